Source: an optimization exercise on an open RTL-to-GDS flow (aim: small area). Production flows keep margins and buffers that such runs may drop.
RTL that was checked went through simulation tests only; none was proved equivalent to the original.
The runs stand in the order in which they began. Some may have run side by side, so a run need not build on the results above it, and the first need not be the original design.
Not every run is shown, and edits may drop behaviour that the tests do not exercise.
No functional check of the RTL was part of runs 2 to 10 and 18.

File: design/flow/design.v
module requant (
	clk,
	ce,
	rst,
	data_in,
	sync_in,
	gain,
	data_out,
	sync_out,
	addr,
	ovfl
);
	parameter integer INPUT_WIDTH = 18;
	parameter integer OUTPUT_WIDTH = 8;
	parameter integer GAIN_WIDTH = (INPUT_WIDTH - OUTPUT_WIDTH) + 1;
	parameter integer CHANNELS = 2048;
	input wire clk;
	input wire ce;
	input wire rst;
	input wire [(2 * INPUT_WIDTH) - 1:0] data_in;
	input wire sync_in;
	input wire [INPUT_WIDTH - OUTPUT_WIDTH:0] gain;
	output reg [(2 * OUTPUT_WIDTH) - 1:0] data_out;
	output reg sync_out;
	output reg [$clog2(CHANNELS) - 1:0] addr;
	output reg ovfl;
	reg signed [INPUT_WIDTH - 1:0] in_re;
	reg signed [INPUT_WIDTH - 1:0] in_im;
	reg signed [OUTPUT_WIDTH - 1:0] out_re;
	reg signed [OUTPUT_WIDTH - 1:0] out_im;
	reg re_ovfl;
	reg im_ovfl;
	reg signed [GAIN_WIDTH:0] gain_buf;
	parameter integer MULT_WIDTH = GAIN_WIDTH + INPUT_WIDTH;
	localparam signed [MULT_WIDTH - 1:0] ClampHigh = (2 ** (INPUT_WIDTH - 1)) - 1;
	localparam signed [MULT_WIDTH - 1:0] ClampLow = -(2 ** (INPUT_WIDTH - 1));
	reg signed [MULT_WIDTH - 1:0] mult_re;
	reg signed [MULT_WIDTH - 1:0] mult_im;
	reg signed [OUTPUT_WIDTH - 1:0] mult_re_trunc;
	reg signed [OUTPUT_WIDTH - 1:0] mult_im_trunc;
	always @(*) begin
		mult_re_trunc = mult_re[INPUT_WIDTH - 1-:OUTPUT_WIDTH];
		mult_im_trunc = mult_im[INPUT_WIDTH - 1-:OUTPUT_WIDTH];
	end
	always @(posedge clk)
		if (rst)
			addr <= 0;
		else if (ce && sync_in)
			addr <= 1;
		else if (ce)
			addr <= addr + 1;
		else
			addr <= addr;
	parameter integer DELAY = 4;
	reg [DELAY - 1:0] sync_fifo;
	always @(posedge clk) sync_fifo[DELAY - 1] <= sync_in;
	genvar i;
	generate
		for (i = 0; i < (DELAY - 1); i = i + 1) begin : genblk1
			always @(posedge clk) sync_fifo[i] <= sync_fifo[i + 1];
		end
	endgenerate
	always @(*) sync_out = sync_fifo[0];
	always @(posedge clk)
		if (rst) begin
			in_re <= 0;
			in_im <= 0;
		end
		else if (ce) begin
			in_re <= data_in[INPUT_WIDTH+:INPUT_WIDTH];
			in_im <= data_in[0+:INPUT_WIDTH];
		end
		else begin
			in_re <= in_re;
			in_im <= in_im;
		end
	always @(posedge clk)
		if (rst)
			gain_buf <= 0;
		else if (ce)
			gain_buf <= $signed({1'b0, gain});
		else
			gain_buf <= gain_buf;
	always @(posedge clk)
		if (rst) begin
			mult_re <= 0;
			mult_im <= 0;
		end
		else if (ce) begin
			mult_re <= gain_buf * in_re;
			mult_im <= gain_buf * in_im;
		end
		else begin
			mult_re <= mult_re;
			mult_im <= mult_im;
		end
	always @(posedge clk)
		if (rst) begin
			out_re <= 0;
			out_im <= 0;
		end
		else if (ce) begin
			if (mult_re > ClampHigh)
				out_re <= ClampHigh[INPUT_WIDTH - 1-:OUTPUT_WIDTH];
			else if (mult_re < ClampLow)
				out_re <= ClampLow[INPUT_WIDTH - 1-:OUTPUT_WIDTH];
			else if (mult_re < 0)
				out_re <= mult_re_trunc + 1;
			else
				out_re <= mult_re_trunc;
			if (mult_im > ClampHigh)
				out_im <= ClampHigh[INPUT_WIDTH - 1-:OUTPUT_WIDTH];
			else if (mult_im < ClampLow)
				out_im <= ClampLow[INPUT_WIDTH - 1-:OUTPUT_WIDTH];
			else if (mult_im < 0)
				out_im <= mult_im_trunc + 1;
			else
				out_im <= mult_im_trunc;
		end
		else begin
			out_re <= out_re;
			out_im <= out_im;
		end
	always @(posedge clk)
		if (rst)
			data_out <= 0;
		else if (ce)
			data_out <= {out_re, out_im};
		else
			data_out <= data_out;
	always @(posedge clk)
		if (rst) begin
			re_ovfl <= 0;
			im_ovfl <= 0;
			ovfl <= 0;
		end
		else if (ce) begin
			if ((mult_re > ClampHigh) || (mult_re < ClampLow))
				re_ovfl <= 1;
			else
				re_ovfl <= 0;
			if ((mult_im > ClampHigh) || (mult_im < ClampLow))
				im_ovfl <= 1;
			else
				im_ovfl <= 0;
			ovfl <= im_ovfl | re_ovfl;
		end
		else begin
			re_ovfl <= re_ovfl;
			im_ovfl <= im_ovfl;
			ovfl <= ovfl;
		end
endmodule
File: design/flow/run.sh
#!/bin/bash
# synth_recipe.tcl (not shown) runs the flow's synth.tcl, then flattens the netlist and writes it again
# the make line also repeats each setting of config.mk as NAME=value (left out here)
make -C /OpenROAD-flow-scripts/flow DESIGN_CONFIG=/design/flow/config.mk WORK_HOME=/design/flow/orfs CLKGATE_MAP_FILE= SYNTH_SCRIPT=/design/flow/synth_recipe.tcl finish
File: design/flow/config.mk
export PLATFORM = sky130hd
export DESIGN_NAME = requant
export DESIGN_NICKNAME = requant
export VERILOG_FILES = /design/flow/design.v
export SDC_FILE = /design/flow/constraint.sdc
export NUM_CORES = 4
export LEC_CHECK = 0
export CAP_MARGIN = 20
export CORE_MARGIN = 2
export CORE_UTILIZATION = 40
export SLEW_MARGIN = 20
File: design/flow/constraint.sdc
create_clock -name core_clock -period 7.0 [get_ports {clk}]
set_input_delay 1.4000 -clock core_clock [delete_from_list [all_inputs] [get_ports {clk}]]
set_output_delay 1.4000 -clock core_clock [all_outputs]
set_load 0.01 [all_outputs]
==> flow_metrics.py, run 1 <==
metrics = {
    "finish": {
        "diodes": 0,
        "multi_input_area_um2": 14900,
        "n_fill_cell": 4870,
        "seqCellArea_um2": 3110,
        "mostFrequentLayoutCells": "inv_1, fa_1, nand2_1",
        "drive_gt1_share_pct": 3.29,
        "syn_to_final_growth_pct": 9.12,
        "layout_commonest_cell": "inv_1",
        "fin_area_um2": 22200,
        "final_nets": 2862,
    },
    "synthesis": {
        "yosysSeqAreaShare_pct": 15.3,
        "syn_area_um2": 20300,
        "ys_warn_count": 1,
        "synth_top_area_share_pct": 34.7,
        "ys_async_sr_fraction_pct": 0,
        "ys_types": 78,
        "synth.largest_area_cell": "fa_1",
        "ys_ff_latch": 155,
        "postSynthCellCount": 2340,
        "synthFlopType": "dfxtp_1",
        "synth.avg_cell_area_um2": 8.68,
        "synthTopCellsByArea": "fa_1, dfxtp_1, inv_1",
        "synth_edf_count": 0,
    },
    "placement": {
        "gp_congestion": 0.865,
        "dp_hpwl_um": 37600,
        "portBuffers": 79,
        "dpl_cell_area_um2": 21600,
    },
    "route": {
        "wirelength_um": 48000,
        "ant_nets": 0,
        "dr.pass1.iters": 5,
        "viasPerCell": 5.01,
        "route.detailed.drc": 0,
        "dr.first_iter.drc_count": 668,
        "routedWlPerCell_um": 15.9,
        "vias": 15100,
    },
    "timing": {
        "tightestPinTransition_ns": 0.968,
        "fin_tns_setup_ns": 0,
        "slew_headroom_pct": 35.4,
        "timing.fmax_ghz": 0.163,
        "min_period_over_period_pct": 87.8,
        "fin_skew_ns": 0.0263,
        "final-hold-violation-count": 0,
        "period_needed_ns": 6.15,
        "slew_viol_final": 0,
        "rsz0062_at_grt": "false",
        "setup_viol": 0,
    },
    "clock_network": {
        "numCtsBuffers": 17,
        "tritoncts": "done",
        "cts_resized": 0,
        "clkTransAtPathRegs_ns": 0.07,
        "cts_num_sinks": 155,
        "clk_path_buf_depth": 2,
        "holdBufCountCts": 0,
        "htree_levels": 4,
        "cts_root_buf": "clkbuf_16",
        "cts_setup_buffers": 0,
        "clk_latency_ns": 0.49,
    },
    "grt": {
        "grt-ovfl-total": 0,
        "grt_pass1_vias": 16000,
        "antenna_found_initial": 0,
        "grt_pass1_wl_um": 82200,
        "grtUsageTotal_pct": 19.4,
        "grt_max_degree": 77,
    },
    "worst_setup_path": {
        "arrival_ns": 6.51,
        "cp_max_fo": 25,
        "cp_data_required_time_ns": 7.37,
        "start_kind": "register",
        "end_kind": "register",
        "timing_worst_setup_path_type": "register to register",
        "reg2reg_slack_ns": 0.85,
    },
    "floorplanning": {
        "die_h_um": 229,
        "ioPinCount": 80,
        "die-area_um2": 52600,
        "rows": 82,
        "core_area_um2": 50200,
        "die_w_um": 229,
        "initial_core_util_pct": 40.5,
    },
    "hold_path": {
        "hold_class": "register to register",
    },
    "status": {
        "status": "no timing/DRC/antenna violations",
    },
    "job": {
        "maxCapViolCount": 0,
    },
}
-- area by class of cell --
type / count / share of cell area (%)
multi-input combinational: 1584 / 67.3
tap: 672 / 3.79
timing repair buffer: 94 / 4.07
clock inverter: 13 / 0.694
sequential: 155 / 14.0
inverter: 478 / 8.10
clock buffer: 19 / 2.00
-- path summary, 6_finish.rpt --
check,to,startpoint,cells past startpoint
worst max-delay path,mult_im[28]$_SDFFE_PP0P_,gain_buf[5]$_SDFFE_PP0P_,19
worst min-delay path,sync_fifo[1]$_DFF_P_,sync_fifo[2]$_DFF_P_,0
worst max register to register,mult_im[28]$_SDFFE_PP0P_,gain_buf[5]$_SDFFE_PP0P_,19
worst min register to register,sync_fifo[1]$_DFF_P_,sync_fifo[2]$_DFF_P_,0
-- state kept, by name (all words and copies together) (netlist names), 8 cells and up --
name      flops
out_im        8
data_out     16
mult_im      29
gain_buf     11
in_im        18
mult_re      29
addr         11
in_re        18
out_re        8
-- metal layers --
metal | global-route usage [%] | routed length (um)
met3 | 3.49 | 2640
met4 | 4.67 | 622
met2 | 29.8 | 20900
met5 | 0 | 0
met1 | 28.2 | 23800
-- stage by stage --
| stage | hold slack, ns | std cells | setup slack, ns | util, % |
|---|---|---|---|---|
| 2_1_floorplan | 0.310 | 2340 | 1.40 | - |
| 3_3_place_gp | 0.311 | 2983 | 1.03 | 43.0 |
| 3_5_place_dp | 0.312 | 2983 | 0.913 | 43.0 |
| 4_1_cts | 0.330 | 3015 | 0.900 | 44.2 |
| 5_1_grt | 0.337 | 3015 | 0.578 | 44.2 |
| 6_report | 0.329 | 3015 | 0.852 | 44.2 |
-- synth_stat cells (all sizes together), types with 20 or more instances --
library cell	count
mux2i	90
o21a	20
fa	352
ha	129
nor2	155
nand4	22
nor3	40
nand2	343
o21ai	33
dfxtp	155
clkbuf	112
inv	478
and2	119
xnor2	34
a21oi	65
-- critical path, cell delays in order, from the launching register on --
cell and delay, ns:
dfxtp_1 0.72, buf_4 0.45, nand2_1 0.12, fa_1 0.54, fa_1 0.45, fa_1 0.54, inv_1 0.05, fa_1 0.47
inv_1 0.05, fa_1 0.47, inv_1 0.04, ha_1 0.35, a21o_1 0.20, a21o_1 0.20, a211o_1 0.33, o221ai_2 0.21
o211a_1 0.29, o31ai_2 0.10, a211o_1 0.31, o311a_1 0.12
-- cell families after synthesis --
kind of cell / after synthesis / synth area share, %
xor+xnor: 50 / 2.16
flops: 155 / 15.3
compound gates: 207 / 7.12
simple gates: 756 / 17.1
fa+ha+maj: 481 / 42.6
buf+inv: 601 / 11.2
mux: 90 / 4.44
Power of run 1 is not shown: the default activity estimate is doubtful for this run.
==> inputs of run 2 (changes only) <==
==> design/flow/design.v (replaced) <==
module requant (
	clk,
	ce,
	rst,
	data_in,
	sync_in,
	gain,
	data_out,
	sync_out,
	addr,
	ovfl
);
	input wire clk;
	input wire ce;
	input wire rst;
	input wire [35:0] data_in;
	input wire sync_in;
	input wire [10:0] gain;
	output wire [15:0] data_out;
	output wire sync_out;
	output reg [10:0] addr;
	output wire ovfl;
	wire [10:0] g = gain;
	wire gnz = |g;
	wire [10:0] gz;       
	assign gz[0] = 1'b1;
	genvar gi;
	generate
		for (gi = 1; gi < 11; gi = gi + 1) begin : gzb
			assign gz[gi] = gz[gi - 1] & ~g[gi - 1];
		end
	endgenerate
	wire [10:0] gm1 = g ^ gz;    
	wire re_s = data_in[35];
	wire [16:0] re_a = data_in[34:18] ^ {17{re_s}};
	wire [10:0] re_c = gm1 & {11{re_s & gnz}};
	wire [16:0] re_po;    
	assign re_po[16] = re_a[16];
	generate
		for (gi = 0; gi < 16; gi = gi + 1) begin : re_pob
			assign re_po[gi] = re_po[gi + 1] | re_a[gi];
		end
	endgenerate
	wire re_c1;
	wire re_c2;
	wire re_s3;
	wire re_c4;
	wire re_c5;
	wire re_s6;
	wire re_c7;
	wire re_s8;
	wire re_c9;
	wire re_c10;
	wire re_s11;
	wire re_c12;
	wire re_s13;
	wire re_c14;
	wire re_s15;
	wire re_c16;
	wire re_c17;
	wire re_s18;
	wire re_c19;
	wire re_s20;
	wire re_c21;
	wire re_s22;
	wire re_c23;
	wire re_s24;
	wire re_c25;
	wire re_c26;
	wire re_s27;
	wire re_c28;
	wire re_s29;
	wire re_c30;
	wire re_s31;
	wire re_c32;
	wire re_s33;
	wire re_c34;
	wire re_s35;
	wire re_c36;
	wire re_c37;
	wire re_s38;
	wire re_c39;
	wire re_s40;
	wire re_c41;
	wire re_s42;
	wire re_c43;
	wire re_s44;
	wire re_c45;
	wire re_s46;
	wire re_c47;
	wire re_s48;
	wire re_c49;
	wire re_c50;
	wire re_s51;
	wire re_c52;
	wire re_s53;
	wire re_c54;
	wire re_s55;
	wire re_c56;
	wire re_s57;
	wire re_c58;
	wire re_s59;
	wire re_c60;
	wire re_s61;
	wire re_c62;
	wire re_s63;
	wire re_c64;
	wire re_c65;
	wire re_s66;
	wire re_c67;
	wire re_s68;
	wire re_c69;
	wire re_s70;
	wire re_c71;
	wire re_s72;
	wire re_c73;
	wire re_s74;
	wire re_c75;
	wire re_s76;
	wire re_c77;
	wire re_s78;
	wire re_c79;
	wire re_s80;
	wire re_c81;
	wire re_c82;
	wire re_s83;
	wire re_c84;
	wire re_s85;
	wire re_c86;
	wire re_s87;
	wire re_c88;
	wire re_s89;
	wire re_c90;
	wire re_s91;
	wire re_c92;
	wire re_s93;
	wire re_c94;
	wire re_s95;
	wire re_c96;
	wire re_s97;
	wire re_c98;
	wire re_s99;
	wire re_c100;
	wire re_c101;
	wire re_s102;
	wire re_c103;
	wire re_s104;
	wire re_c105;
	wire re_s106;
	wire re_c107;
	wire re_s108;
	wire re_c109;
	wire re_s110;
	wire re_c111;
	wire re_s112;
	wire re_c113;
	wire re_s114;
	wire re_c115;
	wire re_s116;
	wire re_c117;
	wire re_s118;
	wire re_c119;
	wire re_s120;
	wire re_c121;
	wire re_s122;
	wire re_c123;
	wire re_s124;
	wire re_c125;
	wire re_s126;
	wire re_c127;
	wire re_s128;
	wire re_c129;
	wire re_s130;
	wire re_c131;
	wire re_s132;
	wire re_c133;
	wire re_s134;
	wire re_c135;
	wire re_s136;
	wire re_c137;
	wire re_s138;
	wire re_c139;
	wire re_s140;
	wire re_c141;
	wire re_s142;
	wire re_c143;
	wire re_s144;
	wire re_c145;
	wire re_s146;
	wire re_c147;
	wire re_s148;
	wire re_c149;
	wire re_s150;
	wire re_c151;
	wire re_s152;
	wire re_c153;
	wire re_s154;
	wire re_c155;
	wire re_s156;
	wire re_c157;
	wire re_s158;
	wire re_c159;
	wire re_s160;
	wire re_c161;
	wire re_s162;
	wire re_c163;
	wire re_s164;
	wire re_c165;
	wire re_s166;
	wire re_c167;
	wire re_s168;
	wire re_c169;
	wire re_s170;
	wire re_c171;
	wire re_s172;
	wire re_c173;
	wire re_s174;
	wire re_c175;
	wire re_s176;
	wire re_c177;
	wire re_s178;
	wire re_c179;
	wire re_s180;
	wire re_c181;
	wire re_s182;
	wire re_c183;
	wire re_s184;
	wire re_c185;
	wire re_s186;
	wire re_c187;
	wire re_s188;
	wire re_c189;
	wire re_s190;
	wire re_c191;
	wire re_s192;
	wire re_c193;
	wire re_s194;
	wire re_c195;
	wire re_s196;
	wire re_c197;
	wire re_s198;
	wire re_c199;
	wire re_s200;
	wire re_c201;
	wire re_s202;
	wire re_c203;
	wire re_s204;
	wire re_c205;
	wire re_s206;
	wire re_c207;
	wire re_s208;
	wire re_c209;
	wire re_s210;
	wire re_c211;
	wire re_s212;
	wire re_c213;
	wire re_s214;
	wire re_c215;
	wire re_s216;
	wire re_c217;
	wire re_s218;
	wire re_c219;
	wire re_s220;
	wire re_c221;
	wire re_s222;
	wire re_c223;
	wire re_s224;
	wire re_c225;
	wire re_s226;
	wire re_c227;
	wire re_s228;
	wire re_c229;
	wire re_s230;
	wire re_c231;
	wire re_s232;
	wire re_c233;
	wire re_s234;
	wire re_c235;
	wire re_s236;
	wire re_c237;
	wire re_s238;
	wire re_c239;
	wire re_s240;
	assign re_c1 = re_c[0] & (re_a[0] & g[0]);
	assign re_s3 = re_c[1] ^ (re_a[1] & g[0]) ^ (re_a[0] & g[1]);
	assign re_c2 = (re_c[1] & (re_a[1] & g[0])) | (re_c[1] & (re_a[0] & g[1])) | ((re_a[1] & g[0]) & (re_a[0] & g[1]));
	assign re_c4 = re_c1 & re_s3;
	assign re_s6 = re_c[2] ^ (re_a[2] & g[0]) ^ (re_a[1] & g[1]);
	assign re_c5 = (re_c[2] & (re_a[2] & g[0])) | (re_c[2] & (re_a[1] & g[1])) | ((re_a[2] & g[0]) & (re_a[1] & g[1]));
	assign re_s8 = (re_a[0] & g[2]) ^ re_c2 ^ re_s6;
	assign re_c7 = ((re_a[0] & g[2]) & re_c2) | ((re_a[0] & g[2]) & re_s6) | (re_c2 & re_s6);
	assign re_c9 = re_c4 & re_s8;
	assign re_s11 = re_c[3] ^ (re_a[3] & g[0]) ^ (re_a[2] & g[1]);
	assign re_c10 = (re_c[3] & (re_a[3] & g[0])) | (re_c[3] & (re_a[2] & g[1])) | ((re_a[3] & g[0]) & (re_a[2] & g[1]));
	assign re_s13 = (re_a[1] & g[2]) ^ (re_a[0] & g[3]) ^ re_c5;
	assign re_c12 = ((re_a[1] & g[2]) & (re_a[0] & g[3])) | ((re_a[1] & g[2]) & re_c5) | ((re_a[0] & g[3]) & re_c5);
	assign re_s15 = re_s11 ^ re_s13 ^ re_c7;
	assign re_c14 = (re_s11 & re_s13) | (re_s11 & re_c7) | (re_s13 & re_c7);
	assign re_c16 = re_c9 & re_s15;
	assign re_s18 = re_c[4] ^ (re_a[4] & g[0]) ^ (re_a[3] & g[1]);
	assign re_c17 = (re_c[4] & (re_a[4] & g[0])) | (re_c[4] & (re_a[3] & g[1])) | ((re_a[4] & g[0]) & (re_a[3] & g[1]));
	assign re_s20 = (re_a[2] & g[2]) ^ (re_a[1] & g[3]) ^ (re_a[0] & g[4]);
	assign re_c19 = ((re_a[2] & g[2]) & (re_a[1] & g[3])) | ((re_a[2] & g[2]) & (re_a[0] & g[4])) | ((re_a[1] & g[3]) & (re_a[0] & g[4]));
	assign re_s22 = re_c10 ^ re_s18 ^ re_s20;
	assign re_c21 = (re_c10 & re_s18) | (re_c10 & re_s20) | (re_s18 & re_s20);
	assign re_s24 = re_c12 ^ re_s22 ^ re_c14;
	assign re_c23 = (re_c12 & re_s22) | (re_c12 & re_c14) | (re_s22 & re_c14);
	assign re_c25 = re_c16 & re_s24;
	assign re_s27 = re_c[5] ^ (re_a[5] & g[0]) ^ (re_a[4] & g[1]);
	assign re_c26 = (re_c[5] & (re_a[5] & g[0])) | (re_c[5] & (re_a[4] & g[1])) | ((re_a[5] & g[0]) & (re_a[4] & g[1]));
	assign re_s29 = (re_a[3] & g[2]) ^ (re_a[2] & g[3]) ^ (re_a[1] & g[4]);
	assign re_c28 = ((re_a[3] & g[2]) & (re_a[2] & g[3])) | ((re_a[3] & g[2]) & (re_a[1] & g[4])) | ((re_a[2] & g[3]) & (re_a[1] & g[4]));
	assign re_s31 = (re_a[0] & g[5]) ^ re_c17 ^ re_c19;
	assign re_c30 = ((re_a[0] & g[5]) & re_c17) | ((re_a[0] & g[5]) & re_c19) | (re_c17 & re_c19);
	assign re_s33 = re_s27 ^ re_s29 ^ re_s31;
	assign re_c32 = (re_s27 & re_s29) | (re_s27 & re_s31) | (re_s29 & re_s31);
	assign re_s35 = re_c21 ^ re_s33 ^ re_c23;
	assign re_c34 = (re_c21 & re_s33) | (re_c21 & re_c23) | (re_s33 & re_c23);
	assign re_c36 = re_c25 & re_s35;
	assign re_s38 = re_c[6] ^ (re_a[6] & g[0]) ^ (re_a[5] & g[1]);
	assign re_c37 = (re_c[6] & (re_a[6] & g[0])) | (re_c[6] & (re_a[5] & g[1])) | ((re_a[6] & g[0]) & (re_a[5] & g[1]));
	assign re_s40 = (re_a[4] & g[2]) ^ (re_a[3] & g[3]) ^ (re_a[2] & g[4]);
	assign re_c39 = ((re_a[4] & g[2]) & (re_a[3] & g[3])) | ((re_a[4] & g[2]) & (re_a[2] & g[4])) | ((re_a[3] & g[3]) & (re_a[2] & g[4]));
	assign re_s42 = (re_a[1] & g[5]) ^ (re_a[0] & g[6]) ^ re_c26;
	assign re_c41 = ((re_a[1] & g[5]) & (re_a[0] & g[6])) | ((re_a[1] & g[5]) & re_c26) | ((re_a[0] & g[6]) & re_c26);
	assign re_s44 = re_c28 ^ re_s38 ^ re_s40;
	assign re_c43 = (re_c28 & re_s38) | (re_c28 & re_s40) | (re_s38 & re_s40);
	assign re_s46 = re_c30 ^ re_s42 ^ re_s44;
	assign re_c45 = (re_c30 & re_s42) | (re_c30 & re_s44) | (re_s42 & re_s44);
	assign re_s48 = re_c32 ^ re_s46 ^ re_c34;
	assign re_c47 = (re_c32 & re_s46) | (re_c32 & re_c34) | (re_s46 & re_c34);
	assign re_c49 = re_c36 & re_s48;
	assign re_s51 = re_c[7] ^ (re_a[7] & g[0]) ^ (re_a[6] & g[1]);
	assign re_c50 = (re_c[7] & (re_a[7] & g[0])) | (re_c[7] & (re_a[6] & g[1])) | ((re_a[7] & g[0]) & (re_a[6] & g[1]));
	assign re_s53 = (re_a[5] & g[2]) ^ (re_a[4] & g[3]) ^ (re_a[3] & g[4]);
	assign re_c52 = ((re_a[5] & g[2]) & (re_a[4] & g[3])) | ((re_a[5] & g[2]) & (re_a[3] & g[4])) | ((re_a[4] & g[3]) & (re_a[3] & g[4]));
	assign re_s55 = (re_a[2] & g[5]) ^ (re_a[1] & g[6]) ^ (re_a[0] & g[7]);
	assign re_c54 = ((re_a[2] & g[5]) & (re_a[1] & g[6])) | ((re_a[2] & g[5]) & (re_a[0] & g[7])) | ((re_a[1] & g[6]) & (re_a[0] & g[7]));
	assign re_s57 = re_c37 ^ re_c39 ^ re_s51;
	assign re_c56 = (re_c37 & re_c39) | (re_c37 & re_s51) | (re_c39 & re_s51);
	assign re_s59 = re_s53 ^ re_s55 ^ re_c41;
	assign re_c58 = (re_s53 & re_s55) | (re_s53 & re_c41) | (re_s55 & re_c41);
	assign re_s61 = re_c43 ^ re_s57 ^ re_s59;
	assign re_c60 = (re_c43 & re_s57) | (re_c43 & re_s59) | (re_s57 & re_s59);
	assign re_s63 = re_c45 ^ re_s61 ^ re_c47;
	assign re_c62 = (re_c45 & re_s61) | (re_c45 & re_c47) | (re_s61 & re_c47);
	assign re_c64 = re_c49 & re_s63;
	assign re_s66 = re_c[8] ^ (re_a[8] & g[0]) ^ (re_a[7] & g[1]);
	assign re_c65 = (re_c[8] & (re_a[8] & g[0])) | (re_c[8] & (re_a[7] & g[1])) | ((re_a[8] & g[0]) & (re_a[7] & g[1]));
	assign re_s68 = (re_a[6] & g[2]) ^ (re_a[5] & g[3]) ^ (re_a[4] & g[4]);
	assign re_c67 = ((re_a[6] & g[2]) & (re_a[5] & g[3])) | ((re_a[6] & g[2]) & (re_a[4] & g[4])) | ((re_a[5] & g[3]) & (re_a[4] & g[4]));
	assign re_s70 = (re_a[3] & g[5]) ^ (re_a[2] & g[6]) ^ (re_a[1] & g[7]);
	assign re_c69 = ((re_a[3] & g[5]) & (re_a[2] & g[6])) | ((re_a[3] & g[5]) & (re_a[1] & g[7])) | ((re_a[2] & g[6]) & (re_a[1] & g[7]));
	assign re_s72 = (re_a[0] & g[8]) ^ re_c50 ^ re_c52;
	assign re_c71 = ((re_a[0] & g[8]) & re_c50) | ((re_a[0] & g[8]) & re_c52) | (re_c50 & re_c52);
	assign re_s74 = re_c54 ^ re_s66 ^ re_s68;
	assign re_c73 = (re_c54 & re_s66) | (re_c54 & re_s68) | (re_s66 & re_s68);
	assign re_s76 = re_s70 ^ re_s72 ^ re_c56;
	assign re_c75 = (re_s70 & re_s72) | (re_s70 & re_c56) | (re_s72 & re_c56);
	assign re_s78 = re_s74 ^ re_c58 ^ re_s76;
	assign re_c77 = (re_s74 & re_c58) | (re_s74 & re_s76) | (re_c58 & re_s76);
	assign re_s80 = re_c60 ^ re_s78 ^ re_c62;
	assign re_c79 = (re_c60 & re_s78) | (re_c60 & re_c62) | (re_s78 & re_c62);
	assign re_c81 = re_c64 & re_s80;
	assign re_s83 = re_c[9] ^ (re_a[9] & g[0]) ^ (re_a[8] & g[1]);
	assign re_c82 = (re_c[9] & (re_a[9] & g[0])) | (re_c[9] & (re_a[8] & g[1])) | ((re_a[9] & g[0]) & (re_a[8] & g[1]));
	assign re_s85 = (re_a[7] & g[2]) ^ (re_a[6] & g[3]) ^ (re_a[5] & g[4]);
	assign re_c84 = ((re_a[7] & g[2]) & (re_a[6] & g[3])) | ((re_a[7] & g[2]) & (re_a[5] & g[4])) | ((re_a[6] & g[3]) & (re_a[5] & g[4]));
	assign re_s87 = (re_a[4] & g[5]) ^ (re_a[3] & g[6]) ^ (re_a[2] & g[7]);
	assign re_c86 = ((re_a[4] & g[5]) & (re_a[3] & g[6])) | ((re_a[4] & g[5]) & (re_a[2] & g[7])) | ((re_a[3] & g[6]) & (re_a[2] & g[7]));
	assign re_s89 = (re_a[1] & g[8]) ^ (re_a[0] & g[9]) ^ re_c65;
	assign re_c88 = ((re_a[1] & g[8]) & (re_a[0] & g[9])) | ((re_a[1] & g[8]) & re_c65) | ((re_a[0] & g[9]) & re_c65);
	assign re_s91 = re_c67 ^ re_c69 ^ re_s83;
	assign re_c90 = (re_c67 & re_c69) | (re_c67 & re_s83) | (re_c69 & re_s83);
	assign re_s93 = re_s85 ^ re_s87 ^ re_c71;
	assign re_c92 = (re_s85 & re_s87) | (re_s85 & re_c71) | (re_s87 & re_c71);
	assign re_s95 = re_s89 ^ re_c73 ^ re_s91;
	assign re_c94 = (re_s89 & re_c73) | (re_s89 & re_s91) | (re_c73 & re_s91);
	assign re_s97 = re_c75 ^ re_s93 ^ re_s95;
	assign re_c96 = (re_c75 & re_s93) | (re_c75 & re_s95) | (re_s93 & re_s95);
	assign re_s99 = re_c77 ^ re_s97 ^ re_c79;
	assign re_c98 = (re_c77 & re_s97) | (re_c77 & re_c79) | (re_s97 & re_c79);
	assign re_c100 = re_c81 & re_s99;
	assign re_s102 = re_c[10] ^ (re_a[10] & g[0]) ^ (re_a[9] & g[1]);
	assign re_c101 = (re_c[10] & (re_a[10] & g[0])) | (re_c[10] & (re_a[9] & g[1])) | ((re_a[10] & g[0]) & (re_a[9] & g[1]));
	assign re_s104 = (re_a[8] & g[2]) ^ (re_a[7] & g[3]) ^ (re_a[6] & g[4]);
	assign re_c103 = ((re_a[8] & g[2]) & (re_a[7] & g[3])) | ((re_a[8] & g[2]) & (re_a[6] & g[4])) | ((re_a[7] & g[3]) & (re_a[6] & g[4]));
	assign re_s106 = (re_a[5] & g[5]) ^ (re_a[4] & g[6]) ^ (re_a[3] & g[7]);
	assign re_c105 = ((re_a[5] & g[5]) & (re_a[4] & g[6])) | ((re_a[5] & g[5]) & (re_a[3] & g[7])) | ((re_a[4] & g[6]) & (re_a[3] & g[7]));
	assign re_s108 = (re_a[2] & g[8]) ^ (re_a[1] & g[9]) ^ (re_a[0] & g[10]);
	assign re_c107 = ((re_a[2] & g[8]) & (re_a[1] & g[9])) | ((re_a[2] & g[8]) & (re_a[0] & g[10])) | ((re_a[1] & g[9]) & (re_a[0] & g[10]));
	assign re_s110 = re_c82 ^ re_c84 ^ re_c86;
	assign re_c109 = (re_c82 & re_c84) | (re_c82 & re_c86) | (re_c84 & re_c86);
	assign re_s112 = re_s102 ^ re_s104 ^ re_s106;
	assign re_c111 = (re_s102 & re_s104) | (re_s102 & re_s106) | (re_s104 & re_s106);
	assign re_s114 = re_s108 ^ re_c88 ^ re_s110;
	assign re_c113 = (re_s108 & re_c88) | (re_s108 & re_s110) | (re_c88 & re_s110);
	assign re_s116 = re_c90 ^ re_s112 ^ re_c92;
	assign re_c115 = (re_c90 & re_s112) | (re_c90 & re_c92) | (re_s112 & re_c92);
	assign re_s118 = re_c94 ^ re_s114 ^ re_s116;
	assign re_c117 = (re_c94 & re_s114) | (re_c94 & re_s116) | (re_s114 & re_s116);
	assign re_s120 = re_c96 ^ re_s118 ^ re_c98;
	assign re_c119 = (re_c96 & re_s118) | (re_c96 & re_c98) | (re_s118 & re_c98);
	assign re_s122 = (re_a[11] & g[0]) ^ (re_a[10] & g[1]) ^ (re_a[9] & g[2]);
	assign re_c121 = ((re_a[11] & g[0]) & (re_a[10] & g[1])) | ((re_a[11] & g[0]) & (re_a[9] & g[2])) | ((re_a[10] & g[1]) & (re_a[9] & g[2]));
	assign re_s124 = (re_a[8] & g[3]) ^ (re_a[7] & g[4]) ^ (re_a[6] & g[5]);
	assign re_c123 = ((re_a[8] & g[3]) & (re_a[7] & g[4])) | ((re_a[8] & g[3]) & (re_a[6] & g[5])) | ((re_a[7] & g[4]) & (re_a[6] & g[5]));
	assign re_s126 = (re_a[5] & g[6]) ^ (re_a[4] & g[7]) ^ (re_a[3] & g[8]);
	assign re_c125 = ((re_a[5] & g[6]) & (re_a[4] & g[7])) | ((re_a[5] & g[6]) & (re_a[3] & g[8])) | ((re_a[4] & g[7]) & (re_a[3] & g[8]));
	assign re_s128 = (re_a[2] & g[9]) ^ (re_a[1] & g[10]) ^ re_c101;
	assign re_c127 = ((re_a[2] & g[9]) & (re_a[1] & g[10])) | ((re_a[2] & g[9]) & re_c101) | ((re_a[1] & g[10]) & re_c101);
	assign re_s130 = re_c103 ^ re_c105 ^ re_c107;
	assign re_c129 = (re_c103 & re_c105) | (re_c103 & re_c107) | (re_c105 & re_c107);
	assign re_s132 = re_s122 ^ re_s124 ^ re_s126;
	assign re_c131 = (re_s122 & re_s124) | (re_s122 & re_s126) | (re_s124 & re_s126);
	assign re_s134 = re_c109 ^ re_s128 ^ re_s130;
	assign re_c133 = (re_c109 & re_s128) | (re_c109 & re_s130) | (re_s128 & re_s130);
	assign re_s136 = re_c111 ^ re_s132 ^ re_c113;
	assign re_c135 = (re_c111 & re_s132) | (re_c111 & re_c113) | (re_s132 & re_c113);
	assign re_s138 = re_s134 ^ re_c115 ^ re_s136;
	assign re_c137 = (re_s134 & re_c115) | (re_s134 & re_s136) | (re_c115 & re_s136);
	assign re_s140 = re_c117 ^ re_s138 ^ re_c119;
	assign re_c139 = (re_c117 & re_s138) | (re_c117 & re_c119) | (re_s138 & re_c119);
	assign re_s142 = (re_a[12] & g[0]) ^ (re_a[11] & g[1]) ^ (re_a[10] & g[2]);
	assign re_c141 = ((re_a[12] & g[0]) & (re_a[11] & g[1])) | ((re_a[12] & g[0]) & (re_a[10] & g[2])) | ((re_a[11] & g[1]) & (re_a[10] & g[2]));
	assign re_s144 = (re_a[9] & g[3]) ^ (re_a[8] & g[4]) ^ (re_a[7] & g[5]);
	assign re_c143 = ((re_a[9] & g[3]) & (re_a[8] & g[4])) | ((re_a[9] & g[3]) & (re_a[7] & g[5])) | ((re_a[8] & g[4]) & (re_a[7] & g[5]));
	assign re_s146 = (re_a[6] & g[6]) ^ (re_a[5] & g[7]) ^ (re_a[4] & g[8]);
	assign re_c145 = ((re_a[6] & g[6]) & (re_a[5] & g[7])) | ((re_a[6] & g[6]) & (re_a[4] & g[8])) | ((re_a[5] & g[7]) & (re_a[4] & g[8]));
	assign re_s148 = (re_a[3] & g[9]) ^ (re_a[2] & g[10]) ^ re_c121;
	assign re_c147 = ((re_a[3] & g[9]) & (re_a[2] & g[10])) | ((re_a[3] & g[9]) & re_c121) | ((re_a[2] & g[10]) & re_c121);
	assign re_s150 = re_c123 ^ re_c125 ^ re_s142;
	assign re_c149 = (re_c123 & re_c125) | (re_c123 & re_s142) | (re_c125 & re_s142);
	assign re_s152 = re_s144 ^ re_s146 ^ re_c127;
	assign re_c151 = (re_s144 & re_s146) | (re_s144 & re_c127) | (re_s146 & re_c127);
	assign re_s154 = re_c129 ^ re_s148 ^ re_c131;
	assign re_c153 = (re_c129 & re_s148) | (re_c129 & re_c131) | (re_s148 & re_c131);
	assign re_s156 = re_s150 ^ re_c133 ^ re_s152;
	assign re_c155 = (re_s150 & re_c133) | (re_s150 & re_s152) | (re_c133 & re_s152);
	assign re_s158 = re_s154 ^ re_c135 ^ re_s156;
	assign re_c157 = (re_s154 & re_c135) | (re_s154 & re_s156) | (re_c135 & re_s156);
	assign re_s160 = re_c137 ^ re_s158 ^ re_c139;
	assign re_c159 = (re_c137 & re_s158) | (re_c137 & re_c139) | (re_s158 & re_c139);
	assign re_s162 = (re_a[13] & g[0]) ^ (re_a[12] & g[1]) ^ (re_a[11] & g[2]);
	assign re_c161 = ((re_a[13] & g[0]) & (re_a[12] & g[1])) | ((re_a[13] & g[0]) & (re_a[11] & g[2])) | ((re_a[12] & g[1]) & (re_a[11] & g[2]));
	assign re_s164 = (re_a[10] & g[3]) ^ (re_a[9] & g[4]) ^ (re_a[8] & g[5]);
	assign re_c163 = ((re_a[10] & g[3]) & (re_a[9] & g[4])) | ((re_a[10] & g[3]) & (re_a[8] & g[5])) | ((re_a[9] & g[4]) & (re_a[8] & g[5]));
	assign re_s166 = (re_a[7] & g[6]) ^ (re_a[6] & g[7]) ^ (re_a[5] & g[8]);
	assign re_c165 = ((re_a[7] & g[6]) & (re_a[6] & g[7])) | ((re_a[7] & g[6]) & (re_a[5] & g[8])) | ((re_a[6] & g[7]) & (re_a[5] & g[8]));
	assign re_s168 = (re_a[4] & g[9]) ^ (re_a[3] & g[10]) ^ re_c141;
	assign re_c167 = ((re_a[4] & g[9]) & (re_a[3] & g[10])) | ((re_a[4] & g[9]) & re_c141) | ((re_a[3] & g[10]) & re_c141);
	assign re_s170 = re_c143 ^ re_c145 ^ re_s162;
	assign re_c169 = (re_c143 & re_c145) | (re_c143 & re_s162) | (re_c145 & re_s162);
	assign re_s172 = re_s164 ^ re_s166 ^ re_c147;
	assign re_c171 = (re_s164 & re_s166) | (re_s164 & re_c147) | (re_s166 & re_c147);
	assign re_s174 = re_s168 ^ re_c149 ^ re_s170;
	assign re_c173 = (re_s168 & re_c149) | (re_s168 & re_s170) | (re_c149 & re_s170);
	assign re_s176 = re_c151 ^ re_c153 ^ re_s172;
	assign re_c175 = (re_c151 & re_c153) | (re_c151 & re_s172) | (re_c153 & re_s172);
	assign re_s178 = re_s174 ^ re_c155 ^ re_s176;
	assign re_c177 = (re_s174 & re_c155) | (re_s174 & re_s176) | (re_c155 & re_s176);
	assign re_s180 = re_c157 ^ re_s178 ^ re_c159;
	assign re_c179 = (re_c157 & re_s178) | (re_c157 & re_c159) | (re_s178 & re_c159);
	assign re_s182 = (re_a[14] & g[0]) ^ (re_a[13] & g[1]) ^ (re_a[12] & g[2]);
	assign re_c181 = ((re_a[14] & g[0]) & (re_a[13] & g[1])) | ((re_a[14] & g[0]) & (re_a[12] & g[2])) | ((re_a[13] & g[1]) & (re_a[12] & g[2]));
	assign re_s184 = (re_a[11] & g[3]) ^ (re_a[10] & g[4]) ^ (re_a[9] & g[5]);
	assign re_c183 = ((re_a[11] & g[3]) & (re_a[10] & g[4])) | ((re_a[11] & g[3]) & (re_a[9] & g[5])) | ((re_a[10] & g[4]) & (re_a[9] & g[5]));
	assign re_s186 = (re_a[8] & g[6]) ^ (re_a[7] & g[7]) ^ (re_a[6] & g[8]);
	assign re_c185 = ((re_a[8] & g[6]) & (re_a[7] & g[7])) | ((re_a[8] & g[6]) & (re_a[6] & g[8])) | ((re_a[7] & g[7]) & (re_a[6] & g[8]));
	assign re_s188 = (re_a[5] & g[9]) ^ (re_a[4] & g[10]) ^ re_c161;
	assign re_c187 = ((re_a[5] & g[9]) & (re_a[4] & g[10])) | ((re_a[5] & g[9]) & re_c161) | ((re_a[4] & g[10]) & re_c161);
	assign re_s190 = re_c163 ^ re_c165 ^ re_s182;
	assign re_c189 = (re_c163 & re_c165) | (re_c163 & re_s182) | (re_c165 & re_s182);
	assign re_s192 = re_s184 ^ re_s186 ^ re_c167;
	assign re_c191 = (re_s184 & re_s186) | (re_s184 & re_c167) | (re_s186 & re_c167);
	assign re_s194 = re_s188 ^ re_c169 ^ re_s190;
	assign re_c193 = (re_s188 & re_c169) | (re_s188 & re_s190) | (re_c169 & re_s190);
	assign re_s196 = re_c171 ^ re_s192 ^ re_c173;
	assign re_c195 = (re_c171 & re_s192) | (re_c171 & re_c173) | (re_s192 & re_c173);
	assign re_s198 = re_s194 ^ re_c175 ^ re_s196;
	assign re_c197 = (re_s194 & re_c175) | (re_s194 & re_s196) | (re_c175 & re_s196);
	assign re_s200 = re_c177 ^ re_s198 ^ re_c179;
	assign re_c199 = (re_c177 & re_s198) | (re_c177 & re_c179) | (re_s198 & re_c179);
	assign re_s202 = (re_a[15] & g[0]) ^ (re_a[14] & g[1]) ^ (re_a[13] & g[2]);
	assign re_c201 = ((re_a[15] & g[0]) & (re_a[14] & g[1])) | ((re_a[15] & g[0]) & (re_a[13] & g[2])) | ((re_a[14] & g[1]) & (re_a[13] & g[2]));
	assign re_s204 = (re_a[12] & g[3]) ^ (re_a[11] & g[4]) ^ (re_a[10] & g[5]);
	assign re_c203 = ((re_a[12] & g[3]) & (re_a[11] & g[4])) | ((re_a[12] & g[3]) & (re_a[10] & g[5])) | ((re_a[11] & g[4]) & (re_a[10] & g[5]));
	assign re_s206 = (re_a[9] & g[6]) ^ (re_a[8] & g[7]) ^ (re_a[7] & g[8]);
	assign re_c205 = ((re_a[9] & g[6]) & (re_a[8] & g[7])) | ((re_a[9] & g[6]) & (re_a[7] & g[8])) | ((re_a[8] & g[7]) & (re_a[7] & g[8]));
	assign re_s208 = (re_a[6] & g[9]) ^ (re_a[5] & g[10]) ^ re_c181;
	assign re_c207 = ((re_a[6] & g[9]) & (re_a[5] & g[10])) | ((re_a[6] & g[9]) & re_c181) | ((re_a[5] & g[10]) & re_c181);
	assign re_s210 = re_c183 ^ re_c185 ^ re_s202;
	assign re_c209 = (re_c183 & re_c185) | (re_c183 & re_s202) | (re_c185 & re_s202);
	assign re_s212 = re_s204 ^ re_s206 ^ re_c187;
	assign re_c211 = (re_s204 & re_s206) | (re_s204 & re_c187) | (re_s206 & re_c187);
	assign re_s214 = re_s208 ^ re_c189 ^ re_s210;
	assign re_c213 = (re_s208 & re_c189) | (re_s208 & re_s210) | (re_c189 & re_s210);
	assign re_s216 = re_c191 ^ re_s212 ^ re_c193;
	assign re_c215 = (re_c191 & re_s212) | (re_c191 & re_c193) | (re_s212 & re_c193);
	assign re_s218 = re_s214 ^ re_c195 ^ re_s216;
	assign re_c217 = (re_s214 & re_c195) | (re_s214 & re_s216) | (re_c195 & re_s216);
	assign re_s220 = re_c197 ^ re_s218 ^ re_c199;
	assign re_c219 = (re_c197 & re_s218) | (re_c197 & re_c199) | (re_s218 & re_c199);
	assign re_s222 = (re_a[16] & g[0]) ^ (re_a[15] & g[1]) ^ (re_a[14] & g[2]);
	assign re_c221 = ((re_a[16] & g[0]) & (re_a[15] & g[1])) | ((re_a[16] & g[0]) & (re_a[14] & g[2])) | ((re_a[15] & g[1]) & (re_a[14] & g[2]));
	assign re_s224 = (re_a[13] & g[3]) ^ (re_a[12] & g[4]) ^ (re_a[11] & g[5]);
	assign re_c223 = ((re_a[13] & g[3]) & (re_a[12] & g[4])) | ((re_a[13] & g[3]) & (re_a[11] & g[5])) | ((re_a[12] & g[4]) & (re_a[11] & g[5]));
	assign re_s226 = (re_a[10] & g[6]) ^ (re_a[9] & g[7]) ^ (re_a[8] & g[8]);
	assign re_c225 = ((re_a[10] & g[6]) & (re_a[9] & g[7])) | ((re_a[10] & g[6]) & (re_a[8] & g[8])) | ((re_a[9] & g[7]) & (re_a[8] & g[8]));
	assign re_s228 = (re_a[7] & g[9]) ^ (re_a[6] & g[10]) ^ re_c201;
	assign re_c227 = ((re_a[7] & g[9]) & (re_a[6] & g[10])) | ((re_a[7] & g[9]) & re_c201) | ((re_a[6] & g[10]) & re_c201);
	assign re_s230 = re_c203 ^ re_c205 ^ re_s222;
	assign re_c229 = (re_c203 & re_c205) | (re_c203 & re_s222) | (re_c205 & re_s222);
	assign re_s232 = re_s224 ^ re_s226 ^ re_c207;
	assign re_c231 = (re_s224 & re_s226) | (re_s224 & re_c207) | (re_s226 & re_c207);
	assign re_s234 = re_s228 ^ re_c209 ^ re_s230;
	assign re_c233 = (re_s228 & re_c209) | (re_s228 & re_s230) | (re_c209 & re_s230);
	assign re_s236 = re_c211 ^ re_s232 ^ re_c213;
	assign re_c235 = (re_c211 & re_s232) | (re_c211 & re_c213) | (re_s232 & re_c213);
	assign re_s238 = re_s234 ^ re_c215 ^ re_s236;
	assign re_c237 = (re_s234 & re_c215) | (re_s234 & re_s236) | (re_c215 & re_s236);
	assign re_s240 = re_c217 ^ re_s238 ^ re_c219;
	assign re_c239 = (re_c217 & re_s238) | (re_c217 & re_c219) | (re_s238 & re_c219);
	wire [6:0] re_q0 = {re_s240, re_s220, re_s200, re_s180, re_s160, re_s140, re_s120};
	wire re_cin = re_c100;
	wire re_ovp = (g[1] & re_po[16]) | (g[2] & re_po[15]) | (g[3] & re_po[14]) | (g[4] & re_po[13]) | (g[5] & re_po[12]) | (g[6] & re_po[11]) | (g[7] & re_po[10]) | (g[8] & re_po[9]) | (g[9] & re_po[8]) | (g[10] & re_po[7]) | re_c221 | re_c223 | re_c225 | re_c227 | re_c229 | re_c231 | re_c233 | re_c235 | re_c237 | re_c239;
	wire im_s = data_in[17];
	wire [16:0] im_a = data_in[16:0] ^ {17{im_s}};
	wire [10:0] im_c = gm1 & {11{im_s & gnz}};
	wire [16:0] im_po;    
	assign im_po[16] = im_a[16];
	generate
		for (gi = 0; gi < 16; gi = gi + 1) begin : im_pob
			assign im_po[gi] = im_po[gi + 1] | im_a[gi];
		end
	endgenerate
	wire im_c1;
	wire im_c2;
	wire im_s3;
	wire im_c4;
	wire im_c5;
	wire im_s6;
	wire im_c7;
	wire im_s8;
	wire im_c9;
	wire im_c10;
	wire im_s11;
	wire im_c12;
	wire im_s13;
	wire im_c14;
	wire im_s15;
	wire im_c16;
	wire im_c17;
	wire im_s18;
	wire im_c19;
	wire im_s20;
	wire im_c21;
	wire im_s22;
	wire im_c23;
	wire im_s24;
	wire im_c25;
	wire im_c26;
	wire im_s27;
	wire im_c28;
	wire im_s29;
	wire im_c30;
	wire im_s31;
	wire im_c32;
	wire im_s33;
	wire im_c34;
	wire im_s35;
	wire im_c36;
	wire im_c37;
	wire im_s38;
	wire im_c39;
	wire im_s40;
	wire im_c41;
	wire im_s42;
	wire im_c43;
	wire im_s44;
	wire im_c45;
	wire im_s46;
	wire im_c47;
	wire im_s48;
	wire im_c49;
	wire im_c50;
	wire im_s51;
	wire im_c52;
	wire im_s53;
	wire im_c54;
	wire im_s55;
	wire im_c56;
	wire im_s57;
	wire im_c58;
	wire im_s59;
	wire im_c60;
	wire im_s61;
	wire im_c62;
	wire im_s63;
	wire im_c64;
	wire im_c65;
	wire im_s66;
	wire im_c67;
	wire im_s68;
	wire im_c69;
	wire im_s70;
	wire im_c71;
	wire im_s72;
	wire im_c73;
	wire im_s74;
	wire im_c75;
	wire im_s76;
	wire im_c77;
	wire im_s78;
	wire im_c79;
	wire im_s80;
	wire im_c81;
	wire im_c82;
	wire im_s83;
	wire im_c84;
	wire im_s85;
	wire im_c86;
	wire im_s87;
	wire im_c88;
	wire im_s89;
	wire im_c90;
	wire im_s91;
	wire im_c92;
	wire im_s93;
	wire im_c94;
	wire im_s95;
	wire im_c96;
	wire im_s97;
	wire im_c98;
	wire im_s99;
	wire im_c100;
	wire im_c101;
	wire im_s102;
	wire im_c103;
	wire im_s104;
	wire im_c105;
	wire im_s106;
	wire im_c107;
	wire im_s108;
	wire im_c109;
	wire im_s110;
	wire im_c111;
	wire im_s112;
	wire im_c113;
	wire im_s114;
	wire im_c115;
	wire im_s116;
	wire im_c117;
	wire im_s118;
	wire im_c119;
	wire im_s120;
	wire im_c121;
	wire im_s122;
	wire im_c123;
	wire im_s124;
	wire im_c125;
	wire im_s126;
	wire im_c127;
	wire im_s128;
	wire im_c129;
	wire im_s130;
	wire im_c131;
	wire im_s132;
	wire im_c133;
	wire im_s134;
	wire im_c135;
	wire im_s136;
	wire im_c137;
	wire im_s138;
	wire im_c139;
	wire im_s140;
	wire im_c141;
	wire im_s142;
	wire im_c143;
	wire im_s144;
	wire im_c145;
	wire im_s146;
	wire im_c147;
	wire im_s148;
	wire im_c149;
	wire im_s150;
	wire im_c151;
	wire im_s152;
	wire im_c153;
	wire im_s154;
	wire im_c155;
	wire im_s156;
	wire im_c157;
	wire im_s158;
	wire im_c159;
	wire im_s160;
	wire im_c161;
	wire im_s162;
	wire im_c163;
	wire im_s164;
	wire im_c165;
	wire im_s166;
	wire im_c167;
	wire im_s168;
	wire im_c169;
	wire im_s170;
	wire im_c171;
	wire im_s172;
	wire im_c173;
	wire im_s174;
	wire im_c175;
	wire im_s176;
	wire im_c177;
	wire im_s178;
	wire im_c179;
	wire im_s180;
	wire im_c181;
	wire im_s182;
	wire im_c183;
	wire im_s184;
	wire im_c185;
	wire im_s186;
	wire im_c187;
	wire im_s188;
	wire im_c189;
	wire im_s190;
	wire im_c191;
	wire im_s192;
	wire im_c193;
	wire im_s194;
	wire im_c195;
	wire im_s196;
	wire im_c197;
	wire im_s198;
	wire im_c199;
	wire im_s200;
	wire im_c201;
	wire im_s202;
	wire im_c203;
	wire im_s204;
	wire im_c205;
	wire im_s206;
	wire im_c207;
	wire im_s208;
	wire im_c209;
	wire im_s210;
	wire im_c211;
	wire im_s212;
	wire im_c213;
	wire im_s214;
	wire im_c215;
	wire im_s216;
	wire im_c217;
	wire im_s218;
	wire im_c219;
	wire im_s220;
	wire im_c221;
	wire im_s222;
	wire im_c223;
	wire im_s224;
	wire im_c225;
	wire im_s226;
	wire im_c227;
	wire im_s228;
	wire im_c229;
	wire im_s230;
	wire im_c231;
	wire im_s232;
	wire im_c233;
	wire im_s234;
	wire im_c235;
	wire im_s236;
	wire im_c237;
	wire im_s238;
	wire im_c239;
	wire im_s240;
	assign im_c1 = im_c[0] & (im_a[0] & g[0]);
	assign im_s3 = im_c[1] ^ (im_a[1] & g[0]) ^ (im_a[0] & g[1]);
	assign im_c2 = (im_c[1] & (im_a[1] & g[0])) | (im_c[1] & (im_a[0] & g[1])) | ((im_a[1] & g[0]) & (im_a[0] & g[1]));
	assign im_c4 = im_c1 & im_s3;
	assign im_s6 = im_c[2] ^ (im_a[2] & g[0]) ^ (im_a[1] & g[1]);
	assign im_c5 = (im_c[2] & (im_a[2] & g[0])) | (im_c[2] & (im_a[1] & g[1])) | ((im_a[2] & g[0]) & (im_a[1] & g[1]));
	assign im_s8 = (im_a[0] & g[2]) ^ im_c2 ^ im_s6;
	assign im_c7 = ((im_a[0] & g[2]) & im_c2) | ((im_a[0] & g[2]) & im_s6) | (im_c2 & im_s6);
	assign im_c9 = im_c4 & im_s8;
	assign im_s11 = im_c[3] ^ (im_a[3] & g[0]) ^ (im_a[2] & g[1]);
	assign im_c10 = (im_c[3] & (im_a[3] & g[0])) | (im_c[3] & (im_a[2] & g[1])) | ((im_a[3] & g[0]) & (im_a[2] & g[1]));
	assign im_s13 = (im_a[1] & g[2]) ^ (im_a[0] & g[3]) ^ im_c5;
	assign im_c12 = ((im_a[1] & g[2]) & (im_a[0] & g[3])) | ((im_a[1] & g[2]) & im_c5) | ((im_a[0] & g[3]) & im_c5);
	assign im_s15 = im_s11 ^ im_s13 ^ im_c7;
	assign im_c14 = (im_s11 & im_s13) | (im_s11 & im_c7) | (im_s13 & im_c7);
	assign im_c16 = im_c9 & im_s15;
	assign im_s18 = im_c[4] ^ (im_a[4] & g[0]) ^ (im_a[3] & g[1]);
	assign im_c17 = (im_c[4] & (im_a[4] & g[0])) | (im_c[4] & (im_a[3] & g[1])) | ((im_a[4] & g[0]) & (im_a[3] & g[1]));
	assign im_s20 = (im_a[2] & g[2]) ^ (im_a[1] & g[3]) ^ (im_a[0] & g[4]);
	assign im_c19 = ((im_a[2] & g[2]) & (im_a[1] & g[3])) | ((im_a[2] & g[2]) & (im_a[0] & g[4])) | ((im_a[1] & g[3]) & (im_a[0] & g[4]));
	assign im_s22 = im_c10 ^ im_s18 ^ im_s20;
	assign im_c21 = (im_c10 & im_s18) | (im_c10 & im_s20) | (im_s18 & im_s20);
	assign im_s24 = im_c12 ^ im_s22 ^ im_c14;
	assign im_c23 = (im_c12 & im_s22) | (im_c12 & im_c14) | (im_s22 & im_c14);
	assign im_c25 = im_c16 & im_s24;
	assign im_s27 = im_c[5] ^ (im_a[5] & g[0]) ^ (im_a[4] & g[1]);
	assign im_c26 = (im_c[5] & (im_a[5] & g[0])) | (im_c[5] & (im_a[4] & g[1])) | ((im_a[5] & g[0]) & (im_a[4] & g[1]));
	assign im_s29 = (im_a[3] & g[2]) ^ (im_a[2] & g[3]) ^ (im_a[1] & g[4]);
	assign im_c28 = ((im_a[3] & g[2]) & (im_a[2] & g[3])) | ((im_a[3] & g[2]) & (im_a[1] & g[4])) | ((im_a[2] & g[3]) & (im_a[1] & g[4]));
	assign im_s31 = (im_a[0] & g[5]) ^ im_c17 ^ im_c19;
	assign im_c30 = ((im_a[0] & g[5]) & im_c17) | ((im_a[0] & g[5]) & im_c19) | (im_c17 & im_c19);
	assign im_s33 = im_s27 ^ im_s29 ^ im_s31;
	assign im_c32 = (im_s27 & im_s29) | (im_s27 & im_s31) | (im_s29 & im_s31);
	assign im_s35 = im_c21 ^ im_s33 ^ im_c23;
	assign im_c34 = (im_c21 & im_s33) | (im_c21 & im_c23) | (im_s33 & im_c23);
	assign im_c36 = im_c25 & im_s35;
	assign im_s38 = im_c[6] ^ (im_a[6] & g[0]) ^ (im_a[5] & g[1]);
	assign im_c37 = (im_c[6] & (im_a[6] & g[0])) | (im_c[6] & (im_a[5] & g[1])) | ((im_a[6] & g[0]) & (im_a[5] & g[1]));
	assign im_s40 = (im_a[4] & g[2]) ^ (im_a[3] & g[3]) ^ (im_a[2] & g[4]);
	assign im_c39 = ((im_a[4] & g[2]) & (im_a[3] & g[3])) | ((im_a[4] & g[2]) & (im_a[2] & g[4])) | ((im_a[3] & g[3]) & (im_a[2] & g[4]));
	assign im_s42 = (im_a[1] & g[5]) ^ (im_a[0] & g[6]) ^ im_c26;
	assign im_c41 = ((im_a[1] & g[5]) & (im_a[0] & g[6])) | ((im_a[1] & g[5]) & im_c26) | ((im_a[0] & g[6]) & im_c26);
	assign im_s44 = im_c28 ^ im_s38 ^ im_s40;
	assign im_c43 = (im_c28 & im_s38) | (im_c28 & im_s40) | (im_s38 & im_s40);
	assign im_s46 = im_c30 ^ im_s42 ^ im_s44;
	assign im_c45 = (im_c30 & im_s42) | (im_c30 & im_s44) | (im_s42 & im_s44);
	assign im_s48 = im_c32 ^ im_s46 ^ im_c34;
	assign im_c47 = (im_c32 & im_s46) | (im_c32 & im_c34) | (im_s46 & im_c34);
	assign im_c49 = im_c36 & im_s48;
	assign im_s51 = im_c[7] ^ (im_a[7] & g[0]) ^ (im_a[6] & g[1]);
	assign im_c50 = (im_c[7] & (im_a[7] & g[0])) | (im_c[7] & (im_a[6] & g[1])) | ((im_a[7] & g[0]) & (im_a[6] & g[1]));
	assign im_s53 = (im_a[5] & g[2]) ^ (im_a[4] & g[3]) ^ (im_a[3] & g[4]);
	assign im_c52 = ((im_a[5] & g[2]) & (im_a[4] & g[3])) | ((im_a[5] & g[2]) & (im_a[3] & g[4])) | ((im_a[4] & g[3]) & (im_a[3] & g[4]));
	assign im_s55 = (im_a[2] & g[5]) ^ (im_a[1] & g[6]) ^ (im_a[0] & g[7]);
	assign im_c54 = ((im_a[2] & g[5]) & (im_a[1] & g[6])) | ((im_a[2] & g[5]) & (im_a[0] & g[7])) | ((im_a[1] & g[6]) & (im_a[0] & g[7]));
	assign im_s57 = im_c37 ^ im_c39 ^ im_s51;
	assign im_c56 = (im_c37 & im_c39) | (im_c37 & im_s51) | (im_c39 & im_s51);
	assign im_s59 = im_s53 ^ im_s55 ^ im_c41;
	assign im_c58 = (im_s53 & im_s55) | (im_s53 & im_c41) | (im_s55 & im_c41);
	assign im_s61 = im_c43 ^ im_s57 ^ im_s59;
	assign im_c60 = (im_c43 & im_s57) | (im_c43 & im_s59) | (im_s57 & im_s59);
	assign im_s63 = im_c45 ^ im_s61 ^ im_c47;
	assign im_c62 = (im_c45 & im_s61) | (im_c45 & im_c47) | (im_s61 & im_c47);
	assign im_c64 = im_c49 & im_s63;
	assign im_s66 = im_c[8] ^ (im_a[8] & g[0]) ^ (im_a[7] & g[1]);
	assign im_c65 = (im_c[8] & (im_a[8] & g[0])) | (im_c[8] & (im_a[7] & g[1])) | ((im_a[8] & g[0]) & (im_a[7] & g[1]));
	assign im_s68 = (im_a[6] & g[2]) ^ (im_a[5] & g[3]) ^ (im_a[4] & g[4]);
	assign im_c67 = ((im_a[6] & g[2]) & (im_a[5] & g[3])) | ((im_a[6] & g[2]) & (im_a[4] & g[4])) | ((im_a[5] & g[3]) & (im_a[4] & g[4]));
	assign im_s70 = (im_a[3] & g[5]) ^ (im_a[2] & g[6]) ^ (im_a[1] & g[7]);
	assign im_c69 = ((im_a[3] & g[5]) & (im_a[2] & g[6])) | ((im_a[3] & g[5]) & (im_a[1] & g[7])) | ((im_a[2] & g[6]) & (im_a[1] & g[7]));
	assign im_s72 = (im_a[0] & g[8]) ^ im_c50 ^ im_c52;
	assign im_c71 = ((im_a[0] & g[8]) & im_c50) | ((im_a[0] & g[8]) & im_c52) | (im_c50 & im_c52);
	assign im_s74 = im_c54 ^ im_s66 ^ im_s68;
	assign im_c73 = (im_c54 & im_s66) | (im_c54 & im_s68) | (im_s66 & im_s68);
	assign im_s76 = im_s70 ^ im_s72 ^ im_c56;
	assign im_c75 = (im_s70 & im_s72) | (im_s70 & im_c56) | (im_s72 & im_c56);
	assign im_s78 = im_s74 ^ im_c58 ^ im_s76;
	assign im_c77 = (im_s74 & im_c58) | (im_s74 & im_s76) | (im_c58 & im_s76);
	assign im_s80 = im_c60 ^ im_s78 ^ im_c62;
	assign im_c79 = (im_c60 & im_s78) | (im_c60 & im_c62) | (im_s78 & im_c62);
	assign im_c81 = im_c64 & im_s80;
	assign im_s83 = im_c[9] ^ (im_a[9] & g[0]) ^ (im_a[8] & g[1]);
	assign im_c82 = (im_c[9] & (im_a[9] & g[0])) | (im_c[9] & (im_a[8] & g[1])) | ((im_a[9] & g[0]) & (im_a[8] & g[1]));
	assign im_s85 = (im_a[7] & g[2]) ^ (im_a[6] & g[3]) ^ (im_a[5] & g[4]);
	assign im_c84 = ((im_a[7] & g[2]) & (im_a[6] & g[3])) | ((im_a[7] & g[2]) & (im_a[5] & g[4])) | ((im_a[6] & g[3]) & (im_a[5] & g[4]));
	assign im_s87 = (im_a[4] & g[5]) ^ (im_a[3] & g[6]) ^ (im_a[2] & g[7]);
	assign im_c86 = ((im_a[4] & g[5]) & (im_a[3] & g[6])) | ((im_a[4] & g[5]) & (im_a[2] & g[7])) | ((im_a[3] & g[6]) & (im_a[2] & g[7]));
	assign im_s89 = (im_a[1] & g[8]) ^ (im_a[0] & g[9]) ^ im_c65;
	assign im_c88 = ((im_a[1] & g[8]) & (im_a[0] & g[9])) | ((im_a[1] & g[8]) & im_c65) | ((im_a[0] & g[9]) & im_c65);
	assign im_s91 = im_c67 ^ im_c69 ^ im_s83;
	assign im_c90 = (im_c67 & im_c69) | (im_c67 & im_s83) | (im_c69 & im_s83);
	assign im_s93 = im_s85 ^ im_s87 ^ im_c71;
	assign im_c92 = (im_s85 & im_s87) | (im_s85 & im_c71) | (im_s87 & im_c71);
	assign im_s95 = im_s89 ^ im_c73 ^ im_s91;
	assign im_c94 = (im_s89 & im_c73) | (im_s89 & im_s91) | (im_c73 & im_s91);
	assign im_s97 = im_c75 ^ im_s93 ^ im_s95;
	assign im_c96 = (im_c75 & im_s93) | (im_c75 & im_s95) | (im_s93 & im_s95);
	assign im_s99 = im_c77 ^ im_s97 ^ im_c79;
	assign im_c98 = (im_c77 & im_s97) | (im_c77 & im_c79) | (im_s97 & im_c79);
	assign im_c100 = im_c81 & im_s99;
	assign im_s102 = im_c[10] ^ (im_a[10] & g[0]) ^ (im_a[9] & g[1]);
	assign im_c101 = (im_c[10] & (im_a[10] & g[0])) | (im_c[10] & (im_a[9] & g[1])) | ((im_a[10] & g[0]) & (im_a[9] & g[1]));
	assign im_s104 = (im_a[8] & g[2]) ^ (im_a[7] & g[3]) ^ (im_a[6] & g[4]);
	assign im_c103 = ((im_a[8] & g[2]) & (im_a[7] & g[3])) | ((im_a[8] & g[2]) & (im_a[6] & g[4])) | ((im_a[7] & g[3]) & (im_a[6] & g[4]));
	assign im_s106 = (im_a[5] & g[5]) ^ (im_a[4] & g[6]) ^ (im_a[3] & g[7]);
	assign im_c105 = ((im_a[5] & g[5]) & (im_a[4] & g[6])) | ((im_a[5] & g[5]) & (im_a[3] & g[7])) | ((im_a[4] & g[6]) & (im_a[3] & g[7]));
	assign im_s108 = (im_a[2] & g[8]) ^ (im_a[1] & g[9]) ^ (im_a[0] & g[10]);
	assign im_c107 = ((im_a[2] & g[8]) & (im_a[1] & g[9])) | ((im_a[2] & g[8]) & (im_a[0] & g[10])) | ((im_a[1] & g[9]) & (im_a[0] & g[10]));
	assign im_s110 = im_c82 ^ im_c84 ^ im_c86;
	assign im_c109 = (im_c82 & im_c84) | (im_c82 & im_c86) | (im_c84 & im_c86);
	assign im_s112 = im_s102 ^ im_s104 ^ im_s106;
	assign im_c111 = (im_s102 & im_s104) | (im_s102 & im_s106) | (im_s104 & im_s106);
	assign im_s114 = im_s108 ^ im_c88 ^ im_s110;
	assign im_c113 = (im_s108 & im_c88) | (im_s108 & im_s110) | (im_c88 & im_s110);
	assign im_s116 = im_c90 ^ im_s112 ^ im_c92;
	assign im_c115 = (im_c90 & im_s112) | (im_c90 & im_c92) | (im_s112 & im_c92);
	assign im_s118 = im_c94 ^ im_s114 ^ im_s116;
	assign im_c117 = (im_c94 & im_s114) | (im_c94 & im_s116) | (im_s114 & im_s116);
	assign im_s120 = im_c96 ^ im_s118 ^ im_c98;
	assign im_c119 = (im_c96 & im_s118) | (im_c96 & im_c98) | (im_s118 & im_c98);
	assign im_s122 = (im_a[11] & g[0]) ^ (im_a[10] & g[1]) ^ (im_a[9] & g[2]);
	assign im_c121 = ((im_a[11] & g[0]) & (im_a[10] & g[1])) | ((im_a[11] & g[0]) & (im_a[9] & g[2])) | ((im_a[10] & g[1]) & (im_a[9] & g[2]));
	assign im_s124 = (im_a[8] & g[3]) ^ (im_a[7] & g[4]) ^ (im_a[6] & g[5]);
	assign im_c123 = ((im_a[8] & g[3]) & (im_a[7] & g[4])) | ((im_a[8] & g[3]) & (im_a[6] & g[5])) | ((im_a[7] & g[4]) & (im_a[6] & g[5]));
	assign im_s126 = (im_a[5] & g[6]) ^ (im_a[4] & g[7]) ^ (im_a[3] & g[8]);
	assign im_c125 = ((im_a[5] & g[6]) & (im_a[4] & g[7])) | ((im_a[5] & g[6]) & (im_a[3] & g[8])) | ((im_a[4] & g[7]) & (im_a[3] & g[8]));
	assign im_s128 = (im_a[2] & g[9]) ^ (im_a[1] & g[10]) ^ im_c101;
	assign im_c127 = ((im_a[2] & g[9]) & (im_a[1] & g[10])) | ((im_a[2] & g[9]) & im_c101) | ((im_a[1] & g[10]) & im_c101);
	assign im_s130 = im_c103 ^ im_c105 ^ im_c107;
	assign im_c129 = (im_c103 & im_c105) | (im_c103 & im_c107) | (im_c105 & im_c107);
	assign im_s132 = im_s122 ^ im_s124 ^ im_s126;
	assign im_c131 = (im_s122 & im_s124) | (im_s122 & im_s126) | (im_s124 & im_s126);
	assign im_s134 = im_c109 ^ im_s128 ^ im_s130;
	assign im_c133 = (im_c109 & im_s128) | (im_c109 & im_s130) | (im_s128 & im_s130);
	assign im_s136 = im_c111 ^ im_s132 ^ im_c113;
	assign im_c135 = (im_c111 & im_s132) | (im_c111 & im_c113) | (im_s132 & im_c113);
	assign im_s138 = im_s134 ^ im_c115 ^ im_s136;
	assign im_c137 = (im_s134 & im_c115) | (im_s134 & im_s136) | (im_c115 & im_s136);
	assign im_s140 = im_c117 ^ im_s138 ^ im_c119;
	assign im_c139 = (im_c117 & im_s138) | (im_c117 & im_c119) | (im_s138 & im_c119);
	assign im_s142 = (im_a[12] & g[0]) ^ (im_a[11] & g[1]) ^ (im_a[10] & g[2]);
	assign im_c141 = ((im_a[12] & g[0]) & (im_a[11] & g[1])) | ((im_a[12] & g[0]) & (im_a[10] & g[2])) | ((im_a[11] & g[1]) & (im_a[10] & g[2]));
	assign im_s144 = (im_a[9] & g[3]) ^ (im_a[8] & g[4]) ^ (im_a[7] & g[5]);
	assign im_c143 = ((im_a[9] & g[3]) & (im_a[8] & g[4])) | ((im_a[9] & g[3]) & (im_a[7] & g[5])) | ((im_a[8] & g[4]) & (im_a[7] & g[5]));
	assign im_s146 = (im_a[6] & g[6]) ^ (im_a[5] & g[7]) ^ (im_a[4] & g[8]);
	assign im_c145 = ((im_a[6] & g[6]) & (im_a[5] & g[7])) | ((im_a[6] & g[6]) & (im_a[4] & g[8])) | ((im_a[5] & g[7]) & (im_a[4] & g[8]));
	assign im_s148 = (im_a[3] & g[9]) ^ (im_a[2] & g[10]) ^ im_c121;
	assign im_c147 = ((im_a[3] & g[9]) & (im_a[2] & g[10])) | ((im_a[3] & g[9]) & im_c121) | ((im_a[2] & g[10]) & im_c121);
	assign im_s150 = im_c123 ^ im_c125 ^ im_s142;
	assign im_c149 = (im_c123 & im_c125) | (im_c123 & im_s142) | (im_c125 & im_s142);
	assign im_s152 = im_s144 ^ im_s146 ^ im_c127;
	assign im_c151 = (im_s144 & im_s146) | (im_s144 & im_c127) | (im_s146 & im_c127);
	assign im_s154 = im_c129 ^ im_s148 ^ im_c131;
	assign im_c153 = (im_c129 & im_s148) | (im_c129 & im_c131) | (im_s148 & im_c131);
	assign im_s156 = im_s150 ^ im_c133 ^ im_s152;
	assign im_c155 = (im_s150 & im_c133) | (im_s150 & im_s152) | (im_c133 & im_s152);
	assign im_s158 = im_s154 ^ im_c135 ^ im_s156;
	assign im_c157 = (im_s154 & im_c135) | (im_s154 & im_s156) | (im_c135 & im_s156);
	assign im_s160 = im_c137 ^ im_s158 ^ im_c139;
	assign im_c159 = (im_c137 & im_s158) | (im_c137 & im_c139) | (im_s158 & im_c139);
	assign im_s162 = (im_a[13] & g[0]) ^ (im_a[12] & g[1]) ^ (im_a[11] & g[2]);
	assign im_c161 = ((im_a[13] & g[0]) & (im_a[12] & g[1])) | ((im_a[13] & g[0]) & (im_a[11] & g[2])) | ((im_a[12] & g[1]) & (im_a[11] & g[2]));
	assign im_s164 = (im_a[10] & g[3]) ^ (im_a[9] & g[4]) ^ (im_a[8] & g[5]);
	assign im_c163 = ((im_a[10] & g[3]) & (im_a[9] & g[4])) | ((im_a[10] & g[3]) & (im_a[8] & g[5])) | ((im_a[9] & g[4]) & (im_a[8] & g[5]));
	assign im_s166 = (im_a[7] & g[6]) ^ (im_a[6] & g[7]) ^ (im_a[5] & g[8]);
	assign im_c165 = ((im_a[7] & g[6]) & (im_a[6] & g[7])) | ((im_a[7] & g[6]) & (im_a[5] & g[8])) | ((im_a[6] & g[7]) & (im_a[5] & g[8]));
	assign im_s168 = (im_a[4] & g[9]) ^ (im_a[3] & g[10]) ^ im_c141;
	assign im_c167 = ((im_a[4] & g[9]) & (im_a[3] & g[10])) | ((im_a[4] & g[9]) & im_c141) | ((im_a[3] & g[10]) & im_c141);
	assign im_s170 = im_c143 ^ im_c145 ^ im_s162;
	assign im_c169 = (im_c143 & im_c145) | (im_c143 & im_s162) | (im_c145 & im_s162);
	assign im_s172 = im_s164 ^ im_s166 ^ im_c147;
	assign im_c171 = (im_s164 & im_s166) | (im_s164 & im_c147) | (im_s166 & im_c147);
	assign im_s174 = im_s168 ^ im_c149 ^ im_s170;
	assign im_c173 = (im_s168 & im_c149) | (im_s168 & im_s170) | (im_c149 & im_s170);
	assign im_s176 = im_c151 ^ im_c153 ^ im_s172;
	assign im_c175 = (im_c151 & im_c153) | (im_c151 & im_s172) | (im_c153 & im_s172);
	assign im_s178 = im_s174 ^ im_c155 ^ im_s176;
	assign im_c177 = (im_s174 & im_c155) | (im_s174 & im_s176) | (im_c155 & im_s176);
	assign im_s180 = im_c157 ^ im_s178 ^ im_c159;
	assign im_c179 = (im_c157 & im_s178) | (im_c157 & im_c159) | (im_s178 & im_c159);
	assign im_s182 = (im_a[14] & g[0]) ^ (im_a[13] & g[1]) ^ (im_a[12] & g[2]);
	assign im_c181 = ((im_a[14] & g[0]) & (im_a[13] & g[1])) | ((im_a[14] & g[0]) & (im_a[12] & g[2])) | ((im_a[13] & g[1]) & (im_a[12] & g[2]));
	assign im_s184 = (im_a[11] & g[3]) ^ (im_a[10] & g[4]) ^ (im_a[9] & g[5]);
	assign im_c183 = ((im_a[11] & g[3]) & (im_a[10] & g[4])) | ((im_a[11] & g[3]) & (im_a[9] & g[5])) | ((im_a[10] & g[4]) & (im_a[9] & g[5]));
	assign im_s186 = (im_a[8] & g[6]) ^ (im_a[7] & g[7]) ^ (im_a[6] & g[8]);
	assign im_c185 = ((im_a[8] & g[6]) & (im_a[7] & g[7])) | ((im_a[8] & g[6]) & (im_a[6] & g[8])) | ((im_a[7] & g[7]) & (im_a[6] & g[8]));
	assign im_s188 = (im_a[5] & g[9]) ^ (im_a[4] & g[10]) ^ im_c161;
	assign im_c187 = ((im_a[5] & g[9]) & (im_a[4] & g[10])) | ((im_a[5] & g[9]) & im_c161) | ((im_a[4] & g[10]) & im_c161);
	assign im_s190 = im_c163 ^ im_c165 ^ im_s182;
	assign im_c189 = (im_c163 & im_c165) | (im_c163 & im_s182) | (im_c165 & im_s182);
	assign im_s192 = im_s184 ^ im_s186 ^ im_c167;
	assign im_c191 = (im_s184 & im_s186) | (im_s184 & im_c167) | (im_s186 & im_c167);
	assign im_s194 = im_s188 ^ im_c169 ^ im_s190;
	assign im_c193 = (im_s188 & im_c169) | (im_s188 & im_s190) | (im_c169 & im_s190);
	assign im_s196 = im_c171 ^ im_s192 ^ im_c173;
	assign im_c195 = (im_c171 & im_s192) | (im_c171 & im_c173) | (im_s192 & im_c173);
	assign im_s198 = im_s194 ^ im_c175 ^ im_s196;
	assign im_c197 = (im_s194 & im_c175) | (im_s194 & im_s196) | (im_c175 & im_s196);
	assign im_s200 = im_c177 ^ im_s198 ^ im_c179;
	assign im_c199 = (im_c177 & im_s198) | (im_c177 & im_c179) | (im_s198 & im_c179);
	assign im_s202 = (im_a[15] & g[0]) ^ (im_a[14] & g[1]) ^ (im_a[13] & g[2]);
	assign im_c201 = ((im_a[15] & g[0]) & (im_a[14] & g[1])) | ((im_a[15] & g[0]) & (im_a[13] & g[2])) | ((im_a[14] & g[1]) & (im_a[13] & g[2]));
	assign im_s204 = (im_a[12] & g[3]) ^ (im_a[11] & g[4]) ^ (im_a[10] & g[5]);
	assign im_c203 = ((im_a[12] & g[3]) & (im_a[11] & g[4])) | ((im_a[12] & g[3]) & (im_a[10] & g[5])) | ((im_a[11] & g[4]) & (im_a[10] & g[5]));
	assign im_s206 = (im_a[9] & g[6]) ^ (im_a[8] & g[7]) ^ (im_a[7] & g[8]);
	assign im_c205 = ((im_a[9] & g[6]) & (im_a[8] & g[7])) | ((im_a[9] & g[6]) & (im_a[7] & g[8])) | ((im_a[8] & g[7]) & (im_a[7] & g[8]));
	assign im_s208 = (im_a[6] & g[9]) ^ (im_a[5] & g[10]) ^ im_c181;
	assign im_c207 = ((im_a[6] & g[9]) & (im_a[5] & g[10])) | ((im_a[6] & g[9]) & im_c181) | ((im_a[5] & g[10]) & im_c181);
	assign im_s210 = im_c183 ^ im_c185 ^ im_s202;
	assign im_c209 = (im_c183 & im_c185) | (im_c183 & im_s202) | (im_c185 & im_s202);
	assign im_s212 = im_s204 ^ im_s206 ^ im_c187;
	assign im_c211 = (im_s204 & im_s206) | (im_s204 & im_c187) | (im_s206 & im_c187);
	assign im_s214 = im_s208 ^ im_c189 ^ im_s210;
	assign im_c213 = (im_s208 & im_c189) | (im_s208 & im_s210) | (im_c189 & im_s210);
	assign im_s216 = im_c191 ^ im_s212 ^ im_c193;
	assign im_c215 = (im_c191 & im_s212) | (im_c191 & im_c193) | (im_s212 & im_c193);
	assign im_s218 = im_s214 ^ im_c195 ^ im_s216;
	assign im_c217 = (im_s214 & im_c195) | (im_s214 & im_s216) | (im_c195 & im_s216);
	assign im_s220 = im_c197 ^ im_s218 ^ im_c199;
	assign im_c219 = (im_c197 & im_s218) | (im_c197 & im_c199) | (im_s218 & im_c199);
	assign im_s222 = (im_a[16] & g[0]) ^ (im_a[15] & g[1]) ^ (im_a[14] & g[2]);
	assign im_c221 = ((im_a[16] & g[0]) & (im_a[15] & g[1])) | ((im_a[16] & g[0]) & (im_a[14] & g[2])) | ((im_a[15] & g[1]) & (im_a[14] & g[2]));
	assign im_s224 = (im_a[13] & g[3]) ^ (im_a[12] & g[4]) ^ (im_a[11] & g[5]);
	assign im_c223 = ((im_a[13] & g[3]) & (im_a[12] & g[4])) | ((im_a[13] & g[3]) & (im_a[11] & g[5])) | ((im_a[12] & g[4]) & (im_a[11] & g[5]));
	assign im_s226 = (im_a[10] & g[6]) ^ (im_a[9] & g[7]) ^ (im_a[8] & g[8]);
	assign im_c225 = ((im_a[10] & g[6]) & (im_a[9] & g[7])) | ((im_a[10] & g[6]) & (im_a[8] & g[8])) | ((im_a[9] & g[7]) & (im_a[8] & g[8]));
	assign im_s228 = (im_a[7] & g[9]) ^ (im_a[6] & g[10]) ^ im_c201;
	assign im_c227 = ((im_a[7] & g[9]) & (im_a[6] & g[10])) | ((im_a[7] & g[9]) & im_c201) | ((im_a[6] & g[10]) & im_c201);
	assign im_s230 = im_c203 ^ im_c205 ^ im_s222;
	assign im_c229 = (im_c203 & im_c205) | (im_c203 & im_s222) | (im_c205 & im_s222);
	assign im_s232 = im_s224 ^ im_s226 ^ im_c207;
	assign im_c231 = (im_s224 & im_s226) | (im_s224 & im_c207) | (im_s226 & im_c207);
	assign im_s234 = im_s228 ^ im_c209 ^ im_s230;
	assign im_c233 = (im_s228 & im_c209) | (im_s228 & im_s230) | (im_c209 & im_s230);
	assign im_s236 = im_c211 ^ im_s232 ^ im_c213;
	assign im_c235 = (im_c211 & im_s232) | (im_c211 & im_c213) | (im_s232 & im_c213);
	assign im_s238 = im_s234 ^ im_c215 ^ im_s236;
	assign im_c237 = (im_s234 & im_c215) | (im_s234 & im_s236) | (im_c215 & im_s236);
	assign im_s240 = im_c217 ^ im_s238 ^ im_c219;
	assign im_c239 = (im_c217 & im_s238) | (im_c217 & im_c219) | (im_s238 & im_c219);
	wire [6:0] im_q0 = {im_s240, im_s220, im_s200, im_s180, im_s160, im_s140, im_s120};
	wire im_cin = im_c100;
	wire im_ovp = (g[1] & im_po[16]) | (g[2] & im_po[15]) | (g[3] & im_po[14]) | (g[4] & im_po[13]) | (g[5] & im_po[12]) | (g[6] & im_po[11]) | (g[7] & im_po[10]) | (g[8] & im_po[9]) | (g[9] & im_po[8]) | (g[10] & im_po[7]) | im_c221 | im_c223 | im_c225 | im_c227 | im_c229 | im_c231 | im_c233 | im_c235 | im_c237 | im_c239;
	reg [6:0] re_q0_r, im_q0_r;
	reg re_cin_r, im_cin_r, re_s_r, im_s_r, re_ovp_r, im_ovp_r;
	always @(posedge clk)
		if (ce) begin
			re_q0_r <= re_q0;
			re_cin_r <= re_cin;
			re_s_r <= re_s;
			re_ovp_r <= re_ovp;
			im_q0_r <= im_q0;
			im_cin_r <= im_cin;
			im_s_r <= im_s;
			im_ovp_r <= im_ovp;
		end
	function automatic [8:0] finish;
		input [6:0] q0;
		input cin, s, ovp;
		reg [7:0] v, r;
		reg [8:0] cy;
		reg ov;
		integer k;
		begin
			v = {s, q0 ^ {7{s}}};
			cy[0] = cin ^ s;
			for (k = 0; k < 8; k = k + 1) begin
				r[k] = v[k] ^ cy[k];
				cy[k + 1] = v[k] & cy[k];
			end
			ov = ovp | (cin & (&q0));
			finish = {ov, ov ? {s, {7{~s}}} : r};
		end
	endfunction
	wire [8:0] re_f = finish(re_q0_r, re_cin_r, re_s_r, re_ovp_r);
	wire [8:0] im_f = finish(im_q0_r, im_cin_r, im_s_r, im_ovp_r);
	reg [16:0] st2, st3, st4;
	reg [3:0] vld;
	always @(posedge clk)
		if (ce) begin
			st2 <= {re_f[8] | im_f[8], re_f[7:0], im_f[7:0]};
			st3 <= st2;
			st4 <= st3;
		end
	always @(posedge clk)
		if (rst)
			vld <= 4'b0000;
		else if (ce)
			vld <= {vld[2:0], 1'b1};
	assign data_out = st4[15:0] & {16{vld[3]}};
	assign ovfl = st4[16] & vld[3];
	wire [10:0] acy;
	assign acy[0] = 1'b1;
	generate
		for (gi = 1; gi < 11; gi = gi + 1) begin : acyb
			assign acy[gi] = acy[gi - 1] & addr[gi - 1];
		end
	endgenerate
	always @(posedge clk)
		if (rst)
			addr <= 11'd0;
		else if (ce) begin
			if (sync_in)
				addr <= 11'd1;
			else
				addr <= addr ^ acy;
		end
	reg [3:0] sync_fifo;
	always @(posedge clk) sync_fifo <= {sync_in, sync_fifo[3:1]};
	assign sync_out = sync_fifo[0];
endmodule
==> flow_metrics.py, run 2 <==
metrics = {
    "worst_setup_path": {
        "start_kind": "input port",
        "critPathCapture": "re_ovp_r$_DFFE_PP_",
        "cpLargestDelayFamily": "adder cells",
        "arrival_ns": 8.59,
        "crit_start": "gain[1]",
        "timing_worst_setup_path_type": "input port to register",
        "worst_r2r_path_depth": 9,
        "worst-path-stages": 31,
        "reg2reg_slack_ns": 4.30,
        "cp_max_fo": 2,
        "critical-path-slowest-cell": "fa_1",
        "crit_buf_inv": 5,
        "timing.rr.start": "im_s_r$_DFFE_PP_",
        "crit_path_frequent_cell": "ha_4",
        "rr_endpoint": "st2[7]$_DFFE_PP_",
        "end_kind": "register",
        "critPathMaxStageDelay_ns": 0.51,
        "cp_data_required_time_ns": 7.09,
    },
    "status": {
        "status": "complete, but fails checks",
        "so.violations": "setup timing",
    },
    "finish": {
        "fin_area_um2": 14000,
        "mostFrequentLayoutCells": "inv_1, fa_1, and2_1",
        "n_fill_cell": 2607,
        "reg_top3": "st2 x17, st3 x17, st4 x17",
        "final_nets": 1559,
        "layout_commonest_cell": "inv_1",
        "diodes": 0,
        "drive_gt1_share_pct": 16.0,
        "syn_to_final_growth_pct": 22.6,
    },
    "route": {
        "wirelength_um": 26700,
        "vias": 7598,
        "dr.first_iter.drc_count": 374,
        "routedWlPerCell_um": 16.4,
        "dr.pass1.iters": 4,
        "route.detailed.drc": 0,
        "viasPerCell": 4.66,
        "ant_nets": 0,
    },
    "timing": {
        "hold_ws_ns": 0.328,
        "setup_viol": 8,
        "slew_viol_final": 0,
        "slew_headroom_pct": 49.2,
        "period_needed_ns": 8.51,
        "timing.fmax_ghz": 0.118,
        "tightestPinTransition_ns": 0.761,
        "fin_ws_ns": -1.51,
        "min_period_over_period_pct": 122,
        "final-hold-violation-count": 0,
        "rsz0062_at_grt": "true",
        "fin_skew_ns": 0.00826,
    },
    "job": {
        "maxCapViolCount": 0,
    },
    "grt": {
        "grt_pass1_wl_um": 43300,
        "grt_pass1_vias": 8309,
        "use_met1_pct": 25.7,
        "grt.busiest_layer": "met2",
        "antenna_found_initial": 0,
        "grt-ovfl-total": 0,
        "grt_max_degree": 65,
        "grtUsageMet3_pct": 3.06,
        "grtUsageTotal_pct": 18.6,
        "grtUsageMet2_pct": 30.9,
    },
    "synthesis": {
        "synth.avg_cell_area_um2": 10.3,
        "ys_async_sr_fraction_pct": 0,
        "synthTopCellsByArea": "fa_1, edfxtp_1, and2_1",
        "synth_top_area_share_pct": 40.4,
        "ys_ff_latch": 90,
        "synth.largest_area_cell": "fa_1",
        "postSynthCellCount": 1106,
        "yosysSeqAreaShare_pct": 22.1,
        "synth_commonest_cells": "fa_1, inv_1, and2_1, nand2_1, edfxtp_1",
        "synth_edf_count": 71,
        "syn_area_um2": 11400,
        "ys_types": 50,
        "synthFlopType": "edfxtp_1",
        "yosysMostFrequentCell": "fa_1",
        "ys_warn_count": 1,
    },
    "floorplanning": {
        "ioPinCount": 80,
        "rows": 61,
        "die_h_um": 173,
        "core_area_um2": 27900,
        "initial_core_util_pct": 40.8,
        "die-area_um2": 29800,
        "die_w_um": 173,
    },
    "placement": {
        "dp_hpwl_um": 20800,
        "portBuffers": 79,
        "gp_congestion": 0.852,
        "dpl_cell_area_um2": 13400,
    },
    "clock_network": {
        "numCtsBuffers": 9,
        "clkTransAtPathRegs_ns": 0.07,
        "htree_levels": 3,
        "clk_path_buf_depth": 2,
        "cts_num_sinks": 90,
        "holdBufCountCts": 0,
        "cts_root_buf": "clkbuf_16",
        "clk_latency_ns": 0.35,
        "tritoncts": "done",
    },
    "hold_path": {
        "hold_class": "register to register",
    },
}
run 2: cell types whose count changed in the layout (fill, tap and decap cells not counted), moves of 86 or more:
cell     delta
ha_1      -108
nand2_1   -233
mux2i_1    -86
inv_1     -271
nor2_1    -116
dfxtp_1   -134
fa_1      -153
run 2: per-layer routing:
layer	wire length [um]	share of wire, %
met1	12100	45
met2	12600	47
met3	1550	5.8
met4	412	1.5
met5	0	0
run 2: kinds of logic after synthesis:
family	count (synthesis)	share of synthesized area, %
and+or+nand+nor	374	17.4
other	1	0.0329
adders and majority gates	260	43.7
buffers and inverters	272	9.19
xor gates and xnor gates	53	4.08
muxes	6	0.549
DFF	90	22.1
AOI/OAI and AO/OA	50	3.00
run 2: through the flow:
| stage | cells | worst slack, ns | TNS, ns | utilization, % |
|---|---|---|---|---|
| CTS | 1629 | -1.96 | -9.53 | 49.4 |
| global route | 1631 | -1.77 | -7.77 | 50.0 |
| floorplan | 1107 | -1.72 | -8.32 | - |
| global placement | 1609 | -2.55 | -19.96 | 48.1 |
| detailed placement | 1609 | -2.65 | -20.74 | 48.1 |
| finish | 1631 | -1.51 | -6.16 | 50.0 |
run 2: area by class of cell:
type / instances / area (um2) / area share, %
clock buffers: 9 / 225 / 1.61
clock inverters: 7 / 81.3 / 0.583
inverters: 218 / 838 / 6.00
well taps: 378 / 473 / 3.39
flip-flops and latches: 90 / 2510 / 18.0
repair buffers: 184 / 1700 / 12.2
multi-input cells: 745 / 8130 / 58.3
run 2: worst min-delay path by stage:
stage / startpoint / endpoint / slack [ns] / cells past startpoint
after floorplan: sync_fifo[1]$_DFF_P_ / sync_fifo[0]$_DFF_P_ / 0.31 / 0
after global placement: sync_fifo[2]$_DFF_P_ / sync_fifo[1]$_DFF_P_ / 0.31 / 0
after detailed placement: sync_fifo[2]$_DFF_P_ / sync_fifo[1]$_DFF_P_ / 0.31 / 0
after CTS: sync_fifo[2]$_DFF_P_ / sync_fifo[1]$_DFF_P_ / 0.33 / 0
after global routing: sync_fifo[3]$_DFF_P_ / sync_fifo[2]$_DFF_P_ / 0.34 / 0
final: sync_fifo[2]$_DFF_P_ / sync_fifo[1]$_DFF_P_ / 0.33 / 0
run 2: worst reg2reg max path, stage by stage (launching register included):
cell	delay (ns)
edfxtp_1	0.60
xor2_1	0.23
ha_1	0.23
ha_1	0.20
ha_1	0.19
ha_1	0.20
ha_1	0.19
ha_1	0.22
nand2_1	0.07
mux2_2	0.33
run 2: repair_timing:
item / 4_1_cts / 5_1_grt
endpoints found under the setup margin: 15 / 14
gates cloned: 0 / 2
pin swaps: 39 / 28
gates resized for setup: 28 / 35
buffers inserted: 4 / 3
Power of run 2 is not shown: the default activity estimate is doubtful for this run.
## Run 3: large edit since run 2, in outline
design/flow/design.v: 1087 -> 1591 lines; modules unchanged: 0
  requant_fa: new, 9 lines
  requant_ha: new, 8 lines
  requant_pp: new, 6 lines
  requant: edited, 1087 -> 1568 lines, shown in part
==> module requant_fa as of run 3 <==
module requant_fa (a, b, ci, s, co);
	input wire a;
	input wire b;
	input wire ci;
	output wire s;
	output wire co;
	assign s = a ^ b ^ ci;
	assign co = (a & b) | (a & ci) | (b & ci);
endmodule
==> module requant_ha as of run 3 <==
module requant_ha (a, b, s, co);
	input wire a;
	input wire b;
	output wire s;
	output wire co;
	assign s = a ^ b;
	assign co = a & b;
endmodule
==> module requant_pp as of run 3 <==
module requant_pp (na, nb, p);
	input wire na;
	input wire nb;
	output wire p;
	assign p = ~(na | nb);
endmodule
==> module requant, changes in run 3, first 86 of 2514 lines <==
@@ -22,1014 +22,1480 @@
 	output wire ovfl;
 	wire [10:0] g = gain;
-	wire gnz = |g;
-	wire [10:0] gz;       
-	assign gz[0] = 1'b1;
-	genvar gi;
-	generate
-		for (gi = 1; gi < 11; gi = gi + 1) begin : gzb
-			assign gz[gi] = gz[gi - 1] & ~g[gi - 1];
-		end
-	endgenerate
-	wire [10:0] gm1 = g ^ gz;    
+	wire [10:0] gn = ~gain;
+	wire [10:0] o2, o4, o8, gor;
+	assign o2 = {g[10:1] | g[9:0], g[0]};
+	assign o4 = {o2[10:2] | o2[8:0], o2[1:0]};
+	assign o8 = {o4[10:4] | o4[6:0], o4[3:0]};
+	assign gor = {o8[10:8] | o8[2:0], o8[7:0]};
+	wire gnz = gor[10];
+	wire [10:0] gm1 = g ^ ~{gor[9:0], 1'b0};           
 	wire re_s = data_in[35];
-	wire [16:0] re_a = data_in[34:18] ^ {17{re_s}};
+	wire [16:0] re_an = ~(data_in[34:18] ^ {17{re_s}});    
+	wire [16:0] re_a = ~re_an;
 	wire [10:0] re_c = gm1 & {11{re_s & gnz}};
 	wire [16:0] re_po;    
 	assign re_po[16] = re_a[16];
-	generate
-		for (gi = 0; gi < 16; gi = gi + 1) begin : re_pob
-			assign re_po[gi] = re_po[gi + 1] | re_a[gi];
-		end
-	endgenerate
-	wire re_c1;
-	wire re_c2;
-	wire re_s3;
-	wire re_c4;
-	wire re_c5;
-	wire re_s6;
-	wire re_c7;
-	wire re_s8;
-	wire re_c9;
-	wire re_c10;
-	wire re_s11;
-	wire re_c12;
-	wire re_s13;
-	wire re_c14;
-	wire re_s15;
-	wire re_c16;
-	wire re_c17;
-	wire re_s18;
-	wire re_c19;
-	wire re_s20;
-	wire re_c21;
-	wire re_s22;
-	wire re_c23;
-	wire re_s24;
-	wire re_c25;
-	wire re_c26;
-	wire re_s27;
-	wire re_c28;
-	wire re_s29;
-	wire re_c30;
-	wire re_s31;
-	wire re_c32;
-	wire re_s33;
-	wire re_c34;
-	wire re_s35;
-	wire re_c36;
-	wire re_c37;
-	wire re_s38;
-	wire re_c39;
-	wire re_s40;
-	wire re_c41;
-	wire re_s42;
-	wire re_c43;
-	wire re_s44;
-	wire re_c45;
-	wire re_s46;
-	wire re_c47;
-	wire re_s48;
-	wire re_c49;
-	wire re_c50;
-	wire re_s51;
-	wire re_c52;
-	wire re_s53;
--- a/design/flow/config.mk
+++ b/design/flow/config.mk
@@ -10,2 +10,4 @@
 export CORE_UTILIZATION = 40
 export SLEW_MARGIN = 20
+export SYNTH_HIERARCHICAL = 1
+export SYNTH_MINIMUM_KEEP_SIZE = 0
==> flow_metrics.py, run 3 <==
metrics = {
    "grt": {
        "grtUsageTotal_pct": 20.0,
        "antenna_found_initial": 1,
        "grt_pass1_vias": 8138,
        "grt_max_degree": 57,
        "grt_pass1_wl_um": 41500,
        "grt-ovfl-total": 0,
    },
    "route": {
        "vias": 7532,
        "viasPerCell": 5.10,
        "met2_wirelength_um": 11700,
        "route.detailed.drc": 0,
        "routed-wl-met3_um": 1290,
        "highest_layer": "met5",
        "ant_nets": 0,
        "routedWlPerCell_um": 16.8,
        "wirelength_um": 24700,
        "dr.first_iter.drc_count": 471,
        "dr.pass1.iters": 5,
        "routedLengthMet1_um": 11300,
    },
    "synthesis": {
        "yosysSeqAreaShare_pct": 24.2,
        "synth-xor-area-share_pct": 5.15,
        "synth.avg_cell_area_um2": 11.2,
        "synth_top_family_by_area": "adder cells",
        "synth-simple-area-share_pct": 16.6,
        "ys_ff_latch": 90,
        "synthTopCellsByArea": "fa_1, edfxtp_1, nor2_1",
        "synth_commonest_cells": "nor2_1, fa_1, edfxtp_1, ha_1, xnor2_1",
        "ys_async_sr_fraction_pct": 0,
        "synth_edf_count": 71,
        "postSynthCellCount": 929,
        "synth_top_area_share_pct": 40.5,
        "syn_area_um2": 10400,
        "synth-compound-area-share_pct": 4.22,
        "synthMuxAreaShare_pct": 0.796,
        "ys_warn_count": 7,
        "synthFlopType": "edfxtp_1",
        "yosysMostFrequentCell": "nor2_1",
        "ys_types": 48,
        "synth.largest_area_cell": "fa_1",
        "synth_fa_ha_area_share_pct": 47.6,
    },
    "timing": {
        "tightestPinTransition_ns": 0.812,
        "min_period_over_period_pct": 103,
        "fin_skew_ns": 0.00997,
        "final-hold-violation-count": 0,
        "fin_ws_ns": -0.178,
        "timing.fmax_ghz": 0.139,
        "slew_headroom_pct": 45.7,
        "rsz0062_at_grt": "true",
        "setup_viol": 2,
        "slew_viol_final": 0,
        "period_needed_ns": 7.18,
    },
    "floorplanning": {
        "die_h_um": 165,
        "die-area_um2": 27200,
        "initial_core_util_pct": 40.9,
        "ioPinCount": 80,
        "die_w_um": 165,
        "core_area_um2": 25300,
        "rows": 58,
    },
    "clock_network": {
        "htree_levels": 3,
        "clk_latency_ns": 0.35,
        "clk_path_buf_depth": 2,
        "holdBufCountCts": 0,
        "tritoncts": "done",
        "cts_num_sinks": 90,
        "clkTransAtPathRegs_ns": 0.07,
        "cts_root_buf": "clkbuf_16",
        "numCtsBuffers": 9,
    },
    "worst_setup_path": {
        "timing_worst_setup_path_type": "input port to register",
        "arrival_ns": 7.28,
        "start_kind": "input port",
        "reg2reg_slack_ns": 4.30,
        "critPathMaxStageDelay_ns": 0.51,
        "cp_data_required_time_ns": 7.10,
        "path_cells": "buf_2, buf_4, xnor2_2, buf_4, nor2_2, fa_1, fa_1, fa_1, fa_1, fa_1, ha_1, fa_2, fa_2, fa_2, fa_2, fa_2, fa_2, nor4_4, nand3_2, nor4_2, nand4_1",
        "end_kind": "register",
        "critical-path-slowest-cell": "fa_1",
        "cp_max_fo": 4,
        "crit_path_frequent_cell": "fa_2",
    },
    "finish": {
        "diodes": 0,
        "final_util_pct": 53.3,
        "syn_to_final_growth_pct": 30.3,
        "mostFrequentLayoutCells": "nor2_1, fa_1, buf_4",
        "final_nets": 1458,
        "layout_commonest_cell": "nor2_1",
        "reg_top3": "st2 x17, st3 x17, st4 x17",
        "final_cells": 1476,
        "drive_gt1_share_pct": 23.2,
    },
    "placement": {
        "gp_congestion": 0.875,
        "dp_hpwl_um": 20500,
        "place_inst": 1443,
        "portBuffers": 79,
    },
    "job": {
        "maxCapViolCount": 0,
    },
    "status": {
        "so.violations": "setup timing",
        "status": "complete, but fails checks",
    },
    "hold_path": {
        "hold_class": "register to register",
    },
}
[run 3: changes by cell type after synthesis, moves of 27 or more]
cell / before / now
and2_1: 178 / 17
xor2_1: 50 / 23
xnor2_1: 3 / 38
nor2_1: 39 / 311
clkbuf_1: 47 / 5
nand2_1: 112 / 12
inv_1: 218 / 24
[run 3: path summary, 6_finish.rpt]
check                        from                    to  depth (start not counted)
max                   data_in[17]    im_ovp_r$_DFFE_PP_                         21
min reg2reg  sync_fifo[1]$_DFF_P_  sync_fifo[0]$_DFF_P_                          0
min          sync_fifo[1]$_DFF_P_  sync_fifo[0]$_DFF_P_                          0
max reg2reg      re_s_r$_DFFE_PP_     st2[14]$_DFFE_PP_                         10
[run 3: per-layer routing]
layer,global-route usage (%),vias to the layer above
met1,28.1,3758
met5,0,-
met3,2.86,29
met4,5.38,2
li1,-,3512
met2,32.6,231
[run 3: final cells by class]
type / count / area (um2)
Clock buffer: 12 / 268
Clock inverter: 4 / 31.3
Fill cell: 2238 / 11800
Inverter: 25 / 105
Multi-Input combinational cell: 802 / 8310
Sequential cell: 90 / 2510
Tap cell: 330 / 413
Timing Repair Buffer: 211 / 1860
Timing Repair inverter: 2 / 12.5
[run 3: worst max-delay path: cells and delay by family]
kind,cells,cell delay (ns)
adder cells (fa/ha/maj),12,4.63
AND/OR/NAND/NOR,5,0.60
buffers and inverters,3,0.47
XOR/XNOR,1,0.16
[run 3: kinds of logic (layout without fill, tap and decap cells)]
kind of cell | count (synthesis) | in the layout
buffers and inverters | 37 | 254
xor gates and xnor gates | 61 | 61
AOI/OAI and AO/OA | 66 | 66
adders and majority gates | 269 | 269
and+or+nand+nor | 398 | 398
muxes | 8 | 8
DFF | 90 | 90
[run 3: metrics by stage]
step	TNS [ns]	setup WS [ns]	cell area (um2)	hold WS, ns
2_1_floorplan	-0.900	-0.452	10800	0.310
3_3_place_gp	-3.41	-1.08	12800	0.311
3_5_place_dp	-4.03	-1.25	12800	0.314
4_1_cts	-0.729	-0.475	13400	0.333
5_1_grt	-0.742	-0.396	13500	0.347
6_report	-0.301	-0.178	13500	0.330
[run 3: modules after synthesis, one instance, submodules excluded]
module / cell area (um2) / times used / cells inside / flip-flops and latches
requant: 4750 / 1 / 421 / 90
requant_fa: 20.0 / 210 / 1 / 0
requant_ha: 12.5 / 34 / 1 / 0
requant_pp: 3.75 / 264 / 1 / 0
[run 3: timing repair]
item                       4_1_cts  5_1_grt
pin swaps                       33       21
cloned                           3        0
hold endpoints to repair         0        0
setup endpoints to repair        4        2
gates resized for setup         92       27
setup buffers                   13        1
Power of run 3 is not shown: the default activity estimate is doubtful for this run.
==> inputs of run 4 (changes only) <==
--- a/design/flow/design.v
+++ b/design/flow/design.v
@@ -759,5 +759,5 @@
 	requant_fa u_re_s394 (.a(re_c242), .b(re_s261), .ci(re_c393), .s(re_s394), .co(re_c395));
 	requant_fa u_re_s396 (.a(re_c262), .b(re_s281), .ci(re_c395), .s(re_s396), .co(re_c397));
-	requant_fa u_re_s398 (.a(re_c282), .b(re_s301), .ci(re_c397), .s(re_s398), .co(re_c399));
+	requant_ha u_re_s398 (.a(re_c282), .b(re_s301), .s(re_s398), .co(re_c399));
 	requant_fa u_re_s400 (.a(re_c302), .b(re_s321), .ci(re_c399), .s(re_s400), .co(re_c401));
 	requant_fa u_re_s402 (.a(re_c322), .b(re_s341), .ci(re_c401), .s(re_s402), .co(re_c403));
@@ -1470,5 +1470,5 @@
 	requant_fa u_im_s394 (.a(im_c242), .b(im_s261), .ci(im_c393), .s(im_s394), .co(im_c395));
 	requant_fa u_im_s396 (.a(im_c262), .b(im_s281), .ci(im_c395), .s(im_s396), .co(im_c397));
-	requant_fa u_im_s398 (.a(im_c282), .b(im_s301), .ci(im_c397), .s(im_s398), .co(im_c399));
+	requant_ha u_im_s398 (.a(im_c282), .b(im_s301), .s(im_s398), .co(im_c399));
 	requant_fa u_im_s400 (.a(im_c302), .b(im_s321), .ci(im_c399), .s(im_s400), .co(im_c401));
 	requant_fa u_im_s402 (.a(im_c322), .b(im_s341), .ci(im_c401), .s(im_s402), .co(im_c403));
@@ -1479,4 +1479,5 @@
 	reg re_r11_0;
 	reg re_r12_0;
+	reg re_k13_r;
 	reg re_r13_0;
 	reg re_r14_0;
@@ -1489,4 +1490,5 @@
 	reg im_r11_0;
 	reg im_r12_0;
+	reg im_k13_r;
 	reg im_r13_0;
 	reg im_r14_0;
@@ -1501,4 +1503,5 @@
 			re_r11_0 <= re_s394;
 			re_r12_0 <= re_s396;
+			re_k13_r <= re_c397;
 			re_r13_0 <= re_s398;
 			re_r14_0 <= re_s400;
@@ -1511,4 +1514,5 @@
 			im_r11_0 <= im_s394;
 			im_r12_0 <= im_s396;
+			im_k13_r <= im_c397;
 			im_r13_0 <= im_s398;
 			im_r14_0 <= im_s400;
@@ -1518,6 +1522,48 @@
 			im_ovp_r <= im_ovp;
 		end
-	wire [8:0] re_f = finish1({re_r16_0, re_r15_0, re_r14_0, re_r13_0, re_r12_0, re_r11_0, re_r10_0}, re_cin_r, re_s_r, re_ovp_r);
-	wire [8:0] im_f = finish1({im_r16_0, im_r15_0, im_r14_0, im_r13_0, im_r12_0, im_r11_0, im_r10_0}, im_cin_r, im_s_r, im_ovp_r);
+	wire re2_s1;
+	wire re2_c2;
+	wire re2_s3;
+	wire re2_c4;
+	wire re2_s5;
+	wire re2_c6;
+	wire re2_s7;
+	wire re2_c8;
+	wire re2_s9;
+	wire re2_c10;
+	wire re2_s11;
+	wire re2_c12;
+	wire re2_s13;
+	wire re2_c14;
+	requant_ha u_re2_s1 (.a(re_cin_r), .b(re_r10_0), .s(re2_s1), .co(re2_c2));
+	requant_ha u_re2_s3 (.a(re_r11_0), .b(re2_c2), .s(re2_s3), .co(re2_c4));
+	requant_ha u_re2_s5 (.a(re_r12_0), .b(re2_c4), .s(re2_s5), .co(re2_c6));
+	requant_fa u_re2_s7 (.a(re_k13_r), .b(re_r13_0), .ci(re2_c6), .s(re2_s7), .co(re2_c8));
+	requant_ha u_re2_s9 (.a(re_r14_0), .b(re2_c8), .s(re2_s9), .co(re2_c10));
+	requant_ha u_re2_s11 (.a(re_r15_0), .b(re2_c10), .s(re2_s11), .co(re2_c12));
+	requant_ha u_re2_s13 (.a(re_r16_0), .b(re2_c12), .s(re2_s13), .co(re2_c14));
+	wire [8:0] re_f = finish2({re2_s13, re2_s11, re2_s9, re2_s7, re2_s5, re2_s3, re2_s1}, re_s_r, re_ovp_r | re2_c14);
+	wire im2_s1;
+	wire im2_c2;
+	wire im2_s3;
+	wire im2_c4;
+	wire im2_s5;
+	wire im2_c6;
+	wire im2_s7;
+	wire im2_c8;
+	wire im2_s9;
+	wire im2_c10;
+	wire im2_s11;
+	wire im2_c12;
+	wire im2_s13;
+	wire im2_c14;
+	requant_ha u_im2_s1 (.a(im_cin_r), .b(im_r10_0), .s(im2_s1), .co(im2_c2));
+	requant_ha u_im2_s3 (.a(im_r11_0), .b(im2_c2), .s(im2_s3), .co(im2_c4));
+	requant_ha u_im2_s5 (.a(im_r12_0), .b(im2_c4), .s(im2_s5), .co(im2_c6));
+	requant_fa u_im2_s7 (.a(im_k13_r), .b(im_r13_0), .ci(im2_c6), .s(im2_s7), .co(im2_c8));
+	requant_ha u_im2_s9 (.a(im_r14_0), .b(im2_c8), .s(im2_s9), .co(im2_c10));
+	requant_ha u_im2_s11 (.a(im_r15_0), .b(im2_c10), .s(im2_s11), .co(im2_c12));
+	requant_ha u_im2_s13 (.a(im_r16_0), .b(im2_c12), .s(im2_s13), .co(im2_c14));
+	wire [8:0] im_f = finish2({im2_s13, im2_s11, im2_s9, im2_s7, im2_s5, im2_s3, im2_s1}, im_s_r, im_ovp_r | im2_c14);
 	function automatic [8:0] finish1;
 		input [6:0] q0;
==> flow_metrics.py, run 4 <==
metrics = {
    "route": {
        "ant_nets": 0,
        "met2_wirelength_um": 12100,
        "vias": 7581,
        "dr.pass1.iters": 5,
        "routed-wl-met3_um": 1050,
        "routedWlPerCell_um": 16.7,
        "routedLengthMet1_um": 11500,
        "dr.first_iter.drc_count": 446,
        "wirelength_um": 25100,
        "highest_layer": "met4",
        "route.detailed.drc": 0,
        "viasPerCell": 5.05,
    },
    "timing": {
        "fin_tns_setup_ns": 0,
        "timing.fmax_ghz": 0.146,
        "period_needed_ns": 6.85,
        "slew_viol_final": 0,
        "tightestPinTransition_ns": 0.875,
        "fin_ws_ns": 0.145,
        "final-hold-violation-count": 0,
        "slew_headroom_pct": 41.5,
        "min_period_over_period_pct": 97.9,
        "fin_skew_ns": 0.0203,
        "setup_viol": 0,
    },
    "synthesis": {
        "synth_fa_ha_area_share_pct": 48.4,
        "postSynthCellCount": 933,
        "ys_ff_latch": 92,
        "syn_area_um2": 10500,
        "synth-simple-area-share_pct": 16.1,
        "yosysSeqAreaShare_pct": 24.4,
        "synthFlopType": "edfxtp_1",
        "synth-xor-area-share_pct": 4.74,
        "synth_top_family_by_area": "adder cells",
        "synth_commonest_cells": "nor2_1, fa_1, edfxtp_1, ha_1, xnor2_1",
        "ys_warn_count": 7,
        "synth.largest_area_cell": "fa_1",
        "synthMuxAreaShare_pct": 0.689,
        "synth-compound-area-share_pct": 4.25,
        "ys_async_sr_fraction_pct": 0,
        "synth.avg_cell_area_um2": 11.3,
        "synth_top_area_share_pct": 39.9,
        "ys_types": 41,
        "synth_edf_count": 73,
        "yosysMostFrequentCell": "nor2_1",
        "synthTopCellsByArea": "fa_1, edfxtp_1, nor2_1",
    },
    "worst_setup_path": {
        "crit_buf_inv": 2,
        "crit_path_frequent_cell": "fa_2",
        "cp_max_fo": 4,
        "arrival_ns": 6.96,
        "crit_start": "data_in[27]",
        "path_cells": "clkdlybuf4s50_1, xor2_2, inv_2, nor2_1, fa_1, fa_2, fa_2, fa_1, fa_1, ha_1, ha_2, fa_2, fa_2, fa_2, nor4_2, nand3_1, nor4_2, nand4_1",
        "end_kind": "register",
        "timing_worst_setup_path_type": "input port to register",
        "critical-path-slowest-cell": "clkdlybuf4s50_1",
        "critPathMaxStageDelay_ns": 0.53,
        "start_kind": "input port",
        "timing.rr.start": "im_cin_r$_DFFE_PP_",
        "cpLargestDelayFamily": "adder cells",
        "cp_data_required_time_ns": 7.10,
    },
    "grt": {
        "grt_max_degree": 56,
        "grtUsageTotal_pct": 18.6,
        "grt_pass1_wl_um": 41300,
        "grt-ovfl-total": 0,
        "antenna_found_initial": 0,
        "grt_pass1_vias": 7999,
    },
    "clock_network": {
        "clk_path_buf_depth": 2,
        "cts_num_sinks": 92,
        "htree_levels": 3,
        "clk_latency_ns": 0.36,
        "tritoncts": "done",
        "cts_root_buf": "clkbuf_16",
        "holdBufCountCts": 0,
        "clkTransAtPathRegs_ns": 0.08,
        "numCtsBuffers": 9,
    },
    "floorplanning": {
        "rows": 59,
        "die-area_um2": 27600,
        "core_area_um2": 26000,
        "die_h_um": 166,
        "die_w_um": 166,
        "initial_core_util_pct": 40.5,
        "ioPinCount": 80,
    },
    "placement": {
        "pre_cts_slack_ns": -0.701,
        "dp_hpwl_um": 20100,
        "gp_congestion": 0.864,
        "portBuffers": 79,
    },
    "hold_path": {
        "hold_start": "sync_fifo[1]$_DFF_P_",
        "hold_class": "register to register",
    },
    "job": {
        "maxCapViolCount": 0,
    },
    "finish": {
        "reg_top3": "st2 x17, st3 x17, st4 x17",
        "layout_commonest_cell": "nor2_1",
        "diodes": 0,
        "syn_to_final_growth_pct": 29.9,
        "mostFrequentLayoutCells": "nor2_1, fa_1, buf_4",
        "drive_gt1_share_pct": 20.5,
        "final_nets": 1492,
    },
    "status": {
        "status": "no timing/DRC/antenna violations",
    },
}
## run 4: cell types whose count changed after synthesis, sizes merged, moves of 3 or more
| cell | before | now |
|---|---|---|
| a21o | 11 | 14 |
| ha | 56 | 68 |
| inv | 25 | 22 |
| xor2 | 23 | 19 |
| nand4 | 9 | 4 |
| o31ai | 3 | 6 |
## run 4: cell type report
cell class | instances | area (um2)
well taps | 335 | 419
multi-input cells | 808 | 8210
fillers | 2305 | 12300
repair buffers | 230 | 2120
inverters | 22 | 85.1
clock buffers | 10 | 229
clock inverters | 5 | 40.0
flip-flops and latches | 92 | 2570
## run 4: metal layers
| layer | GRT usage (%) | up-vias |
|---|---|---|
| met1 | 27.0 | 3803 |
| met3 | 2.17 | 23 |
| met5 | 0 | - |
| met4 | 4.54 | 0 |
| li1 | - | 3547 |
| met2 | 30.3 | 208 |
## run 4: repair_timing
action | in CTS | in global routing
pin swaps | 0 | 22
resized for setup | 3 | 80
setup buffers | 0 | 9
gates cloned | 0 | 2
hold endpoints to repair | 0 | 0
setup endpoints to repair | 2 | 2
## run 4: per-stage QoR
stage          util, %  instance area (um2)  cells  hold slack, ns
2_1_floorplan        -                10600    933           0.310
3_3_place_gp      49.7                12900   1476           0.313
6_report          52.6                13700   1502           0.332
4_1_cts           50.8                13200   1491           0.332
3_5_place_dp      49.7                12900   1476           0.313
5_1_grt           52.6                13700   1502           0.339
## run 4: cell families (layout without fill, tap and decap cells)
group,count (synthesis),in the layout
buffers and inverters,33,267
AO/OA/AOI/OAI,65,65
XOR/XNOR,57,57
adder cells (fa/ha/maj),282,282
flip-flops,92,92
multiplexers,7,7
AND/OR/NAND/NOR,397,397
## run 4: Yosys stat by module, one instance, submodules excluded
module      copies in the design  cell area [um2]  flip-flops and latches
requant_ha                    48             12.5                       0
requant_fa                   210             20.0                       0
requant_pp                   264             3.75                       0
requant                        1             4730                      92
## run 4: final timing paths
check                          to  slack (ns)  cells after the start
max            re_ovp_r$_DFFE_PP_        0.15                     18
min          sync_fifo[0]$_DFF_P_        0.33                      0
max reg2reg      st2[0]$_DFFE_PP_        3.71                     10
min reg2reg  sync_fifo[0]$_DFF_P_        0.33                      0
Power of run 4 is not shown: the default activity estimate is doubtful for this run.
==> inputs of run 5 (changes only) <==
--- a/design/flow/config.mk
+++ b/design/flow/config.mk
@@ -9,4 +9,5 @@
 export CORE_MARGIN = 2
 export CORE_UTILIZATION = 40
+export GPL_TIMING_DRIVEN = 0
 export SLEW_MARGIN = 20
 export SYNTH_HIERARCHICAL = 1
==> flow_metrics.py, run 5 <==
metrics = {
    "worst_setup_path": {
        "path_cells": "clkdlybuf4s50_1, xnor2_4, nor2_1, fa_1, fa_1, fa_1, fa_1, fa_1, ha_1, ha_1, fa_1, fa_1, fa_2, nor4_1, nand3_1, nor4_2, nand4_1",
        "timing_worst_setup_path_type": "input port to register",
        "cp_data_required_time_ns": 7.00,
        "cp_max_fo": 3,
        "crit_start": "data_in[12]",
        "crit_buf_inv": 1,
        "arrival_ns": 7.07,
        "critical-path-slowest-cell": "clkdlybuf4s50_1",
        "reg2reg_slack_ns": 3.80,
        "worst_r2r_path_depth": 10,
        "critPathMaxStageDelay_ns": 0.64,
        "rr_endpoint": "st2[1]$_DFFE_PP_",
        "cpLargestDelayFamily": "adder cells",
        "timing.rr.start": "im_cin_r$_DFFE_PP_",
        "end_kind": "register",
        "start_kind": "input port",
        "crit_path_frequent_cell": "fa_1",
    },
    "hold_path": {
        "min_delay_path_depth": 0,
        "hold_class": "register to register",
        "whs_endpoint": "sync_fifo[0]$_DFF_P_",
        "hold_start": "sync_fifo[1]$_DFF_P_",
    },
    "synthesis": {
        "ys_async_sr_fraction_pct": 0,
        "ys_ff_latch": 92,
        "synth.largest_area_cell": "fa_1",
        "synthTopCellsByArea": "fa_1, edfxtp_1, nor2_1",
        "synth_commonest_cells": "nor2_1, fa_1, edfxtp_1, ha_1, xnor2_1",
        "ys_warn_count": 7,
        "synthFlopType": "edfxtp_1",
        "syn_area_um2": 10500,
        "synth_edf_count": 73,
        "yosysMostFrequentCell": "nor2_1",
        "synth_top_area_share_pct": 39.9,
        "synth.avg_cell_area_um2": 11.3,
        "postSynthCellCount": 933,
        "yosysSeqAreaShare_pct": 24.4,
        "ys_types": 41,
    },
    "floorplanning": {
        "core_area_um2": 26000,
        "die_w_um": 166,
        "die-area_um2": 27600,
        "ioPinCount": 80,
        "rows": 59,
        "die_h_um": 166,
        "initial_core_util_pct": 40.5,
    },
    "timing": {
        "slew_viol_final": 0,
        "period_needed_ns": 7.07,
        "final-hold-violation-count": 0,
        "min_period_over_period_pct": 101,
        "setup_viol": 1,
        "fin_skew_ns": 0.00615,
        "rsz0062_at_grt": "true",
        "tightestPinTransition_ns": 0.784,
        "timing.fmax_ghz": 0.141,
        "fin_ws_ns": -0.0725,
        "slew_headroom_pct": 47.5,
    },
    "placement": {
        "dpl_cell_area_um2": 11900,
        "dp_hpwl_um": 18100,
        "portBuffers": 79,
        "gp_congestion": 0.834,
    },
    "finish": {
        "drive_gt1_share_pct": 15.4,
        "syn_to_final_growth_pct": 27.3,
        "reg_top3": "st2 x17, st3 x17, st4 x17",
        "layout_commonest_cell": "nor2_1",
        "final_nets": 1430,
        "mostFrequentLayoutCells": "nor2_1, fa_1, edfxtp_1",
        "fin_area_um2": 13400,
    },
    "clock_network": {
        "clk_latency_ns": 0.33,
        "cts_root_buf": "clkbuf_16",
        "cts_num_sinks": 92,
        "clkTransAtPathRegs_ns": 0.07,
        "clk_path_buf_depth": 2,
        "htree_levels": 3,
        "numCtsBuffers": 9,
        "tritoncts": "done",
    },
    "grt": {
        "grtUsageTotal_pct": 19.5,
        "grt_max_degree": 59,
        "antenna_found_initial": 1,
        "grt-ovfl-total": 0,
        "grt_pass1_vias": 8290,
        "grt_pass1_wl_um": 43000,
    },
    "job": {
        "maxCapViolCount": 0,
    },
    "route": {
        "dr.first_iter.drc_count": 518,
        "route.detailed.drc": 0,
        "dr.pass1.iters": 5,
        "ant_nets": 0,
        "routedWlPerCell_um": 18.0,
        "viasPerCell": 5.31,
        "vias": 7662,
        "wirelength_um": 26000,
    },
    "status": {
        "so.violations": "setup timing",
        "status": "complete, but fails checks",
    },
}
[run 5: cell type report]
| class | count | area, um2 |
|---|---|---|
| Timing Repair Buffer | 152 | 1430 |
| Clock inverter | 5 | 60.1 |
| Buffer | 11 | 125 |
| Fill cell | 2277 | 12600 |
| Multi-Input combinational cell | 808 | 8320 |
| Clock buffer | 11 | 233 |
| Tap cell | 335 | 419 |
| Inverter | 22 | 206 |
| Sequential cell | 92 | 2570 |
| Antenna cell | 1 | 2.50 |
| Timing Repair inverter | 5 | 40.0 |
[run 5: through the flow]
step                      util (%)  hold slack (ns)  TNS (ns)  setup WS (ns)  std cells
after floorplan                  -            0.310         0        0.00976        933
after global placement        45.5            0.312     -8.31          -1.97       1347
after detailed placement      45.8            0.313     -7.33          -1.83       1349
after CTS                     51.4            0.329   -0.0109        -0.0109       1441
after global routing          51.6            0.345    -0.434         -0.231       1441
final                         51.6            0.327   -0.0725        -0.0725       1442
[run 5: how the worst max path moves through the flow]
stage | end | slack [ns] | cells past startpoint
floorplan | re_ovp_r$_DFFE_PP_ | 0.01 | 18
global placement | re_ovp_r$_DFFE_PP_ | -1.97 | 19
detailed placement | re_ovp_r$_DFFE_PP_ | -1.83 | 19
CTS | re_ovp_r$_DFFE_PP_ | -0.01 | 17
global route | im_ovp_r$_DFFE_PP_ | -0.23 | 18
finish | im_ovp_r$_DFFE_PP_ | -0.07 | 17
[run 5: cells by family after synthesis]
family / synth area share [%]
compound gates: 4.25
xor+xnor: 4.74
fa+ha+maj: 48.4
buf+inv: 1.35
flops: 24.4
mux: 0.689
simple gates: 16.1
[run 5: Yosys stat by module (local to each module, per instance)]
module      copies in the design  cells inside
requant                        1           411
requant_fa                   210             1
requant_ha                    48             1
requant_pp                   264             1
[run 5: repair_timing]
action | CTS | global route
endpoints found under the setup margin | 7 | 2
endpoints found under the hold margin | 0 | 0
hold buffers | 0 | 0
gates resized for setup | 120 | 9
gates cloned | 5 | 0
pin swaps | 28 | 3
buffers inserted | 71 | 0
[run 5: layer usage]
metal,global-route usage (%),vias to the layer above,routed length (um)
met5,0,-,0
met2,31.0,333,12100
met3,4.03,53,2130
li1,-,3433,-
met4,6.00,0,664
met1,27.3,3843,11100
Power of run 5 is not shown: the default activity estimate is doubtful for this run.
==> inputs of run 6 (changes only) <==
--- a/design/flow/design.v
+++ b/design/flow/design.v
@@ -16,4 +16,23 @@
 	assign co = a & b;
 endmodule
+module requant_and2 (a, b, y);
+	input wire a;
+	input wire b;
+	output wire y;
+	assign y = a & b;
+endmodule
+module requant_or2 (a, b, y);
+	input wire a;
+	input wire b;
+	output wire y;
+	assign y = a | b;
+endmodule
+module requant_ao21 (a, b, c, y);
+	input wire a;
+	input wire b;
+	input wire c;
+	output wire y;
+	assign y = (a & b) | c;
+endmodule
 module requant_pp (na, nb, p);
 	input wire na;
@@ -437,33 +456,33 @@
 	wire re_s361;
 	wire re_c362;
-	wire re_g363;
-	wire re_p364;
-	wire re_g365;
-	wire re_p366;
-	wire re_g367;
-	wire re_p368;
-	wire re_g369;
-	wire re_p370;
-	wire re_g371;
-	wire re_p372;
-	wire re_g373;
-	wire re_p374;
-	wire re_g375;
-	wire re_p376;
-	wire re_g377;
-	wire re_p378;
-	wire re_g379;
-	wire re_p380;
-	wire re_g381;
-	wire re_p382;
-	wire re_g383;
-	wire re_g384;
-	wire re_g385;
-	wire re_g386;
-	wire re_g387;
-	wire re_g388;
-	wire re_g389;
-	wire re_g390;
-	wire re_g391;
+	wire re_w363;
+	wire re_w364;
+	wire re_w365;
+	wire re_w366;
+	wire re_w367;
+	wire re_w368;
+	wire re_w369;
+	wire re_w370;
+	wire re_w371;
+	wire re_w372;
+	wire re_w373;
+	wire re_w374;
+	wire re_w375;
+	wire re_w376;
+	wire re_w377;
+	wire re_w378;
+	wire re_w379;
+	wire re_w380;
+	wire re_w381;
+	wire re_w382;
+	wire re_w383;
+	wire re_w384;
+	wire re_w385;
+	wire re_w386;
+	wire re_w387;
+	wire re_w388;
+	wire re_w389;
+	wire re_w390;
+	wire re_w391;
 	wire re_s392;
 	wire re_c393;
@@ -480,4 +499,15 @@
 	wire re_s404;
 	wire re_c405;
+	wire re_w406;
+	wire re_w407;
+	wire re_w408;
+	wire re_w409;
+	wire re_w410;
+	wire re_w411;
+	wire re_w412;
+	wire re_w413;
+	wire re_w414;
+	wire re_w415;
+	wire re_w416;
 	requant_pp u_re_p1 (.na(re_an[0]), .nb(gn[0]), .p(re_p1));
 	requant_pp u_re_p2 (.na(re_an[1]), .nb(gn[0]), .p(re_p2));
@@ -727,33 +757,33 @@
 	requant_fa u_re_s359 (.a(re_s355), .b(re_c338), .ci(re_s357), .s(re_s359), .co(re_c360));
 	requant_ha u_re_s361 (.a(re_c340), .b(re_s359), .s(re_s361), .co(re_c362));
-	assign re_g363 = re_p1 & re_c[0];
-	assign re_p364 = re_p1 | re_c[0];
-	assign re_g365 = re_s133 & re_c[1];
-	assign re_p366 = re_s133 | re_c[1];
-	assign re_g367 = re_c[2] & re_s137;
-	assign re_p368 = re_c[2] | re_s137;
-	assign re_g369 = re_s141 & re_s143;
-	assign re_p370 = re_s141 | re_s143;
-	assign re_g371 = re_s151 & re_s149;
-	assign re_p372 = re_s151 | re_s149;
-	assign re_g373 = re_s159 & re_s161;
-	assign re_p374 = re_s159 | re_s161;
-	assign re_g375 = re_s171 & re_s173;
-	assign re_p376 = re_s171 | re_s173;
-	assign re_g377 = re_s185 & re_s187;
-	assign re_p378 = re_s185 | re_s187;
-	assign re_g379 = re_s201 & re_s203;
-	assign re_p380 = re_s201 | re_s203;
-	assign re_g381 = re_c204 & re_s221;
-	assign re_p382 = re_c204 | re_s221;
-	assign re_g383 = re_g365 | (re_p366 & re_g363);
-	assign re_g384 = re_g367 | (re_p368 & re_g383);
-	assign re_g385 = re_g369 | (re_p370 & re_g384);
-	assign re_g386 = re_g371 | (re_p372 & re_g385);
-	assign re_g387 = re_g373 | (re_p374 & re_g386);
-	assign re_g388 = re_g375 | (re_p376 & re_g387);
-	assign re_g389 = re_g377 | (re_p378 & re_g388);
-	assign re_g390 = re_g379 | (re_p380 & re_g389);
-	assign re_g391 = re_g381 | (re_p382 & re_g390);
+	requant_and2 u_re_w363 (.a(re_p1), .b(re_c[0]), .y(re_w363));
+	requant_or2 u_re_w364 (.a(re_p1), .b(re_c[0]), .y(re_w364));
+	requant_and2 u_re_w365 (.a(re_s133), .b(re_c[1]), .y(re_w365));
+	requant_or2 u_re_w366 (.a(re_s133), .b(re_c[1]), .y(re_w366));
+	requant_and2 u_re_w367 (.a(re_c[2]), .b(re_s137), .y(re_w367));
+	requant_or2 u_re_w368 (.a(re_c[2]), .b(re_s137), .y(re_w368));
+	requant_and2 u_re_w369 (.a(re_s141), .b(re_s143), .y(re_w369));
+	requant_or2 u_re_w370 (.a(re_s141), .b(re_s143), .y(re_w370));
+	requant_and2 u_re_w371 (.a(re_s151), .b(re_s149), .y(re_w371));
+	requant_or2 u_re_w372 (.a(re_s151), .b(re_s149), .y(re_w372));
+	requant_and2 u_re_w373 (.a(re_s159), .b(re_s161), .y(re_w373));
+	requant_or2 u_re_w374 (.a(re_s159), .b(re_s161), .y(re_w374));
+	requant_and2 u_re_w375 (.a(re_s171), .b(re_s173), .y(re_w375));
+	requant_or2 u_re_w376 (.a(re_s171), .b(re_s173), .y(re_w376));
+	requant_and2 u_re_w377 (.a(re_s185), .b(re_s187), .y(re_w377));
+	requant_or2 u_re_w378 (.a(re_s185), .b(re_s187), .y(re_w378));
+	requant_and2 u_re_w379 (.a(re_s201), .b(re_s203), .y(re_w379));
+	requant_or2 u_re_w380 (.a(re_s201), .b(re_s203), .y(re_w380));
+	requant_and2 u_re_w381 (.a(re_c204), .b(re_s221), .y(re_w381));
+	requant_or2 u_re_w382 (.a(re_c204), .b(re_s221), .y(re_w382));
+	requant_ao21 u_re_w383 (.a(re_w366), .b(re_w363), .c(re_w365), .y(re_w383));
+	requant_ao21 u_re_w384 (.a(re_w368), .b(re_w383), .c(re_w367), .y(re_w384));
+	requant_ao21 u_re_w385 (.a(re_w370), .b(re_w384), .c(re_w369), .y(re_w385));
+	requant_ao21 u_re_w386 (.a(re_w372), .b(re_w385), .c(re_w371), .y(re_w386));
+	requant_ao21 u_re_w387 (.a(re_w374), .b(re_w386), .c(re_w373), .y(re_w387));
+	requant_ao21 u_re_w388 (.a(re_w376), .b(re_w387), .c(re_w375), .y(re_w388));
+	requant_ao21 u_re_w389 (.a(re_w378), .b(re_w388), .c(re_w377), .y(re_w389));
+	requant_ao21 u_re_w390 (.a(re_w380), .b(re_w389), .c(re_w379), .y(re_w390));
+	requant_ao21 u_re_w391 (.a(re_w382), .b(re_w390), .c(re_w381), .y(re_w391));
 	requant_ha u_re_s392 (.a(re_s239), .b(re_s241), .s(re_s392), .co(re_c393));
 	requant_fa u_re_s394 (.a(re_c242), .b(re_s261), .ci(re_c393), .s(re_s394), .co(re_c395));
@@ -763,5 +793,17 @@
 	requant_fa u_re_s402 (.a(re_c322), .b(re_s341), .ci(re_c401), .s(re_s402), .co(re_c403));
 	requant_fa u_re_s404 (.a(re_c342), .b(re_s361), .ci(re_c403), .s(re_s404), .co(re_c405));
-	wire re_ovp = (g[1] & re_po[16]) | (g[2] & re_po[15]) | (g[3] & re_po[14]) | (g[4] & re_po[13]) | (g[5] & re_po[12]) | (g[6] & re_po[11]) | (g[7] & re_po[10]) | (g[8] & re_po[9]) | (g[9] & re_po[8]) | (g[10] & re_po[7]) | re_c344 | re_c346 | re_c348 | re_c350 | re_c352 | re_c354 | re_c356 | re_c358 | re_c360 | re_c362 | re_c405;
+	requant_or2 u_re_w406 (.a(re_c344), .b(re_c346), .y(re_w406));
+	requant_or2 u_re_w407 (.a(re_c348), .b(re_w406), .y(re_w407));
+	requant_or2 u_re_w408 (.a(re_ovhi), .b(re_c350), .y(re_w408));
+	requant_or2 u_re_w409 (.a(re_w407), .b(re_c352), .y(re_w409));
+	requant_or2 u_re_w410 (.a(re_w408), .b(re_w409), .y(re_w410));
+	requant_or2 u_re_w411 (.a(re_c354), .b(re_w410), .y(re_w411));
+	requant_or2 u_re_w412 (.a(re_c356), .b(re_w411), .y(re_w412));
+	requant_or2 u_re_w413 (.a(re_w412), .b(re_c358), .y(re_w413));
+	requant_or2 u_re_w414 (.a(re_w413), .b(re_c360), .y(re_w414));
+	requant_or2 u_re_w415 (.a(re_w414), .b(re_c362), .y(re_w415));
+	requant_or2 u_re_w416 (.a(re_w415), .b(re_c405), .y(re_w416));
+	wire re_ovhi = (g[1] & re_po[16]) | (g[2] & re_po[15]) | (g[3] & re_po[14]) | (g[4] & re_po[13]) | (g[5] & re_po[12]) | (g[6] & re_po[11]) | (g[7] & re_po[10]) | (g[8] & re_po[9]) | (g[9] & re_po[8]) | (g[10] & re_po[7]);
+	wire re_ovp = re_w416;
 	wire im_s = data_in[17];
 	wire [16:0] im_an = ~(data_in[16:0] ^ {17{im_s}});    
@@ -1148,33 +1190,33 @@
 	wire im_s361;
 	wire im_c362;
-	wire im_g363;
-	wire im_p364;
-	wire im_g365;
-	wire im_p366;
-	wire im_g367;
-	wire im_p368;
-	wire im_g369;
-	wire im_p370;
-	wire im_g371;
-	wire im_p372;
-	wire im_g373;
-	wire im_p374;
-	wire im_g375;
-	wire im_p376;
-	wire im_g377;
-	wire im_p378;
-	wire im_g379;
-	wire im_p380;
-	wire im_g381;
-	wire im_p382;
-	wire im_g383;
-	wire im_g384;
-	wire im_g385;
-	wire im_g386;
-	wire im_g387;
-	wire im_g388;
-	wire im_g389;
-	wire im_g390;
-	wire im_g391;
+	wire im_w363;
+	wire im_w364;
+	wire im_w365;
+	wire im_w366;
+	wire im_w367;
+	wire im_w368;
+	wire im_w369;
+	wire im_w370;
+	wire im_w371;
+	wire im_w372;
+	wire im_w373;
+	wire im_w374;
+	wire im_w375;
+	wire im_w376;
+	wire im_w377;
+	wire im_w378;
+	wire im_w379;
+	wire im_w380;
+	wire im_w381;
+	wire im_w382;
+	wire im_w383;
+	wire im_w384;
+	wire im_w385;
+	wire im_w386;
+	wire im_w387;
+	wire im_w388;
+	wire im_w389;
+	wire im_w390;
+	wire im_w391;
 	wire im_s392;
 	wire im_c393;
@@ -1191,4 +1233,15 @@
 	wire im_s404;
 	wire im_c405;
+	wire im_w406;
+	wire im_w407;
+	wire im_w408;
+	wire im_w409;
+	wire im_w410;
+	wire im_w411;
+	wire im_w412;
+	wire im_w413;
+	wire im_w414;
+	wire im_w415;
+	wire im_w416;
 	requant_pp u_im_p1 (.na(im_an[0]), .nb(gn[0]), .p(im_p1));
 	requant_pp u_im_p2 (.na(im_an[1]), .nb(gn[0]), .p(im_p2));
@@ -1438,33 +1491,33 @@
 	requant_fa u_im_s359 (.a(im_s355), .b(im_c338), .ci(im_s357), .s(im_s359), .co(im_c360));
 	requant_ha u_im_s361 (.a(im_c340), .b(im_s359), .s(im_s361), .co(im_c362));
-	assign im_g363 = im_p1 & im_c[0];
-	assign im_p364 = im_p1 | im_c[0];
-	assign im_g365 = im_s133 & im_c[1];
-	assign im_p366 = im_s133 | im_c[1];
-	assign im_g367 = im_c[2] & im_s137;
-	assign im_p368 = im_c[2] | im_s137;
-	assign im_g369 = im_s141 & im_s143;
-	assign im_p370 = im_s141 | im_s143;
-	assign im_g371 = im_s151 & im_s149;
-	assign im_p372 = im_s151 | im_s149;
-	assign im_g373 = im_s159 & im_s161;
-	assign im_p374 = im_s159 | im_s161;
-	assign im_g375 = im_s171 & im_s173;
-	assign im_p376 = im_s171 | im_s173;
-	assign im_g377 = im_s185 & im_s187;
-	assign im_p378 = im_s185 | im_s187;
-	assign im_g379 = im_s201 & im_s203;
-	assign im_p380 = im_s201 | im_s203;
-	assign im_g381 = im_c204 & im_s221;
-	assign im_p382 = im_c204 | im_s221;
-	assign im_g383 = im_g365 | (im_p366 & im_g363);
-	assign im_g384 = im_g367 | (im_p368 & im_g383);
-	assign im_g385 = im_g369 | (im_p370 & im_g384);
-	assign im_g386 = im_g371 | (im_p372 & im_g385);
-	assign im_g387 = im_g373 | (im_p374 & im_g386);
-	assign im_g388 = im_g375 | (im_p376 & im_g387);
-	assign im_g389 = im_g377 | (im_p378 & im_g388);
-	assign im_g390 = im_g379 | (im_p380 & im_g389);
-	assign im_g391 = im_g381 | (im_p382 & im_g390);
+	requant_and2 u_im_w363 (.a(im_p1), .b(im_c[0]), .y(im_w363));
+	requant_or2 u_im_w364 (.a(im_p1), .b(im_c[0]), .y(im_w364));
+	requant_and2 u_im_w365 (.a(im_s133), .b(im_c[1]), .y(im_w365));
+	requant_or2 u_im_w366 (.a(im_s133), .b(im_c[1]), .y(im_w366));
+	requant_and2 u_im_w367 (.a(im_c[2]), .b(im_s137), .y(im_w367));
+	requant_or2 u_im_w368 (.a(im_c[2]), .b(im_s137), .y(im_w368));
+	requant_and2 u_im_w369 (.a(im_s141), .b(im_s143), .y(im_w369));
+	requant_or2 u_im_w370 (.a(im_s141), .b(im_s143), .y(im_w370));
+	requant_and2 u_im_w371 (.a(im_s151), .b(im_s149), .y(im_w371));
+	requant_or2 u_im_w372 (.a(im_s151), .b(im_s149), .y(im_w372));
+	requant_and2 u_im_w373 (.a(im_s159), .b(im_s161), .y(im_w373));
+	requant_or2 u_im_w374 (.a(im_s159), .b(im_s161), .y(im_w374));
+	requant_and2 u_im_w375 (.a(im_s171), .b(im_s173), .y(im_w375));
+	requant_or2 u_im_w376 (.a(im_s171), .b(im_s173), .y(im_w376));
+	requant_and2 u_im_w377 (.a(im_s185), .b(im_s187), .y(im_w377));
+	requant_or2 u_im_w378 (.a(im_s185), .b(im_s187), .y(im_w378));
+	requant_and2 u_im_w379 (.a(im_s201), .b(im_s203), .y(im_w379));
+	requant_or2 u_im_w380 (.a(im_s201), .b(im_s203), .y(im_w380));
+	requant_and2 u_im_w381 (.a(im_c204), .b(im_s221), .y(im_w381));
+	requant_or2 u_im_w382 (.a(im_c204), .b(im_s221), .y(im_w382));
+	requant_ao21 u_im_w383 (.a(im_w366), .b(im_w363), .c(im_w365), .y(im_w383));
+	requant_ao21 u_im_w384 (.a(im_w368), .b(im_w383), .c(im_w367), .y(im_w384));
+	requant_ao21 u_im_w385 (.a(im_w370), .b(im_w384), .c(im_w369), .y(im_w385));
+	requant_ao21 u_im_w386 (.a(im_w372), .b(im_w385), .c(im_w371), .y(im_w386));
+	requant_ao21 u_im_w387 (.a(im_w374), .b(im_w386), .c(im_w373), .y(im_w387));
+	requant_ao21 u_im_w388 (.a(im_w376), .b(im_w387), .c(im_w375), .y(im_w388));
+	requant_ao21 u_im_w389 (.a(im_w378), .b(im_w388), .c(im_w377), .y(im_w389));
+	requant_ao21 u_im_w390 (.a(im_w380), .b(im_w389), .c(im_w379), .y(im_w390));
+	requant_ao21 u_im_w391 (.a(im_w382), .b(im_w390), .c(im_w381), .y(im_w391));
 	requant_ha u_im_s392 (.a(im_s239), .b(im_s241), .s(im_s392), .co(im_c393));
 	requant_fa u_im_s394 (.a(im_c242), .b(im_s261), .ci(im_c393), .s(im_s394), .co(im_c395));
@@ -1474,5 +1527,17 @@
 	requant_fa u_im_s402 (.a(im_c322), .b(im_s341), .ci(im_c401), .s(im_s402), .co(im_c403));
 	requant_fa u_im_s404 (.a(im_c342), .b(im_s361), .ci(im_c403), .s(im_s404), .co(im_c405));
-	wire im_ovp = (g[1] & im_po[16]) | (g[2] & im_po[15]) | (g[3] & im_po[14]) | (g[4] & im_po[13]) | (g[5] & im_po[12]) | (g[6] & im_po[11]) | (g[7] & im_po[10]) | (g[8] & im_po[9]) | (g[9] & im_po[8]) | (g[10] & im_po[7]) | im_c344 | im_c346 | im_c348 | im_c350 | im_c352 | im_c354 | im_c356 | im_c358 | im_c360 | im_c362 | im_c405;
+	requant_or2 u_im_w406 (.a(im_c344), .b(im_c346), .y(im_w406));
+	requant_or2 u_im_w407 (.a(im_c348), .b(im_w406), .y(im_w407));
+	requant_or2 u_im_w408 (.a(im_ovhi), .b(im_c350), .y(im_w408));
+	requant_or2 u_im_w409 (.a(im_w407), .b(im_c352), .y(im_w409));
+	requant_or2 u_im_w410 (.a(im_w408), .b(im_w409), .y(im_w410));
+	requant_or2 u_im_w411 (.a(im_c354), .b(im_w410), .y(im_w411));
+	requant_or2 u_im_w412 (.a(im_c356), .b(im_w411), .y(im_w412));
+	requant_or2 u_im_w413 (.a(im_w412), .b(im_c358), .y(im_w413));
+	requant_or2 u_im_w414 (.a(im_w413), .b(im_c360), .y(im_w414));
+	requant_or2 u_im_w415 (.a(im_w414), .b(im_c362), .y(im_w415));
+	requant_or2 u_im_w416 (.a(im_w415), .b(im_c405), .y(im_w416));
+	wire im_ovhi = (g[1] & im_po[16]) | (g[2] & im_po[15]) | (g[3] & im_po[14]) | (g[4] & im_po[13]) | (g[5] & im_po[12]) | (g[6] & im_po[11]) | (g[7] & im_po[10]) | (g[8] & im_po[9]) | (g[9] & im_po[8]) | (g[10] & im_po[7]);
+	wire im_ovp = im_w416;
 	reg re_cin_r;
 	reg re_r10_0;
@@ -1499,5 +1564,5 @@
 	always @(posedge clk)
 		if (ce) begin
-			re_cin_r <= re_g391;
+			re_cin_r <= re_w391;
 			re_r10_0 <= re_s392;
 			re_r11_0 <= re_s394;
@@ -1510,5 +1575,5 @@
 			re_s_r <= re_s;
 			re_ovp_r <= re_ovp;
-			im_cin_r <= im_g391;
+			im_cin_r <= im_w391;
 			im_r10_0 <= im_s392;
 			im_r11_0 <= im_s394;
==> design/flow/flow/run.sh (new file) <==
#!/bin/bash
# Standard ORFS layout, with plain buf_1 cells as the port buffers.
set -euo pipefail
bash standard.sh "BUFFER_PORTS_ARGS=-buffer_cell sky130_fd_sc_hd__buf_1" finish > make_finish.log 2>&1
==> design/flow/standard.sh (new file) <==
#!/bin/bash
# synth_recipe.tcl (not shown) runs the flow's synth.tcl, then flattens the netlist and writes it again
# the make line also repeats each setting of config.mk as NAME=value (left out here)
make -C /OpenROAD-flow-scripts/flow DESIGN_CONFIG=/design/flow/config.mk WORK_HOME=/design/flow/orfs CLKGATE_MAP_FILE= SYNTH_SCRIPT=/design/flow/synth_recipe.tcl "${@:-finish}"
removed: design/flow/run.sh
==> flow_metrics.py, run 6 <==
metrics = {
    "status": {
        "status": "no timing/DRC/antenna violations",
    },
    "finish": {
        "final_nets": 1391,
        "n_fill_cell": 2463,
        "syn_to_final_growth_pct": 13.5,
        "multi_input_area_um2": 8370,
        "mostFrequentLayoutCells": "nor2_1, fa_1, buf_1",
        "fin_area_um2": 12200,
        "layout_commonest_cell": "nor2_1",
        "diodes": 0,
        "seqCellArea_um2": 2570,
        "drive_gt1_share_pct": 6.37,
        "reg_top3": "st2 x17, st3 x17, st4 x17",
    },
    "worst_setup_path": {
        "timing_worst_setup_path_type": "input port to register",
        "worst_r2r_path_depth": 10,
        "arrival_ns": 6.91,
        "end_kind": "register",
        "reg2reg_slack_ns": 3.89,
        "cp_data_required_time_ns": 7.09,
        "timing.rr.start": "im_cin_r$_DFFE_PP_",
        "critPathMaxStageDelay_ns": 0.51,
        "cp_max_fo": 11,
        "crit_path_frequent_cell": "fa_1",
        "critical-path-slowest-cell": "fa_1",
        "rr_endpoint": "st2[3]$_DFFE_PP_",
        "path_cells": "clkbuf_2, buf_6, clkbuf_4, buf_8, xnor2_4, nor2_1, fa_1, fa_1, fa_1, fa_1, fa_1, ha_1, ha_1, fa_1, fa_1, fa_1, or2_1",
        "start_kind": "input port",
    },
    "timing": {
        "slew_viol_final": 0,
        "tightestPinTransition_ns": 1.05,
        "fin_ws_ns": 0.181,
        "fin_skew_ns": 0.00834,
        "min_period_over_period_pct": 97.4,
        "slew_headroom_pct": 29.8,
        "setup_viol": 0,
        "rsz0062_at_grt": "false",
        "timing.fmax_ghz": 0.147,
        "final-hold-violation-count": 0,
        "period_needed_ns": 6.82,
    },
    "job": {
        "maxCapViolCount": 0,
    },
    "synthesis": {
        "synth_edf_count": 73,
        "synthFlopType": "edfxtp_1",
        "synthTopCellsByArea": "fa_1, edfxtp_1, nor2_1",
        "yosysSeqAreaShare_pct": 23.9,
        "synth_commonest_cells": "nor2_1, fa_1, edfxtp_1, ha_1, xnor2_1",
        "postSynthCellCount": 967,
        "synth.avg_cell_area_um2": 11.1,
        "synth_top_area_share_pct": 39.0,
        "ys_types": 46,
        "yosysMostFrequentCell": "nor2_1",
        "ys_ff_latch": 92,
        "ys_async_sr_fraction_pct": 0,
        "syn_area_um2": 10800,
        "synth.largest_area_cell": "fa_1",
        "ys_warn_count": 7,
    },
    "placement": {
        "dpl_cell_area_um2": 11600,
        "dp_hpwl_um": 17600,
        "pre_cts_slack_ns": -0.781,
        "portBuffers": 79,
        "gp_congestion": 0.824,
    },
    "floorplanning": {
        "ioPinCount": 80,
        "rows": 60,
        "die-area_um2": 28200,
        "die_h_um": 168,
        "core_area_um2": 26700,
        "die_w_um": 168,
        "initial_core_util_pct": 40.3,
    },
    "grt": {
        "grtUsageTotal_pct": 17.6,
        "grt-ovfl-total": 0,
        "grt_pass1_wl_um": 39200,
        "antenna_found_initial": 0,
        "grt_max_degree": 36,
        "grt_pass1_vias": 7836,
    },
    "clock_network": {
        "cts_root_buf": "clkbuf_16",
        "cts_setup_buffers": 0,
        "cts_num_sinks": 92,
        "tritoncts": "done",
        "numCtsBuffers": 9,
        "holdBufCountCts": 0,
        "clk_path_buf_depth": 2,
        "clk_latency_ns": 0.35,
        "htree_levels": 3,
        "clkTransAtPathRegs_ns": 0.07,
    },
    "route": {
        "vias": 7324,
        "route.detailed.drc": 0,
        "viasPerCell": 5.20,
        "dr.first_iter.drc_count": 400,
        "routedWlPerCell_um": 16.9,
        "dr.pass1.iters": 4,
        "wirelength_um": 23700,
        "ant_nets": 0,
    },
    "hold_path": {
        "whs_endpoint": "sync_fifo[2]$_DFF_P_",
        "hold_class": "register to register",
        "min_delay_path_depth": 0,
        "hold_start": "sync_fifo[3]$_DFF_P_",
    },
}
[run 6: worst max-delay path, delay by kind of cell]
kind                       cells  cell delay [ns]
xor gates and xnor gates       1             0.40
adders and majority gates     10             3.92
buffers and inverters          4             0.81
and+or+nand+nor                2             0.37
[run 6: worst max path at each step]
stage | to | slack, ns | start | cells past startpoint
floorplan | im_ovp_r$_DFFE_PP_ | 0.17 | data_in[17] | 16
global placement | im_ovp_r$_DFFE_PP_ | -0.74 | data_in[17] | 17
detailed placement | im_ovp_r$_DFFE_PP_ | -0.78 | data_in[17] | 17
CTS | im_ovp_r$_DFFE_PP_ | -0.04 | data_in[17] | 17
global route | im_ovp_r$_DFFE_PP_ | 0.02 | data_in[17] | 17
finish | im_ovp_r$_DFFE_PP_ | 0.18 | data_in[17] | 17
[run 6: layer usage]
metal / GRT usage (%) / vias to the layer above / share of wire (%)
li1: - / 3370 / -
met1: 23.9 / 3692 / 44
met2: 29.6 / 220 / 48
met3: 2.28 / 42 / 5.2
met4: 5.32 / 0 / 2.4
met5: 0 / - / 0
[run 6: cell families (layout without fill, tap and decap cells)]
logic type	count (synthesis)	count (layout)	synth area share (%)
and+or+nand+nor	449	449	18.9
adders and majority gates	278	278	46.9
DFF	92	92	23.9
AOI/OAI and AO/OA	60	60	3.95
xor gates and xnor gates	57	57	4.64
buffers and inverters	26	126	1.21
muxes	5	5	0.488
[run 6: repair_timing]
action / 4_1_cts / 5_1_grt
resized for setup: 13 / 26
pin swaps: 0 / 0
endpoints found under the setup margin: 4 / 4
[run 6: area by class of cell]
class | instances | share of cell area (%)
Clock inverter | 6 | 0.512
Inverter | 11 | 0.338
Sequential cell | 92 | 21.0
Tap cell | 341 | 3.49
Multi-Input combinational cell | 849 | 68.5
Buffer | 15 | 0.880
Timing Repair Buffer | 84 | 3.18
Clock buffer | 10 | 2.05
[run 6: per-stage QoR]
stage | TNS, ns | cells | util [%] | hold WS [ns]
after floorplan | 0 | 967 | - | 0.310
after global placement | -2.65 | 1387 | 43.0 | 0.313
after detailed placement | -2.90 | 1392 | 43.4 | 0.316
after CTS | -0.0385 | 1408 | 44.9 | 0.332
after global routing | 0 | 1408 | 45.7 | 0.339
final | 0 | 1408 | 45.7 | 0.328
[run 6: Yosys stat by module (local to each module, per instance)]
module	flops+latches	cells inside	cell area, um2
requant	92	367	4460
requant_and2	0	1	6.26
requant_ao21	0	1	7.51
requant_fa	0	1	20.0
requant_ha	0	1	12.5
requant_or2	0	1	6.26
requant_pp	0	1	3.75
Power of run 6 is not shown: the default activity estimate is doubtful for this run.
==> inputs of run 7 (changes only) <==
--- a/design/flow/config.mk
+++ b/design/flow/config.mk
@@ -9,5 +9,4 @@
 export CORE_MARGIN = 2
 export CORE_UTILIZATION = 40
-export GPL_TIMING_DRIVEN = 0
 export SLEW_MARGIN = 20
 export SYNTH_HIERARCHICAL = 1
==> flow_metrics.py, run 7 <==
metrics = {
    "status": {
        "status": "no timing/DRC/antenna violations",
    },
    "timing": {
        "setup_viol": 0,
        "fin_tns_setup_ns": 0,
        "min_period_over_period_pct": 94.3,
        "timing.fmax_ghz": 0.152,
        "period_needed_ns": 6.60,
        "slew_viol_final": 0,
        "final-hold-violation-count": 0,
        "rsz0062_at_grt": "false",
        "tightestPinTransition_ns": 0.904,
        "slew_headroom_pct": 39.3,
        "fin_skew_ns": 0.00869,
    },
    "synthesis": {
        "ys_types": 46,
        "ys_warn_count": 7,
        "synth_commonest_cells": "nor2_1, fa_1, edfxtp_1, ha_1, xnor2_1",
        "synthFlopType": "edfxtp_1",
        "synth.avg_cell_area_um2": 11.1,
        "ys_ff_latch": 92,
        "yosysSeqAreaShare_pct": 23.9,
        "yosysMostFrequentCell": "nor2_1",
        "ys_async_sr_fraction_pct": 0,
        "synth_top_area_share_pct": 39.0,
        "synth.largest_area_cell": "fa_1",
        "postSynthCellCount": 967,
        "synthTopCellsByArea": "fa_1, edfxtp_1, nor2_1",
        "syn_area_um2": 10800,
        "synth_edf_count": 73,
    },
    "job": {
        "maxCapViolCount": 0,
    },
    "route": {
        "route.detailed.drc": 0,
        "wirelength_um": 24000,
        "ant_nets": 0,
        "dr.first_iter.drc_count": 523,
        "vias": 7381,
        "dr.pass1.iters": 5,
        "routedWlPerCell_um": 16.5,
        "viasPerCell": 5.08,
    },
    "clock_network": {
        "holdBufCountCts": 0,
        "cts_num_sinks": 92,
        "tritoncts": "done",
        "numCtsBuffers": 9,
        "clk_path_buf_depth": 2,
        "clkTransAtPathRegs_ns": 0.08,
        "cts_setup_buffers": 0,
        "cts_resized": 0,
        "clk_latency_ns": 0.35,
        "cts_root_buf": "clkbuf_16",
        "htree_levels": 3,
    },
    "worst_setup_path": {
        "cp_max_fo": 9,
        "critPathMaxStageDelay_ns": 0.81,
        "timing_worst_setup_path_type": "input port to register",
        "critical-path-slowest-cell": "xnor2_1",
        "start_kind": "input port",
        "end_kind": "register",
        "path_cells": "clkbuf_2, xnor2_1, nor2_1, fa_1, fa_1, fa_1, fa_1, fa_1, ha_1, ha_1, fa_1, fa_1, fa_1, or2_1",
        "crit_path_frequent_cell": "fa_1",
        "cp_data_required_time_ns": 7.11,
        "arrival_ns": 6.71,
    },
    "floorplanning": {
        "initial_core_util_pct": 40.3,
        "rows": 60,
        "die_w_um": 168,
        "ioPinCount": 80,
        "die_h_um": 168,
        "core_area_um2": 26700,
        "die-area_um2": 28200,
    },
    "grt": {
        "grt_pass1_vias": 7758,
        "grt-ovfl-total": 0,
        "grt_pass1_wl_um": 40500,
        "antenna_found_initial": 1,
        "grt_max_degree": 61,
        "grtUsageTotal_pct": 18.2,
    },
    "placement": {
        "dp_hpwl_um": 19600,
        "portBuffers": 79,
        "gp_congestion": 0.882,
        "place_inst": 1436,
    },
    "finish": {
        "syn_to_final_growth_pct": 13.6,
        "final_nets": 1435,
        "seqCellArea_um2": 2570,
        "mostFrequentLayoutCells": "nor2_1, fa_1, buf_1",
        "multi_input_area_um2": 8070,
        "n_fill_cell": 2550,
        "reg_top3": "st2 x17, st3 x17, st4 x17",
        "final_cells": 1453,
        "layout_commonest_cell": "nor2_1",
        "drive_gt1_share_pct": 8.10,
    },
    "hold_path": {
        "hold_class": "register to register",
    },
}
## run 7: kinds of logic (layout without fill, tap and decap cells)
group	after synthesis	after routing	share of synthesized area, %
mux	5	5	0.488
flops	92	92	23.9
simple gates	449	449	18.9
buf+inv	26	170	1.21
xor+xnor	57	57	4.64
compound gates	60	60	3.95
fa+ha+maj	278	278	46.9
other cells	0	1	0
## run 7: layer usage
metal | GRT usage, % | vias up | part of all wire, % | routed length (um)
li1 | - | 3441 | - | -
met1 | 26.5 | 3698 | 47 | 11300
met2 | 29.0 | 215 | 47 | 11200
met3 | 2.07 | 27 | 4.5 | 1080
met4 | 5.36 | 0 | 1.8 | 428
met5 | 0 | - | 0 | 0
## run 7: final timing paths
check | slack [ns] | cells past startpoint | end | startpoint
setup reg to reg | 3.91 | 10 | st2[15]$_DFFE_PP_ | re_r10_0$_DFFE_PP_
hold reg to reg | 0.33 | 0 | sync_fifo[0]$_DFF_P_ | sync_fifo[1]$_DFF_P_
setup / recovery | 0.40 | 14 | im_ovp_r$_DFFE_PP_ | data_in[17]
hold / removal | 0.33 | 0 | sync_fifo[0]$_DFF_P_ | sync_fifo[1]$_DFF_P_
## run 7: cell type report
| class | count | area share, % |
|---|---|---|
| multi-input combinational | 849 | 65.9 |
| sequential | 92 | 21.0 |
| timing repair buffer | 143 | 6.80 |
| tap | 341 | 3.49 |
| clock buffer | 9 | 1.84 |
| clock inverter | 7 | 0.583 |
| inverter | 11 | 0.337 |
| antenna | 1 | 0.0204 |
## run 7: per-stage QoR
step	hold slack, ns	util [%]	setup WS (ns)	cell area (um2)
finish	0.330	45.8	0.402	12200
global route	0.347	45.8	0.171	12200
CTS	0.334	45.8	0.408	12200
detailed placement	0.316	44.7	0.0259	11900
global placement	0.312	44.7	0.0645	11900
floorplan	0.310	-	0.170	10800
## run 7: critical path, delay by kind of cell
family | cells | cell delay, ns
adders and majority gates | 10 | 3.86
and+or+nand+nor | 2 | 0.34
buffers and inverters | 1 | 0.26
xor gates and xnor gates | 1 | 0.81
## run 7: per-module statistics from Yosys (local to each module, per instance)
module / flops+latches / copies in the design
requant_or2: 0 / 40
requant_and2: 0 / 20
requant: 92 / 1
requant_ha: 0 / 48
requant_fa: 0 / 210
requant_ao21: 0 / 18
requant_pp: 0 / 264
Power of run 7 is not shown: the default activity estimate is doubtful for this run.
==> inputs of run 8 (changes only) <==
--- a/design/flow/config.mk
+++ b/design/flow/config.mk
@@ -6,7 +6,9 @@
 export NUM_CORES = 4
 export LEC_CHECK = 0
+export ABC_AREA = 1
 export CAP_MARGIN = 20
 export CORE_MARGIN = 2
 export CORE_UTILIZATION = 40
+export GPL_TIMING_DRIVEN = 0
 export SLEW_MARGIN = 20
 export SYNTH_HIERARCHICAL = 1
==> flow_metrics.py, run 8 <==
metrics = {
    "worst_setup_path": {
        "critPathMaxStageDelay_ns": 0.77,
        "critical-path-slowest-cell": "xnor2_1",
        "start_kind": "input port",
        "end_kind": "register",
        "timing_worst_setup_path_type": "input port to register",
        "cpLargestDelayFamily": "adder cells",
        "arrival_ns": 6.80,
        "crit_path_frequent_cell": "fa_1",
        "cp_max_fo": 10,
        "path_cells": "buf_1, buf_6, xnor2_1, nor2_1, fa_1, fa_1, fa_1, fa_1, fa_1, ha_1, ha_1, fa_1, fa_1, fa_1, inv_1, nand2_1",
        "cp_data_required_time_ns": 7.05,
        "crit_buf_inv": 3,
    },
    "clock_network": {
        "cts_root_buf": "clkbuf_16",
        "clkTransAtPathRegs_ns": 0.07,
        "tritoncts": "done",
        "numCtsBuffers": 9,
        "holdBufCountCts": 0,
        "htree_levels": 3,
        "clk_path_buf_depth": 2,
        "clk_latency_ns": 0.33,
        "cts_num_sinks": 92,
    },
    "timing": {
        "timing.fmax_ghz": 0.148,
        "setup_viol": 0,
        "slew_viol_final": 0,
        "fin_ws_ns": 0.253,
        "period_needed_ns": 6.75,
        "rsz0062_at_grt": "false",
        "fin_skew_ns": 0.00828,
        "final-hold-violation-count": 0,
        "slew_headroom_pct": 25.0,
        "tightestPinTransition_ns": 1.12,
        "hold_ws_ns": 0.327,
        "min_period_over_period_pct": 96.4,
    },
    "finish": {
        "final_util_pct": 45.8,
        "syn_to_final_growth_pct": 13.7,
        "diodes": 0,
        "drive_gt1_share_pct": 5.07,
        "layout_commonest_cell": "nor2_1",
        "final_nets": 1607,
        "mostFrequentLayoutCells": "nor2_1, nand2_1, fa_1",
        "fin_area_um2": 12600,
        "reg_top3": "st2 x17, st3 x17, st4 x17",
    },
    "grt": {
        "grtUsageTotal_pct": 17.4,
        "grt_pass1_vias": 7970,
        "grt_pass1_wl_um": 39700,
        "grt_max_degree": 37,
        "antenna_found_initial": 0,
        "grt-ovfl-total": 0,
    },
    "placement": {
        "gp_congestion": 0.831,
        "dpl_cell_area_um2": 12000,
        "pre_cts_slack_ns": -0.606,
        "dp_hpwl_um": 18600,
        "portBuffers": 79,
    },
    "synthesis": {
        "synth_top_area_share_pct": 37.8,
        "synth_edf_count": 73,
        "synthTopCellsByArea": "fa_1, edfxtp_1, nor2_1",
        "ys_async_sr_fraction_pct": 0,
        "ys_ff_latch": 92,
        "synth.largest_area_cell": "fa_1",
        "yosysMostFrequentCell": "nor2_1",
        "postSynthCellCount": 1184,
        "synth_commonest_cells": "nor2_1, nand2_1, fa_1, inv_1, edfxtp_1",
        "yosysSeqAreaShare_pct": 23.2,
        "synth.avg_cell_area_um2": 9.38,
        "syn_area_um2": 11100,
        "synthFlopType": "edfxtp_1",
        "ys_warn_count": 7,
        "ys_types": 27,
    },
    "route": {
        "route.detailed.drc": 0,
        "ant_nets": 0,
        "dr.pass1.iters": 5,
        "routedWlPerCell_um": 14.7,
        "wirelength_um": 24400,
        "vias": 7987,
        "dr.first_iter.drc_count": 435,
        "viasPerCell": 4.81,
    },
    "status": {
        "status": "no timing/DRC/antenna violations",
    },
    "hold_path": {
        "hold_class": "register to register",
    },
    "floorplanning": {
        "core_area_um2": 27600,
        "die_w_um": 171,
        "ioPinCount": 80,
        "initial_core_util_pct": 40.3,
        "rows": 61,
        "die-area_um2": 29100,
        "die_h_um": 171,
    },
    "job": {
        "maxCapViolCount": 0,
    },
}
==> run 8: layout make-up <==
class                      instances  area (um2)
fill                            2656       14900
inverter                         170         641
tap                              378         473
multi-input combinational        909        8150
buffer                            13        95.1
clock inverter                     4        35.0
timing repair buffer              83         380
clock buffer                      12         279
sequential                        92        2570
==> run 8: cells by family (layout without fill, tap and decap cells) <==
group	Yosys count	after routing	synth area share, %
compound gates	31	31	1.49
xor+xnor	47	47	3.71
fa+ha+maj	278	278	45.5
buf+inv	183	282	6.49
flops	92	92	23.2
simple gates	553	553	19.7
==> run 8: Yosys stat by module, one instance, submodules excluded <==
module	cells inside	cell area (um2)	times used	flip-flops and latches
requant_or2	3	11.3	40	0
requant	448	4510	1	92
requant_ha	1	12.5	48	0
requant_ao21	3	11.3	18	0
requant_and2	2	7.51	20	0
requant_pp	1	3.75	264	0
requant_fa	1	20.0	210	0
==> run 8: timing repair <==
action	4_1_cts	5_1_grt
setup buffers	0	0
endpoints found under the setup margin	4	4
gates resized for setup	16	25
==> run 8: per-stage QoR <==
stage | setup TNS (ns) | cells
2_1_floorplan | 0 | 1184
3_3_place_gp | -2.58 | 1641
3_5_place_dp | -2.66 | 1645
4_1_cts | 0 | 1661
5_1_grt | 0 | 1661
6_report | 0 | 1661
==> run 8: path summary, 6_finish.rpt <==
path / from / endpoint / slack (ns) / cells after the start
worst max-delay path: data_in[35] / re_ovp_r$_DFFE_PP_ / 0.25 / 16
worst min-delay path: sync_fifo[2]$_DFF_P_ / sync_fifo[1]$_DFF_P_ / 0.33 / 0
worst min register to register: sync_fifo[2]$_DFF_P_ / sync_fifo[1]$_DFF_P_ / 0.33 / 0
worst max register to register: im_cin_r$_DFFE_PP_ / st2[6]$_DFFE_PP_ / 4.00 / 11
==> run 8: layer usage <==
metal  up-vias  global-route usage (%)  wire (um)
met1      3914                    23.1      10500
met2       264                    29.8      12000
met3        33                    2.17       1400
met5         -                       0          0
li1       3776                       -          -
met4         0                    5.05        467
==> run 8: worst reg2reg max path: cells and delay by family, from the launching register on <==
family	cells	cell delay (ns)
AND/OR/NAND/NOR	1	0.45
XOR/XNOR	1	0.17
adder cells (fa/ha/maj)	7	1.50
AO/OA/AOI/OAI	1	0.22
flip-flops	1	0.37
buffers and inverters	1	0.05
Power of run 8 is not shown: the default activity estimate is doubtful for this run.
==> inputs of run 9 (changes only) <==
--- a/design/flow/config.mk
+++ b/design/flow/config.mk
@@ -6,8 +6,8 @@
 export NUM_CORES = 4
 export LEC_CHECK = 0
-export ABC_AREA = 1
 export CAP_MARGIN = 20
 export CORE_MARGIN = 2
 export CORE_UTILIZATION = 40
+export CTS_BUF_LIST = sky130_fd_sc_hd__clkbuf_8
 export GPL_TIMING_DRIVEN = 0
 export SLEW_MARGIN = 20
==> flow_metrics.py, run 9 <==
metrics = {
    "status": {
        "status": "no timing/DRC/antenna violations",
    },
    "floorplanning": {
        "core_area_um2": 26700,
        "die_h_um": 168,
        "rows": 60,
        "die-area_um2": 28200,
        "ioPinCount": 80,
        "die_w_um": 168,
        "initial_core_util_pct": 40.3,
    },
    "route": {
        "dr.pass1.iters": 5,
        "vias": 7311,
        "viasPerCell": 5.19,
        "ant_nets": 0,
        "route.detailed.drc": 0,
        "routedWlPerCell_um": 16.8,
        "wirelength_um": 23700,
        "dr.first_iter.drc_count": 396,
    },
    "clock_network": {
        "cts_num_sinks": 92,
        "cts_setup_buffers": 0,
        "htree_levels": 3,
        "cts_root_buf": "clkbuf_8",
        "clk_latency_ns": 0.37,
        "numCtsBuffers": 9,
        "clkTransAtPathRegs_ns": 0.09,
        "tritoncts": "done",
        "clk_path_buf_depth": 2,
    },
    "worst_setup_path": {
        "cp_max_fo": 11,
        "path_cells": "clkbuf_2, buf_6, clkbuf_4, xnor2_2, nor2_1, fa_1, fa_1, fa_1, fa_1, fa_1, ha_1, ha_1, fa_1, fa_1, fa_1, or2_1",
        "crit_path_frequent_cell": "fa_1",
        "end_kind": "register",
        "arrival_ns": 6.98,
        "reg2reg_slack_ns": 3.88,
        "start_kind": "input port",
        "timing.rr.start": "im_cin_r$_DFFE_PP_",
        "critical-path-slowest-cell": "xnor2_2",
        "rr_endpoint": "st2[3]$_DFFE_PP_",
        "worst_r2r_path_depth": 10,
        "timing_worst_setup_path_type": "input port to register",
        "critPathMaxStageDelay_ns": 0.67,
        "cp_data_required_time_ns": 7.12,
    },
    "timing": {
        "hold_ws_ns": 0.335,
        "rsz0062_at_grt": "false",
        "tightestPinTransition_ns": 1.07,
        "fin_skew_ns": 0.0119,
        "min_period_over_period_pct": 98.0,
        "slew_headroom_pct": 28.4,
        "period_needed_ns": 6.86,
        "fin_ws_ns": 0.137,
        "setup_viol": 0,
        "timing.fmax_ghz": 0.146,
        "final-hold-violation-count": 0,
        "slew_viol_final": 0,
    },
    "hold_path": {
        "whs_endpoint": "sync_fifo[0]$_DFF_P_",
        "hold_class": "register to register",
        "hold_start": "sync_fifo[1]$_DFF_P_",
        "min_delay_path_depth": 0,
    },
    "finish": {
        "reg_top3": "st2 x17, st3 x17, st4 x17",
        "mostFrequentLayoutCells": "nor2_1, fa_1, buf_1",
        "final_util_pct": 45.3,
        "n_fill_cell": 2477,
        "layout_commonest_cell": "nor2_1",
        "diodes": 0,
        "final_nets": 1391,
        "fin_area_um2": 12100,
        "drive_gt1_share_pct": 6.19,
        "syn_to_final_growth_pct": 12.3,
    },
    "synthesis": {
        "ys_async_sr_fraction_pct": 0,
        "yosysSeqAreaShare_pct": 23.9,
        "ys_ff_latch": 92,
        "ys_types": 46,
        "synth.avg_cell_area_um2": 11.1,
        "synth_top_area_share_pct": 39.0,
        "postSynthCellCount": 967,
        "ys_warn_count": 7,
        "synth.largest_area_cell": "fa_1",
        "synth_edf_count": 73,
        "yosysMostFrequentCell": "nor2_1",
        "synthFlopType": "edfxtp_1",
        "synthTopCellsByArea": "fa_1, edfxtp_1, nor2_1",
        "synth_commonest_cells": "nor2_1, fa_1, edfxtp_1, ha_1, xnor2_1",
        "syn_area_um2": 10800,
    },
    "placement": {
        "gp_congestion": 0.824,
        "pre_cts_slack_ns": -0.781,
        "portBuffers": 79,
        "dp_hpwl_um": 17600,
        "dpl_cell_area_um2": 11600,
    },
    "job": {
        "maxCapViolCount": 0,
    },
    "grt": {
        "grt-ovfl-total": 0,
        "grt_pass1_wl_um": 38900,
        "antenna_found_initial": 0,
        "grt_pass1_vias": 7801,
        "grtUsageTotal_pct": 17.4,
        "grt_max_degree": 36,
    },
}
[run 9: cell count changes in the layout (fill, tap and decap cells not counted), moves of 8 or more]
cell,delta
o21ai_0,-8
or2_1,+38
nand2_1,-202
xnor2_2,+8
a21o_1,+30
and2_1,+38
nor2b_1,+11
inv_1,-161
xnor2_1,+16
clkbuf_8,+9
xor2_1,-8
clkbuf_16,-11
[run 9: worst max-delay path, delay by kind of cell]
family | cells | cell delay (ns)
fa+ha+maj | 10 | 3.95
xor+xnor | 1 | 0.67
buf+inv | 3 | 0.55
simple gates | 2 | 0.39
[run 9: worst max-delay path by stage]
stage / from / end / slack, ns / cells past startpoint
5_1_grt: data_in[17] / im_ovp_r$_DFFE_PP_ / 0.001 / 16
3_5_place_dp: data_in[17] / im_ovp_r$_DFFE_PP_ / -0.78 / 17
6_report: data_in[17] / im_ovp_r$_DFFE_PP_ / 0.14 / 16
2_1_floorplan: data_in[17] / im_ovp_r$_DFFE_PP_ / 0.17 / 16
4_1_cts: data_in[17] / im_ovp_r$_DFFE_PP_ / -0.003 / 17
3_3_place_gp: data_in[17] / im_ovp_r$_DFFE_PP_ / -0.74 / 17
[run 9: Yosys stat by module, one instance, submodules excluded]
module        cells  times used  flip-flops and latches  area (um2)
requant_pp        1         264                       0        3.75
requant_or2       1          40                       0        6.26
requant         367           1                      92        4460
requant_ao21      1          18                       0        7.51
requant_fa        1         210                       0        20.0
requant_ha        1          48                       0        12.5
requant_and2      1          20                       0        6.26
[run 9: what timing repair did]
action | 4_1_cts | 5_1_grt
endpoints found under the setup margin | 4 | 3
hold buffers | 0 | 0
gates cloned | 0 | 0
resized for setup | 13 | 22
[run 9: cell type report]
class	count	area, um2	area share (%)
multi-input combinational	849	8350	69.0
clock inverter	7	92.6	0.765
timing repair buffer	84	389	3.22
sequential	92	2570	21.3
clock buffer	9	124	1.02
inverter	11	41.3	0.341
buffer	15	104	0.859
tap	341	427	3.53
[run 9: logic make-up after synthesis]
group,count (synthesis),synth area share (%)
adder cells (fa/ha/maj),278,46.9
multiplexers,5,0.488
buffers and inverters,26,1.21
AND/OR/NAND/NOR,449,18.9
AO/OA/AOI/OAI,60,3.95
XOR/XNOR,57,4.64
flip-flops,92,23.9
[run 9: metrics by stage]
| step | instances | TNS (ns) |
|---|---|---|
| finish | 1408 | 0 |
| global route | 1408 | 0 |
| CTS | 1408 | -0.00315 |
| detailed placement | 1392 | -2.90 |
| global placement | 1387 | -2.65 |
| floorplan | 967 | 0 |
[run 9: routing by layer]
layer | track usage, % | routed length [um] | vias up
li1 | - | - | 3356
met1 | 23.8 | 10600 | 3702
met2 | 29.3 | 11400 | 214
met3 | 2.33 | 1120 | 39
met4 | 5.13 | 539 | 0
met5 | 0 | 0 | -
Power of run 9 is not shown: the default activity estimate is doubtful for this run.
==> inputs of run 10 (changes only) <==
--- a/design/flow/design.v
+++ b/design/flow/design.v
@@ -16,4 +16,11 @@
 	assign co = a & b;
 endmodule
+module requant_maj (a, b, ci, y);
+	input wire a;
+	input wire b;
+	input wire ci;
+	output wire y;
+	assign y = (a & b) | (a & ci) | (b & ci);
+endmodule
 module requant_and2 (a, b, y);
 	input wire a;
@@ -94,4 +101,6 @@
 	assign re_po[1] = re_po[2] | re_a[1];
 	assign re_po[0] = re_po[1] | re_a[0];
+	wire re_ovhi = (g[1] & re_po[16]) | (g[2] & re_po[15]) | (g[3] & re_po[14]) | (g[4] & re_po[13]) | (g[5] & re_po[12]) | (g[6] & re_po[11]) | (g[7] & re_po[10]) | (g[8] & re_po[9]) | (g[9] & re_po[8]) | (g[10] & re_po[7]);    
+	wire re_ovearly;
 	wire re_p1;
 	wire re_p2;
@@ -474,40 +483,20 @@
 	wire re_w379;
 	wire re_w380;
-	wire re_w381;
-	wire re_w382;
-	wire re_w383;
-	wire re_w384;
-	wire re_w385;
-	wire re_w386;
-	wire re_w387;
-	wire re_w388;
-	wire re_w389;
-	wire re_w390;
-	wire re_w391;
-	wire re_s392;
-	wire re_c393;
-	wire re_s394;
-	wire re_c395;
-	wire re_s396;
-	wire re_c397;
-	wire re_s398;
-	wire re_c399;
-	wire re_s400;
-	wire re_c401;
-	wire re_s402;
-	wire re_c403;
-	wire re_s404;
-	wire re_c405;
-	wire re_w406;
-	wire re_w407;
-	wire re_w408;
-	wire re_w409;
-	wire re_w410;
-	wire re_w411;
-	wire re_w412;
-	wire re_w413;
-	wire re_w414;
-	wire re_w415;
-	wire re_w416;
+	wire re_s381;
+	wire re_c382;
+	wire re_s383;
+	wire re_c384;
+	wire re_s385;
+	wire re_c386;
+	wire re_s387;
+	wire re_c388;
+	wire re_s389;
+	wire re_c390;
+	wire re_s391;
+	wire re_c392;
+	wire re_s393;
+	wire re_c394;
+	wire re_w395;
+	wire re_w396;
 	requant_pp u_re_p1 (.na(re_an[0]), .nb(gn[0]), .p(re_p1));
 	requant_pp u_re_p2 (.na(re_an[1]), .nb(gn[0]), .p(re_p2));
@@ -644,35 +633,35 @@
 	requant_ha u_re_s133 (.a(re_p2), .b(re_p18), .s(re_s133), .co(re_c134));
 	requant_fa u_re_s135 (.a(re_p3), .b(re_p19), .ci(re_p34), .s(re_s135), .co(re_c136));
-	requant_ha u_re_s137 (.a(re_c134), .b(re_s135), .s(re_s137), .co(re_c138));
+	requant_ha u_re_s137 (.a(re_c134), .b(re_c[2]), .s(re_s137), .co(re_c138));
 	requant_fa u_re_s139 (.a(re_p4), .b(re_p20), .ci(re_p35), .s(re_s139), .co(re_c140));
-	requant_fa u_re_s141 (.a(re_p49), .b(re_c136), .ci(re_s139), .s(re_s141), .co(re_c142));
-	requant_ha u_re_s143 (.a(re_c[3]), .b(re_c138), .s(re_s143), .co(re_c144));
+	requant_fa u_re_s141 (.a(re_p49), .b(re_c[3]), .ci(re_c136), .s(re_s141), .co(re_c142));
+	requant_ha u_re_s143 (.a(re_s139), .b(re_c138), .s(re_s143), .co(re_c144));
 	requant_fa u_re_s145 (.a(re_p5), .b(re_p21), .ci(re_p36), .s(re_s145), .co(re_c146));
-	requant_fa u_re_s147 (.a(re_p50), .b(re_p63), .ci(re_c140), .s(re_s147), .co(re_c148));
-	requant_fa u_re_s149 (.a(re_s145), .b(re_c[4]), .ci(re_c142), .s(re_s149), .co(re_c150));
-	requant_ha u_re_s151 (.a(re_s147), .b(re_c144), .s(re_s151), .co(re_c152));
+	requant_fa u_re_s147 (.a(re_p50), .b(re_p63), .ci(re_c[4]), .s(re_s147), .co(re_c148));
+	requant_fa u_re_s149 (.a(re_c140), .b(re_s145), .ci(re_c144), .s(re_s149), .co(re_c150));
+	requant_ha u_re_s151 (.a(re_c142), .b(re_s147), .s(re_s151), .co(re_c152));
 	requant_fa u_re_s153 (.a(re_p6), .b(re_p22), .ci(re_p37), .s(re_s153), .co(re_c154));
 	requant_fa u_re_s155 (.a(re_p51), .b(re_p64), .ci(re_p76), .s(re_s155), .co(re_c156));
-	requant_fa u_re_s157 (.a(re_c146), .b(re_s153), .ci(re_s155), .s(re_s157), .co(re_c158));
-	requant_fa u_re_s159 (.a(re_c[5]), .b(re_c148), .ci(re_s157), .s(re_s159), .co(re_c160));
+	requant_fa u_re_s157 (.a(re_c[5]), .b(re_c146), .ci(re_s153), .s(re_s157), .co(re_c158));
+	requant_fa u_re_s159 (.a(re_s155), .b(re_c148), .ci(re_s157), .s(re_s159), .co(re_c160));
 	requant_ha u_re_s161 (.a(re_c152), .b(re_c150), .s(re_s161), .co(re_c162));
 	requant_fa u_re_s163 (.a(re_p7), .b(re_p23), .ci(re_p38), .s(re_s163), .co(re_c164));
 	requant_fa u_re_s165 (.a(re_p52), .b(re_p65), .ci(re_p77), .s(re_s165), .co(re_c166));
-	requant_fa u_re_s167 (.a(re_p88), .b(re_c154), .ci(re_c156), .s(re_s167), .co(re_c168));
-	requant_fa u_re_s169 (.a(re_s163), .b(re_s165), .ci(re_c[6]), .s(re_s169), .co(re_c170));
+	requant_fa u_re_s167 (.a(re_p88), .b(re_c[6]), .ci(re_c154), .s(re_s167), .co(re_c168));
+	requant_fa u_re_s169 (.a(re_c156), .b(re_s163), .ci(re_s165), .s(re_s169), .co(re_c170));
 	requant_fa u_re_s171 (.a(re_c158), .b(re_s167), .ci(re_s169), .s(re_s171), .co(re_c172));
-	requant_ha u_re_s173 (.a(re_c160), .b(re_c162), .s(re_s173), .co(re_c174));
+	requant_ha u_re_s173 (.a(re_c162), .b(re_c160), .s(re_s173), .co(re_c174));
 	requant_fa u_re_s175 (.a(re_p8), .b(re_p24), .ci(re_p39), .s(re_s175), .co(re_c176));
 	requant_fa u_re_s177 (.a(re_p53), .b(re_p66), .ci(re_p78), .s(re_s177), .co(re_c178));
-	requant_fa u_re_s179 (.a(re_p89), .b(re_p99), .ci(re_c164), .s(re_s179), .co(re_c180));
-	requant_fa u_re_s181 (.a(re_c166), .b(re_s175), .ci(re_s177), .s(re_s181), .co(re_c182));
-	requant_fa u_re_s183 (.a(re_c[7]), .b(re_c168), .ci(re_s179), .s(re_s183), .co(re_c184));
-	requant_fa u_re_s185 (.a(re_s181), .b(re_c170), .ci(re_s183), .s(re_s185), .co(re_c186));
+	requant_fa u_re_s179 (.a(re_p89), .b(re_p99), .ci(re_c[7]), .s(re_s179), .co(re_c180));
+	requant_fa u_re_s181 (.a(re_c164), .b(re_c166), .ci(re_s175), .s(re_s181), .co(re_c182));
+	requant_fa u_re_s183 (.a(re_s177), .b(re_c168), .ci(re_s179), .s(re_s183), .co(re_c184));
+	requant_fa u_re_s185 (.a(re_c170), .b(re_s181), .ci(re_s183), .s(re_s185), .co(re_c186));
 	requant_ha u_re_s187 (.a(re_c172), .b(re_c174), .s(re_s187), .co(re_c188));
 	requant_fa u_re_s189 (.a(re_p9), .b(re_p25), .ci(re_p40), .s(re_s189), .co(re_c190));
 	requant_fa u_re_s191 (.a(re_p54), .b(re_p67), .ci(re_p79), .s(re_s191), .co(re_c192));
 	requant_fa u_re_s193 (.a(re_p90), .b(re_p100), .ci(re_p109), .s(re_s193), .co(re_c194));
-	requant_fa u_re_s195 (.a(re_c176), .b(re_c178), .ci(re_s189), .s(re_s195), .co(re_c196));
-	requant_fa u_re_s197 (.a(re_s191), .b(re_s193), .ci(re_c[8]), .s(re_s197), .co(re_c198));
+	requant_fa u_re_s195 (.a(re_c[8]), .b(re_c176), .ci(re_c178), .s(re_s195), .co(re_c196));
+	requant_fa u_re_s197 (.a(re_s189), .b(re_s191), .ci(re_s193), .s(re_s197), .co(re_c198));
 	requant_fa u_re_s199 (.a(re_c180), .b(re_c182), .ci(re_s195), .s(re_s199), .co(re_c200));
 	requant_fa u_re_s201 (.a(re_s197), .b(re_c184), .ci(re_s199), .s(re_s201), .co(re_c202));
@@ -681,8 +670,8 @@
 	requant_fa u_re_s207 (.a(re_p55), .b(re_p68), .ci(re_p80), .s(re_s207), .co(re_c208));
 	requant_fa u_re_s209 (.a(re_p91), .b(re_p101), .ci(re_p110), .s(re_s209), .co(re_c210));
-	requant_fa u_re_s211 (.a(re_p118), .b(re_c190), .ci(re_c192), .s(re_s211), .co(re_c212));
-	requant_fa u_re_s213 (.a(re_c194), .b(re_s205), .ci(re_s207), .s(re_s213), .co(re_c214));
-	requant_fa u_re_s215 (.a(re_s209), .b(re_c[9]), .ci(re_c196), .s(re_s215), .co(re_c216));
-	requant_fa u_re_s217 (.a(re_s211), .b(re_s213), .ci(re_c198), .s(re_s217), .co(re_c218));
+	requant_fa u_re_s211 (.a(re_p118), .b(re_c[9]), .ci(re_c190), .s(re_s211), .co(re_c212));
+	requant_fa u_re_s213 (.a(re_c192), .b(re_c194), .ci(re_s205), .s(re_s213), .co(re_c214));
+	requant_fa u_re_s215 (.a(re_s207), .b(re_s209), .ci(re_c196), .s(re_s215), .co(re_c216));
+	requant_fa u_re_s217 (.a(re_c198), .b(re_s211), .ci(re_s213), .s(re_s217), .co(re_c218));
 	requant_fa u_re_s219 (.a(re_c200), .b(re_s215), .ci(re_s217), .s(re_s219), .co(re_c220));
 	requant_ha u_re_s221 (.a(re_c202), .b(re_s219), .s(re_s221), .co(re_c222));
@@ -690,11 +679,11 @@
 	requant_fa u_re_s225 (.a(re_p56), .b(re_p69), .ci(re_p81), .s(re_s225), .co(re_c226));
 	requant_fa u_re_s227 (.a(re_p92), .b(re_p102), .ci(re_p111), .s(re_s227), .co(re_c228));
-	requant_fa u_re_s229 (.a(re_p119), .b(re_p126), .ci(re_c206), .s(re_s229), .co(re_c230));
-	requant_fa u_re_s231 (.a(re_c208), .b(re_c210), .ci(re_s223), .s(re_s231), .co(re_c232));
-	requant_fa u_re_s233 (.a(re_s225), .b(re_s227), .ci(re_c[10]), .s(re_s233), .co(re_c234));
-	requant_fa u_re_s235 (.a(re_c212), .b(re_c214), .ci(re_s229), .s(re_s235), .co(re_c236));
+	requant_fa u_re_s229 (.a(re_p119), .b(re_p126), .ci(re_c[10]), .s(re_s229), .co(re_c230));
+	requant_fa u_re_s231 (.a(re_c206), .b(re_c208), .ci(re_c210), .s(re_s231), .co(re_c232));
+	requant_fa u_re_s233 (.a(re_s223), .b(re_s225), .ci(re_s227), .s(re_s233), .co(re_c234));
+	requant_fa u_re_s235 (.a(re_c212), .b(re_s229), .ci(re_c214), .s(re_s235), .co(re_c236));
 	requant_fa u_re_s237 (.a(re_s231), .b(re_s233), .ci(re_c216), .s(re_s237), .co(re_c238));
-	requant_fa u_re_s239 (.a(re_s235), .b(re_c218), .ci(re_s237), .s(re_s239), .co(re_c240));
-	requant_ha u_re_s241 (.a(re_c220), .b(re_c222), .s(re_s241), .co(re_c242));
+	requant_fa u_re_s239 (.a(re_c218), .b(re_s235), .ci(re_s237), .s(re_s239), .co(re_c240));
+	requant_ha u_re_s241 (.a(re_c220), .b(re_s239), .s(re_s241), .co(re_c242));
 	requant_fa u_re_s243 (.a(re_p12), .b(re_p28), .ci(re_p43), .s(re_s243), .co(re_c244));
 	requant_fa u_re_s245 (.a(re_p57), .b(re_p70), .ci(re_p82), .s(re_s245), .co(re_c246));
@@ -703,6 +692,6 @@
 	requant_fa u_re_s251 (.a(re_c226), .b(re_c228), .ci(re_s243), .s(re_s251), .co(re_c252));
 	requant_fa u_re_s253 (.a(re_s245), .b(re_s247), .ci(re_c230), .s(re_s253), .co(re_c254));
-	requant_fa u_re_s255 (.a(re_c232), .b(re_s249), .ci(re_s251), .s(re_s255), .co(re_c256));
-	requant_fa u_re_s257 (.a(re_c234), .b(re_c236), .ci(re_s253), .s(re_s257), .co(re_c258));
+	requant_fa u_re_s255 (.a(re_c232), .b(re_c234), .ci(re_s249), .s(re_s255), .co(re_c256));
+	requant_fa u_re_s257 (.a(re_s251), .b(re_s253), .ci(re_c236), .s(re_s257), .co(re_c258));
 	requant_fa u_re_s259 (.a(re_s255), .b(re_c238), .ci(re_s257), .s(re_s259), .co(re_c260));
 	requant_ha u_re_s261 (.a(re_c240), .b(re_s259), .s(re_s261), .co(re_c262));
@@ -714,5 +703,5 @@
 	requant_fa u_re_s273 (.a(re_s265), .b(re_s267), .ci(re_c250), .s(re_s273), .co(re_c274));
 	requant_fa u_re_s275 (.a(re_c252), .b(re_s269), .ci(re_s271), .s(re_s275), .co(re_c276));
-	requant_fa u_re_s277 (.a(re_c254), .b(re_s273), .ci(re_c256), .s(re_s277), .co(re_c278));
+	requant_fa u_re_s277 (.a(re_c254), .b(re_c256), .ci(re_s273), .s(re_s277), .co(re_c278));
 	requant_fa u_re_s279 (.a(re_s275), .b(re_c258), .ci(re_s277), .s(re_s279), .co(re_c280));
 	requant_ha u_re_s281 (.a(re_c260), .b(re_s279), .s(re_s281), .co(re_c282));
@@ -758,52 +747,32 @@
 	requant_ha u_re_s361 (.a(re_c340), .b(re_s359), .s(re_s361), .co(re_c362));
 	requant_and2 u_re_w363 (.a(re_p1), .b(re_c[0]), .y(re_w363));
-	requant_or2 u_re_w364 (.a(re_p1), .b(re_c[0]), .y(re_w364));
-	requant_and2 u_re_w365 (.a(re_s133), .b(re_c[1]), .y(re_w365));
-	requant_or2 u_re_w366 (.a(re_s133), .b(re_c[1]), .y(re_w366));
-	requant_and2 u_re_w367 (.a(re_c[2]), .b(re_s137), .y(re_w367));
-	requant_or2 u_re_w368 (.a(re_c[2]), .b(re_s137), .y(re_w368));
-	requant_and2 u_re_w369 (.a(re_s141), .b(re_s143), .y(re_w369));
-	requant_or2 u_re_w370 (.a(re_s141), .b(re_s143), .y(re_w370));
-	requant_and2 u_re_w371 (.a(re_s151), .b(re_s149), .y(re_w371));
-	requant_or2 u_re_w372 (.a(re_s151), .b(re_s149), .y(re_w372));
-	requant_and2 u_re_w373 (.a(re_s159), .b(re_s161), .y(re_w373));
-	requant_or2 u_re_w374 (.a(re_s159), .b(re_s161), .y(re_w374));
-	requant_and2 u_re_w375 (.a(re_s171), .b(re_s173), .y(re_w375));
-	requant_or2 u_re_w376 (.a(re_s171), .b(re_s173), .y(re_w376));
-	requant_and2 u_re_w377 (.a(re_s185), .b(re_s187), .y(re_w377));
-	requant_or2 u_re_w378 (.a(re_s185), .b(re_s187), .y(re_w378));
-	requant_and2 u_re_w379 (.a(re_s201), .b(re_s203), .y(re_w379));
-	requant_or2 u_re_w380 (.a(re_s201), .b(re_s203), .y(re_w380));
-	requant_and2 u_re_w381 (.a(re_c204), .b(re_s221), .y(re_w381));
-	requant_or2 u_re_w382 (.a(re_c204), .b(re_s221), .y(re_w382));
-	requant_ao21 u_re_w383 (.a(re_w366), .b(re_w363), .c(re_w365), .y(re_w383));
-	requant_ao21 u_re_w384 (.a(re_w368), .b(re_w383), .c(re_w367), .y(re_w384));
-	requant_ao21 u_re_w385 (.a(re_w370), .b(re_w384), .c(re_w369), .y(re_w385));
-	requant_ao21 u_re_w386 (.a(re_w372), .b(re_w385), .c(re_w371), .y(re_w386));
-	requant_ao21 u_re_w387 (.a(re_w374), .b(re_w386), .c(re_w373), .y(re_w387));
-	requant_ao21 u_re_w388 (.a(re_w376), .b(re_w387), .c(re_w375), .y(re_w388));
-	requant_ao21 u_re_w389 (.a(re_w378), .b(re_w388), .c(re_w377), .y(re_w389));
-	requant_ao21 u_re_w390 (.a(re_w380), .b(re_w389), .c(re_w379), .y(re_w390));
-	requant_ao21 u_re_w391 (.a(re_w382), .b(re_w390), .c(re_w381), .y(re_w391));
-	requant_ha u_re_s392 (.a(re_s239), .b(re_s241), .s(re_s392), .co(re_c393));
-	requant_fa u_re_s394 (.a(re_c242), .b(re_s261), .ci(re_c393), .s(re_s394), .co(re_c395));
-	requant_fa u_re_s396 (.a(re_c262), .b(re_s281), .ci(re_c395), .s(re_s396), .co(re_c397));
-	requant_ha u_re_s398 (.a(re_c282), .b(re_s301), .s(re_s398), .co(re_c399));
-	requant_fa u_re_s400 (.a(re_c302), .b(re_s321), .ci(re_c399), .s(re_s400), .co(re_c401));
-	requant_fa u_re_s402 (.a(re_c322), .b(re_s341), .ci(re_c401), .s(re_s402), .co(re_c403));
-	requant_fa u_re_s404 (.a(re_c342), .b(re_s361), .ci(re_c403), .s(re_s404), .co(re_c405));
-	requant_or2 u_re_w406 (.a(re_c344), .b(re_c346), .y(re_w406));
-	requant_or2 u_re_w407 (.a(re_c348), .b(re_w406), .y(re_w407));
-	requant_or2 u_re_w408 (.a(re_ovhi), .b(re_c350), .y(re_w408));
-	requant_or2 u_re_w409 (.a(re_w407), .b(re_c352), .y(re_w409));
-	requant_or2 u_re_w410 (.a(re_w408), .b(re_w409), .y(re_w410));
-	requant_or2 u_re_w411 (.a(re_c354), .b(re_w410), .y(re_w411));
-	requant_or2 u_re_w412 (.a(re_c356), .b(re_w411), .y(re_w412));
-	requant_or2 u_re_w413 (.a(re_w412), .b(re_c358), .y(re_w413));
-	requant_or2 u_re_w414 (.a(re_w413), .b(re_c360), .y(re_w414));
-	requant_or2 u_re_w415 (.a(re_w414), .b(re_c362), .y(re_w415));
-	requant_or2 u_re_w416 (.a(re_w415), .b(re_c405), .y(re_w416));
-	wire re_ovhi = (g[1] & re_po[16]) | (g[2] & re_po[15]) | (g[3] & re_po[14]) | (g[4] & re_po[13]) | (g[5] & re_po[12]) | (g[6] & re_po[11]) | (g[7] & re_po[10]) | (g[8] & re_po[9]) | (g[9] & re_po[8]) | (g[10] & re_po[7]);
-	wire re_ovp = re_w416;
+	requant_maj u_re_w364 (.a(re_c[1]), .b(re_s133), .ci(re_w363), .y(re_w364));
+	requant_maj u_re_w365 (.a(re_s135), .b(re_s137), .ci(re_w364), .y(re_w365));
+	requant_maj u_re_w366 (.a(re_s143), .b(re_s141), .ci(re_w365), .y(re_w366));
+	requant_maj u_re_w367 (.a(re_s151), .b(re_s149), .ci(re_w366), .y(re_w367));
+	requant_maj u_re_w368 (.a(re_s161), .b(re_s159), .ci(re_w367), .y(re_w368));
+	requant_maj u_re_w369 (.a(re_s171), .b(re_s173), .ci(re_w368), .y(re_w369));
+	requant_and2 u_re_w370 (.a(re_s185), .b(re_s187), .y(re_w370));
+	requant_or2 u_re_w371 (.a(re_s185), .b(re_s187), .y(re_w371));
+	requant_and2 u_re_w372 (.a(re_s201), .b(re_s203), .y(re_w372));
+	requant_or2 u_re_w373 (.a(re_s201), .b(re_s203), .y(re_w373));
+	requant_and2 u_re_w374 (.a(re_c204), .b(re_s221), .y(re_w374));
+	requant_or2 u_re_w375 (.a(re_c204), .b(re_s221), .y(re_w375));
+	requant_ao21 u_re_w376 (.a(re_w373), .b(re_w370), .c(re_w372), .y(re_w376));
+	requant_and2 u_re_w377 (.a(re_w373), .b(re_w371), .y(re_w377));
+	requant_ao21 u_re_w378 (.a(re_w375), .b(re_w376), .c(re_w374), .y(re_w378));
+	requant_and2 u_re_w379 (.a(re_w375), .b(re_w377), .y(re_w379));
+	requant_ao21 u_re_w380 (.a(re_w379), .b(re_w369), .c(re_w378), .y(re_w380));
+	requant_ha u_re_s381 (.a(re_c222), .b(re_s241), .s(re_s381), .co(re_c382));
+	requant_fa u_re_s383 (.a(re_c242), .b(re_s261), .ci(re_c382), .s(re_s383), .co(re_c384));
+	requant_fa u_re_s385 (.a(re_c262), .b(re_s281), .ci(re_c384), .s(re_s385), .co(re_c386));
+	requant_ha u_re_s387 (.a(re_c282), .b(re_s301), .s(re_s387), .co(re_c388));
+	requant_fa u_re_s389 (.a(re_c302), .b(re_s321), .ci(re_c388), .s(re_s389), .co(re_c390));
+	requant_fa u_re_s391 (.a(re_c322), .b(re_s341), .ci(re_c390), .s(re_s391), .co(re_c392));
+	requant_fa u_re_s393 (.a(re_c342), .b(re_s361), .ci(re_c392), .s(re_s393), .co(re_c394));
+	assign re_ovearly = re_ovhi | re_c344 | re_c346 | re_c348 | re_c350 | re_c352 | re_c354 | re_c356 | re_c358 | re_c360;
+	requant_or2 u_re_w395 (.a(re_ovearly), .b(re_c362), .y(re_w395));
+	requant_or2 u_re_w396 (.a(re_w395), .b(re_c394), .y(re_w396));
+	wire re_ovp = re_w396;
 	wire im_s = data_in[17];
 	wire [16:0] im_an = ~(data_in[16:0] ^ {17{im_s}});    
@@ -828,4 +797,6 @@
 	assign im_po[1] = im_po[2] | im_a[1];
 	assign im_po[0] = im_po[1] | im_a[0];
+	wire im_ovhi = (g[1] & im_po[16]) | (g[2] & im_po[15]) | (g[3] & im_po[14]) | (g[4] & im_po[13]) | (g[5] & im_po[12]) | (g[6] & im_po[11]) | (g[7] & im_po[10]) | (g[8] & im_po[9]) | (g[9] & im_po[8]) | (g[10] & im_po[7]);    
+	wire im_ovearly;
 	wire im_p1;
 	wire im_p2;
@@ -1208,40 +1179,20 @@
 	wire im_w379;
 	wire im_w380;
-	wire im_w381;
-	wire im_w382;
-	wire im_w383;
-	wire im_w384;
-	wire im_w385;
-	wire im_w386;
-	wire im_w387;
-	wire im_w388;
-	wire im_w389;
-	wire im_w390;
-	wire im_w391;
-	wire im_s392;
-	wire im_c393;
-	wire im_s394;
-	wire im_c395;
-	wire im_s396;
-	wire im_c397;
-	wire im_s398;
-	wire im_c399;
-	wire im_s400;
-	wire im_c401;
-	wire im_s402;
-	wire im_c403;
-	wire im_s404;
-	wire im_c405;
-	wire im_w406;
-	wire im_w407;
-	wire im_w408;
-	wire im_w409;
-	wire im_w410;
-	wire im_w411;
-	wire im_w412;
-	wire im_w413;
-	wire im_w414;
-	wire im_w415;
-	wire im_w416;
+	wire im_s381;
+	wire im_c382;
+	wire im_s383;
+	wire im_c384;
+	wire im_s385;
+	wire im_c386;
+	wire im_s387;
+	wire im_c388;
+	wire im_s389;
+	wire im_c390;
+	wire im_s391;
+	wire im_c392;
+	wire im_s393;
+	wire im_c394;
+	wire im_w395;
+	wire im_w396;
 	requant_pp u_im_p1 (.na(im_an[0]), .nb(gn[0]), .p(im_p1));
 	requant_pp u_im_p2 (.na(im_an[1]), .nb(gn[0]), .p(im_p2));
@@ -1378,35 +1329,35 @@
 	requant_ha u_im_s133 (.a(im_p2), .b(im_p18), .s(im_s133), .co(im_c134));
 	requant_fa u_im_s135 (.a(im_p3), .b(im_p19), .ci(im_p34), .s(im_s135), .co(im_c136));
-	requant_ha u_im_s137 (.a(im_c134), .b(im_s135), .s(im_s137), .co(im_c138));
+	requant_ha u_im_s137 (.a(im_c134), .b(im_c[2]), .s(im_s137), .co(im_c138));
 	requant_fa u_im_s139 (.a(im_p4), .b(im_p20), .ci(im_p35), .s(im_s139), .co(im_c140));
-	requant_fa u_im_s141 (.a(im_p49), .b(im_c136), .ci(im_s139), .s(im_s141), .co(im_c142));
-	requant_ha u_im_s143 (.a(im_c[3]), .b(im_c138), .s(im_s143), .co(im_c144));
+	requant_fa u_im_s141 (.a(im_p49), .b(im_c[3]), .ci(im_c136), .s(im_s141), .co(im_c142));
+	requant_ha u_im_s143 (.a(im_s139), .b(im_c138), .s(im_s143), .co(im_c144));
 	requant_fa u_im_s145 (.a(im_p5), .b(im_p21), .ci(im_p36), .s(im_s145), .co(im_c146));
-	requant_fa u_im_s147 (.a(im_p50), .b(im_p63), .ci(im_c140), .s(im_s147), .co(im_c148));
-	requant_fa u_im_s149 (.a(im_s145), .b(im_c[4]), .ci(im_c142), .s(im_s149), .co(im_c150));
-	requant_ha u_im_s151 (.a(im_s147), .b(im_c144), .s(im_s151), .co(im_c152));
+	requant_fa u_im_s147 (.a(im_p50), .b(im_p63), .ci(im_c[4]), .s(im_s147), .co(im_c148));
+	requant_fa u_im_s149 (.a(im_c140), .b(im_s145), .ci(im_c144), .s(im_s149), .co(im_c150));
+	requant_ha u_im_s151 (.a(im_c142), .b(im_s147), .s(im_s151), .co(im_c152));
 	requant_fa u_im_s153 (.a(im_p6), .b(im_p22), .ci(im_p37), .s(im_s153), .co(im_c154));
 	requant_fa u_im_s155 (.a(im_p51), .b(im_p64), .ci(im_p76), .s(im_s155), .co(im_c156));
-	requant_fa u_im_s157 (.a(im_c146), .b(im_s153), .ci(im_s155), .s(im_s157), .co(im_c158));
-	requant_fa u_im_s159 (.a(im_c[5]), .b(im_c148), .ci(im_s157), .s(im_s159), .co(im_c160));
+	requant_fa u_im_s157 (.a(im_c[5]), .b(im_c146), .ci(im_s153), .s(im_s157), .co(im_c158));
+	requant_fa u_im_s159 (.a(im_s155), .b(im_c148), .ci(im_s157), .s(im_s159), .co(im_c160));
 	requant_ha u_im_s161 (.a(im_c152), .b(im_c150), .s(im_s161), .co(im_c162));
 	requant_fa u_im_s163 (.a(im_p7), .b(im_p23), .ci(im_p38), .s(im_s163), .co(im_c164));
 	requant_fa u_im_s165 (.a(im_p52), .b(im_p65), .ci(im_p77), .s(im_s165), .co(im_c166));
-	requant_fa u_im_s167 (.a(im_p88), .b(im_c154), .ci(im_c156), .s(im_s167), .co(im_c168));
-	requant_fa u_im_s169 (.a(im_s163), .b(im_s165), .ci(im_c[6]), .s(im_s169), .co(im_c170));
+	requant_fa u_im_s167 (.a(im_p88), .b(im_c[6]), .ci(im_c154), .s(im_s167), .co(im_c168));
+	requant_fa u_im_s169 (.a(im_c156), .b(im_s163), .ci(im_s165), .s(im_s169), .co(im_c170));
 	requant_fa u_im_s171 (.a(im_c158), .b(im_s167), .ci(im_s169), .s(im_s171), .co(im_c172));
-	requant_ha u_im_s173 (.a(im_c160), .b(im_c162), .s(im_s173), .co(im_c174));
+	requant_ha u_im_s173 (.a(im_c162), .b(im_c160), .s(im_s173), .co(im_c174));
 	requant_fa u_im_s175 (.a(im_p8), .b(im_p24), .ci(im_p39), .s(im_s175), .co(im_c176));
 	requant_fa u_im_s177 (.a(im_p53), .b(im_p66), .ci(im_p78), .s(im_s177), .co(im_c178));
-	requant_fa u_im_s179 (.a(im_p89), .b(im_p99), .ci(im_c164), .s(im_s179), .co(im_c180));
-	requant_fa u_im_s181 (.a(im_c166), .b(im_s175), .ci(im_s177), .s(im_s181), .co(im_c182));
-	requant_fa u_im_s183 (.a(im_c[7]), .b(im_c168), .ci(im_s179), .s(im_s183), .co(im_c184));
-	requant_fa u_im_s185 (.a(im_s181), .b(im_c170), .ci(im_s183), .s(im_s185), .co(im_c186));
+	requant_fa u_im_s179 (.a(im_p89), .b(im_p99), .ci(im_c[7]), .s(im_s179), .co(im_c180));
+	requant_fa u_im_s181 (.a(im_c164), .b(im_c166), .ci(im_s175), .s(im_s181), .co(im_c182));
+	requant_fa u_im_s183 (.a(im_s177), .b(im_c168), .ci(im_s179), .s(im_s183), .co(im_c184));
+	requant_fa u_im_s185 (.a(im_c170), .b(im_s181), .ci(im_s183), .s(im_s185), .co(im_c186));
 	requant_ha u_im_s187 (.a(im_c172), .b(im_c174), .s(im_s187), .co(im_c188));
 	requant_fa u_im_s189 (.a(im_p9), .b(im_p25), .ci(im_p40), .s(im_s189), .co(im_c190));
 	requant_fa u_im_s191 (.a(im_p54), .b(im_p67), .ci(im_p79), .s(im_s191), .co(im_c192));
 	requant_fa u_im_s193 (.a(im_p90), .b(im_p100), .ci(im_p109), .s(im_s193), .co(im_c194));
-	requant_fa u_im_s195 (.a(im_c176), .b(im_c178), .ci(im_s189), .s(im_s195), .co(im_c196));
-	requant_fa u_im_s197 (.a(im_s191), .b(im_s193), .ci(im_c[8]), .s(im_s197), .co(im_c198));
+	requant_fa u_im_s195 (.a(im_c[8]), .b(im_c176), .ci(im_c178), .s(im_s195), .co(im_c196));
+	requant_fa u_im_s197 (.a(im_s189), .b(im_s191), .ci(im_s193), .s(im_s197), .co(im_c198));
 	requant_fa u_im_s199 (.a(im_c180), .b(im_c182), .ci(im_s195), .s(im_s199), .co(im_c200));
 	requant_fa u_im_s201 (.a(im_s197), .b(im_c184), .ci(im_s199), .s(im_s201), .co(im_c202));
@@ -1415,8 +1366,8 @@
 	requant_fa u_im_s207 (.a(im_p55), .b(im_p68), .ci(im_p80), .s(im_s207), .co(im_c208));
 	requant_fa u_im_s209 (.a(im_p91), .b(im_p101), .ci(im_p110), .s(im_s209), .co(im_c210));
-	requant_fa u_im_s211 (.a(im_p118), .b(im_c190), .ci(im_c192), .s(im_s211), .co(im_c212));
-	requant_fa u_im_s213 (.a(im_c194), .b(im_s205), .ci(im_s207), .s(im_s213), .co(im_c214));
-	requant_fa u_im_s215 (.a(im_s209), .b(im_c[9]), .ci(im_c196), .s(im_s215), .co(im_c216));
-	requant_fa u_im_s217 (.a(im_s211), .b(im_s213), .ci(im_c198), .s(im_s217), .co(im_c218));
+	requant_fa u_im_s211 (.a(im_p118), .b(im_c[9]), .ci(im_c190), .s(im_s211), .co(im_c212));
+	requant_fa u_im_s213 (.a(im_c192), .b(im_c194), .ci(im_s205), .s(im_s213), .co(im_c214));
+	requant_fa u_im_s215 (.a(im_s207), .b(im_s209), .ci(im_c196), .s(im_s215), .co(im_c216));
+	requant_fa u_im_s217 (.a(im_c198), .b(im_s211), .ci(im_s213), .s(im_s217), .co(im_c218));
 	requant_fa u_im_s219 (.a(im_c200), .b(im_s215), .ci(im_s217), .s(im_s219), .co(im_c220));
 	requant_ha u_im_s221 (.a(im_c202), .b(im_s219), .s(im_s221), .co(im_c222));
@@ -1424,11 +1375,11 @@
 	requant_fa u_im_s225 (.a(im_p56), .b(im_p69), .ci(im_p81), .s(im_s225), .co(im_c226));
 	requant_fa u_im_s227 (.a(im_p92), .b(im_p102), .ci(im_p111), .s(im_s227), .co(im_c228));
-	requant_fa u_im_s229 (.a(im_p119), .b(im_p126), .ci(im_c206), .s(im_s229), .co(im_c230));
-	requant_fa u_im_s231 (.a(im_c208), .b(im_c210), .ci(im_s223), .s(im_s231), .co(im_c232));
-	requant_fa u_im_s233 (.a(im_s225), .b(im_s227), .ci(im_c[10]), .s(im_s233), .co(im_c234));
-	requant_fa u_im_s235 (.a(im_c212), .b(im_c214), .ci(im_s229), .s(im_s235), .co(im_c236));
+	requant_fa u_im_s229 (.a(im_p119), .b(im_p126), .ci(im_c[10]), .s(im_s229), .co(im_c230));
+	requant_fa u_im_s231 (.a(im_c206), .b(im_c208), .ci(im_c210), .s(im_s231), .co(im_c232));
+	requant_fa u_im_s233 (.a(im_s223), .b(im_s225), .ci(im_s227), .s(im_s233), .co(im_c234));
+	requant_fa u_im_s235 (.a(im_c212), .b(im_s229), .ci(im_c214), .s(im_s235), .co(im_c236));
 	requant_fa u_im_s237 (.a(im_s231), .b(im_s233), .ci(im_c216), .s(im_s237), .co(im_c238));
-	requant_fa u_im_s239 (.a(im_s235), .b(im_c218), .ci(im_s237), .s(im_s239), .co(im_c240));
-	requant_ha u_im_s241 (.a(im_c220), .b(im_c222), .s(im_s241), .co(im_c242));
+	requant_fa u_im_s239 (.a(im_c218), .b(im_s235), .ci(im_s237), .s(im_s239), .co(im_c240));
+	requant_ha u_im_s241 (.a(im_c220), .b(im_s239), .s(im_s241), .co(im_c242));
 	requant_fa u_im_s243 (.a(im_p12), .b(im_p28), .ci(im_p43), .s(im_s243), .co(im_c244));
 	requant_fa u_im_s245 (.a(im_p57), .b(im_p70), .ci(im_p82), .s(im_s245), .co(im_c246));
@@ -1437,6 +1388,6 @@
 	requant_fa u_im_s251 (.a(im_c226), .b(im_c228), .ci(im_s243), .s(im_s251), .co(im_c252));
 	requant_fa u_im_s253 (.a(im_s245), .b(im_s247), .ci(im_c230), .s(im_s253), .co(im_c254));
-	requant_fa u_im_s255 (.a(im_c232), .b(im_s249), .ci(im_s251), .s(im_s255), .co(im_c256));
-	requant_fa u_im_s257 (.a(im_c234), .b(im_c236), .ci(im_s253), .s(im_s257), .co(im_c258));
+	requant_fa u_im_s255 (.a(im_c232), .b(im_c234), .ci(im_s249), .s(im_s255), .co(im_c256));
+	requant_fa u_im_s257 (.a(im_s251), .b(im_s253), .ci(im_c236), .s(im_s257), .co(im_c258));
 	requant_fa u_im_s259 (.a(im_s255), .b(im_c238), .ci(im_s257), .s(im_s259), .co(im_c260));
 	requant_ha u_im_s261 (.a(im_c240), .b(im_s259), .s(im_s261), .co(im_c262));
@@ -1448,5 +1399,5 @@
 	requant_fa u_im_s273 (.a(im_s265), .b(im_s267), .ci(im_c250), .s(im_s273), .co(im_c274));
 	requant_fa u_im_s275 (.a(im_c252), .b(im_s269), .ci(im_s271), .s(im_s275), .co(im_c276));
-	requant_fa u_im_s277 (.a(im_c254), .b(im_s273), .ci(im_c256), .s(im_s277), .co(im_c278));
+	requant_fa u_im_s277 (.a(im_c254), .b(im_c256), .ci(im_s273), .s(im_s277), .co(im_c278));
 	requant_fa u_im_s279 (.a(im_s275), .b(im_c258), .ci(im_s277), .s(im_s279), .co(im_c280));
 	requant_ha u_im_s281 (.a(im_c260), .b(im_s279), .s(im_s281), .co(im_c282));
@@ -1492,52 +1443,32 @@
 	requant_ha u_im_s361 (.a(im_c340), .b(im_s359), .s(im_s361), .co(im_c362));
 	requant_and2 u_im_w363 (.a(im_p1), .b(im_c[0]), .y(im_w363));
-	requant_or2 u_im_w364 (.a(im_p1), .b(im_c[0]), .y(im_w364));
-	requant_and2 u_im_w365 (.a(im_s133), .b(im_c[1]), .y(im_w365));
-	requant_or2 u_im_w366 (.a(im_s133), .b(im_c[1]), .y(im_w366));
-	requant_and2 u_im_w367 (.a(im_c[2]), .b(im_s137), .y(im_w367));
-	requant_or2 u_im_w368 (.a(im_c[2]), .b(im_s137), .y(im_w368));
-	requant_and2 u_im_w369 (.a(im_s141), .b(im_s143), .y(im_w369));
-	requant_or2 u_im_w370 (.a(im_s141), .b(im_s143), .y(im_w370));
-	requant_and2 u_im_w371 (.a(im_s151), .b(im_s149), .y(im_w371));
-	requant_or2 u_im_w372 (.a(im_s151), .b(im_s149), .y(im_w372));
-	requant_and2 u_im_w373 (.a(im_s159), .b(im_s161), .y(im_w373));
-	requant_or2 u_im_w374 (.a(im_s159), .b(im_s161), .y(im_w374));
-	requant_and2 u_im_w375 (.a(im_s171), .b(im_s173), .y(im_w375));
-	requant_or2 u_im_w376 (.a(im_s171), .b(im_s173), .y(im_w376));
-	requant_and2 u_im_w377 (.a(im_s185), .b(im_s187), .y(im_w377));
-	requant_or2 u_im_w378 (.a(im_s185), .b(im_s187), .y(im_w378));
-	requant_and2 u_im_w379 (.a(im_s201), .b(im_s203), .y(im_w379));
-	requant_or2 u_im_w380 (.a(im_s201), .b(im_s203), .y(im_w380));
-	requant_and2 u_im_w381 (.a(im_c204), .b(im_s221), .y(im_w381));
-	requant_or2 u_im_w382 (.a(im_c204), .b(im_s221), .y(im_w382));
-	requant_ao21 u_im_w383 (.a(im_w366), .b(im_w363), .c(im_w365), .y(im_w383));
-	requant_ao21 u_im_w384 (.a(im_w368), .b(im_w383), .c(im_w367), .y(im_w384));
-	requant_ao21 u_im_w385 (.a(im_w370), .b(im_w384), .c(im_w369), .y(im_w385));
-	requant_ao21 u_im_w386 (.a(im_w372), .b(im_w385), .c(im_w371), .y(im_w386));
-	requant_ao21 u_im_w387 (.a(im_w374), .b(im_w386), .c(im_w373), .y(im_w387));
-	requant_ao21 u_im_w388 (.a(im_w376), .b(im_w387), .c(im_w375), .y(im_w388));
-	requant_ao21 u_im_w389 (.a(im_w378), .b(im_w388), .c(im_w377), .y(im_w389));
-	requant_ao21 u_im_w390 (.a(im_w380), .b(im_w389), .c(im_w379), .y(im_w390));
-	requant_ao21 u_im_w391 (.a(im_w382), .b(im_w390), .c(im_w381), .y(im_w391));
-	requant_ha u_im_s392 (.a(im_s239), .b(im_s241), .s(im_s392), .co(im_c393));
-	requant_fa u_im_s394 (.a(im_c242), .b(im_s261), .ci(im_c393), .s(im_s394), .co(im_c395));
-	requant_fa u_im_s396 (.a(im_c262), .b(im_s281), .ci(im_c395), .s(im_s396), .co(im_c397));
-	requant_ha u_im_s398 (.a(im_c282), .b(im_s301), .s(im_s398), .co(im_c399));
-	requant_fa u_im_s400 (.a(im_c302), .b(im_s321), .ci(im_c399), .s(im_s400), .co(im_c401));
-	requant_fa u_im_s402 (.a(im_c322), .b(im_s341), .ci(im_c401), .s(im_s402), .co(im_c403));
-	requant_fa u_im_s404 (.a(im_c342), .b(im_s361), .ci(im_c403), .s(im_s404), .co(im_c405));
-	requant_or2 u_im_w406 (.a(im_c344), .b(im_c346), .y(im_w406));
-	requant_or2 u_im_w407 (.a(im_c348), .b(im_w406), .y(im_w407));
-	requant_or2 u_im_w408 (.a(im_ovhi), .b(im_c350), .y(im_w408));
-	requant_or2 u_im_w409 (.a(im_w407), .b(im_c352), .y(im_w409));
-	requant_or2 u_im_w410 (.a(im_w408), .b(im_w409), .y(im_w410));
-	requant_or2 u_im_w411 (.a(im_c354), .b(im_w410), .y(im_w411));
-	requant_or2 u_im_w412 (.a(im_c356), .b(im_w411), .y(im_w412));
-	requant_or2 u_im_w413 (.a(im_w412), .b(im_c358), .y(im_w413));
-	requant_or2 u_im_w414 (.a(im_w413), .b(im_c360), .y(im_w414));
-	requant_or2 u_im_w415 (.a(im_w414), .b(im_c362), .y(im_w415));
-	requant_or2 u_im_w416 (.a(im_w415), .b(im_c405), .y(im_w416));
-	wire im_ovhi = (g[1] & im_po[16]) | (g[2] & im_po[15]) | (g[3] & im_po[14]) | (g[4] & im_po[13]) | (g[5] & im_po[12]) | (g[6] & im_po[11]) | (g[7] & im_po[10]) | (g[8] & im_po[9]) | (g[9] & im_po[8]) | (g[10] & im_po[7]);
-	wire im_ovp = im_w416;
+	requant_maj u_im_w364 (.a(im_c[1]), .b(im_s133), .ci(im_w363), .y(im_w364));
+	requant_maj u_im_w365 (.a(im_s135), .b(im_s137), .ci(im_w364), .y(im_w365));
+	requant_maj u_im_w366 (.a(im_s143), .b(im_s141), .ci(im_w365), .y(im_w366));
+	requant_maj u_im_w367 (.a(im_s151), .b(im_s149), .ci(im_w366), .y(im_w367));
+	requant_maj u_im_w368 (.a(im_s161), .b(im_s159), .ci(im_w367), .y(im_w368));
+	requant_maj u_im_w369 (.a(im_s171), .b(im_s173), .ci(im_w368), .y(im_w369));
+	requant_and2 u_im_w370 (.a(im_s185), .b(im_s187), .y(im_w370));
+	requant_or2 u_im_w371 (.a(im_s185), .b(im_s187), .y(im_w371));
+	requant_and2 u_im_w372 (.a(im_s201), .b(im_s203), .y(im_w372));
+	requant_or2 u_im_w373 (.a(im_s201), .b(im_s203), .y(im_w373));
+	requant_and2 u_im_w374 (.a(im_c204), .b(im_s221), .y(im_w374));
+	requant_or2 u_im_w375 (.a(im_c204), .b(im_s221), .y(im_w375));
+	requant_ao21 u_im_w376 (.a(im_w373), .b(im_w370), .c(im_w372), .y(im_w376));
+	requant_and2 u_im_w377 (.a(im_w373), .b(im_w371), .y(im_w377));
+	requant_ao21 u_im_w378 (.a(im_w375), .b(im_w376), .c(im_w374), .y(im_w378));
+	requant_and2 u_im_w379 (.a(im_w375), .b(im_w377), .y(im_w379));
+	requant_ao21 u_im_w380 (.a(im_w379), .b(im_w369), .c(im_w378), .y(im_w380));
+	requant_ha u_im_s381 (.a(im_c222), .b(im_s241), .s(im_s381), .co(im_c382));
+	requant_fa u_im_s383 (.a(im_c242), .b(im_s261), .ci(im_c382), .s(im_s383), .co(im_c384));
+	requant_fa u_im_s385 (.a(im_c262), .b(im_s281), .ci(im_c384), .s(im_s385), .co(im_c386));
+	requant_ha u_im_s387 (.a(im_c282), .b(im_s301), .s(im_s387), .co(im_c388));
+	requant_fa u_im_s389 (.a(im_c302), .b(im_s321), .ci(im_c388), .s(im_s389), .co(im_c390));
+	requant_fa u_im_s391 (.a(im_c322), .b(im_s341), .ci(im_c390), .s(im_s391), .co(im_c392));
+	requant_fa u_im_s393 (.a(im_c342), .b(im_s361), .ci(im_c392), .s(im_s393), .co(im_c394));
+	assign im_ovearly = im_ovhi | im_c344 | im_c346 | im_c348 | im_c350 | im_c352 | im_c354 | im_c356 | im_c358 | im_c360;
+	requant_or2 u_im_w395 (.a(im_ovearly), .b(im_c362), .y(im_w395));
+	requant_or2 u_im_w396 (.a(im_w395), .b(im_c394), .y(im_w396));
+	wire im_ovp = im_w396;
 	reg re_cin_r;
 	reg re_r10_0;
@@ -1564,24 +1495,24 @@
 	always @(posedge clk)
 		if (ce) begin
-			re_cin_r <= re_w391;
-			re_r10_0 <= re_s392;
-			re_r11_0 <= re_s394;
-			re_r12_0 <= re_s396;
-			re_k13_r <= re_c397;
-			re_r13_0 <= re_s398;
-			re_r14_0 <= re_s400;
-			re_r15_0 <= re_s402;
-			re_r16_0 <= re_s404;
+			re_cin_r <= re_w380;
+			re_r10_0 <= re_s381;
+			re_r11_0 <= re_s383;
+			re_r12_0 <= re_s385;
+			re_k13_r <= re_c386;
+			re_r13_0 <= re_s387;
+			re_r14_0 <= re_s389;
+			re_r15_0 <= re_s391;
+			re_r16_0 <= re_s393;
 			re_s_r <= re_s;
 			re_ovp_r <= re_ovp;
-			im_cin_r <= im_w391;
-			im_r10_0 <= im_s392;
-			im_r11_0 <= im_s394;
-			im_r12_0 <= im_s396;
-			im_k13_r <= im_c397;
-			im_r13_0 <= im_s398;
-			im_r14_0 <= im_s400;
-			im_r15_0 <= im_s402;
-			im_r16_0 <= im_s404;
+			im_cin_r <= im_w380;
+			im_r10_0 <= im_s381;
+			im_r11_0 <= im_s383;
+			im_r12_0 <= im_s385;
+			im_k13_r <= im_c386;
+			im_r13_0 <= im_s387;
+			im_r14_0 <= im_s389;
+			im_r15_0 <= im_s391;
+			im_r16_0 <= im_s393;
 			im_s_r <= im_s;
 			im_ovp_r <= im_ovp;
==> flow_metrics.py, run 10 <==
metrics = {
    "worst_setup_path": {
        "start_kind": "input port",
        "crit_path_frequent_cell": "fa_1",
        "cp_max_fo": 10,
        "crit_buf_inv": 2,
        "worst_r2r_path_depth": 10,
        "cp_data_required_time_ns": 7.10,
        "timing_worst_setup_path_type": "input port to register",
        "cpLargestDelayFamily": "adder cells",
        "critical-path-slowest-cell": "xnor2_1",
        "reg2reg_slack_ns": 3.88,
        "path_cells": "clkbuf_2, clkbuf_4, xnor2_1, nor2_1, fa_1, fa_1, fa_1, fa_1, fa_1, ha_1, ha_1, fa_1, fa_1, fa_1, or2_1",
        "arrival_ns": 6.95,
        "end_kind": "register",
        "critPathMaxStageDelay_ns": 0.79,
        "timing.rr.start": "im_cin_r$_DFFE_PP_",
        "rr_endpoint": "st2[0]$_DFFE_PP_",
    },
    "synthesis": {
        "syn_area_um2": 10500,
        "synthMuxAreaShare_pct": 0.498,
        "ys_warn_count": 7,
        "synth_top_area_share_pct": 39.9,
        "yosysMostFrequentCell": "nor2_1",
        "synth-compound-area-share_pct": 2.92,
        "synthFlopType": "edfxtp_1",
        "postSynthCellCount": 933,
        "synth-xor-area-share_pct": 4.73,
        "ys_types": 39,
        "synth_edf_count": 73,
        "yosysSeqAreaShare_pct": 24.4,
        "synth_top_family_by_area": "adder cells",
        "ys_async_sr_fraction_pct": 0,
        "synth.avg_cell_area_um2": 11.3,
        "synth.largest_area_cell": "fa_1",
        "synthTopCellsByArea": "fa_1, edfxtp_1, nor2_1",
        "synth_commonest_cells": "nor2_1, fa_1, edfxtp_1, ha_1, xnor2_1",
        "ys_ff_latch": 92,
        "synth_fa_ha_area_share_pct": 49.2,
        "synth-simple-area-share_pct": 17.3,
    },
    "grt": {
        "grt_pass1_wl_um": 39100,
        "grt-ovfl-total": 0,
        "antenna_found_initial": 0,
        "grt_pass1_vias": 7859,
        "grtUsageTotal_pct": 17.5,
        "grt_max_degree": 36,
    },
    "timing": {
        "tightestPinTransition_ns": 0.951,
        "hold_ws_ns": 0.332,
        "slew_headroom_pct": 36.2,
        "min_period_over_period_pct": 97.9,
        "period_needed_ns": 6.85,
        "final-hold-violation-count": 0,
        "slew_viol_final": 0,
        "setup_viol": 0,
        "fin_skew_ns": 0.0119,
        "timing.fmax_ghz": 0.146,
    },
    "route": {
        "dr.pass1.iters": 5,
        "wirelength_um": 23000,
        "vias": 7135,
        "ant_nets": 0,
        "dr.first_iter.drc_count": 402,
        "route.detailed.drc": 0,
        "routedWlPerCell_um": 16.8,
        "viasPerCell": 5.21,
    },
    "finish": {
        "reg_top3": "st2 x17, st3 x17, st4 x17",
        "syn_to_final_growth_pct": 12.4,
        "mostFrequentLayoutCells": "nor2_1, fa_1, buf_1",
        "final_nets": 1359,
        "diodes": 0,
        "layout_commonest_cell": "nor2_1",
        "drive_gt1_share_pct": 7.34,
    },
    "floorplanning": {
        "die_h_um": 166,
        "die_w_um": 166,
        "initial_core_util_pct": 40.6,
        "core_area_um2": 26000,
        "ioPinCount": 80,
        "die-area_um2": 27700,
        "rows": 59,
    },
    "clock_network": {
        "cts_num_sinks": 92,
        "tritoncts": "done",
        "htree_levels": 3,
        "cts_setup_buffers": 0,
        "clk_latency_ns": 0.35,
        "cts_root_buf": "clkbuf_8",
        "cts_resized": 18,
        "holdBufCountCts": 0,
        "clkTransAtPathRegs_ns": 0.09,
        "numCtsBuffers": 9,
        "clk_path_buf_depth": 2,
    },
    "placement": {
        "dp_hpwl_um": 17500,
        "gp_congestion": 0.858,
        "portBuffers": 79,
    },
    "status": {
        "status": "no timing/DRC/antenna violations",
    },
    "job": {
        "maxCapViolCount": 0,
    },
    "hold_path": {
        "hold_class": "register to register",
        "whs_endpoint": "sync_fifo[0]$_DFF_P_",
        "min_delay_path_depth": 0,
        "hold_start": "sync_fifo[1]$_DFF_P_",
    },
}
## run 10: cell count changes after synthesis, moves of 4 or more
cell      previous run  this run
or4_4                0         4
or2_1               40        10
o221ai_1             0         4
maj3_2               0        12
and2_1              38        29
nand3_1              6        10
a21o_1              30        18
nor2_1             312       322
o22ai_1              0         4
## run 10: cells by family (layout without fill, tap and decap cells)
logic type | count (synthesis) | after routing
buffers and inverters | 23 | 125
AND/OR/NAND/NOR | 423 | 423
multiplexers | 5 | 5
flip-flops | 92 | 92
XOR/XNOR | 57 | 57
AO/OA/AOI/OAI | 43 | 43
adder cells (fa/ha/maj) | 290 | 290
## run 10: worst max path at each step
| stage | start | endpoint | depth (start not counted) |
|---|---|---|---|
| 3_3_place_gp | data_in[17] | im_ovp_r$_DFFE_PP_ | 16 |
| 4_1_cts | data_in[35] | re_ovp_r$_DFFE_PP_ | 16 |
| 6_report | data_in[17] | im_ovp_r$_DFFE_PP_ | 15 |
| 2_1_floorplan | data_in[17] | im_ovp_r$_DFFE_PP_ | 15 |
| 5_1_grt | data_in[35] | re_ovp_r$_DFFE_PP_ | 16 |
| 3_5_place_dp | data_in[17] | im_ovp_r$_DFFE_PP_ | 16 |
## run 10: cell type report
| class | count | area [um2] |
|---|---|---|
| Buffer | 12 | 75.1 |
| Clock buffer | 9 | 124 |
| Clock inverter | 7 | 96.3 |
| Fill cell | 2469 | 14100 |
| Inverter | 11 | 45.0 |
| Multi-Input combinational cell | 818 | 8110 |
| Sequential cell | 92 | 2570 |
| Tap cell | 335 | 419 |
| Timing Repair Buffer | 86 | 410 |
## run 10: through the flow
stage	cells	utilization (%)	cell area [um2]	setup WS [ns]	setup TNS, ns
floorplan	933	-	10500	0.161	0
global placement	1347	43.3	11300	-0.807	-3.60
detailed placement	1349	43.5	11300	-0.798	-3.97
CTS	1365	44.8	11600	0.0474	0
global route	1370	45.6	11900	-0.0104	-0.0104
finish	1370	45.6	11900	0.149	0
## run 10: layer usage
metal  global-route usage [%]  vias up  routed length (um)
li1                         -     3248                   -
met1                     23.7     3646               10200
met2                     29.1      220               11300
met3                     2.74       21                1160
met4                     5.13        0                 320
met5                        0        -                   0
## run 10: per-module statistics from Yosys (local to each module, per instance), excerpt
module,cells inside,cell area [um2],times used,flip-flops and latches
requant_pp,1,3.75,264,0
requant,371,4430,1,92
requant_maj,1,11.3,12,0
requant_or2,1,6.26,10,0
requant_ha,1,12.5,48,0
requant_and2,1,6.26,12,0
Power of run 10 is not shown: the default activity estimate is doubtful for this run.
==> inputs of run 11 (changes only) <==
--- a/design/flow/design.v
+++ b/design/flow/design.v
@@ -480,23 +480,20 @@
 	wire re_w376;
 	wire re_w377;
-	wire re_w378;
-	wire re_w379;
-	wire re_w380;
-	wire re_s381;
-	wire re_c382;
-	wire re_s383;
-	wire re_c384;
-	wire re_s385;
-	wire re_c386;
-	wire re_s387;
-	wire re_c388;
-	wire re_s389;
-	wire re_c390;
-	wire re_s391;
-	wire re_c392;
-	wire re_s393;
-	wire re_c394;
-	wire re_w395;
-	wire re_w396;
+	wire re_s378;
+	wire re_c379;
+	wire re_s380;
+	wire re_c381;
+	wire re_s382;
+	wire re_c383;
+	wire re_s384;
+	wire re_c385;
+	wire re_s386;
+	wire re_c387;
+	wire re_s388;
+	wire re_c389;
+	wire re_s390;
+	wire re_c391;
+	wire re_w392;
+	wire re_w393;
 	requant_pp u_re_p1 (.na(re_an[0]), .nb(gn[0]), .p(re_p1));
 	requant_pp u_re_p2 (.na(re_an[1]), .nb(gn[0]), .p(re_p2));
@@ -753,26 +750,23 @@
 	requant_maj u_re_w368 (.a(re_s161), .b(re_s159), .ci(re_w367), .y(re_w368));
 	requant_maj u_re_w369 (.a(re_s171), .b(re_s173), .ci(re_w368), .y(re_w369));
-	requant_and2 u_re_w370 (.a(re_s185), .b(re_s187), .y(re_w370));
-	requant_or2 u_re_w371 (.a(re_s185), .b(re_s187), .y(re_w371));
-	requant_and2 u_re_w372 (.a(re_s201), .b(re_s203), .y(re_w372));
-	requant_or2 u_re_w373 (.a(re_s201), .b(re_s203), .y(re_w373));
-	requant_and2 u_re_w374 (.a(re_c204), .b(re_s221), .y(re_w374));
-	requant_or2 u_re_w375 (.a(re_c204), .b(re_s221), .y(re_w375));
-	requant_ao21 u_re_w376 (.a(re_w373), .b(re_w370), .c(re_w372), .y(re_w376));
-	requant_and2 u_re_w377 (.a(re_w373), .b(re_w371), .y(re_w377));
-	requant_ao21 u_re_w378 (.a(re_w375), .b(re_w376), .c(re_w374), .y(re_w378));
-	requant_and2 u_re_w379 (.a(re_w375), .b(re_w377), .y(re_w379));
-	requant_ao21 u_re_w380 (.a(re_w379), .b(re_w369), .c(re_w378), .y(re_w380));
-	requant_ha u_re_s381 (.a(re_c222), .b(re_s241), .s(re_s381), .co(re_c382));
-	requant_fa u_re_s383 (.a(re_c242), .b(re_s261), .ci(re_c382), .s(re_s383), .co(re_c384));
-	requant_fa u_re_s385 (.a(re_c262), .b(re_s281), .ci(re_c384), .s(re_s385), .co(re_c386));
-	requant_ha u_re_s387 (.a(re_c282), .b(re_s301), .s(re_s387), .co(re_c388));
-	requant_fa u_re_s389 (.a(re_c302), .b(re_s321), .ci(re_c388), .s(re_s389), .co(re_c390));
-	requant_fa u_re_s391 (.a(re_c322), .b(re_s341), .ci(re_c390), .s(re_s391), .co(re_c392));
-	requant_fa u_re_s393 (.a(re_c342), .b(re_s361), .ci(re_c392), .s(re_s393), .co(re_c394));
+	requant_maj u_re_w370 (.a(re_s185), .b(re_s187), .ci(re_w369), .y(re_w370));
+	requant_and2 u_re_w371 (.a(re_s201), .b(re_s203), .y(re_w371));
+	requant_or2 u_re_w372 (.a(re_s201), .b(re_s203), .y(re_w372));
+	requant_and2 u_re_w373 (.a(re_c204), .b(re_s221), .y(re_w373));
+	requant_or2 u_re_w374 (.a(re_c204), .b(re_s221), .y(re_w374));
+	requant_ao21 u_re_w375 (.a(re_w374), .b(re_w371), .c(re_w373), .y(re_w375));
+	requant_and2 u_re_w376 (.a(re_w374), .b(re_w372), .y(re_w376));
+	requant_ao21 u_re_w377 (.a(re_w376), .b(re_w370), .c(re_w375), .y(re_w377));
+	requant_ha u_re_s378 (.a(re_c222), .b(re_s241), .s(re_s378), .co(re_c379));
+	requant_fa u_re_s380 (.a(re_c242), .b(re_s261), .ci(re_c379), .s(re_s380), .co(re_c381));
+	requant_fa u_re_s382 (.a(re_c262), .b(re_s281), .ci(re_c381), .s(re_s382), .co(re_c383));
+	requant_ha u_re_s384 (.a(re_c282), .b(re_s301), .s(re_s384), .co(re_c385));
+	requant_fa u_re_s386 (.a(re_c302), .b(re_s321), .ci(re_c385), .s(re_s386), .co(re_c387));
+	requant_fa u_re_s388 (.a(re_c322), .b(re_s341), .ci(re_c387), .s(re_s388), .co(re_c389));
+	requant_fa u_re_s390 (.a(re_c342), .b(re_s361), .ci(re_c389), .s(re_s390), .co(re_c391));
 	assign re_ovearly = re_ovhi | re_c344 | re_c346 | re_c348 | re_c350 | re_c352 | re_c354 | re_c356 | re_c358 | re_c360;
-	requant_or2 u_re_w395 (.a(re_ovearly), .b(re_c362), .y(re_w395));
-	requant_or2 u_re_w396 (.a(re_w395), .b(re_c394), .y(re_w396));
-	wire re_ovp = re_w396;
+	requant_or2 u_re_w392 (.a(re_ovearly), .b(re_c362), .y(re_w392));
+	requant_or2 u_re_w393 (.a(re_w392), .b(re_c391), .y(re_w393));
+	wire re_ovp = re_w393;
 	wire im_s = data_in[17];
 	wire [16:0] im_an = ~(data_in[16:0] ^ {17{im_s}});    
@@ -1176,23 +1170,20 @@
 	wire im_w376;
 	wire im_w377;
-	wire im_w378;
-	wire im_w379;
-	wire im_w380;
-	wire im_s381;
-	wire im_c382;
-	wire im_s383;
-	wire im_c384;
-	wire im_s385;
-	wire im_c386;
-	wire im_s387;
-	wire im_c388;
-	wire im_s389;
-	wire im_c390;
-	wire im_s391;
-	wire im_c392;
-	wire im_s393;
-	wire im_c394;
-	wire im_w395;
-	wire im_w396;
+	wire im_s378;
+	wire im_c379;
+	wire im_s380;
+	wire im_c381;
+	wire im_s382;
+	wire im_c383;
+	wire im_s384;
+	wire im_c385;
+	wire im_s386;
+	wire im_c387;
+	wire im_s388;
+	wire im_c389;
+	wire im_s390;
+	wire im_c391;
+	wire im_w392;
+	wire im_w393;
 	requant_pp u_im_p1 (.na(im_an[0]), .nb(gn[0]), .p(im_p1));
 	requant_pp u_im_p2 (.na(im_an[1]), .nb(gn[0]), .p(im_p2));
@@ -1449,26 +1440,23 @@
 	requant_maj u_im_w368 (.a(im_s161), .b(im_s159), .ci(im_w367), .y(im_w368));
 	requant_maj u_im_w369 (.a(im_s171), .b(im_s173), .ci(im_w368), .y(im_w369));
-	requant_and2 u_im_w370 (.a(im_s185), .b(im_s187), .y(im_w370));
-	requant_or2 u_im_w371 (.a(im_s185), .b(im_s187), .y(im_w371));
-	requant_and2 u_im_w372 (.a(im_s201), .b(im_s203), .y(im_w372));
-	requant_or2 u_im_w373 (.a(im_s201), .b(im_s203), .y(im_w373));
-	requant_and2 u_im_w374 (.a(im_c204), .b(im_s221), .y(im_w374));
-	requant_or2 u_im_w375 (.a(im_c204), .b(im_s221), .y(im_w375));
-	requant_ao21 u_im_w376 (.a(im_w373), .b(im_w370), .c(im_w372), .y(im_w376));
-	requant_and2 u_im_w377 (.a(im_w373), .b(im_w371), .y(im_w377));
-	requant_ao21 u_im_w378 (.a(im_w375), .b(im_w376), .c(im_w374), .y(im_w378));
-	requant_and2 u_im_w379 (.a(im_w375), .b(im_w377), .y(im_w379));
-	requant_ao21 u_im_w380 (.a(im_w379), .b(im_w369), .c(im_w378), .y(im_w380));
-	requant_ha u_im_s381 (.a(im_c222), .b(im_s241), .s(im_s381), .co(im_c382));
-	requant_fa u_im_s383 (.a(im_c242), .b(im_s261), .ci(im_c382), .s(im_s383), .co(im_c384));
-	requant_fa u_im_s385 (.a(im_c262), .b(im_s281), .ci(im_c384), .s(im_s385), .co(im_c386));
-	requant_ha u_im_s387 (.a(im_c282), .b(im_s301), .s(im_s387), .co(im_c388));
-	requant_fa u_im_s389 (.a(im_c302), .b(im_s321), .ci(im_c388), .s(im_s389), .co(im_c390));
-	requant_fa u_im_s391 (.a(im_c322), .b(im_s341), .ci(im_c390), .s(im_s391), .co(im_c392));
-	requant_fa u_im_s393 (.a(im_c342), .b(im_s361), .ci(im_c392), .s(im_s393), .co(im_c394));
+	requant_maj u_im_w370 (.a(im_s185), .b(im_s187), .ci(im_w369), .y(im_w370));
+	requant_and2 u_im_w371 (.a(im_s201), .b(im_s203), .y(im_w371));
+	requant_or2 u_im_w372 (.a(im_s201), .b(im_s203), .y(im_w372));
+	requant_and2 u_im_w373 (.a(im_c204), .b(im_s221), .y(im_w373));
+	requant_or2 u_im_w374 (.a(im_c204), .b(im_s221), .y(im_w374));
+	requant_ao21 u_im_w375 (.a(im_w374), .b(im_w371), .c(im_w373), .y(im_w375));
+	requant_and2 u_im_w376 (.a(im_w374), .b(im_w372), .y(im_w376));
+	requant_ao21 u_im_w377 (.a(im_w376), .b(im_w370), .c(im_w375), .y(im_w377));
+	requant_ha u_im_s378 (.a(im_c222), .b(im_s241), .s(im_s378), .co(im_c379));
+	requant_fa u_im_s380 (.a(im_c242), .b(im_s261), .ci(im_c379), .s(im_s380), .co(im_c381));
+	requant_fa u_im_s382 (.a(im_c262), .b(im_s281), .ci(im_c381), .s(im_s382), .co(im_c383));
+	requant_ha u_im_s384 (.a(im_c282), .b(im_s301), .s(im_s384), .co(im_c385));
+	requant_fa u_im_s386 (.a(im_c302), .b(im_s321), .ci(im_c385), .s(im_s386), .co(im_c387));
+	requant_fa u_im_s388 (.a(im_c322), .b(im_s341), .ci(im_c387), .s(im_s388), .co(im_c389));
+	requant_fa u_im_s390 (.a(im_c342), .b(im_s361), .ci(im_c389), .s(im_s390), .co(im_c391));
 	assign im_ovearly = im_ovhi | im_c344 | im_c346 | im_c348 | im_c350 | im_c352 | im_c354 | im_c356 | im_c358 | im_c360;
-	requant_or2 u_im_w395 (.a(im_ovearly), .b(im_c362), .y(im_w395));
-	requant_or2 u_im_w396 (.a(im_w395), .b(im_c394), .y(im_w396));
-	wire im_ovp = im_w396;
+	requant_or2 u_im_w392 (.a(im_ovearly), .b(im_c362), .y(im_w392));
+	requant_or2 u_im_w393 (.a(im_w392), .b(im_c391), .y(im_w393));
+	wire im_ovp = im_w393;
 	reg re_cin_r;
 	reg re_r10_0;
@@ -1495,24 +1483,24 @@
 	always @(posedge clk)
 		if (ce) begin
-			re_cin_r <= re_w380;
-			re_r10_0 <= re_s381;
-			re_r11_0 <= re_s383;
-			re_r12_0 <= re_s385;
-			re_k13_r <= re_c386;
-			re_r13_0 <= re_s387;
-			re_r14_0 <= re_s389;
-			re_r15_0 <= re_s391;
-			re_r16_0 <= re_s393;
+			re_cin_r <= re_w377;
+			re_r10_0 <= re_s378;
+			re_r11_0 <= re_s380;
+			re_r12_0 <= re_s382;
+			re_k13_r <= re_c383;
+			re_r13_0 <= re_s384;
+			re_r14_0 <= re_s386;
+			re_r15_0 <= re_s388;
+			re_r16_0 <= re_s390;
 			re_s_r <= re_s;
 			re_ovp_r <= re_ovp;
-			im_cin_r <= im_w380;
-			im_r10_0 <= im_s381;
-			im_r11_0 <= im_s383;
-			im_r12_0 <= im_s385;
-			im_k13_r <= im_c386;
-			im_r13_0 <= im_s387;
-			im_r14_0 <= im_s389;
-			im_r15_0 <= im_s391;
-			im_r16_0 <= im_s393;
+			im_cin_r <= im_w377;
+			im_r10_0 <= im_s378;
+			im_r11_0 <= im_s380;
+			im_r12_0 <= im_s382;
+			im_k13_r <= im_c383;
+			im_r13_0 <= im_s384;
+			im_r14_0 <= im_s386;
+			im_r15_0 <= im_s388;
+			im_r16_0 <= im_s390;
 			im_s_r <= im_s;
 			im_ovp_r <= im_ovp;
==> flow_metrics.py, run 11 <==
metrics = {
    "clock_network": {
        "holdBufCountCts": 0,
        "clk_path_buf_depth": 2,
        "htree_levels": 3,
        "cts_num_sinks": 92,
        "tritoncts": "done",
        "numCtsBuffers": 9,
        "cts_setup_buffers": 0,
        "cts_root_buf": "clkbuf_8",
        "clk_latency_ns": 0.36,
        "clkTransAtPathRegs_ns": 0.10,
    },
    "synthesis": {
        "synth_top_area_share_pct": 40.0,
        "ys_types": 39,
        "yosysMostFrequentCell": "nor2_1",
        "yosysSeqAreaShare_pct": 24.5,
        "synth.largest_area_cell": "fa_1",
        "synthTopCellsByArea": "fa_1, edfxtp_1, nor2_1",
        "synth_commonest_cells": "nor2_1, fa_1, edfxtp_1, ha_1, xnor2_1",
        "synth.avg_cell_area_um2": 11.3,
        "postSynthCellCount": 927,
        "ys_ff_latch": 92,
        "synthFlopType": "edfxtp_1",
        "syn_area_um2": 10500,
        "ys_warn_count": 7,
        "ys_async_sr_fraction_pct": 0,
        "synth_edf_count": 73,
    },
    "worst_setup_path": {
        "crit_path_frequent_cell": "fa_1",
        "cp_data_required_time_ns": 7.11,
        "path_cells": "clkbuf_2, clkbuf_4, xnor2_1, nor2_1, fa_1, fa_1, fa_1, fa_1, fa_1, ha_1, ha_1, fa_1, fa_1, fa_1, or2_1",
        "reg2reg_slack_ns": 3.86,
        "end_kind": "register",
        "cp_max_fo": 10,
        "arrival_ns": 7.00,
        "crit_buf_inv": 2,
        "critPathMaxStageDelay_ns": 0.83,
        "critical-path-slowest-cell": "xnor2_1",
        "start_kind": "input port",
        "cpLargestDelayFamily": "adder cells",
        "timing_worst_setup_path_type": "input port to register",
    },
    "floorplanning": {
        "die_h_um": 166,
        "ioPinCount": 80,
        "die_w_um": 166,
        "rows": 59,
        "initial_core_util_pct": 40.6,
        "core_area_um2": 25900,
        "die-area_um2": 27600,
    },
    "placement": {
        "dp_hpwl_um": 17600,
        "gp_congestion": 0.843,
        "pre_cts_slack_ns": -0.855,
        "place_inst": 1344,
        "portBuffers": 79,
        "dpl_cell_area_um2": 11300,
    },
    "timing": {
        "tightestPinTransition_ns": 1.16,
        "min_period_over_period_pct": 98.4,
        "period_needed_ns": 6.89,
        "fin_tns_setup_ns": 0,
        "slew_headroom_pct": 21.9,
        "rsz0062_at_grt": "false",
        "slew_viol_final": 0,
        "timing.fmax_ghz": 0.145,
        "fin_skew_ns": 0.00875,
        "setup_viol": 0,
        "fin_ws_ns": 0.111,
        "final-hold-violation-count": 0,
    },
    "grt": {
        "grt_max_degree": 36,
        "grtUsageTotal_pct": 17.4,
        "grt_pass1_wl_um": 38900,
        "grt_pass1_vias": 7747,
        "grt-ovfl-total": 0,
        "antenna_found_initial": 0,
    },
    "finish": {
        "mostFrequentLayoutCells": "nor2_1, fa_1, buf_1",
        "drive_gt1_share_pct": 7.59,
        "fin_area_um2": 11800,
        "syn_to_final_growth_pct": 12.6,
        "diodes": 0,
        "reg_top3": "st2 x17, st3 x17, st4 x17",
        "final_cells": 1362,
        "layout_commonest_cell": "nor2_1",
        "n_fill_cell": 2385,
        "final_nets": 1351,
    },
    "route": {
        "dr.pass1.iters": 5,
        "viasPerCell": 5.18,
        "dr.first_iter.drc_count": 460,
        "ant_nets": 0,
        "route.detailed.drc": 0,
        "wirelength_um": 23400,
        "routedWlPerCell_um": 17.1,
        "vias": 7058,
    },
    "status": {
        "status": "no timing/DRC/antenna violations",
    },
    "hold_path": {
        "hold_class": "register to register",
    },
    "job": {
        "maxCapViolCount": 0,
    },
}
-- run 11: cell types whose count changed after synthesis --
cell and delta:
maj3_2 +2, a21o_1 -2, and2_1 -4, or2_1 -2
-- run 11: layout make-up --
class                           count  area, um2  area share, %
Tap cell                          335        419           3.54
Sequential cell                    92       2570           21.7
Inverter                           11       52.6          0.444
Timing Repair inverter              1       5.00         0.0423
Timing Repair Buffer               83        393           3.32
Buffer                             12       75.1          0.634
Multi-Input combinational cell    812       8130           68.7
Clock buffer                        9        124           1.05
Clock inverter                      7       65.1          0.550
-- run 11: final timing paths --
kind	depth (start not counted)	end	from
max	15	im_ovp_r$_DFFE_PP_	data_in[17]
max reg2reg	10	st2[1]$_DFFE_PP_	im_cin_r$_DFFE_PP_
min	0	sync_fifo[1]$_DFF_P_	sync_fifo[2]$_DFF_P_
min reg2reg	0	sync_fifo[1]$_DFF_P_	sync_fifo[2]$_DFF_P_
-- run 11: cells by family (layout without fill, tap and decap cells) --
group                    count (synthesis)  count (layout)  share of synthesized area (%)
adder cells (fa/ha/maj)                292             292                           49.6
AND/OR/NAND/NOR                        417             417                           16.9
buffers and inverters                   23             123                          0.988
multiplexers                             5               5                          0.500
flip-flops                              92              92                           24.5
XOR/XNOR                                57              57                           4.75
AO/OA/AOI/OAI                           41              41                           2.78
-- run 11: layer usage --
layer / vias to the layer above / track usage [%] / part of all wire [%]
met5: - / 0 / 0
met4: 0 / 5.33 / 1.9
met3: 29 / 2.03 / 5.7
met2: 245 / 28.2 / 47
met1: 3557 / 24.9 / 45
li1: 3227 / - / -
-- run 11: stage by stage --
stage	util (%)	hold WS [ns]
detailed placement	43.6	0.315
global route	45.7	0.351
global placement	43.3	0.312
CTS	44.8	0.338
floorplan	-	0.310
finish	45.7	0.336
-- run 11: Yosys stat by module (local to each module, per instance) --
module	times used	flops+latches
requant_or2	8	0
requant_fa	210	0
requant_ha	48	0
requant	1	92
requant_and2	8	0
requant_pp	264	0
requant_ao21	4	0
requant_maj	14	0
-- run 11: timing repair --
item                       in CTS  in global routing
setup endpoints to repair       4                  4
cloned                          0                  1
resized for setup              18                 23
Power of run 11 is not shown: the default activity estimate is doubtful for this run.
==> inputs of run 12 (changes only) <==
--- a/design/flow/config.mk
+++ b/design/flow/config.mk
@@ -8,7 +8,8 @@
 export CAP_MARGIN = 20
 export CORE_MARGIN = 2
-export CORE_UTILIZATION = 40
+export CORE_UTILIZATION = 65
 export CTS_BUF_LIST = sky130_fd_sc_hd__clkbuf_8
 export GPL_TIMING_DRIVEN = 0
+export PLACE_DENSITY = 0.75
 export SLEW_MARGIN = 20
 export SYNTH_HIERARCHICAL = 1
==> flow_metrics.py, run 12 <==
metrics = {
    "worst_setup_path": {
        "critPathMaxStageDelay_ns": 0.54,
        "timing_worst_setup_path_type": "input port to register",
        "cp_max_fo": 10,
        "worst_r2r_path_depth": 10,
        "cp_data_required_time_ns": 7.09,
        "crit_path_frequent_cell": "fa_1",
        "start_kind": "input port",
        "path_cells": "clkbuf_2, clkbuf_4, buf_4, xnor2_2, nor2_1, fa_1, fa_1, fa_1, fa_1, fa_1, ha_1, ha_1, fa_1, fa_1, fa_1, or2_1",
        "end_kind": "register",
        "arrival_ns": 6.95,
        "critical-path-slowest-cell": "xnor2_2",
    },
    "route": {
        "wirelength_um": 22000,
        "viasPerCell": 5.84,
        "vias": 7254,
        "route.detailed.drc": 0,
        "routedLengthMet1_um": 9180,
        "routed-wl-met3_um": 1640,
        "routedWlPerCell_um": 17.7,
        "highest_layer": "met4",
        "ant_nets": 0,
        "dr.first_iter.drc_count": 553,
        "met2_wirelength_um": 10800,
        "dr.pass1.iters": 5,
    },
    "synthesis": {
        "synth-compound-area-share_pct": 2.78,
        "synth_top_family_by_area": "adder cells",
        "synthFlopType": "edfxtp_1",
        "ys_warn_count": 7,
        "synth_top_area_share_pct": 40.0,
        "synth.avg_cell_area_um2": 11.3,
        "postSynthCellCount": 927,
        "ys_ff_latch": 92,
        "yosysMostFrequentCell": "nor2_1",
        "synth_edf_count": 73,
        "ys_types": 39,
        "synthMuxAreaShare_pct": 0.500,
        "synth-simple-area-share_pct": 16.9,
        "synth_fa_ha_area_share_pct": 49.6,
        "synthTopCellsByArea": "fa_1, edfxtp_1, nor2_1",
        "ys_async_sr_fraction_pct": 0,
        "synth_commonest_cells": "nor2_1, fa_1, edfxtp_1, ha_1, xnor2_1",
        "yosysSeqAreaShare_pct": 24.5,
        "synth-xor-area-share_pct": 4.75,
        "synth.largest_area_cell": "fa_1",
        "syn_area_um2": 10500,
    },
    "finish": {
        "multi_input_area_um2": 8020,
        "n_fill_cell": 1159,
        "reg_top3": "st2 x17, st3 x17, st4 x17",
        "diodes": 0,
        "seqCellArea_um2": 2570,
        "syn_to_final_growth_pct": 9.84,
        "layout_commonest_cell": "nor2_1",
        "final_nets": 1351,
        "mostFrequentLayoutCells": "nor2_1, fa_1, buf_1",
        "drive_gt1_share_pct": 7.01,
        "final_util_pct": 73.0,
    },
    "timing": {
        "setup_viol": 0,
        "fin_tns_setup_ns": 0,
        "final-hold-violation-count": 0,
        "hold_ws_ns": 0.331,
        "tightestPinTransition_ns": 1.14,
        "slew_viol_final": 0,
        "slew_headroom_pct": 24.2,
        "period_needed_ns": 6.86,
        "timing.fmax_ghz": 0.146,
        "fin_skew_ns": 0.00935,
        "min_period_over_period_pct": 98.0,
    },
    "placement": {
        "gp_congestion": 0.852,
        "portBuffers": 79,
        "dp_hpwl_um": 16400,
    },
    "clock_network": {
        "cts_setup_buffers": 0,
        "clkTransAtPathRegs_ns": 0.09,
        "tritoncts": "done",
        "numCtsBuffers": 9,
        "clk_latency_ns": 0.35,
        "cts_root_buf": "clkbuf_8",
        "cts_num_sinks": 92,
        "htree_levels": 3,
        "clk_path_buf_depth": 2,
    },
    "floorplanning": {
        "rows": 46,
        "ioPinCount": 80,
        "die_w_um": 131,
        "core_area_um2": 15800,
        "die-area_um2": 17200,
        "initial_core_util_pct": 66.4,
        "die_h_um": 131,
    },
    "grt": {
        "grt-ovfl-total": 0,
        "antenna_found_initial": 0,
        "grt_pass1_vias": 7641,
        "grtUsageTotal_pct": 26.5,
        "grt_pass1_wl_um": 36500,
        "grt_max_degree": 36,
    },
    "hold_path": {
        "min_delay_path_depth": 0,
        "hold_class": "register to register",
    },
    "job": {
        "maxCapViolCount": 0,
    },
    "status": {
        "status": "no timing/DRC/antenna violations",
    },
}
[run 12: layout make-up]
class	count	area share [%]
clock inverters	7	0.585
inverters	11	0.520
plain buffers	12	0.650
clock buffers	9	1.07
multi-input cells	812	69.4
repair inverters	2	0.0867
well taps	216	2.34
flip-flops and latches	92	22.3
repair buffers	82	3.08
[run 12: worst max-delay path: cells and delay by family]
kind,cells,cell delay (ns)
buf+inv,3,0.68
simple gates,2,0.38
fa+ha+maj,10,3.93
xor+xnor,1,0.54
[run 12: metrics by stage]
| stage | setup slack, ns | std cells | instance area (um2) |
|---|---|---|---|
| finish | 0.141 | 1243 | 11500 |
| global route | -0.0458 | 1243 | 11500 |
| CTS | 0.00239 | 1241 | 11400 |
| detailed placement | -0.881 | 1225 | 11100 |
| global placement | -0.716 | 1222 | 11100 |
| floorplan | 0.161 | 927 | 10500 |
[run 12: cell families after synthesis]
logic type / count (synthesis)
compound gates: 41
xor+xnor: 57
fa+ha+maj: 292
buf+inv: 23
flops: 92
mux: 5
simple gates: 417
[run 12: path summary, 6_finish.rpt]
kind | from | end | slack, ns
worst max-delay path | data_in[17] | im_ovp_r$_DFFE_PP_ | 0.14
worst max register to register | im_cin_r$_DFFE_PP_ | st2[1]$_DFFE_PP_ | 3.92
worst min-delay path | sync_fifo[1]$_DFF_P_ | sync_fifo[0]$_DFF_P_ | 0.33
worst min register to register | sync_fifo[1]$_DFF_P_ | sync_fifo[0]$_DFF_P_ | 0.33
[run 12: repair_timing]
action,in CTS,in global routing
pin swaps,0,0
cloned,0,2
setup endpoints to repair,4,4
hold buffers,0,0
resized for setup,19,15
[run 12: layer usage]
metal	GRT usage [%]	vias to the layer above
met5	0	-
li1	-	3232
met4	7.67	0
met2	45.2	337
met3	4.67	32
met1	35.4	3653
[run 12: per-module statistics from Yosys, one instance, submodules excluded]
module	cells	copies in the design	flops+latches	cell area, um2
requant_or2	1	8	0	6.26
requant_pp	1	264	0	3.75
requant_and2	1	8	0	6.26
requant_maj	1	14	0	11.3
requant_fa	1	210	0	20.0
requant	371	1	92	4430
requant_ha	1	48	0	12.5
requant_ao21	1	4	0	7.51
Power of run 12 is not shown: the default activity estimate is doubtful for this run.
==> inputs of run 13 (changes only) <==
--- a/design/flow/config.mk
+++ b/design/flow/config.mk
@@ -8,8 +8,8 @@
 export CAP_MARGIN = 20
 export CORE_MARGIN = 2
-export CORE_UTILIZATION = 65
+export CORE_UTILIZATION = 80
 export CTS_BUF_LIST = sky130_fd_sc_hd__clkbuf_8
 export GPL_TIMING_DRIVEN = 0
-export PLACE_DENSITY = 0.75
+export PLACE_DENSITY = 0.88
 export SLEW_MARGIN = 20
 export SYNTH_HIERARCHICAL = 1
==> flow_metrics.py, run 13 <==
metrics = {
    "status": {
        "status": "no timing/DRC/antenna violations",
    },
    "floorplanning": {
        "ioPinCount": 80,
        "die-area_um2": 14100,
        "die_w_um": 119,
        "core_area_um2": 12700,
        "initial_core_util_pct": 82.7,
        "die_h_um": 119,
        "rows": 41,
    },
    "worst_setup_path": {
        "cp_data_required_time_ns": 7.12,
        "arrival_ns": 6.99,
        "start_kind": "input port",
        "reg2reg_slack_ns": 3.83,
        "end_kind": "register",
        "timing_worst_setup_path_type": "input port to register",
        "cp_max_fo": 21,
    },
    "timing": {
        "slew_viol_final": 0,
        "setup_viol": 0,
        "fin_ws_ns": 0.125,
        "final-hold-violation-count": 0,
        "period_needed_ns": 6.87,
        "tightestPinTransition_ns": 1.12,
        "fin_skew_ns": 0.0101,
        "min_period_over_period_pct": 98.2,
        "timing.fmax_ghz": 0.145,
        "slew_headroom_pct": 25.6,
    },
    "route": {
        "vias": 7876,
        "wirelength_um": 25100,
        "dr.first_iter.drc_count": 1020,
        "routedWlPerCell_um": 21.0,
        "viasPerCell": 6.57,
        "route.detailed.drc": 0,
        "dr.pass1.iters": 7,
        "ant_nets": 0,
    },
    "clock_network": {
        "htree_levels": 3,
        "cts_root_buf": "clkbuf_8",
        "clk_latency_ns": 0.36,
        "clk_path_buf_depth": 2,
        "cts_setup_buffers": 0,
        "clkTransAtPathRegs_ns": 0.09,
        "tritoncts": "done",
        "cts_num_sinks": 92,
        "numCtsBuffers": 9,
        "holdBufCountCts": 0,
    },
    "synthesis": {
        "ys_warn_count": 7,
        "synth_commonest_cells": "nor2_1, fa_1, edfxtp_1, ha_1, xnor2_1",
        "ys_async_sr_fraction_pct": 0,
        "synth_edf_count": 73,
        "ys_ff_latch": 92,
        "ys_types": 39,
        "yosysMostFrequentCell": "nor2_1",
        "synthTopCellsByArea": "fa_1, edfxtp_1, nor2_1",
        "yosysSeqAreaShare_pct": 24.5,
        "postSynthCellCount": 927,
        "synthFlopType": "edfxtp_1",
        "synth_top_area_share_pct": 40.0,
        "syn_area_um2": 10500,
        "synth.largest_area_cell": "fa_1",
        "synth.avg_cell_area_um2": 11.3,
    },
    "hold_path": {
        "hold_class": "register to register",
    },
    "grt": {
        "grt_pass1_wl_um": 40100,
        "grt_pass1_vias": 8224,
        "use_met1_pct": 48.1,
        "grt_max_degree": 36,
        "grt.busiest_layer": "met2",
        "grtUsageMet2_pct": 61.5,
        "grtUsageMet3_pct": 8.16,
        "grtUsageTotal_pct": 36.9,
        "grt-ovfl-total": 0,
        "antenna_found_initial": 0,
    },
    "finish": {
        "layout_commonest_cell": "nor2_1",
        "diodes": 0,
        "fin_area_um2": 11500,
        "final_nets": 1351,
        "final_cells": 1199,
        "drive_gt1_share_pct": 7.11,
        "n_fill_cell": 531,
        "mostFrequentLayoutCells": "nor2_1, fa_1, buf_1",
        "syn_to_final_growth_pct": 9.65,
        "reg_top3": "st2 x17, st3 x17, st4 x17",
    },
    "placement": {
        "pre_cts_slack_ns": -0.812,
        "place_inst": 1180,
        "gp_congestion": 0.887,
        "portBuffers": 79,
        "dp_hpwl_um": 17500,
        "dpl_cell_area_um2": 11100,
    },
    "job": {
        "maxCapViolCount": 0,
    },
}
## run 13: changes by cell type in the layout (fill, tap and decap cells not counted), sizes merged
cell | before | now
clkinv | 1 | 4
inv | 10 | 9
bufinv | 1 | 0
buf | 85 | 86
clkinvlp | 8 | 6
## run 13: per-layer routing
layer / vias to the layer above / part of all wire (%)
met2: 672 / 50
met1: 3846 / 35
met5: - / 0
met3: 119 / 11
li1: 3239 / -
met4: 0 / 3.7
## run 13: final timing paths
check / end / from / depth (start not counted)
min: sync_fifo[1]$_DFF_P_ / sync_fifo[2]$_DFF_P_ / 0
max reg2reg: st2[7]$_DFFE_PP_ / im_cin_r$_DFFE_PP_ / 10
min reg2reg: sync_fifo[1]$_DFF_P_ / sync_fifo[2]$_DFF_P_ / 0
max: im_ovp_r$_DFFE_PP_ / gain[8] / 17
## run 13: per-module statistics from Yosys (local to each module, per instance)
module	cells inside	flops+latches	copies in the design
requant	371	92	1
requant_and2	1	0	8
requant_ao21	1	0	4
requant_fa	1	0	210
requant_ha	1	0	48
requant_maj	1	0	14
requant_or2	1	0	8
requant_pp	1	0	264
## run 13: through the flow
| step | hold slack, ns | TNS [ns] | util, % |
|---|---|---|---|
| finish | 0.334 | 0 | 90.6 |
| detailed placement | 0.318 | -3.63 | 87.0 |
| CTS | 0.336 | 0 | 89.1 |
| floorplan | 0.310 | 0 | - |
| global route | 0.343 | -0.0652 | 90.6 |
| global placement | 0.315 | -2.31 | 86.7 |
## run 13: layout make-up
type	instances	area, um2	share of cell area [%]
repair inverters	1	5.00	0.0434
inverters	11	56.3	0.488
repair buffers	83	367	3.18
flip-flops and latches	92	2570	22.3
multi-input cells	812	8080	70.1
well taps	172	215	1.87
plain buffers	12	75.1	0.651
clock inverters	7	36.3	0.315
clock buffers	9	124	1.07
## run 13: logic make-up after synthesis
| family | synth area share [%] |
|---|---|
| AND/OR/NAND/NOR | 16.9 |
| adder cells (fa/ha/maj) | 49.6 |
| flip-flops | 24.5 |
| XOR/XNOR | 4.75 |
| AO/OA/AOI/OAI | 2.78 |
| buffers and inverters | 0.988 |
| multiplexers | 0.500 |
## run 13: worst max-delay path, cell delays in order
cell and delay, ns:
buf_1 0.13, inv_1 0.70, nand3_1 0.27, or4_4 0.50, nand2_2 0.11, buf_6 0.15
nor2_1 0.07, fa_1 0.45, fa_1 0.49, fa_1 0.43, fa_1 0.42, ha_1 0.31
ha_1 0.19, fa_1 0.38, fa_1 0.39, fa_1 0.35, or2_1 0.25
## run 13: repair_timing
item	in CTS	in global routing
gates resized for setup	19	19
endpoints found under the hold margin	0	0
endpoints found under the setup margin	4	4
cloned	0	1
Power of run 13 is not shown: the default activity estimate is doubtful for this run.
==> inputs of run 14 (changes only) <==
--- a/design/flow/design.v
+++ b/design/flow/design.v
@@ -760,8 +760,8 @@
 	requant_ha u_re_s378 (.a(re_c222), .b(re_s241), .s(re_s378), .co(re_c379));
 	requant_fa u_re_s380 (.a(re_c242), .b(re_s261), .ci(re_c379), .s(re_s380), .co(re_c381));
-	requant_fa u_re_s382 (.a(re_c262), .b(re_s281), .ci(re_c381), .s(re_s382), .co(re_c383));
-	requant_ha u_re_s384 (.a(re_c282), .b(re_s301), .s(re_s384), .co(re_c385));
+	requant_ha u_re_s382 (.a(re_c262), .b(re_s281), .s(re_s382), .co(re_c383));
+	requant_fa u_re_s384 (.a(re_c282), .b(re_s301), .ci(re_c383), .s(re_s384), .co(re_c385));
 	requant_fa u_re_s386 (.a(re_c302), .b(re_s321), .ci(re_c385), .s(re_s386), .co(re_c387));
-	requant_fa u_re_s388 (.a(re_c322), .b(re_s341), .ci(re_c387), .s(re_s388), .co(re_c389));
+	requant_ha u_re_s388 (.a(re_c322), .b(re_s341), .s(re_s388), .co(re_c389));
 	requant_fa u_re_s390 (.a(re_c342), .b(re_s361), .ci(re_c389), .s(re_s390), .co(re_c391));
 	assign re_ovearly = re_ovhi | re_c344 | re_c346 | re_c348 | re_c350 | re_c352 | re_c354 | re_c356 | re_c358 | re_c360;
@@ -1450,8 +1450,8 @@
 	requant_ha u_im_s378 (.a(im_c222), .b(im_s241), .s(im_s378), .co(im_c379));
 	requant_fa u_im_s380 (.a(im_c242), .b(im_s261), .ci(im_c379), .s(im_s380), .co(im_c381));
-	requant_fa u_im_s382 (.a(im_c262), .b(im_s281), .ci(im_c381), .s(im_s382), .co(im_c383));
-	requant_ha u_im_s384 (.a(im_c282), .b(im_s301), .s(im_s384), .co(im_c385));
+	requant_ha u_im_s382 (.a(im_c262), .b(im_s281), .s(im_s382), .co(im_c383));
+	requant_fa u_im_s384 (.a(im_c282), .b(im_s301), .ci(im_c383), .s(im_s384), .co(im_c385));
 	requant_fa u_im_s386 (.a(im_c302), .b(im_s321), .ci(im_c385), .s(im_s386), .co(im_c387));
-	requant_fa u_im_s388 (.a(im_c322), .b(im_s341), .ci(im_c387), .s(im_s388), .co(im_c389));
+	requant_ha u_im_s388 (.a(im_c322), .b(im_s341), .s(im_s388), .co(im_c389));
 	requant_fa u_im_s390 (.a(im_c342), .b(im_s361), .ci(im_c389), .s(im_s390), .co(im_c391));
 	assign im_ovearly = im_ovhi | im_c344 | im_c346 | im_c348 | im_c350 | im_c352 | im_c354 | im_c356 | im_c358 | im_c360;
@@ -1462,8 +1462,9 @@
 	reg re_r10_0;
 	reg re_r11_0;
+	reg re_k12_r;
 	reg re_r12_0;
-	reg re_k13_r;
 	reg re_r13_0;
 	reg re_r14_0;
+	reg re_k15_r;
 	reg re_r15_0;
 	reg re_r16_0;
@@ -1473,8 +1474,9 @@
 	reg im_r10_0;
 	reg im_r11_0;
+	reg im_k12_r;
 	reg im_r12_0;
-	reg im_k13_r;
 	reg im_r13_0;
 	reg im_r14_0;
+	reg im_k15_r;
 	reg im_r15_0;
 	reg im_r16_0;
@@ -1486,8 +1488,9 @@
 			re_r10_0 <= re_s378;
 			re_r11_0 <= re_s380;
+			re_k12_r <= re_c381;
 			re_r12_0 <= re_s382;
-			re_k13_r <= re_c383;
 			re_r13_0 <= re_s384;
 			re_r14_0 <= re_s386;
+			re_k15_r <= re_c387;
 			re_r15_0 <= re_s388;
 			re_r16_0 <= re_s390;
@@ -1497,8 +1500,9 @@
 			im_r10_0 <= im_s378;
 			im_r11_0 <= im_s380;
+			im_k12_r <= im_c381;
 			im_r12_0 <= im_s382;
-			im_k13_r <= im_c383;
 			im_r13_0 <= im_s384;
 			im_r14_0 <= im_s386;
+			im_k15_r <= im_c387;
 			im_r15_0 <= im_s388;
 			im_r16_0 <= im_s390;
@@ -1522,8 +1526,8 @@
 	requant_ha u_re2_s1 (.a(re_cin_r), .b(re_r10_0), .s(re2_s1), .co(re2_c2));
 	requant_ha u_re2_s3 (.a(re_r11_0), .b(re2_c2), .s(re2_s3), .co(re2_c4));
-	requant_ha u_re2_s5 (.a(re_r12_0), .b(re2_c4), .s(re2_s5), .co(re2_c6));
-	requant_fa u_re2_s7 (.a(re_k13_r), .b(re_r13_0), .ci(re2_c6), .s(re2_s7), .co(re2_c8));
+	requant_fa u_re2_s5 (.a(re_k12_r), .b(re_r12_0), .ci(re2_c4), .s(re2_s5), .co(re2_c6));
+	requant_ha u_re2_s7 (.a(re_r13_0), .b(re2_c6), .s(re2_s7), .co(re2_c8));
 	requant_ha u_re2_s9 (.a(re_r14_0), .b(re2_c8), .s(re2_s9), .co(re2_c10));
-	requant_ha u_re2_s11 (.a(re_r15_0), .b(re2_c10), .s(re2_s11), .co(re2_c12));
+	requant_fa u_re2_s11 (.a(re_k15_r), .b(re_r15_0), .ci(re2_c10), .s(re2_s11), .co(re2_c12));
 	requant_ha u_re2_s13 (.a(re_r16_0), .b(re2_c12), .s(re2_s13), .co(re2_c14));
 	wire [8:0] re_f = finish2({re2_s13, re2_s11, re2_s9, re2_s7, re2_s5, re2_s3, re2_s1}, re_s_r, re_ovp_r | re2_c14);
@@ -1544,8 +1548,8 @@
 	requant_ha u_im2_s1 (.a(im_cin_r), .b(im_r10_0), .s(im2_s1), .co(im2_c2));
 	requant_ha u_im2_s3 (.a(im_r11_0), .b(im2_c2), .s(im2_s3), .co(im2_c4));
-	requant_ha u_im2_s5 (.a(im_r12_0), .b(im2_c4), .s(im2_s5), .co(im2_c6));
-	requant_fa u_im2_s7 (.a(im_k13_r), .b(im_r13_0), .ci(im2_c6), .s(im2_s7), .co(im2_c8));
+	requant_fa u_im2_s5 (.a(im_k12_r), .b(im_r12_0), .ci(im2_c4), .s(im2_s5), .co(im2_c6));
+	requant_ha u_im2_s7 (.a(im_r13_0), .b(im2_c6), .s(im2_s7), .co(im2_c8));
 	requant_ha u_im2_s9 (.a(im_r14_0), .b(im2_c8), .s(im2_s9), .co(im2_c10));
-	requant_ha u_im2_s11 (.a(im_r15_0), .b(im2_c10), .s(im2_s11), .co(im2_c12));
+	requant_fa u_im2_s11 (.a(im_k15_r), .b(im_r15_0), .ci(im2_c10), .s(im2_s11), .co(im2_c12));
 	requant_ha u_im2_s13 (.a(im_r16_0), .b(im2_c12), .s(im2_s13), .co(im2_c14));
 	wire [8:0] im_f = finish2({im2_s13, im2_s11, im2_s9, im2_s7, im2_s5, im2_s3, im2_s1}, im_s_r, im_ovp_r | im2_c14);
--- a/design/flow/config.mk
+++ b/design/flow/config.mk
@@ -6,10 +6,11 @@
 export NUM_CORES = 4
 export LEC_CHECK = 0
+export ABC_CLOCK_PERIOD_IN_PS = 20000
 export CAP_MARGIN = 20
 export CORE_MARGIN = 2
-export CORE_UTILIZATION = 80
+export CORE_UTILIZATION = 65
 export CTS_BUF_LIST = sky130_fd_sc_hd__clkbuf_8
 export GPL_TIMING_DRIVEN = 0
-export PLACE_DENSITY = 0.88
+export PLACE_DENSITY = 0.75
 export SLEW_MARGIN = 20
 export SYNTH_HIERARCHICAL = 1
==> flow_metrics.py, run 14 <==
metrics = {
    "worst_setup_path": {
        "crit_path_frequent_cell": "fa_1",
        "timing_worst_setup_path_type": "input port to register",
        "crit_buf_inv": 3,
        "end_kind": "register",
        "reg2reg_slack_ns": 3.68,
        "crit_start": "data_in[17]",
        "critPathMaxStageDelay_ns": 0.53,
        "critical-path-slowest-cell": "fa_1",
        "arrival_ns": 6.75,
        "path_cells": "buf_1, buf_2, clkbuf_2, xnor2_2, nor2_1, fa_1, fa_1, fa_1, fa_1, fa_1, ha_1, ha_1, fa_1, fa_1",
        "cpLargestDelayFamily": "adder cells",
        "start_kind": "input port",
        "cp_max_fo": 11,
        "timing.rr.start": "im_cin_r$_DFFE_PP_",
        "cp_data_required_time_ns": 7.10,
    },
    "route": {
        "routedWlPerCell_um": 17.8,
        "route.detailed.drc": 0,
        "viasPerCell": 5.86,
        "met2_wirelength_um": 10800,
        "wirelength_um": 22100,
        "highest_layer": "met5",
        "routed-wl-met3_um": 1680,
        "ant_nets": 0,
        "routedLengthMet1_um": 9150,
        "dr.first_iter.drc_count": 513,
        "vias": 7284,
        "dr.pass1.iters": 5,
    },
    "finish": {
        "mostFrequentLayoutCells": "nor2_1, fa_1, buf_1",
        "reg_top3": "st2 x17, st3 x17, st4 x17",
        "layout_commonest_cell": "nor2_1",
        "drive_gt1_share_pct": 5.65,
        "final_nets": 1351,
        "final_cells": 1243,
        "seqCellArea_um2": 2630,
        "syn_to_final_growth_pct": 8.46,
        "n_fill_cell": 1169,
        "multi_input_area_um2": 7910,
        "diodes": 0,
    },
    "floorplanning": {
        "ioPinCount": 80,
        "die-area_um2": 17300,
        "rows": 46,
        "die_w_um": 132,
        "die_h_um": 132,
        "initial_core_util_pct": 66.6,
        "core_area_um2": 15900,
    },
    "clock_network": {
        "cts_root_buf": "clkbuf_8",
        "htree_levels": 3,
        "clkTransAtPathRegs_ns": 0.09,
        "tritoncts": "done",
        "cts_setup_buffers": 0,
        "clk_latency_ns": 0.35,
        "cts_num_sinks": 94,
        "clk_path_buf_depth": 2,
        "numCtsBuffers": 9,
    },
    "placement": {
        "place_inst": 1227,
        "dp_hpwl_um": 16900,
        "portBuffers": 79,
        "gp_congestion": 0.846,
    },
    "synthesis": {
        "synth.avg_cell_area_um2": 11.4,
        "syn_area_um2": 10600,
        "synth_top_area_share_pct": 39.8,
        "synth_edf_count": 75,
        "synth_commonest_cells": "nor2_1, fa_1, edfxtp_1, ha_1, xnor2_1",
        "postSynthCellCount": 929,
        "ys_async_sr_fraction_pct": 0,
        "synthFlopType": "edfxtp_1",
        "yosysMostFrequentCell": "nor2_1",
        "synth.largest_area_cell": "fa_1",
        "yosysSeqAreaShare_pct": 24.9,
        "ys_warn_count": 7,
        "ys_ff_latch": 94,
        "synthTopCellsByArea": "fa_1, edfxtp_1, nor2_1",
        "ys_types": 39,
    },
    "timing": {
        "slew_viol_final": 0,
        "timing.fmax_ghz": 0.150,
        "rsz0062_at_grt": "false",
        "slew_headroom_pct": 23.6,
        "fin_skew_ns": 0.0157,
        "period_needed_ns": 6.65,
        "min_period_over_period_pct": 95.0,
        "setup_viol": 0,
        "tightestPinTransition_ns": 1.14,
        "final-hold-violation-count": 0,
    },
    "grt": {
        "grt_pass1_wl_um": 37500,
        "grt_pass1_vias": 7582,
        "grt_max_degree": 36,
        "antenna_found_initial": 1,
        "grt-ovfl-total": 0,
        "grtUsageTotal_pct": 27.3,
    },
    "status": {
        "status": "no timing/DRC/antenna violations",
    },
    "hold_path": {
        "hold_class": "register to register",
        "hold_start": "sync_fifo[2]$_DFF_P_",
    },
    "job": {
        "maxCapViolCount": 0,
    },
}
## run 14: kinds of logic after synthesis
logic type / share of synthesized area (%)
simple gates: 16.8
fa+ha+maj: 49.3
flops: 24.9
xor+xnor: 4.72
compound gates: 2.77
buf+inv: 0.982
mux: 0.497
## run 14: through the flow
step	hold WS, ns	setup TNS (ns)	worst slack (ns)	utilization, %	cell area [um2]
final	0.331	0	0.347	72.2	11500
after global placement	0.312	-0.738	-0.245	70.1	11100
after detailed placement	0.314	-1.11	-0.308	70.5	11200
after floorplan	0.310	0	0.638	-	10600
after global routing	0.341	0	0.158	72.2	11500
after CTS	0.334	0	0.0895	71.6	11400
## run 14: per-layer routing
metal  vias to the layer above  GRT usage (%)
met4                         2           8.03
met1                      3664           38.4
met5                         -              0
met3                        38           4.55
met2                       340           44.5
li1                       3240              -
## run 14: final timing paths
check	endpoint	depth (start not counted)
worst max-delay path	im_r14_0$_DFFE_PP_	14
worst max register to register	st2[5]$_DFFE_PP_	10
worst min register to register	sync_fifo[1]$_DFF_P_	0
worst min-delay path	sync_fifo[1]$_DFF_P_	0
## run 14: layout make-up
type	count	share of cell area, %
multi-input cells	812	69.0
flip-flops and latches	94	23.0
repair buffers	83	3.27
well taps	216	2.36
clock buffers	10	1.20
plain buffers	11	0.524
inverters	11	0.393
clock inverters	6	0.305
## run 14: repair_timing
| item | 4_1_cts | 5_1_grt |
|---|---|---|
| hold buffers | 0 | 0 |
| resized for setup | 0 | 5 |
| endpoints found under the setup margin | 0 | 6 |
## run 14: Yosys stat by module, one instance, submodules excluded
| module | cell area [um2] | flip-flops and latches | copies in the design | cells inside |
|---|---|---|---|---|
| requant_ha | 12.5 | 0 | 48 | 1 |
| requant_ao21 | 7.51 | 0 | 4 | 1 |
| requant | 4490 | 94 | 1 | 373 |
| requant_fa | 20.0 | 0 | 210 | 1 |
| requant_maj | 11.3 | 0 | 14 | 1 |
| requant_and2 | 6.26 | 0 | 8 | 1 |
| requant_or2 | 6.26 | 0 | 8 | 1 |
| requant_pp | 3.75 | 0 | 264 | 1 |
## run 14: worst register-to-register path, stage by stage (launching register included)
cell	delay, ns
edfxtp_1	0.37
ha_1	0.21
ha_1	0.19
fa_1	0.37
ha_1	0.19
ha_1	0.19
fa_1	0.36
ha_1	0.18
nor2_1	0.55
nor2_1	0.25
a21o_1	0.23
Power of run 14 is not shown: the default activity estimate is doubtful for this run.
==> inputs of run 15 (changes only) <==
--- a/design/flow/config.mk
+++ b/design/flow/config.mk
@@ -6,5 +6,5 @@
 export NUM_CORES = 4
 export LEC_CHECK = 0
-export ABC_CLOCK_PERIOD_IN_PS = 20000
+export ABC_AREA = 1
 export CAP_MARGIN = 20
 export CORE_MARGIN = 2
==> flow_metrics.py, run 15 <==
metrics = {
    "worst_setup_path": {
        "critical-path-slowest-cell": "clkinv_1",
        "end_kind": "register",
        "start_kind": "input port",
        "arrival_ns": 6.85,
        "critPathMaxStageDelay_ns": 1.01,
        "crit_buf_inv": 2,
        "path_cells": "buf_1, clkinv_1, nor2_1, fa_1, fa_1, fa_1, fa_1, fa_1, ha_1, ha_1, fa_1, fa_1",
        "cpLargestDelayFamily": "adder cells",
        "crit_path_frequent_cell": "fa_1",
        "cp_data_required_time_ns": 7.09,
        "cp_max_fo": 28,
        "timing_worst_setup_path_type": "input port to register",
    },
    "route": {
        "dr.pass1.iters": 5,
        "wirelength_um": 22400,
        "vias": 7779,
        "route.detailed.drc": 0,
        "dr.first_iter.drc_count": 508,
        "routedWlPerCell_um": 16.1,
        "ant_nets": 0,
        "viasPerCell": 5.58,
    },
    "synthesis": {
        "yosysMostFrequentCell": "nor2_1",
        "syn_area_um2": 10900,
        "synth.avg_cell_area_um2": 10.1,
        "synth.largest_area_cell": "fa_1",
        "synth_top_area_share_pct": 38.7,
        "synth_edf_count": 75,
        "yosysSeqAreaShare_pct": 24.2,
        "ys_async_sr_fraction_pct": 0,
        "synthFlopType": "edfxtp_1",
        "synth_commonest_cells": "nor2_1, fa_1, nand2_1, inv_1, edfxtp_1",
        "ys_warn_count": 7,
        "synthTopCellsByArea": "fa_1, edfxtp_1, nor2_1",
        "postSynthCellCount": 1077,
        "ys_types": 29,
        "ys_ff_latch": 94,
    },
    "clock_network": {
        "clk_latency_ns": 0.35,
        "cts_resized": 0,
        "tritoncts": "done",
        "numCtsBuffers": 9,
        "htree_levels": 3,
        "cts_num_sinks": 94,
        "clkTransAtPathRegs_ns": 0.09,
        "cts_setup_buffers": 0,
        "cts_root_buf": "clkbuf_8",
        "holdBufCountCts": 0,
        "clk_path_buf_depth": 2,
    },
    "status": {
        "status": "no timing/DRC/antenna violations",
    },
    "finish": {
        "mostFrequentLayoutCells": "nor2_1, fa_1, nand2_1",
        "final_nets": 1499,
        "syn_to_final_growth_pct": 7.55,
        "layout_commonest_cell": "nor2_1",
        "drive_gt1_share_pct": 5.36,
        "final_util_pct": 71.0,
        "reg_top3": "st2 x17, st3 x17, st4 x17",
        "fin_area_um2": 11700,
        "diodes": 0,
    },
    "timing": {
        "timing.fmax_ghz": 0.148,
        "slew_viol_final": 0,
        "tightestPinTransition_ns": 1.18,
        "period_needed_ns": 6.76,
        "slew_headroom_pct": 21.0,
        "min_period_over_period_pct": 96.6,
        "fin_skew_ns": 0.0115,
        "final-hold-violation-count": 0,
        "rsz0062_at_grt": "false",
        "setup_viol": 0,
    },
    "grt": {
        "grt_max_degree": 37,
        "grtUsageTotal_pct": 27.0,
        "grt_pass1_vias": 7969,
        "antenna_found_initial": 0,
        "grt_pass1_wl_um": 37900,
        "grt-ovfl-total": 0,
    },
    "placement": {
        "dpl_cell_area_um2": 11500,
        "portBuffers": 79,
        "gp_congestion": 0.878,
        "dp_hpwl_um": 17200,
    },
    "floorplanning": {
        "core_area_um2": 16500,
        "initial_core_util_pct": 66.0,
        "die_w_um": 133,
        "ioPinCount": 80,
        "rows": 47,
        "die_h_um": 133,
        "die-area_um2": 17800,
    },
    "job": {
        "maxCapViolCount": 0,
    },
    "hold_path": {
        "hold_class": "register to register",
    },
}
## run 15: changes by cell type after synthesis, moves of 11 or more
| cell | change |
|---|---|
| maj3_2 | -14 |
| nand3_2 | +17 |
| and2_1 | -25 |
| xnor2_1 | -20 |
| nor2_1 | -17 |
| nand2_1 | +161 |
| nor2b_1 | -12 |
| a21o_1 | -16 |
| a21oi_1 | +11 |
| inv_1 | +68 |
## run 15: Yosys stat by module (local to each module, per instance)
module / copies in the design / cell area [um2] / flip-flops and latches / cells
requant: 1 / 4580 / 94 / 447
requant_and2: 8 / 7.51 / 0 / 2
requant_ao21: 4 / 11.3 / 0 / 3
requant_fa: 210 / 20.0 / 0 / 1
requant_ha: 48 / 12.5 / 0 / 1
requant_maj: 14 / 21.3 / 0 / 4
requant_or2: 8 / 11.3 / 0 / 3
requant_pp: 264 / 3.75 / 0 / 1
## run 15: layer usage
metal	global-route usage, %	part of all wire (%)	wire (um)
met1	36.7	42	9350
met2	45.5	48	10800
met3	4.11	7.5	1680
met4	8.45	2.5	567
met5	0	0	0
## run 15: layout make-up
cell class / instances / area (um2)
timing repair buffer: 82 / 353
inverter: 81 / 304
clock inverter: 7 / 46.3
fill: 1272 / 4780
sequential: 94 / 2630
multi-input combinational: 889 / 7870
buffer: 13 / 87.6
tap: 220 / 275
clock buffer: 9 / 124
## run 15: path summary, 6_finish.rpt
check / startpoint / end / slack, ns / depth (start not counted)
worst max-delay path: gain[3] / im_r14_0$_DFFE_PP_ / 0.24 / 12
worst min-delay path: sync_fifo[2]$_DFF_P_ / sync_fifo[1]$_DFF_P_ / 0.33 / 0
worst max register to register: im_cin_r$_DFFE_PP_ / st2[6]$_DFFE_PP_ / 3.62 / 13
worst min register to register: sync_fifo[2]$_DFF_P_ / sync_fifo[1]$_DFF_P_ / 0.33 / 0
## run 15: kinds of logic (layout without fill, tap and decap cells)
group / after synthesis / after routing / synth area share, %
AND/OR/NAND/NOR: 533 / 533 / 20.4
flip-flops: 94 / 94 / 24.2
XOR/XNOR: 45 / 45 / 3.63
adder cells (fa/ha/maj): 278 / 278 / 46.5
buffers and inverters: 94 / 192 / 3.60
AO/OA/AOI/OAI: 33 / 33 / 1.61
## run 15: through the flow
step	setup TNS, ns	setup WS, ns	hold slack [ns]	std cells
after floorplan	0	0.675	0.310	1077
after global placement	-1.01	-0.294	0.312	1376
after detailed placement	0	0.0592	0.316	1379
after CTS	0	0.435	0.338	1395
after global routing	0	0.0389	0.340	1395
final	0	0.237	0.334	1395
Power of run 15 is not shown: the default activity estimate is doubtful for this run.
--- run 16: outline of the changes from run 15 ---
design/flow/design.v: 1625 -> 1621 lines; modules unchanged: 7
  requant: edited, 1576 -> 1572 lines, shown in part
==> module requant as of run 16, first 59 of 1572 lines <==
module requant (
	clk,
	ce,
	rst,
	data_in,
	sync_in,
	gain,
	data_out,
	sync_out,
	addr,
	ovfl
);
	input wire clk;
	input wire ce;
	input wire rst;
	input wire [35:0] data_in;
	input wire sync_in;
	input wire [10:0] gain;
	output wire [15:0] data_out;
	output wire sync_out;
	output reg [10:0] addr;
	output wire ovfl;
	wire [10:0] g = gain;
	wire [10:0] gn = ~gain;
	wire [10:0] o2, o4, o8, gor;
	assign o2 = {g[10:1] | g[9:0], g[0]};
	assign o4 = {o2[10:2] | o2[8:0], o2[1:0]};
	assign o8 = {o4[10:4] | o4[6:0], o4[3:0]};
	assign gor = {o8[10:8] | o8[2:0], o8[7:0]};
	wire gnz = gor[10];
	wire [10:0] gm1 = g ^ ~{gor[9:0], 1'b0};           
	wire re_s = data_in[35];
	wire [16:0] re_an = ~(data_in[34:18] ^ {17{re_s}});    
	wire [16:0] re_a = ~re_an;
	wire [10:0] re_c = gm1 & {11{re_s & gnz}};
	wire [16:0] re_po;    
	assign re_po[16] = re_a[16];
	assign re_po[15] = re_po[16] | re_a[15];
	assign re_po[14] = re_po[15] | re_a[14];
	assign re_po[13] = re_po[14] | re_a[13];
	assign re_po[12] = re_po[13] | re_a[12];
	assign re_po[11] = re_po[12] | re_a[11];
	assign re_po[10] = re_po[11] | re_a[10];
	assign re_po[9] = re_po[10] | re_a[9];
	assign re_po[8] = re_po[9] | re_a[8];
	assign re_po[7] = re_po[8] | re_a[7];
	assign re_po[6] = re_po[7] | re_a[6];
	assign re_po[5] = re_po[6] | re_a[5];
	assign re_po[4] = re_po[5] | re_a[4];
	assign re_po[3] = re_po[4] | re_a[3];
	assign re_po[2] = re_po[3] | re_a[2];
	assign re_po[1] = re_po[2] | re_a[1];
	assign re_po[0] = re_po[1] | re_a[0];
	wire re_ovhi = (g[1] & re_po[16]) | (g[2] & re_po[15]) | (g[3] & re_po[14]) | (g[4] & re_po[13]) | (g[5] & re_po[12]) | (g[6] & re_po[11]) | (g[7] & re_po[10]) | (g[8] & re_po[9]) | (g[9] & re_po[8]) | (g[10] & re_po[7]);    
	wire re_ovearly;
	wire re_p1;
	wire re_p2;
	wire re_p3;
	wire re_p4;
--- a/design/flow/config.mk
+++ b/design/flow/config.mk
@@ -6,5 +6,4 @@
 export NUM_CORES = 4
 export LEC_CHECK = 0
-export ABC_AREA = 1
 export CAP_MARGIN = 20
 export CORE_MARGIN = 2
==> flow_metrics.py, run 16 <==
metrics = {
    "status": {
        "status": "no timing/DRC/antenna violations",
    },
    "timing": {
        "slew_viol_final": 0,
        "period_needed_ns": 6.62,
        "rsz0062_at_grt": "false",
        "setup_viol": 0,
        "fin_skew_ns": 0.0110,
        "final-hold-violation-count": 0,
        "slew_headroom_pct": 26.2,
        "timing.fmax_ghz": 0.151,
        "min_period_over_period_pct": 94.6,
        "tightestPinTransition_ns": 1.10,
        "hold_ws_ns": 0.336,
    },
    "finish": {
        "layout_commonest_cell": "nor2_1",
        "final_util_pct": 72.9,
        "mostFrequentLayoutCells": "nor2_1, fa_1, buf_1",
        "syn_to_final_growth_pct": 9.71,
        "reg_top3": "st2 x17, st3 x17, st4 x17",
        "multi_input_area_um2": 7960,
        "final_nets": 1350,
        "drive_gt1_share_pct": 6.14,
        "seqCellArea_um2": 2570,
        "n_fill_cell": 1164,
        "fin_area_um2": 11500,
    },
    "worst_setup_path": {
        "arrival_ns": 6.73,
        "critPathCapture": "re_r13_0$_DFFE_PP_",
        "timing.rr.start": "im_cin_r$_DFFE_PP_",
        "rr_endpoint": "st2[2]$_DFFE_PP_",
        "critPathMaxStageDelay_ns": 0.55,
        "cp_data_required_time_ns": 7.10,
        "worst_r2r_path_depth": 10,
        "timing_worst_setup_path_type": "input port to register",
        "critical-path-slowest-cell": "clkbuf_2",
        "path_cells": "buf_1, buf_2, clkbuf_2, xnor2_2, nor2_1, fa_1, fa_1, fa_1, fa_1, fa_1, fa_1, fa_1, fa_1",
        "cp_max_fo": 10,
        "end_kind": "register",
        "crit_start": "data_in[35]",
        "crit_path_frequent_cell": "fa_1",
        "start_kind": "input port",
        "reg2reg_slack_ns": 3.90,
    },
    "clock_network": {
        "numCtsBuffers": 9,
        "cts_root_buf": "clkbuf_8",
        "tritoncts": "done",
        "holdBufCountCts": 0,
        "cts_resized": 0,
        "clk_latency_ns": 0.35,
        "clkTransAtPathRegs_ns": 0.09,
        "clk_path_buf_depth": 2,
        "htree_levels": 3,
        "cts_setup_buffers": 0,
        "cts_num_sinks": 92,
    },
    "floorplanning": {
        "die_w_um": 131,
        "ioPinCount": 80,
        "rows": 46,
        "die_h_um": 131,
        "core_area_um2": 15800,
        "die-area_um2": 17200,
        "initial_core_util_pct": 66.4,
    },
    "synthesis": {
        "ys_types": 39,
        "syn_area_um2": 10500,
        "yosysSeqAreaShare_pct": 24.5,
        "ys_async_sr_fraction_pct": 0,
        "synth_commonest_cells": "nor2_1, fa_1, edfxtp_1, ha_1, xnor2_1",
        "synth.largest_area_cell": "fa_1",
        "synth_top_area_share_pct": 40.0,
        "synthFlopType": "edfxtp_1",
        "yosysMostFrequentCell": "nor2_1",
        "synthTopCellsByArea": "fa_1, edfxtp_1, nor2_1",
        "ys_ff_latch": 92,
        "synth.avg_cell_area_um2": 11.3,
        "ys_warn_count": 7,
        "postSynthCellCount": 927,
        "synth_edf_count": 73,
    },
    "route": {
        "vias": 7325,
        "ant_nets": 0,
        "route.detailed.drc": 0,
        "wirelength_um": 23200,
        "viasPerCell": 5.89,
        "dr.pass1.iters": 5,
        "routedWlPerCell_um": 18.7,
        "dr.first_iter.drc_count": 548,
    },
    "grt": {
        "antenna_found_initial": 2,
        "grtUsageTotal_pct": 28.1,
        "grt-ovfl-total": 0,
        "grt_pass1_vias": 7798,
        "grt_max_degree": 36,
        "grt_pass1_wl_um": 38200,
    },
    "placement": {
        "dpl_cell_area_um2": 11200,
        "portBuffers": 79,
        "gp_congestion": 0.839,
        "dp_hpwl_um": 17800,
    },
    "hold_path": {
        "hold_start": "sync_fifo[3]$_DFF_P_",
        "hold_class": "register to register",
    },
    "job": {
        "maxCapViolCount": 0,
    },
}
run 16: changes by cell type after synthesis, sizes merged, moves of 7 or more:
cell   delta
xnor2    +20
a21o     +16
inv      -70
a21oi    -11
and2     +25
maj3     +14
nor2     +15
nand3    -20
o21ai     -7
xor2      -8
nor2b    +12
nand4     -8
nand2   -164
run 16: area by class of cell:
cell class	instances	area share (%)
Antenna cell	1	0.0217
Buffer	11	0.521
Clock buffer	10	1.19
Clock inverter	6	0.770
Inverter	11	0.358
Multi-Input combinational cell	812	69.0
Sequential cell	92	22.3
Tap cell	216	2.34
Timing Repair Buffer	84	3.47
run 16: worst min-delay path by stage:
stage	slack (ns)	to	cells past startpoint
after floorplan	0.31	sync_fifo[0]$_DFF_P_	0
after global placement	0.31	sync_fifo[1]$_DFF_P_	0
after detailed placement	0.32	sync_fifo[2]$_DFF_P_	0
after CTS	0.34	sync_fifo[2]$_DFF_P_	0
after global routing	0.35	sync_fifo[2]$_DFF_P_	0
final	0.34	sync_fifo[2]$_DFF_P_	0
run 16: kinds of logic after synthesis:
| family | after synthesis | share of synthesized area [%] |
|---|---|---|
| buffers and inverters | 23 | 0.988 |
| DFF | 92 | 24.5 |
| adders and majority gates | 292 | 49.6 |
| muxes | 5 | 0.500 |
| xor gates and xnor gates | 57 | 4.75 |
| AOI/OAI and AO/OA | 41 | 2.78 |
| and+or+nand+nor | 417 | 16.9 |
run 16: metrics by stage:
step	setup WS, ns	cells	TNS [ns]
2_1_floorplan	0.668	927	0
3_5_place_dp	-0.286	1227	-1.37
5_1_grt	0.189	1242	0
3_3_place_gp	-0.238	1222	-0.972
6_report	0.376	1243	0
4_1_cts	0.116	1243	0
run 16: per-module statistics from Yosys, one instance, submodules excluded:
module        flops+latches  copies in the design  cell area [um2]  cells
requant_or2               0                     8             6.26      1
requant                  92                     1             4430    371
requant_ao21              0                     4             7.51      1
requant_and2              0                     8             6.26      1
requant_maj               0                    14             11.3      1
requant_fa                0                   210             20.0      1
requant_pp                0                   264             3.75      1
requant_ha                0                    48             12.5      1
run 16: worst max-delay path: cells and delay by family:
family                     cells  cell delay [ns]
and+or+nand+nor                1             0.21
xor gates and xnor gates       1             0.31
buffers and inverters          3             1.23
adders and majority gates      8             3.57
run 16: layer usage:
metal | global-route usage, % | up-vias | wire length [um]
met1 | 38.7 | 3677 | 9620
met4 | 8.64 | 2 | 479
met3 | 3.74 | 50 | 1760
li1 | - | 3238 | -
met5 | 0 | - | 8
met2 | 47.2 | 358 | 11400
Power of run 16 is not shown: the default activity estimate is doubtful for this run.
==> inputs of run 17 (changes only) <==
==> design/flow/design.v: back to that of run 14 <==
==> flow_metrics.py, run 17 <==
metrics = {
    "timing": {
        "min_period_over_period_pct": 95.0,
        "rsz0062_at_grt": "false",
        "slew_viol_final": 0,
        "slew_headroom_pct": 23.6,
        "fin_skew_ns": 0.0157,
        "fin_tns_setup_ns": 0,
        "timing.fmax_ghz": 0.150,
        "tightestPinTransition_ns": 1.14,
        "fin_ws_ns": 0.347,
        "final-hold-violation-count": 0,
        "setup_viol": 0,
        "period_needed_ns": 6.65,
    },
    "worst_setup_path": {
        "critPathMaxStageDelay_ns": 0.53,
        "path_cells": "buf_1, buf_2, clkbuf_2, xnor2_2, nor2_1, fa_1, fa_1, fa_1, fa_1, fa_1, ha_1, ha_1, fa_1, fa_1",
        "cp_data_required_time_ns": 7.10,
        "cp_max_fo": 11,
        "arrival_ns": 6.75,
        "end_kind": "register",
        "start_kind": "input port",
        "worst_r2r_path_depth": 10,
        "timing_worst_setup_path_type": "input port to register",
        "crit_path_frequent_cell": "fa_1",
        "critical-path-slowest-cell": "fa_1",
    },
    "synthesis": {
        "synth.largest_area_cell": "fa_1",
        "synth_top_area_share_pct": 39.8,
        "synthTopCellsByArea": "fa_1, edfxtp_1, nor2_1",
        "ys_warn_count": 7,
        "ys_ff_latch": 94,
        "syn_area_um2": 10600,
        "synth-xor-area-share_pct": 4.72,
        "synth_top_family_by_area": "adder cells",
        "ys_types": 39,
        "synthMuxAreaShare_pct": 0.497,
        "synth-simple-area-share_pct": 16.8,
        "synth_fa_ha_area_share_pct": 49.3,
        "synth_edf_count": 75,
        "synth_commonest_cells": "nor2_1, fa_1, edfxtp_1, ha_1, xnor2_1",
        "synth-compound-area-share_pct": 2.77,
        "postSynthCellCount": 929,
        "yosysSeqAreaShare_pct": 24.9,
        "ys_async_sr_fraction_pct": 0,
        "synthFlopType": "edfxtp_1",
        "synth.avg_cell_area_um2": 11.4,
        "yosysMostFrequentCell": "nor2_1",
    },
    "clock_network": {
        "cts_root_buf": "clkbuf_8",
        "numCtsBuffers": 9,
        "clkTransAtPathRegs_ns": 0.09,
        "tritoncts": "done",
        "clk_latency_ns": 0.35,
        "holdBufCountCts": 0,
        "cts_setup_buffers": 0,
        "clk_path_buf_depth": 2,
        "htree_levels": 3,
        "cts_num_sinks": 94,
    },
    "placement": {
        "pre_cts_slack_ns": -0.308,
        "dpl_cell_area_um2": 11200,
        "dp_hpwl_um": 16900,
        "gp_congestion": 0.846,
        "portBuffers": 79,
    },
    "finish": {
        "diodes": 0,
        "seqCellArea_um2": 2630,
        "n_fill_cell": 1169,
        "layout_commonest_cell": "nor2_1",
        "final_nets": 1351,
        "multi_input_area_um2": 7910,
        "reg_top3": "st2 x17, st3 x17, st4 x17",
        "fin_area_um2": 11500,
        "drive_gt1_share_pct": 5.65,
        "syn_to_final_growth_pct": 8.46,
        "mostFrequentLayoutCells": "nor2_1, fa_1, buf_1",
    },
    "route": {
        "ant_nets": 0,
        "viasPerCell": 5.86,
        "route.detailed.drc": 0,
        "wirelength_um": 22100,
        "dr.first_iter.drc_count": 513,
        "routedWlPerCell_um": 17.8,
        "dr.pass1.iters": 5,
        "vias": 7284,
    },
    "grt": {
        "grtUsageTotal_pct": 27.3,
        "grt_pass1_wl_um": 37500,
        "grt_max_degree": 36,
        "grt-ovfl-total": 0,
        "grt_pass1_vias": 7582,
        "antenna_found_initial": 1,
    },
    "job": {
        "maxCapViolCount": 0,
    },
    "floorplanning": {
        "initial_core_util_pct": 66.6,
        "ioPinCount": 80,
        "rows": 46,
        "die_w_um": 132,
        "core_area_um2": 15900,
        "die_h_um": 132,
        "die-area_um2": 17300,
    },
    "hold_path": {
        "hold_class": "register to register",
        "min_delay_path_depth": 0,
    },
    "status": {
        "status": "no timing/DRC/antenna violations",
    },
}
==> run 17: per-module statistics from Yosys (local to each module, per instance) <==
module	flip-flops and latches	copies in the design	area, um2	cells
requant_or2	0	8	6.26	1
requant_ha	0	48	12.5	1
requant_fa	0	210	20.0	1
requant_maj	0	14	11.3	1
requant_pp	0	264	3.75	1
requant_and2	0	8	6.26	1
requant_ao21	0	4	7.51	1
requant	94	1	4490	373
==> run 17: cell families after synthesis <==
family                     count (synthesis)
and+or+nand+nor                          417
adders and majority gates                292
DFF                                       94
xor gates and xnor gates                  57
AOI/OAI and AO/OA                         41
buffers and inverters                     23
muxes                                      5
==> run 17: critical path: cells and delay by family <==
family / cells / cell delay (ns)
adder cells (fa/ha/maj): 9 / 3.63
buffers and inverters: 3 / 1.19
XOR/XNOR: 1 / 0.30
AND/OR/NAND/NOR: 1 / 0.21
==> run 17: cell type report <==
class / count / area share [%]
multi-input combinational: 812 / 69.0
sequential: 94 / 23.0
timing repair buffer: 83 / 3.27
tap: 216 / 2.36
clock buffer: 10 / 1.20
buffer: 11 / 0.524
inverter: 11 / 0.393
clock inverter: 6 / 0.305
==> run 17: stage by stage <==
stage | instances | hold slack [ns] | utilization (%)
final | 1243 | 0.331 | 72.2
after global routing | 1243 | 0.341 | 72.2
after CTS | 1243 | 0.334 | 71.6
after detailed placement | 1227 | 0.314 | 70.5
after global placement | 1224 | 0.312 | 70.1
after floorplan | 929 | 0.310 | -
==> run 17: routing by layer <==
| layer | up-vias | GRT usage [%] | wire, um | share of wire (%) |
|---|---|---|---|---|
| li1 | 3240 | - | - | - |
| met1 | 3664 | 38.4 | 9150 | 41 |
| met2 | 340 | 44.5 | 10800 | 49 |
| met3 | 38 | 4.55 | 1680 | 7.6 |
| met4 | 2 | 8.03 | 496 | 2.2 |
| met5 | - | 0 | 12 | 0.054 |
==> run 17: what timing repair did <==
action                                 4_1_cts  5_1_grt
resized for setup                            0        5
setup endpoints to repair                    0        6
endpoints found under the hold margin        0        0
==> run 17: path summary, 6_finish.rpt <==
check                            start                   end  slack, ns
hold / removal    sync_fifo[2]$_DFF_P_  sync_fifo[1]$_DFF_P_       0.33
hold reg to reg   sync_fifo[2]$_DFF_P_  sync_fifo[1]$_DFF_P_       0.33
setup / recovery           data_in[17]    im_r14_0$_DFFE_PP_       0.35
setup reg to reg    im_cin_r$_DFFE_PP_      st2[5]$_DFFE_PP_       3.68
Power of run 17 is not shown: the default activity estimate is doubtful for this run.
==> inputs of run 18 (changes only) <==
--- a/design/flow/design.v
+++ b/design/flow/design.v
@@ -628,142 +628,142 @@
 	requant_pp u_re_p131 (.na(re_an[5]), .nb(gn[10]), .p(re_p131));
 	requant_pp u_re_p132 (.na(re_an[6]), .nb(gn[10]), .p(re_p132));
-	requant_ha u_re_s133 (.a(re_p2), .b(re_p18), .s(re_s133), .co(re_c134));
-	requant_fa u_re_s135 (.a(re_p3), .b(re_p19), .ci(re_p34), .s(re_s135), .co(re_c136));
-	requant_ha u_re_s137 (.a(re_c134), .b(re_c[2]), .s(re_s137), .co(re_c138));
-	requant_fa u_re_s139 (.a(re_p4), .b(re_p20), .ci(re_p35), .s(re_s139), .co(re_c140));
-	requant_fa u_re_s141 (.a(re_p49), .b(re_c[3]), .ci(re_c136), .s(re_s141), .co(re_c142));
-	requant_ha u_re_s143 (.a(re_s139), .b(re_c138), .s(re_s143), .co(re_c144));
-	requant_fa u_re_s145 (.a(re_p5), .b(re_p21), .ci(re_p36), .s(re_s145), .co(re_c146));
-	requant_fa u_re_s147 (.a(re_p50), .b(re_p63), .ci(re_c[4]), .s(re_s147), .co(re_c148));
-	requant_fa u_re_s149 (.a(re_c140), .b(re_s145), .ci(re_c144), .s(re_s149), .co(re_c150));
-	requant_ha u_re_s151 (.a(re_c142), .b(re_s147), .s(re_s151), .co(re_c152));
-	requant_fa u_re_s153 (.a(re_p6), .b(re_p22), .ci(re_p37), .s(re_s153), .co(re_c154));
-	requant_fa u_re_s155 (.a(re_p51), .b(re_p64), .ci(re_p76), .s(re_s155), .co(re_c156));
-	requant_fa u_re_s157 (.a(re_c[5]), .b(re_c146), .ci(re_s153), .s(re_s157), .co(re_c158));
-	requant_fa u_re_s159 (.a(re_s155), .b(re_c148), .ci(re_s157), .s(re_s159), .co(re_c160));
-	requant_ha u_re_s161 (.a(re_c152), .b(re_c150), .s(re_s161), .co(re_c162));
-	requant_fa u_re_s163 (.a(re_p7), .b(re_p23), .ci(re_p38), .s(re_s163), .co(re_c164));
-	requant_fa u_re_s165 (.a(re_p52), .b(re_p65), .ci(re_p77), .s(re_s165), .co(re_c166));
-	requant_fa u_re_s167 (.a(re_p88), .b(re_c[6]), .ci(re_c154), .s(re_s167), .co(re_c168));
-	requant_fa u_re_s169 (.a(re_c156), .b(re_s163), .ci(re_s165), .s(re_s169), .co(re_c170));
-	requant_fa u_re_s171 (.a(re_c158), .b(re_s167), .ci(re_s169), .s(re_s171), .co(re_c172));
-	requant_ha u_re_s173 (.a(re_c162), .b(re_c160), .s(re_s173), .co(re_c174));
-	requant_fa u_re_s175 (.a(re_p8), .b(re_p24), .ci(re_p39), .s(re_s175), .co(re_c176));
-	requant_fa u_re_s177 (.a(re_p53), .b(re_p66), .ci(re_p78), .s(re_s177), .co(re_c178));
-	requant_fa u_re_s179 (.a(re_p89), .b(re_p99), .ci(re_c[7]), .s(re_s179), .co(re_c180));
-	requant_fa u_re_s181 (.a(re_c164), .b(re_c166), .ci(re_s175), .s(re_s181), .co(re_c182));
-	requant_fa u_re_s183 (.a(re_s177), .b(re_c168), .ci(re_s179), .s(re_s183), .co(re_c184));
-	requant_fa u_re_s185 (.a(re_c170), .b(re_s181), .ci(re_s183), .s(re_s185), .co(re_c186));
-	requant_ha u_re_s187 (.a(re_c172), .b(re_c174), .s(re_s187), .co(re_c188));
-	requant_fa u_re_s189 (.a(re_p9), .b(re_p25), .ci(re_p40), .s(re_s189), .co(re_c190));
-	requant_fa u_re_s191 (.a(re_p54), .b(re_p67), .ci(re_p79), .s(re_s191), .co(re_c192));
-	requant_fa u_re_s193 (.a(re_p90), .b(re_p100), .ci(re_p109), .s(re_s193), .co(re_c194));
-	requant_fa u_re_s195 (.a(re_c[8]), .b(re_c176), .ci(re_c178), .s(re_s195), .co(re_c196));
-	requant_fa u_re_s197 (.a(re_s189), .b(re_s191), .ci(re_s193), .s(re_s197), .co(re_c198));
-	requant_fa u_re_s199 (.a(re_c180), .b(re_c182), .ci(re_s195), .s(re_s199), .co(re_c200));
-	requant_fa u_re_s201 (.a(re_s197), .b(re_c184), .ci(re_s199), .s(re_s201), .co(re_c202));
-	requant_ha u_re_s203 (.a(re_c186), .b(re_c188), .s(re_s203), .co(re_c204));
-	requant_fa u_re_s205 (.a(re_p10), .b(re_p26), .ci(re_p41), .s(re_s205), .co(re_c206));
-	requant_fa u_re_s207 (.a(re_p55), .b(re_p68), .ci(re_p80), .s(re_s207), .co(re_c208));
-	requant_fa u_re_s209 (.a(re_p91), .b(re_p101), .ci(re_p110), .s(re_s209), .co(re_c210));
-	requant_fa u_re_s211 (.a(re_p118), .b(re_c[9]), .ci(re_c190), .s(re_s211), .co(re_c212));
-	requant_fa u_re_s213 (.a(re_c192), .b(re_c194), .ci(re_s205), .s(re_s213), .co(re_c214));
-	requant_fa u_re_s215 (.a(re_s207), .b(re_s209), .ci(re_c196), .s(re_s215), .co(re_c216));
-	requant_fa u_re_s217 (.a(re_c198), .b(re_s211), .ci(re_s213), .s(re_s217), .co(re_c218));
-	requant_fa u_re_s219 (.a(re_c200), .b(re_s215), .ci(re_s217), .s(re_s219), .co(re_c220));
-	requant_ha u_re_s221 (.a(re_c202), .b(re_s219), .s(re_s221), .co(re_c222));
-	requant_fa u_re_s223 (.a(re_p11), .b(re_p27), .ci(re_p42), .s(re_s223), .co(re_c224));
-	requant_fa u_re_s225 (.a(re_p56), .b(re_p69), .ci(re_p81), .s(re_s225), .co(re_c226));
-	requant_fa u_re_s227 (.a(re_p92), .b(re_p102), .ci(re_p111), .s(re_s227), .co(re_c228));
-	requant_fa u_re_s229 (.a(re_p119), .b(re_p126), .ci(re_c[10]), .s(re_s229), .co(re_c230));
-	requant_fa u_re_s231 (.a(re_c206), .b(re_c208), .ci(re_c210), .s(re_s231), .co(re_c232));
-	requant_fa u_re_s233 (.a(re_s223), .b(re_s225), .ci(re_s227), .s(re_s233), .co(re_c234));
-	requant_fa u_re_s235 (.a(re_c212), .b(re_s229), .ci(re_c214), .s(re_s235), .co(re_c236));
-	requant_fa u_re_s237 (.a(re_s231), .b(re_s233), .ci(re_c216), .s(re_s237), .co(re_c238));
-	requant_fa u_re_s239 (.a(re_c218), .b(re_s235), .ci(re_s237), .s(re_s239), .co(re_c240));
-	requant_ha u_re_s241 (.a(re_c220), .b(re_s239), .s(re_s241), .co(re_c242));
-	requant_fa u_re_s243 (.a(re_p12), .b(re_p28), .ci(re_p43), .s(re_s243), .co(re_c244));
-	requant_fa u_re_s245 (.a(re_p57), .b(re_p70), .ci(re_p82), .s(re_s245), .co(re_c246));
-	requant_fa u_re_s247 (.a(re_p93), .b(re_p103), .ci(re_p112), .s(re_s247), .co(re_c248));
-	requant_fa u_re_s249 (.a(re_p120), .b(re_p127), .ci(re_c224), .s(re_s249), .co(re_c250));
-	requant_fa u_re_s251 (.a(re_c226), .b(re_c228), .ci(re_s243), .s(re_s251), .co(re_c252));
-	requant_fa u_re_s253 (.a(re_s245), .b(re_s247), .ci(re_c230), .s(re_s253), .co(re_c254));
-	requant_fa u_re_s255 (.a(re_c232), .b(re_c234), .ci(re_s249), .s(re_s255), .co(re_c256));
-	requant_fa u_re_s257 (.a(re_s251), .b(re_s253), .ci(re_c236), .s(re_s257), .co(re_c258));
-	requant_fa u_re_s259 (.a(re_s255), .b(re_c238), .ci(re_s257), .s(re_s259), .co(re_c260));
-	requant_ha u_re_s261 (.a(re_c240), .b(re_s259), .s(re_s261), .co(re_c262));
-	requant_fa u_re_s263 (.a(re_p13), .b(re_p29), .ci(re_p44), .s(re_s263), .co(re_c264));
-	requant_fa u_re_s265 (.a(re_p58), .b(re_p71), .ci(re_p83), .s(re_s265), .co(re_c266));
-	requant_fa u_re_s267 (.a(re_p94), .b(re_p104), .ci(re_p113), .s(re_s267), .co(re_c268));
-	requant_fa u_re_s269 (.a(re_p121), .b(re_p128), .ci(re_c244), .s(re_s269), .co(re_c270));
-	requant_fa u_re_s271 (.a(re_c246), .b(re_c248), .ci(re_s263), .s(re_s271), .co(re_c272));
-	requant_fa u_re_s273 (.a(re_s265), .b(re_s267), .ci(re_c250), .s(re_s273), .co(re_c274));
-	requant_fa u_re_s275 (.a(re_c252), .b(re_s269), .ci(re_s271), .s(re_s275), .co(re_c276));
-	requant_fa u_re_s277 (.a(re_c254), .b(re_c256), .ci(re_s273), .s(re_s277), .co(re_c278));
-	requant_fa u_re_s279 (.a(re_s275), .b(re_c258), .ci(re_s277), .s(re_s279), .co(re_c280));
-	requant_ha u_re_s281 (.a(re_c260), .b(re_s279), .s(re_s281), .co(re_c282));
-	requant_fa u_re_s283 (.a(re_p14), .b(re_p30), .ci(re_p45), .s(re_s283), .co(re_c284));
-	requant_fa u_re_s285 (.a(re_p59), .b(re_p72), .ci(re_p84), .s(re_s285), .co(re_c286));
-	requant_fa u_re_s287 (.a(re_p95), .b(re_p105), .ci(re_p114), .s(re_s287), .co(re_c288));
-	requant_fa u_re_s289 (.a(re_p122), .b(re_p129), .ci(re_c264), .s(re_s289), .co(re_c290));
-	requant_fa u_re_s291 (.a(re_c266), .b(re_c268), .ci(re_s283), .s(re_s291), .co(re_c292));
-	requant_fa u_re_s293 (.a(re_s285), .b(re_s287), .ci(re_c270), .s(re_s293), .co(re_c294));
-	requant_fa u_re_s295 (.a(re_c272), .b(re_s289), .ci(re_s291), .s(re_s295), .co(re_c296));
-	requant_fa u_re_s297 (.a(re_c274), .b(re_s293), .ci(re_c276), .s(re_s297), .co(re_c298));
-	requant_fa u_re_s299 (.a(re_s295), .b(re_c278), .ci(re_s297), .s(re_s299), .co(re_c300));
-	requant_ha u_re_s301 (.a(re_c280), .b(re_s299), .s(re_s301), .co(re_c302));
-	requant_fa u_re_s303 (.a(re_p15), .b(re_p31), .ci(re_p46), .s(re_s303), .co(re_c304));
-	requant_fa u_re_s305 (.a(re_p60), .b(re_p73), .ci(re_p85), .s(re_s305), .co(re_c306));
-	requant_fa u_re_s307 (.a(re_p96), .b(re_p106), .ci(re_p115), .s(re_s307), .co(re_c308));
-	requant_fa u_re_s309 (.a(re_p123), .b(re_p130), .ci(re_c284), .s(re_s309), .co(re_c310));
-	requant_fa u_re_s311 (.a(re_c286), .b(re_c288), .ci(re_s303), .s(re_s311), .co(re_c312));
-	requant_fa u_re_s313 (.a(re_s305), .b(re_s307), .ci(re_c290), .s(re_s313), .co(re_c314));
-	requant_fa u_re_s315 (.a(re_c292), .b(re_s309), .ci(re_s311), .s(re_s315), .co(re_c316));
-	requant_fa u_re_s317 (.a(re_c294), .b(re_s313), .ci(re_c296), .s(re_s317), .co(re_c318));
-	requant_fa u_re_s319 (.a(re_s315), .b(re_c298), .ci(re_s317), .s(re_s319), .co(re_c320));
-	requant_ha u_re_s321 (.a(re_c300), .b(re_s319), .s(re_s321), .co(re_c322));
-	requant_fa u_re_s323 (.a(re_p16), .b(re_p32), .ci(re_p47), .s(re_s323), .co(re_c324));
-	requant_fa u_re_s325 (.a(re_p61), .b(re_p74), .ci(re_p86), .s(re_s325), .co(re_c326));
-	requant_fa u_re_s327 (.a(re_p97), .b(re_p107), .ci(re_p116), .s(re_s327), .co(re_c328));
-	requant_fa u_re_s329 (.a(re_p124), .b(re_p131), .ci(re_c304), .s(re_s329), .co(re_c330));
-	requant_fa u_re_s331 (.a(re_c306), .b(re_c308), .ci(re_s323), .s(re_s331), .co(re_c332));
-	requant_fa u_re_s333 (.a(re_s325), .b(re_s327), .ci(re_c310), .s(re_s333), .co(re_c334));
-	requant_fa u_re_s335 (.a(re_c312), .b(re_s329), .ci(re_s331), .s(re_s335), .co(re_c336));
-	requant_fa u_re_s337 (.a(re_c314), .b(re_s333), .ci(re_c316), .s(re_s337), .co(re_c338));
-	requant_fa u_re_s339 (.a(re_s335), .b(re_c318), .ci(re_s337), .s(re_s339), .co(re_c340));
-	requant_ha u_re_s341 (.a(re_c320), .b(re_s339), .s(re_s341), .co(re_c342));
-	requant_fa u_re_s343 (.a(re_p17), .b(re_p33), .ci(re_p48), .s(re_s343), .co(re_c344));
-	requant_fa u_re_s345 (.a(re_p62), .b(re_p75), .ci(re_p87), .s(re_s345), .co(re_c346));
-	requant_fa u_re_s347 (.a(re_p98), .b(re_p108), .ci(re_p117), .s(re_s347), .co(re_c348));
-	requant_fa u_re_s349 (.a(re_p125), .b(re_p132), .ci(re_c324), .s(re_s349), .co(re_c350));
-	requant_fa u_re_s351 (.a(re_c326), .b(re_c328), .ci(re_s343), .s(re_s351), .co(re_c352));
-	requant_fa u_re_s353 (.a(re_s345), .b(re_s347), .ci(re_c330), .s(re_s353), .co(re_c354));
-	requant_fa u_re_s355 (.a(re_c332), .b(re_s349), .ci(re_s351), .s(re_s355), .co(re_c356));
-	requant_fa u_re_s357 (.a(re_c334), .b(re_s353), .ci(re_c336), .s(re_s357), .co(re_c358));
-	requant_fa u_re_s359 (.a(re_s355), .b(re_c338), .ci(re_s357), .s(re_s359), .co(re_c360));
-	requant_ha u_re_s361 (.a(re_c340), .b(re_s359), .s(re_s361), .co(re_c362));
+	requant_ha u_re_s133 (.a(re_p9), .b(re_p25), .s(re_s133), .co(re_c134));
+	requant_fa u_re_s135 (.a(re_p10), .b(re_p26), .ci(re_p41), .s(re_s135), .co(re_c136));
+	requant_ha u_re_s137 (.a(re_p55), .b(re_p68), .s(re_s137), .co(re_c138));
+	requant_fa u_re_s139 (.a(re_p11), .b(re_p27), .ci(re_p42), .s(re_s139), .co(re_c140));
+	requant_fa u_re_s141 (.a(re_p56), .b(re_p69), .ci(re_p81), .s(re_s141), .co(re_c142));
+	requant_ha u_re_s143 (.a(re_p92), .b(re_p102), .s(re_s143), .co(re_c144));
+	requant_fa u_re_s145 (.a(re_p12), .b(re_p28), .ci(re_p43), .s(re_s145), .co(re_c146));
+	requant_fa u_re_s147 (.a(re_p57), .b(re_p70), .ci(re_p82), .s(re_s147), .co(re_c148));
+	requant_ha u_re_s149 (.a(re_p93), .b(re_p103), .s(re_s149), .co(re_c150));
+	requant_fa u_re_s151 (.a(re_p13), .b(re_p29), .ci(re_p44), .s(re_s151), .co(re_c152));
+	requant_fa u_re_s153 (.a(re_p58), .b(re_p71), .ci(re_p83), .s(re_s153), .co(re_c154));
+	requant_ha u_re_s155 (.a(re_p94), .b(re_p104), .s(re_s155), .co(re_c156));
+	requant_fa u_re_s157 (.a(re_p14), .b(re_p30), .ci(re_p45), .s(re_s157), .co(re_c158));
+	requant_fa u_re_s159 (.a(re_p59), .b(re_p72), .ci(re_p84), .s(re_s159), .co(re_c160));
+	requant_ha u_re_s161 (.a(re_p95), .b(re_p105), .s(re_s161), .co(re_c162));
+	requant_fa u_re_s163 (.a(re_p15), .b(re_p31), .ci(re_p46), .s(re_s163), .co(re_c164));
+	requant_fa u_re_s165 (.a(re_p60), .b(re_p73), .ci(re_p85), .s(re_s165), .co(re_c166));
+	requant_ha u_re_s167 (.a(re_p96), .b(re_p106), .s(re_s167), .co(re_c168));
+	requant_fa u_re_s169 (.a(re_p16), .b(re_p32), .ci(re_p47), .s(re_s169), .co(re_c170));
+	requant_fa u_re_s171 (.a(re_p61), .b(re_p74), .ci(re_p86), .s(re_s171), .co(re_c172));
+	requant_ha u_re_s173 (.a(re_p97), .b(re_p107), .s(re_s173), .co(re_c174));
+	requant_fa u_re_s175 (.a(re_p17), .b(re_p33), .ci(re_p48), .s(re_s175), .co(re_c176));
+	requant_fa u_re_s177 (.a(re_p62), .b(re_p75), .ci(re_p87), .s(re_s177), .co(re_c178));
+	requant_ha u_re_s179 (.a(re_p98), .b(re_p108), .s(re_s179), .co(re_c180));
+	requant_ha u_re_s181 (.a(re_p6), .b(re_p22), .s(re_s181), .co(re_c182));
+	requant_fa u_re_s183 (.a(re_p7), .b(re_p23), .ci(re_p38), .s(re_s183), .co(re_c184));
+	requant_ha u_re_s185 (.a(re_p52), .b(re_p65), .s(re_s185), .co(re_c186));
+	requant_fa u_re_s187 (.a(re_p8), .b(re_p24), .ci(re_p39), .s(re_s187), .co(re_c188));
+	requant_fa u_re_s189 (.a(re_p53), .b(re_p66), .ci(re_p78), .s(re_s189), .co(re_c190));
+	requant_ha u_re_s191 (.a(re_p89), .b(re_p99), .s(re_s191), .co(re_c192));
+	requant_fa u_re_s193 (.a(re_p40), .b(re_p54), .ci(re_p67), .s(re_s193), .co(re_c194));
+	requant_fa u_re_s195 (.a(re_p79), .b(re_p90), .ci(re_p100), .s(re_s195), .co(re_c196));
+	requant_fa u_re_s197 (.a(re_p109), .b(re_c192), .ci(re_c[8]), .s(re_s197), .co(re_c198));
+	requant_fa u_re_s199 (.a(re_p80), .b(re_p91), .ci(re_p101), .s(re_s199), .co(re_c200));
+	requant_fa u_re_s201 (.a(re_p110), .b(re_p118), .ci(re_c134), .s(re_s201), .co(re_c202));
+	requant_fa u_re_s203 (.a(re_c[9]), .b(re_s137), .ci(re_c194), .s(re_s203), .co(re_c204));
+	requant_fa u_re_s205 (.a(re_p111), .b(re_p119), .ci(re_p126), .s(re_s205), .co(re_c206));
+	requant_fa u_re_s207 (.a(re_c138), .b(re_c[10]), .ci(re_s143), .s(re_s207), .co(re_c208));
+	requant_fa u_re_s209 (.a(re_c136), .b(re_c200), .ci(re_s139), .s(re_s209), .co(re_c210));
+	requant_fa u_re_s211 (.a(re_p112), .b(re_p120), .ci(re_p127), .s(re_s211), .co(re_c212));
+	requant_fa u_re_s213 (.a(re_c144), .b(re_s149), .ci(re_c140), .s(re_s213), .co(re_c214));
+	requant_fa u_re_s215 (.a(re_c142), .b(re_c206), .ci(re_s145), .s(re_s215), .co(re_c216));
+	requant_fa u_re_s217 (.a(re_p113), .b(re_p121), .ci(re_p128), .s(re_s217), .co(re_c218));
+	requant_fa u_re_s219 (.a(re_c150), .b(re_s155), .ci(re_c146), .s(re_s219), .co(re_c220));
+	requant_fa u_re_s221 (.a(re_c148), .b(re_c212), .ci(re_s151), .s(re_s221), .co(re_c222));
+	requant_fa u_re_s223 (.a(re_p114), .b(re_p122), .ci(re_p129), .s(re_s223), .co(re_c224));
+	requant_fa u_re_s225 (.a(re_c156), .b(re_s161), .ci(re_c152), .s(re_s225), .co(re_c226));
+	requant_fa u_re_s227 (.a(re_c154), .b(re_c218), .ci(re_s157), .s(re_s227), .co(re_c228));
+	requant_fa u_re_s229 (.a(re_p115), .b(re_p123), .ci(re_p130), .s(re_s229), .co(re_c230));
+	requant_fa u_re_s231 (.a(re_c162), .b(re_s167), .ci(re_c158), .s(re_s231), .co(re_c232));
+	requant_fa u_re_s233 (.a(re_c160), .b(re_c224), .ci(re_s163), .s(re_s233), .co(re_c234));
+	requant_fa u_re_s235 (.a(re_p116), .b(re_p124), .ci(re_p131), .s(re_s235), .co(re_c236));
+	requant_fa u_re_s237 (.a(re_c168), .b(re_s173), .ci(re_c164), .s(re_s237), .co(re_c238));
+	requant_fa u_re_s239 (.a(re_c166), .b(re_c230), .ci(re_s169), .s(re_s239), .co(re_c240));
+	requant_fa u_re_s241 (.a(re_p117), .b(re_p125), .ci(re_p132), .s(re_s241), .co(re_c242));
+	requant_fa u_re_s243 (.a(re_c174), .b(re_s179), .ci(re_c170), .s(re_s243), .co(re_c244));
+	requant_fa u_re_s245 (.a(re_c172), .b(re_c236), .ci(re_s175), .s(re_s245), .co(re_c246));
+	requant_ha u_re_s247 (.a(re_p4), .b(re_p20), .s(re_s247), .co(re_c248));
+	requant_fa u_re_s249 (.a(re_p5), .b(re_p21), .ci(re_p36), .s(re_s249), .co(re_c250));
+	requant_ha u_re_s251 (.a(re_p50), .b(re_p63), .s(re_s251), .co(re_c252));
+	requant_fa u_re_s253 (.a(re_p37), .b(re_p51), .ci(re_p64), .s(re_s253), .co(re_c254));
+	requant_fa u_re_s255 (.a(re_p76), .b(re_c252), .ci(re_c[5]), .s(re_s255), .co(re_c256));
+	requant_fa u_re_s257 (.a(re_p77), .b(re_p88), .ci(re_c182), .s(re_s257), .co(re_c258));
+	requant_fa u_re_s259 (.a(re_c[6]), .b(re_s185), .ci(re_c254), .s(re_s259), .co(re_c260));
+	requant_fa u_re_s261 (.a(re_c186), .b(re_c[7]), .ci(re_s191), .s(re_s261), .co(re_c262));
+	requant_fa u_re_s263 (.a(re_c184), .b(re_s187), .ci(re_s189), .s(re_s263), .co(re_c264));
+	requant_fa u_re_s265 (.a(re_s133), .b(re_c188), .ci(re_c190), .s(re_s265), .co(re_c266));
+	requant_fa u_re_s267 (.a(re_s193), .b(re_s195), .ci(re_c262), .s(re_s267), .co(re_c268));
+	requant_fa u_re_s269 (.a(re_c196), .b(re_s135), .ci(re_s199), .s(re_s269), .co(re_c270));
+	requant_fa u_re_s271 (.a(re_c198), .b(re_s201), .ci(re_c266), .s(re_s271), .co(re_c272));
+	requant_fa u_re_s273 (.a(re_s141), .b(re_s205), .ci(re_c202), .s(re_s273), .co(re_c274));
+	requant_fa u_re_s275 (.a(re_c204), .b(re_s207), .ci(re_c270), .s(re_s275), .co(re_c276));
+	requant_fa u_re_s277 (.a(re_s147), .b(re_s211), .ci(re_c208), .s(re_s277), .co(re_c278));
+	requant_fa u_re_s279 (.a(re_c210), .b(re_s213), .ci(re_s215), .s(re_s279), .co(re_c280));
+	requant_fa u_re_s281 (.a(re_s153), .b(re_s217), .ci(re_c214), .s(re_s281), .co(re_c282));
+	requant_fa u_re_s283 (.a(re_c216), .b(re_s219), .ci(re_s221), .s(re_s283), .co(re_c284));
+	requant_fa u_re_s285 (.a(re_s159), .b(re_s223), .ci(re_c220), .s(re_s285), .co(re_c286));
+	requant_fa u_re_s287 (.a(re_c222), .b(re_s225), .ci(re_s227), .s(re_s287), .co(re_c288));
+	requant_fa u_re_s289 (.a(re_s165), .b(re_s229), .ci(re_c226), .s(re_s289), .co(re_c290));
+	requant_fa u_re_s291 (.a(re_c228), .b(re_s231), .ci(re_s233), .s(re_s291), .co(re_c292));
+	requant_fa u_re_s293 (.a(re_s171), .b(re_s235), .ci(re_c232), .s(re_s293), .co(re_c294));
+	requant_fa u_re_s295 (.a(re_c234), .b(re_s237), .ci(re_s239), .s(re_s295), .co(re_c296));
+	requant_fa u_re_s297 (.a(re_s177), .b(re_s241), .ci(re_c238), .s(re_s297), .co(re_c298));
+	requant_fa u_re_s299 (.a(re_c240), .b(re_s243), .ci(re_s245), .s(re_s299), .co(re_c300));
+	requant_ha u_re_s301 (.a(re_p3), .b(re_p19), .s(re_s301), .co(re_c302));
+	requant_fa u_re_s303 (.a(re_p35), .b(re_p49), .ci(re_c302), .s(re_s303), .co(re_c304));
+	requant_fa u_re_s305 (.a(re_c248), .b(re_c[4]), .ci(re_s251), .s(re_s305), .co(re_c306));
+	requant_fa u_re_s307 (.a(re_s181), .b(re_c250), .ci(re_s253), .s(re_s307), .co(re_c308));
+	requant_fa u_re_s309 (.a(re_s183), .b(re_c256), .ci(re_s257), .s(re_s309), .co(re_c310));
+	requant_fa u_re_s311 (.a(re_c258), .b(re_c260), .ci(re_s261), .s(re_s311), .co(re_c312));
+	requant_fa u_re_s313 (.a(re_s197), .b(re_c264), .ci(re_s265), .s(re_s313), .co(re_c314));
+	requant_fa u_re_s315 (.a(re_s203), .b(re_s269), .ci(re_c268), .s(re_s315), .co(re_c316));
+	requant_fa u_re_s317 (.a(re_s209), .b(re_s273), .ci(re_c272), .s(re_s317), .co(re_c318));
+	requant_fa u_re_s319 (.a(re_c274), .b(re_s277), .ci(re_c276), .s(re_s319), .co(re_c320));
+	requant_fa u_re_s321 (.a(re_c278), .b(re_s281), .ci(re_c280), .s(re_s321), .co(re_c322));
+	requant_fa u_re_s323 (.a(re_c282), .b(re_s285), .ci(re_c284), .s(re_s323), .co(re_c324));
+	requant_fa u_re_s325 (.a(re_c286), .b(re_s289), .ci(re_c288), .s(re_s325), .co(re_c326));
+	requant_fa u_re_s327 (.a(re_c290), .b(re_s293), .ci(re_c292), .s(re_s327), .co(re_c328));
+	requant_fa u_re_s329 (.a(re_c294), .b(re_s297), .ci(re_c296), .s(re_s329), .co(re_c330));
+	requant_ha u_re_s331 (.a(re_p2), .b(re_p18), .s(re_s331), .co(re_c332));
+	requant_fa u_re_s333 (.a(re_p34), .b(re_c332), .ci(re_c[2]), .s(re_s333), .co(re_c334));
+	requant_fa u_re_s335 (.a(re_c[3]), .b(re_s247), .ci(re_c334), .s(re_s335), .co(re_c336));
+	requant_fa u_re_s337 (.a(re_s249), .b(re_c304), .ci(re_s305), .s(re_s337), .co(re_c338));
+	requant_fa u_re_s339 (.a(re_c306), .b(re_s255), .ci(re_s307), .s(re_s339), .co(re_c340));
+	requant_fa u_re_s341 (.a(re_s259), .b(re_c308), .ci(re_s309), .s(re_s341), .co(re_c342));
+	requant_fa u_re_s343 (.a(re_s263), .b(re_c310), .ci(re_s311), .s(re_s343), .co(re_c344));
+	requant_fa u_re_s345 (.a(re_s267), .b(re_c312), .ci(re_s313), .s(re_s345), .co(re_c346));
+	requant_fa u_re_s347 (.a(re_s271), .b(re_c314), .ci(re_s315), .s(re_s347), .co(re_c348));
+	requant_fa u_re_s349 (.a(re_s275), .b(re_c316), .ci(re_s317), .s(re_s349), .co(re_c350));
+	requant_fa u_re_s351 (.a(re_s279), .b(re_c318), .ci(re_s319), .s(re_s351), .co(re_c352));
+	requant_fa u_re_s353 (.a(re_s283), .b(re_c320), .ci(re_s321), .s(re_s353), .co(re_c354));
+	requant_fa u_re_s355 (.a(re_s287), .b(re_c322), .ci(re_s323), .s(re_s355), .co(re_c356));
+	requant_fa u_re_s357 (.a(re_s291), .b(re_c324), .ci(re_s325), .s(re_s357), .co(re_c358));
+	requant_fa u_re_s359 (.a(re_s295), .b(re_c326), .ci(re_s327), .s(re_s359), .co(re_c360));
+	requant_fa u_re_s361 (.a(re_s299), .b(re_c328), .ci(re_s329), .s(re_s361), .co(re_c362));
 	requant_and2 u_re_w363 (.a(re_p1), .b(re_c[0]), .y(re_w363));
-	requant_maj u_re_w364 (.a(re_c[1]), .b(re_s133), .ci(re_w363), .y(re_w364));
-	requant_maj u_re_w365 (.a(re_s135), .b(re_s137), .ci(re_w364), .y(re_w365));
-	requant_maj u_re_w366 (.a(re_s143), .b(re_s141), .ci(re_w365), .y(re_w366));
-	requant_maj u_re_w367 (.a(re_s151), .b(re_s149), .ci(re_w366), .y(re_w367));
-	requant_maj u_re_w368 (.a(re_s161), .b(re_s159), .ci(re_w367), .y(re_w368));
-	requant_maj u_re_w369 (.a(re_s171), .b(re_s173), .ci(re_w368), .y(re_w369));
-	requant_maj u_re_w370 (.a(re_s185), .b(re_s187), .ci(re_w369), .y(re_w370));
-	requant_and2 u_re_w371 (.a(re_s201), .b(re_s203), .y(re_w371));
-	requant_or2 u_re_w372 (.a(re_s201), .b(re_s203), .y(re_w372));
-	requant_and2 u_re_w373 (.a(re_c204), .b(re_s221), .y(re_w373));
-	requant_or2 u_re_w374 (.a(re_c204), .b(re_s221), .y(re_w374));
+	requant_maj u_re_w364 (.a(re_c[1]), .b(re_s331), .ci(re_w363), .y(re_w364));
+	requant_maj u_re_w365 (.a(re_s301), .b(re_s333), .ci(re_w364), .y(re_w365));
+	requant_maj u_re_w366 (.a(re_s303), .b(re_s335), .ci(re_w365), .y(re_w366));
+	requant_maj u_re_w367 (.a(re_c336), .b(re_s337), .ci(re_w366), .y(re_w367));
+	requant_maj u_re_w368 (.a(re_c338), .b(re_s339), .ci(re_w367), .y(re_w368));
+	requant_maj u_re_w369 (.a(re_c340), .b(re_s341), .ci(re_w368), .y(re_w369));
+	requant_maj u_re_w370 (.a(re_c342), .b(re_s343), .ci(re_w369), .y(re_w370));
+	requant_and2 u_re_w371 (.a(re_c344), .b(re_s345), .y(re_w371));
+	requant_or2 u_re_w372 (.a(re_c344), .b(re_s345), .y(re_w372));
+	requant_and2 u_re_w373 (.a(re_c346), .b(re_s347), .y(re_w373));
+	requant_or2 u_re_w374 (.a(re_c346), .b(re_s347), .y(re_w374));
 	requant_ao21 u_re_w375 (.a(re_w374), .b(re_w371), .c(re_w373), .y(re_w375));
 	requant_and2 u_re_w376 (.a(re_w374), .b(re_w372), .y(re_w376));
 	requant_ao21 u_re_w377 (.a(re_w376), .b(re_w370), .c(re_w375), .y(re_w377));
-	requant_ha u_re_s378 (.a(re_c222), .b(re_s241), .s(re_s378), .co(re_c379));
-	requant_fa u_re_s380 (.a(re_c242), .b(re_s261), .ci(re_c379), .s(re_s380), .co(re_c381));
-	requant_ha u_re_s382 (.a(re_c262), .b(re_s281), .s(re_s382), .co(re_c383));
-	requant_fa u_re_s384 (.a(re_c282), .b(re_s301), .ci(re_c383), .s(re_s384), .co(re_c385));
-	requant_fa u_re_s386 (.a(re_c302), .b(re_s321), .ci(re_c385), .s(re_s386), .co(re_c387));
-	requant_ha u_re_s388 (.a(re_c322), .b(re_s341), .s(re_s388), .co(re_c389));
-	requant_fa u_re_s390 (.a(re_c342), .b(re_s361), .ci(re_c389), .s(re_s390), .co(re_c391));
-	assign re_ovearly = re_ovhi | re_c344 | re_c346 | re_c348 | re_c350 | re_c352 | re_c354 | re_c356 | re_c358 | re_c360;
+	requant_ha u_re_s378 (.a(re_c348), .b(re_s349), .s(re_s378), .co(re_c379));
+	requant_fa u_re_s380 (.a(re_c350), .b(re_s351), .ci(re_c379), .s(re_s380), .co(re_c381));
+	requant_ha u_re_s382 (.a(re_c352), .b(re_s353), .s(re_s382), .co(re_c383));
+	requant_fa u_re_s384 (.a(re_c354), .b(re_s355), .ci(re_c383), .s(re_s384), .co(re_c385));
+	requant_fa u_re_s386 (.a(re_c356), .b(re_s357), .ci(re_c385), .s(re_s386), .co(re_c387));
+	requant_ha u_re_s388 (.a(re_c358), .b(re_s359), .s(re_s388), .co(re_c389));
+	requant_fa u_re_s390 (.a(re_c360), .b(re_s361), .ci(re_c389), .s(re_s390), .co(re_c391));
+	assign re_ovearly = re_ovhi | re_c180 | re_c176 | re_c178 | re_c242 | re_c244 | re_c246 | re_c298 | re_c300 | re_c330;
 	requant_or2 u_re_w392 (.a(re_ovearly), .b(re_c362), .y(re_w392));
 	requant_or2 u_re_w393 (.a(re_w392), .b(re_c391), .y(re_w393));
@@ -1318,142 +1318,142 @@
 	requant_pp u_im_p131 (.na(im_an[5]), .nb(gn[10]), .p(im_p131));
 	requant_pp u_im_p132 (.na(im_an[6]), .nb(gn[10]), .p(im_p132));
-	requant_ha u_im_s133 (.a(im_p2), .b(im_p18), .s(im_s133), .co(im_c134));
-	requant_fa u_im_s135 (.a(im_p3), .b(im_p19), .ci(im_p34), .s(im_s135), .co(im_c136));
-	requant_ha u_im_s137 (.a(im_c134), .b(im_c[2]), .s(im_s137), .co(im_c138));
-	requant_fa u_im_s139 (.a(im_p4), .b(im_p20), .ci(im_p35), .s(im_s139), .co(im_c140));
-	requant_fa u_im_s141 (.a(im_p49), .b(im_c[3]), .ci(im_c136), .s(im_s141), .co(im_c142));
-	requant_ha u_im_s143 (.a(im_s139), .b(im_c138), .s(im_s143), .co(im_c144));
-	requant_fa u_im_s145 (.a(im_p5), .b(im_p21), .ci(im_p36), .s(im_s145), .co(im_c146));
-	requant_fa u_im_s147 (.a(im_p50), .b(im_p63), .ci(im_c[4]), .s(im_s147), .co(im_c148));
-	requant_fa u_im_s149 (.a(im_c140), .b(im_s145), .ci(im_c144), .s(im_s149), .co(im_c150));
-	requant_ha u_im_s151 (.a(im_c142), .b(im_s147), .s(im_s151), .co(im_c152));
-	requant_fa u_im_s153 (.a(im_p6), .b(im_p22), .ci(im_p37), .s(im_s153), .co(im_c154));
-	requant_fa u_im_s155 (.a(im_p51), .b(im_p64), .ci(im_p76), .s(im_s155), .co(im_c156));
-	requant_fa u_im_s157 (.a(im_c[5]), .b(im_c146), .ci(im_s153), .s(im_s157), .co(im_c158));
-	requant_fa u_im_s159 (.a(im_s155), .b(im_c148), .ci(im_s157), .s(im_s159), .co(im_c160));
-	requant_ha u_im_s161 (.a(im_c152), .b(im_c150), .s(im_s161), .co(im_c162));
-	requant_fa u_im_s163 (.a(im_p7), .b(im_p23), .ci(im_p38), .s(im_s163), .co(im_c164));
-	requant_fa u_im_s165 (.a(im_p52), .b(im_p65), .ci(im_p77), .s(im_s165), .co(im_c166));
-	requant_fa u_im_s167 (.a(im_p88), .b(im_c[6]), .ci(im_c154), .s(im_s167), .co(im_c168));
-	requant_fa u_im_s169 (.a(im_c156), .b(im_s163), .ci(im_s165), .s(im_s169), .co(im_c170));
-	requant_fa u_im_s171 (.a(im_c158), .b(im_s167), .ci(im_s169), .s(im_s171), .co(im_c172));
-	requant_ha u_im_s173 (.a(im_c162), .b(im_c160), .s(im_s173), .co(im_c174));
-	requant_fa u_im_s175 (.a(im_p8), .b(im_p24), .ci(im_p39), .s(im_s175), .co(im_c176));
-	requant_fa u_im_s177 (.a(im_p53), .b(im_p66), .ci(im_p78), .s(im_s177), .co(im_c178));
-	requant_fa u_im_s179 (.a(im_p89), .b(im_p99), .ci(im_c[7]), .s(im_s179), .co(im_c180));
-	requant_fa u_im_s181 (.a(im_c164), .b(im_c166), .ci(im_s175), .s(im_s181), .co(im_c182));
-	requant_fa u_im_s183 (.a(im_s177), .b(im_c168), .ci(im_s179), .s(im_s183), .co(im_c184));
-	requant_fa u_im_s185 (.a(im_c170), .b(im_s181), .ci(im_s183), .s(im_s185), .co(im_c186));
-	requant_ha u_im_s187 (.a(im_c172), .b(im_c174), .s(im_s187), .co(im_c188));
-	requant_fa u_im_s189 (.a(im_p9), .b(im_p25), .ci(im_p40), .s(im_s189), .co(im_c190));
-	requant_fa u_im_s191 (.a(im_p54), .b(im_p67), .ci(im_p79), .s(im_s191), .co(im_c192));
-	requant_fa u_im_s193 (.a(im_p90), .b(im_p100), .ci(im_p109), .s(im_s193), .co(im_c194));
-	requant_fa u_im_s195 (.a(im_c[8]), .b(im_c176), .ci(im_c178), .s(im_s195), .co(im_c196));
-	requant_fa u_im_s197 (.a(im_s189), .b(im_s191), .ci(im_s193), .s(im_s197), .co(im_c198));
-	requant_fa u_im_s199 (.a(im_c180), .b(im_c182), .ci(im_s195), .s(im_s199), .co(im_c200));
-	requant_fa u_im_s201 (.a(im_s197), .b(im_c184), .ci(im_s199), .s(im_s201), .co(im_c202));
-	requant_ha u_im_s203 (.a(im_c186), .b(im_c188), .s(im_s203), .co(im_c204));
-	requant_fa u_im_s205 (.a(im_p10), .b(im_p26), .ci(im_p41), .s(im_s205), .co(im_c206));
-	requant_fa u_im_s207 (.a(im_p55), .b(im_p68), .ci(im_p80), .s(im_s207), .co(im_c208));
-	requant_fa u_im_s209 (.a(im_p91), .b(im_p101), .ci(im_p110), .s(im_s209), .co(im_c210));
-	requant_fa u_im_s211 (.a(im_p118), .b(im_c[9]), .ci(im_c190), .s(im_s211), .co(im_c212));
-	requant_fa u_im_s213 (.a(im_c192), .b(im_c194), .ci(im_s205), .s(im_s213), .co(im_c214));
-	requant_fa u_im_s215 (.a(im_s207), .b(im_s209), .ci(im_c196), .s(im_s215), .co(im_c216));
-	requant_fa u_im_s217 (.a(im_c198), .b(im_s211), .ci(im_s213), .s(im_s217), .co(im_c218));
-	requant_fa u_im_s219 (.a(im_c200), .b(im_s215), .ci(im_s217), .s(im_s219), .co(im_c220));
-	requant_ha u_im_s221 (.a(im_c202), .b(im_s219), .s(im_s221), .co(im_c222));
-	requant_fa u_im_s223 (.a(im_p11), .b(im_p27), .ci(im_p42), .s(im_s223), .co(im_c224));
-	requant_fa u_im_s225 (.a(im_p56), .b(im_p69), .ci(im_p81), .s(im_s225), .co(im_c226));
-	requant_fa u_im_s227 (.a(im_p92), .b(im_p102), .ci(im_p111), .s(im_s227), .co(im_c228));
-	requant_fa u_im_s229 (.a(im_p119), .b(im_p126), .ci(im_c[10]), .s(im_s229), .co(im_c230));
-	requant_fa u_im_s231 (.a(im_c206), .b(im_c208), .ci(im_c210), .s(im_s231), .co(im_c232));
-	requant_fa u_im_s233 (.a(im_s223), .b(im_s225), .ci(im_s227), .s(im_s233), .co(im_c234));
-	requant_fa u_im_s235 (.a(im_c212), .b(im_s229), .ci(im_c214), .s(im_s235), .co(im_c236));
-	requant_fa u_im_s237 (.a(im_s231), .b(im_s233), .ci(im_c216), .s(im_s237), .co(im_c238));
-	requant_fa u_im_s239 (.a(im_c218), .b(im_s235), .ci(im_s237), .s(im_s239), .co(im_c240));
-	requant_ha u_im_s241 (.a(im_c220), .b(im_s239), .s(im_s241), .co(im_c242));
-	requant_fa u_im_s243 (.a(im_p12), .b(im_p28), .ci(im_p43), .s(im_s243), .co(im_c244));
-	requant_fa u_im_s245 (.a(im_p57), .b(im_p70), .ci(im_p82), .s(im_s245), .co(im_c246));
-	requant_fa u_im_s247 (.a(im_p93), .b(im_p103), .ci(im_p112), .s(im_s247), .co(im_c248));
-	requant_fa u_im_s249 (.a(im_p120), .b(im_p127), .ci(im_c224), .s(im_s249), .co(im_c250));
-	requant_fa u_im_s251 (.a(im_c226), .b(im_c228), .ci(im_s243), .s(im_s251), .co(im_c252));
-	requant_fa u_im_s253 (.a(im_s245), .b(im_s247), .ci(im_c230), .s(im_s253), .co(im_c254));
-	requant_fa u_im_s255 (.a(im_c232), .b(im_c234), .ci(im_s249), .s(im_s255), .co(im_c256));
-	requant_fa u_im_s257 (.a(im_s251), .b(im_s253), .ci(im_c236), .s(im_s257), .co(im_c258));
-	requant_fa u_im_s259 (.a(im_s255), .b(im_c238), .ci(im_s257), .s(im_s259), .co(im_c260));
-	requant_ha u_im_s261 (.a(im_c240), .b(im_s259), .s(im_s261), .co(im_c262));
-	requant_fa u_im_s263 (.a(im_p13), .b(im_p29), .ci(im_p44), .s(im_s263), .co(im_c264));
-	requant_fa u_im_s265 (.a(im_p58), .b(im_p71), .ci(im_p83), .s(im_s265), .co(im_c266));
-	requant_fa u_im_s267 (.a(im_p94), .b(im_p104), .ci(im_p113), .s(im_s267), .co(im_c268));
-	requant_fa u_im_s269 (.a(im_p121), .b(im_p128), .ci(im_c244), .s(im_s269), .co(im_c270));
-	requant_fa u_im_s271 (.a(im_c246), .b(im_c248), .ci(im_s263), .s(im_s271), .co(im_c272));
-	requant_fa u_im_s273 (.a(im_s265), .b(im_s267), .ci(im_c250), .s(im_s273), .co(im_c274));
-	requant_fa u_im_s275 (.a(im_c252), .b(im_s269), .ci(im_s271), .s(im_s275), .co(im_c276));
-	requant_fa u_im_s277 (.a(im_c254), .b(im_c256), .ci(im_s273), .s(im_s277), .co(im_c278));
-	requant_fa u_im_s279 (.a(im_s275), .b(im_c258), .ci(im_s277), .s(im_s279), .co(im_c280));
-	requant_ha u_im_s281 (.a(im_c260), .b(im_s279), .s(im_s281), .co(im_c282));
-	requant_fa u_im_s283 (.a(im_p14), .b(im_p30), .ci(im_p45), .s(im_s283), .co(im_c284));
-	requant_fa u_im_s285 (.a(im_p59), .b(im_p72), .ci(im_p84), .s(im_s285), .co(im_c286));
-	requant_fa u_im_s287 (.a(im_p95), .b(im_p105), .ci(im_p114), .s(im_s287), .co(im_c288));
-	requant_fa u_im_s289 (.a(im_p122), .b(im_p129), .ci(im_c264), .s(im_s289), .co(im_c290));
-	requant_fa u_im_s291 (.a(im_c266), .b(im_c268), .ci(im_s283), .s(im_s291), .co(im_c292));
-	requant_fa u_im_s293 (.a(im_s285), .b(im_s287), .ci(im_c270), .s(im_s293), .co(im_c294));
-	requant_fa u_im_s295 (.a(im_c272), .b(im_s289), .ci(im_s291), .s(im_s295), .co(im_c296));
-	requant_fa u_im_s297 (.a(im_c274), .b(im_s293), .ci(im_c276), .s(im_s297), .co(im_c298));
-	requant_fa u_im_s299 (.a(im_s295), .b(im_c278), .ci(im_s297), .s(im_s299), .co(im_c300));
-	requant_ha u_im_s301 (.a(im_c280), .b(im_s299), .s(im_s301), .co(im_c302));
-	requant_fa u_im_s303 (.a(im_p15), .b(im_p31), .ci(im_p46), .s(im_s303), .co(im_c304));
-	requant_fa u_im_s305 (.a(im_p60), .b(im_p73), .ci(im_p85), .s(im_s305), .co(im_c306));
-	requant_fa u_im_s307 (.a(im_p96), .b(im_p106), .ci(im_p115), .s(im_s307), .co(im_c308));
-	requant_fa u_im_s309 (.a(im_p123), .b(im_p130), .ci(im_c284), .s(im_s309), .co(im_c310));
-	requant_fa u_im_s311 (.a(im_c286), .b(im_c288), .ci(im_s303), .s(im_s311), .co(im_c312));
-	requant_fa u_im_s313 (.a(im_s305), .b(im_s307), .ci(im_c290), .s(im_s313), .co(im_c314));
-	requant_fa u_im_s315 (.a(im_c292), .b(im_s309), .ci(im_s311), .s(im_s315), .co(im_c316));
-	requant_fa u_im_s317 (.a(im_c294), .b(im_s313), .ci(im_c296), .s(im_s317), .co(im_c318));
-	requant_fa u_im_s319 (.a(im_s315), .b(im_c298), .ci(im_s317), .s(im_s319), .co(im_c320));
-	requant_ha u_im_s321 (.a(im_c300), .b(im_s319), .s(im_s321), .co(im_c322));
-	requant_fa u_im_s323 (.a(im_p16), .b(im_p32), .ci(im_p47), .s(im_s323), .co(im_c324));
-	requant_fa u_im_s325 (.a(im_p61), .b(im_p74), .ci(im_p86), .s(im_s325), .co(im_c326));
-	requant_fa u_im_s327 (.a(im_p97), .b(im_p107), .ci(im_p116), .s(im_s327), .co(im_c328));
-	requant_fa u_im_s329 (.a(im_p124), .b(im_p131), .ci(im_c304), .s(im_s329), .co(im_c330));
-	requant_fa u_im_s331 (.a(im_c306), .b(im_c308), .ci(im_s323), .s(im_s331), .co(im_c332));
-	requant_fa u_im_s333 (.a(im_s325), .b(im_s327), .ci(im_c310), .s(im_s333), .co(im_c334));
-	requant_fa u_im_s335 (.a(im_c312), .b(im_s329), .ci(im_s331), .s(im_s335), .co(im_c336));
-	requant_fa u_im_s337 (.a(im_c314), .b(im_s333), .ci(im_c316), .s(im_s337), .co(im_c338));
-	requant_fa u_im_s339 (.a(im_s335), .b(im_c318), .ci(im_s337), .s(im_s339), .co(im_c340));
-	requant_ha u_im_s341 (.a(im_c320), .b(im_s339), .s(im_s341), .co(im_c342));
-	requant_fa u_im_s343 (.a(im_p17), .b(im_p33), .ci(im_p48), .s(im_s343), .co(im_c344));
-	requant_fa u_im_s345 (.a(im_p62), .b(im_p75), .ci(im_p87), .s(im_s345), .co(im_c346));
-	requant_fa u_im_s347 (.a(im_p98), .b(im_p108), .ci(im_p117), .s(im_s347), .co(im_c348));
-	requant_fa u_im_s349 (.a(im_p125), .b(im_p132), .ci(im_c324), .s(im_s349), .co(im_c350));
-	requant_fa u_im_s351 (.a(im_c326), .b(im_c328), .ci(im_s343), .s(im_s351), .co(im_c352));
-	requant_fa u_im_s353 (.a(im_s345), .b(im_s347), .ci(im_c330), .s(im_s353), .co(im_c354));
-	requant_fa u_im_s355 (.a(im_c332), .b(im_s349), .ci(im_s351), .s(im_s355), .co(im_c356));
-	requant_fa u_im_s357 (.a(im_c334), .b(im_s353), .ci(im_c336), .s(im_s357), .co(im_c358));
-	requant_fa u_im_s359 (.a(im_s355), .b(im_c338), .ci(im_s357), .s(im_s359), .co(im_c360));
-	requant_ha u_im_s361 (.a(im_c340), .b(im_s359), .s(im_s361), .co(im_c362));
+	requant_ha u_im_s133 (.a(im_p9), .b(im_p25), .s(im_s133), .co(im_c134));
+	requant_fa u_im_s135 (.a(im_p10), .b(im_p26), .ci(im_p41), .s(im_s135), .co(im_c136));
+	requant_ha u_im_s137 (.a(im_p55), .b(im_p68), .s(im_s137), .co(im_c138));
+	requant_fa u_im_s139 (.a(im_p11), .b(im_p27), .ci(im_p42), .s(im_s139), .co(im_c140));
+	requant_fa u_im_s141 (.a(im_p56), .b(im_p69), .ci(im_p81), .s(im_s141), .co(im_c142));
+	requant_ha u_im_s143 (.a(im_p92), .b(im_p102), .s(im_s143), .co(im_c144));
+	requant_fa u_im_s145 (.a(im_p12), .b(im_p28), .ci(im_p43), .s(im_s145), .co(im_c146));
+	requant_fa u_im_s147 (.a(im_p57), .b(im_p70), .ci(im_p82), .s(im_s147), .co(im_c148));
+	requant_ha u_im_s149 (.a(im_p93), .b(im_p103), .s(im_s149), .co(im_c150));
+	requant_fa u_im_s151 (.a(im_p13), .b(im_p29), .ci(im_p44), .s(im_s151), .co(im_c152));
+	requant_fa u_im_s153 (.a(im_p58), .b(im_p71), .ci(im_p83), .s(im_s153), .co(im_c154));
+	requant_ha u_im_s155 (.a(im_p94), .b(im_p104), .s(im_s155), .co(im_c156));
+	requant_fa u_im_s157 (.a(im_p14), .b(im_p30), .ci(im_p45), .s(im_s157), .co(im_c158));
+	requant_fa u_im_s159 (.a(im_p59), .b(im_p72), .ci(im_p84), .s(im_s159), .co(im_c160));
+	requant_ha u_im_s161 (.a(im_p95), .b(im_p105), .s(im_s161), .co(im_c162));
+	requant_fa u_im_s163 (.a(im_p15), .b(im_p31), .ci(im_p46), .s(im_s163), .co(im_c164));
+	requant_fa u_im_s165 (.a(im_p60), .b(im_p73), .ci(im_p85), .s(im_s165), .co(im_c166));
+	requant_ha u_im_s167 (.a(im_p96), .b(im_p106), .s(im_s167), .co(im_c168));
+	requant_fa u_im_s169 (.a(im_p16), .b(im_p32), .ci(im_p47), .s(im_s169), .co(im_c170));
+	requant_fa u_im_s171 (.a(im_p61), .b(im_p74), .ci(im_p86), .s(im_s171), .co(im_c172));
+	requant_ha u_im_s173 (.a(im_p97), .b(im_p107), .s(im_s173), .co(im_c174));
+	requant_fa u_im_s175 (.a(im_p17), .b(im_p33), .ci(im_p48), .s(im_s175), .co(im_c176));
+	requant_fa u_im_s177 (.a(im_p62), .b(im_p75), .ci(im_p87), .s(im_s177), .co(im_c178));
+	requant_ha u_im_s179 (.a(im_p98), .b(im_p108), .s(im_s179), .co(im_c180));
+	requant_ha u_im_s181 (.a(im_p6), .b(im_p22), .s(im_s181), .co(im_c182));
+	requant_fa u_im_s183 (.a(im_p7), .b(im_p23), .ci(im_p38), .s(im_s183), .co(im_c184));
+	requant_ha u_im_s185 (.a(im_p52), .b(im_p65), .s(im_s185), .co(im_c186));
+	requant_fa u_im_s187 (.a(im_p8), .b(im_p24), .ci(im_p39), .s(im_s187), .co(im_c188));
+	requant_fa u_im_s189 (.a(im_p53), .b(im_p66), .ci(im_p78), .s(im_s189), .co(im_c190));
+	requant_ha u_im_s191 (.a(im_p89), .b(im_p99), .s(im_s191), .co(im_c192));
+	requant_fa u_im_s193 (.a(im_p40), .b(im_p54), .ci(im_p67), .s(im_s193), .co(im_c194));
+	requant_fa u_im_s195 (.a(im_p79), .b(im_p90), .ci(im_p100), .s(im_s195), .co(im_c196));
+	requant_fa u_im_s197 (.a(im_p109), .b(im_c192), .ci(im_c[8]), .s(im_s197), .co(im_c198));
+	requant_fa u_im_s199 (.a(im_p80), .b(im_p91), .ci(im_p101), .s(im_s199), .co(im_c200));
+	requant_fa u_im_s201 (.a(im_p110), .b(im_p118), .ci(im_c134), .s(im_s201), .co(im_c202));
+	requant_fa u_im_s203 (.a(im_c[9]), .b(im_s137), .ci(im_c194), .s(im_s203), .co(im_c204));
+	requant_fa u_im_s205 (.a(im_p111), .b(im_p119), .ci(im_p126), .s(im_s205), .co(im_c206));
+	requant_fa u_im_s207 (.a(im_c138), .b(im_c[10]), .ci(im_s143), .s(im_s207), .co(im_c208));
+	requant_fa u_im_s209 (.a(im_c136), .b(im_c200), .ci(im_s139), .s(im_s209), .co(im_c210));
+	requant_fa u_im_s211 (.a(im_p112), .b(im_p120), .ci(im_p127), .s(im_s211), .co(im_c212));
+	requant_fa u_im_s213 (.a(im_c144), .b(im_s149), .ci(im_c140), .s(im_s213), .co(im_c214));
+	requant_fa u_im_s215 (.a(im_c142), .b(im_c206), .ci(im_s145), .s(im_s215), .co(im_c216));
+	requant_fa u_im_s217 (.a(im_p113), .b(im_p121), .ci(im_p128), .s(im_s217), .co(im_c218));
+	requant_fa u_im_s219 (.a(im_c150), .b(im_s155), .ci(im_c146), .s(im_s219), .co(im_c220));
+	requant_fa u_im_s221 (.a(im_c148), .b(im_c212), .ci(im_s151), .s(im_s221), .co(im_c222));
+	requant_fa u_im_s223 (.a(im_p114), .b(im_p122), .ci(im_p129), .s(im_s223), .co(im_c224));
+	requant_fa u_im_s225 (.a(im_c156), .b(im_s161), .ci(im_c152), .s(im_s225), .co(im_c226));
+	requant_fa u_im_s227 (.a(im_c154), .b(im_c218), .ci(im_s157), .s(im_s227), .co(im_c228));
+	requant_fa u_im_s229 (.a(im_p115), .b(im_p123), .ci(im_p130), .s(im_s229), .co(im_c230));
+	requant_fa u_im_s231 (.a(im_c162), .b(im_s167), .ci(im_c158), .s(im_s231), .co(im_c232));
+	requant_fa u_im_s233 (.a(im_c160), .b(im_c224), .ci(im_s163), .s(im_s233), .co(im_c234));
+	requant_fa u_im_s235 (.a(im_p116), .b(im_p124), .ci(im_p131), .s(im_s235), .co(im_c236));
+	requant_fa u_im_s237 (.a(im_c168), .b(im_s173), .ci(im_c164), .s(im_s237), .co(im_c238));
+	requant_fa u_im_s239 (.a(im_c166), .b(im_c230), .ci(im_s169), .s(im_s239), .co(im_c240));
+	requant_fa u_im_s241 (.a(im_p117), .b(im_p125), .ci(im_p132), .s(im_s241), .co(im_c242));
+	requant_fa u_im_s243 (.a(im_c174), .b(im_s179), .ci(im_c170), .s(im_s243), .co(im_c244));
+	requant_fa u_im_s245 (.a(im_c172), .b(im_c236), .ci(im_s175), .s(im_s245), .co(im_c246));
+	requant_ha u_im_s247 (.a(im_p4), .b(im_p20), .s(im_s247), .co(im_c248));
+	requant_fa u_im_s249 (.a(im_p5), .b(im_p21), .ci(im_p36), .s(im_s249), .co(im_c250));
+	requant_ha u_im_s251 (.a(im_p50), .b(im_p63), .s(im_s251), .co(im_c252));
+	requant_fa u_im_s253 (.a(im_p37), .b(im_p51), .ci(im_p64), .s(im_s253), .co(im_c254));
+	requant_fa u_im_s255 (.a(im_p76), .b(im_c252), .ci(im_c[5]), .s(im_s255), .co(im_c256));
+	requant_fa u_im_s257 (.a(im_p77), .b(im_p88), .ci(im_c182), .s(im_s257), .co(im_c258));
+	requant_fa u_im_s259 (.a(im_c[6]), .b(im_s185), .ci(im_c254), .s(im_s259), .co(im_c260));
+	requant_fa u_im_s261 (.a(im_c186), .b(im_c[7]), .ci(im_s191), .s(im_s261), .co(im_c262));
+	requant_fa u_im_s263 (.a(im_c184), .b(im_s187), .ci(im_s189), .s(im_s263), .co(im_c264));
+	requant_fa u_im_s265 (.a(im_s133), .b(im_c188), .ci(im_c190), .s(im_s265), .co(im_c266));
+	requant_fa u_im_s267 (.a(im_s193), .b(im_s195), .ci(im_c262), .s(im_s267), .co(im_c268));
+	requant_fa u_im_s269 (.a(im_c196), .b(im_s135), .ci(im_s199), .s(im_s269), .co(im_c270));
+	requant_fa u_im_s271 (.a(im_c198), .b(im_s201), .ci(im_c266), .s(im_s271), .co(im_c272));
+	requant_fa u_im_s273 (.a(im_s141), .b(im_s205), .ci(im_c202), .s(im_s273), .co(im_c274));
+	requant_fa u_im_s275 (.a(im_c204), .b(im_s207), .ci(im_c270), .s(im_s275), .co(im_c276));
+	requant_fa u_im_s277 (.a(im_s147), .b(im_s211), .ci(im_c208), .s(im_s277), .co(im_c278));
+	requant_fa u_im_s279 (.a(im_c210), .b(im_s213), .ci(im_s215), .s(im_s279), .co(im_c280));
+	requant_fa u_im_s281 (.a(im_s153), .b(im_s217), .ci(im_c214), .s(im_s281), .co(im_c282));
+	requant_fa u_im_s283 (.a(im_c216), .b(im_s219), .ci(im_s221), .s(im_s283), .co(im_c284));
+	requant_fa u_im_s285 (.a(im_s159), .b(im_s223), .ci(im_c220), .s(im_s285), .co(im_c286));
+	requant_fa u_im_s287 (.a(im_c222), .b(im_s225), .ci(im_s227), .s(im_s287), .co(im_c288));
+	requant_fa u_im_s289 (.a(im_s165), .b(im_s229), .ci(im_c226), .s(im_s289), .co(im_c290));
+	requant_fa u_im_s291 (.a(im_c228), .b(im_s231), .ci(im_s233), .s(im_s291), .co(im_c292));
+	requant_fa u_im_s293 (.a(im_s171), .b(im_s235), .ci(im_c232), .s(im_s293), .co(im_c294));
+	requant_fa u_im_s295 (.a(im_c234), .b(im_s237), .ci(im_s239), .s(im_s295), .co(im_c296));
+	requant_fa u_im_s297 (.a(im_s177), .b(im_s241), .ci(im_c238), .s(im_s297), .co(im_c298));
+	requant_fa u_im_s299 (.a(im_c240), .b(im_s243), .ci(im_s245), .s(im_s299), .co(im_c300));
+	requant_ha u_im_s301 (.a(im_p3), .b(im_p19), .s(im_s301), .co(im_c302));
+	requant_fa u_im_s303 (.a(im_p35), .b(im_p49), .ci(im_c302), .s(im_s303), .co(im_c304));
+	requant_fa u_im_s305 (.a(im_c248), .b(im_c[4]), .ci(im_s251), .s(im_s305), .co(im_c306));
+	requant_fa u_im_s307 (.a(im_s181), .b(im_c250), .ci(im_s253), .s(im_s307), .co(im_c308));
+	requant_fa u_im_s309 (.a(im_s183), .b(im_c256), .ci(im_s257), .s(im_s309), .co(im_c310));
+	requant_fa u_im_s311 (.a(im_c258), .b(im_c260), .ci(im_s261), .s(im_s311), .co(im_c312));
+	requant_fa u_im_s313 (.a(im_s197), .b(im_c264), .ci(im_s265), .s(im_s313), .co(im_c314));
+	requant_fa u_im_s315 (.a(im_s203), .b(im_s269), .ci(im_c268), .s(im_s315), .co(im_c316));
+	requant_fa u_im_s317 (.a(im_s209), .b(im_s273), .ci(im_c272), .s(im_s317), .co(im_c318));
+	requant_fa u_im_s319 (.a(im_c274), .b(im_s277), .ci(im_c276), .s(im_s319), .co(im_c320));
+	requant_fa u_im_s321 (.a(im_c278), .b(im_s281), .ci(im_c280), .s(im_s321), .co(im_c322));
+	requant_fa u_im_s323 (.a(im_c282), .b(im_s285), .ci(im_c284), .s(im_s323), .co(im_c324));
+	requant_fa u_im_s325 (.a(im_c286), .b(im_s289), .ci(im_c288), .s(im_s325), .co(im_c326));
+	requant_fa u_im_s327 (.a(im_c290), .b(im_s293), .ci(im_c292), .s(im_s327), .co(im_c328));
+	requant_fa u_im_s329 (.a(im_c294), .b(im_s297), .ci(im_c296), .s(im_s329), .co(im_c330));
+	requant_ha u_im_s331 (.a(im_p2), .b(im_p18), .s(im_s331), .co(im_c332));
+	requant_fa u_im_s333 (.a(im_p34), .b(im_c332), .ci(im_c[2]), .s(im_s333), .co(im_c334));
+	requant_fa u_im_s335 (.a(im_c[3]), .b(im_s247), .ci(im_c334), .s(im_s335), .co(im_c336));
+	requant_fa u_im_s337 (.a(im_s249), .b(im_c304), .ci(im_s305), .s(im_s337), .co(im_c338));
+	requant_fa u_im_s339 (.a(im_c306), .b(im_s255), .ci(im_s307), .s(im_s339), .co(im_c340));
+	requant_fa u_im_s341 (.a(im_s259), .b(im_c308), .ci(im_s309), .s(im_s341), .co(im_c342));
+	requant_fa u_im_s343 (.a(im_s263), .b(im_c310), .ci(im_s311), .s(im_s343), .co(im_c344));
+	requant_fa u_im_s345 (.a(im_s267), .b(im_c312), .ci(im_s313), .s(im_s345), .co(im_c346));
+	requant_fa u_im_s347 (.a(im_s271), .b(im_c314), .ci(im_s315), .s(im_s347), .co(im_c348));
+	requant_fa u_im_s349 (.a(im_s275), .b(im_c316), .ci(im_s317), .s(im_s349), .co(im_c350));
+	requant_fa u_im_s351 (.a(im_s279), .b(im_c318), .ci(im_s319), .s(im_s351), .co(im_c352));
+	requant_fa u_im_s353 (.a(im_s283), .b(im_c320), .ci(im_s321), .s(im_s353), .co(im_c354));
+	requant_fa u_im_s355 (.a(im_s287), .b(im_c322), .ci(im_s323), .s(im_s355), .co(im_c356));
+	requant_fa u_im_s357 (.a(im_s291), .b(im_c324), .ci(im_s325), .s(im_s357), .co(im_c358));
+	requant_fa u_im_s359 (.a(im_s295), .b(im_c326), .ci(im_s327), .s(im_s359), .co(im_c360));
+	requant_fa u_im_s361 (.a(im_s299), .b(im_c328), .ci(im_s329), .s(im_s361), .co(im_c362));
 	requant_and2 u_im_w363 (.a(im_p1), .b(im_c[0]), .y(im_w363));
-	requant_maj u_im_w364 (.a(im_c[1]), .b(im_s133), .ci(im_w363), .y(im_w364));
-	requant_maj u_im_w365 (.a(im_s135), .b(im_s137), .ci(im_w364), .y(im_w365));
-	requant_maj u_im_w366 (.a(im_s143), .b(im_s141), .ci(im_w365), .y(im_w366));
-	requant_maj u_im_w367 (.a(im_s151), .b(im_s149), .ci(im_w366), .y(im_w367));
-	requant_maj u_im_w368 (.a(im_s161), .b(im_s159), .ci(im_w367), .y(im_w368));
-	requant_maj u_im_w369 (.a(im_s171), .b(im_s173), .ci(im_w368), .y(im_w369));
-	requant_maj u_im_w370 (.a(im_s185), .b(im_s187), .ci(im_w369), .y(im_w370));
-	requant_and2 u_im_w371 (.a(im_s201), .b(im_s203), .y(im_w371));
-	requant_or2 u_im_w372 (.a(im_s201), .b(im_s203), .y(im_w372));
-	requant_and2 u_im_w373 (.a(im_c204), .b(im_s221), .y(im_w373));
-	requant_or2 u_im_w374 (.a(im_c204), .b(im_s221), .y(im_w374));
+	requant_maj u_im_w364 (.a(im_c[1]), .b(im_s331), .ci(im_w363), .y(im_w364));
+	requant_maj u_im_w365 (.a(im_s301), .b(im_s333), .ci(im_w364), .y(im_w365));
+	requant_maj u_im_w366 (.a(im_s303), .b(im_s335), .ci(im_w365), .y(im_w366));
+	requant_maj u_im_w367 (.a(im_c336), .b(im_s337), .ci(im_w366), .y(im_w367));
+	requant_maj u_im_w368 (.a(im_c338), .b(im_s339), .ci(im_w367), .y(im_w368));
+	requant_maj u_im_w369 (.a(im_c340), .b(im_s341), .ci(im_w368), .y(im_w369));
+	requant_maj u_im_w370 (.a(im_c342), .b(im_s343), .ci(im_w369), .y(im_w370));
+	requant_and2 u_im_w371 (.a(im_c344), .b(im_s345), .y(im_w371));
+	requant_or2 u_im_w372 (.a(im_c344), .b(im_s345), .y(im_w372));
+	requant_and2 u_im_w373 (.a(im_c346), .b(im_s347), .y(im_w373));
+	requant_or2 u_im_w374 (.a(im_c346), .b(im_s347), .y(im_w374));
 	requant_ao21 u_im_w375 (.a(im_w374), .b(im_w371), .c(im_w373), .y(im_w375));
 	requant_and2 u_im_w376 (.a(im_w374), .b(im_w372), .y(im_w376));
 	requant_ao21 u_im_w377 (.a(im_w376), .b(im_w370), .c(im_w375), .y(im_w377));
-	requant_ha u_im_s378 (.a(im_c222), .b(im_s241), .s(im_s378), .co(im_c379));
-	requant_fa u_im_s380 (.a(im_c242), .b(im_s261), .ci(im_c379), .s(im_s380), .co(im_c381));
-	requant_ha u_im_s382 (.a(im_c262), .b(im_s281), .s(im_s382), .co(im_c383));
-	requant_fa u_im_s384 (.a(im_c282), .b(im_s301), .ci(im_c383), .s(im_s384), .co(im_c385));
-	requant_fa u_im_s386 (.a(im_c302), .b(im_s321), .ci(im_c385), .s(im_s386), .co(im_c387));
-	requant_ha u_im_s388 (.a(im_c322), .b(im_s341), .s(im_s388), .co(im_c389));
-	requant_fa u_im_s390 (.a(im_c342), .b(im_s361), .ci(im_c389), .s(im_s390), .co(im_c391));
-	assign im_ovearly = im_ovhi | im_c344 | im_c346 | im_c348 | im_c350 | im_c352 | im_c354 | im_c356 | im_c358 | im_c360;
+	requant_ha u_im_s378 (.a(im_c348), .b(im_s349), .s(im_s378), .co(im_c379));
+	requant_fa u_im_s380 (.a(im_c350), .b(im_s351), .ci(im_c379), .s(im_s380), .co(im_c381));
+	requant_ha u_im_s382 (.a(im_c352), .b(im_s353), .s(im_s382), .co(im_c383));
+	requant_fa u_im_s384 (.a(im_c354), .b(im_s355), .ci(im_c383), .s(im_s384), .co(im_c385));
+	requant_fa u_im_s386 (.a(im_c356), .b(im_s357), .ci(im_c385), .s(im_s386), .co(im_c387));
+	requant_ha u_im_s388 (.a(im_c358), .b(im_s359), .s(im_s388), .co(im_c389));
+	requant_fa u_im_s390 (.a(im_c360), .b(im_s361), .ci(im_c389), .s(im_s390), .co(im_c391));
+	assign im_ovearly = im_ovhi | im_c180 | im_c176 | im_c178 | im_c242 | im_c244 | im_c246 | im_c298 | im_c300 | im_c330;
 	requant_or2 u_im_w392 (.a(im_ovearly), .b(im_c362), .y(im_w392));
 	requant_or2 u_im_w393 (.a(im_w392), .b(im_c391), .y(im_w393));
==> flow_metrics.py, run 18 <==
metrics = {
    "grt": {
        "grt_pass1_vias": 7732,
        "antenna_found_initial": 0,
        "grt-ovfl-total": 0,
        "grtUsageTotal_pct": 28.4,
        "grt_max_degree": 37,
        "grt_pass1_wl_um": 38400,
    },
    "clock_network": {
        "cts_num_sinks": 94,
        "numCtsBuffers": 9,
        "cts_resized": 0,
        "htree_levels": 3,
        "clk_path_buf_depth": 2,
        "clkTransAtPathRegs_ns": 0.09,
        "cts_setup_buffers": 0,
        "clk_latency_ns": 0.36,
        "holdBufCountCts": 0,
        "tritoncts": "done",
        "cts_root_buf": "clkbuf_8",
    },
    "placement": {
        "place_inst": 1227,
        "dp_hpwl_um": 17100,
        "gp_congestion": 0.864,
        "pre_cts_slack_ns": -0.0924,
        "portBuffers": 79,
    },
    "finish": {
        "final_nets": 1352,
        "drive_gt1_share_pct": 5.74,
        "syn_to_final_growth_pct": 8.97,
        "final_cells": 1245,
        "layout_commonest_cell": "nor2_1",
        "final_util_pct": 72.5,
        "mostFrequentLayoutCells": "nor2_1, fa_1, buf_1",
        "reg_top3": "st2 x17, st3 x17, st4 x17",
    },
    "route": {
        "dr.pass1.iters": 5,
        "vias": 7229,
        "wirelength_um": 22900,
        "viasPerCell": 5.81,
        "routedWlPerCell_um": 18.4,
        "ant_nets": 0,
        "route.detailed.drc": 0,
        "dr.first_iter.drc_count": 563,
    },
    "synthesis": {
        "ys_types": 39,
        "synth_edf_count": 75,
        "synth_commonest_cells": "nor2_1, fa_1, edfxtp_1, ha_1, xnor2_1",
        "synth.largest_area_cell": "fa_1",
        "yosysMostFrequentCell": "nor2_1",
        "ys_ff_latch": 94,
        "postSynthCellCount": 929,
        "syn_area_um2": 10600,
        "synth.avg_cell_area_um2": 11.4,
        "synthFlopType": "edfxtp_1",
        "synthTopCellsByArea": "fa_1, edfxtp_1, nor2_1",
        "synth_top_area_share_pct": 39.8,
        "ys_warn_count": 7,
        "yosysSeqAreaShare_pct": 24.9,
        "ys_async_sr_fraction_pct": 0,
    },
    "floorplanning": {
        "core_area_um2": 15900,
        "initial_core_util_pct": 66.6,
        "rows": 46,
        "die_h_um": 132,
        "ioPinCount": 80,
        "die-area_um2": 17300,
        "die_w_um": 132,
    },
    "worst_setup_path": {
        "timing_worst_setup_path_type": "input port to register",
        "cp_data_required_time_ns": 7.10,
        "cpLargestDelayFamily": "adder cells",
        "arrival_ns": 6.82,
        "critPathMaxStageDelay_ns": 0.63,
        "start_kind": "input port",
        "crit_buf_inv": 3,
        "reg2reg_slack_ns": 3.63,
        "end_kind": "register",
        "critical-path-slowest-cell": "buf_1",
        "crit_path_frequent_cell": "fa_1",
        "path_cells": "buf_1, buf_2, buf_1, xnor2_1, nor2_1, fa_1, fa_1, fa_1, fa_1, fa_1, ha_1, fa_1, fa_1",
        "cp_max_fo": 11,
    },
    "timing": {
        "fin_ws_ns": 0.280,
        "slew_headroom_pct": 22.9,
        "fin_skew_ns": 0.0147,
        "setup_viol": 0,
        "slew_viol_final": 0,
        "final-hold-violation-count": 0,
        "min_period_over_period_pct": 96.0,
        "period_needed_ns": 6.72,
        "timing.fmax_ghz": 0.149,
        "fin_tns_setup_ns": 0,
        "rsz0062_at_grt": "false",
        "tightestPinTransition_ns": 1.15,
    },
    "job": {
        "maxCapViolCount": 0,
    },
    "hold_path": {
        "hold_class": "register to register",
    },
    "status": {
        "status": "no timing/DRC/antenna violations",
    },
}
run 18: worst paths after layout:
kind,from,to,depth (start not counted)
min,sync_fifo[3]$_DFF_P_,sync_fifo[2]$_DFF_P_,0
max reg2reg,im_r10_0$_DFFE_PP_,st2[1]$_DFFE_PP_,10
min reg2reg,sync_fifo[3]$_DFF_P_,sync_fifo[2]$_DFF_P_,0
max,data_in[35],re_r14_0$_DFFE_PP_,13
run 18: metal layers:
metal  part of all wire [%]  GRT usage (%)  vias to the layer above
met5                      0              0                        -
met3                    7.8           3.86                       34
met4                    1.9           7.67                        0
met1                     42           40.0                     3612
met2                     48           47.0                      338
li1                       -              -                     3245
run 18: logic make-up after synthesis:
group                    synth area share [%]
multiplexers                            0.497
buffers and inverters                   0.982
flip-flops                               24.9
XOR/XNOR                                 4.72
adder cells (fa/ha/maj)                  49.3
AO/OA/AOI/OAI                            2.77
AND/OR/NAND/NOR                          16.8
run 18: per-stage QoR:
stage,instance area (um2),hold WS (ns)
2_1_floorplan,10600,0.310
3_3_place_gp,11100,0.311
3_5_place_dp,11200,0.312
4_1_cts,11400,0.334
5_1_grt,11500,0.344
6_report,11500,0.334
run 18: final cells by class:
type	count	area, um2
Multi-Input combinational cell	812	7920
Fill cell	1159	4360
Sequential cell	94	2630
Timing Repair Buffer	83	380
Tap cell	216	270
Clock buffer	9	124
Clock inverter	7	88.8
Buffer	12	62.6
Inverter	11	41.3
Antenna cell	1	2.50
run 18: worst register-to-register path: stages (launching register included):
cell and delay (ns):
edfxtp_1 0.39, ha_1 0.20, ha_1 0.19, fa_1 0.37
ha_1 0.19, ha_1 0.19, fa_1 0.38, ha_1 0.20
nor2_1 0.55, nor2_1 0.23, a21o_1 0.23
run 18: Yosys stat by module, one instance, submodules excluded:
module,cell area (um2),times used
requant_ha,12.5,48
requant,4490,1
requant_maj,11.3,14
requant_fa,20.0,210
requant_and2,6.26,8
requant_pp,3.75,264
requant_or2,6.26,8
requant_ao21,7.51,4
Power of run 18 is not shown: the default activity estimate is doubtful for this run.
==> inputs of run 19 (changes only) <==
==> design/flow/design.v: back to that of run 14 <==
==> design/flow/flow/run.sh (replaced) <==
#!/bin/bash
# Standard ORFS layout, with plain buf_1 cells as the port buffers and
# power recovery (downsizing of gates off the critical paths) after global routing.
set -euo pipefail
bash standard.sh "BUFFER_PORTS_ARGS=-buffer_cell sky130_fd_sc_hd__buf_1" RECOVER_POWER=100 finish > make_finish.log 2>&1
==> flow_metrics.py, run 19 <==
metrics = {
    "status": {
        "status": "complete, but fails checks",
        "so.violations": "capacitance limit, slew limit",
    },
    "clock_network": {
        "holdBufCountCts": 0,
        "tritoncts": "done",
        "cts_root_buf": "clkbuf_8",
        "htree_levels": 3,
        "cts_num_sinks": 94,
        "numCtsBuffers": 9,
        "clkTransAtPathRegs_ns": 0.09,
        "clk_latency_ns": 0.35,
        "clk_path_buf_depth": 2,
    },
    "synthesis": {
        "ys_types": 39,
        "yosysSeqAreaShare_pct": 24.9,
        "ys_warn_count": 7,
        "synth.avg_cell_area_um2": 11.4,
        "synth.largest_area_cell": "fa_1",
        "syn_area_um2": 10600,
        "ys_ff_latch": 94,
        "yosysMostFrequentCell": "nor2_1",
        "synthFlopType": "edfxtp_1",
        "synth_edf_count": 75,
        "synthTopCellsByArea": "fa_1, edfxtp_1, nor2_1",
        "synth_top_area_share_pct": 39.8,
        "synth_commonest_cells": "nor2_1, fa_1, edfxtp_1, ha_1, xnor2_1",
        "ys_async_sr_fraction_pct": 0,
        "postSynthCellCount": 929,
    },
    "finish": {
        "drive_gt1_share_pct": 5.36,
        "multi_input_area_um2": 7910,
        "mostFrequentLayoutCells": "nor2_1, fa_1, edfxtp_1, buf_1, ha_1",
        "diodes": 0,
        "syn_to_final_growth_pct": 8.07,
        "seqCellArea_um2": 2630,
        "n_fill_cell": 1177,
        "reg_top3": "st2 x17, st3 x17, st4 x17",
        "final_nets": 1351,
        "layout_commonest_cell": "nor2_1",
    },
    "worst_setup_path": {
        "timing_worst_setup_path_type": "input port to register",
        "end_kind": "register",
        "start_kind": "input port",
        "cp_max_fo": 11,
        "critPathMaxStageDelay_ns": 0.53,
        "crit_path_frequent_cell": "fa_1",
        "critical-path-slowest-cell": "fa_1",
        "arrival_ns": 6.74,
        "cp_data_required_time_ns": 7.10,
        "path_cells": "clkbuf_1, buf_2, clkbuf_2, xnor2_2, nor2_1, fa_1, fa_1, fa_1, fa_1, fa_1, ha_1, ha_1, fa_1, fa_1",
    },
    "route": {
        "wirelength_um": 22100,
        "route.detailed.drc": 0,
        "highest_layer": "met5",
        "dr.first_iter.drc_count": 504,
        "ant_nets": 0,
        "vias": 7292,
        "viasPerCell": 5.87,
        "routedLengthMet1_um": 9140,
        "dr.pass1.iters": 5,
        "routedWlPerCell_um": 17.7,
        "routed-wl-met3_um": 1710,
        "met2_wirelength_um": 10700,
    },
    "timing": {
        "setup_viol": 0,
        "timing.fmax_ghz": 0.150,
        "tightestPinTransition_ns": 1.59,
        "final-hold-violation-count": 0,
        "period_needed_ns": 6.65,
        "fin_ws_ns": 0.352,
        "hold_ws_ns": 0.331,
        "fin_skew_ns": 0.0156,
        "slew_headroom_pct": -6.06,
        "min_period_over_period_pct": 95.0,
        "rsz0062_at_grt": "false",
        "slew_viol_final": 65,
    },
    "hold_path": {
        "hold_class": "register to register",
    },
    "placement": {
        "portBuffers": 79,
        "dp_hpwl_um": 16900,
        "pre_cts_slack_ns": -0.308,
        "gp_congestion": 0.846,
    },
    "floorplanning": {
        "initial_core_util_pct": 66.6,
        "core_area_um2": 15900,
        "die-area_um2": 17300,
        "rows": 46,
        "ioPinCount": 80,
        "die_h_um": 132,
        "die_w_um": 132,
    },
    "grt": {
        "grt-ovfl-total": 0,
        "grt_max_degree": 36,
        "grt_pass1_wl_um": 37500,
        "grtUsageTotal_pct": 27.3,
        "grt_pass1_vias": 7582,
        "antenna_found_initial": 1,
    },
    "job": {
        "maxCapViolCount": 2,
    },
}
[run 19: cell count changes in the layout (fill, tap and decap cells not counted), sizes merged]
cell      change
diode         -1
clkinv        +5
clkinvlp      +1
clkbuf        +8
bufinv        -2
inv           -5
buf           -8
[run 19: kinds of logic (layout without fill, tap and decap cells)]
group,Yosys count,after routing,share of synthesized area [%]
AO/OA/AOI/OAI,41,41,2.77
XOR/XNOR,57,57,4.72
AND/OR/NAND/NOR,417,417,16.8
flip-flops,94,94,24.9
multiplexers,5,5,0.497
buffers and inverters,23,121,0.982
adder cells (fa/ha/maj),292,292,49.3
[run 19: worst paths after layout]
kind / from / cells after the start / endpoint / slack (ns)
worst max register to register: im_cin_r$_DFFE_PP_ / 10 / st2[5]$_DFFE_PP_ / 3.68
worst min register to register: sync_fifo[2]$_DFF_P_ / 0 / sync_fifo[1]$_DFF_P_ / 0.33
worst min-delay path: sync_fifo[2]$_DFF_P_ / 0 / sync_fifo[1]$_DFF_P_ / 0.33
worst max-delay path: data_in[17] / 14 / im_r14_0$_DFFE_PP_ / 0.35
[run 19: per-layer routing]
layer	vias to the layer above	global-route usage (%)
li1	3238	-
met1	3663	38.4
met2	351	44.5
met3	38	4.55
met4	2	8.03
met5	-	0
[run 19: area by class of cell]
class	instances	share of cell area, %
tap	216	2.36
buffer	11	0.526
multi-input combinational	812	69.2
timing repair buffer	83	2.92
clock inverter	6	0.307
sequential	94	23.0
inverter	11	0.394
clock buffer	10	1.20
[run 19: repair_timing]
item	in CTS	in global routing
resized for setup	0	5
setup endpoints to repair	0	6
hold endpoints to repair	0	0
setup buffers	0	0
[run 19: per-stage QoR]
stage	cells	util, %	TNS [ns]	area [um2]
after floorplan	929	-	0	10600
after global placement	1224	70.1	-0.738	11100
after detailed placement	1227	70.5	-1.11	11200
after CTS	1243	71.6	0	11400
after global routing	1243	71.9	0	11400
final	1243	71.9	0	11400
[run 19: critical path: cells and delay by family]
kind | cells | cell delay [ns]
xor gates and xnor gates | 1 | 0.30
buffers and inverters | 3 | 1.19
adders and majority gates | 9 | 3.63
and+or+nand+nor | 1 | 0.21
[run 19: Yosys stat by module (local to each module, per instance)]
module / flops+latches / times used
requant_pp: 0 / 264
requant_ao21: 0 / 4
requant_ha: 0 / 48
requant_maj: 0 / 14
requant_fa: 0 / 210
requant: 94 / 1
requant_or2: 0 / 8
requant_and2: 0 / 8
Power of run 19 is not shown: the default activity estimate is doubtful for this run.
==> inputs of run 20 (changes only) <==
==> design/flow/flow/run.sh (replaced) <==
#!/bin/bash
# Standard ORFS layout, with plain buf_1 cells as the port buffers.
set -euo pipefail
bash standard.sh "BUFFER_PORTS_ARGS=-buffer_cell sky130_fd_sc_hd__buf_1" finish > make_finish.log 2>&1
--- a/design/flow/config.mk
+++ b/design/flow/config.mk
@@ -9,5 +9,5 @@
 export CORE_MARGIN = 2
 export CORE_UTILIZATION = 65
-export CTS_BUF_LIST = sky130_fd_sc_hd__clkbuf_8
+export CTS_BUF_LIST = sky130_fd_sc_hd__clkbuf_4 sky130_fd_sc_hd__clkbuf_8
 export GPL_TIMING_DRIVEN = 0
 export PLACE_DENSITY = 0.75
==> flow_metrics.py, run 20 <==
metrics = {
    "synthesis": {
        "ys_async_sr_fraction_pct": 0,
        "ys_warn_count": 7,
        "synth_top_area_share_pct": 39.8,
        "yosysMostFrequentCell": "nor2_1",
        "ys_types": 39,
        "synth_edf_count": 75,
        "ys_ff_latch": 94,
        "synth.avg_cell_area_um2": 11.4,
        "synth_commonest_cells": "nor2_1, fa_1, edfxtp_1, ha_1, xnor2_1",
        "yosysSeqAreaShare_pct": 24.9,
        "postSynthCellCount": 929,
        "synth.largest_area_cell": "fa_1",
        "synthFlopType": "edfxtp_1",
        "syn_area_um2": 10600,
        "synthTopCellsByArea": "fa_1, edfxtp_1, nor2_1",
    },
    "hold_path": {
        "hold_class": "register to register",
        "min_delay_path_depth": 0,
        "hold_start": "sync_fifo[2]$_DFF_P_",
    },
    "finish": {
        "final_nets": 1351,
        "diodes": 0,
        "reg_top3": "st2 x17, st3 x17, st4 x17",
        "layout_commonest_cell": "nor2_1",
        "mostFrequentLayoutCells": "nor2_1, fa_1, buf_1",
        "fin_area_um2": 11500,
        "syn_to_final_growth_pct": 8.49,
        "drive_gt1_share_pct": 5.74,
    },
    "floorplanning": {
        "die-area_um2": 17300,
        "ioPinCount": 80,
        "core_area_um2": 15900,
        "die_h_um": 132,
        "die_w_um": 132,
        "initial_core_util_pct": 66.6,
        "rows": 46,
    },
    "timing": {
        "min_period_over_period_pct": 94.9,
        "timing.fmax_ghz": 0.150,
        "slew_headroom_pct": 23.2,
        "fin_ws_ns": 0.354,
        "final-hold-violation-count": 0,
        "rsz0062_at_grt": "false",
        "tightestPinTransition_ns": 1.14,
        "setup_viol": 0,
        "period_needed_ns": 6.65,
        "fin_tns_setup_ns": 0,
        "slew_viol_final": 0,
        "fin_skew_ns": 0.0160,
    },
    "worst_setup_path": {
        "timing.rr.start": "im_cin_r$_DFFE_PP_",
        "end_kind": "register",
        "critical-path-slowest-cell": "fa_1",
        "crit_start": "data_in[17]",
        "crit_path_frequent_cell": "fa_1",
        "cp_max_fo": 11,
        "timing_worst_setup_path_type": "input port to register",
        "critPathMaxStageDelay_ns": 0.53,
        "cp_data_required_time_ns": 7.10,
        "start_kind": "input port",
        "arrival_ns": 6.74,
        "path_cells": "buf_1, buf_2, clkbuf_2, xnor2_2, nor2_1, fa_1, fa_1, fa_1, fa_1, fa_1, ha_1, ha_1, fa_1, fa_1",
        "worst_r2r_path_depth": 10,
    },
    "job": {
        "maxCapViolCount": 0,
    },
    "route": {
        "viasPerCell": 5.87,
        "routed-wl-met3_um": 1730,
        "vias": 7293,
        "routedLengthMet1_um": 9150,
        "dr.pass1.iters": 6,
        "highest_layer": "met5",
        "wirelength_um": 22100,
        "ant_nets": 0,
        "route.detailed.drc": 0,
        "routedWlPerCell_um": 17.8,
        "dr.first_iter.drc_count": 494,
        "met2_wirelength_um": 10800,
    },
    "placement": {
        "gp_congestion": 0.846,
        "dpl_cell_area_um2": 11200,
        "portBuffers": 79,
        "dp_hpwl_um": 16900,
        "pre_cts_slack_ns": -0.308,
    },
    "clock_network": {
        "tritoncts": "done",
        "cts_resized": 0,
        "clk_path_buf_depth": 2,
        "clk_latency_ns": 0.35,
        "cts_root_buf": "clkbuf_8",
        "cts_setup_buffers": 0,
        "holdBufCountCts": 0,
        "htree_levels": 3,
        "cts_num_sinks": 94,
        "clkTransAtPathRegs_ns": 0.09,
        "numCtsBuffers": 9,
    },
    "grt": {
        "grt_pass1_wl_um": 37500,
        "grtUsageTotal_pct": 27.3,
        "grt_max_degree": 36,
        "grt-ovfl-total": 0,
        "grt_pass1_vias": 7579,
        "antenna_found_initial": 1,
    },
    "status": {
        "status": "no timing/DRC/antenna violations",
    },
}
run 20: cell type report:
type	instances	area, um2
Multi-Input combinational cell	812	7910
Fill cell	1169	4410
Sequential cell	94	2630
Timing Repair Buffer	83	375
Tap cell	216	270
Clock buffer	11	145
Buffer	11	60.1
Inverter	11	45.0
Clock inverter	5	31.3
run 20: cell families after synthesis:
kind of cell,after synthesis,synth area share (%)
and+or+nand+nor,417,16.8
adders and majority gates,292,49.3
DFF,94,24.9
xor gates and xnor gates,57,4.72
AOI/OAI and AO/OA,41,2.77
buffers and inverters,23,0.982
muxes,5,0.497
run 20: worst max-delay path, delay by kind of cell:
kind                       cells  cell delay [ns]
xor gates and xnor gates       1             0.30
buffers and inverters          3             1.18
and+or+nand+nor                1             0.21
adders and majority gates      9             3.63
run 20: metal layers:
| metal | track usage (%) | vias up |
|---|---|---|
| li1 | - | 3240 |
| met2 | 44.5 | 355 |
| met1 | 38.5 | 3655 |
| met3 | 4.55 | 41 |
| met5 | 0 | - |
| met4 | 8.03 | 2 |
run 20: worst paths after layout:
kind | end | slack, ns
max reg2reg | st2[5]$_DFFE_PP_ | 3.68
max | im_r14_0$_DFFE_PP_ | 0.35
min reg2reg | sync_fifo[1]$_DFF_P_ | 0.33
min | sync_fifo[1]$_DFF_P_ | 0.33
run 20: stage by stage:
step	std cells	utilization, %	hold WS [ns]
6_report	1243	72.2	0.331
5_1_grt	1243	72.2	0.341
4_1_cts	1243	71.7	0.334
3_5_place_dp	1227	70.5	0.314
3_3_place_gp	1224	70.1	0.312
2_1_floorplan	929	-	0.310
run 20: modules after synthesis, one instance, submodules excluded, excerpt:
module	cell area (um2)	cells inside	flip-flops and latches	times used
requant_ha	12.5	1	0	48
requant_and2	6.26	1	0	8
requant_or2	6.26	1	0	8
requant_pp	3.75	1	0	264
requant_maj	11.3	1	0	14
requant_fa	20.0	1	0	210
Power of run 20 is not shown: the default activity estimate is doubtful for this run.
==> inputs of run 21 (changes only) <==
==> design/flow/config.mk (replaced) <==
export PLATFORM = sky130hd
export DESIGN_NAME = requant
export DESIGN_NICKNAME = requant
export VERILOG_FILES = /design/flow/design.v
export SDC_FILE = /design/flow/constraint.sdc
export NUM_CORES = 4
export LEC_CHECK = 0
export CAP_MARGIN = 5
export CORE_MARGIN = 2
export CORE_UTILIZATION = 65
export CTS_BUF_LIST = sky130_fd_sc_hd__clkbuf_8
export GPL_TIMING_DRIVEN = 0
export PLACE_DENSITY = 0.75
export SLEW_MARGIN = 5
export SYNTH_HIERARCHICAL = 1
export SYNTH_MINIMUM_KEEP_SIZE = 0
==> flow_metrics.py, run 21 <==
metrics = {
    "route": {
        "dr.first_iter.drc_count": 637,
        "routedWlPerCell_um": 17.8,
        "dr.pass1.iters": 5,
        "viasPerCell": 5.86,
        "route.detailed.drc": 0,
        "ant_nets": 0,
        "wirelength_um": 22000,
        "vias": 7262,
    },
    "synthesis": {
        "yosysMostFrequentCell": "nor2_1",
        "synth_commonest_cells": "nor2_1, fa_1, edfxtp_1, ha_1, xnor2_1",
        "postSynthCellCount": 929,
        "ys_ff_latch": 94,
        "synthTopCellsByArea": "fa_1, edfxtp_1, nor2_1",
        "synthFlopType": "edfxtp_1",
        "yosysSeqAreaShare_pct": 24.9,
        "syn_area_um2": 10600,
        "synth.avg_cell_area_um2": 11.4,
        "ys_warn_count": 7,
        "ys_types": 39,
        "synth.largest_area_cell": "fa_1",
        "synth_edf_count": 75,
        "synth_top_area_share_pct": 39.8,
        "ys_async_sr_fraction_pct": 0,
    },
    "finish": {
        "diodes": 0,
        "final_nets": 1347,
        "reg_top3": "st2 x17, st3 x17, st4 x17",
        "mostFrequentLayoutCells": "nor2_1, fa_1, buf_1",
        "syn_to_final_growth_pct": 7.87,
        "layout_commonest_cell": "nor2_1",
        "drive_gt1_share_pct": 4.89,
        "fin_area_um2": 11400,
    },
    "timing": {
        "timing.fmax_ghz": 0.149,
        "fin_skew_ns": 0.0124,
        "period_needed_ns": 6.70,
        "final-hold-violation-count": 0,
        "fin_ws_ns": 0.305,
        "setup_viol": 0,
        "tightestPinTransition_ns": 1.24,
        "rsz0062_at_grt": "false",
        "min_period_over_period_pct": 95.6,
        "slew_viol_final": 0,
        "hold_ws_ns": 0.332,
        "slew_headroom_pct": 17.4,
    },
    "floorplanning": {
        "die_h_um": 132,
        "ioPinCount": 80,
        "die-area_um2": 17300,
        "rows": 46,
        "die_w_um": 132,
        "core_area_um2": 15900,
        "initial_core_util_pct": 66.6,
    },
    "grt": {
        "grt_pass1_vias": 7715,
        "grt_max_degree": 45,
        "grt_pass1_wl_um": 37200,
        "grtUsageTotal_pct": 27.1,
        "grt-ovfl-total": 0,
        "antenna_found_initial": 0,
    },
    "status": {
        "status": "no timing/DRC/antenna violations",
    },
    "clock_network": {
        "tritoncts": "done",
        "holdBufCountCts": 0,
        "clk_latency_ns": 0.35,
        "numCtsBuffers": 9,
        "cts_root_buf": "clkbuf_8",
        "cts_setup_buffers": 0,
        "clk_path_buf_depth": 2,
        "clkTransAtPathRegs_ns": 0.09,
        "htree_levels": 3,
        "cts_num_sinks": 94,
    },
    "worst_setup_path": {
        "timing_worst_setup_path_type": "input port to register",
        "start_kind": "input port",
        "cp_data_required_time_ns": 7.10,
        "end_kind": "register",
        "arrival_ns": 6.79,
        "cp_max_fo": 19,
    },
    "placement": {
        "portBuffers": 79,
        "dpl_cell_area_um2": 11200,
        "dp_hpwl_um": 16600,
        "gp_congestion": 0.846,
        "pre_cts_slack_ns": -0.310,
    },
    "job": {
        "maxCapViolCount": 0,
    },
    "hold_path": {
        "hold_class": "register to register",
    },
}
## run 21: cell counts after synthesis
No cell type changed its count.
## run 21: kinds of logic after synthesis
group                    synth area share [%]
AND/OR/NAND/NOR                          16.8
XOR/XNOR                                 4.72
AO/OA/AOI/OAI                            2.77
multiplexers                            0.497
flip-flops                               24.9
buffers and inverters                   0.982
adder cells (fa/ha/maj)                  49.3
## run 21: worst max-delay path: stages
cell and delay, ns:
buf_1 0.21, buf_2 0.37, xnor2_1 0.95, nor2_1 0.15, fa_1 0.56, fa_1 0.43, fa_1 0.43, fa_1 0.53
fa_1 0.43, ha_1 0.29, ha_1 0.19, fa_1 0.39, fa_1 0.44
## run 21: what timing repair did
action,CTS,global route
endpoints found under the setup margin,0,6
hold endpoints to repair,0,0
gates resized for setup,0,5
## run 21: per-module statistics from Yosys (local to each module, per instance)
module,times used,flip-flops and latches,cells
requant,1,94,373
requant_and2,8,0,1
requant_ao21,4,0,1
requant_fa,210,0,1
requant_ha,48,0,1
requant_maj,14,0,1
requant_or2,8,0,1
requant_pp,264,0,1
## run 21: metal layers
layer	part of all wire (%)	global-route usage, %	vias to the layer above
met2	49	45.2	309
met3	6.8	4.05	31
met1	43	37.7	3698
met4	1.7	7.61	0
li1	-	-	3224
met5	0	0	-
## run 21: per-stage QoR
stage	setup TNS, ns	cells	util [%]
detailed placement	-1.20	1225	70.3
finish	0	1239	71.8
global route	0	1239	71.8
CTS	0	1241	71.6
global placement	-0.738	1224	70.1
floorplan	0	929	-
## run 21: final timing paths
kind | slack [ns] | endpoint | startpoint | cells past startpoint
setup reg to reg | 3.67 | st2[2]$_DFFE_PP_ | im_cin_r$_DFFE_PP_ | 10
hold / removal | 0.33 | sync_fifo[1]$_DFF_P_ | sync_fifo[2]$_DFF_P_ | 0
hold reg to reg | 0.33 | sync_fifo[1]$_DFF_P_ | sync_fifo[2]$_DFF_P_ | 0
setup / recovery | 0.30 | im_r14_0$_DFFE_PP_ | data_in[17] | 13
## run 21: layout make-up
| cell class | count | area [um2] |
|---|---|---|
| multi-input cells | 812 | 7880 |
| fillers | 1214 | 4480 |
| flip-flops and latches | 94 | 2630 |
| repair buffers | 80 | 318 |
| well taps | 216 | 270 |
| clock buffers | 11 | 151 |
| clock inverters | 5 | 62.6 |
| plain buffers | 10 | 55.1 |
| inverters | 11 | 41.3 |
Power of run 21 is not shown: the default activity estimate is doubtful for this run.
==> inputs of run 22 (changes only) <==
--- a/design/flow/config.mk
+++ b/design/flow/config.mk
@@ -6,5 +6,5 @@
 export NUM_CORES = 4
 export LEC_CHECK = 0
-export CAP_MARGIN = 5
+export CAP_MARGIN = 0
 export CORE_MARGIN = 2
 export CORE_UTILIZATION = 65
@@ -12,5 +12,5 @@
 export GPL_TIMING_DRIVEN = 0
 export PLACE_DENSITY = 0.75
-export SLEW_MARGIN = 5
+export SLEW_MARGIN = 0
 export SYNTH_HIERARCHICAL = 1
 export SYNTH_MINIMUM_KEEP_SIZE = 0
==> flow_metrics.py, run 22 <==
metrics = {
    "status": {
        "status": "no timing/DRC/antenna violations",
    },
    "grt": {
        "grt_max_degree": 46,
        "grtUsageTotal_pct": 26.8,
        "grt-ovfl-total": 0,
        "antenna_found_initial": 1,
        "grt_pass1_wl_um": 36900,
        "grt_pass1_vias": 7537,
    },
    "floorplanning": {
        "die_h_um": 132,
        "ioPinCount": 80,
        "die_w_um": 132,
        "core_area_um2": 15900,
        "initial_core_util_pct": 66.6,
        "die-area_um2": 17300,
        "rows": 46,
    },
    "worst_setup_path": {
        "timing_worst_setup_path_type": "input port to register",
        "start_kind": "input port",
        "critical-path-slowest-cell": "xnor2_1",
        "path_cells": "buf_1, buf_2, xnor2_1, nor2_1, fa_1, fa_1, fa_1, fa_1, fa_1, ha_1, ha_1, fa_1, fa_1",
        "arrival_ns": 6.79,
        "cp_data_required_time_ns": 7.10,
        "crit_path_frequent_cell": "fa_1",
        "reg2reg_slack_ns": 3.70,
        "critPathMaxStageDelay_ns": 0.96,
        "end_kind": "register",
        "cp_max_fo": 19,
    },
    "synthesis": {
        "synth_commonest_cells": "nor2_1, fa_1, edfxtp_1, ha_1, xnor2_1",
        "synth_top_family_by_area": "adder cells",
        "synthMuxAreaShare_pct": 0.497,
        "synth-xor-area-share_pct": 4.72,
        "synth-simple-area-share_pct": 16.8,
        "ys_async_sr_fraction_pct": 0,
        "synthTopCellsByArea": "fa_1, edfxtp_1, nor2_1",
        "syn_area_um2": 10600,
        "synth-compound-area-share_pct": 2.77,
        "ys_ff_latch": 94,
        "yosysSeqAreaShare_pct": 24.9,
        "synth_fa_ha_area_share_pct": 49.3,
        "synth_top_area_share_pct": 39.8,
        "synth.avg_cell_area_um2": 11.4,
        "synth.largest_area_cell": "fa_1",
        "synth_edf_count": 75,
        "yosysMostFrequentCell": "nor2_1",
        "postSynthCellCount": 929,
        "ys_types": 39,
        "synthFlopType": "edfxtp_1",
        "ys_warn_count": 7,
    },
    "timing": {
        "slew_headroom_pct": 15.8,
        "period_needed_ns": 6.69,
        "slew_viol_final": 0,
        "final-hold-violation-count": 0,
        "setup_viol": 0,
        "fin_skew_ns": 0.0151,
        "tightestPinTransition_ns": 1.26,
        "fin_ws_ns": 0.314,
        "timing.fmax_ghz": 0.150,
        "min_period_over_period_pct": 95.5,
        "rsz0062_at_grt": "false",
    },
    "finish": {
        "final_nets": 1347,
        "mostFrequentLayoutCells": "nor2_1, fa_1, buf_1",
        "layout_commonest_cell": "nor2_1",
        "syn_to_final_growth_pct": 7.48,
        "reg_top3": "st2 x17, st3 x17, st4 x17",
        "drive_gt1_share_pct": 4.40,
        "diodes": 0,
    },
    "job": {
        "maxCapViolCount": 0,
    },
    "route": {
        "vias": 7246,
        "dr.pass1.iters": 5,
        "dr.first_iter.drc_count": 469,
        "viasPerCell": 5.85,
        "route.detailed.drc": 0,
        "wirelength_um": 21800,
        "routedWlPerCell_um": 17.6,
        "ant_nets": 0,
    },
    "placement": {
        "pre_cts_slack_ns": -0.247,
        "dp_hpwl_um": 16500,
        "gp_congestion": 0.846,
        "portBuffers": 79,
    },
    "clock_network": {
        "cts_root_buf": "clkbuf_8",
        "clk_path_buf_depth": 2,
        "tritoncts": "done",
        "htree_levels": 3,
        "clk_latency_ns": 0.36,
        "numCtsBuffers": 9,
        "cts_num_sinks": 94,
        "clkTransAtPathRegs_ns": 0.08,
        "holdBufCountCts": 0,
    },
    "hold_path": {
        "hold_class": "register to register",
    },
}
[run 22: cell types whose count changed in the layout (fill, tap and decap cells not counted)]
| cell | previous run | this run |
|---|---|---|
| xnor2_1 | 40 | 42 |
| xnor2_2 | 5 | 3 |
| clkbuf_8 | 11 | 9 |
| clkinvlp_4 | 2 | 0 |
| clkinv_2 | 0 | 1 |
| clkinv_1 | 0 | 1 |
| inv_1 | 11 | 13 |
[run 22: stage by stage]
step | hold WS (ns) | cell area (um2) | std cells | util (%) | setup TNS [ns]
after global routing | 0.342 | 11400 | 1239 | 71.6 | 0
after global placement | 0.312 | 11100 | 1224 | 70.1 | -0.738
final | 0.332 | 11400 | 1239 | 71.6 | 0
after CTS | 0.334 | 11400 | 1241 | 71.5 | 0
after detailed placement | 0.314 | 11200 | 1225 | 70.3 | -0.806
after floorplan | 0.310 | 10600 | 929 | - | 0
[run 22: kinds of logic after synthesis]
kind of cell | count (synthesis)
simple gates | 417
fa+ha+maj | 292
flops | 94
xor+xnor | 57
compound gates | 41
buf+inv | 23
mux | 5
[run 22: metal layers]
layer	wire [um]	share of wire [%]	global-route usage (%)
met5	7	0.032	0
met4	405	1.9	7.13
met3	1520	7.0	4.13
met2	10600	49	44.5
met1	9250	42	37.6
[run 22: area by class of cell]
class | count | area (um2)
clock inverter | 7 | 63.8
buffer | 10 | 55.1
fill | 1224 | 4520
inverter | 11 | 41.3
multi-input combinational | 812 | 7860
timing repair buffer | 80 | 318
sequential | 94 | 2630
clock buffer | 9 | 124
tap | 216 | 270
[run 22: repair_timing]
item / in CTS / in global routing
gates resized for setup: 0 / 3
setup endpoints to repair: 0 / 6
setup buffers: 0 / 0
[run 22: path summary, 6_finish.rpt]
| check | from | end | cells past startpoint |
|---|---|---|---|
| max | data_in[17] | im_r14_0$_DFFE_PP_ | 13 |
| min | sync_fifo[2]$_DFF_P_ | sync_fifo[1]$_DFF_P_ | 0 |
| max reg2reg | im_cin_r$_DFFE_PP_ | st2[2]$_DFFE_PP_ | 10 |
| min reg2reg | sync_fifo[2]$_DFF_P_ | sync_fifo[1]$_DFF_P_ | 0 |
[run 22: critical path, delay by kind of cell]
kind,cells,cell delay [ns]
adders and majority gates,9,3.71
and+or+nand+nor,1,0.15
buffers and inverters,2,0.56
xor gates and xnor gates,1,0.96
[run 22: modules after synthesis, one instance, submodules excluded, a selection]
module        area, um2  copies in the design  flip-flops and latches
requant_and2       6.26                     8                       0
requant_or2        6.26                     8                       0
requant_fa         20.0                   210                       0
requant_maj        11.3                    14                       0
requant_ha         12.5                    48                       0
requant_ao21       7.51                     4                       0
Power of run 22 is not shown: the default activity estimate is doubtful for this run.
==> inputs of run 23 (changes only) <==
==> design/flow/flow/run.sh (replaced) <==
#!/bin/bash
# Standard ORFS layout, with plain buf_1 cells as the port buffers and, after
# floorplanning, synthesis's sized-up combinational cells reset to drive 1
# (flow/downsize.tcl); later repair steps size up where needed.
set -euo pipefail
bash standard.sh "BUFFER_PORTS_ARGS=-buffer_cell sky130_fd_sc_hd__buf_1" \
  "POST_FLOORPLAN_TCL=$PWD/flow/downsize.tcl" finish > make_finish.log 2>&1
==> design/flow/flow/downsize.tcl (new file) <==
# After floorplanning: put every combinational cell that synthesis sized up
# back to the smallest drive strength of the same function; the later
# repair steps size up again wherever timing, slew or load need it.
# Registers keep the cell type synthesis gave them.
set block [ord::get_db_block]
set n 0
foreach inst [$block getInsts] {
  set master [[$inst getMaster] getName]
  if { ![regexp {^(sky130_fd_sc_hd__[a-z0-9]+)_([0-9]+)$} $master -> base drive] } { continue }
  if { [regexp {__(df|edf|sdf|dl|sedf|tap|fill|decap|conb|clkbuf|clkinv|clkdly|dlygate|dlymetal)} $base] } { continue }
  foreach d {0 1 2} {
    if { $d >= $drive } { break }
    set cand [get_lib_cells -quiet ${base}_$d]
    if { [llength $cand] > 0 && [lsearch $::env(DONT_USE_CELLS) ${base}_$d] < 0 } {
      replace_cell [$inst getName] [get_name [lindex $cand 0]]
      incr n
      break
    }
  }
}
puts "downsize.tcl: resized $n instances"
==> flow_metrics.py, run 23 <==
metrics = {
    "worst_setup_path": {
        "start_kind": "input port",
        "cp_max_fo": 10,
        "critPathCapture": "im_r14_0$_DFFE_PP_",
        "cp_data_required_time_ns": 7.09,
        "crit_start": "data_in[17]",
        "reg2reg_slack_ns": 3.70,
        "arrival_ns": 6.82,
        "timing.rr.start": "im_cin_r$_DFFE_PP_",
        "end_kind": "register",
        "worst_r2r_path_depth": 10,
        "rr_endpoint": "st2[7]$_DFFE_PP_",
        "timing_worst_setup_path_type": "input port to register",
    },
    "grt": {
        "grt_max_degree": 45,
        "grt-ovfl-total": 0,
        "grt_pass1_vias": 7351,
        "antenna_found_initial": 1,
        "grtUsageTotal_pct": 26.2,
        "grt_pass1_wl_um": 35900,
    },
    "clock_network": {
        "cts_num_sinks": 94,
        "clk_path_buf_depth": 2,
        "clk_latency_ns": 0.35,
        "numCtsBuffers": 9,
        "clkTransAtPathRegs_ns": 0.08,
        "tritoncts": "done",
        "cts_root_buf": "clkbuf_8",
        "htree_levels": 3,
    },
    "timing": {
        "min_period_over_period_pct": 96.1,
        "fin_skew_ns": 0.0123,
        "slew_headroom_pct": 17.5,
        "setup_viol": 0,
        "slew_viol_final": 0,
        "fin_ws_ns": 0.270,
        "rsz0062_at_grt": "false",
        "tightestPinTransition_ns": 1.24,
        "final-hold-violation-count": 0,
        "timing.fmax_ghz": 0.149,
        "period_needed_ns": 6.73,
    },
    "synthesis": {
        "synth_commonest_cells": "nor2_1, fa_1, edfxtp_1, ha_1, xnor2_1",
        "ys_warn_count": 7,
        "ys_async_sr_fraction_pct": 0,
        "yosysSeqAreaShare_pct": 24.9,
        "ys_types": 39,
        "synth_edf_count": 75,
        "yosysMostFrequentCell": "nor2_1",
        "synth_top_area_share_pct": 39.8,
        "synthFlopType": "edfxtp_1",
        "synth.avg_cell_area_um2": 11.4,
        "ys_ff_latch": 94,
        "syn_area_um2": 10600,
        "synth.largest_area_cell": "fa_1",
        "postSynthCellCount": 929,
        "synthTopCellsByArea": "fa_1, edfxtp_1, nor2_1",
    },
    "route": {
        "dr.pass1.iters": 5,
        "viasPerCell": 5.78,
        "wirelength_um": 21500,
        "route.detailed.drc": 0,
        "dr.first_iter.drc_count": 575,
        "vias": 7168,
        "routedWlPerCell_um": 17.3,
        "ant_nets": 0,
    },
    "finish": {
        "final_util_pct": 71.5,
        "layout_commonest_cell": "nor2_1",
        "fin_area_um2": 11400,
        "final_cells": 1241,
        "final_nets": 1349,
        "drive_gt1_share_pct": 2.93,
        "mostFrequentLayoutCells": "nor2_1, fa_1, buf_1",
        "syn_to_final_growth_pct": 7.38,
        "diodes": 0,
        "reg_top3": "st2 x17, st3 x17, st4 x17",
    },
    "floorplanning": {
        "die_h_um": 132,
        "rows": 46,
        "initial_core_util_pct": 66.6,
        "die_w_um": 132,
        "ioPinCount": 80,
        "die-area_um2": 17300,
        "core_area_um2": 15900,
    },
    "placement": {
        "pre_cts_slack_ns": -0.401,
        "place_inst": 1225,
        "dp_hpwl_um": 16300,
        "portBuffers": 79,
        "gp_congestion": 0.826,
        "dpl_cell_area_um2": 11100,
    },
    "hold_path": {
        "hold_class": "register to register",
    },
    "job": {
        "maxCapViolCount": 0,
    },
    "status": {
        "status": "no timing/DRC/antenna violations",
    },
}
run 23: cell types whose count changed in the layout (fill, tap and decap cells not counted), moves of 4 or more:
cell	before	now
or4_4	4	0
and2_0	0	25
xnor2_1	42	34
or4_1	0	4
or2_0	0	8
or2_1	8	0
maj3_2	14	0
xnor2_2	3	11
and2_1	25	0
maj3_1	0	14
clkbuf_2	0	4
run 23: worst min-delay path by stage:
stage          cells past startpoint              endpoint            startpoint  slack, ns
2_1_floorplan                      0  sync_fifo[0]$_DFF_P_  sync_fifo[1]$_DFF_P_       0.31
3_3_place_gp                       0  sync_fifo[2]$_DFF_P_  sync_fifo[3]$_DFF_P_       0.31
3_5_place_dp                       0  sync_fifo[0]$_DFF_P_  sync_fifo[1]$_DFF_P_       0.31
4_1_cts                            0  sync_fifo[1]$_DFF_P_  sync_fifo[2]$_DFF_P_       0.33
5_1_grt                            0  sync_fifo[1]$_DFF_P_  sync_fifo[2]$_DFF_P_       0.34
6_report                           0  sync_fifo[0]$_DFF_P_  sync_fifo[1]$_DFF_P_       0.33
run 23: worst max-delay path, stage by stage:
cell and delay (ns):
buf_1 0.19, clkbuf_2 0.28, clkbuf_2 0.35, xnor2_1 0.79, nor2_1 0.14, fa_1 0.48
fa_1 0.46, fa_1 0.46, fa_1 0.54, fa_1 0.42, ha_1 0.29, ha_1 0.19
fa_1 0.37, fa_1 0.43
run 23: cell type report:
| type | instances | area [um2] |
|---|---|---|
| Multi-Input combinational cell | 812 | 7880 |
| Fill cell | 1210 | 4530 |
| Sequential cell | 94 | 2630 |
| Timing Repair Buffer | 80 | 318 |
| Tap cell | 216 | 270 |
| Clock buffer | 9 | 124 |
| Buffer | 12 | 50.0 |
| Clock inverter | 7 | 41.3 |
| Inverter | 11 | 41.3 |
run 23: per-stage QoR:
step | setup TNS, ns | hold WS, ns
after floorplan | 0 | 0.310
after global placement | -1.63 | 0.312
after detailed placement | -2.06 | 0.312
after CTS | 0 | 0.333
after global routing | 0 | 0.342
final | 0 | 0.332
run 23: routing by layer:
layer  wire (um)  up-vias  GRT usage [%]  part of all wire [%]
li1            -     3233              -                     -
met1        9290     3571           37.4                    43
met2       10200      332           41.7                    47
met3        1570       32           4.59                   7.3
met4         442        0           8.51                   2.1
met5           0        -              0                     0
run 23: cell families (layout without fill, tap and decap cells):
kind of cell | after synthesis | after routing | synth area share (%)
xor+xnor | 57 | 57 | 4.72
simple gates | 417 | 417 | 16.8
flops | 94 | 94 | 24.9
compound gates | 41 | 41 | 2.77
mux | 5 | 5 | 0.497
buf+inv | 23 | 119 | 0.982
fa+ha+maj | 292 | 292 | 49.3
run 23: what timing repair did:
item / CTS / global route
setup buffers: 0 / 0
pin swaps: 0 / 0
hold buffers: 0 / 0
gates resized for setup: 1 / 14
endpoints found under the setup margin: 1 / 6
run 23: Yosys stat by module, one instance, submodules excluded:
module        area, um2  cells inside
requant            4490           373
requant_fa         20.0             1
requant_ha         12.5             1
requant_maj        11.3             1
requant_ao21       7.51             1
requant_and2       6.26             1
requant_or2        6.26             1
requant_pp         3.75             1
Power of run 23 is not shown: the default activity estimate is doubtful for this run.
==> inputs of run 24 (changes only) <==
==> design/flow/flow/run.sh (replaced) <==
#!/bin/bash
# Standard ORFS layout, with plain buf_1 cells as the port buffers and a clock
# tree of clkbuf_8 cells without dummy loads.
set -euo pipefail
bash standard.sh "BUFFER_PORTS_ARGS=-buffer_cell sky130_fd_sc_hd__buf_1" \
  "CTS_ARGS=-sink_clustering_enable -repair_clock_nets -buf_list sky130_fd_sc_hd__clkbuf_8 -dont_use_dummy_load" \
  finish > make_finish.log 2>&1
--- a/design/flow/config.mk
+++ b/design/flow/config.mk
@@ -9,5 +9,4 @@
 export CORE_MARGIN = 2
 export CORE_UTILIZATION = 65
-export CTS_BUF_LIST = sky130_fd_sc_hd__clkbuf_8
 export GPL_TIMING_DRIVEN = 0
 export PLACE_DENSITY = 0.75
removed: design/flow/flow/downsize.tcl
==> flow_metrics.py, run 24 <==
metrics = {
    "floorplanning": {
        "ioPinCount": 80,
        "die-area_um2": 17300,
        "core_area_um2": 15900,
        "die_h_um": 132,
        "rows": 46,
        "initial_core_util_pct": 66.6,
        "die_w_um": 132,
    },
    "placement": {
        "gp_congestion": 0.846,
        "place_inst": 1225,
        "portBuffers": 79,
        "dpl_cell_area_um2": 11200,
        "dp_hpwl_um": 16500,
    },
    "worst_setup_path": {
        "cp_max_fo": 19,
        "end_kind": "register",
        "arrival_ns": 6.77,
        "cp_data_required_time_ns": 7.08,
        "timing_worst_setup_path_type": "input port to register",
        "start_kind": "input port",
    },
    "route": {
        "dr.pass1.iters": 6,
        "route.detailed.drc": 0,
        "viasPerCell": 5.86,
        "dr.first_iter.drc_count": 459,
        "wirelength_um": 21900,
        "routedWlPerCell_um": 17.8,
        "ant_nets": 0,
        "vias": 7222,
    },
    "hold_path": {
        "hold_class": "register to register",
    },
    "grt": {
        "grtUsageTotal_pct": 26.8,
        "grt-ovfl-total": 0,
        "antenna_found_initial": 1,
        "grt_pass1_wl_um": 36900,
        "grt_max_degree": 46,
        "grt_pass1_vias": 7546,
    },
    "finish": {
        "layout_commonest_cell": "nor2_1",
        "n_fill_cell": 1228,
        "final_nets": 1347,
        "mostFrequentLayoutCells": "nor2_1, fa_1, buf_1",
        "multi_input_area_um2": 7860,
        "seqCellArea_um2": 2630,
        "fin_area_um2": 11300,
        "reg_top3": "st2 x17, st3 x17, st4 x17",
        "diodes": 0,
        "drive_gt1_share_pct": 4.04,
        "final_cells": 1232,
        "syn_to_final_growth_pct": 6.87,
    },
    "clock_network": {
        "clkTransAtPathRegs_ns": 0.08,
        "cts_setup_buffers": 0,
        "cts_root_buf": "clkbuf_8",
        "cts_num_sinks": 94,
        "clk_path_buf_depth": 2,
        "clk_latency_ns": 0.34,
        "numCtsBuffers": 9,
        "htree_levels": 3,
        "tritoncts": "done",
    },
    "timing": {
        "hold_ws_ns": 0.331,
        "period_needed_ns": 6.69,
        "fin_tns_setup_ns": 0,
        "tightestPinTransition_ns": 1.24,
        "slew_viol_final": 0,
        "setup_viol": 0,
        "final-hold-violation-count": 0,
        "fin_skew_ns": 0.0243,
        "slew_headroom_pct": 16.5,
        "min_period_over_period_pct": 95.6,
        "rsz0062_at_grt": "false",
        "timing.fmax_ghz": 0.149,
    },
    "synthesis": {
        "syn_area_um2": 10600,
        "synthFlopType": "edfxtp_1",
        "ys_ff_latch": 94,
        "yosysMostFrequentCell": "nor2_1",
        "ys_warn_count": 7,
        "postSynthCellCount": 929,
        "ys_types": 39,
        "ys_async_sr_fraction_pct": 0,
        "yosysSeqAreaShare_pct": 24.9,
        "synth_commonest_cells": "nor2_1, fa_1, edfxtp_1, ha_1, xnor2_1",
        "synth_top_area_share_pct": 39.8,
        "synth.largest_area_cell": "fa_1",
        "synthTopCellsByArea": "fa_1, edfxtp_1, nor2_1",
        "synth.avg_cell_area_um2": 11.4,
        "synth_edf_count": 75,
    },
    "job": {
        "maxCapViolCount": 0,
    },
    "status": {
        "status": "no timing/DRC/antenna violations",
    },
}
run 24: cell counts after synthesis:
No cell type changed its count.
run 24: logic make-up after synthesis:
| logic type | after synthesis | synth area share, % |
|---|---|---|
| XOR/XNOR | 57 | 4.72 |
| flip-flops | 94 | 24.9 |
| AO/OA/AOI/OAI | 41 | 2.77 |
| multiplexers | 5 | 0.497 |
| AND/OR/NAND/NOR | 417 | 16.8 |
| buffers and inverters | 23 | 0.982 |
| adder cells (fa/ha/maj) | 292 | 49.3 |
run 24: final cells by class:
type | count | area share [%]
Multi-Input combinational cell | 812 | 69.6
Sequential cell | 94 | 23.3
Timing Repair Buffer | 80 | 2.81
Tap cell | 216 | 2.39
Clock buffer | 9 | 1.10
Buffer | 10 | 0.487
Inverter | 11 | 0.365
run 24: final timing paths:
| kind | depth (start not counted) | end | from | slack [ns] |
|---|---|---|---|---|
| min reg2reg | 0 | sync_fifo[1]$_DFF_P_ | sync_fifo[2]$_DFF_P_ | 0.33 |
| max reg2reg | 10 | st2[2]$_DFFE_PP_ | im_cin_r$_DFFE_PP_ | 3.71 |
| min | 0 | sync_fifo[1]$_DFF_P_ | sync_fifo[2]$_DFF_P_ | 0.33 |
| max | 13 | im_r14_0$_DFFE_PP_ | data_in[17] | 0.31 |
run 24: critical path, cell delays in order:
cell and delay, ns:
buf_1 0.19, buf_2 0.36, xnor2_1 0.96, nor2_1 0.15, fa_1 0.56, fa_1 0.43, fa_1 0.44, fa_1 0.53
fa_1 0.43, ha_1 0.30, ha_1 0.19, fa_1 0.39, fa_1 0.44
run 24: per-module statistics from Yosys (local to each module, per instance):
module | cells inside | flip-flops and latches
requant_fa | 1 | 0
requant_maj | 1 | 0
requant | 373 | 94
requant_ha | 1 | 0
requant_and2 | 1 | 0
requant_or2 | 1 | 0
requant_pp | 1 | 0
requant_ao21 | 1 | 0
run 24: routing by layer:
layer	track usage (%)	vias up	wire length [um]
met2	44.5	325	10600
met5	0	-	7
met1	37.7	3647	9230
met4	7.13	2	368
met3	3.82	31	1670
li1	-	3217	-
run 24: timing repair:
| action | in CTS | in global routing |
|---|---|---|
| resized for setup | 0 | 3 |
| hold buffers | 0 | 0 |
| setup endpoints to repair | 0 | 6 |
run 24: through the flow:
stage          setup slack, ns  utilization [%]
2_1_floorplan            0.638                -
3_3_place_gp            -0.245             70.1
3_5_place_dp            -0.247             70.3
4_1_cts                 0.0937             71.1
5_1_grt                  0.114             71.1
6_report                 0.309             71.1
Power of run 24 is not shown: the default activity estimate is doubtful for this run.
==> inputs of run 25 (changes only) <==
==> design/flow/flow/run.sh (replaced) <==
#!/bin/bash
# Standard ORFS layout, with plain buf_1 cells as the port buffers and a clock
# tree of clkbuf_8 cells without dummy loads.
set -euo pipefail
bash standard.sh "BUFFER_PORTS_ARGS=-buffer_cell sky130_fd_sc_hd__buf_1" \
  "CTS_ARGS=-sink_clustering_enable -repair_clock_nets -buf_list sky130_fd_sc_hd__clkbuf_8 -dont_use_dummy_load -sink_clustering_size 24 -sink_clustering_max_diameter 120" \
  finish > make_finish.log 2>&1
==> flow_metrics.py, run 25 <==
metrics = {
    "grt": {
        "grt_max_degree": 46,
        "grt_pass1_wl_um": 36900,
        "grt-ovfl-total": 0,
        "grt_pass1_vias": 7546,
        "grtUsageTotal_pct": 26.8,
        "antenna_found_initial": 1,
    },
    "clock_network": {
        "cts_root_buf": "clkbuf_8",
        "cts_setup_buffers": 0,
        "tritoncts": "done",
        "htree_levels": 3,
        "cts_num_sinks": 94,
        "numCtsBuffers": 9,
        "clkTransAtPathRegs_ns": 0.08,
        "clk_path_buf_depth": 2,
        "cts_resized": 0,
        "holdBufCountCts": 0,
        "clk_latency_ns": 0.34,
    },
    "synthesis": {
        "yosysMostFrequentCell": "nor2_1",
        "synthFlopType": "edfxtp_1",
        "syn_area_um2": 10600,
        "synth.largest_area_cell": "fa_1",
        "ys_warn_count": 7,
        "synth.avg_cell_area_um2": 11.4,
        "ys_types": 39,
        "yosysSeqAreaShare_pct": 24.9,
        "synth_top_area_share_pct": 39.8,
        "postSynthCellCount": 929,
        "synthTopCellsByArea": "fa_1, edfxtp_1, nor2_1",
        "synth_edf_count": 75,
        "synth_commonest_cells": "nor2_1, fa_1, edfxtp_1, ha_1, xnor2_1",
        "ys_async_sr_fraction_pct": 0,
        "ys_ff_latch": 94,
    },
    "worst_setup_path": {
        "end_kind": "register",
        "timing_worst_setup_path_type": "input port to register",
        "timing.rr.start": "im_cin_r$_DFFE_PP_",
        "crit_start": "data_in[17]",
        "crit_path_frequent_cell": "fa_1",
        "critical-path-slowest-cell": "xnor2_1",
        "critPathMaxStageDelay_ns": 0.96,
        "cp_max_fo": 19,
        "start_kind": "input port",
        "cpLargestDelayFamily": "adder cells",
        "crit_buf_inv": 2,
        "arrival_ns": 6.77,
        "cp_data_required_time_ns": 7.08,
        "path_cells": "buf_1, buf_2, xnor2_1, nor2_1, fa_1, fa_1, fa_1, fa_1, fa_1, ha_1, ha_1, fa_1, fa_1",
    },
    "placement": {
        "dp_hpwl_um": 16500,
        "portBuffers": 79,
        "gp_congestion": 0.846,
        "pre_cts_slack_ns": -0.247,
    },
    "route": {
        "ant_nets": 0,
        "wirelength_um": 21900,
        "highest_layer": "met5",
        "route.detailed.drc": 0,
        "vias": 7222,
        "routedLengthMet1_um": 9230,
        "dr.first_iter.drc_count": 459,
        "routedWlPerCell_um": 17.8,
        "routed-wl-met3_um": 1670,
        "met2_wirelength_um": 10600,
        "viasPerCell": 5.86,
        "dr.pass1.iters": 6,
    },
    "job": {
        "maxCapViolCount": 0,
    },
    "hold_path": {
        "hold_start": "sync_fifo[2]$_DFF_P_",
        "hold_class": "register to register",
    },
    "finish": {
        "n_fill_cell": 1228,
        "seqCellArea_um2": 2630,
        "layout_commonest_cell": "nor2_1",
        "reg_top3": "st2 x17, st3 x17, st4 x17",
        "syn_to_final_growth_pct": 6.87,
        "final_nets": 1347,
        "diodes": 0,
        "mostFrequentLayoutCells": "nor2_1, fa_1, buf_1",
        "multi_input_area_um2": 7860,
        "drive_gt1_share_pct": 4.04,
    },
    "timing": {
        "rsz0062_at_grt": "false",
        "min_period_over_period_pct": 95.6,
        "setup_viol": 0,
        "final-hold-violation-count": 0,
        "hold_ws_ns": 0.331,
        "tightestPinTransition_ns": 1.24,
        "slew_headroom_pct": 16.5,
        "period_needed_ns": 6.69,
        "fin_ws_ns": 0.309,
        "timing.fmax_ghz": 0.149,
        "slew_viol_final": 0,
        "fin_skew_ns": 0.0243,
    },
    "floorplanning": {
        "die_w_um": 132,
        "initial_core_util_pct": 66.6,
        "core_area_um2": 15900,
        "die_h_um": 132,
        "rows": 46,
        "die-area_um2": 17300,
        "ioPinCount": 80,
    },
    "status": {
        "status": "no timing/DRC/antenna violations",
    },
}
[run 25: area by class of cell]
type	count	share of cell area [%]
Buffer	10	0.487
Clock buffer	9	1.10
Inverter	11	0.365
Multi-Input combinational cell	812	69.6
Sequential cell	94	23.3
Tap cell	216	2.39
Timing Repair Buffer	80	2.81
[run 25: worst paths after layout]
kind,end,slack (ns),cells past startpoint
max,im_r14_0$_DFFE_PP_,0.31,13
min,sync_fifo[1]$_DFF_P_,0.33,0
max reg2reg,st2[2]$_DFFE_PP_,3.71,10
min reg2reg,sync_fifo[1]$_DFF_P_,0.33,0
[run 25: per-module statistics from Yosys (local to each module, per instance)]
module / cell area [um2] / cells / flops+latches
requant: 4490 / 373 / 94
requant_fa: 20.0 / 1 / 0
requant_ha: 12.5 / 1 / 0
requant_maj: 11.3 / 1 / 0
requant_ao21: 7.51 / 1 / 0
requant_and2: 6.26 / 1 / 0
requant_or2: 6.26 / 1 / 0
requant_pp: 3.75 / 1 / 0
[run 25: cells by family after synthesis]
family	share of synthesized area [%]
multiplexers	0.497
AO/OA/AOI/OAI	2.77
AND/OR/NAND/NOR	16.8
buffers and inverters	0.982
XOR/XNOR	4.72
adder cells (fa/ha/maj)	49.3
flip-flops	24.9
[run 25: through the flow]
stage	area (um2)	setup TNS [ns]	util, %	cells
finish	11300	0	71.1	1232
global route	11300	0	71.1	1232
CTS	11300	0	71.1	1234
detailed placement	11200	-0.806	70.3	1225
global placement	11100	-0.738	70.1	1224
floorplan	10600	0	-	929
[run 25: routing by layer]
metal | up-vias | track usage [%]
met5 | - | 0
met1 | 3647 | 37.7
met4 | 2 | 7.13
li1 | 3217 | -
met3 | 31 | 3.82
met2 | 325 | 44.5
Power of run 25 is not shown: the default activity estimate is doubtful for this run.
==> inputs of run 26 (changes only) <==
==> design/flow/flow/run.sh (replaced) <==
#!/bin/bash
# Standard ORFS layout, with plain buf_1 cells as the port buffers and a clock
# tree of clkbuf_8 cells without dummy loads; synthesis buffers are removed at floorplanning.
set -euo pipefail
bash standard.sh "BUFFER_PORTS_ARGS=-buffer_cell sky130_fd_sc_hd__buf_1" \
  "CTS_ARGS=-sink_clustering_enable -repair_clock_nets -buf_list sky130_fd_sc_hd__clkbuf_8 -dont_use_dummy_load" \
  REMOVE_ABC_BUFFERS=1 finish > make_finish.log 2>&1
==> flow_metrics.py, run 26 <==
metrics = {
    "placement": {
        "portBuffers": 79,
        "dp_hpwl_um": 16300,
        "dpl_cell_area_um2": 11100,
        "place_inst": 1214,
        "gp_congestion": 0.825,
    },
    "grt": {
        "grtUsageMet3_pct": 4.05,
        "use_met1_pct": 37.1,
        "antenna_found_initial": 0,
        "grt_pass1_wl_um": 36600,
        "grtUsageMet2_pct": 43.6,
        "grtUsageTotal_pct": 26.6,
        "grt_max_degree": 40,
        "grt_pass1_vias": 7535,
        "grt-ovfl-total": 0,
        "grt.busiest_layer": "met2",
    },
    "clock_network": {
        "clk_path_buf_depth": 2,
        "numCtsBuffers": 9,
        "clk_latency_ns": 0.35,
        "clkTransAtPathRegs_ns": 0.07,
        "cts_num_sinks": 94,
        "cts_setup_buffers": 0,
        "holdBufCountCts": 0,
        "cts_resized": 0,
        "htree_levels": 3,
        "tritoncts": "done",
        "cts_root_buf": "clkbuf_8",
    },
    "floorplanning": {
        "rows": 46,
        "core_area_um2": 15900,
        "die_h_um": 132,
        "initial_core_util_pct": 66.6,
        "die-area_um2": 17300,
        "die_w_um": 132,
        "ioPinCount": 80,
    },
    "synthesis": {
        "synth_edf_count": 75,
        "postSynthCellCount": 929,
        "ys_types": 39,
        "ys_ff_latch": 94,
        "synth_top_area_share_pct": 39.8,
        "yosysMostFrequentCell": "nor2_1",
        "synth.avg_cell_area_um2": 11.4,
        "synth.largest_area_cell": "fa_1",
        "synthFlopType": "edfxtp_1",
        "ys_warn_count": 7,
        "ys_async_sr_fraction_pct": 0,
        "synth_commonest_cells": "nor2_1, fa_1, edfxtp_1, ha_1, xnor2_1",
        "synthTopCellsByArea": "fa_1, edfxtp_1, nor2_1",
        "yosysSeqAreaShare_pct": 24.9,
        "syn_area_um2": 10600,
    },
    "worst_setup_path": {
        "arrival_ns": 6.74,
        "timing_worst_setup_path_type": "input port to register",
        "rr_endpoint": "st2[3]$_DFFE_PP_",
        "cp_data_required_time_ns": 7.08,
        "end_kind": "register",
        "cp_max_fo": 24,
        "critPathCapture": "im_r14_0$_DFFE_PP_",
        "worst_r2r_path_depth": 10,
        "reg2reg_slack_ns": 3.70,
        "crit_start": "data_in[17]",
        "timing.rr.start": "im_cin_r$_DFFE_PP_",
        "start_kind": "input port",
    },
    "status": {
        "status": "no timing/DRC/antenna violations",
    },
    "finish": {
        "final_nets": 1338,
        "syn_to_final_growth_pct": 6.35,
        "drive_gt1_share_pct": 3.67,
        "final_cells": 1223,
        "mostFrequentLayoutCells": "nor2_1, fa_1, buf_1",
        "diodes": 0,
        "layout_commonest_cell": "nor2_1",
        "reg_top3": "st2 x17, st3 x17, st4 x17",
        "fin_area_um2": 11200,
    },
    "job": {
        "maxCapViolCount": 0,
    },
    "timing": {
        "period_needed_ns": 6.66,
        "min_period_over_period_pct": 95.1,
        "fin_skew_ns": 0.0193,
        "timing.fmax_ghz": 0.150,
        "fin_tns_setup_ns": 0,
        "final-hold-violation-count": 0,
        "setup_viol": 0,
        "slew_viol_final": 0,
        "rsz0062_at_grt": "false",
        "slew_headroom_pct": 15.0,
        "tightestPinTransition_ns": 1.27,
    },
    "route": {
        "viasPerCell": 5.88,
        "dr.first_iter.drc_count": 635,
        "route.detailed.drc": 0,
        "wirelength_um": 21600,
        "dr.pass1.iters": 5,
        "ant_nets": 0,
        "routedWlPerCell_um": 17.6,
        "vias": 7197,
    },
    "hold_path": {
        "min_delay_path_depth": 0,
        "hold_class": "register to register",
    },
}
## run 26: cell types whose count changed in the layout (fill, tap and decap cells not counted)
cell	change
buf_1	-2
xnor2_1	+3
buf_2	-2
clkbuf_2	+2
xnor2_2	-3
buf_12	+1
clkbuf_1	-6
buf_6	-2
## run 26: final cells by class
cell class / instances / area, um2
multi-input cells: 812 / 7840
fillers: 1205 / 4640
flip-flops and latches: 94 / 2630
repair buffers: 81 / 340
well taps: 216 / 270
clock buffers: 9 / 124
inverters: 11 / 41.3
## run 26: per-layer routing
layer  vias up  part of all wire (%)
met5         -                     0
li1       3198                     -
met3        34                   7.5
met2       336                    48
met1      3629                    42
met4         0                   1.9
## run 26: critical path, stage by stage
cell,delay [ns]
clkbuf_2,0.40
xnor2_1,1.10
nor2_1,0.15
fa_1,0.49
fa_1,0.44
fa_1,0.47
fa_1,0.55
fa_1,0.42
ha_1,0.29
ha_1,0.19
fa_1,0.38
fa_1,0.44
## run 26: worst min-delay path by stage
stage | start | endpoint | slack, ns
global placement | sync_fifo[1]$_DFF_P_ | sync_fifo[0]$_DFF_P_ | 0.31
CTS | sync_fifo[2]$_DFF_P_ | sync_fifo[1]$_DFF_P_ | 0.33
global route | sync_fifo[1]$_DFF_P_ | sync_fifo[0]$_DFF_P_ | 0.34
finish | sync_fifo[2]$_DFF_P_ | sync_fifo[1]$_DFF_P_ | 0.33
detailed placement | sync_fifo[2]$_DFF_P_ | sync_fifo[1]$_DFF_P_ | 0.31
floorplan | sync_fifo[1]$_DFF_P_ | sync_fifo[0]$_DFF_P_ | 0.31
## run 26: Yosys stat by module, one instance, submodules excluded
module / flops+latches / times used
requant: 94 / 1
requant_fa: 0 / 210
requant_ha: 0 / 48
requant_maj: 0 / 14
requant_ao21: 0 / 4
requant_and2: 0 / 8
requant_or2: 0 / 8
requant_pp: 0 / 264
## run 26: cell families (layout without fill, tap and decap cells)
kind of cell	count (synthesis)	count (layout)	synth area share, %
fa+ha+maj	292	292	49.3
compound gates	41	41	2.77
mux	5	5	0.497
simple gates	417	417	16.8
buf+inv	23	101	0.982
flops	94	94	24.9
xor+xnor	57	57	4.72
## run 26: stage by stage
stage,setup slack [ns],hold WS [ns],utilization (%)
detailed placement,-0.329,0.312,70.0
CTS,0.0501,0.331,70.8
global placement,-0.213,0.311,69.7
floorplan,0.817,0.310,-
finish,0.343,0.330,70.8
global route,0.117,0.339,70.8
Power of run 26 is not shown: the default activity estimate is doubtful for this run.
==> inputs of run 27 (changes only) <==
==> design/flow/design.v: back to that of run 16 <==
==> flow_metrics.py, run 27 <==
metrics = {
    "finish": {
        "diodes": 0,
        "final_nets": 1337,
        "final_cells": 1222,
        "drive_gt1_share_pct": 3.98,
        "layout_commonest_cell": "nor2_1",
        "syn_to_final_growth_pct": 6.58,
        "reg_top3": "st2 x17, st3 x17, st4 x17",
        "n_fill_cell": 1163,
        "mostFrequentLayoutCells": "nor2_1, fa_1, buf_1",
    },
    "route": {
        "wirelength_um": 22300,
        "viasPerCell": 5.95,
        "routedWlPerCell_um": 18.2,
        "dr.first_iter.drc_count": 516,
        "vias": 7269,
        "ant_nets": 0,
        "route.detailed.drc": 0,
        "dr.pass1.iters": 5,
    },
    "hold_path": {
        "hold_class": "register to register",
        "min_delay_path_depth": 0,
    },
    "clock_network": {
        "cts_setup_buffers": 0,
        "holdBufCountCts": 0,
        "htree_levels": 3,
        "cts_resized": 0,
        "tritoncts": "done",
        "clkTransAtPathRegs_ns": 0.08,
        "clk_latency_ns": 0.34,
        "numCtsBuffers": 9,
        "cts_num_sinks": 92,
        "clk_path_buf_depth": 2,
        "cts_root_buf": "clkbuf_8",
    },
    "synthesis": {
        "yosysMostFrequentCell": "nor2_1",
        "yosysSeqAreaShare_pct": 24.5,
        "ys_types": 39,
        "postSynthCellCount": 927,
        "synth-simple-area-share_pct": 16.9,
        "synth_top_area_share_pct": 40.0,
        "synth.largest_area_cell": "fa_1",
        "synthTopCellsByArea": "fa_1, edfxtp_1, nor2_1",
        "synthMuxAreaShare_pct": 0.500,
        "ys_ff_latch": 92,
        "synth.avg_cell_area_um2": 11.3,
        "ys_async_sr_fraction_pct": 0,
        "synth_edf_count": 73,
        "synth_fa_ha_area_share_pct": 49.6,
        "synth_top_family_by_area": "adder cells",
        "synth_commonest_cells": "nor2_1, fa_1, edfxtp_1, ha_1, xnor2_1",
        "ys_warn_count": 7,
        "synthFlopType": "edfxtp_1",
        "syn_area_um2": 10500,
        "synth-xor-area-share_pct": 4.75,
        "synth-compound-area-share_pct": 2.78,
    },
    "timing": {
        "rsz0062_at_grt": "false",
        "timing.fmax_ghz": 0.148,
        "slew_viol_final": 0,
        "tightestPinTransition_ns": 1.30,
        "min_period_over_period_pct": 96.7,
        "final-hold-violation-count": 0,
        "period_needed_ns": 6.77,
        "fin_skew_ns": 0.0186,
        "fin_ws_ns": 0.228,
        "setup_viol": 0,
        "slew_headroom_pct": 12.7,
    },
    "worst_setup_path": {
        "cp_max_fo": 24,
        "start_kind": "input port",
        "arrival_ns": 6.86,
        "cp_data_required_time_ns": 7.09,
        "worst_r2r_path_depth": 10,
        "timing_worst_setup_path_type": "input port to register",
        "end_kind": "register",
    },
    "placement": {
        "gp_congestion": 0.814,
        "pre_cts_slack_ns": -0.275,
        "place_inst": 1212,
        "portBuffers": 79,
        "dp_hpwl_um": 16500,
    },
    "floorplanning": {
        "die_w_um": 131,
        "ioPinCount": 80,
        "rows": 46,
        "die_h_um": 131,
        "die-area_um2": 17200,
        "core_area_um2": 15800,
        "initial_core_util_pct": 66.4,
    },
    "grt": {
        "grt_pass1_wl_um": 37000,
        "grt_pass1_vias": 7685,
        "grt-ovfl-total": 0,
        "antenna_found_initial": 0,
        "grtUsageTotal_pct": 27.1,
        "grt_max_degree": 48,
    },
    "job": {
        "maxCapViolCount": 0,
    },
    "status": {
        "status": "no timing/DRC/antenna violations",
    },
}
run 27: worst max-delay path, stage by stage:
cell and delay (ns):
clkbuf_2 0.40, xnor2_1 1.18, nor2_1 0.17, fa_1 0.51
fa_1 0.44, fa_1 0.40, fa_1 0.51, fa_1 0.42
ha_1 0.21, fa_1 0.37, fa_1 0.39, fa_1 0.44
run 27: through the flow:
step           instance area [um2]  hold slack (ns)  util, %  TNS (ns)
2_1_floorplan                10500            0.310        -         0
3_3_place_gp                 11000            0.312     69.6    -0.738
3_5_place_dp                 11100            0.312     69.9    -0.995
4_1_cts                      11200            0.333     70.7         0
5_1_grt                      11200            0.336     70.8         0
6_report                     11200            0.332     70.8         0
run 27: metal layers:
layer | vias to the layer above | part of all wire [%] | wire, um | GRT usage [%]
met5 | - | 0 | 0 | 0
met4 | 0 | 3.0 | 671 | 10.2
met3 | 51 | 9.4 | 2100 | 4.86
met2 | 417 | 48 | 10700 | 44.4
met1 | 3611 | 40 | 8820 | 36.8
li1 | 3190 | - | - | -
run 27: layout make-up:
cell class                 instances  area (um2)  share of cell area, %
clock buffer                       9         124                   1.11
timing repair inverter             1        5.00                 0.0447
tap                              216         270                   2.41
multi-input combinational        812        7840                   69.9
timing repair buffer              81         348                   3.10
sequential                        92        2570                   23.0
inverter                          11        48.8                  0.435
run 27: path summary, 6_finish.rpt:
path                         from              endpoint  slack [ns]
min          sync_fifo[1]$_DFF_P_  sync_fifo[0]$_DFF_P_        0.33
max                   data_in[17]    im_r13_0$_DFFE_PP_        0.23
min reg2reg  sync_fifo[1]$_DFF_P_  sync_fifo[0]$_DFF_P_        0.33
max reg2reg    re_r10_0$_DFFE_PP_     st2[11]$_DFFE_PP_        3.89
run 27: cells by family (layout without fill, tap and decap cells):
logic type,Yosys count,in the layout
AO/OA/AOI/OAI,41,41
AND/OR/NAND/NOR,417,417
multiplexers,5,5
XOR/XNOR,57,57
adder cells (fa/ha/maj),292,292
buffers and inverters,23,102
flip-flops,92,92
run 27: per-module statistics from Yosys (local to each module, per instance):
module / copies in the design / flops+latches / cells inside
requant: 1 / 92 / 371
requant_and2: 8 / 0 / 1
requant_ao21: 4 / 0 / 1
requant_fa: 210 / 0 / 1
requant_ha: 48 / 0 / 1
requant_maj: 14 / 0 / 1
requant_or2: 8 / 0 / 1
requant_pp: 264 / 0 / 1
Power of run 27 is not shown: the default activity estimate is doubtful for this run.

## separate check: timing with driven ports
The flow's constraints put no driver on any port. The routed layouts listed below were extracted and timed again, unchanged, in two steps.
Step 1 assumes that a clkbuf_16 drives the clock port and a buf_2 every other input.
Step 2, shift: input delay + t, output delay - t, t = (earliest + latest rising clock arrival at the registers) / 2. This alone moves slack from input paths to output paths.
Three values: ideal ports, drivers, drivers and shift; two values: the first two.
run	t, ns	setup slack, ns	latest minus earliest clock arrival (ns)
run 1	0.532	0.852 / 0.852 / 0.852	0.027 / 0.026
run 2	0.388	-1.505 / -1.521 / -1.909	0.010 / 0.010
run 3	0.391	-0.178 / -0.153 / -0.543	0.013 / 0.013
run 4	0.392	0.145 / 0.166 / -0.226	0.021 / 0.022
run 5	0.367	-0.072 / -0.067 / -0.434	0.008 / 0.008
run 6	0.385	0.181 / 0.196 / -0.189	0.010 / 0.010
run 7	0.386	0.402 / 0.422 / 0.036	0.014 / 0.014
run 8	0.368	0.253 / 0.271 / -0.097	0.014 / 0.014
run 9	0.398	0.137 / 0.144 / -0.254	0.014 / 0.014
run 10	0.378	0.149 / 0.162 / -0.216	0.017 / 0.017
run 11	0.385	0.111 / 0.123 / -0.262	0.010 / 0.010
run 12	0.377	0.141 / 0.154 / -0.223	0.011 / 0.011
run 13	0.389	0.125 / 0.130 / -0.259	0.011 / 0.011
run 14	0.384	0.347 / 0.361 / -0.022	0.016 / 0.015
run 15	0.374	0.237 / 0.245 / -0.129	0.014 / 0.014
run 16	0.376	0.376 / 0.382 / 0.007	0.011 / 0.011
run 17	0.384	0.347 / 0.361 / -0.022	0.016 / 0.015
run 18	0.387	0.280 / 0.296 / -0.091	0.015 / 0.015
run 19	0.382	0.352 / 0.365 / -0.017	0.016 / 0.015
run 20	0.382	0.354 / 0.367 / -0.015	0.016 / 0.016
run 21	0.378	0.305 / 0.319 / -0.059	0.012 / 0.012
run 22	0.383	0.314 / 0.326 / -0.057	0.016 / 0.016
run 23	0.378	0.270 / 0.284 / -0.094	0.013 / 0.013
run 24	0.362	0.309 / 0.295 / -0.068	0.024 / 0.025
run 25	0.362	0.309 / 0.295 / -0.068	0.024 / 0.025
run 26	0.375	0.343 / 0.353 / -0.022	0.021 / 0.020
run 27	0.367	0.228 / 0.241 / -0.126	0.019 / 0.019
The setup slack of run 2, which loses most, moves by -0.016 ns with the drivers and by -0.404 ns with both steps.
